Context: an optimization exercise on an open-source flow, tuned for small area, a short achievable clock period and few clock cycles. The choices shown serve that exercise and are no tape-out recipe. Where RTL was checked, it was by simulation tests only, not by an equivalence proof against the original. Order is by start time. A run may have started before the one above it ended, and the first run may already hold edits. Some runs may be left out. An edit can pass the tests and still lose a function that they never use. Only the layout flow was run in runs 4, 5, 8, 9, 12, 14 to 16, 21, 26, 27, 33, 34, 36, 39 and 40; the RTL was not checked for function there. Power figures rest on the tool's default switching activity, not on a simulated workload.

### flow/config.mk
export PLATFORM = sky130hd
export DESIGN_NAME = UT_TOP
export DESIGN_NICKNAME = UT_TOP
export VERILOG_FILES = /design/flow/design.v
export SDC_FILE = /design/flow/constraint.sdc
export NUM_CORES = 4
export LEC_CHECK = 0
export CAP_MARGIN = 20
export CORE_MARGIN = 2
export CORE_UTILIZATION = 40
export SLEW_MARGIN = 20
### flow/constraint.sdc
create_clock -name core_clock -period 9.0 [get_ports {clk}]
set_input_delay 1.8000 -clock core_clock [delete_from_list [all_inputs] [get_ports {clk}]]
set_output_delay 1.8000 -clock core_clock [all_outputs]
set_load 0.01 [all_outputs]
### flow/design.v
module B2BCD_IP #(parameter WIDTH = 4, parameter DIGIT = 2) (
    Binary_code,
    BCD_code
);
input  [WIDTH-1:0]   Binary_code;
output [DIGIT*4-1:0] BCD_code;
wire [DIGIT*4+WIDTH-1 : 0] bcd[WIDTH:0];
genvar i, j;
generate
	assign bcd[0][WIDTH-1:0] = Binary_code;
	assign bcd[0][DIGIT*4+WIDTH-1:WIDTH] = 1'b0;
	for(i = 1; i < WIDTH ; i = i + 1) begin
		assign bcd[i][WIDTH-1:0] = {bcd[i-1][WIDTH-1:0], 1'b0};
		for(j = 1; j <= DIGIT;j = j + 1)begin
			assign bcd[i][(WIDTH-1+(j*4)) -: 4] = (bcd[i-1][(WIDTH-1+(j*4)-1) -: 4] > 4) ?  bcd[i-1][(WIDTH-1+(j*4)-1) -: 4] + 2'b11 :  bcd[i-1][(WIDTH-1+(j*4)- 1) -: 4] ;  
		end
	end
	assign bcd[WIDTH] = {bcd[WIDTH-1][DIGIT*4+WIDTH-2: 0], 1'b0};
	assign BCD_code = bcd[WIDTH][DIGIT*4+WIDTH-1 : WIDTH];
endgenerate
endmodule
module UT_TOP (
    clk, rst_n, in_valid, in_time,
    out_valid, out_display, out_day
);
input clk, rst_n, in_valid;
input [30:0] in_time;
output reg out_valid;
output reg [3:0] out_display;
output reg [2:0] out_day;
reg [3:0] c_state, n_state;
parameter ST_IDLE = 'd0,
	  	  ST_INPUT = 'd1,
	  	  ST_RUN = 'd2,
	  	  ST_OUT = 'd3;
reg [3:0] out_counter;
reg [2:0] run_counter;
reg [30:0] in_binary_time;
wire [24:0] sub1_in_b;
reg [27:0] sub4_in_a;
wire [27:0] sub64_out;
wire [30:0] sub64_in_a, sub32_in_a;
wire [29:0] sub32_out;
wire [28:0] sub16_out;
wire [27:0] sub8_out;
wire [26:0] sub4_out;
wire [25:0] sub2_out;
wire [24:0] sub1_out;
wire [6:0] sub_y_op;
wire larger64y;
reg [6:0] op_y;
wire [2:0] week_day_y[6:0];
wire [5:0] week_day_y_sum0;
wire [4:0] week_day_y_sum1;
wire [3:0] week_day_y_sum2;
wire [2:0] week_day_y_sum3;
wire [11:0] sub_w_op;
wire [30:0] sub_w_out11;
wire [29:0] sub_w_out10;
wire [28:0] sub_w_out9;
wire [27:0] sub_w_out8;
wire [26:0] sub_w_out7;
reg [26:0] sub_w_pip1;
wire [25:0] sub_w_out6;
wire [24:0] sub_w_out5;
wire [23:0] sub_w_out4;
wire [22:0] sub_w_out3;
wire [21:0] sub_w_out2;
reg [21:0] sub_w_pip2;
wire [20:0] sub_w_out1;
wire [19:0] sub_w_out0;
wire [18:0] sub_wd_out2;
wire [17:0] sub_wd_out1;
wire [16:0] sub_wd_out0;
wire [2:0] sub_wd_op;
reg[24:0] month_in;
wire[24:0] month_in2;
wire [24:0] subm_out[10:0];
reg [21:0] feb;
wire largerJUL;
reg [24:0] MAR_out, JUL_out;
reg MAR_op_en, JUL_op_en;
wire [10:0] sub_m_op;
reg [21:0] day_in;
wire [20:0] sub_d_out[4:0];
wire [4:0] sub_d_op;
reg [16:0] hour_in;
wire [16:0] sub_h_out[4:0];
wire [4:0] sub_h_op;
reg [11:0] minute_in;
wire [11:0] sub_min_out[5:0];
wire [5:0] sub_min_op;
wire [2:0] display_week;
reg [5:0] display_second;
reg [3:0] display_month;
reg [10:0] display_year;
reg [4:0] display_day;
reg [4:0] display_hour;
reg [5:0] display_minute;
wire [15:0] bcd_year;
wire [7:0] bcd_month;
wire [7:0] bcd_day;
wire [7:0] bcd_hour;
wire [7:0] bcd_minute;
wire [7:0] bcd_second;
always @(posedge clk or negedge rst_n)begin
	if(!rst_n) c_state <= ST_IDLE;
	else c_state <= n_state;
end
always @(*) begin
	case(c_state)
	ST_IDLE: begin
		if(in_valid) n_state = ST_INPUT;
		else n_state = ST_IDLE;
	end
	ST_INPUT: begin
		n_state = ST_RUN;
	end
	ST_RUN: begin
		if(run_counter == 3'd2) n_state = ST_OUT;
		else n_state = ST_RUN;
	end
	ST_OUT: begin
		if(out_counter == 4'd14) n_state = ST_IDLE;
		else n_state = ST_OUT;
	end
	default: n_state = ST_IDLE;
	endcase
end
always @(posedge clk or negedge rst_n) begin
	if(!rst_n) out_counter <= 4'b0;
	else begin
		case(n_state)
		ST_OUT: out_counter <= out_counter + 1'b1;
		default: out_counter <= 4'b0;
		endcase
	end
end
always @(posedge clk or negedge rst_n) begin
	if(!rst_n) run_counter <= 3'b0;
	else begin
		case(n_state)
		ST_RUN: run_counter <= run_counter + 1'b1;
		default: run_counter <= 3'b0;
		endcase
	end
end
always @(posedge clk or negedge rst_n) begin
	if(!rst_n) in_binary_time <= 31'b0;
	else begin
		case(n_state)
		ST_IDLE: in_binary_time <= 31'b0;
		ST_INPUT: in_binary_time <= in_time;
		default: in_binary_time <= in_binary_time;
		endcase
	end
end
assign larger64y = (in_binary_time >= 31'h7861_F800) ? 1'b1 : 1'b0;  
assign sub64_in_a = (larger64y)? in_binary_time : 31'b0;
assign sub32_in_a = (larger64y)? 31'b0 : in_binary_time;
SUB_IP #(31, 31, 28) Usub64(.in_a(sub64_in_a), .in_b(31'h7861_F800), .out(sub64_out), .op(sub_y_op[6]));
SUB_IP #(31, 30, 30) Usub32(.in_a(sub32_in_a), .in_b(30'h3C30_FC00), .out(sub32_out), .op(sub_y_op[5]));
SUB_IP #(30, 29, 29) Usub16(.in_a(sub32_out), .in_b(29'h1E18_7E00), .out(sub16_out), .op(sub_y_op[4]));
SUB_IP #(29, 28, 28) Usub8(.in_a(sub16_out), .in_b(28'hF0C_3F00), .out(sub8_out), .op(sub_y_op[3]));
SUB_IP #(28, 27, 27) Usub4(.in_a(sub4_in_a), .in_b(27'h786_1F80), .out(sub4_out), .op(sub_y_op[2]));
SUB_IP #(27, 26, 26) Usub2(.in_a(sub4_out), .in_b(26'h3C2_6700), .out(sub2_out), .op(sub_y_op[1]));
assign sub1_in_b = (sub_y_op[1])? ((sub2_out >=  25'h1E2_8500)? 25'h1E1_3380 : 25'h1E2_8500) : 25'h1E1_3380;
SUB_IP #(26, 25, 25) Usub1(.in_a(sub2_out), .in_b(sub1_in_b), .out(sub1_out), .op(sub_y_op[0]));
SUB_IP #(31, 31, 31) Usub_w2048(.in_a(in_binary_time), .in_b(31'h49D4_0000), .out(sub_w_out11), .op(sub_w_op[11]));  
SUB_IP #(31, 30, 30) Usub_w1024(.in_a(sub_w_out11), .in_b(30'h24EA_0000), .out(sub_w_out10), .op(sub_w_op[10]));  
SUB_IP #(30, 29, 29) Usub_w512(.in_a(sub_w_out10), .in_b(29'h1275_0000), .out(sub_w_out9), .op(sub_w_op[9]));  
SUB_IP #(29, 28, 28) Usub_w256(.in_a(sub_w_out9), .in_b(28'h93A_8000), .out(sub_w_out8), .op(sub_w_op[8]));  
SUB_IP #(28, 27, 27) Usub_w128(.in_a(sub_w_out8), .in_b(27'h49D_4000), .out(sub_w_out7), .op(sub_w_op[7]));  
always @(posedge clk or negedge rst_n) begin
	if(!rst_n) sub_w_pip1 <= 27'b0;
	else begin
		case(n_state)
		ST_IDLE: sub_w_pip1 <= 27'b0;
		ST_RUN: begin
			sub_w_pip1 <= sub_w_out7;
		end
		ST_OUT: sub_w_pip1 <= sub_w_out7;
		default: sub_w_pip1 <= sub_w_pip1;
		endcase
	end
end
SUB_IP #(27, 26, 26) Usub_w64(.in_a(sub_w_pip1), .in_b(26'h24E_A000), .out(sub_w_out6), .op(sub_w_op[6]));  
SUB_IP #(26, 25, 25) Usub_w32(.in_a(sub_w_out6), .in_b(25'h127_5000), .out(sub_w_out5), .op(sub_w_op[5]));  
SUB_IP #(25, 24, 24) Usub_w16(.in_a(sub_w_out5), .in_b(24'h93_A800), .out(sub_w_out4), .op(sub_w_op[4]));  
SUB_IP #(24, 23, 23) Usub_w8(.in_a(sub_w_out4), .in_b(23'h49_D400), .out(sub_w_out3), .op(sub_w_op[3]));  
SUB_IP #(23, 22, 22) Usub_w4(.in_a(sub_w_out3), .in_b(22'h24_EA00), .out(sub_w_out2), .op(sub_w_op[2]));  
always @(posedge clk or negedge rst_n) begin
	if(!rst_n) sub_w_pip2 <= 22'b0;
	else begin
		case(n_state)
		ST_IDLE: sub_w_pip2 <= 22'b0;
		ST_RUN: begin
			sub_w_pip2 <= sub_w_out2;
		end
		ST_OUT: sub_w_pip2 <= sub_w_out2;
		default: sub_w_pip2 <= sub_w_pip2;
		endcase
	end
end
SUB_IP #(22, 21, 21) Usub_w2(.in_a(sub_w_pip2), .in_b(21'h12_7500), .out(sub_w_out1), .op(sub_w_op[1]));  
SUB_IP #(21, 20, 20) Usub_w1(.in_a(sub_w_out1), .in_b(20'h9_3A80), .out(sub_w_out0), .op(sub_w_op[0]));  
SUB_IP #(20, 19, 19) Usub_wd4(.in_a(sub_w_out0), .in_b(19'h5_4600), .out(sub_wd_out2), .op(sub_wd_op[2]));  
SUB_IP #(19, 18, 18) Usub_wd2(.in_a(sub_wd_out2), .in_b(18'h2_A300), .out(sub_wd_out1), .op(sub_wd_op[1]));  
SUB_IP #(18, 17, 17) Usub_wd1(.in_a(sub_wd_out1), .in_b(17'h1_5180), .out(sub_wd_out0), .op(sub_wd_op[0]));  
assign display_week = (sub_wd_op >= 2'd3)? (sub_wd_op - 2'd3): (sub_wd_op + 3'd4);
always @(posedge clk or negedge rst_n) begin
	if(!rst_n) sub4_in_a <= 28'b0;
	else begin
		case(n_state)
		ST_IDLE: sub4_in_a <= 1'b0;
		ST_RUN: begin
			if(larger64y) sub4_in_a <= sub64_out;
			else sub4_in_a <= sub8_out;
		end
		ST_OUT: begin
			if(larger64y) sub4_in_a <= sub64_out;
			else sub4_in_a <= sub8_out;
		end
		default: sub4_in_a <= sub4_in_a;
		endcase
	end
end
always @(posedge clk or negedge rst_n) begin
	if(!rst_n) op_y <= 7'b0;
	else begin
		case(n_state)
		ST_IDLE: op_y <= 1'b1;
		ST_RUN: op_y <= sub_y_op[6:0];
		ST_OUT: op_y <= sub_y_op[6:0];
		default: op_y <= op_y;
		endcase
	end
end
always @(posedge clk or negedge rst_n) begin
	if(!rst_n) month_in <= 25'b0;
	else begin
		case(n_state)
		ST_IDLE: month_in <= 1'b0;
		ST_RUN: begin
			month_in <= sub1_out;
		end
		ST_OUT: month_in <= sub1_out;
		default: month_in <= month_in;
		endcase
	end
end
always @(posedge clk or negedge rst_n) begin
	if(!rst_n) display_year <= 11'b0;
	else begin
		case(n_state)
		ST_IDLE: display_year <= 1'b0;
		ST_RUN: begin
			display_year <= 11'd1970 + sub_y_op;
		end
		ST_OUT: display_year <= 11'd1970 + sub_y_op;
		default: display_year <= display_year;
		endcase
	end
end
always @(*) begin
	if(op_y[0] == 1'b0 && op_y[1] == 1'b1) feb = 22'h26_3B80;
	else feb = 22'h24_EA00;
end
assign month_in2 = (op_y[1] && op_y[0])? (month_in - 20'h1_5180) : month_in;
SUB_IP #(25, 22, 25) Usubm1(.in_a(month_in2), .in_b(22'h28_DE80), .out(subm_out[0]), .op(sub_m_op[0]));  
SUB_LOCK_IP #(25, 22, 25) Usubm2(.in_a(subm_out[0]), .in_b(feb), .en(sub_m_op[0]),.out(subm_out[1]), .op(sub_m_op[1]));  
SUB_LOCK_IP #(25, 22, 25) Usubm3(.in_a(subm_out[1]), .in_b(22'h28_DE80), .en(sub_m_op[1]), .out(subm_out[2]), .op(sub_m_op[2]));  
SUB_LOCK_IP #(25, 22, 25) Usubm4(.in_a(MAR_out), .in_b(22'h27_8D00), .en(MAR_op_en), .out(subm_out[3]), .op(sub_m_op[3]));  
SUB_LOCK_IP #(25, 22, 25) Usubm5(.in_a(subm_out[3]), .in_b(22'h28_DE80), .en(sub_m_op[3]), .out(subm_out[4]), .op(sub_m_op[4]));  
SUB_LOCK_IP #(25, 22, 25) Usubm6(.in_a(subm_out[4]), .in_b(22'h27_8D00), .en(sub_m_op[4]), .out(subm_out[5]), .op(sub_m_op[5]));  
SUB_LOCK_IP #(25, 22, 25) Usubm7(.in_a(subm_out[5]), .in_b(22'h28_DE80), .en(sub_m_op[5]), .out(subm_out[6]), .op(sub_m_op[6]));  
SUB_LOCK_IP #(25, 22, 25) Usubm8(.in_a(JUL_out), .in_b(22'h28_DE80), .en(JUL_op_en), .out(subm_out[7]), .op(sub_m_op[7]));  
SUB_LOCK_IP #(25, 22, 25) Usubm9(.in_a(subm_out[7]), .in_b(22'h27_8D00), .en(sub_m_op[7]), .out(subm_out[8]), .op(sub_m_op[8]));  
SUB_LOCK_IP #(25, 22, 25) Usubm10(.in_a(subm_out[8]), .in_b(22'h28_DE80), .en(sub_m_op[8]), .out(subm_out[9]), .op(sub_m_op[9]));  
SUB_LOCK_IP #(25, 22, 25) Usubm11(.in_a(subm_out[9]), .in_b(22'h27_8D00), .en(sub_m_op[9]), .out(subm_out[10]), .op(sub_m_op[10]));  
always @(posedge clk or negedge rst_n) begin
	if(!rst_n) MAR_out <= 25'b0;
	else begin
		case(n_state)
		ST_IDLE: MAR_out <= 1'b0;
		ST_RUN: begin
			MAR_out <= subm_out[2];
		end
		ST_OUT: MAR_out <= subm_out[2];
		default: MAR_out <= MAR_out;
		endcase
	end
end
always @(posedge clk or negedge rst_n) begin
	if(!rst_n) MAR_op_en <= 1'b0;
	else begin
		case(n_state)
		ST_IDLE: MAR_op_en <= 1'b0;
		ST_RUN: begin
			MAR_op_en <= sub_m_op[2];
		end
		ST_OUT: MAR_op_en <= sub_m_op[2];
		default: MAR_op_en <= MAR_op_en;
		endcase
	end
end
always @(posedge clk or negedge rst_n) begin
	if(!rst_n) JUL_out <= 25'b0;
	else begin
		case(n_state)
		ST_IDLE: JUL_out <= 1'b0;
		ST_RUN: begin
			JUL_out <= subm_out[6];
		end
		ST_OUT: JUL_out <= subm_out[6];
		default: JUL_out <= JUL_out;
		endcase
	end
end
always @(posedge clk or negedge rst_n) begin
	if(!rst_n) JUL_op_en <= 1'b0;
	else begin
		case(n_state)
		ST_IDLE: JUL_op_en <= 1'b0;
		ST_RUN: begin
			JUL_op_en <= sub_m_op[6];
		end
		ST_OUT: JUL_op_en <= sub_m_op[6];
		default: JUL_op_en <= JUL_op_en;
		endcase
	end
end
always @(posedge clk or negedge rst_n) begin
	if(!rst_n) display_month <= 4'b0;
	else begin
		case(n_state)
		ST_IDLE: display_month <= 4'b0;
		ST_RUN: begin
			display_month <= sub_m_op[0] + sub_m_op[1] + sub_m_op[2]
			 + sub_m_op[3] + sub_m_op[4] + sub_m_op[5] +sub_m_op[6] 
			 + sub_m_op[7] + sub_m_op[8] + sub_m_op[9] + sub_m_op[10] + 1'b1;
		end
		ST_OUT: begin
			display_month <= sub_m_op[0] + sub_m_op[1] + sub_m_op[2]
			 + sub_m_op[3] + sub_m_op[4] + sub_m_op[5] +sub_m_op[6] 
			 + sub_m_op[7] + sub_m_op[8] + sub_m_op[9] + sub_m_op[10] + 1'b1;
		end
		default: display_month <= display_month;
		endcase
	end
end
always @(posedge clk or negedge rst_n) begin
	if(!rst_n) day_in <= 22'b0;
	else begin
		case(n_state)
		ST_IDLE: day_in <= 22'b0;
		ST_RUN: begin
			day_in <= subm_out[10][21:0];
		end
		ST_OUT: begin
			day_in <= subm_out[10][21:0];
		end
		default: day_in <= day_in;
		endcase
	end
end
SUB_IP #(22, 21, 21) Usub_d16(.in_a(day_in), .in_b(21'h15_1800), .out(sub_d_out[4]), .op(sub_d_op[4]));  
SUB_IP #(21, 20, 21) Usub_d8(.in_a(sub_d_out[4]), .in_b(20'hA_8C00), .out(sub_d_out[3]), .op(sub_d_op[3]));  
SUB_IP #(21, 20, 21) Usub_d4(.in_a(sub_d_out[3]), .in_b(20'h5_4600), .out(sub_d_out[2]), .op(sub_d_op[2]));  
SUB_IP #(21, 20, 21) Usub_d2(.in_a(sub_d_out[2]), .in_b(20'h2_A300), .out(sub_d_out[1]), .op(sub_d_op[1]));  
SUB_IP #(21, 20, 21) Usub_d1(.in_a(sub_d_out[1]), .in_b(20'h1_5180), .out(sub_d_out[0]), .op(sub_d_op[0]));  
always @(posedge clk or negedge rst_n) begin
	if(!rst_n) display_day <= 5'b0;
	else begin
		case(n_state)
		ST_IDLE: display_day <= 5'b0;
		ST_RUN: begin
			display_day <= sub_d_op + 1'b1;
		end
		ST_OUT: display_day <= sub_d_op + 1'b1;
		default: display_day <= display_day;
		endcase
	end
end
always @(posedge clk or negedge rst_n) begin
	if(!rst_n) hour_in <= 17'b0;
	else begin
		case(n_state)
		ST_IDLE: hour_in <= 17'b0;
		ST_RUN: begin
			hour_in <= sub_d_out[0][16:0];
		end
		ST_OUT: hour_in <= sub_d_out[0][16:0];
		default: hour_in <= hour_in;
		endcase
	end
end
SUB_IP #(17, 16, 17) Usub_h12(.in_a(hour_in), .in_b(16'hE100), .out(sub_h_out[4]), .op(sub_h_op[4]));  
SUB_IP #(17, 16, 17) Usub_h8(.in_a(sub_h_out[4]), .in_b(16'h7080), .out(sub_h_out[3]), .op(sub_h_op[3]));  
SUB_IP #(17, 16, 17) Usub_h4(.in_a(sub_h_out[3]), .in_b(16'h3840), .out(sub_h_out[2]), .op(sub_h_op[2]));  
SUB_IP #(17, 16, 17) Usub_h2(.in_a(sub_h_out[2]), .in_b(16'h1C20), .out(sub_h_out[1]), .op(sub_h_op[1]));  
SUB_IP #(17, 12, 17) Usub_h1(.in_a(sub_h_out[1]), .in_b(12'hE10), .out(sub_h_out[0]), .op(sub_h_op[0]));  
always @(posedge clk or negedge rst_n) begin
	if(!rst_n) display_hour <= 5'b0;
	else begin
		case(n_state)
		ST_IDLE: display_hour <= 5'b0;
		ST_RUN: begin
			display_hour <= sub_h_op;
		end
		ST_OUT: display_hour <= sub_h_op;
		default: display_hour <= display_hour;
		endcase
	end
end
always @(posedge clk or negedge rst_n) begin
	if(!rst_n) minute_in <= 12'b0;
	else begin
		case(n_state)
		ST_IDLE: minute_in <= 12'b0;
		ST_RUN: begin
			minute_in <= sub_h_out[0][11:0];
		end
		ST_OUT: minute_in <= sub_h_out[0][11:0];
		default: minute_in <= minute_in;
		endcase
	end
end
SUB_IP #(12, 12, 12) Usub_min32(.in_a(minute_in), .in_b(12'h780), .out(sub_min_out[5]), .op(sub_min_op[5]));  
SUB_IP #(12, 12, 12) Usub_min16(.in_a(sub_min_out[5]), .in_b(12'h3C0), .out(sub_min_out[4]), .op(sub_min_op[4]));  
SUB_IP #(12, 12, 12) Usub_mib8(.in_a(sub_min_out[4]), .in_b(12'h1E0), .out(sub_min_out[3]), .op(sub_min_op[3]));  
SUB_IP #(12, 8, 12) Usub_min4(.in_a(sub_min_out[3]), .in_b(8'hF0), .out(sub_min_out[2]), .op(sub_min_op[2]));  
SUB_IP #(12, 8, 12) Usub_min2(.in_a(sub_min_out[2]), .in_b(8'h78), .out(sub_min_out[1]), .op(sub_min_op[1]));  
SUB_IP #(12, 8, 12) Usub_min1(.in_a(sub_min_out[1]), .in_b(8'h3C), .out(sub_min_out[0]), .op(sub_min_op[0]));  
always @(posedge clk or negedge rst_n) begin
	if(!rst_n) display_minute <= 6'b0;
	else begin
		case(n_state)
		ST_IDLE: display_minute <= 6'b0;
		ST_RUN: begin
			display_minute <= sub_min_op;
		end
		ST_OUT: display_minute <= sub_min_op;
		default: display_minute <= display_minute;
		endcase
	end
end
always @(posedge clk or negedge rst_n) begin
	if(!rst_n) display_second <= 6'b0;
	else begin
		case(n_state)
		ST_IDLE: display_second <= 6'b0;
		ST_RUN: begin
			display_second <= sub_min_out[0][5:0];
		end
		ST_OUT: display_second <= sub_min_out[0][5:0];
		default: display_second <= display_second;
		endcase
	end
end
B2BCD_IP #(11, 4) Ubcd_year(.Binary_code(display_year),.BCD_code(bcd_year));
B2BCD_IP #(4, 2) Ubcd_month(.Binary_code(display_month),.BCD_code(bcd_month));
B2BCD_IP #(5, 2) Ubcd_day(.Binary_code(display_day),.BCD_code(bcd_day));
B2BCD_IP #(5, 2) Ubcd_hour(.Binary_code(display_hour),.BCD_code(bcd_hour));
B2BCD_IP #(6, 2) Ubcd_minute(.Binary_code(display_minute),.BCD_code(bcd_minute));
B2BCD_IP #(6, 2) Ubcd_second(.Binary_code(display_second),.BCD_code(bcd_second));
always @(posedge clk or negedge rst_n) begin
	if(!rst_n) out_valid <= 1'b0;
	else begin
		case(n_state)
		ST_OUT: out_valid <= 1'b1;
		default: out_valid <= 1'b0;
		endcase
	end
end
always @(posedge clk or negedge rst_n) begin
	if(!rst_n) out_display <= 4'b0;
	else begin
		case(n_state)
		ST_OUT: begin
			case (out_counter)
				4'd0: out_display <= bcd_year[15:12];
				4'd1: out_display <= bcd_year[11:8];
				4'd2: out_display <= bcd_year[7:4];
				4'd3: out_display <= bcd_year[3:0];
				4'd4: out_display <= bcd_month[7:4];
				4'd5: out_display <= bcd_month[3:0];
				4'd6: out_display <= bcd_day[7:4];
				4'd7: out_display <= bcd_day[3:0];
				4'd8: out_display <= bcd_hour[7:4];
				4'd9: out_display <= bcd_hour[3:0];
				4'd10: out_display <= bcd_minute[7:4];
				4'd11: out_display <= bcd_minute[3:0];
				4'd12: out_display <= bcd_second[7:4];
				4'd13: out_display <= bcd_second[3:0];
				default: out_display <= 1'b0;
			endcase
		end
		default: out_display <= 4'b0;
		endcase
	end
end
always @(posedge clk or negedge rst_n) begin
	if(!rst_n) out_day <= 3'b0;
	else begin
		case(n_state)
		ST_OUT: out_day <= display_week;
		default: out_day <= 3'b0;
		endcase
	end
end
endmodule
module SUB_IP #(parameter WIDTH_IN_A = 4, parameter WIDTH_IN_B = 4, parameter WIDTH_OUT = 4) (
    in_a,
	in_b,
    out,
	op
);
	input [WIDTH_IN_A-1:0] in_a;
	input [WIDTH_IN_B-1:0] in_b;
	output reg [WIDTH_OUT-1:0] out;
	output reg op;
	generate
		always @(*) begin: SUB
			if(in_a >= in_b) out = in_a - in_b;
			else out = in_a;
		end
		always @(*) begin: OP
			if(in_a >= in_b) op = 1'b1;
			else op = 1'b0;
		end
	endgenerate
endmodule
module SUB_LOCK_IP #(parameter WIDTH_IN_A = 4, parameter WIDTH_IN_B = 4, parameter WIDTH_OUT = 4) (
    in_a,
	in_b,
	en,
    out,
	op
);
	input [WIDTH_IN_A-1:0] in_a;
	input [WIDTH_IN_B-1:0] in_b;
	input en;
	output reg [WIDTH_OUT-1:0] out;
	output reg op;
	generate
		always @(*) begin: SUB_L
			if((in_a >= in_b) && en) out = in_a - in_b;
			else out = in_a;
		end
		always @(*) begin: OP_L
			if((in_a >= in_b) && en) op = 1'b1;
			else op = 1'b0;
		end
	endgenerate
endmodule
### flow/run.sh
#!/bin/bash
# synth_recipe.tcl (not shown) runs the flow's synth.tcl, then flattens the netlist and writes it again
# the make line also repeats each setting of config.mk as NAME=value (left out here)
make -C /OpenROAD-flow-scripts/flow DESIGN_CONFIG=/design/flow/config.mk WORK_HOME=/design/flow/orfs CLKGATE_MAP_FILE= SYNTH_SCRIPT=/design/flow/synth_recipe.tcl finish
==> results of run 1 <==
cell type report:
cell class                 count  area (um^2)
fill                        9496        53130
clock inverter                18        232.7
multi-input combinational   4406        29550
tap                         1265         1583
timing repair buffer         185         1521
clock buffer                  52         1094
inverter                     206        778.2
sequential                   279         6982
registers in the layout, summed over array words and instances (netlist names), 2 cells and up:
name,count
JUL_out,25
MAR_out,25
c_state,2
day_in,22
display_day,5
display_hour,5
display_minute,6
display_month,4
display_second,6
display_year,11
hour_in,17
in_binary_time,31
minute_in,12
month_in,25
op_y,2
out_counter,4
out_day,3
out_display,4
run_counter,3
sub4_in_a,28
sub_w_pip1,19
sub_w_pip2,17
worst max-delay path, delay by kind of cell (launching register included):
kind / cells / cell delay (ns)
DFF: 1 / 0.48
xor gates and xnor gates: 3 / 0.51
and+or+nand+nor: 9 / 2.36
AOI/OAI and AO/OA: 8 / 1.95
adders and majority gates: 7 / 2.56
buffers and inverters: 6 / 0.56
stage by stage:
| stage | util | instance area, um^2 |
|---|---|---|
| floorplan | - | 38280 |
| CTS | 0.4384 | 41590 |
| global placement | 0.4244 | 40270 |
| finish | 0.4399 | 41740 |
| global route | 0.4399 | 41740 |
| detailed placement | 0.4244 | 40270 |
worst max path at each step:
stage,start,endpoint,slack (ns)
4_1_cts,JUL_out[7],display_month[2],0.04
6_report,JUL_out[7],display_month[2],0.40
3_3_place_gp,sub_w_pip2[8],out_day[1],0.20
5_1_grt,JUL_out[7],display_month[2],-0.02
2_1_floorplan,JUL_out[7],display_month[2],0.43
3_5_place_dp,JUL_out[7],display_month[2],0.07
repair_timing:
item,in CTS,in global routing
buffers inserted,0,3
gates resized for setup,0,21
endpoints found under the setup margin,0,19
layout by cell type, fill, tap and decap left out, types with 49 or more instances in the layout:
cell	count
sky130_fd_sc_hd__nand2_1	576
sky130_fd_sc_hd__nor2_1	416
sky130_fd_sc_hd__xnor2_1	385
sky130_fd_sc_hd__o21ai_0	317
sky130_fd_sc_hd__a21oi_1	283
sky130_fd_sc_hd__dfrtp_1	279
sky130_fd_sc_hd__inv_1	193
sky130_fd_sc_hd__nor3_1	158
sky130_fd_sc_hd__xor2_1	153
sky130_fd_sc_hd__ha_1	150
sky130_fd_sc_hd__nand3_1	148
sky130_fd_sc_hd__buf_4	142
sky130_fd_sc_hd__mux2i_1	99
sky130_fd_sc_hd__o22ai_1	80
sky130_fd_sc_hd__a31oi_1	80
sky130_fd_sc_hd__a22o_1	80
sky130_fd_sc_hd__and2_1	71
sky130_fd_sc_hd__nor4_1	69
sky130_fd_sc_hd__o211ai_1	65
sky130_fd_sc_hd__o21ai_1	58
sky130_fd_sc_hd__and3_1	58
sky130_fd_sc_hd__or3_1	57
sky130_fd_sc_hd__o21a_1	53
sky130_fd_sc_hd__nand4_1	52
sky130_fd_sc_hd__a21o_1	51
sky130_fd_sc_hd__nand2b_1	50
sky130_fd_sc_hd__or2_2	49
sky130_fd_sc_hd__a211oi_1	49
routing by layer:
layer / global-route usage / wire length (um) / up-vias
met2: 0.3842 / 54450 / 1136
met5: 0 / 0 / -
li1: - / - / 19020
met4: 0.05894 / 2618 / 0
met3: 0.02144 / 5647 / 158
met1: 0.3282 / 55490 / 18550
cells by family after synthesis:
family | Yosys count | synth area share
xor gates and xnor gates | 545 | 0.1255
buffers and inverters | 470 | 0.04978
adders and majority gates | 156 | 0.05217
and+or+nand+nor | 1942 | 0.2562
AOI/OAI and AO/OA | 1622 | 0.2953
muxes | 141 | 0.03867
DFF | 279 | 0.1824
==> impl_metrics.xml, run 1 <==
<?xml version="1.0" encoding="UTF-8"?>
<metrics>
  <group name="timing">
    <metric name="fin_crit" unit="ns">8.604</metric>
    <metric name="normalized_max_slew_margin" unit="">0.2928</metric>
    <metric name="timing.hold.ws" unit="ns">0.4614</metric>
    <metric name="fin_skew" unit="ns">0.03008</metric>
    <metric name="final.period_utilization" unit="">0.9560</metric>
    <metric name="max_freq" unit="MHz">116.2</metric>
    <metric name="setup_viol_count_final" unit="">0</metric>
    <metric name="worst_slack" unit="ns">0.3963</metric>
    <metric name="timing.final.max_slew_violations" unit="">0</metric>
    <metric name="fin_tns_setup" unit="ns">0</metric>
    <metric name="max_slew.worst_pin.slew" unit="ns">1.058</metric>
    <metric name="hold_violations" unit="">0</metric>
  </group>
  <group name="yosys">
    <metric name="synth_flop_cell" unit="">sky130_fd_sc_hd__dfrtp_1</metric>
    <metric name="mean_syn_cell_area" unit="um^2">7.425</metric>
    <metric name="ys.warnings.count" unit="">28</metric>
    <metric name="synthDominantAreaCellType" unit="">sky130_fd_sc_hd__dfrtp_1</metric>
    <metric name="ys_types" unit="">141</metric>
    <metric name="syn-cell-area" unit="um^2">38280</metric>
    <metric name="synthMostInstantiatedCell" unit="">sky130_fd_sc_hd__nand2_1</metric>
    <metric name="synthTopCellsByCount" unit="">sky130_fd_sc_hd__nand2_1, sky130_fd_sc_hd__nor2_1, sky130_fd_sc_hd__xnor2_1, sky130_fd_sc_hd__o21ai_0, sky130_fd_sc_hd__a21oi_1</metric>
    <metric name="ys_top_cells_by_area" unit="">sky130_fd_sc_hd__dfrtp_1, sky130_fd_sc_hd__xnor2_1, sky130_fd_sc_hd__nand2_1</metric>
    <metric name="postSynth.asyncResetShare" unit="">1.000</metric>
    <metric name="synth_edf_count" unit="">0</metric>
    <metric name="ys_seq_elements" unit="">279</metric>
    <metric name="syn-instance-count" unit="">5155</metric>
    <metric name="synth_fp_nets" unit="">5345</metric>
    <metric name="synth_top_cell_area_share" unit="">0.1824</metric>
    <metric name="ys_seq_area_frac" unit="">0.1824</metric>
  </group>
  <group name="setup_path">
    <metric name="critical_path.reg2reg.startpoint" unit="">JUL_out[7]</metric>
    <metric name="r2r.worst_path.cells" unit="">33</metric>
    <metric name="timing.reg2reg.setup_slack" unit="ns">0.40</metric>
    <metric name="critPathLaunchType" unit="">register</metric>
    <metric name="timing.critical_path.required" unit="ns">9.44</metric>
    <metric name="capture_point_of_the_worst_reg_to_reg_path" unit="">display_month[2]</metric>
    <metric name="critical_path_top_delay_cell" unit="">sky130_fd_sc_hd__or4_1</metric>
    <metric name="crit_arrival" unit="ns">9.04</metric>
    <metric name="worst_path_largest_cell_delay" unit="ns">0.58</metric>
    <metric name="end_kind" unit="">register</metric>
    <metric name="cpMostUsedCell" unit="">sky130_fd_sc_hd__fa_1</metric>
    <metric name="setup.worst_path.class" unit="">register to register</metric>
    <metric name="crit_path_max_fanout" unit="">14</metric>
  </group>
  <group name="floorplan">
    <metric name="die_area" unit="um^2">98180</metric>
    <metric name="floorplan.die.width" unit="um">313.3</metric>
    <metric name="floorplan.initialDensity" unit="">0.4035</metric>
    <metric name="core_area" unit="um^2">94870</metric>
    <metric name="rows" unit="">113</metric>
    <metric name="io_pins" unit="">42</metric>
    <metric name="die_h" unit="um">313.3</metric>
  </group>
  <group name="routing">
    <metric name="postRouteAntennaNets" unit="">0</metric>
    <metric name="route.vias.total" unit="">38870</metric>
    <metric name="drt-vias-per-instance" unit="">6.062</metric>
    <metric name="initialDrtViolationCount" unit="">3185</metric>
    <metric name="finalWirelength" unit="um">118200</metric>
    <metric name="wire_per_inst" unit="um">18.44</metric>
    <metric name="drcViolationCount" unit="">0</metric>
    <metric name="drt_pre_antenna_iters" unit="">6</metric>
  </group>
  <group name="status">
    <metric name="run_status" unit="">complete, no violations</metric>
  </group>
  <group name="clock_tree">
    <metric name="clkSinkCount" unit="">279</metric>
    <metric name="clk_pin_slew_worst_paths" unit="ns">0.06</metric>
    <metric name="cts_buffers" unit="">38</metric>
    <metric name="cts_tree" unit="">done</metric>
    <metric name="cts_hold_buf" unit="">0</metric>
    <metric name="clk-insertion-delay-late" unit="ns">0.59</metric>
    <metric name="ctsRootBufferMaster" unit="">sky130_fd_sc_hd__clkbuf_16</metric>
    <metric name="cts_htree_levels" unit="">2</metric>
    <metric name="clock_path_buffers" unit="">3</metric>
  </group>
  <group name="hold_path">
    <metric name="whs_path_cells" unit="">1</metric>
    <metric name="hold_path.class" unit="">register to register</metric>
    <metric name="worstHoldStart" unit="">run_counter[0]</metric>
    <metric name="timing.hold.worst_endpoint" unit="">run_counter[0]</metric>
  </group>
  <group name="place">
    <metric name="numPortBuffers" unit="">41</metric>
    <metric name="detailed_place_hpwl" unit="um">90070</metric>
    <metric name="place.detailed.instances" unit="">6338</metric>
    <metric name="preCtsSetupSlack" unit="ns">0.07322</metric>
    <metric name="gp_weighted_congestion" unit="">0.9314</metric>
  </group>
  <group name="finish">
    <metric name="layout.nets" unit="">5306</metric>
    <metric name="layout-drive-gt1-share" unit="">0.08725</metric>
    <metric name="final_cell_count_no_fill" unit="">6411</metric>
    <metric name="insertedDiodeCount" unit="">0</metric>
    <metric name="synthToLayoutAreaGrowth" unit="%">9.042</metric>
  </group>
  <group name="run">
    <metric name="cap_viol_max_count" unit="">0</metric>
  </group>
  <group name="global_routing">
    <metric name="grt.overflow.total" unit="">0</metric>
    <metric name="vias_in_the_first_global_route" unit="">36010</metric>
    <metric name="grt_first_pass_wirelength" unit="um">193400</metric>
    <metric name="global_route.usage.total" unit="">0.2335</metric>
    <metric name="grt_start_max_net_pins" unit="">174</metric>
    <metric name="antenna_found_initial" unit="">1</metric>
  </group>
</metrics>
Testbench counts, summed over its fixed seeds: cycles 9,208.
Power of run 1 is left out: the tool's default activity adds up to more than one toggle a clock period on the data nets, which glitch-free logic cannot reach.
==> inputs of run 2 (changes only) <==
==> flow/design.v (replaced) <==
module B2BCD_IP (
    input  [5:0] bin,
    output [3:0] tens,
    output [3:0] units
);
assign tens  = bin / 6'd10;
assign units = bin % 6'd10;
endmodule
module UT_TOP (
    clk, rst_n, in_valid, in_time,
    out_valid, out_display, out_day
);
input clk, rst_n, in_valid;
input [30:0] in_time;
output reg out_valid;
output reg [3:0] out_display;
output reg [2:0] out_day;
reg [4:0] cnt;
reg [9:0]  R1;     
reg [15:0] S;      
reg [6:0]  LO;     
reg [1:0]  QD;     
reg [2:0]  W;      
reg        gt, lt; 
reg [10:0] R2;
reg [6:0]  Y;
reg [1:0]  HH;
reg [3:0]  MO;
reg [4:0]  DY;
wire [11:0] x1 = {R1, S[15:14]};
wire [1:0]  q1 = (x1 >= 12'd2025) ? 2'd3 : (x1 >= 12'd1350) ? 2'd2 : (x1 >= 12'd675) ? 2'd1 : 2'd0;
wire [11:0] r1n = (x1 >= 12'd2025) ? x1 - 12'd2025 : (x1 >= 12'd1350) ? x1 - 12'd1350 :
                  (x1 >= 12'd675) ? x1 - 12'd675 : x1;
wire [12:0] x2 = {R2, QD};
wire [1:0]  q2 = (x2 >= 13'd4383) ? 2'd3 : (x2 >= 13'd2922) ? 2'd2 : (x2 >= 13'd1461) ? 2'd1 : 2'd0;
wire [12:0] r2n = (x2 >= 13'd4383) ? x2 - 13'd4383 : (x2 >= 13'd2922) ? x2 - 13'd2922 :
                  (x2 >= 13'd1461) ? x2 - 13'd1461 : x2;
reg [2:0] wn;
always @(*) begin
    case ({W, q1})
        default: wn = ({W, 2'b00} + q1) % 7;
    endcase
end
reg [1:0] gdig;
always @(*) begin
    case (cnt[3:0])
        4'd2, 4'd3, 4'd4: gdig = 2'd2;
        4'd5: gdig = 2'd3;
        4'd7: gdig = 2'd3;
        4'd8: gdig = 2'd1;
        default: gdig = 2'd0;
    endcase
end
wire [1:0]  hh = (R1 >= 10'd450) ? 2'd2 : (R1 >= 10'd225) ? 2'd1 : 2'd0;
wire [9:0]  r1h = (R1 >= 10'd450) ? R1 - 10'd450 : (R1 >= 10'd225) ? R1 - 10'd225 : R1;
wire [8:0]  xh = {R1[7:0], LO[6]};
wire        bh = (xh >= 9'd225);
wire [8:0]  rh = bh ? xh - 9'd225 : xh;
wire [6:0]  xm = {R1[7:2], R1[1]};
wire        bm = (xm >= 7'd60);
wire [6:0]  rm = bm ? xm - 7'd60 : xm;
wire [8:0] doy  = R2[10:2];
wire       leap = (Y[1:0] == 2'b10);
wire [8:0] doyL = doy - (leap && (doy[8:5] != 4'd0));
wire [3:0] mcalc = (doy >= 9'd31) + (doyL >= 9'd59) + (doyL >= 9'd90) + (doyL >= 9'd120) +
                   (doyL >= 9'd151) + (doyL >= 9'd181) + (doyL >= 9'd212) + (doyL >= 9'd243) +
                   (doyL >= 9'd273) + (doyL >= 9'd304) + (doyL >= 9'd334);
reg [8:0] mst;    
always @(*) begin
    case (MO)
        4'd0: mst = 9'h1FF;
        4'd1: mst = 9'd30;
        4'd2: mst = 9'd58;
        4'd3: mst = 9'd89;
        4'd4: mst = 9'd119;
        4'd5: mst = 9'd150;
        4'd6: mst = 9'd180;
        4'd7: mst = 9'd211;
        4'd8: mst = 9'd242;
        4'd9: mst = 9'd272;
        4'd10: mst = 9'd303;
        default: mst = 9'd333;
    endcase
end
wire [8:0] dcalc = ((MO <= 4'd1) ? doy : doyL) - mst;
wire [7:0] yv = {1'b0, Y} + 8'd70;
wire [6:0] y99 = (yv >= 8'd100) ? yv - 8'd100 : yv[6:0];
wire [3:0] ytens = y99 / 7'd10;
wire [3:0] yunits = y99 % 7'd10;
reg [5:0] cv;
always @(*) begin
    case (cnt)
        5'd15, 5'd16: cv = {1'b0, DY};
        5'd17, 5'd18: cv = {1'b0, HH, LO[2:0]};
        5'd19, 5'd20: cv = {R1[1:0], LO[6:3]};
        default:      cv = R1[7:2];
    endcase
end
wire [3:0] ctens, cunits;
B2BCD_IP u_bcd (.bin(cv), .tens(ctens), .units(cunits));
wire GE = gt | ~lt;
wire [3:0] mo1 = MO + 4'd1;
reg [3:0] dig;
always @(*) begin
    case (cnt)
        5'd9:  dig = GE ? 4'd2 : 4'd1;
        5'd10: dig = GE ? 4'd0 : 4'd9;
        5'd11: dig = ytens;
        5'd12: dig = yunits;
        5'd13: dig = (MO >= 4'd9) ? 4'd1 : 4'd0;
        5'd14: dig = (MO >= 4'd9) ? MO - 4'd9 : mo1;
        5'd15, 5'd17, 5'd19, 5'd21: dig = ctens;
        5'd16, 5'd18, 5'd20, 5'd22: dig = cunits;
        default: dig = 4'd0;
    endcase
end
wire dslot = (cnt >= 5'd9) && (cnt <= 5'd22);
always @(posedge clk or negedge rst_n) begin
    if (!rst_n) begin
        cnt <= 5'd0;
        out_valid <= 1'b0;
        out_display <= 4'd0;
        out_day <= 3'd0;
    end else begin
        if (in_valid) cnt <= 5'd1;
        else if (cnt == 5'd23) cnt <= 5'd0;
        else if (cnt != 5'd0) cnt <= cnt + 5'd1;
        out_valid <= dslot;
        out_display <= dslot ? dig : 4'd0;
        out_day <= dslot ? W : 3'd0;
    end
end
always @(posedge clk) begin
    if (in_valid) begin
        R1 <= {2'b00, in_time[30:23]};
        S  <= in_time[22:7];
        LO <= in_time[6:0];
        QD <= 2'd0;
        W  <= 3'd2;
        gt <= 1'b0;
        lt <= 1'b0;
        R2 <= 11'd0;
    end else begin
        if (cnt >= 5'd1 && cnt <= 5'd8) begin
            R1 <= r1n[9:0];
            S  <= {S[13:0], 2'b00};
            QD <= q1;
            W  <= wn;
            if (!gt && !lt) begin
                gt <= (q1 > gdig);
                lt <= (q1 < gdig);
            end
        end
        if (cnt == 5'd9) QD <= 2'd2;
        if (cnt >= 5'd1 && cnt <= 5'd10) begin
            R2 <= r2n[10:0];
            Y  <= {Y[4:0], q2};
        end
        if (cnt == 5'd9) begin
            R1 <= r1h;
            HH <= hh;
        end
        if (cnt >= 5'd10 && cnt <= 5'd12) begin
            R1[7:0] <= rh[7:0];
            LO <= {LO[5:0], bh};
        end
        if (cnt >= 5'd13 && cnt <= 5'd18) begin
            R1[7:0] <= {rm[5:0], R1[0], LO[6]};
            LO[6:3] <= {LO[5:3], bm};
        end
        if (cnt == 5'd11) MO <= mcalc;
        if (cnt == 5'd12) DY <= dcalc[4:0];
    end
end
endmodule
==> run 2 against run 1 <==
  * Sequential cell count shrank 192
  * Cell count is 78% lower
  * Critical endpoint is now mst[1]
  * Largest cell class unchanged
  * Global-route usage decreased by 2.8 points
  * Still clean
  * Via count down 79%
  * Hold slack better by 0.051 ns
==> impl_metrics.xml, run 2 <==
<?xml version="1.0" encoding="UTF-8"?>
<metrics>
  <group name="status">
    <metric name="run_status" unit="">complete, no violations</metric>
  </group>
  <group name="setup_path">
    <metric name="capture_point_of_the_worst_reg_to_reg_path" unit="">mst[1]</metric>
    <metric name="critical_path_top_delay_cell" unit="">sky130_fd_sc_hd__nor4_1</metric>
    <metric name="cpMostUsedCell" unit="">sky130_fd_sc_hd__fa_1</metric>
    <metric name="timing.reg2reg.setup_slack" unit="ns">2.48</metric>
    <metric name="timing.critical_path.required" unit="ns">9.23</metric>
    <metric name="endpoint_of_the_worst_setup_timing_path" unit="">mst[1]</metric>
    <metric name="crit_path_max_fanout" unit="">11</metric>
    <metric name="worst_path_largest_cell_delay" unit="ns">0.51</metric>
    <metric name="end_kind" unit="">register</metric>
    <metric name="critical_path.reg2reg.startpoint" unit="">R2[7]</metric>
    <metric name="setup.worst_path.class" unit="">register to register</metric>
    <metric name="startpoint" unit="">R2[7]</metric>
    <metric name="crit_arrival" unit="ns">6.75</metric>
    <metric name="critPathLaunchType" unit="">register</metric>
    <metric name="r2r.worst_path.cells" unit="">26</metric>
  </group>
  <group name="floorplan">
    <metric name="io_pins" unit="">42</metric>
    <metric name="core_area" unit="um^2">21820</metric>
    <metric name="die_h" unit="um">153.0</metric>
    <metric name="floorplan.initialDensity" unit="">0.4068</metric>
    <metric name="floorplan.die.width" unit="um">153.0</metric>
    <metric name="rows" unit="">54</metric>
    <metric name="die_area" unit="um^2">23400</metric>
  </group>
  <group name="finish">
    <metric name="largest_registers" unit="">S x16, R2 x11, R1 x10</metric>
    <metric name="layout.nets" unit="">1202</metric>
    <metric name="layout-drive-gt1-share" unit="">0.06962</metric>
    <metric name="fillCellCount" unit="">2169</metric>
    <metric name="final_common_cell" unit="">sky130_fd_sc_hd__nand2_1</metric>
    <metric name="number_of_flip_flops_in_the_largest_register" unit="">16</metric>
    <metric name="synthToLayoutAreaGrowth" unit="%">9.387</metric>
    <metric name="largest-register" unit="">S</metric>
    <metric name="final_cell_mix" unit="">sky130_fd_sc_hd__nand2_1, sky130_fd_sc_hd__nor2_1, sky130_fd_sc_hd__a21oi_1</metric>
    <metric name="insertedDiodeCount" unit="">0</metric>
    <metric name="multi_input_comb_area" unit="um^2">6040</metric>
    <metric name="final-seq-area" unit="um^2">2297</metric>
  </group>
  <group name="place">
    <metric name="detailed_place_hpwl" unit="um">17820</metric>
    <metric name="numPortBuffers" unit="">41</metric>
    <metric name="gp_weighted_congestion" unit="">0.9224</metric>
  </group>
  <group name="routing">
    <metric name="wire_per_inst" unit="um">17.43</metric>
    <metric name="initialDrtViolationCount" unit="">564</metric>
    <metric name="route.vias.total" unit="">8203</metric>
    <metric name="drcViolationCount" unit="">0</metric>
    <metric name="postRouteAntennaNets" unit="">0</metric>
    <metric name="drt_pre_antenna_iters" unit="">5</metric>
    <metric name="drt-vias-per-instance" unit="">5.918</metric>
    <metric name="finalWirelength" unit="um">24160</metric>
  </group>
  <group name="clock_tree">
    <metric name="cts_hold_buf" unit="">0</metric>
    <metric name="cts_buffers" unit="">9</metric>
    <metric name="ctsRootBufferMaster" unit="">sky130_fd_sc_hd__clkbuf_16</metric>
    <metric name="cts_setup_buffers" unit="">0</metric>
    <metric name="clk-insertion-delay-late" unit="ns">0.36</metric>
    <metric name="clkSinkCount" unit="">87</metric>
    <metric name="cts_resized" unit="">0</metric>
    <metric name="cts_htree_levels" unit="">3</metric>
    <metric name="clk_pin_slew_worst_paths" unit="ns">0.07</metric>
    <metric name="cts_tree" unit="">done</metric>
    <metric name="clock_path_buffers" unit="">2</metric>
  </group>
  <group name="yosys">
    <metric name="mean_syn_cell_area" unit="um^2">7.990</metric>
    <metric name="syn-instance-count" unit="">1111</metric>
    <metric name="ys.warnings.count" unit="">1</metric>
    <metric name="postSynth.asyncResetShare" unit="">0.1494</metric>
    <metric name="synthDominantAreaCellType" unit="">sky130_fd_sc_hd__edfxtp_1</metric>
    <metric name="ys_seq_area_frac" unit="">0.2588</metric>
    <metric name="synth_flop_cell" unit="">sky130_fd_sc_hd__edfxtp_1</metric>
    <metric name="synth_edf_count" unit="">49</metric>
    <metric name="syn-cell-area" unit="um^2">8877</metric>
    <metric name="synthTopCellsByCount" unit="">sky130_fd_sc_hd__nand2_1, sky130_fd_sc_hd__nor2_1, sky130_fd_sc_hd__a21oi_1, sky130_fd_sc_hd__o21ai_0, sky130_fd_sc_hd__inv_1</metric>
    <metric name="synthMostInstantiatedCell" unit="">sky130_fd_sc_hd__nand2_1</metric>
    <metric name="ys_seq_elements" unit="">87</metric>
    <metric name="ys_types" unit="">98</metric>
    <metric name="synth_top_cell_area_share" unit="">0.1658</metric>
    <metric name="ys_top_cells_by_area" unit="">sky130_fd_sc_hd__edfxtp_1, sky130_fd_sc_hd__ha_1, sky130_fd_sc_hd__dfxtp_1</metric>
    <metric name="synth_fp_nets" unit="">1212</metric>
  </group>
  <group name="timing">
    <metric name="fin_crit" unit="ns">6.523</metric>
    <metric name="normalized_max_slew_margin" unit="">0.3135</metric>
    <metric name="final.period_utilization" unit="">0.7247</metric>
    <metric name="hold_violations" unit="">0</metric>
    <metric name="timing.final.max_slew_violations" unit="">0</metric>
    <metric name="fin_tns_setup" unit="ns">0</metric>
    <metric name="rsz0062_at_grt" unit="">no</metric>
    <metric name="max_freq" unit="MHz">153.3</metric>
    <metric name="setup_viol_count_final" unit="">0</metric>
    <metric name="fin_skew" unit="ns">0.005675</metric>
    <metric name="max_slew.worst_pin.slew" unit="ns">1.023</metric>
  </group>
  <group name="global_routing">
    <metric name="antenna_found_initial" unit="">0</metric>
    <metric name="grt_start_max_net_pins" unit="">68</metric>
    <metric name="grt.overflow.total" unit="">0</metric>
    <metric name="global_route.usage.total" unit="">0.2050</metric>
    <metric name="vias_in_the_first_global_route" unit="">7618</metric>
    <metric name="grt_first_pass_wirelength" unit="um">39530</metric>
  </group>
  <group name="run">
    <metric name="cap_viol_max_count" unit="">0</metric>
  </group>
  <group name="hold_path">
    <metric name="hold_path.class" unit="">register to register</metric>
  </group>
</metrics>
[run 2: cell types whose count changed in the layout (fill, tap and decap cells not counted), moves of 116 or more]
cell / before / now
sky130_fd_sc_hd__nand3_1: 148 / 32
sky130_fd_sc_hd__buf_4: 142 / 7
sky130_fd_sc_hd__o21ai_0: 317 / 76
sky130_fd_sc_hd__inv_1: 193 / 69
sky130_fd_sc_hd__xor2_1: 153 / 14
sky130_fd_sc_hd__xnor2_1: 385 / 36
sky130_fd_sc_hd__dfrtp_1: 279 / 13
sky130_fd_sc_hd__a21oi_1: 283 / 79
sky130_fd_sc_hd__nor2_1: 416 / 95
sky130_fd_sc_hd__nor3_1: 158 / 30
sky130_fd_sc_hd__nand2_1: 576 / 108
[run 2: per-layer routing]
| layer | global-route usage | routed length (um) | vias up |
|---|---|---|---|
| met5 | 0 | 0 | - |
| met4 | 0.08289 | 695 | 0 |
| met3 | 0.02864 | 1255 | 40 |
| met2 | 0.3278 | 11110 | 261 |
| met1 | 0.2798 | 11100 | 3844 |
| li1 | - | - | 4058 |
[run 2: critical path, delay by kind of cell (launching register included)]
| family | cells | cell delay (ns) |
|---|---|---|
| mux | 1 | 0.08 |
| fa+ha+maj | 8 | 2.88 |
| flops | 1 | 0.42 |
| buf+inv | 3 | 0.25 |
| simple gates | 7 | 1.16 |
| xor+xnor | 1 | 0.51 |
| compound gates | 6 | 1.09 |
[run 2: how the worst min path moves through the flow]
stage,to,cells after the start,start
after global routing,lt,2,lt
final,lt,2,lt
after floorplan,Y[6],0,Y[4]
after detailed placement,lt,2,lt
after global placement,lt,2,lt
after CTS,gt,2,gt
[run 2: through the flow]
step | util | setup slack (ns) | area, um^2 | hold WS (ns) | instances
after floorplan | - | 3.127 | 8877 | 0.4277 | 1111
after global routing | 0.4450 | 1.764 | 9711 | 0.5374 | 1386
final | 0.4450 | 2.477 | 9711 | 0.5128 | 1386
after global placement | 0.4309 | 2.729 | 9404 | 0.4711 | 1370
after detailed placement | 0.4309 | 2.473 | 9404 | 0.4922 | 1370
after CTS | 0.4450 | 2.443 | 9711 | 0.5113 | 1386
[run 2: final cells by class]
| cell class | count | area share |
|---|---|---|
| Clock inverter | 6 | 0.005798 |
| Sequential cell | 87 | 0.2366 |
| Multi-Input combinational cell | 886 | 0.6220 |
| Timing Repair Buffer | 48 | 0.04716 |
| Clock buffer | 10 | 0.02577 |
| Tap cell | 280 | 0.03608 |
| Inverter | 69 | 0.02667 |
[run 2: kinds of logic after synthesis]
group / synth area share
buffers and inverters: 0.06145
AOI/OAI and AO/OA: 0.2825
adders and majority gates: 0.1023
xor gates and xnor gates: 0.04933
DFF: 0.2588
muxes: 0.05469
and+or+nand+nor: 0.1910
Testbench counts for the RTL of run 2, summed over its fixed seeds: cycles 12,280.
Power of run 2 is not shown: the default activity estimate is doubtful for this run.
==> inputs of run 3 (changes only) <==
--- a/flow/config.mk
+++ b/flow/config.mk
@@ -6,6 +6,7 @@
 export NUM_CORES = 4
 export LEC_CHECK = 0
+export ABC_AREA = 1
 export CAP_MARGIN = 20
 export CORE_MARGIN = 2
-export CORE_UTILIZATION = 40
+export CORE_UTILIZATION = 60
 export SLEW_MARGIN = 20
==> run 3 against run 2 <==
  * Still clean
  * Setup slack improved by 0.26 ns
  * Global-route usage rose by 10 points
  * Sequential cell count did not move
  * Core utilization rose by 22 points
  * Critical path depth fell by 1
  * Via count rose by 1.1%
  * Register-to-register slack improved by 0.26 ns
  * Critical endpoint is now mst[2]
==> impl_metrics.xml, run 3 <==
<?xml version="1.0" encoding="UTF-8"?>
<metrics>
  <group name="status">
    <metric name="run_status" unit="">complete, no violations</metric>
  </group>
  <group name="setup_path">
    <metric name="crit_path_max_fanout" unit="">8</metric>
    <metric name="setup.worst_path.class" unit="">register to register</metric>
    <metric name="end_kind" unit="">register</metric>
    <metric name="timing.critical_path.required" unit="ns">9.25</metric>
    <metric name="critPathLaunchType" unit="">register</metric>
    <metric name="crit_arrival" unit="ns">6.52</metric>
  </group>
  <group name="floorplan">
    <metric name="die_h" unit="um">122.4</metric>
    <metric name="floorplan.die.width" unit="um">122.4</metric>
    <metric name="io_pins" unit="">42</metric>
    <metric name="die_area" unit="um^2">14970</metric>
    <metric name="floorplan.initialDensity" unit="">0.6102</metric>
    <metric name="rows" unit="">43</metric>
    <metric name="core_area" unit="um^2">13770</metric>
  </group>
  <group name="finish">
    <metric name="synthToLayoutAreaGrowth" unit="%">9.692</metric>
    <metric name="largest_registers" unit="">S x16, R2 x11, R1 x10</metric>
    <metric name="layout_utilization" unit="">0.6693</metric>
    <metric name="layout-drive-gt1-share" unit="">0.06891</metric>
    <metric name="insertedDiodeCount" unit="">0</metric>
    <metric name="final_cell_mix" unit="">sky130_fd_sc_hd__nand2_1, sky130_fd_sc_hd__inv_1, sky130_fd_sc_hd__nor2_1</metric>
    <metric name="final_common_cell" unit="">sky130_fd_sc_hd__nand2_1</metric>
    <metric name="number_of_flip_flops_in_the_largest_register" unit="">16</metric>
    <metric name="layout.nets" unit="">1344</metric>
    <metric name="largest-register" unit="">S</metric>
  </group>
  <group name="routing">
    <metric name="finalWirelength" unit="um">22840</metric>
    <metric name="wire_per_inst" unit="um">16.00</metric>
    <metric name="drt-vias-per-instance" unit="">5.806</metric>
    <metric name="drt_pre_antenna_iters" unit="">7</metric>
    <metric name="postRouteAntennaNets" unit="">0</metric>
    <metric name="drcViolationCount" unit="">0</metric>
    <metric name="route.vias.total" unit="">8291</metric>
    <metric name="initialDrtViolationCount" unit="">661</metric>
  </group>
  <group name="global_routing">
    <metric name="global_route.usage.total" unit="">0.3071</metric>
    <metric name="vias_in_the_first_global_route" unit="">7471</metric>
    <metric name="grt.overflow.total" unit="">0</metric>
    <metric name="grt_first_pass_wirelength" unit="um">36130</metric>
    <metric name="grt_start_max_net_pins" unit="">52</metric>
    <metric name="antenna_found_initial" unit="">1</metric>
  </group>
  <group name="timing">
    <metric name="fin_crit" unit="ns">6.263</metric>
    <metric name="final.period_utilization" unit="">0.6959</metric>
    <metric name="fin_tns_setup" unit="ns">0</metric>
    <metric name="timing.final.max_slew_violations" unit="">0</metric>
    <metric name="normalized_max_slew_margin" unit="">0.3933</metric>
    <metric name="max_freq" unit="MHz">159.7</metric>
    <metric name="max_slew.worst_pin.slew" unit="ns">0.9100</metric>
    <metric name="fin_skew" unit="ns">0.01347</metric>
    <metric name="hold_violations" unit="">0</metric>
    <metric name="rsz0062_at_grt" unit="">no</metric>
    <metric name="setup_viol_count_final" unit="">0</metric>
  </group>
  <group name="clock_tree">
    <metric name="cts_resized" unit="">0</metric>
    <metric name="cts_htree_levels" unit="">3</metric>
    <metric name="ctsRootBufferMaster" unit="">sky130_fd_sc_hd__clkbuf_16</metric>
    <metric name="clk_pin_slew_worst_paths" unit="ns">0.08</metric>
    <metric name="cts_setup_buffers" unit="">0</metric>
    <metric name="clk-insertion-delay-late" unit="ns">0.37</metric>
    <metric name="clock_path_buffers" unit="">2</metric>
    <metric name="clkSinkCount" unit="">87</metric>
    <metric name="cts_hold_buf" unit="">0</metric>
    <metric name="cts_tree" unit="">done</metric>
    <metric name="cts_buffers" unit="">9</metric>
  </group>
  <group name="yosys">
    <metric name="synth_top_cell_area_share" unit="">0.1751</metric>
    <metric name="ys_types" unit="">60</metric>
    <metric name="synthDominantAreaCellType" unit="">sky130_fd_sc_hd__edfxtp_1</metric>
    <metric name="mean_syn_cell_area" unit="um^2">6.883</metric>
    <metric name="ys_top_cells_by_area" unit="">sky130_fd_sc_hd__edfxtp_1, sky130_fd_sc_hd__nand2_1, sky130_fd_sc_hd__ha_1</metric>
    <metric name="synth_edf_count" unit="">49</metric>
    <metric name="syn-cell-area" unit="um^2">8404</metric>
    <metric name="synthMostInstantiatedCell" unit="">sky130_fd_sc_hd__nand2_1</metric>
    <metric name="ys_seq_area_frac" unit="">0.2733</metric>
    <metric name="synthTopCellsByCount" unit="">sky130_fd_sc_hd__nand2_1, sky130_fd_sc_hd__inv_1, sky130_fd_sc_hd__nor2_1, sky130_fd_sc_hd__o21ai_0, sky130_fd_sc_hd__a21oi_1</metric>
    <metric name="postSynth.asyncResetShare" unit="">0.1494</metric>
    <metric name="ys_seq_elements" unit="">87</metric>
    <metric name="synth_fp_nets" unit="">1322</metric>
    <metric name="ys.warnings.count" unit="">1</metric>
    <metric name="syn-instance-count" unit="">1221</metric>
    <metric name="synth_flop_cell" unit="">sky130_fd_sc_hd__edfxtp_1</metric>
  </group>
  <group name="run">
    <metric name="cap_viol_max_count" unit="">0</metric>
  </group>
  <group name="place">
    <metric name="detailed_place_hpwl" unit="um">17340</metric>
    <metric name="numPortBuffers" unit="">41</metric>
    <metric name="gp_weighted_congestion" unit="">0.9857</metric>
  </group>
  <group name="hold_path">
    <metric name="hold_path.class" unit="">register to register</metric>
  </group>
</metrics>
-- run 3: metal layers --
layer  wire length (um)  GRT usage  vias to the layer above  part of all wire
li1                   -          -                     4109                 -
met1              10010     0.4051                     3814              0.44
met2              10520     0.5024                      306              0.46
met3               1426    0.03439                       60             0.062
met4                874     0.1487                        2             0.038
met5                 13          0                        -           0.00057
-- run 3: logic make-up after synthesis --
family,Yosys count,synth area share
and+or+nand+nor,525,0.2753
xor gates and xnor gates,37,0.03856
adders and majority gates,67,0.1069
AOI/OAI and AO/OA,282,0.2037
buffers and inverters,223,0.1023
DFF,87,0.2733
-- run 3: per-stage QoR --
step | setup WS (ns) | hold WS [ns] | std cells | area, um^2
finish | 2.737 | 0.4830 | 1428 | 9219
floorplan | 3.349 | 0.4458 | 1221 | 8404
CTS | 2.774 | 0.4873 | 1428 | 9219
global placement | 2.974 | 0.4597 | 1412 | 8911
detailed placement | 2.776 | 0.4753 | 1412 | 8911
global route | 2.263 | 0.5104 | 1428 | 9219
-- run 3: worst paths after layout --
path,to,start,depth (start not counted),slack [ns]
worst max-delay path,mst[2],R2[7],25,2.74
worst min-delay path,gt,gt,2,0.48
worst max register to register,mst[2],R2[7],25,2.74
worst min register to register,gt,gt,2,0.48
max in group asynchronous,out_display[3],rst_n,1,6.59
min in group asynchronous,out_valid,rst_n,1,1.89
-- run 3: final cells by class --
type,count,area (um^2)
inverter,190,713.2
clock buffer,9,225.2
clock inverter,7,82.58
tap,180,225.2
multi-input combinational,911,5248
timing repair buffer,44,427.9
sequential,87,2297
fill,1271,4554
-- run 3: critical path, cell delays in order, from the launching register on --
cell and delay [ns]:
sky130_fd_sc_hd__dfxtp_1 0.49, sky130_fd_sc_hd__nor2_1 0.11, sky130_fd_sc_hd__inv_1 0.08, sky130_fd_sc_hd__nor2_1 0.07, sky130_fd_sc_hd__nor3_1 0.17, sky130_fd_sc_hd__ha_1 0.24
sky130_fd_sc_hd__ha_1 0.24, sky130_fd_sc_hd__nand4_1 0.17, sky130_fd_sc_hd__nor3_1 0.20, sky130_fd_sc_hd__xor2_1 0.36, sky130_fd_sc_hd__inv_1 0.17, sky130_fd_sc_hd__nor2_1 0.31
sky130_fd_sc_hd__a31oi_1 0.11, sky130_fd_sc_hd__fa_1 0.55, sky130_fd_sc_hd__inv_1 0.05, sky130_fd_sc_hd__fa_1 0.48, sky130_fd_sc_hd__inv_1 0.06, sky130_fd_sc_hd__fa_1 0.50
sky130_fd_sc_hd__fa_1 0.45, sky130_fd_sc_hd__inv_1 0.10, sky130_fd_sc_hd__fa_1 0.44, sky130_fd_sc_hd__o21ai_0 0.36, sky130_fd_sc_hd__ha_1 0.23, sky130_fd_sc_hd__o21ai_0 0.10
sky130_fd_sc_hd__nand3_1 0.09, sky130_fd_sc_hd__nand2_1 0.05
Power of run 3 is not shown: the default activity estimate is doubtful for this run.
==> inputs of run 4 (changes only) <==
==> flow/design.v (replaced) <==
module B2BCD_IP (
    input  [5:0] bin,
    output reg [7:0] bcd
);
always @(*) begin
    case (bin)
        6'd0: bcd = 8'h00;
        6'd1: bcd = 8'h01;
        6'd2: bcd = 8'h02;
        6'd3: bcd = 8'h03;
        6'd4: bcd = 8'h04;
        6'd5: bcd = 8'h05;
        6'd6: bcd = 8'h06;
        6'd7: bcd = 8'h07;
        6'd8: bcd = 8'h08;
        6'd9: bcd = 8'h09;
        6'd10: bcd = 8'h10;
        6'd11: bcd = 8'h11;
        6'd12: bcd = 8'h12;
        6'd13: bcd = 8'h13;
        6'd14: bcd = 8'h14;
        6'd15: bcd = 8'h15;
        6'd16: bcd = 8'h16;
        6'd17: bcd = 8'h17;
        6'd18: bcd = 8'h18;
        6'd19: bcd = 8'h19;
        6'd20: bcd = 8'h20;
        6'd21: bcd = 8'h21;
        6'd22: bcd = 8'h22;
        6'd23: bcd = 8'h23;
        6'd24: bcd = 8'h24;
        6'd25: bcd = 8'h25;
        6'd26: bcd = 8'h26;
        6'd27: bcd = 8'h27;
        6'd28: bcd = 8'h28;
        6'd29: bcd = 8'h29;
        6'd30: bcd = 8'h30;
        6'd31: bcd = 8'h31;
        6'd32: bcd = 8'h32;
        6'd33: bcd = 8'h33;
        6'd34: bcd = 8'h34;
        6'd35: bcd = 8'h35;
        6'd36: bcd = 8'h36;
        6'd37: bcd = 8'h37;
        6'd38: bcd = 8'h38;
        6'd39: bcd = 8'h39;
        6'd40: bcd = 8'h40;
        6'd41: bcd = 8'h41;
        6'd42: bcd = 8'h42;
        6'd43: bcd = 8'h43;
        6'd44: bcd = 8'h44;
        6'd45: bcd = 8'h45;
        6'd46: bcd = 8'h46;
        6'd47: bcd = 8'h47;
        6'd48: bcd = 8'h48;
        6'd49: bcd = 8'h49;
        6'd50: bcd = 8'h50;
        6'd51: bcd = 8'h51;
        6'd52: bcd = 8'h52;
        6'd53: bcd = 8'h53;
        6'd54: bcd = 8'h54;
        6'd55: bcd = 8'h55;
        6'd56: bcd = 8'h56;
        6'd57: bcd = 8'h57;
        6'd58: bcd = 8'h58;
        6'd59: bcd = 8'h59;
        6'd60: bcd = 8'h60;
        6'd61: bcd = 8'h61;
        6'd62: bcd = 8'h62;
        6'd63: bcd = 8'h63;
    endcase
end
endmodule
module YEAR_LUT (
    input  [6:0] y,
    output reg [7:0] bcd
);
always @(*) begin
    case (y)
        7'd0: bcd = 8'h70;
        7'd1: bcd = 8'h71;
        7'd2: bcd = 8'h72;
        7'd3: bcd = 8'h73;
        7'd4: bcd = 8'h74;
        7'd5: bcd = 8'h75;
        7'd6: bcd = 8'h76;
        7'd7: bcd = 8'h77;
        7'd8: bcd = 8'h78;
        7'd9: bcd = 8'h79;
        7'd10: bcd = 8'h80;
        7'd11: bcd = 8'h81;
        7'd12: bcd = 8'h82;
        7'd13: bcd = 8'h83;
        7'd14: bcd = 8'h84;
        7'd15: bcd = 8'h85;
        7'd16: bcd = 8'h86;
        7'd17: bcd = 8'h87;
        7'd18: bcd = 8'h88;
        7'd19: bcd = 8'h89;
        7'd20: bcd = 8'h90;
        7'd21: bcd = 8'h91;
        7'd22: bcd = 8'h92;
        7'd23: bcd = 8'h93;
        7'd24: bcd = 8'h94;
        7'd25: bcd = 8'h95;
        7'd26: bcd = 8'h96;
        7'd27: bcd = 8'h97;
        7'd28: bcd = 8'h98;
        7'd29: bcd = 8'h99;
        7'd30: bcd = 8'h00;
        7'd31: bcd = 8'h01;
        7'd32: bcd = 8'h02;
        7'd33: bcd = 8'h03;
        7'd34: bcd = 8'h04;
        7'd35: bcd = 8'h05;
        7'd36: bcd = 8'h06;
        7'd37: bcd = 8'h07;
        7'd38: bcd = 8'h08;
        7'd39: bcd = 8'h09;
        7'd40: bcd = 8'h10;
        7'd41: bcd = 8'h11;
        7'd42: bcd = 8'h12;
        7'd43: bcd = 8'h13;
        7'd44: bcd = 8'h14;
        7'd45: bcd = 8'h15;
        7'd46: bcd = 8'h16;
        7'd47: bcd = 8'h17;
        7'd48: bcd = 8'h18;
        7'd49: bcd = 8'h19;
        7'd50: bcd = 8'h20;
        7'd51: bcd = 8'h21;
        7'd52: bcd = 8'h22;
        7'd53: bcd = 8'h23;
        7'd54: bcd = 8'h24;
        7'd55: bcd = 8'h25;
        7'd56: bcd = 8'h26;
        7'd57: bcd = 8'h27;
        7'd58: bcd = 8'h28;
        7'd59: bcd = 8'h29;
        7'd60: bcd = 8'h30;
        7'd61: bcd = 8'h31;
        7'd62: bcd = 8'h32;
        7'd63: bcd = 8'h33;
        7'd64: bcd = 8'h34;
        7'd65: bcd = 8'h35;
        7'd66: bcd = 8'h36;
        7'd67: bcd = 8'h37;
        7'd68: bcd = 8'h38;
        7'd69: bcd = 8'h39;
        7'd70: bcd = 8'h40;
        7'd71: bcd = 8'h41;
        7'd72: bcd = 8'h42;
        7'd73: bcd = 8'h43;
        7'd74: bcd = 8'h44;
        7'd75: bcd = 8'h45;
        7'd76: bcd = 8'h46;
        7'd77: bcd = 8'h47;
        7'd78: bcd = 8'h48;
        7'd79: bcd = 8'h49;
        7'd80: bcd = 8'h50;
        7'd81: bcd = 8'h51;
        7'd82: bcd = 8'h52;
        7'd83: bcd = 8'h53;
        7'd84: bcd = 8'h54;
        7'd85: bcd = 8'h55;
        7'd86: bcd = 8'h56;
        7'd87: bcd = 8'h57;
        7'd88: bcd = 8'h58;
        7'd89: bcd = 8'h59;
        7'd90: bcd = 8'h60;
        7'd91: bcd = 8'h61;
        7'd92: bcd = 8'h62;
        7'd93: bcd = 8'h63;
        7'd94: bcd = 8'h64;
        7'd95: bcd = 8'h65;
        7'd96: bcd = 8'h66;
        7'd97: bcd = 8'h67;
        7'd98: bcd = 8'h68;
        7'd99: bcd = 8'h69;
        7'd100: bcd = 8'h70;
        7'd101: bcd = 8'h71;
        7'd102: bcd = 8'h72;
        7'd103: bcd = 8'h73;
        7'd104: bcd = 8'h74;
        7'd105: bcd = 8'h75;
        7'd106: bcd = 8'h76;
        7'd107: bcd = 8'h77;
        7'd108: bcd = 8'h78;
        7'd109: bcd = 8'h79;
        7'd110: bcd = 8'h80;
        7'd111: bcd = 8'h81;
        7'd112: bcd = 8'h82;
        7'd113: bcd = 8'h83;
        7'd114: bcd = 8'h84;
        7'd115: bcd = 8'h85;
        7'd116: bcd = 8'h86;
        7'd117: bcd = 8'h87;
        7'd118: bcd = 8'h88;
        7'd119: bcd = 8'h89;
        7'd120: bcd = 8'h90;
        7'd121: bcd = 8'h91;
        7'd122: bcd = 8'h92;
        7'd123: bcd = 8'h93;
        7'd124: bcd = 8'h94;
        7'd125: bcd = 8'h95;
        7'd126: bcd = 8'h96;
        7'd127: bcd = 8'h97;
    endcase
end
endmodule
module UT_TOP (
    clk, rst_n, in_valid, in_time,
    out_valid, out_display, out_day
);
input clk, rst_n, in_valid;
input [30:0] in_time;
output reg out_valid;
output reg [3:0] out_display;
output reg [2:0] out_day;
reg [4:0] cnt;
function ge_c;
    input [12:0] x;
    input [12:0] c;
    integer i;
    reg g;
    begin
        g = 1'b1;
        for (i = 0; i < 13; i = i + 1)
            g = c[i] ? (x[i] & g) : (x[i] | g);
        ge_c = g;
    end
endfunction
function [12:0] sub_c;
    input [12:0] x;
    input [12:0] c;
    integer i;
    reg b;
    begin
        b = 1'b0;
        for (i = 0; i < 13; i = i + 1) begin
            sub_c[i] = x[i] ^ c[i] ^ b;
            b = c[i] ? (~x[i] | b) : (~x[i] & b);
        end
    end
endfunction
reg [9:0]  R1;     
reg [15:0] S;      
reg [6:0]  LO;     
reg [1:0]  QD;     
reg [2:0]  W;      
reg        gt, lt; 
reg [10:0] R2;
reg [6:0]  Y;
reg [1:0]  HH;
reg [3:0]  MO;
reg [4:0]  DY;
wire [11:0] x1 = {R1, S[15:14]};
wire        c1a = ge_c({1'b0, x1}, 13'd675), c1b = ge_c({1'b0, x1}, 13'd1350), c1c = ge_c({1'b0, x1}, 13'd2025);
wire [1:0]  q1 = c1c ? 2'd3 : c1b ? 2'd2 : c1a ? 2'd1 : 2'd0;
wire [12:0] s1a = sub_c({1'b0, x1}, 13'd675), s1b = sub_c({1'b0, x1}, 13'd1350), s1c = sub_c({1'b0, x1}, 13'd2025);
wire [11:0] r1n = c1c ? s1c[11:0] : c1b ? s1b[11:0] : c1a ? s1a[11:0] : x1;
wire [12:0] x2 = {R2, QD};
wire        c2a = ge_c(x2, 13'd1461), c2b = ge_c(x2, 13'd2922), c2c = ge_c(x2, 13'd4383);
wire [1:0]  q2 = c2c ? 2'd3 : c2b ? 2'd2 : c2a ? 2'd1 : 2'd0;
wire [12:0] s2a = sub_c(x2, 13'd1461), s2b = sub_c(x2, 13'd2922), s2c = sub_c(x2, 13'd4383);
wire [12:0] r2n = c2c ? s2c : c2b ? s2b : c2a ? s2a : x2;
reg [2:0] wn;
always @(*) begin
    case ({W, q1})
        5'd0: wn = 3'd0;
        5'd1: wn = 3'd1;
        5'd2: wn = 3'd2;
        5'd3: wn = 3'd3;
        5'd4: wn = 3'd4;
        5'd5: wn = 3'd5;
        5'd6: wn = 3'd6;
        5'd7: wn = 3'd0;
        5'd8: wn = 3'd1;
        5'd9: wn = 3'd2;
        5'd10: wn = 3'd3;
        5'd11: wn = 3'd4;
        5'd12: wn = 3'd5;
        5'd13: wn = 3'd6;
        5'd14: wn = 3'd0;
        5'd15: wn = 3'd1;
        5'd16: wn = 3'd2;
        5'd17: wn = 3'd3;
        5'd18: wn = 3'd4;
        5'd19: wn = 3'd5;
        5'd20: wn = 3'd6;
        5'd21: wn = 3'd0;
        5'd22: wn = 3'd1;
        5'd23: wn = 3'd2;
        5'd24: wn = 3'd3;
        5'd25: wn = 3'd4;
        5'd26: wn = 3'd5;
        5'd27: wn = 3'd6;
        5'd28: wn = 3'd0;
        5'd29: wn = 3'd1;
        5'd30: wn = 3'd2;
        5'd31: wn = 3'd3;
    endcase
end
reg [1:0] gdig;
always @(*) begin
    case (cnt[3:0])
        4'd2, 4'd3, 4'd4: gdig = 2'd2;
        4'd5: gdig = 2'd3;
        4'd7: gdig = 2'd3;
        4'd8: gdig = 2'd1;
        default: gdig = 2'd0;
    endcase
end
wire GEnow = gt | (~lt & c1a);
wire GE = gt | ~lt;
wire        ch1 = ge_c({3'b0, R1}, 13'd225), ch2 = ge_c({3'b0, R1}, 13'd450);
wire [1:0]  hh = ch2 ? 2'd2 : ch1 ? 2'd1 : 2'd0;
wire [12:0] sh1 = sub_c({3'b0, R1}, 13'd225), sh2 = sub_c({3'b0, R1}, 13'd450);
wire [9:0]  r1h = ch2 ? sh2[9:0] : ch1 ? sh1[9:0] : R1;
wire [8:0]  xh = {R1[7:0], LO[6]};
wire        bh = ge_c({4'b0, xh}, 13'd225);
wire [12:0] shh = sub_c({4'b0, xh}, 13'd225);
wire [8:0]  rh = bh ? shh[8:0] : xh;
wire        cm1 = ge_c({5'b0, R1[7:0]}, 13'd60), cm2 = ge_c({5'b0, R1[7:0]}, 13'd120), cm3 = ge_c({5'b0, R1[7:0]}, 13'd180);
wire [1:0]  mq = cm3 ? 2'd3 : cm2 ? 2'd2 : cm1 ? 2'd1 : 2'd0;
wire [12:0] sm1 = sub_c({5'b0, R1[7:0]}, 13'd60), sm2 = sub_c({5'b0, R1[7:0]}, 13'd120), sm3 = sub_c({5'b0, R1[7:0]}, 13'd180);
wire [7:0]  rmq = cm3 ? sm3[7:0] : cm2 ? sm2[7:0] : cm1 ? sm1[7:0] : R1[7:0];
wire [6:0]  xm = {R1[5:0], LO[6]};
wire        bm = ge_c({6'b0, xm}, 13'd60);
wire [12:0] smm = sub_c({6'b0, xm}, 13'd60);
wire [6:0]  rm = bm ? smm[6:0] : xm;
wire [8:0] doy  = R2[10:2];
wire       leap = (Y[1:0] == 2'b10);
wire T1 = ge_c({4'b0, doy}, 13'd31);
wire T2 = leap ? ge_c({4'b0, doy}, 13'd60) : ge_c({4'b0, doy}, 13'd59);
wire T3 = leap ? ge_c({4'b0, doy}, 13'd91) : ge_c({4'b0, doy}, 13'd90);
wire T4 = leap ? ge_c({4'b0, doy}, 13'd121) : ge_c({4'b0, doy}, 13'd120);
wire T5 = leap ? ge_c({4'b0, doy}, 13'd152) : ge_c({4'b0, doy}, 13'd151);
wire T6 = leap ? ge_c({4'b0, doy}, 13'd182) : ge_c({4'b0, doy}, 13'd181);
wire T7 = leap ? ge_c({4'b0, doy}, 13'd213) : ge_c({4'b0, doy}, 13'd212);
wire T8 = leap ? ge_c({4'b0, doy}, 13'd244) : ge_c({4'b0, doy}, 13'd243);
wire T9 = leap ? ge_c({4'b0, doy}, 13'd274) : ge_c({4'b0, doy}, 13'd273);
wire T10 = leap ? ge_c({4'b0, doy}, 13'd305) : ge_c({4'b0, doy}, 13'd304);
wire T11 = leap ? ge_c({4'b0, doy}, 13'd335) : ge_c({4'b0, doy}, 13'd334);
wire [3:0] mcalc;
assign mcalc[3] = T8;
assign mcalc[2] = T4 & ~T8;
assign mcalc[1] = (T2 & ~T4) | (T6 & ~T8) | T10;
assign mcalc[0] = (T1 & ~T2) | (T3 & ~T4) | (T5 & ~T6) | (T7 & ~T8) | (T9 & ~T10) | T11;
reg [4:0] mst;
always @(*) begin
    case ({leap, MO})
        5'd0: mst = 5'd31;
        5'd1: mst = 5'd30;
        5'd2: mst = 5'd26;
        5'd3: mst = 5'd25;
        5'd4: mst = 5'd23;
        5'd5: mst = 5'd22;
        5'd6: mst = 5'd20;
        5'd7: mst = 5'd19;
        5'd8: mst = 5'd18;
        5'd9: mst = 5'd16;
        5'd10: mst = 5'd15;
        5'd11: mst = 5'd13;
        5'd16: mst = 5'd31;
        5'd17: mst = 5'd30;
        5'd18: mst = 5'd27;
        5'd19: mst = 5'd26;
        5'd20: mst = 5'd24;
        5'd21: mst = 5'd23;
        5'd22: mst = 5'd21;
        5'd23: mst = 5'd20;
        5'd24: mst = 5'd19;
        5'd25: mst = 5'd17;
        5'd26: mst = 5'd16;
        5'd27: mst = 5'd14;
        default: mst = 5'd0;
    endcase
end
wire [12:0] dsub = sub_c({8'b0, doy[4:0]}, {8'b0, mst});
wire [4:0] dcalc = dsub[4:0];
wire [6:0] yin = (cnt == 5'd10) ? {Y[4:0], q2} : Y;
wire [7:0] ybcd;
YEAR_LUT u_year (.y(yin), .bcd(ybcd));
reg [5:0] cv;
always @(*) begin
    case (cnt)
        5'd14, 5'd15: cv = {1'b0, DY};
        5'd16, 5'd17: cv = {1'b0, HH, LO[2:0]};
        5'd18, 5'd19: cv = {LO[6:3], R1[7:6]};
        default:      cv = R1[5:0];
    endcase
end
wire [7:0] cbcd;
B2BCD_IP u_bcd (.bin(cv), .bcd(cbcd));
reg [3:0] mun;
always @(*) begin
    case (MO)
        4'd0: mun = 4'd1;
        4'd1: mun = 4'd2;
        4'd2: mun = 4'd3;
        4'd3: mun = 4'd4;
        4'd4: mun = 4'd5;
        4'd5: mun = 4'd6;
        4'd6: mun = 4'd7;
        4'd7: mun = 4'd8;
        4'd8: mun = 4'd9;
        4'd9: mun = 4'd0;
        4'd10: mun = 4'd1;
        4'd11: mun = 4'd2;
        default: mun = 4'd0;
    endcase
end
reg [3:0] dig;
always @(*) begin
    case (cnt)
        5'd8:  dig = GEnow ? 4'd2 : 4'd1;
        5'd9:  dig = GE ? 4'd0 : 4'd9;
        5'd10: dig = ybcd[7:4];
        5'd11: dig = ybcd[3:0];
        5'd12: dig = (MO >= 4'd9) ? 4'd1 : 4'd0;
        5'd13: dig = mun;
        5'd14, 5'd16, 5'd18, 5'd20: dig = cbcd[7:4];
        default: dig = cbcd[3:0];
    endcase
end
wire dslot = (cnt >= 5'd8) && (cnt <= 5'd21);
always @(posedge clk or negedge rst_n) begin
    if (!rst_n) begin
        cnt <= 5'd0;
        out_valid <= 1'b0;
        out_display <= 4'd0;
        out_day <= 3'd0;
    end else begin
        if (in_valid) cnt <= 5'd1;
        else if (cnt == 5'd22) cnt <= 5'd0;
        else if (cnt != 5'd0) cnt <= cnt + 5'd1;
        out_valid <= dslot;
        out_display <= dslot ? dig : 4'd0;
        if (cnt == 5'd8) out_day <= wn;
        else if (!dslot) out_day <= 3'd0;
    end
end
always @(posedge clk) begin
    if (in_valid) begin
        R1 <= {2'b00, in_time[30:23]};
        S  <= in_time[22:7];
        LO <= in_time[6:0];
        QD <= 2'd0;
        W  <= 3'd2;
        gt <= 1'b0;
        lt <= 1'b0;
        R2 <= 11'd0;
    end else begin
        if (cnt >= 5'd1 && cnt <= 5'd8) begin
            R1 <= r1n[9:0];
            S  <= {S[13:0], 2'b00};
            QD <= q1;
            W  <= wn;
            if (!gt && !lt) begin
                gt <= (q1 > gdig);
                lt <= (q1 < gdig);
            end
        end
        if (cnt == 5'd9) QD <= 2'd2;
        if (cnt >= 5'd1 && cnt <= 5'd10) begin
            R2 <= r2n[10:0];
            Y  <= {Y[4:0], q2};
        end
        if (cnt == 5'd9) begin
            R1 <= r1h;
            HH <= hh;
        end
        if (cnt >= 5'd10 && cnt <= 5'd12) begin
            R1[7:0] <= rh[7:0];
            LO <= {LO[5:0], bh};
        end
        if (cnt == 5'd13) begin
            R1[7:0] <= {mq, rmq[5:0]};
        end
        if (cnt >= 5'd14 && cnt <= 5'd17) begin
            R1[5:0] <= rm[5:0];
            R1[7:6] <= {R1[6], bm};
            LO[6:3] <= {LO[5:3], R1[7]};
        end
        if (cnt == 5'd11) MO <= mcalc;
        if (cnt == 5'd12) DY <= dcalc;
    end
end
endmodule
==> run 4 against run 3 <==
  * Via count rose by 1.4%
  * Cell count increased by 2.7%
  * Synthesized cell count is 3.6% higher
==> impl_metrics.xml, run 4 <==
<?xml version="1.0" encoding="UTF-8"?>
<metrics>
  <group name="floorplan">
    <metric name="floorplan.die.width" unit="um">123.9</metric>
    <metric name="io_pins" unit="">42</metric>
    <metric name="die_area" unit="um^2">15360</metric>
    <metric name="rows" unit="">43</metric>
    <metric name="die_h" unit="um">123.9</metric>
    <metric name="core_area" unit="um^2">13990</metric>
    <metric name="floorplan.initialDensity" unit="">0.6169</metric>
  </group>
  <group name="routing">
    <metric name="drt_pre_antenna_iters" unit="">5</metric>
    <metric name="wire_per_inst" unit="um">15.21</metric>
    <metric name="drt-vias-per-instance" unit="">5.735</metric>
    <metric name="initialDrtViolationCount" unit="">742</metric>
    <metric name="route.vias.total" unit="">8408</metric>
    <metric name="drcViolationCount" unit="">0</metric>
    <metric name="postRouteAntennaNets" unit="">0</metric>
    <metric name="finalWirelength" unit="um">22300</metric>
  </group>
  <group name="power">
    <metric name="p_comb_frac" unit="">0.614</metric>
    <metric name="share_seq_of_total_power" unit="">0.247</metric>
    <metric name="pwr_dens" unit="nW/um^2">307.8</metric>
    <metric name="switching_share_of_total_power" unit="">0.5179</metric>
    <metric name="power.switching" unit="uW">1498</metric>
    <metric name="power_leakage" unit="uW">0.004606</metric>
    <metric name="clock_power_share" unit="">0.139</metric>
    <metric name="p_int" unit="uW">1394</metric>
    <metric name="irDropWorstVdd" unit="uV">226.0</metric>
  </group>
  <group name="finish">
    <metric name="fillCellCount" unit="">1329</metric>
    <metric name="synthToLayoutAreaGrowth" unit="%">8.888</metric>
    <metric name="final_cell_mix" unit="">sky130_fd_sc_hd__nand2_1, sky130_fd_sc_hd__inv_1, sky130_fd_sc_hd__nor2_1</metric>
    <metric name="insertedDiodeCount" unit="">0</metric>
    <metric name="number_of_flip_flops_in_the_largest_register" unit="">16</metric>
    <metric name="layout_utilization" unit="">0.6717</metric>
    <metric name="largest_registers" unit="">S x16, R2 x11, R1 x10</metric>
    <metric name="final_cell_count_no_fill" unit="">1466</metric>
    <metric name="final_common_cell" unit="">sky130_fd_sc_hd__nand2_1</metric>
    <metric name="layout.nets" unit="">1420</metric>
    <metric name="largest-register" unit="">S</metric>
    <metric name="layout-drive-gt1-share" unit="">0.06221</metric>
  </group>
  <group name="place">
    <metric name="numPortBuffers" unit="">41</metric>
    <metric name="preCtsSetupSlack" unit="ns">4.587</metric>
    <metric name="detailed_place_hpwl" unit="um">16840</metric>
    <metric name="place.detailed.instances" unit="">1450</metric>
    <metric name="gp_weighted_congestion" unit="">0.9739</metric>
  </group>
  <group name="clock_tree">
    <metric name="clkSinkCount" unit="">86</metric>
    <metric name="clock_path_buffers" unit="">2</metric>
    <metric name="cts_tree" unit="">done</metric>
    <metric name="cts_hold_buf" unit="">0</metric>
    <metric name="clk-insertion-delay-late" unit="ns">0.36</metric>
    <metric name="cts_buffers" unit="">9</metric>
    <metric name="cts_resized" unit="">0</metric>
    <metric name="cts_htree_levels" unit="">3</metric>
    <metric name="cts_setup_buffers" unit="">0</metric>
    <metric name="clk_pin_slew_worst_paths" unit="ns">0.07</metric>
    <metric name="ctsRootBufferMaster" unit="">sky130_fd_sc_hd__clkbuf_16</metric>
  </group>
  <group name="timing">
    <metric name="worst_slack" unit="ns">4.501</metric>
    <metric name="hold_violations" unit="">0</metric>
    <metric name="fin_tns_setup" unit="ns">0</metric>
    <metric name="normalized_max_slew_margin" unit="">0.3211</metric>
    <metric name="timing.final.max_slew_violations" unit="">0</metric>
    <metric name="max_freq" unit="MHz">222.3</metric>
    <metric name="setup_viol_count_final" unit="">0</metric>
    <metric name="rsz0062_at_grt" unit="">no</metric>
    <metric name="fin_skew" unit="ns">0.009393</metric>
    <metric name="max_slew.worst_pin.slew" unit="ns">1.012</metric>
    <metric name="final.period_utilization" unit="">0.4999</metric>
    <metric name="fin_crit" unit="ns">4.499</metric>
    <metric name="timing.hold.ws" unit="ns">0.4706</metric>
  </group>
  <group name="setup_path">
    <metric name="path_buf_inv" unit="">4</metric>
    <metric name="crit_arrival" unit="ns">4.55</metric>
    <metric name="critPathLaunchType" unit="">primary input</metric>
    <metric name="end_kind" unit="">register</metric>
    <metric name="cpLargestDelayFamily" unit="">buffers and inverters</metric>
    <metric name="critical_path_top_delay_cell" unit="">sky130_fd_sc_hd__clkinv_1</metric>
    <metric name="crit_path_cell_trace" unit="">buf_2, buf_4, clkinv_1, nand2_1, nor2_1, nand3_1, inv_1, a311oi_1</metric>
    <metric name="setup.worst_path.class" unit="">primary input to register</metric>
    <metric name="timing.reg2reg.setup_slack" unit="ns">4.51</metric>
    <metric name="worst_path_largest_cell_delay" unit="ns">1.00</metric>
    <metric name="crit_path_max_fanout" unit="">56</metric>
    <metric name="timing.critical_path.required" unit="ns">9.05</metric>
  </group>
  <group name="hold_path">
    <metric name="hold_path.class" unit="">register to register</metric>
  </group>
  <group name="yosys">
    <metric name="synth_edf_count" unit="">49</metric>
    <metric name="synth_fp_nets" unit="">1404</metric>
    <metric name="ys_top_cells_by_area" unit="">sky130_fd_sc_hd__edfxtp_1, sky130_fd_sc_hd__nand2_1, sky130_fd_sc_hd__ha_1</metric>
    <metric name="ys_seq_area_frac" unit="">0.2639</metric>
    <metric name="synthDominantAreaCellType" unit="">sky130_fd_sc_hd__edfxtp_1</metric>
    <metric name="syn-cell-area" unit="um^2">8630</metric>
    <metric name="synthTopCellsByCount" unit="">sky130_fd_sc_hd__nand2_1, sky130_fd_sc_hd__inv_1, sky130_fd_sc_hd__nor2_1, sky130_fd_sc_hd__ha_1, sky130_fd_sc_hd__nand3_1</metric>
    <metric name="synthMostInstantiatedCell" unit="">sky130_fd_sc_hd__nand2_1</metric>
    <metric name="syn-instance-count" unit="">1265</metric>
    <metric name="ys_types" unit="">51</metric>
    <metric name="mean_syn_cell_area" unit="um^2">6.822</metric>
    <metric name="postSynth.asyncResetShare" unit="">0.1512</metric>
    <metric name="ys_seq_elements" unit="">86</metric>
    <metric name="ys.warnings.count" unit="">3</metric>
    <metric name="synth_top_cell_area_share" unit="">0.1705</metric>
    <metric name="synth_flop_cell" unit="">sky130_fd_sc_hd__edfxtp_1</metric>
  </group>
  <group name="run">
    <metric name="cap_viol_max_count" unit="">0</metric>
  </group>
  <group name="global_routing">
    <metric name="vias_in_the_first_global_route" unit="">7420</metric>
    <metric name="antenna_found_initial" unit="">0</metric>
    <metric name="grt.overflow.total" unit="">0</metric>
    <metric name="global_route.usage.total" unit="">0.3005</metric>
    <metric name="grt_start_max_net_pins" unit="">57</metric>
    <metric name="grt_first_pass_wirelength" unit="um">36490</metric>
  </group>
  <group name="status">
    <metric name="run_status" unit="">complete, no violations</metric>
  </group>
</metrics>
run 4: cell count changes after synthesis, sizes merged, moves of 11 or more:
cell   before  now
a31oi      16    5
xor2       31   10
inv       184  168
ha         59  105
nand2     296  374
nand3      70  104
o21ai     115   77
run 4: cells by family after synthesis:
logic type      synth area share
mux                     0.001160
xor+xnor                 0.01218
fa+ha+maj                 0.1522
simple gates              0.3140
compound gates            0.1608
buf+inv                  0.09569
flops                     0.2639
run 4: through the flow:
step	total power [uW]	instance area (um^2)
CTS	2868	9397
global route	3185	9397
floorplan	2024	8630
detailed placement	2455	9082
finish	2892	9397
global placement	2427	9082
run 4: area by class of cell:
cell class	count	area, um^2	area share
flip-flops and latches	86	2277	0.2423
clock inverters	7	88.84	0.009454
well taps	180	225.2	0.02397
repair buffers	43	420.4	0.04474
clock buffers	9	225.2	0.02397
multi-input cells	973	5527	0.5881
inverters	168	633.1	0.06738
run 4: metal layers:
layer	global-route usage	vias to the layer above	wire length [um]
met5	0	-	0
met4	0.09199	0	324
met3	0.04121	26	1495
met2	0.4739	280	10120
met1	0.4286	3852	10360
li1	-	4250	-
run 4: worst paths after layout:
kind                          start    endpoint  cells after the start
setup / recovery           in_valid       R1[2]                      8
hold / removal                 Y[0]        Y[2]                      0
setup reg to reg              R1[1]  out_day[0]                     25
hold reg to reg                Y[0]        Y[2]                      0
max in group asynchronous     rst_n      cnt[0]                      1
min in group asynchronous     rst_n  out_day[2]                      1
run 4: worst reg2reg max path: stages, from the launching register on:
cell                       delay [ns]
sky130_fd_sc_hd__edfxtp_1        0.55
sky130_fd_sc_hd__inv_1           0.27
sky130_fd_sc_hd__ha_1            0.27
sky130_fd_sc_hd__ha_1            0.17
sky130_fd_sc_hd__inv_1           0.05
sky130_fd_sc_hd__ha_1            0.13
sky130_fd_sc_hd__inv_1           0.04
sky130_fd_sc_hd__ha_1            0.17
sky130_fd_sc_hd__inv_1           0.05
sky130_fd_sc_hd__ha_1            0.13
sky130_fd_sc_hd__inv_1           0.04
sky130_fd_sc_hd__ha_1            0.17
sky130_fd_sc_hd__inv_1           0.05
sky130_fd_sc_hd__ha_1            0.14
sky130_fd_sc_hd__nor2_1          0.04
sky130_fd_sc_hd__nand2_1         0.31
sky130_fd_sc_hd__inv_1           0.22
sky130_fd_sc_hd__nor2_1          0.31
sky130_fd_sc_hd__inv_1           0.19
sky130_fd_sc_hd__ha_1            0.23
sky130_fd_sc_hd__inv_1           0.09
sky130_fd_sc_hd__nand2_1         0.07
sky130_fd_sc_hd__nor2_1          0.19
sky130_fd_sc_hd__a21oi_1         0.12
sky130_fd_sc_hd__o211ai_1        0.23
sky130_fd_sc_hd__o21ai_0         0.13
run 4: power by group through the flow:
stage,clock (uW),sequential (uW),combinational (uW)
detailed placement,0,719,1740
finish,402,715,1770
global route,420,732,2030
global placement,0,718,1710
CTS,408,712,1750
floorplan,0,631,1390
==> inputs of run 5 (changes only) <==
--- a/flow/config.mk
+++ b/flow/config.mk
@@ -10,3 +10,4 @@
 export CORE_MARGIN = 2
 export CORE_UTILIZATION = 60
+export SETUP_SLACK_MARGIN = 5
 export SLEW_MARGIN = 20
==> run 5 against run 4 <==
  * Still clean
  * Design area is 4.6% higher
  * Wire length up 5.0%
  * Largest cell class unchanged
  * Via count up 2.9%
  * Sequential power decreased by 2%
==> impl_metrics.xml, run 5 <==
<?xml version="1.0" encoding="UTF-8"?>
<metrics>
  <group name="routing">
    <metric name="drt_pre_antenna_iters" unit="">5</metric>
    <metric name="postRouteAntennaNets" unit="">0</metric>
    <metric name="initialDrtViolationCount" unit="">921</metric>
    <metric name="drt-vias-per-instance" unit="">5.775</metric>
    <metric name="wire_per_inst" unit="um">15.64</metric>
    <metric name="route.vias.total" unit="">8651</metric>
    <metric name="drcViolationCount" unit="">0</metric>
    <metric name="finalWirelength" unit="um">23420</metric>
  </group>
  <group name="timing">
    <metric name="max_slew.worst_pin.slew" unit="ns">0.8287</metric>
    <metric name="fin_crit" unit="ns">3.813</metric>
    <metric name="rsz0062_at_grt" unit="">yes</metric>
    <metric name="normalized_max_slew_margin" unit="">0.4439</metric>
    <metric name="timing.final.max_slew_violations" unit="">0</metric>
    <metric name="setup_viol_count_final" unit="">0</metric>
    <metric name="max_freq" unit="MHz">262.2</metric>
    <metric name="hold_violations" unit="">0</metric>
    <metric name="final.period_utilization" unit="">0.4237</metric>
    <metric name="fin_tns_setup" unit="ns">0</metric>
    <metric name="fin_skew" unit="ns">0.01185</metric>
  </group>
  <group name="global_routing">
    <metric name="global_route.usage.total" unit="">0.3080</metric>
    <metric name="vias_in_the_first_global_route" unit="">7517</metric>
    <metric name="grt.overflow.total" unit="">0</metric>
    <metric name="antenna_found_initial" unit="">0</metric>
    <metric name="grt_start_max_net_pins" unit="">58</metric>
    <metric name="grt_first_pass_wirelength" unit="um">37260</metric>
  </group>
  <group name="finish">
    <metric name="layout-drive-gt1-share" unit="">0.1206</metric>
    <metric name="design_area" unit="um^2">9833</metric>
    <metric name="synthToLayoutAreaGrowth" unit="%">13.95</metric>
    <metric name="layout.nets" unit="">1452</metric>
    <metric name="layout_utilization" unit="">0.7030</metric>
    <metric name="final_cell_mix" unit="">sky130_fd_sc_hd__nand2_1, sky130_fd_sc_hd__inv_1, sky130_fd_sc_hd__nor2_1</metric>
    <metric name="final_cell_count_no_fill" unit="">1498</metric>
    <metric name="insertedDiodeCount" unit="">0</metric>
    <metric name="number_of_flip_flops_in_the_largest_register" unit="">16</metric>
    <metric name="final_common_cell" unit="">sky130_fd_sc_hd__nand2_1</metric>
    <metric name="largest-register" unit="">S</metric>
    <metric name="largest_registers" unit="">S x16, R2 x11, R1 x10</metric>
  </group>
  <group name="power">
    <metric name="pwr_dens" unit="nW/um^2">316.7</metric>
    <metric name="irDropWorstVdd" unit="uV">220.8</metric>
    <metric name="p_comb_frac" unit="">0.645</metric>
    <metric name="power.switching" unit="uW">1595</metric>
    <metric name="power_leakage" unit="uW">0.004762</metric>
    <metric name="share_seq_of_total_power" unit="">0.225</metric>
    <metric name="clock_power_share" unit="">0.130</metric>
    <metric name="p_int" unit="uW">1519</metric>
    <metric name="switching_share_of_total_power" unit="">0.5123</metric>
  </group>
  <group name="status">
    <metric name="run_status" unit="">complete, no violations</metric>
  </group>
  <group name="setup_path">
    <metric name="critical_path_top_delay_cell" unit="">sky130_fd_sc_hd__edfxtp_1</metric>
    <metric name="crit_path_max_fanout" unit="">9</metric>
    <metric name="setup.worst_path.class" unit="">register to register</metric>
    <metric name="critPathLaunchType" unit="">register</metric>
    <metric name="crit_path_cell_trace" unit="">inv_2, ha_1, ha_1, inv_1, ha_1, inv_1, ha_1, inv_1, ha_1, ha_1, ha_1, ha_1, ha_1, a21oi_4, inv_4, nor2_4, buf_4, buf_4, o211ai_1, nand4_1, o211ai_1, nand2_1, o21ai_0, a21oi_1</metric>
    <metric name="timing.critical_path.required" unit="ns">9.22</metric>
    <metric name="cpMostUsedCell" unit="">sky130_fd_sc_hd__ha_1</metric>
    <metric name="end_kind" unit="">register</metric>
    <metric name="crit_arrival" unit="ns">4.03</metric>
    <metric name="worst_path_largest_cell_delay" unit="ns">0.43</metric>
  </group>
  <group name="clock_tree">
    <metric name="clk-insertion-delay-late" unit="ns">0.36</metric>
    <metric name="cts_hold_buf" unit="">0</metric>
    <metric name="clk_pin_slew_worst_paths" unit="ns">0.07</metric>
    <metric name="clkSinkCount" unit="">86</metric>
    <metric name="cts_buffers" unit="">9</metric>
    <metric name="cts_htree_levels" unit="">3</metric>
    <metric name="ctsRootBufferMaster" unit="">sky130_fd_sc_hd__clkbuf_16</metric>
    <metric name="cts_tree" unit="">done</metric>
    <metric name="clock_path_buffers" unit="">2</metric>
  </group>
  <group name="yosys">
    <metric name="ys_seq_area_frac" unit="">0.2639</metric>
    <metric name="ys.warnings.count" unit="">3</metric>
    <metric name="synth_fp_nets" unit="">1404</metric>
    <metric name="ys_seq_elements" unit="">86</metric>
    <metric name="synth_flop_cell" unit="">sky130_fd_sc_hd__edfxtp_1</metric>
    <metric name="ys_types" unit="">51</metric>
    <metric name="mean_syn_cell_area" unit="um^2">6.822</metric>
    <metric name="syn-instance-count" unit="">1265</metric>
    <metric name="postSynth.asyncResetShare" unit="">0.1512</metric>
    <metric name="syn-cell-area" unit="um^2">8630</metric>
    <metric name="synth_edf_count" unit="">49</metric>
    <metric name="synthMostInstantiatedCell" unit="">sky130_fd_sc_hd__nand2_1</metric>
    <metric name="synth_top_cell_area_share" unit="">0.1705</metric>
    <metric name="ys_top_cells_by_area" unit="">sky130_fd_sc_hd__edfxtp_1, sky130_fd_sc_hd__nand2_1, sky130_fd_sc_hd__ha_1</metric>
    <metric name="synthTopCellsByCount" unit="">sky130_fd_sc_hd__nand2_1, sky130_fd_sc_hd__inv_1, sky130_fd_sc_hd__nor2_1, sky130_fd_sc_hd__ha_1, sky130_fd_sc_hd__nand3_1</metric>
    <metric name="synthDominantAreaCellType" unit="">sky130_fd_sc_hd__edfxtp_1</metric>
  </group>
  <group name="floorplan">
    <metric name="die_h" unit="um">123.9</metric>
    <metric name="rows" unit="">43</metric>
    <metric name="die_area" unit="um^2">15360</metric>
    <metric name="floorplan.initialDensity" unit="">0.6169</metric>
    <metric name="io_pins" unit="">42</metric>
    <metric name="floorplan.die.width" unit="um">123.9</metric>
    <metric name="core_area" unit="um^2">13990</metric>
  </group>
  <group name="place">
    <metric name="numPortBuffers" unit="">41</metric>
    <metric name="place.detailed.instances" unit="">1450</metric>
    <metric name="gp_weighted_congestion" unit="">0.9739</metric>
    <metric name="detailed_place_hpwl" unit="um">16840</metric>
    <metric name="postPlaceCellArea" unit="um^2">9082</metric>
  </group>
  <group name="hold_path">
    <metric name="hold_path.class" unit="">register to register</metric>
  </group>
  <group name="run">
    <metric name="cap_viol_max_count" unit="">0</metric>
  </group>
</metrics>
run 5: cell counts after synthesis:
Identical to the previous run, type by type.
run 5: cell type report:
| class | count | area [um^2] |
|---|---|---|
| Timing Repair inverter | 1 | 5.005 |
| Tap cell | 180 | 225.2 |
| Clock inverter | 7 | 88.84 |
| Fill cell | 1254 | 4155 |
| Clock buffer | 9 | 225.2 |
| Inverter | 168 | 649.4 |
| Multi-Input combinational cell | 973 | 5703 |
| Timing Repair Buffer | 74 | 656.9 |
| Sequential cell | 86 | 2280 |
run 5: path summary, 6_finish.rpt:
check	start	to	slack, ns	cells past startpoint
max in group asynchronous	rst_n	cnt[0]	6.68	1
max reg2reg	S[15]	R1[6]	5.19	24
min	Y[0]	Y[2]	0.47	0
min in group asynchronous	rst_n	out_day[0]	1.87	1
max	S[15]	R1[6]	5.19	24
min reg2reg	Y[0]	Y[2]	0.47	0
run 5: metal layers:
metal  vias up  wire (um)  track usage
met3        34       1776      0.04670
met1      3943      10570       0.4398
met5         -          0            0
met4         0        397      0.09831
li1       4330          -            -
met2       344      10680       0.4797
run 5: critical path, delay by kind of cell, from the launching register on:
kind                       cells  cell delay, ns
adders and majority gates      9            1.54
AOI/OAI and AO/OA              5            0.70
buffers and inverters          7            0.60
DFF                            1            0.43
and+or+nand+nor                3            0.39
run 5: power by group through the flow:
stage | registers [uW] | clock network, uW | logic (uW)
CTS | 695 | 408 | 1810
global route | 717 | 421 | 2260
detailed placement | 719 | 0 | 1740
finish | 702 | 404 | 2010
floorplan | 631 | 0 | 1390
global placement | 718 | 0 | 1710
run 5: cell families (layout without fill, tap and decap cells):
group	after synthesis	in the layout	synth area share
multiplexers	1	1	0.001160
AO/OA/AOI/OAI	229	229	0.1608
XOR/XNOR	12	12	0.01218
AND/OR/NAND/NOR	626	626	0.3140
buffers and inverters	206	259	0.09569
adder cells (fa/ha/maj)	105	105	0.1522
flip-flops	86	86	0.2639
run 5: repair_timing:
| action | in CTS | in global routing |
|---|---|---|
| pin swaps | 1 | 21 |
| endpoints found under the setup margin | 21 | 22 |
| setup buffers | 8 | 23 |
| resized for setup | 9 | 57 |
| cloned | 1 | 0 |
run 5: metrics by stage:
stage               power (uW)  hold slack, ns  setup slack (ns)
finish                    3115          0.4716             5.187
global route              3400          0.4790             4.972
CTS                       2915          0.4699             4.957
detailed placement        2455          0.4477             4.587
global placement          2427          0.4292             4.626
floorplan                 2024          0.4264             5.473
==> run 6: too many edits to list; what changed since run 5 <==
flow/design.v: 490 -> 313 lines; modules unchanged: 1
  YEAR_LUT: edited, 137 -> 42 lines
  UT_TOP: edited, 280 -> 198 lines, shown in part
==> module YEAR_LUT as of run 6 <==
module YEAR_LUT (
    input  [4:0] y4,
    output reg [3:0] t,
    output reg [2:0] u
);
always @(*) begin
    case (y4)
        5'd0: begin t = 4'd7; u = 3'd0; end
        5'd1: begin t = 4'd7; u = 3'd2; end
        5'd2: begin t = 4'd7; u = 3'd4; end
        5'd3: begin t = 4'd8; u = 3'd1; end
        5'd4: begin t = 4'd8; u = 3'd3; end
        5'd5: begin t = 4'd9; u = 3'd0; end
        5'd6: begin t = 4'd9; u = 3'd2; end
        5'd7: begin t = 4'd9; u = 3'd4; end
        5'd8: begin t = 4'd0; u = 3'd1; end
        5'd9: begin t = 4'd0; u = 3'd3; end
        5'd10: begin t = 4'd1; u = 3'd0; end
        5'd11: begin t = 4'd1; u = 3'd2; end
        5'd12: begin t = 4'd1; u = 3'd4; end
        5'd13: begin t = 4'd2; u = 3'd1; end
        5'd14: begin t = 4'd2; u = 3'd3; end
        5'd15: begin t = 4'd3; u = 3'd0; end
        5'd16: begin t = 4'd3; u = 3'd2; end
        5'd17: begin t = 4'd3; u = 3'd4; end
        5'd18: begin t = 4'd4; u = 3'd1; end
        5'd19: begin t = 4'd4; u = 3'd3; end
        5'd20: begin t = 4'd5; u = 3'd0; end
        5'd21: begin t = 4'd5; u = 3'd2; end
        5'd22: begin t = 4'd5; u = 3'd4; end
        5'd23: begin t = 4'd6; u = 3'd1; end
        5'd24: begin t = 4'd6; u = 3'd3; end
        5'd25: begin t = 4'd7; u = 3'd0; end
        5'd26: begin t = 4'd7; u = 3'd2; end
        5'd27: begin t = 4'd7; u = 3'd4; end
        5'd28: begin t = 4'd8; u = 3'd1; end
        5'd29: begin t = 4'd8; u = 3'd3; end
        5'd30: begin t = 4'd9; u = 3'd0; end
        5'd31: begin t = 4'd9; u = 3'd2; end
    endcase
end
endmodule
==> module UT_TOP, changes in run 6, first 52 of 299 lines <==
@@ -9,29 +9,5 @@
 output reg [2:0] out_day;
 reg [4:0] cnt;
-function ge_c;
-    input [12:0] x;
-    input [12:0] c;
-    integer i;
-    reg g;
-    begin
-        g = 1'b1;
-        for (i = 0; i < 13; i = i + 1)
-            g = c[i] ? (x[i] & g) : (x[i] | g);
-        ge_c = g;
-    end
-endfunction
-function [12:0] sub_c;
-    input [12:0] x;
-    input [12:0] c;
-    integer i;
-    reg b;
-    begin
-        b = 1'b0;
-        for (i = 0; i < 13; i = i + 1) begin
-            sub_c[i] = x[i] ^ c[i] ^ b;
-            b = c[i] ? (~x[i] | b) : (~x[i] & b);
-        end
-    end
-endfunction
+wire idle = (cnt == 5'd0);
 reg [9:0]  R1;     
 reg [15:0] S;      
@@ -41,53 +17,28 @@
 reg        gt, lt; 
 reg [10:0] R2;
-reg [6:0]  Y;
+reg [4:0]  Y;      
+reg [1:0]  YO;     
 reg [1:0]  HH;
 reg [3:0]  MO;
 reg [4:0]  DY;
 wire [11:0] x1 = {R1, S[15:14]};
-wire        c1a = ge_c({1'b0, x1}, 13'd675), c1b = ge_c({1'b0, x1}, 13'd1350), c1c = ge_c({1'b0, x1}, 13'd2025);
+wire        c1a = (x1 >= 12'd675), c1b = (x1 >= 12'd1350), c1c = (x1 >= 12'd2025);
 wire [1:0]  q1 = c1c ? 2'd3 : c1b ? 2'd2 : c1a ? 2'd1 : 2'd0;
-wire [12:0] s1a = sub_c({1'b0, x1}, 13'd675), s1b = sub_c({1'b0, x1}, 13'd1350), s1c = sub_c({1'b0, x1}, 13'd2025);
-wire [11:0] r1n = c1c ? s1c[11:0] : c1b ? s1b[11:0] : c1a ? s1a[11:0] : x1;
+wire [11:0] r1n = c1c ? x1 - 12'd2025 : c1b ? x1 - 12'd1350 : c1a ? x1 - 12'd675 : x1;
 wire [12:0] x2 = {R2, QD};
-wire        c2a = ge_c(x2, 13'd1461), c2b = ge_c(x2, 13'd2922), c2c = ge_c(x2, 13'd4383);
+wire        c2a = (x2 >= 13'd1461), c2b = (x2 >= 13'd2922), c2c = (x2 >= 13'd4383);
 wire [1:0]  q2 = c2c ? 2'd3 : c2b ? 2'd2 : c2a ? 2'd1 : 2'd0;
-wire [12:0] s2a = sub_c(x2, 13'd1461), s2b = sub_c(x2, 13'd2922), s2c = sub_c(x2, 13'd4383);
--- a/flow/config.mk
+++ b/flow/config.mk
@@ -6,5 +6,6 @@
 export NUM_CORES = 4
 export LEC_CHECK = 0
-export ABC_AREA = 1
+export ABC_AREA = 0
+export ABC_CLOCK_PERIOD_IN_PS = 2500
 export CAP_MARGIN = 20
 export CORE_MARGIN = 2
==> run 6 against run 5 <==
  * Sequential share of layout area up 0.89 points
  * Register-to-register slack improved by 0.03 ns
  * Setup slack better by 0.031 ns
  * Critical path depth shrank 14
  * Die area about the same
  * Design area decreased by 4.5%
  * Count of clock-buffer cells in the layout up 3
  * Highest routed layer unchanged
  * Core utilization shrank 3.2 points
  * Wire length up 10%
  * Clock skew decreased by 0.0032 ns
  * Still clean
  * Maximum frequency rose by 0.81%
==> impl_metrics.xml, run 6 <==
<?xml version="1.0" encoding="UTF-8"?>
<metrics>
  <group name="floorplan">
    <metric name="io_pins" unit="">42</metric>
    <metric name="die_h" unit="um">123.9</metric>
    <metric name="floorplan.initialDensity" unit="">0.6168</metric>
    <metric name="die_area" unit="um^2">15360</metric>
    <metric name="floorplan.die.width" unit="um">123.9</metric>
    <metric name="core_area" unit="um^2">13990</metric>
    <metric name="rows" unit="">43</metric>
  </group>
  <group name="finish">
    <metric name="largest-register" unit="">S</metric>
    <metric name="layout-drive-gt1-share" unit="">0.06016</metric>
    <metric name="design_area" unit="um^2">9388</metric>
    <metric name="synthToLayoutAreaGrowth" unit="%">8.802</metric>
    <metric name="final_cell_mix" unit="">sky130_fd_sc_hd__nand2_1, sky130_fd_sc_hd__a21oi_1, sky130_fd_sc_hd__nor2_1</metric>
    <metric name="final_common_cell" unit="">sky130_fd_sc_hd__nand2_1</metric>
    <metric name="largest_registers" unit="">S x16, R2 x11, R1 x10</metric>
    <metric name="number_of_flip_flops_in_the_largest_register" unit="">16</metric>
    <metric name="insertedDiodeCount" unit="">0</metric>
    <metric name="fillCellCount" unit="">1225</metric>
    <metric name="layout.nets" unit="">1246</metric>
  </group>
  <group name="timing">
    <metric name="max_slew.worst_pin.slew" unit="ns">1.083</metric>
    <metric name="rsz0062_at_grt" unit="">no</metric>
    <metric name="final.period_utilization" unit="">0.4203</metric>
    <metric name="timing.final.max_slew_violations" unit="">0</metric>
    <metric name="fin_skew" unit="ns">0.008677</metric>
    <metric name="setup_viol_count_final" unit="">0</metric>
    <metric name="hold_violations" unit="">0</metric>
    <metric name="normalized_max_slew_margin" unit="">0.2778</metric>
    <metric name="fin_tns_setup" unit="ns">0</metric>
    <metric name="fin_crit" unit="ns">3.782</metric>
    <metric name="max_freq" unit="MHz">264.4</metric>
  </group>
  <group name="global_routing">
    <metric name="grt_first_pass_wirelength" unit="um">40590</metric>
    <metric name="grt_start_max_net_pins" unit="">50</metric>
    <metric name="global_route.usage.total" unit="">0.3381</metric>
    <metric name="antenna_found_initial" unit="">0</metric>
    <metric name="vias_in_the_first_global_route" unit="">7789</metric>
    <metric name="grt.overflow.total" unit="">0</metric>
  </group>
  <group name="yosys">
    <metric name="synthMostInstantiatedCell" unit="">sky130_fd_sc_hd__nand2_1</metric>
    <metric name="synth_top_cell_area_share" unit="">0.1148</metric>
    <metric name="ys_seq_area_frac" unit="">0.2616</metric>
    <metric name="ys_top_cells_by_area" unit="">sky130_fd_sc_hd__edfxtp_1, sky130_fd_sc_hd__dfxtp_1, sky130_fd_sc_hd__ha_1</metric>
    <metric name="mean_syn_cell_area" unit="um^2">7.490</metric>
    <metric name="synthDominantAreaCellType" unit="">sky130_fd_sc_hd__edfxtp_1</metric>
    <metric name="synth_edf_count" unit="">33</metric>
    <metric name="ys_types" unit="">81</metric>
    <metric name="synth_fp_nets" unit="">1256</metric>
    <metric name="synthTopCellsByCount" unit="">sky130_fd_sc_hd__nand2_1, sky130_fd_sc_hd__a21oi_1, sky130_fd_sc_hd__nor2_1, sky130_fd_sc_hd__o21ai_0, sky130_fd_sc_hd__ha_1</metric>
    <metric name="synth_flop_cell" unit="">sky130_fd_sc_hd__dfxtp_1</metric>
    <metric name="ys.warnings.count" unit="">3</metric>
    <metric name="ys_seq_elements" unit="">93</metric>
    <metric name="syn-cell-area" unit="um^2">8628</metric>
    <metric name="postSynth.asyncResetShare" unit="">0.1398</metric>
    <metric name="syn-instance-count" unit="">1152</metric>
  </group>
  <group name="clock_tree">
    <metric name="clk_pin_slew_worst_paths" unit="ns">0.07</metric>
    <metric name="clkSinkCount" unit="">93</metric>
    <metric name="cts_htree_levels" unit="">3</metric>
    <metric name="cts_tree" unit="">done</metric>
    <metric name="clock_path_buffers" unit="">2</metric>
    <metric name="ctsRootBufferMaster" unit="">sky130_fd_sc_hd__clkbuf_16</metric>
    <metric name="cts_buffers" unit="">9</metric>
    <metric name="clk-insertion-delay-late" unit="ns">0.36</metric>
  </group>
  <group name="setup_path">
    <metric name="critPathLaunchType" unit="">register</metric>
    <metric name="crit_path_max_fanout" unit="">14</metric>
    <metric name="end_kind" unit="">register</metric>
    <metric name="crit_arrival" unit="ns">4.00</metric>
    <metric name="setup.worst_path.class" unit="">register to register</metric>
    <metric name="timing.critical_path.required" unit="ns">9.21</metric>
  </group>
  <group name="routing">
    <metric name="initialDrtViolationCount" unit="">1164</metric>
    <metric name="route.vias.total" unit="">8734</metric>
    <metric name="wire_per_inst" unit="um">19.41</metric>
    <metric name="postRouteAntennaNets" unit="">0</metric>
    <metric name="finalWirelength" unit="um">25760</metric>
    <metric name="drt-vias-per-instance" unit="">6.582</metric>
    <metric name="drcViolationCount" unit="">0</metric>
    <metric name="drt_pre_antenna_iters" unit="">9</metric>
  </group>
  <group name="status">
    <metric name="run_status" unit="">complete, no violations</metric>
  </group>
  <group name="hold_path">
    <metric name="hold_path.class" unit="">register to register</metric>
  </group>
  <group name="place">
    <metric name="numPortBuffers" unit="">41</metric>
    <metric name="gp_weighted_congestion" unit="">0.9973</metric>
    <metric name="detailed_place_hpwl" unit="um">18670</metric>
    <metric name="postPlaceCellArea" unit="um^2">9000</metric>
  </group>
  <group name="run">
    <metric name="cap_viol_max_count" unit="">0</metric>
  </group>
</metrics>
run 6: critical path: stages (launching register included):
cell and delay, ns:
sky130_fd_sc_hd__dfrtp_1 0.51, sky130_fd_sc_hd__inv_1 0.14, sky130_fd_sc_hd__ha_1 0.38, sky130_fd_sc_hd__or4_4 0.61
sky130_fd_sc_hd__a221oi_4 0.46, sky130_fd_sc_hd__a22o_1 0.35, sky130_fd_sc_hd__nor2_1 0.18, sky130_fd_sc_hd__or3_1 0.35
sky130_fd_sc_hd__a31oi_1 0.19, sky130_fd_sc_hd__o21ai_1 0.08, sky130_fd_sc_hd__a211oi_1 0.40
run 6: metal layers:
layer	up-vias	GRT usage	wire length [um]
met1	4012	0.4638	10770
li1	4142	-	-
met4	0	0.1278	983
met2	495	0.5343	11490
met3	85	0.05723	2509
met5	-	0	0
run 6: layout make-up:
| type | instances | area (um^2) | area share |
|---|---|---|---|
| tap | 180 | 225.2 | 0.02399 |
| clock buffer | 12 | 261.5 | 0.02786 |
| timing repair buffer | 56 | 526.8 | 0.05611 |
| inverter | 63 | 236.5 | 0.02519 |
| sequential | 93 | 2260 | 0.2407 |
| clock inverter | 4 | 37.54 | 0.003998 |
| multi-input combinational | 919 | 5841 | 0.6222 |
run 6: final timing paths:
check                        from        endpoint  slack [ns]  cells past startpoint
max                        cnt[1]  out_display[0]        5.22                     10
min                         S[12]           S[14]        0.42                      2
max reg2reg                cnt[1]  out_display[0]        5.22                     10
min reg2reg                 S[12]           S[14]        0.42                      2
max in group asynchronous   rst_n          cnt[3]        6.49                      1
min in group asynchronous   rst_n  out_display[0]        1.93                      1
run 6: through the flow:
stage | instances | util | hold slack [ns] | setup slack [ns]
final | 1327 | 0.6711 | 0.4197 | 5.218
after global routing | 1327 | 0.6711 | 0.4298 | 4.999
after CTS | 1318 | 0.6649 | 0.4215 | 5.011
after detailed placement | 1302 | 0.6434 | 0.4050 | 4.972
after global placement | 1302 | 0.6434 | 0.4021 | 4.894
after floorplan | 1152 | - | 0.3988 | 5.658
run 6: repair_timing:
item                                    in CTS  in global routing
setup buffers                                0                  8
resized for setup                            1                  7
endpoints found under the hold margin        0                  0
pin swaps                                    0                  1
endpoints found under the setup margin       2                 15
hold buffers                                 0                  0
run 6: cell families (layout without fill, tap and decap cells):
group                      count (synthesis)  count (layout)  synth area share
AOI/OAI and AO/OA                        397             397            0.2999
xor gates and xnor gates                  42              42           0.04263
adders and majority gates                 70              70            0.1024
buffers and inverters                    140             135           0.06395
DFF                                       93              93            0.2616
muxes                                     20              20           0.02697
and+or+nand+nor                          390             390            0.2026
Testbench counts for the RTL of run 6, summed over its fixed seeds: cycles 11,768.
Power of run 6 is not shown: the default activity estimate is doubtful for this run.
==> inputs of run 7 (changes only) <==
--- a/flow/config.mk
+++ b/flow/config.mk
@@ -6,6 +6,5 @@
 export NUM_CORES = 4
 export LEC_CHECK = 0
-export ABC_AREA = 0
-export ABC_CLOCK_PERIOD_IN_PS = 2500
+export ABC_AREA = 1
 export CAP_MARGIN = 20
 export CORE_MARGIN = 2
==> run 7 against run 6 <==
  * Design area rose by 5.0%
  * Count of clock-buffer cells in the layout fell by 1
  * Critical endpoint is now out_day[1]
  * Via count rose by 10%
  * Sequential cell count did not move
  * Global-route usage fell by 1.4 points
  * Setup slack improved by 0.15 ns
  * Wire length rose by 1.7%
==> impl_metrics.xml, run 7 <==
<?xml version="1.0" encoding="UTF-8"?>
<metrics>
  <group name="status">
    <metric name="run_status" unit="">complete, no violations</metric>
  </group>
  <group name="run">
    <metric name="cap_viol_max_count" unit="">0</metric>
  </group>
  <group name="setup_path">
    <metric name="startpoint" unit="">R1[2]</metric>
    <metric name="r2r.worst_path.cells" unit="">16</metric>
    <metric name="critPathLaunchType" unit="">register</metric>
    <metric name="crit_arrival" unit="ns">3.85</metric>
    <metric name="critical_path_top_delay_cell" unit="">sky130_fd_sc_hd__edfxtp_1</metric>
    <metric name="crit_path_cell_trace" unit="">inv_2, ha_1, inv_1, nor2_1, nand4_1, nand3_2, clkinvlp_4, nand2_1, inv_1, ha_1, or2_2, a21boi_0, o21ai_0, nand2_1, o21ai_0, o21ai_0</metric>
    <metric name="path_depth" unit="">16</metric>
    <metric name="cpMostUsedCell" unit="">sky130_fd_sc_hd__o21ai_0</metric>
    <metric name="timing.critical_path.required" unit="ns">9.22</metric>
    <metric name="crit_path_max_fanout" unit="">12</metric>
    <metric name="path_buf_inv" unit="">4</metric>
    <metric name="end_kind" unit="">register</metric>
    <metric name="critical_path.reg2reg.startpoint" unit="">R1[2]</metric>
    <metric name="worst_path_largest_cell_delay" unit="ns">0.58</metric>
    <metric name="setup.worst_path.class" unit="">register to register</metric>
    <metric name="timing.reg2reg.setup_slack" unit="ns">5.37</metric>
    <metric name="cpLargestDelayFamily" unit="">simple AND/OR/NAND/NOR gates</metric>
  </group>
  <group name="finish">
    <metric name="layout_utilization" unit="">0.6755</metric>
    <metric name="largest-register" unit="">S</metric>
    <metric name="layout.nets" unit="">1541</metric>
    <metric name="synthToLayoutAreaGrowth" unit="%">9.663</metric>
    <metric name="fillCellCount" unit="">1338</metric>
    <metric name="insertedDiodeCount" unit="">0</metric>
    <metric name="layout-drive-gt1-share" unit="">0.05895</metric>
    <metric name="number_of_flip_flops_in_the_largest_register" unit="">16</metric>
    <metric name="largest_registers" unit="">S x16, R2 x11, R1 x10</metric>
    <metric name="final_cell_mix" unit="">sky130_fd_sc_hd__nand2_1, sky130_fd_sc_hd__inv_1, sky130_fd_sc_hd__nand3_1</metric>
    <metric name="final_common_cell" unit="">sky130_fd_sc_hd__nand2_1</metric>
  </group>
  <group name="routing">
    <metric name="finalWirelength" unit="um">26190</metric>
    <metric name="drt_pre_antenna_iters" unit="">6</metric>
    <metric name="initialDrtViolationCount" unit="">956</metric>
    <metric name="dr_wl_met2" unit="um">11970</metric>
    <metric name="wire_per_inst" unit="um">16.10</metric>
    <metric name="postRouteAntennaNets" unit="">0</metric>
    <metric name="drt-vias-per-instance" unit="">5.919</metric>
    <metric name="route.vias.total" unit="">9625</metric>
    <metric name="routed.top_layer" unit="">met4</metric>
    <metric name="drcViolationCount" unit="">0</metric>
    <metric name="route.met3.wl" unit="um">2231</metric>
    <metric name="m1WireLength" unit="um">10810</metric>
  </group>
  <group name="yosys">
    <metric name="postSynth.asyncResetShare" unit="">0.1398</metric>
    <metric name="ys_top_cells_by_area" unit="">sky130_fd_sc_hd__nand2_1, sky130_fd_sc_hd__edfxtp_1, sky130_fd_sc_hd__dfxtp_1</metric>
    <metric name="synth_top_cell_area_share" unit="">0.1792</metric>
    <metric name="ys.warnings.count" unit="">3</metric>
    <metric name="ys_types" unit="">63</metric>
    <metric name="synth_flop_cell" unit="">sky130_fd_sc_hd__dfxtp_1</metric>
    <metric name="synthDominantAreaCellType" unit="">sky130_fd_sc_hd__nand2_1</metric>
    <metric name="syn-instance-count" unit="">1414</metric>
    <metric name="synth_fp_nets" unit="">1518</metric>
    <metric name="syn-cell-area" unit="um^2">8986</metric>
    <metric name="synth_edf_count" unit="">33</metric>
    <metric name="ys_seq_area_frac" unit="">0.2512</metric>
    <metric name="ys_seq_elements" unit="">93</metric>
    <metric name="mean_syn_cell_area" unit="um^2">6.355</metric>
    <metric name="synthTopCellsByCount" unit="">sky130_fd_sc_hd__nand2_1, sky130_fd_sc_hd__inv_1, sky130_fd_sc_hd__nand3_1, sky130_fd_sc_hd__o21ai_0, sky130_fd_sc_hd__nor2_1</metric>
    <metric name="synthMostInstantiatedCell" unit="">sky130_fd_sc_hd__nand2_1</metric>
  </group>
  <group name="timing">
    <metric name="max_freq" unit="MHz">275.4</metric>
    <metric name="rsz0062_at_grt" unit="">no</metric>
    <metric name="setup_viol_count_final" unit="">0</metric>
    <metric name="max_slew.worst_pin.slew" unit="ns">0.8995</metric>
    <metric name="fin_skew" unit="ns">0.008966</metric>
    <metric name="fin_crit" unit="ns">3.631</metric>
    <metric name="normalized_max_slew_margin" unit="">0.3977</metric>
    <metric name="fin_tns_setup" unit="ns">0</metric>
    <metric name="hold_violations" unit="">0</metric>
    <metric name="timing.final.max_slew_violations" unit="">0</metric>
    <metric name="final.period_utilization" unit="">0.4034</metric>
  </group>
  <group name="clock_tree">
    <metric name="clkSinkCount" unit="">93</metric>
    <metric name="clk-insertion-delay-late" unit="ns">0.35</metric>
    <metric name="clock_path_buffers" unit="">2</metric>
    <metric name="cts_htree_levels" unit="">3</metric>
    <metric name="cts_hold_buf" unit="">0</metric>
    <metric name="cts_tree" unit="">done</metric>
    <metric name="cts_buffers" unit="">9</metric>
    <metric name="clk_pin_slew_worst_paths" unit="ns">0.07</metric>
    <metric name="ctsRootBufferMaster" unit="">sky130_fd_sc_hd__clkbuf_16</metric>
  </group>
  <group name="floorplan">
    <metric name="floorplan.initialDensity" unit="">0.6160</metric>
    <metric name="io_pins" unit="">42</metric>
    <metric name="floorplan.die.width" unit="um">126.4</metric>
    <metric name="core_area" unit="um^2">14590</metric>
    <metric name="die_h" unit="um">126.4</metric>
    <metric name="rows" unit="">44</metric>
    <metric name="die_area" unit="um^2">15970</metric>
  </group>
  <group name="global_routing">
    <metric name="global_route.usage.total" unit="">0.3246</metric>
    <metric name="grt_start_max_net_pins" unit="">55</metric>
    <metric name="grt.overflow.total" unit="">0</metric>
    <metric name="grt_first_pass_wirelength" unit="um">42590</metric>
    <metric name="antenna_found_initial" unit="">0</metric>
    <metric name="vias_in_the_first_global_route" unit="">8841</metric>
  </group>
  <group name="place">
    <metric name="numPortBuffers" unit="">41</metric>
    <metric name="gp_weighted_congestion" unit="">1.068</metric>
    <metric name="detailed_place_hpwl" unit="um">19250</metric>
  </group>
  <group name="hold_path">
    <metric name="whs_path_cells" unit="">2</metric>
    <metric name="hold_path.class" unit="">register to register</metric>
    <metric name="worstHoldStart" unit="">S[2]</metric>
  </group>
</metrics>
==> run 7: per-stage QoR <==
step                      instance area (um^2)  worst slack (ns)  hold slack (ns)  cells
after floorplan                           8986             6.037           0.3960   1414
after global placement                    9454             5.252           0.3993   1598
after detailed placement                  9454             5.145           0.4039   1598
after CTS                                 9729             5.125           0.4220   1614
after global routing                      9854             5.045           0.4405   1626
final                                     9854             5.369           0.4189   1626
==> run 7: tightest hold or removal path: stages, from the launching register on <==
cell	delay, ns
sky130_fd_sc_hd__dfxtp_1	0.31
sky130_fd_sc_hd__nand2_1	0.04
sky130_fd_sc_hd__nand2_1	0.04
==> run 7: cells by family (layout without fill, tap and decap cells) <==
family / after synthesis / after routing / synth area share
compound gates: 282 / 282 / 0.1834
xor+xnor: 39 / 39 / 0.03801
fa+ha+maj: 70 / 70 / 0.09830
buf+inv: 223 / 251 / 0.09816
flops: 93 / 93 / 0.2512
mux: 1 / 1 / 0.001114
simple gates: 706 / 706 / 0.3299
==> run 7: area by class of cell <==
class / count / area, um^2 / area share
multi-input cells: 1098 / 5858 / 0.5945
clock buffers: 11 / 232.7 / 0.02362
clock inverters: 5 / 42.54 / 0.004317
repair buffers: 59 / 558.0 / 0.05663
well taps: 184 / 230.2 / 0.02336
flip-flops and latches: 93 / 2257 / 0.2290
inverters: 176 / 675.6 / 0.06856
==> run 7: what timing repair did <==
action,4_1_cts,5_1_grt
hold endpoints to repair,0,0
resized for setup,0,6
buffers inserted,0,12
setup endpoints to repair,0,5
==> run 7: final timing paths <==
path	end
worst max-delay path	out_day[1]
worst min-delay path	S[4]
worst max register to register	out_day[1]
worst min register to register	S[4]
max in group asynchronous	out_day[0]
min in group asynchronous	cnt[2]
==> run 7: layer usage <==
layer  up-vias  track usage
li1       4704            -
met1      4296       0.4181
met2       512       0.5307
met3       113      0.06580
met4         0       0.1383
met5         -            0
Power of run 7 is not shown: the default activity estimate is doubtful for this run.
==> inputs of run 8 (changes only) <==
--- a/flow/design.v
+++ b/flow/design.v
@@ -124,5 +124,36 @@
 output reg [2:0] out_day;
 reg [4:0] cnt;
-wire idle = (cnt == 5'd0);
+reg [4:0] cnt_inc;
+reg idle, ph_d1, ph_y, ph_r2, dslot;
+always @(*) begin
+    case (cnt)
+        5'd0:  cnt_inc = 5'd0;   5'd1:  cnt_inc = 5'd2;   5'd2:  cnt_inc = 5'd3;
+        5'd3:  cnt_inc = 5'd4;   5'd4:  cnt_inc = 5'd5;   5'd5:  cnt_inc = 5'd6;
+        5'd6:  cnt_inc = 5'd7;   5'd7:  cnt_inc = 5'd8;   5'd8:  cnt_inc = 5'd9;
+        5'd9:  cnt_inc = 5'd10;  5'd10: cnt_inc = 5'd11;  5'd11: cnt_inc = 5'd12;
+        5'd12: cnt_inc = 5'd13;  5'd13: cnt_inc = 5'd14;  5'd14: cnt_inc = 5'd15;
+        5'd15: cnt_inc = 5'd16;  5'd16: cnt_inc = 5'd17;  5'd17: cnt_inc = 5'd18;
+        5'd18: cnt_inc = 5'd19;  5'd19: cnt_inc = 5'd20;  5'd20: cnt_inc = 5'd21;
+        5'd21: cnt_inc = 5'd22;  default: cnt_inc = 5'd0;
+    endcase
+    idle  = (cnt == 5'd0);
+    ph_d1 = 1'b0; ph_y = 1'b0; ph_r2 = 1'b0; dslot = 1'b0;
+    case (cnt)
+        5'd1, 5'd2, 5'd3, 5'd4, 5'd5, 5'd6, 5'd7, 5'd8: begin
+            ph_d1 = 1'b1; ph_y = 1'b1; ph_r2 = 1'b1;
+        end
+        default: ;
+    endcase
+    case (cnt)
+        5'd9:  begin ph_y = 1'b1; ph_r2 = 1'b1; end
+        5'd10: ph_r2 = 1'b1;
+        default: ;
+    endcase
+    case (cnt)
+        5'd8, 5'd9, 5'd10, 5'd11, 5'd12, 5'd13, 5'd14, 5'd15,
+        5'd16, 5'd17, 5'd18, 5'd19, 5'd20, 5'd21: dslot = 1'b1;
+        default: ;
+    endcase
+end
 reg [9:0]  R1;     
 reg [15:0] S;      
@@ -134,7 +165,7 @@
 reg [4:0]  Y;      
 reg [1:0]  YO;     
-reg [1:0]  HH;
 reg [3:0]  MO;
 reg [4:0]  DY;
+reg [7:0]  FB;     
 wire [11:0] x1 = {R1, S[15:14]};
 wire        c1a = (x1 >= 12'd675), c1b = (x1 >= 12'd1350), c1c = (x1 >= 12'd2025);
@@ -145,17 +176,18 @@
 wire [1:0]  q2 = c2c ? 2'd3 : c2b ? 2'd2 : c2a ? 2'd1 : 2'd0;
 wire [12:0] r2n = c2c ? x2 - 13'd4383 : c2b ? x2 - 13'd2922 : c2a ? x2 - 13'd1461 : x2;
-reg [2:0] wn;
+reg [2:0] w0, w1, w2, w3;
 always @(*) begin
-    case ({W, q1})
-        5'd0: wn = 3'd0;   5'd1: wn = 3'd1;   5'd2: wn = 3'd2;   5'd3: wn = 3'd3;
-        5'd4: wn = 3'd4;   5'd5: wn = 3'd5;   5'd6: wn = 3'd6;   5'd7: wn = 3'd0;
-        5'd8: wn = 3'd1;   5'd9: wn = 3'd2;   5'd10: wn = 3'd3;  5'd11: wn = 3'd4;
-        5'd12: wn = 3'd5;  5'd13: wn = 3'd6;  5'd14: wn = 3'd0;  5'd15: wn = 3'd1;
-        5'd16: wn = 3'd2;  5'd17: wn = 3'd3;  5'd18: wn = 3'd4;  5'd19: wn = 3'd5;
-        5'd20: wn = 3'd6;  5'd21: wn = 3'd0;  5'd22: wn = 3'd1;  5'd23: wn = 3'd2;
-        5'd24: wn = 3'd3;  5'd25: wn = 3'd4;  5'd26: wn = 3'd5;  5'd27: wn = 3'd6;
-        5'd28: wn = 3'd0;  5'd29: wn = 3'd1;  5'd30: wn = 3'd2;  default: wn = 3'd3;
+    case (W)
+        3'd0: begin w0 = 3'd0; w1 = 3'd1; w2 = 3'd2; w3 = 3'd3; end
+        3'd1: begin w0 = 3'd4; w1 = 3'd5; w2 = 3'd6; w3 = 3'd0; end
+        3'd2: begin w0 = 3'd1; w1 = 3'd2; w2 = 3'd3; w3 = 3'd4; end
+        3'd3: begin w0 = 3'd5; w1 = 3'd6; w2 = 3'd0; w3 = 3'd1; end
+        3'd4: begin w0 = 3'd2; w1 = 3'd3; w2 = 3'd4; w3 = 3'd5; end
+        3'd5: begin w0 = 3'd6; w1 = 3'd0; w2 = 3'd1; w3 = 3'd2; end
+        3'd6: begin w0 = 3'd3; w1 = 3'd4; w2 = 3'd5; w3 = 3'd6; end
+        default: begin w0 = 3'd0; w1 = 3'd1; w2 = 3'd2; w3 = 3'd3; end
     endcase
 end
+wire [2:0] wn = c1c ? w3 : c1b ? w2 : c1a ? w1 : w0;
 reg [1:0] gdig;
 always @(*) begin
@@ -170,17 +202,12 @@
 wire GEnow = gt | (~lt & c1a);
 wire GE = gt | ~lt;
-wire        ch1 = (R1 >= 10'd225), ch2 = (R1 >= 10'd450);
-wire [1:0]  hh = ch2 ? 2'd2 : ch1 ? 2'd1 : 2'd0;
-wire [9:0]  r1h = ch2 ? R1 - 10'd450 : ch1 ? R1 - 10'd225 : R1;
-wire [8:0]  xh = {R1[7:0], LO[6]};
-wire        bh = (xh >= 9'd225);
-wire [8:0]  rh = bh ? xh - 9'd225 : xh;
-wire [7:0]  RH = R1[7:0];
-wire        cm1 = (RH >= 8'd60), cm2 = (RH >= 8'd120), cm3 = (RH >= 8'd180);
-wire [1:0]  mq = cm3 ? 2'd3 : cm2 ? 2'd2 : cm1 ? 2'd1 : 2'd0;
-wire [7:0]  rmq = cm3 ? RH - 8'd180 : cm2 ? RH - 8'd120 : cm1 ? RH - 8'd60 : RH;
-wire [6:0]  xm = {R1[5:0], LO[6]};
-wire        bm = (xm >= 7'd60);
-wire [6:0]  rm = bm ? xm - 7'd60 : xm;
+wire [9:0]  xh = (cnt == 5'd9) ? {1'b0, R1[9:1]} : {S[15:8], S[5:4]};
+wire        cha = (xh >= 10'd225), chb = (xh >= 10'd450), chc = (xh >= 10'd675);
+wire [1:0]  qh = chc ? 2'd3 : chb ? 2'd2 : cha ? 2'd1 : 2'd0;
+wire [9:0]  rh = chc ? xh - 10'd675 : chb ? xh - 10'd450 : cha ? xh - 10'd225 : xh;
+wire [7:0]  xm = (cnt == 5'd12) ? S[15:8] : {S[13:8], R1[5:4]};
+wire        cma = (xm >= 8'd60), cmb = (xm >= 8'd120), cmc = (xm >= 8'd180);
+wire [1:0]  qm = cmc ? 2'd3 : cmb ? 2'd2 : cma ? 2'd1 : 2'd0;
+wire [7:0]  rm = cmc ? xm - 8'd180 : cmb ? xm - 8'd120 : cma ? xm - 8'd60 : xm;
 wire [8:0] doy  = R2[10:2];
 wire       leap = (YO == 2'd2);
@@ -222,19 +249,29 @@
     endcase
 end
+wire mten = MO[3] & (MO[1] | MO[0]) | (MO[3] & MO[2]);
 wire [3:0] yt;
 wire [2:0] yu;
 YEAR_LUT u_year (.y4(Y), .t(yt), .u(yu));
-wire [1:0] yo = (cnt == 5'd10) ? q2 : YO;
+wire [1:0] yo = cnt[0] ? YO : q2;
 wire       ycarry = (yu == 3'd4) && yo[1];
 wire [3:0] ytens = ycarry ? ((yt == 4'd9) ? 4'd0 : yt + 4'd1) : yt;
-wire [3:0] yu2 = {yu, 1'b0} + yo;
-wire [3:0] yunits = (yu2 >= 4'd10) ? yu2 - 4'd10 : yu2;
+reg  [3:0] yunits;
+always @(*) begin
+    case ({yu, yo})
+        5'd0: yunits = 4'd0;  5'd1: yunits = 4'd1;  5'd2: yunits = 4'd2;  5'd3: yunits = 4'd3;
+        5'd4: yunits = 4'd2;  5'd5: yunits = 4'd3;  5'd6: yunits = 4'd4;  5'd7: yunits = 4'd5;
+        5'd8: yunits = 4'd4;  5'd9: yunits = 4'd5;  5'd10: yunits = 4'd6; 5'd11: yunits = 4'd7;
+        5'd12: yunits = 4'd6; 5'd13: yunits = 4'd7; 5'd14: yunits = 4'd8; 5'd15: yunits = 4'd9;
+        5'd16: yunits = 4'd8; 5'd17: yunits = 4'd9; 5'd18: yunits = 4'd0; 5'd19: yunits = 4'd1;
+        default: yunits = 4'd0;
+    endcase
+end
 reg [5:0] cv;
 always @(*) begin
-    case (cnt)
-        5'd14, 5'd15: cv = {1'b0, DY};
-        5'd16, 5'd17: cv = {1'b0, HH, LO[2:0]};
-        5'd18, 5'd19: cv = {LO[6:3], R1[7:6]};
-        default:      cv = R1[5:0];
+    case (cnt[2:1])
+        2'b10:   cv = {1'b0, DY};       
+        2'b11:   cv = S[5:0];           
+        2'b00:   cv = R1[5:0];          
+        default: cv = S[13:8];          
     endcase
 end
@@ -248,11 +285,10 @@
         5'd10: dig = ytens;
         5'd11: dig = yunits;
-        5'd12: dig = (MO >= 4'd9) ? 4'd1 : 4'd0;
+        5'd12: dig = {3'b000, mten};
         5'd13: dig = mun;
-        5'd14, 5'd16, 5'd18, 5'd20: dig = cbcd[7:4];
-        default: dig = cbcd[3:0];
+        5'd14, 5'd16, 5'd18, 5'd20: dig = FB[7:4];
+        default: dig = FB[3:0];
     endcase
 end
-wire dslot = (cnt >= 5'd8) && (cnt <= 5'd21);
 always @(posedge clk or negedge rst_n) begin
     if (!rst_n) begin
@@ -262,7 +298,5 @@
         out_day <= 3'd0;
     end else begin
-        if (in_valid) cnt <= 5'd1;
-        else if (cnt == 5'd22) cnt <= 5'd0;
-        else if (!idle) cnt <= cnt + 5'd1;
+        cnt <= in_valid ? 5'd1 : cnt_inc;
         out_valid <= dslot;
         out_display <= dslot ? dig : 4'd0;
@@ -282,5 +316,4 @@
         R2 <= 11'd0;
     end else begin
-        S  <= {S[13:0], 2'b00};
         QD <= (cnt == 5'd9) ? 2'd2 : q1;
         W  <= wn;
@@ -289,24 +322,30 @@
             lt <= (q1 < gdig);
         end
-        if (cnt <= 5'd10) R2 <= r2n[10:0];
-        if (cnt <= 5'd9) Y <= {Y[2:0], q2};
+        if (ph_r2) R2 <= r2n[10:0];
+        if (ph_y) Y <= {Y[2:0], q2};
         if (cnt == 5'd10) YO <= q2;
-        if (cnt <= 5'd8) R1 <= r1n[9:0];
+        if (ph_d1) begin
+            R1 <= r1n[9:0];
+            S  <= {S[13:0], 2'b00};
+        end
         if (cnt == 5'd9) begin
-            R1 <= r1h;
-            HH <= hh;
+            S[15:8] <= rh[7:0];
+            S[5:0]  <= {R1[0], LO[6:4], qh};
+        end
+        if (cnt == 5'd10 || cnt == 5'd11) begin
+            S[15:8] <= rh[7:0];
+            S[5:0]  <= {S[3:0], qh};
+        end
+        if (cnt == 5'd12) begin
+            S[13:8] <= rm[5:0];
+            R1[5:0] <= {LO[3:0], qm};
         end
-        if (cnt >= 5'd10 && cnt <= 5'd12) begin
-            R1[7:0] <= rh[7:0];
-            LO <= {LO[5:0], bh};
-        end
-        if (cnt == 5'd13) R1[7:0] <= {mq, rmq[5:0]};
-        if (cnt >= 5'd14 && cnt <= 5'd17) begin
-            R1[5:0] <= rm[5:0];
-            R1[7:6] <= {R1[6], bm};
-            LO[6:3] <= {LO[5:3], R1[7]};
+        if (cnt == 5'd13 || cnt == 5'd14) begin
+            S[13:8] <= rm[5:0];
+            R1[5:0] <= {R1[3:0], qm};
         end
         if (cnt == 5'd11) MO <= mcalc;
         if (cnt == 5'd12) DY <= dcalc;
+        if (cnt == 5'd13 || cnt == 5'd15 || cnt == 5'd17 || cnt == 5'd19) FB <= cbcd;
     end
 end
==> run 8 against run 7 <==
  * Still clean on timing, DRC and antenna
  * Global-route usage barely moved
  * Area after synthesis up 5.6%
  * Die area is 5.4% higher
  * Setup slack improved by 0.0088 ns
  * Cell count fell by 1.5%
  * Critical endpoint is now S[10]
  * Largest cell class unchanged
==> impl_metrics.xml, run 8 <==
<?xml version="1.0" encoding="UTF-8"?>
<metrics>
  <group name="timing">
    <metric name="fin_crit" unit="ns">3.622</metric>
    <metric name="hold_violations" unit="">0</metric>
    <metric name="max_freq" unit="MHz">276.1</metric>
    <metric name="rsz0062_at_grt" unit="">no</metric>
    <metric name="max_slew.worst_pin.slew" unit="ns">1.087</metric>
    <metric name="final.period_utilization" unit="">0.4024</metric>
    <metric name="fin_skew" unit="ns">0.007507</metric>
    <metric name="fin_tns_setup" unit="ns">0</metric>
    <metric name="timing.final.max_slew_violations" unit="">0</metric>
    <metric name="setup_viol_count_final" unit="">0</metric>
    <metric name="normalized_max_slew_margin" unit="">0.2713</metric>
  </group>
  <group name="routing">
    <metric name="postRouteAntennaNets" unit="">0</metric>
    <metric name="wire_per_inst" unit="um">16.75</metric>
    <metric name="drcViolationCount" unit="">0</metric>
    <metric name="drt-vias-per-instance" unit="">5.896</metric>
    <metric name="drt_pre_antenna_iters" unit="">7</metric>
    <metric name="route.vias.total" unit="">9440</metric>
    <metric name="finalWirelength" unit="um">26820</metric>
    <metric name="initialDrtViolationCount" unit="">889</metric>
  </group>
  <group name="yosys">
    <metric name="synth_fp_nets" unit="">1470</metric>
    <metric name="synth_mux_area_frac" unit="">0.001055</metric>
    <metric name="adder_cell_area_share_of_the_yosys_netlist" unit="">0.07730</metric>
    <metric name="share_of_synthesized_cell_area_in_and_or_nand_and_nor_gates" unit="">0.3048</metric>
    <metric name="ys_seq_elements" unit="">98</metric>
    <metric name="mean_syn_cell_area" unit="um^2">6.883</metric>
    <metric name="synthTopCellsByCount" unit="">sky130_fd_sc_hd__nand2_1, sky130_fd_sc_hd__inv_1, sky130_fd_sc_hd__nor2_1, sky130_fd_sc_hd__o21ai_0, sky130_fd_sc_hd__nand3_1</metric>
    <metric name="ys_top_cells_by_area" unit="">sky130_fd_sc_hd__edfxtp_1, sky130_fd_sc_hd__nand2_1, sky130_fd_sc_hd__ha_1</metric>
    <metric name="synthMostInstantiatedCell" unit="">sky130_fd_sc_hd__nand2_1</metric>
    <metric name="ys_types" unit="">69</metric>
    <metric name="syn-instance-count" unit="">1378</metric>
    <metric name="postSynth.asyncResetShare" unit="">0.1327</metric>
    <metric name="ys.warnings.count" unit="">3</metric>
    <metric name="ys_seq_area_frac" unit="">0.2707</metric>
    <metric name="synthDominantAreaCellType" unit="">sky130_fd_sc_hd__edfxtp_1</metric>
    <metric name="syn-cell-area" unit="um^2">9485</metric>
    <metric name="synth_flop_cell" unit="">sky130_fd_sc_hd__edfxtp_1</metric>
    <metric name="post_synth_xor_area_fraction" unit="">0.03693</metric>
    <metric name="synth_edf_count" unit="">54</metric>
    <metric name="synth_compound_gate_area_share" unit="">0.2092</metric>
    <metric name="dominant_combinational_cell_family_by_area_after_synthesis" unit="">simple AND/OR/NAND/NOR gates</metric>
    <metric name="synth_top_cell_area_share" unit="">0.1710</metric>
  </group>
  <group name="finish">
    <metric name="largest-register" unit="">S</metric>
    <metric name="largest_registers" unit="">S x16, R2 x11, R1 x10</metric>
    <metric name="insertedDiodeCount" unit="">0</metric>
    <metric name="synthToLayoutAreaGrowth" unit="%">7.295</metric>
    <metric name="layout.nets" unit="">1477</metric>
    <metric name="layout_utilization" unit="">0.6645</metric>
    <metric name="final_cell_mix" unit="">sky130_fd_sc_hd__nand2_1, sky130_fd_sc_hd__inv_1, sky130_fd_sc_hd__nor2_1</metric>
    <metric name="final_common_cell" unit="">sky130_fd_sc_hd__nand2_1</metric>
    <metric name="number_of_flip_flops_in_the_largest_register" unit="">16</metric>
    <metric name="layout-drive-gt1-share" unit="">0.1022</metric>
  </group>
  <group name="clock_tree">
    <metric name="cts_setup_buffers" unit="">0</metric>
    <metric name="cts_tree" unit="">done</metric>
    <metric name="clk-insertion-delay-late" unit="ns">0.36</metric>
    <metric name="ctsRootBufferMaster" unit="">sky130_fd_sc_hd__clkbuf_16</metric>
    <metric name="cts_hold_buf" unit="">0</metric>
    <metric name="cts_resized" unit="">0</metric>
    <metric name="cts_htree_levels" unit="">3</metric>
    <metric name="cts_buffers" unit="">9</metric>
    <metric name="clock_path_buffers" unit="">2</metric>
    <metric name="clk_pin_slew_worst_paths" unit="ns">0.07</metric>
    <metric name="clkSinkCount" unit="">98</metric>
  </group>
  <group name="power">
    <metric name="pwr_dens" unit="nW/um^2">365.2</metric>
    <metric name="power_leakage" unit="uW">0.004670</metric>
    <metric name="irDropWorstVdd" unit="uV">230.4</metric>
  </group>
  <group name="hold_path">
    <metric name="whs_path_cells" unit="">0</metric>
    <metric name="worstHoldStart" unit="">Y[1]</metric>
    <metric name="hold_path.class" unit="">register to register</metric>
    <metric name="timing.hold.worst_endpoint" unit="">Y[3]</metric>
  </group>
  <group name="floorplan">
    <metric name="floorplan.die.width" unit="um">129.7</metric>
    <metric name="die_area" unit="um^2">16830</metric>
    <metric name="rows" unit="">45</metric>
    <metric name="die_h" unit="um">129.7</metric>
    <metric name="io_pins" unit="">42</metric>
    <metric name="floorplan.initialDensity" unit="">0.6194</metric>
    <metric name="core_area" unit="um^2">15310</metric>
  </group>
  <group name="status">
    <metric name="run_status" unit="">complete, no violations</metric>
  </group>
  <group name="place">
    <metric name="numPortBuffers" unit="">41</metric>
    <metric name="gp_weighted_congestion" unit="">0.9733</metric>
    <metric name="detailed_place_hpwl" unit="um">20010</metric>
  </group>
  <group name="setup_path">
    <metric name="crit_arrival" unit="ns">3.74</metric>
    <metric name="critical_path.reg2reg.startpoint" unit="">cnt[1]</metric>
    <metric name="setup.worst_path.class" unit="">register to register</metric>
    <metric name="capture_point_of_the_worst_reg_to_reg_path" unit="">S[10]</metric>
    <metric name="timing.critical_path.required" unit="ns">9.12</metric>
    <metric name="timing.reg2reg.setup_slack" unit="ns">5.38</metric>
    <metric name="r2r.worst_path.cells" unit="">18</metric>
    <metric name="crit_path_max_fanout" unit="">21</metric>
    <metric name="end_kind" unit="">register</metric>
    <metric name="critPathLaunchType" unit="">register</metric>
  </group>
  <group name="global_routing">
    <metric name="grt.overflow.total" unit="">0</metric>
    <metric name="vias_in_the_first_global_route" unit="">8535</metric>
    <metric name="antenna_found_initial" unit="">0</metric>
    <metric name="global_route.usage.total" unit="">0.3246</metric>
    <metric name="grt_first_pass_wirelength" unit="um">43180</metric>
    <metric name="grt_start_max_net_pins" unit="">40</metric>
  </group>
  <group name="run">
    <metric name="cap_viol_max_count" unit="">0</metric>
  </group>
</metrics>
==> run 8: worst max-delay path, stage by stage (launching register included) <==
cell and delay [ns]:
sky130_fd_sc_hd__dfrtp_1 0.54, sky130_fd_sc_hd__inv_1 0.15, sky130_fd_sc_hd__ha_1 0.20, sky130_fd_sc_hd__inv_1 0.17, sky130_fd_sc_hd__nor2_1 0.09, sky130_fd_sc_hd__nand2_2 0.46, sky130_fd_sc_hd__nand2_1 0.11, sky130_fd_sc_hd__o21ai_1 0.29
sky130_fd_sc_hd__inv_1 0.24, sky130_fd_sc_hd__ha_1 0.25, sky130_fd_sc_hd__inv_1 0.09, sky130_fd_sc_hd__nand3_1 0.10, sky130_fd_sc_hd__nand3_2 0.12, sky130_fd_sc_hd__inv_2 0.07, sky130_fd_sc_hd__nand2_2 0.12, sky130_fd_sc_hd__xor2_1 0.15
sky130_fd_sc_hd__a21oi_1 0.08, sky130_fd_sc_hd__nand2_1 0.08, sky130_fd_sc_hd__nand2_1 0.04
==> run 8: worst max-delay path by stage <==
stage	cells after the start	endpoint	slack, ns	start
2_1_floorplan	21	S[10]	6.09	cnt[1]
3_3_place_gp	17	S[10]	5.58	cnt[1]
3_5_place_dp	24	S[15]	5.49	cnt[1]
4_1_cts	24	S[15]	5.45	cnt[1]
5_1_grt	21	S[9]	5.04	cnt[1]
6_report	18	S[10]	5.38	cnt[1]
==> run 8: through the flow <==
step | power, uW | worst slack, ns | instance area (um^2) | std cells | hold slack (ns)
after detailed placement | 3284 | 5.490 | 9901 | 1585 | 0.4375
after CTS | 3677 | 5.450 | 10180 | 1601 | 0.4685
after floorplan | 2746 | 6.086 | 9485 | 1378 | 0.4264
after global routing | 4069 | 5.045 | 10180 | 1601 | 0.4727
after global placement | 3266 | 5.578 | 9901 | 1585 | 0.4535
final | 3717 | 5.378 | 10180 | 1601 | 0.4646
==> run 8: cell families after synthesis <==
group	after synthesis
AO/OA/AOI/OAI	324
XOR/XNOR	40
AND/OR/NAND/NOR	638
multiplexers	1
adder cells (fa/ha/maj)	58
buffers and inverters	219
flip-flops	98
==> run 8: area by class of cell <==
| class | instances | area [um^2] |
|---|---|---|
| Multi-Input combinational cell | 1061 | 5977 |
| Clock inverter | 7 | 51.30 |
| Inverter | 171 | 659.4 |
| Timing Repair Buffer | 44 | 432.9 |
| Fill cell | 1453 | 5137 |
| Clock buffer | 9 | 225.2 |
| Tap cell | 211 | 264.0 |
| Sequential cell | 98 | 2567 |
==> run 8: power by group <==
| group | switching, uW | internal [uW] |
|---|---|---|
| registers | 246 | 663 |
| clock network | 187 | 190 |
| logic | 1610 | 823 |
==> run 8: layer usage <==
| layer | GRT usage | wire [um] |
|---|---|---|
| met5 | 0 | 0 |
| met4 | 0.1448 | 920 |
| met3 | 0.04756 | 1968 |
| met2 | 0.5257 | 12410 |
| met1 | 0.4330 | 11520 |
==> inputs of run 9 (changes only) <==
--- a/flow/config.mk
+++ b/flow/config.mk
@@ -6,5 +6,6 @@
 export NUM_CORES = 4
 export LEC_CHECK = 0
-export ABC_AREA = 1
+export ABC_AREA = 0
+export ABC_CLOCK_PERIOD_IN_PS = 2500
 export CAP_MARGIN = 20
 export CORE_MARGIN = 2
==> run 9 against run 8 <==
  * Design area decreased by 4.6%
  * Count of clock-buffer cells in the layout increased by 1
  * Core utilization increased by 0.62 points
  * Sequential cell count unchanged
  * Hold slack improved by 0.046 ns
  * Global-route usage decreased by 0.72 points
  * Clock skew increased by 0.0059 ns
  * Synthesized cell count decreased by 22%
  * Die area decreased by 6.5%
  * Non-clock buffer count increased by 17
  * Wire length decreased by 6.0%
  * Sequential share of layout area increased by 1.2 points
  * Critical endpoint is now yu[1]
  * Largest cell class unchanged
==> impl_metrics.xml, run 9 <==
<?xml version="1.0" encoding="UTF-8"?>
<metrics>
  <group name="setup_path">
    <metric name="timing.reg2reg.setup_slack" unit="ns">5.25</metric>
    <metric name="timing.critical_path.required" unit="ns">9.24</metric>
    <metric name="cpLargestDelayFamily" unit="">compound AO/OA/AOI/OAI gates</metric>
    <metric name="r2r.worst_path.cells" unit="">15</metric>
    <metric name="path_buf_inv" unit="">1</metric>
    <metric name="worst_path_largest_cell_delay" unit="ns">0.52</metric>
    <metric name="end_kind" unit="">register</metric>
    <metric name="crit_path_cell_trace" unit="">nor3_4, nand3_1, a2111o_1, nand2_4, o21ai_0, buf_4, mux2_2, ha_1, nand2_1, o21ai_0, mux2i_1, nand2_1, o21a_1, o21ai_0, o22ai_1</metric>
    <metric name="path_depth" unit="">15</metric>
    <metric name="cpMostUsedCell" unit="">sky130_fd_sc_hd__o21ai_0</metric>
    <metric name="endpoint_of_the_worst_setup_timing_path" unit="">yu[1]</metric>
    <metric name="critical_path.reg2reg.startpoint" unit="">R2[4]</metric>
    <metric name="critical_path_top_delay_cell" unit="">sky130_fd_sc_hd__dfxtp_1</metric>
    <metric name="crit_arrival" unit="ns">3.98</metric>
    <metric name="crit_path_max_fanout" unit="">16</metric>
    <metric name="setup.worst_path.class" unit="">register to register</metric>
    <metric name="critPathLaunchType" unit="">register</metric>
    <metric name="startpoint" unit="">R2[4]</metric>
    <metric name="capture_point_of_the_worst_reg_to_reg_path" unit="">yu[1]</metric>
  </group>
  <group name="clock_tree">
    <metric name="cts_tree" unit="">done</metric>
    <metric name="cts_buffers" unit="">9</metric>
    <metric name="ctsRootBufferMaster" unit="">sky130_fd_sc_hd__clkbuf_16</metric>
    <metric name="cts_htree_levels" unit="">3</metric>
    <metric name="clkSinkCount" unit="">98</metric>
    <metric name="clk_pin_slew_worst_paths" unit="ns">0.08</metric>
    <metric name="clk-insertion-delay-late" unit="ns">0.36</metric>
    <metric name="clock_path_buffers" unit="">2</metric>
  </group>
  <group name="yosys">
    <metric name="synthMostInstantiatedCell" unit="">sky130_fd_sc_hd__nand2_1</metric>
    <metric name="synth_flop_cell" unit="">sky130_fd_sc_hd__edfxtp_1</metric>
    <metric name="mean_syn_cell_area" unit="um^2">8.203</metric>
    <metric name="synth_fp_nets" unit="">1171</metric>
    <metric name="synthTopCellsByCount" unit="">sky130_fd_sc_hd__nand2_1, sky130_fd_sc_hd__nor2_1, sky130_fd_sc_hd__o21ai_0, sky130_fd_sc_hd__a21oi_1, sky130_fd_sc_hd__ha_1</metric>
    <metric name="syn-instance-count" unit="">1079</metric>
    <metric name="ys_types" unit="">97</metric>
    <metric name="synthDominantAreaCellType" unit="">sky130_fd_sc_hd__edfxtp_1</metric>
    <metric name="synth_top_cell_area_share" unit="">0.1832</metric>
    <metric name="ys_top_cells_by_area" unit="">sky130_fd_sc_hd__edfxtp_1, sky130_fd_sc_hd__ha_1, sky130_fd_sc_hd__dfxtp_1</metric>
    <metric name="syn-cell-area" unit="um^2">8851</metric>
    <metric name="ys_seq_area_frac" unit="">0.2901</metric>
    <metric name="synth_edf_count" unit="">54</metric>
    <metric name="ys.warnings.count" unit="">3</metric>
    <metric name="ys_seq_elements" unit="">98</metric>
    <metric name="postSynth.asyncResetShare" unit="">0.1327</metric>
  </group>
  <group name="finish">
    <metric name="final_common_cell" unit="">sky130_fd_sc_hd__nand2_1</metric>
    <metric name="insertedDiodeCount" unit="">0</metric>
    <metric name="fillCellCount" unit="">1263</metric>
    <metric name="layout-drive-gt1-share" unit="">0.08973</metric>
    <metric name="synthToLayoutAreaGrowth" unit="%">9.726</metric>
    <metric name="number_of_flip_flops_in_the_largest_register" unit="">16</metric>
    <metric name="layout.nets" unit="">1168</metric>
    <metric name="layout_utilization" unit="">0.6708</metric>
    <metric name="final_cell_mix" unit="">sky130_fd_sc_hd__nand2_1, sky130_fd_sc_hd__nor2_1, sky130_fd_sc_hd__o21ai_0</metric>
    <metric name="largest-register" unit="">S</metric>
    <metric name="largest_registers" unit="">S x16, R2 x11, R1 x10</metric>
  </group>
  <group name="routing">
    <metric name="wire_per_inst" unit="um">19.92</metric>
    <metric name="m1WireLength" unit="um">11380</metric>
    <metric name="dr_wl_met2" unit="um">10930</metric>
    <metric name="routed.top_layer" unit="">met4</metric>
    <metric name="postRouteAntennaNets" unit="">0</metric>
    <metric name="route.vias.total" unit="">8324</metric>
    <metric name="initialDrtViolationCount" unit="">1052</metric>
    <metric name="drcViolationCount" unit="">0</metric>
    <metric name="drt_pre_antenna_iters" unit="">6</metric>
    <metric name="drt-vias-per-instance" unit="">6.580</metric>
    <metric name="route.met3.wl" unit="um">2361</metric>
    <metric name="finalWirelength" unit="um">25200</metric>
  </group>
  <group name="floorplan">
    <metric name="floorplan.die.width" unit="um">125.5</metric>
    <metric name="rows" unit="">44</metric>
    <metric name="die_area" unit="um^2">15740</metric>
    <metric name="io_pins" unit="">42</metric>
    <metric name="core_area" unit="um^2">14480</metric>
    <metric name="die_h" unit="um">125.5</metric>
    <metric name="floorplan.initialDensity" unit="">0.6113</metric>
  </group>
  <group name="global_routing">
    <metric name="global_route.usage.total" unit="">0.3174</metric>
    <metric name="grt_start_max_net_pins" unit="">32</metric>
    <metric name="antenna_found_initial" unit="">0</metric>
    <metric name="grt.overflow.total" unit="">0</metric>
    <metric name="grt_first_pass_wirelength" unit="um">40180</metric>
    <metric name="vias_in_the_first_global_route" unit="">7480</metric>
  </group>
  <group name="place">
    <metric name="preCtsSetupSlack" unit="ns">4.463</metric>
    <metric name="gp_weighted_congestion" unit="">0.9880</metric>
    <metric name="numPortBuffers" unit="">41</metric>
    <metric name="detailed_place_hpwl" unit="um">17710</metric>
  </group>
  <group name="timing">
    <metric name="hold_violations" unit="">0</metric>
    <metric name="max_freq" unit="MHz">266.7</metric>
    <metric name="fin_skew" unit="ns">0.01342</metric>
    <metric name="worst_slack" unit="ns">5.251</metric>
    <metric name="rsz0062_at_grt" unit="">no</metric>
    <metric name="final.period_utilization" unit="">0.4166</metric>
    <metric name="fin_tns_setup" unit="ns">0</metric>
    <metric name="fin_crit" unit="ns">3.749</metric>
    <metric name="normalized_max_slew_margin" unit="">0.3366</metric>
    <metric name="setup_viol_count_final" unit="">0</metric>
    <metric name="timing.final.max_slew_violations" unit="">0</metric>
    <metric name="max_slew.worst_pin.slew" unit="ns">0.9914</metric>
  </group>
  <group name="run">
    <metric name="cap_viol_max_count" unit="">0</metric>
  </group>
  <group name="hold_path">
    <metric name="hold_path.class" unit="">register to register</metric>
  </group>
  <group name="status">
    <metric name="run_status" unit="">complete, no violations</metric>
  </group>
</metrics>
[run 9: cell count changes after synthesis, sizes merged, moves of 35 or more]
cell   change
inv      -111
mux2i     +35
nand2    -238
nand3     -58
nor2      -50
o21ai     -44
[run 9: cell type report]
class                      instances  area, um^2  area share
sequential                        98        2571      0.2648
timing repair buffer              61       560.5     0.05772
tap                              184       230.2     0.02371
multi-input combinational        852        5816      0.5988
clock buffer                      10       250.2     0.02577
inverter                          54       219.0     0.02255
clock inverter                     6       65.06    0.006699
[run 9: worst min path at each step]
stage | startpoint | depth (start not counted) | endpoint
final | lt | 2 | lt
after global routing | out_day[1] | 2 | out_day[1]
after CTS | lt | 2 | lt
after detailed placement | lt | 2 | lt
after global placement | out_day[0] | 2 | out_day[0]
after floorplan | lt | 2 | lt
[run 9: cell families after synthesis]
logic type | Yosys count | share of synthesized area
AO/OA/AOI/OAI | 354 | 0.2655
AND/OR/NAND/NOR | 351 | 0.1886
buffers and inverters | 130 | 0.06262
flip-flops | 98 | 0.2901
adder cells (fa/ha/maj) | 59 | 0.08397
multiplexers | 54 | 0.07662
XOR/XNOR | 33 | 0.03266
[run 9: stage by stage]
step	instances	hold slack [ns]	cell area (um^2)
finish	1265	0.5103	9712
CTS	1253	0.5108	9560
global placement	1236	0.4936	9205
detailed placement	1236	0.4983	9205
global route	1265	0.5414	9712
floorplan	1079	0.4586	8851
[run 9: layer usage]
| layer | up-vias | GRT usage |
|---|---|---|
| met5 | - | 0 |
| met4 | 0 | 0.09150 |
| met3 | 43 | 0.06076 |
| met2 | 392 | 0.4738 |
| met1 | 3933 | 0.4690 |
| li1 | 3956 | - |
[run 9: what timing repair did]
action                                  CTS  global route
gates resized for setup                   7            13
pin swaps                                 1             1
endpoints found under the setup margin   12            13
gates cloned                              0             1
hold buffers                              0             0
buffers inserted                          1            11
[run 9: worst reg2reg max path, delay by kind of cell (launching register included)]
family,cells,cell delay (ns)
flip-flops,1,0.52
AND/OR/NAND/NOR,5,0.92
multiplexers,2,0.58
AO/OA/AOI/OAI,6,1.17
adder cells (fa/ha/maj),1,0.25
buffers and inverters,1,0.18
Power of run 9 is not shown: the default activity estimate is doubtful for this run.
==> inputs of run 10 (changes only) <==
==> flow/design.v: back to that of run 6 <==
==> flow/flow/run.sh (new file) <==
#!/bin/bash
# Standard layout, except that synthesis maps adders and comparators through ABC
# (no full/half-adder cell extraction), which gives smaller and faster logic here.
set -euo pipefail
bash standard.sh ADDER_MAP_FILE= finish > flow_make.log 2>&1
==> flow/standard.sh (new file) <==
#!/bin/bash
# synth_recipe.tcl (not shown) runs the flow's synth.tcl, then flattens the netlist and writes it again
# the make line also repeats each setting of config.mk as NAME=value (left out here)
make -C /OpenROAD-flow-scripts/flow DESIGN_CONFIG=/design/flow/config.mk WORK_HOME=/design/flow/orfs CLKGATE_MAP_FILE= SYNTH_SCRIPT=/design/flow/synth_recipe.tcl "${@:-finish}"
--- a/flow/config.mk
+++ b/flow/config.mk
@@ -6,6 +6,5 @@
 export NUM_CORES = 4
 export LEC_CHECK = 0
-export ABC_AREA = 0
-export ABC_CLOCK_PERIOD_IN_PS = 2500
+export ABC_AREA = 1
 export CAP_MARGIN = 20
 export CORE_MARGIN = 2
removed: flow/run.sh
==> run 10 against run 9 <==
  * Core utilization rose by 1.3 points
  * Non-clock buffer count decreased by 17
  * Global-route usage up 0.98 points
==> impl_metrics.xml, run 10 <==
<?xml version="1.0" encoding="UTF-8"?>
<metrics>
  <group name="status">
    <metric name="run_status" unit="">complete, no violations</metric>
  </group>
  <group name="floorplan">
    <metric name="rows" unit="">40</metric>
    <metric name="io_pins" unit="">42</metric>
    <metric name="die_h" unit="um">115.9</metric>
    <metric name="core_area" unit="um^2">12110</metric>
    <metric name="floorplan.die.width" unit="um">115.9</metric>
    <metric name="floorplan.initialDensity" unit="">0.6198</metric>
    <metric name="die_area" unit="um^2">13420</metric>
  </group>
  <group name="power">
    <metric name="share_seq_of_total_power" unit="">0.272</metric>
    <metric name="pwr_dens" unit="nW/um^2">348.4</metric>
    <metric name="power.switching" unit="uW">1527</metric>
    <metric name="p_comb_frac" unit="">0.590</metric>
    <metric name="switching_share_of_total_power" unit="">0.5291</metric>
    <metric name="irDropWorstVdd" unit="uV">228.4</metric>
    <metric name="power" unit="uW">2885</metric>
    <metric name="p_int" unit="uW">1359</metric>
    <metric name="clock_power_share" unit="">0.138</metric>
    <metric name="power_leakage" unit="uW">0.003975</metric>
  </group>
  <group name="clock_tree">
    <metric name="clk_pin_slew_worst_paths" unit="ns">0.07</metric>
    <metric name="clkSinkCount" unit="">93</metric>
    <metric name="cts_htree_levels" unit="">3</metric>
    <metric name="clock_path_buffers" unit="">2</metric>
    <metric name="cts_buffers" unit="">9</metric>
    <metric name="clk-insertion-delay-late" unit="ns">0.36</metric>
    <metric name="cts_tree" unit="">done</metric>
    <metric name="ctsRootBufferMaster" unit="">sky130_fd_sc_hd__clkbuf_16</metric>
    <metric name="cts_setup_buffers" unit="">0</metric>
    <metric name="cts_hold_buf" unit="">0</metric>
    <metric name="cts_resized" unit="">0</metric>
  </group>
  <group name="setup_path">
    <metric name="timing.reg2reg.setup_slack" unit="ns">5.76</metric>
    <metric name="end_kind" unit="">register</metric>
    <metric name="timing.critical_path.required" unit="ns">9.22</metric>
    <metric name="crit_arrival" unit="ns">3.46</metric>
    <metric name="setup.worst_path.class" unit="">register to register</metric>
    <metric name="critPathLaunchType" unit="">register</metric>
    <metric name="crit_path_max_fanout" unit="">13</metric>
  </group>
  <group name="yosys">
    <metric name="synth_fp_nets" unit="">1267</metric>
    <metric name="synth_flop_cell" unit="">sky130_fd_sc_hd__dfxtp_1</metric>
    <metric name="ys_types" unit="">53</metric>
    <metric name="synthDominantAreaCellType" unit="">sky130_fd_sc_hd__nand2_1</metric>
    <metric name="mean_syn_cell_area" unit="um^2">6.089</metric>
    <metric name="postSynth.asyncResetShare" unit="">0.1398</metric>
    <metric name="ys_top_cells_by_area" unit="">sky130_fd_sc_hd__nand2_1, sky130_fd_sc_hd__edfxtp_1, sky130_fd_sc_hd__dfxtp_1</metric>
    <metric name="synthMostInstantiatedCell" unit="">sky130_fd_sc_hd__nand2_1</metric>
    <metric name="synthTopCellsByCount" unit="">sky130_fd_sc_hd__nand2_1, sky130_fd_sc_hd__nor2_1, sky130_fd_sc_hd__inv_1, sky130_fd_sc_hd__o21ai_0, sky130_fd_sc_hd__nand3_1</metric>
    <metric name="ys_seq_elements" unit="">93</metric>
    <metric name="ys_seq_area_frac" unit="">0.3007</metric>
    <metric name="synth_top_cell_area_share" unit="">0.1980</metric>
    <metric name="ys.warnings.count" unit="">3</metric>
    <metric name="syn-instance-count" unit="">1233</metric>
    <metric name="syn-cell-area" unit="um^2">7507</metric>
    <metric name="synth_edf_count" unit="">33</metric>
  </group>
  <group name="finish">
    <metric name="largest-register" unit="">S</metric>
    <metric name="final_common_cell" unit="">sky130_fd_sc_hd__nand2_1</metric>
    <metric name="fillCellCount" unit="">1128</metric>
    <metric name="final_cell_mix" unit="">sky130_fd_sc_hd__nand2_1, sky130_fd_sc_hd__nor2_1, sky130_fd_sc_hd__inv_1</metric>
    <metric name="insertedDiodeCount" unit="">0</metric>
    <metric name="layout_utilization" unit="">0.6838</metric>
    <metric name="layout-drive-gt1-share" unit="">0.05502</metric>
    <metric name="synthToLayoutAreaGrowth" unit="%">10.32</metric>
    <metric name="layout.nets" unit="">1283</metric>
    <metric name="largest_registers" unit="">S x16, R2 x11, R1 x10</metric>
    <metric name="number_of_flip_flops_in_the_largest_register" unit="">16</metric>
    <metric name="final_cell_count_no_fill" unit="">1422</metric>
  </group>
  <group name="routing">
    <metric name="drt-vias-per-instance" unit="">5.771</metric>
    <metric name="initialDrtViolationCount" unit="">1007</metric>
    <metric name="finalWirelength" unit="um">21370</metric>
    <metric name="route.vias.total" unit="">8207</metric>
    <metric name="postRouteAntennaNets" unit="">0</metric>
    <metric name="drt_pre_antenna_iters" unit="">6</metric>
    <metric name="wire_per_inst" unit="um">15.03</metric>
    <metric name="drcViolationCount" unit="">0</metric>
  </group>
  <group name="timing">
    <metric name="max_freq" unit="MHz">308.6</metric>
    <metric name="final.period_utilization" unit="">0.3601</metric>
    <metric name="max_slew.worst_pin.slew" unit="ns">0.9822</metric>
    <metric name="fin_tns_setup" unit="ns">0</metric>
    <metric name="rsz0062_at_grt" unit="">no</metric>
    <metric name="fin_skew" unit="ns">0.01161</metric>
    <metric name="fin_crit" unit="ns">3.241</metric>
    <metric name="worst_slack" unit="ns">5.759</metric>
    <metric name="normalized_max_slew_margin" unit="">0.3428</metric>
    <metric name="hold_violations" unit="">0</metric>
    <metric name="timing.final.max_slew_violations" unit="">0</metric>
    <metric name="setup_viol_count_final" unit="">0</metric>
  </group>
  <group name="global_routing">
    <metric name="vias_in_the_first_global_route" unit="">7383</metric>
    <metric name="grt_first_pass_wirelength" unit="um">35020</metric>
    <metric name="grt_start_max_net_pins" unit="">47</metric>
    <metric name="antenna_found_initial" unit="">0</metric>
    <metric name="grt.overflow.total" unit="">0</metric>
    <metric name="global_route.usage.total" unit="">0.3272</metric>
  </group>
  <group name="place">
    <metric name="numPortBuffers" unit="">41</metric>
    <metric name="place.detailed.instances" unit="">1405</metric>
    <metric name="preCtsSetupSlack" unit="ns">5.893</metric>
    <metric name="detailed_place_hpwl" unit="um">15950</metric>
    <metric name="gp_weighted_congestion" unit="">0.9913</metric>
  </group>
  <group name="run">
    <metric name="cap_viol_max_count" unit="">0</metric>
  </group>
  <group name="hold_path">
    <metric name="hold_path.class" unit="">register to register</metric>
  </group>
</metrics>
-- run 10: changes by cell type in the layout (fill, tap and decap cells not counted), moves of 24 or more --
| cell | change |
|---|---|
| sky130_fd_sc_hd__nand2_1 | +276 |
| sky130_fd_sc_hd__mux2i_1 | -31 |
| sky130_fd_sc_hd__inv_1 | +77 |
| sky130_fd_sc_hd__xnor2_1 | -24 |
| sky130_fd_sc_hd__nand3_1 | +51 |
| sky130_fd_sc_hd__nor2_1 | +38 |
| sky130_fd_sc_hd__ha_1 | -56 |
-- run 10: cell families after synthesis --
family	count (synthesis)	share of synthesized area
xor+xnor	25	0.02917
simple gates	675	0.3765
compound gates	254	0.1940
buf+inv	186	0.09967
flops	93	0.3007
-- run 10: path summary, 6_finish.rpt --
check / from / end / depth (start not counted)
max: R1[2] / out_day[0] / 13
min reg2reg: S[1] / S[3] / 2
min in group asynchronous: rst_n / out_day[1] / 1
max in group asynchronous: rst_n / cnt[1] / 1
min: S[1] / S[3] / 2
max reg2reg: R1[2] / out_day[0] / 13
-- run 10: area by class of cell --
cell class,count,area (um^2),share of cell area
multi-input combinational,954,4502,0.5436
sequential,93,2257,0.2725
inverter,147,551.8,0.06663
timing repair buffer,44,452.9,0.05469
clock buffer,10,250.2,0.03022
tap,168,210.2,0.02538
clock inverter,6,57.56,0.006950
-- run 10: metal layers --
layer,vias to the layer above,wire length [um],GRT usage
li1,4092,-,-
met1,3690,8807,0.4266
met2,363,10090,0.5411
met3,62,1654,0.04498
met4,0,817,0.1500
met5,-,0,0
-- run 10: power groups by stage --
| stage | sequential [uW] | combinational, uW | clock (uW) |
|---|---|---|---|
| after floorplan | 662 | 1410 | 0 |
| after global placement | 786 | 1660 | 0 |
| after detailed placement | 785 | 1650 | 0 |
| after CTS | 777 | 1660 | 402 |
| after global routing | 803 | 1940 | 418 |
| final | 784 | 1700 | 399 |
-- run 10: stage by stage --
stage / instance area, um^2 / hold slack, ns
final: 8282 / 0.4290
after global routing: 8282 / 0.4440
after CTS: 8254 / 0.4263
after detailed placement: 7946 / 0.4088
after global placement: 7946 / 0.4050
after floorplan: 7507 / 0.4030
-- run 10: critical path: stages (launching register included) --
cell	delay (ns)
sky130_fd_sc_hd__edfxtp_1	0.68
sky130_fd_sc_hd__inv_1	0.28
sky130_fd_sc_hd__nand2_1	0.26
sky130_fd_sc_hd__nor2_1	0.06
sky130_fd_sc_hd__nand3_1	0.07
sky130_fd_sc_hd__nand3_1	0.37
sky130_fd_sc_hd__inv_1	0.46
sky130_fd_sc_hd__nand2_1	0.22
sky130_fd_sc_hd__nand2_1	0.20
sky130_fd_sc_hd__nand3_1	0.11
sky130_fd_sc_hd__nand2_1	0.08
sky130_fd_sc_hd__a21oi_1	0.04
sky130_fd_sc_hd__o21ai_1	0.16
sky130_fd_sc_hd__o21ai_0	0.12
Testbench counts for the RTL of run 10, summed over its fixed seeds: cycles 11,768.
==> inputs of run 11 (changes only) <==
==> flow/flow/run.sh (replaced) <==
#!/bin/bash
# Standard layout, except that synthesis maps adders and comparators through ABC
# (no full/half-adder cell extraction), and timing repair aims for 2.5 ns paths.
set -euo pipefail
bash standard.sh ADDER_MAP_FILE= SETUP_SLACK_MARGIN=6.5 finish > flow_make.log 2>&1
==> run 11 against run 10 <==
  * Global-route usage rose by 0.67 points
  * Register-to-register slack gained 0.81 ns
  * Count of clock-buffer cells in the layout unchanged
  * First-iteration DRC count rose by 11%
  * Non-clock buffer count rose by 48
  * Combinational power rose by 18%
==> impl_metrics.xml, run 11 <==
<?xml version="1.0" encoding="UTF-8"?>
<metrics>
  <group name="finish">
    <metric name="final_cell_mix" unit="">sky130_fd_sc_hd__nand2_1, sky130_fd_sc_hd__nor2_1, sky130_fd_sc_hd__inv_1</metric>
    <metric name="layout.nets" unit="">1332</metric>
    <metric name="number_of_flip_flops_in_the_largest_register" unit="">16</metric>
    <metric name="largest_registers" unit="">S x16, R2 x11, R1 x10</metric>
    <metric name="insertedDiodeCount" unit="">0</metric>
    <metric name="final-seq-area" unit="um^2">2272</metric>
    <metric name="fillCellCount" unit="">1069</metric>
    <metric name="final_common_cell" unit="">sky130_fd_sc_hd__nand2_1</metric>
    <metric name="layout-drive-gt1-share" unit="">0.1397</metric>
    <metric name="largest-register" unit="">S</metric>
    <metric name="multi_input_comb_area" unit="um^2">4737</metric>
    <metric name="synthToLayoutAreaGrowth" unit="%">18.35</metric>
  </group>
  <group name="status">
    <metric name="run_status" unit="">complete, no violations</metric>
  </group>
  <group name="clock_tree">
    <metric name="clkSinkCount" unit="">93</metric>
    <metric name="clk-insertion-delay-late" unit="ns">0.36</metric>
    <metric name="cts_buffers" unit="">9</metric>
    <metric name="cts_hold_buf" unit="">0</metric>
    <metric name="cts_tree" unit="">done</metric>
    <metric name="ctsRootBufferMaster" unit="">sky130_fd_sc_hd__clkbuf_16</metric>
    <metric name="clock_path_buffers" unit="">2</metric>
    <metric name="clk_pin_slew_worst_paths" unit="ns">0.08</metric>
    <metric name="cts_htree_levels" unit="">3</metric>
  </group>
  <group name="setup_path">
    <metric name="critical_path.reg2reg.startpoint" unit="">R1[7]</metric>
    <metric name="critical_path_top_delay_cell" unit="">sky130_fd_sc_hd__dfrtp_1</metric>
    <metric name="crit_arrival" unit="ns">0.90</metric>
    <metric name="end_kind" unit="">primary output</metric>
    <metric name="crit_path_max_fanout" unit="">2</metric>
    <metric name="setup.worst_path.class" unit="">register to primary output</metric>
    <metric name="cpLargestDelayFamily" unit="">flip-flops</metric>
    <metric name="crit_path_cell_trace" unit="">buf_2</metric>
    <metric name="timing.critical_path.required" unit="ns">7.20</metric>
    <metric name="critPathLaunchType" unit="">register</metric>
    <metric name="path_buf_inv" unit="">1</metric>
    <metric name="r2r.worst_path.cells" unit="">11</metric>
    <metric name="worst_path_largest_cell_delay" unit="ns">0.39</metric>
    <metric name="timing.reg2reg.setup_slack" unit="ns">6.57</metric>
    <metric name="capture_point_of_the_worst_reg_to_reg_path" unit="">R1[1]</metric>
  </group>
  <group name="yosys">
    <metric name="postSynth.asyncResetShare" unit="">0.1398</metric>
    <metric name="synth_flop_cell" unit="">sky130_fd_sc_hd__dfxtp_1</metric>
    <metric name="ys_types" unit="">53</metric>
    <metric name="syn-instance-count" unit="">1233</metric>
    <metric name="ys_seq_elements" unit="">93</metric>
    <metric name="syn-cell-area" unit="um^2">7507</metric>
    <metric name="synth_fp_nets" unit="">1267</metric>
    <metric name="synthDominantAreaCellType" unit="">sky130_fd_sc_hd__nand2_1</metric>
    <metric name="synth_edf_count" unit="">33</metric>
    <metric name="synth_top_cell_area_share" unit="">0.1980</metric>
    <metric name="ys_top_cells_by_area" unit="">sky130_fd_sc_hd__nand2_1, sky130_fd_sc_hd__edfxtp_1, sky130_fd_sc_hd__dfxtp_1</metric>
    <metric name="synthTopCellsByCount" unit="">sky130_fd_sc_hd__nand2_1, sky130_fd_sc_hd__nor2_1, sky130_fd_sc_hd__inv_1, sky130_fd_sc_hd__o21ai_0, sky130_fd_sc_hd__nand3_1</metric>
    <metric name="synthMostInstantiatedCell" unit="">sky130_fd_sc_hd__nand2_1</metric>
    <metric name="ys_seq_area_frac" unit="">0.3007</metric>
    <metric name="ys.warnings.count" unit="">3</metric>
    <metric name="mean_syn_cell_area" unit="um^2">6.089</metric>
  </group>
  <group name="timing">
    <metric name="fin_skew" unit="ns">0.01086</metric>
    <metric name="hold_violations" unit="">0</metric>
    <metric name="normalized_max_slew_margin" unit="">0.5964</metric>
    <metric name="rsz0062_at_grt" unit="">yes</metric>
    <metric name="setup_viol_count_final" unit="">0</metric>
    <metric name="fin_tns_setup" unit="ns">0</metric>
    <metric name="timing.final.max_slew_violations" unit="">0</metric>
    <metric name="fin_crit" unit="ns">2.696</metric>
    <metric name="max_slew.worst_pin.slew" unit="ns">0.6035</metric>
    <metric name="final.period_utilization" unit="">0.2995</metric>
    <metric name="max_freq" unit="MHz">371.0</metric>
  </group>
  <group name="routing">
    <metric name="drt-vias-per-instance" unit="">5.837</metric>
    <metric name="drt_pre_antenna_iters" unit="">6</metric>
    <metric name="wire_per_inst" unit="um">15.60</metric>
    <metric name="initialDrtViolationCount" unit="">1117</metric>
    <metric name="route.vias.total" unit="">8586</metric>
    <metric name="drcViolationCount" unit="">0</metric>
    <metric name="finalWirelength" unit="um">22950</metric>
    <metric name="postRouteAntennaNets" unit="">0</metric>
  </group>
  <group name="place">
    <metric name="numPortBuffers" unit="">41</metric>
    <metric name="gp_weighted_congestion" unit="">0.9913</metric>
    <metric name="detailed_place_hpwl" unit="um">15950</metric>
  </group>
  <group name="floorplan">
    <metric name="floorplan.die.width" unit="um">115.9</metric>
    <metric name="floorplan.initialDensity" unit="">0.6198</metric>
    <metric name="die_area" unit="um^2">13420</metric>
    <metric name="core_area" unit="um^2">12110</metric>
    <metric name="io_pins" unit="">42</metric>
    <metric name="rows" unit="">40</metric>
    <metric name="die_h" unit="um">115.9</metric>
  </group>
  <group name="global_routing">
    <metric name="vias_in_the_first_global_route" unit="">7571</metric>
    <metric name="grt_start_max_net_pins" unit="">47</metric>
    <metric name="grt_first_pass_wirelength" unit="um">35700</metric>
    <metric name="antenna_found_initial" unit="">0</metric>
    <metric name="global_route.usage.total" unit="">0.3339</metric>
    <metric name="grt.overflow.total" unit="">0</metric>
  </group>
  <group name="power">
    <metric name="irDropWorstVdd" unit="uV">203.1</metric>
    <metric name="power_leakage" unit="uW">0.004237</metric>
    <metric name="pwr_dens" unit="nW/um^2">354.5</metric>
    <metric name="power" unit="uW">3150</metric>
  </group>
  <group name="hold_path">
    <metric name="timing.hold.worst_endpoint" unit="">S[7]</metric>
    <metric name="hold_path.class" unit="">register to register</metric>
    <metric name="worstHoldStart" unit="">S[5]</metric>
    <metric name="whs_path_cells" unit="">2</metric>
  </group>
  <group name="run">
    <metric name="cap_viol_max_count" unit="">0</metric>
  </group>
</metrics>
run 11: how the worst max path moves through the flow:
stage                startpoint    endpoint  cells past startpoint
global placement         cnt[0]       R1[2]                      9
global route         out_day[2]  out_day[2]                      1
finish               out_day[2]  out_day[2]                      1
CTS                  out_day[2]  out_day[2]                      1
detailed placement        R1[2]  out_day[0]                     13
floorplan           in_time[27]       R1[4]                      3
run 11: power breakdown:
part	total (uW)	switching, uW	internal [uW]
clock network	401	189	212
logic	2000	1300	695
registers	753	156	596
run 11: through the flow:
stage	instances	instance area (um^2)	utilization	setup WS [ns]	hold slack (ns)
final	1471	8885	0.7336	6.304	0.4265
after global routing	1471	8885	0.7336	6.290	0.4385
after CTS	1437	8394	0.6931	6.299	0.4263
after detailed placement	1405	7946	0.6561	5.893	0.4088
after global placement	1405	7946	0.6561	6.041	0.4050
after floorplan	1233	7507	-	6.687	0.4030
run 11: cell families (layout without fill, tap and decap cells):
kind of cell	count (synthesis)	in the layout	share of synthesized area
simple gates	675	676	0.3765
compound gates	254	254	0.1940
buf+inv	186	255	0.09967
flops	93	93	0.3007
xor+xnor	25	25	0.02917
run 11: per-layer routing:
layer  part of all wire  track usage  up-vias
met2               0.47       0.5489      474
met3              0.088      0.05596      114
met4              0.051       0.1762        0
met5                  0            0        -
li1                   -            -     4181
met1               0.39       0.4223     3817
run 11: repair_timing:
item	4_1_cts	5_1_grt
endpoints found under the setup margin	60	54
pin swaps	1	14
gates cloned	0	1
resized for setup	53	72
setup buffers	16	33
run 11: layout make-up:
type | count | share of cell area
repair buffers | 92 | 0.08773
clock inverters | 6 | 0.006478
clock buffers | 10 | 0.02817
well taps | 168 | 0.02366
flip-flops and latches | 93 | 0.2557
inverters | 147 | 0.06506
multi-input cells | 955 | 0.5332
==> inputs of run 12 (changes only) <==
--- a/flow/design.v
+++ b/flow/design.v
@@ -137,4 +137,7 @@
 reg [3:0]  MO;
 reg [4:0]  DY;
+wire [9:0]  a0  = in_time[30:21];
+wire        c0  = (a0 >= 10'd675);
+wire [9:0]  r0  = c0 ? a0 - 10'd675 : a0;
 wire [11:0] x1 = {R1, S[15:14]};
 wire        c1a = (x1 >= 12'd675), c1b = (x1 >= 12'd1350), c1c = (x1 >= 12'd2025);
@@ -161,8 +164,8 @@
 always @(*) begin
     case (cnt[3:0])
-        4'd2, 4'd3, 4'd4: gdig = 2'd2;
-        4'd5: gdig = 2'd3;
-        4'd7: gdig = 2'd3;
-        4'd8: gdig = 2'd1;
+        4'd1, 4'd2, 4'd3: gdig = 2'd2;
+        4'd4: gdig = 2'd3;
+        4'd6: gdig = 2'd3;
+        4'd7: gdig = 2'd1;
         default: gdig = 2'd0;
     endcase
@@ -225,5 +228,5 @@
 wire [2:0] yu;
 YEAR_LUT u_year (.y4(Y), .t(yt), .u(yu));
-wire [1:0] yo = (cnt == 5'd10) ? q2 : YO;
+wire [1:0] yo = (cnt == 5'd9) ? q2 : YO;
 wire       ycarry = (yu == 3'd4) && yo[1];
 wire [3:0] ytens = ycarry ? ((yt == 4'd9) ? 4'd0 : yt + 4'd1) : yt;
@@ -233,7 +236,7 @@
 always @(*) begin
     case (cnt)
-        5'd14, 5'd15: cv = {1'b0, DY};
-        5'd16, 5'd17: cv = {1'b0, HH, LO[2:0]};
-        5'd18, 5'd19: cv = {LO[6:3], R1[7:6]};
+        5'd13, 5'd14: cv = {1'b0, DY};
+        5'd15, 5'd16: cv = {1'b0, HH, LO[2:0]};
+        5'd17, 5'd18: cv = {LO[6:3], R1[7:6]};
         default:      cv = R1[5:0];
     endcase
@@ -244,15 +247,15 @@
 always @(*) begin
     case (cnt)
-        5'd8:  dig = GEnow ? 4'd2 : 4'd1;
-        5'd9:  dig = GE ? 4'd0 : 4'd9;
-        5'd10: dig = ytens;
-        5'd11: dig = yunits;
-        5'd12: dig = (MO >= 4'd9) ? 4'd1 : 4'd0;
-        5'd13: dig = mun;
-        5'd14, 5'd16, 5'd18, 5'd20: dig = cbcd[7:4];
+        5'd7:  dig = GEnow ? 4'd2 : 4'd1;
+        5'd8:  dig = GE ? 4'd0 : 4'd9;
+        5'd9:  dig = ytens;
+        5'd10: dig = yunits;
+        5'd11: dig = (MO >= 4'd9) ? 4'd1 : 4'd0;
+        5'd12: dig = mun;
+        5'd13, 5'd15, 5'd17, 5'd19: dig = cbcd[7:4];
         default: dig = cbcd[3:0];
     endcase
 end
-wire dslot = (cnt >= 5'd8) && (cnt <= 5'd21);
+wire dslot = (cnt >= 5'd7) && (cnt <= 5'd20);
 always @(posedge clk or negedge rst_n) begin
     if (!rst_n) begin
@@ -263,9 +266,9 @@
     end else begin
         if (in_valid) cnt <= 5'd1;
-        else if (cnt == 5'd22) cnt <= 5'd0;
+        else if (cnt == 5'd21) cnt <= 5'd0;
         else if (!idle) cnt <= cnt + 5'd1;
         out_valid <= dslot;
         out_display <= dslot ? dig : 4'd0;
-        if (cnt == 5'd8) out_day <= wn;
+        if (cnt == 5'd7) out_day <= wn;
         else if (!dslot) out_day <= 3'd0;
     end
@@ -273,15 +276,15 @@
 always @(posedge clk) begin
     if (idle) begin
-        R1 <= {2'b00, in_time[30:23]};
-        S  <= in_time[22:7];
+        R1 <= r0;
+        S  <= {in_time[20:7], 2'b00};
         LO <= in_time[6:0];
-        QD <= 2'd0;
-        W  <= 3'd2;
-        gt <= 1'b0;
+        QD <= {1'b0, c0};
+        W  <= c0 ? 3'd2 : 3'd1;
+        gt <= c0;
         lt <= 1'b0;
         R2 <= 11'd0;
     end else begin
         S  <= {S[13:0], 2'b00};
-        QD <= (cnt == 5'd9) ? 2'd2 : q1;
+        QD <= (cnt == 5'd8) ? 2'd2 : q1;
         W  <= wn;
         if (!gt && !lt) begin
@@ -289,24 +292,24 @@
             lt <= (q1 < gdig);
         end
-        if (cnt <= 5'd10) R2 <= r2n[10:0];
-        if (cnt <= 5'd9) Y <= {Y[2:0], q2};
-        if (cnt == 5'd10) YO <= q2;
-        if (cnt <= 5'd8) R1 <= r1n[9:0];
-        if (cnt == 5'd9) begin
+        if (cnt <= 5'd9) R2 <= r2n[10:0];
+        if (cnt <= 5'd8) Y <= {Y[2:0], q2};
+        if (cnt == 5'd9) YO <= q2;
+        if (cnt <= 5'd7) R1 <= r1n[9:0];
+        if (cnt == 5'd8) begin
             R1 <= r1h;
             HH <= hh;
         end
-        if (cnt >= 5'd10 && cnt <= 5'd12) begin
+        if (cnt >= 5'd9 && cnt <= 5'd11) begin
             R1[7:0] <= rh[7:0];
             LO <= {LO[5:0], bh};
         end
-        if (cnt == 5'd13) R1[7:0] <= {mq, rmq[5:0]};
-        if (cnt >= 5'd14 && cnt <= 5'd17) begin
+        if (cnt == 5'd12) R1[7:0] <= {mq, rmq[5:0]};
+        if (cnt >= 5'd13 && cnt <= 5'd16) begin
             R1[5:0] <= rm[5:0];
             R1[7:6] <= {R1[6], bm};
             LO[6:3] <= {LO[5:3], R1[7]};
         end
-        if (cnt == 5'd11) MO <= mcalc;
-        if (cnt == 5'd12) DY <= dcalc;
+        if (cnt == 5'd10) MO <= mcalc;
+        if (cnt == 5'd11) DY <= dcalc;
     end
 end
==> flow/flow/run.sh (replaced) <==
#!/bin/bash
# Standard layout, except that synthesis maps adders and comparators through ABC
# (no full/half-adder cell extraction), which gives smaller and faster logic here.
set -euo pipefail
bash standard.sh ADDER_MAP_FILE= finish > flow_make.log 2>&1
==> run 12 against run 11 <==
  * Still clean on timing, DRC and antenna
  * Count of clock-buffer cells in the layout fell by 1
  * Register-to-register slack lost 0.78 ns
  * Hold slack worse by 0.0071 ns
  * Total power down 7.3%
  * Sequential power up 5.3%
  * Die area increased by 2.2%
  * Non-clock buffer count fell by 47
  * Critical path type is now primary input to register
  * Critical endpoint is now R1[1]
==> impl_metrics.xml, run 12 <==
<?xml version="1.0" encoding="UTF-8"?>
<metrics>
  <group name="global_routing">
    <metric name="grt_start_max_net_pins" unit="">37</metric>
    <metric name="vias_in_the_first_global_route" unit="">7484</metric>
    <metric name="antenna_found_initial" unit="">0</metric>
    <metric name="grt.overflow.total" unit="">0</metric>
    <metric name="global_route.usage.total" unit="">0.3431</metric>
    <metric name="grt_first_pass_wirelength" unit="um">36650</metric>
  </group>
  <group name="run">
    <metric name="cap_viol_max_count" unit="">0</metric>
  </group>
  <group name="setup_path">
    <metric name="cpMostUsedCell" unit="">sky130_fd_sc_hd__nand2_1</metric>
    <metric name="cpLargestDelayFamily" unit="">compound AO/OA/AOI/OAI gates</metric>
    <metric name="path_buf_inv" unit="">3</metric>
    <metric name="crit_path_max_fanout" unit="">8</metric>
    <metric name="crit_arrival" unit="ns">3.82</metric>
    <metric name="critical_path_top_delay_cell" unit="">sky130_fd_sc_hd__clkdlybuf4s50_1</metric>
    <metric name="worst_path_largest_cell_delay" unit="ns">0.46</metric>
    <metric name="path_depth" unit="">13</metric>
    <metric name="setup.worst_path.class" unit="">primary input to register</metric>
    <metric name="critPathLaunchType" unit="">primary input</metric>
    <metric name="crit_path_cell_trace" unit="">clkdlybuf4s50_1, nand2_1, nand2_1, inv_1, nand2_1, a21oi_1, nor2_1, o21ai_2, inv_1, nand2_1, o21ai_0, a21oi_1, a21oi_1</metric>
    <metric name="r2r.worst_path.cells" unit="">14</metric>
    <metric name="timing.critical_path.required" unit="ns">9.11</metric>
    <metric name="end_kind" unit="">register</metric>
  </group>
  <group name="routing">
    <metric name="wire_per_inst" unit="um">15.56</metric>
    <metric name="drt_pre_antenna_iters" unit="">5</metric>
    <metric name="drcViolationCount" unit="">0</metric>
    <metric name="initialDrtViolationCount" unit="">974</metric>
    <metric name="drt-vias-per-instance" unit="">5.771</metric>
    <metric name="postRouteAntennaNets" unit="">0</metric>
    <metric name="route.vias.total" unit="">8495</metric>
    <metric name="finalWirelength" unit="um">22900</metric>
  </group>
  <group name="clock_tree">
    <metric name="cts_hold_buf" unit="">0</metric>
    <metric name="clock_path_buffers" unit="">2</metric>
    <metric name="cts_setup_buffers" unit="">0</metric>
    <metric name="cts_tree" unit="">done</metric>
    <metric name="ctsRootBufferMaster" unit="">sky130_fd_sc_hd__clkbuf_16</metric>
    <metric name="cts_buffers" unit="">9</metric>
    <metric name="cts_htree_levels" unit="">3</metric>
    <metric name="clk_pin_slew_worst_paths" unit="ns">0.07</metric>
    <metric name="clkSinkCount" unit="">91</metric>
    <metric name="clk-insertion-delay-late" unit="ns">0.35</metric>
    <metric name="cts_resized" unit="">0</metric>
  </group>
  <group name="finish">
    <metric name="layout.nets" unit="">1328</metric>
    <metric name="final_common_cell" unit="">sky130_fd_sc_hd__nand2_1</metric>
    <metric name="largest_registers" unit="">S x14, R2 x11, R1 x10</metric>
    <metric name="final-seq-area" unit="um^2">2247</metric>
    <metric name="final_cell_mix" unit="">sky130_fd_sc_hd__nand2_1, sky130_fd_sc_hd__inv_1, sky130_fd_sc_hd__nor2_1</metric>
    <metric name="synthToLayoutAreaGrowth" unit="%">10.07</metric>
    <metric name="layout_utilization" unit="">0.6723</metric>
    <metric name="fillCellCount" unit="">1199</metric>
    <metric name="layout-drive-gt1-share" unit="">0.07236</metric>
    <metric name="multi_input_comb_area" unit="um^2">4652</metric>
    <metric name="largest-register" unit="">S</metric>
    <metric name="number_of_flip_flops_in_the_largest_register" unit="">14</metric>
  </group>
  <group name="timing">
    <metric name="normalized_max_slew_margin" unit="">0.3006</metric>
    <metric name="final.period_utilization" unit="">0.4126</metric>
    <metric name="worst_slack" unit="ns">5.287</metric>
    <metric name="fin_crit" unit="ns">3.713</metric>
    <metric name="timing.final.max_slew_violations" unit="">0</metric>
    <metric name="setup_viol_count_final" unit="">0</metric>
    <metric name="rsz0062_at_grt" unit="">no</metric>
    <metric name="fin_tns_setup" unit="ns">0</metric>
    <metric name="hold_violations" unit="">0</metric>
    <metric name="max_freq" unit="MHz">269.3</metric>
    <metric name="max_slew.worst_pin.slew" unit="ns">1.045</metric>
    <metric name="timing.hold.ws" unit="ns">0.4193</metric>
    <metric name="fin_skew" unit="ns">0.008770</metric>
  </group>
  <group name="status">
    <metric name="run_status" unit="">complete, no violations</metric>
  </group>
  <group name="place">
    <metric name="preCtsSetupSlack" unit="ns">4.968</metric>
    <metric name="gp_weighted_congestion" unit="">1.010</metric>
    <metric name="numPortBuffers" unit="">41</metric>
    <metric name="detailed_place_hpwl" unit="um">17070</metric>
  </group>
  <group name="yosys">
    <metric name="syn-instance-count" unit="">1273</metric>
    <metric name="ys_seq_elements" unit="">91</metric>
    <metric name="syn-cell-area" unit="um^2">7676</metric>
    <metric name="synth_edf_count" unit="">36</metric>
    <metric name="synthDominantAreaCellType" unit="">sky130_fd_sc_hd__nand2_1</metric>
    <metric name="ys_types" unit="">50</metric>
    <metric name="ys_top_cells_by_area" unit="">sky130_fd_sc_hd__nand2_1, sky130_fd_sc_hd__edfxtp_1, sky130_fd_sc_hd__dfxtp_1</metric>
    <metric name="synth_top_cell_area_share" unit="">0.2068</metric>
    <metric name="synthMostInstantiatedCell" unit="">sky130_fd_sc_hd__nand2_1</metric>
    <metric name="ys.warnings.count" unit="">3</metric>
    <metric name="synth_fp_nets" unit="">1307</metric>
    <metric name="ys_seq_area_frac" unit="">0.2927</metric>
    <metric name="postSynth.asyncResetShare" unit="">0.1429</metric>
    <metric name="synth_flop_cell" unit="">sky130_fd_sc_hd__dfxtp_1</metric>
    <metric name="synthTopCellsByCount" unit="">sky130_fd_sc_hd__nand2_1, sky130_fd_sc_hd__inv_1, sky130_fd_sc_hd__nor2_1, sky130_fd_sc_hd__nand3_1, sky130_fd_sc_hd__o21ai_0</metric>
    <metric name="mean_syn_cell_area" unit="um^2">6.030</metric>
  </group>
  <group name="power">
    <metric name="irDropWorstVdd" unit="uV">213.8</metric>
    <metric name="share_seq_of_total_power" unit="">0.272</metric>
    <metric name="switching_share_of_total_power" unit="">0.5351</metric>
    <metric name="power.switching" unit="uW">1562</metric>
    <metric name="pwr_dens" unit="nW/um^2">345.4</metric>
    <metric name="p_comb_frac" unit="">0.597</metric>
    <metric name="power_leakage" unit="uW">0.004059</metric>
    <metric name="clock_power_share" unit="">0.131</metric>
    <metric name="p_int" unit="uW">1357</metric>
  </group>
  <group name="floorplan">
    <metric name="floorplan.initialDensity" unit="">0.6108</metric>
    <metric name="io_pins" unit="">42</metric>
    <metric name="floorplan.die.width" unit="um">117.1</metric>
    <metric name="core_area" unit="um^2">12570</metric>
    <metric name="die_area" unit="um^2">13710</metric>
    <metric name="die_h" unit="um">117.1</metric>
    <metric name="rows" unit="">41</metric>
  </group>
  <group name="hold_path">
    <metric name="whs_path_cells" unit="">2</metric>
    <metric name="hold_path.class" unit="">register to register</metric>
  </group>
</metrics>
run 12: changes by cell type in the layout (fill, tap and decap cells not counted), moves of 9 or more:
cell,change
sky130_fd_sc_hd__nor2_4,-9
sky130_fd_sc_hd__a21oi_1,+11
sky130_fd_sc_hd__buf_4,-44
sky130_fd_sc_hd__nand3_1,+13
sky130_fd_sc_hd__inv_1,+12
sky130_fd_sc_hd__nand2_1,+38
run 12: worst min-delay path, cell delays in order, from the launching register on:
cell and delay [ns]:
sky130_fd_sc_hd__dfxtp_1 0.31, sky130_fd_sc_hd__nand2_1 0.04, sky130_fd_sc_hd__nand2_1 0.05
run 12: final timing paths:
| check | start | end | slack, ns |
|---|---|---|---|
| min reg2reg | S[11] | S[13] | 0.42 |
| max reg2reg | R1[3] | R1[9] | 5.79 |
| min | S[11] | S[13] | 0.42 |
| min in group asynchronous | rst_n | out_display[2] | 1.81 |
| max in group asynchronous | rst_n | out_display[3] | 6.83 |
| max | in_time[21] | R1[1] | 5.29 |
run 12: area by class of cell:
cell class,instances,share of cell area
diodes,1,0.0002962
clock buffers,9,0.02665
clock inverters,7,0.008441
inverters,158,0.07049
multi-input cells,989,0.5506
flip-flops and latches,91,0.2660
well taps,172,0.02547
repair buffers,45,0.05212
run 12: logic make-up after synthesis:
group	Yosys count	share of synthesized area
flops	91	0.2927
simple gates	715	0.3987
xor+xnor	19	0.02168
compound gates	255	0.1857
buf+inv	193	0.1012
run 12: metal layers:
metal,part of all wire,vias to the layer above,track usage
li1,-,4212,-
met2,0.46,393,0.5592
met1,0.41,3801,0.4471
met3,0.084,89,0.05561
met4,0.044,0,0.1631
met5,0,-,0
run 12: stage by stage:
stage | cells | instance area (um^2) | power, uW
after floorplan | 1273 | 7676 | 2068
after CTS | 1471 | 8447 | 2867
after global placement | 1455 | 8150 | 2458
final | 1472 | 8449 | 2919
after detailed placement | 1455 | 8150 | 2471
after global routing | 1471 | 8447 | 3186
run 12: power groups by stage:
stage                     Clock (uW)  Sequential [uW]  Combinational (uW)
after floorplan                    0              666                1400
after global placement             0              795                1660
after detailed placement           0              794                1680
after CTS                        388              786                1690
after global routing             405              814                1970
final                            383              793                1740
==> inputs of run 13 (changes only) <==
--- a/flow/design.v
+++ b/flow/design.v
@@ -97,18 +97,5 @@
         5'd16: begin t = 4'd3; u = 3'd2; end
         5'd17: begin t = 4'd3; u = 3'd4; end
-        5'd18: begin t = 4'd4; u = 3'd1; end
-        5'd19: begin t = 4'd4; u = 3'd3; end
-        5'd20: begin t = 4'd5; u = 3'd0; end
-        5'd21: begin t = 4'd5; u = 3'd2; end
-        5'd22: begin t = 4'd5; u = 3'd4; end
-        5'd23: begin t = 4'd6; u = 3'd1; end
-        5'd24: begin t = 4'd6; u = 3'd3; end
-        5'd25: begin t = 4'd7; u = 3'd0; end
-        5'd26: begin t = 4'd7; u = 3'd2; end
-        5'd27: begin t = 4'd7; u = 3'd4; end
-        5'd28: begin t = 4'd8; u = 3'd1; end
-        5'd29: begin t = 4'd8; u = 3'd3; end
-        5'd30: begin t = 4'd9; u = 3'd0; end
-        5'd31: begin t = 4'd9; u = 3'd2; end
+        default: begin t = y4[3:0]; u = y4[2:0]; end
     endcase
 end
@@ -137,7 +124,4 @@
 reg [3:0]  MO;
 reg [4:0]  DY;
-wire [9:0]  a0  = in_time[30:21];
-wire        c0  = (a0 >= 10'd675);
-wire [9:0]  r0  = c0 ? a0 - 10'd675 : a0;
 wire [11:0] x1 = {R1, S[15:14]};
 wire        c1a = (x1 >= 12'd675), c1b = (x1 >= 12'd1350), c1c = (x1 >= 12'd2025);
@@ -164,8 +148,8 @@
 always @(*) begin
     case (cnt[3:0])
-        4'd1, 4'd2, 4'd3: gdig = 2'd2;
-        4'd4: gdig = 2'd3;
-        4'd6: gdig = 2'd3;
-        4'd7: gdig = 2'd1;
+        4'd2, 4'd3, 4'd4: gdig = 2'd2;
+        4'd5: gdig = 2'd3;
+        4'd7: gdig = 2'd3;
+        4'd8: gdig = 2'd1;
         default: gdig = 2'd0;
     endcase
@@ -222,5 +206,6 @@
         4'd0: mun = 4'd1;  4'd1: mun = 4'd2;  4'd2: mun = 4'd3;  4'd3: mun = 4'd4;
         4'd4: mun = 4'd5;  4'd5: mun = 4'd6;  4'd6: mun = 4'd7;  4'd7: mun = 4'd8;
-        4'd8: mun = 4'd9;  4'd9: mun = 4'd0;  4'd10: mun = 4'd1; default: mun = 4'd2;
+        4'd8: mun = 4'd9;  4'd9: mun = 4'd0;  4'd10: mun = 4'd1; 4'd11: mun = 4'd2;
+        default: mun = MO;    
     endcase
 end
@@ -228,5 +213,5 @@
 wire [2:0] yu;
 YEAR_LUT u_year (.y4(Y), .t(yt), .u(yu));
-wire [1:0] yo = (cnt == 5'd9) ? q2 : YO;
+wire [1:0] yo = (cnt == 5'd10) ? q2 : YO;
 wire       ycarry = (yu == 3'd4) && yo[1];
 wire [3:0] ytens = ycarry ? ((yt == 4'd9) ? 4'd0 : yt + 4'd1) : yt;
@@ -236,7 +221,7 @@
 always @(*) begin
     case (cnt)
-        5'd13, 5'd14: cv = {1'b0, DY};
-        5'd15, 5'd16: cv = {1'b0, HH, LO[2:0]};
-        5'd17, 5'd18: cv = {LO[6:3], R1[7:6]};
+        5'd14, 5'd15: cv = {1'b0, DY};
+        5'd16, 5'd17: cv = {1'b0, HH, LO[2:0]};
+        5'd18, 5'd19: cv = {LO[6:3], R1[7:6]};
         default:      cv = R1[5:0];
     endcase
@@ -247,69 +232,67 @@
 always @(*) begin
     case (cnt)
-        5'd7:  dig = GEnow ? 4'd2 : 4'd1;
-        5'd8:  dig = GE ? 4'd0 : 4'd9;
-        5'd9:  dig = ytens;
-        5'd10: dig = yunits;
-        5'd11: dig = (MO >= 4'd9) ? 4'd1 : 4'd0;
-        5'd12: dig = mun;
-        5'd13, 5'd15, 5'd17, 5'd19: dig = cbcd[7:4];
+        5'd8:  dig = GEnow ? 4'd2 : 4'd1;
+        5'd9:  dig = GE ? 4'd0 : 4'd9;
+        5'd10: dig = ytens;
+        5'd11: dig = yunits;
+        5'd12: dig = (MO >= 4'd9) ? 4'd1 : 4'd0;
+        5'd13: dig = mun;
+        5'd14, 5'd16, 5'd18, 5'd20: dig = cbcd[7:4];
         default: dig = cbcd[3:0];
     endcase
 end
-wire dslot = (cnt >= 5'd7) && (cnt <= 5'd20);
+wire dslot = (cnt >= 5'd8) && (cnt <= 5'd21);
 always @(posedge clk or negedge rst_n) begin
     if (!rst_n) begin
         cnt <= 5'd0;
-        out_valid <= 1'b0;
-        out_display <= 4'd0;
-        out_day <= 3'd0;
     end else begin
         if (in_valid) cnt <= 5'd1;
-        else if (cnt == 5'd21) cnt <= 5'd0;
+        else if (cnt == 5'd22) cnt <= 5'd0;
         else if (!idle) cnt <= cnt + 5'd1;
-        out_valid <= dslot;
-        out_display <= dslot ? dig : 4'd0;
-        if (cnt == 5'd7) out_day <= wn;
-        else if (!dslot) out_day <= 3'd0;
     end
 end
 always @(posedge clk) begin
+    out_valid <= dslot;
+    out_display <= dslot ? dig : 4'd0;
+    out_day <= (cnt == 5'd8) ? wn : dslot ? W : 3'd0;
+end
+always @(posedge clk) begin
     if (idle) begin
-        R1 <= r0;
-        S  <= {in_time[20:7], 2'b00};
+        R1 <= {2'b00, in_time[30:23]};
+        S  <= in_time[22:7];
         LO <= in_time[6:0];
-        QD <= {1'b0, c0};
-        W  <= c0 ? 3'd2 : 3'd1;
-        gt <= c0;
+        QD <= 2'd0;
+        W  <= 3'd2;
+        gt <= 1'b0;
         lt <= 1'b0;
         R2 <= 11'd0;
     end else begin
         S  <= {S[13:0], 2'b00};
-        QD <= (cnt == 5'd8) ? 2'd2 : q1;
-        W  <= wn;
+        QD <= (cnt == 5'd9) ? 2'd2 : q1;
+        if (cnt <= 5'd8) W <= wn;
         if (!gt && !lt) begin
             gt <= (q1 > gdig);
             lt <= (q1 < gdig);
         end
-        if (cnt <= 5'd9) R2 <= r2n[10:0];
-        if (cnt <= 5'd8) Y <= {Y[2:0], q2};
-        if (cnt == 5'd9) YO <= q2;
-        if (cnt <= 5'd7) R1 <= r1n[9:0];
-        if (cnt == 5'd8) begin
+        if (cnt <= 5'd10) R2 <= r2n[10:0];
+        if (cnt <= 5'd9) Y <= {Y[2:0], q2};
+        if (cnt == 5'd10) YO <= q2;
+        if (cnt <= 5'd8) R1 <= r1n[9:0];
+        if (cnt == 5'd9) begin
             R1 <= r1h;
             HH <= hh;
         end
-        if (cnt >= 5'd9 && cnt <= 5'd11) begin
+        if (cnt >= 5'd10 && cnt <= 5'd12) begin
             R1[7:0] <= rh[7:0];
             LO <= {LO[5:0], bh};
         end
-        if (cnt == 5'd12) R1[7:0] <= {mq, rmq[5:0]};
-        if (cnt >= 5'd13 && cnt <= 5'd16) begin
+        if (cnt == 5'd13) R1[7:0] <= {mq, rmq[5:0]};
+        if (cnt >= 5'd14 && cnt <= 5'd17) begin
             R1[5:0] <= rm[5:0];
             R1[7:6] <= {R1[6], bm};
             LO[6:3] <= {LO[5:3], R1[7]};
         end
-        if (cnt == 5'd10) MO <= mcalc;
-        if (cnt == 5'd11) DY <= dcalc;
+        if (cnt == 5'd11) MO <= mcalc;
+        if (cnt == 5'd12) DY <= dcalc;
     end
 end
==> flow/flow/run.sh (replaced) <==
#!/bin/bash
# Standard layout, except that synthesis maps adders and comparators through ABC
# (no full/half-adder cell extraction), and timing repair aims for 2.5 ns paths.
set -euo pipefail
bash standard.sh ADDER_MAP_FILE= SETUP_SLACK_MARGIN=6.5 finish > flow_make.log 2>&1
--- a/flow/config.mk
+++ b/flow/config.mk
@@ -6,5 +6,6 @@
 export NUM_CORES = 4
 export LEC_CHECK = 0
-export ABC_AREA = 1
+export ABC_AREA = 0
+export ABC_CLOCK_PERIOD_IN_PS = 2500
 export CAP_MARGIN = 20
 export CORE_MARGIN = 2
==> run 13 against run 12 <==
  * Still clean on timing, DRC and antenna
  * Synthesized cell count fell by 20%
  * Sequential cell count fell by 9
  * Wire length rose by 27%
  * Maximum frequency rose by 29%
  * Die area fell by 4.8%
  * Sequential share of layout area fell by 5.5 points
  * Sequential power rose by 0.9%
  * Register-to-register slack improved by 0.34 ns
  * Hold slack improved by 0.0063 ns
  * Combinational power rose by 45%
==> impl_metrics.xml, run 13 <==
<?xml version="1.0" encoding="UTF-8"?>
<metrics>
  <group name="status">
    <metric name="run_status" unit="">complete, no violations</metric>
  </group>
  <group name="finish">
    <metric name="final_cell_mix" unit="">sky130_fd_sc_hd__nand2_1, sky130_fd_sc_hd__buf_4, sky130_fd_sc_hd__a21oi_1</metric>
    <metric name="layout-drive-gt1-share" unit="">0.2754</metric>
    <metric name="fillCellCount" unit="">746</metric>
    <metric name="layout.nets" unit="">1162</metric>
    <metric name="number_of_flip_flops_in_the_largest_register" unit="">16</metric>
    <metric name="final_common_cell" unit="">sky130_fd_sc_hd__nand2_1</metric>
    <metric name="synthToLayoutAreaGrowth" unit="%">32.74</metric>
    <metric name="largest_registers" unit="">S x16, R2 x11, R1 x10</metric>
    <metric name="largest-register" unit="">S</metric>
    <metric name="insertedDiodeCount" unit="">0</metric>
  </group>
  <group name="run">
    <metric name="cap_viol_max_count" unit="">0</metric>
  </group>
  <group name="timing">
    <metric name="max_slew.worst_pin.slew" unit="ns">0.9713</metric>
    <metric name="worst_slack" unit="ns">6.126</metric>
    <metric name="fin_crit" unit="ns">2.874</metric>
    <metric name="hold_violations" unit="">0</metric>
    <metric name="fin_tns_setup" unit="ns">0</metric>
    <metric name="setup_viol_count_final" unit="">0</metric>
    <metric name="normalized_max_slew_margin" unit="">0.3486</metric>
    <metric name="rsz0062_at_grt" unit="">yes</metric>
    <metric name="final.period_utilization" unit="">0.3193</metric>
    <metric name="fin_skew" unit="ns">0.02229</metric>
    <metric name="timing.final.max_slew_violations" unit="">0</metric>
    <metric name="max_freq" unit="MHz">347.9</metric>
  </group>
  <group name="yosys">
    <metric name="syn-instance-count" unit="">1016</metric>
    <metric name="synth_edf_count" unit="">33</metric>
    <metric name="synthTopCellsByCount" unit="">sky130_fd_sc_hd__nand2_1, sky130_fd_sc_hd__a21oi_1, sky130_fd_sc_hd__nor2_1, sky130_fd_sc_hd__o21ai_0, sky130_fd_sc_hd__clkbuf_1</metric>
    <metric name="ys.warnings.count" unit="">3</metric>
    <metric name="synth_flop_cell" unit="">sky130_fd_sc_hd__dfxtp_1</metric>
    <metric name="ys_types" unit="">91</metric>
    <metric name="ys_seq_elements" unit="">82</metric>
    <metric name="postSynth.asyncResetShare" unit="">0.06098</metric>
    <metric name="mean_syn_cell_area" unit="um^2">7.177</metric>
    <metric name="synth_fp_nets" unit="">1050</metric>
    <metric name="synthMostInstantiatedCell" unit="">sky130_fd_sc_hd__nand2_1</metric>
    <metric name="ys_seq_area_frac" unit="">0.2739</metric>
    <metric name="synth_top_cell_area_share" unit="">0.1359</metric>
    <metric name="ys_top_cells_by_area" unit="">sky130_fd_sc_hd__edfxtp_1, sky130_fd_sc_hd__dfxtp_1, sky130_fd_sc_hd__nand2_1</metric>
    <metric name="syn-cell-area" unit="um^2">7292</metric>
    <metric name="synthDominantAreaCellType" unit="">sky130_fd_sc_hd__edfxtp_1</metric>
  </group>
  <group name="setup_path">
    <metric name="crit_path_max_fanout" unit="">8</metric>
    <metric name="setup.worst_path.class" unit="">register to register</metric>
    <metric name="timing.critical_path.required" unit="ns">9.10</metric>
    <metric name="end_kind" unit="">register</metric>
    <metric name="critPathLaunchType" unit="">register</metric>
    <metric name="crit_arrival" unit="ns">2.97</metric>
  </group>
  <group name="routing">
    <metric name="finalWirelength" unit="um">29110</metric>
    <metric name="initialDrtViolationCount" unit="">1920</metric>
    <metric name="postRouteAntennaNets" unit="">0</metric>
    <metric name="wire_per_inst" unit="um">22.74</metric>
    <metric name="route.vias.total" unit="">9355</metric>
    <metric name="drcViolationCount" unit="">0</metric>
    <metric name="drt-vias-per-instance" unit="">7.309</metric>
    <metric name="drt_pre_antenna_iters" unit="">9</metric>
  </group>
  <group name="clock_tree">
    <metric name="clk-insertion-delay-late" unit="ns">0.37</metric>
    <metric name="clock_path_buffers" unit="">2</metric>
    <metric name="cts_htree_levels" unit="">3</metric>
    <metric name="clk_pin_slew_worst_paths" unit="ns">0.09</metric>
    <metric name="ctsRootBufferMaster" unit="">sky130_fd_sc_hd__clkbuf_16</metric>
    <metric name="cts_tree" unit="">done</metric>
    <metric name="cts_buffers" unit="">9</metric>
    <metric name="clkSinkCount" unit="">82</metric>
  </group>
  <group name="global_routing">
    <metric name="global_route.usage.total" unit="">0.3791</metric>
    <metric name="vias_in_the_first_global_route" unit="">7779</metric>
    <metric name="grt_first_pass_wirelength" unit="um">39740</metric>
    <metric name="grt_start_max_net_pins" unit="">45</metric>
    <metric name="grt.overflow.total" unit="">0</metric>
    <metric name="antenna_found_initial" unit="">1</metric>
  </group>
  <group name="power">
    <metric name="pwr_dens" unit="nW/um^2">382.6</metric>
    <metric name="irDropWorstVdd" unit="uV">262.1</metric>
    <metric name="power_leakage" unit="uW">0.003799</metric>
  </group>
  <group name="floorplan">
    <metric name="floorplan.initialDensity" unit="">0.6096</metric>
    <metric name="rows" unit="">40</metric>
    <metric name="core_area" unit="um^2">11960</metric>
    <metric name="floorplan.die.width" unit="um">114.2</metric>
    <metric name="die_area" unit="um^2">13050</metric>
    <metric name="io_pins" unit="">42</metric>
    <metric name="die_h" unit="um">114.2</metric>
  </group>
  <group name="place">
    <metric name="gp_weighted_congestion" unit="">0.9634</metric>
    <metric name="detailed_place_hpwl" unit="um">14970</metric>
    <metric name="preCtsSetupSlack" unit="ns">5.368</metric>
    <metric name="numPortBuffers" unit="">41</metric>
  </group>
  <group name="hold_path">
    <metric name="hold_path.class" unit="">register to register</metric>
  </group>
</metrics>
==> run 13: changes by cell type after synthesis, moves of 15 or more <==
cell / before / now
sky130_fd_sc_hd__clkbuf_1: 11 / 72
sky130_fd_sc_hd__xnor2_1: 3 / 30
sky130_fd_sc_hd__nor2_1: 121 / 91
sky130_fd_sc_hd__a211oi_1: 1 / 16
sky130_fd_sc_hd__nand3_1: 99 / 36
sky130_fd_sc_hd__inv_1: 127 / 23
sky130_fd_sc_hd__o21ai_1: 23 / 5
sky130_fd_sc_hd__nand2_1: 423 / 149
sky130_fd_sc_hd__o21ai_0: 95 / 74
sky130_fd_sc_hd__inv_2: 27 / 1
sky130_fd_sc_hd__a21oi_1: 83 / 100
==> run 13: worst max-delay path, stage by stage, from the launching register on <==
cell                        delay (ns)
sky130_fd_sc_hd__edfxtp_1         0.56
sky130_fd_sc_hd__buf_6            0.20
sky130_fd_sc_hd__a2111oi_4        0.39
sky130_fd_sc_hd__o211ai_1         0.17
sky130_fd_sc_hd__a311o_1          0.33
sky130_fd_sc_hd__buf_4            0.16
sky130_fd_sc_hd__and2_4           0.21
sky130_fd_sc_hd__xnor2_2          0.13
sky130_fd_sc_hd__o21ai_1          0.09
sky130_fd_sc_hd__o21ai_0          0.26
sky130_fd_sc_hd__a21oi_1          0.11
==> run 13: kinds of logic after synthesis <==
| group | count (synthesis) | share of synthesized area |
|---|---|---|
| buf+inv | 123 | 0.06846 |
| mux | 16 | 0.02299 |
| flops | 82 | 0.2738 |
| compound gates | 364 | 0.3339 |
| xor+xnor | 41 | 0.04924 |
| fa+ha+maj | 4 | 0.006005 |
| simple gates | 386 | 0.2455 |
==> run 13: metal layers <==
metal | share of wire | up-vias | wire [um] | global-route usage
met5 | 0.00065 | - | 19 | 0
met4 | 0.073 | 2 | 2117 | 0.1382
met3 | 0.15 | 275 | 4347 | 0.09052
met2 | 0.42 | 978 | 12210 | 0.5794
met1 | 0.36 | 4145 | 10410 | 0.5235
li1 | - | 3955 | - | -
==> run 13: what timing repair did <==
item	in CTS	in global routing
setup buffers	86	55
resized for setup	130	95
pin swaps	27	60
cloned	2	1
hold buffers	0	0
endpoints found under the setup margin	58	46
==> run 13: final cells by class <==
| class | count | area [um^2] | share of cell area |
|---|---|---|---|
| Multi-Input combinational cell | 811 | 5326 | 0.5503 |
| Timing Repair Buffer | 194 | 1697 | 0.1753 |
| Clock inverter | 6 | 47.55 | 0.004912 |
| Sequential cell | 82 | 2043 | 0.2111 |
| Tap cell | 147 | 183.9 | 0.01900 |
| Inverter | 30 | 131.4 | 0.01357 |
| Clock buffer | 10 | 250.2 | 0.02585 |
==> run 13: through the flow <==
stage	utilization	instances	power (uW)	hold slack, ns	cell area, um^2
floorplan	-	1016	2071	0.3988	7302
global placement	0.6338	1120	2396	0.3998	7581
detailed placement	0.6338	1120	2431	0.4075	7581
CTS	0.7428	1224	3194	0.4294	8885
global route	0.8092	1280	3857	0.4449	9679
finish	0.8092	1280	3703	0.4256	9679
==> run 13: final timing paths <==
path | slack, ns | end | start | cells past startpoint
hold / removal | 0.43 | S[7] | S[5] | 2
min in group asynchronous | 1.70 | cnt[0] | rst_n | 1
hold reg to reg | 0.43 | S[7] | S[5] | 2
setup reg to reg | 6.13 | R1[0] | R1[1] | 10
setup / recovery | 6.13 | R1[0] | R1[1] | 10
max in group asynchronous | 7.04 | cnt[3] | rst_n | 1
==> run 13: report_power, final <==
group / switching [uW] / internal [uW]
registers: 261 / 539
clock network: 175 / 207
logic: 1390 / 1130
total: 1830 / 1870
Testbench counts for the RTL of run 13, summed over its fixed seeds: cycles 11,768.
==> inputs of run 14 (changes only) <==
--- a/flow/design.v
+++ b/flow/design.v
@@ -127,9 +127,27 @@
 wire        c1a = (x1 >= 12'd675), c1b = (x1 >= 12'd1350), c1c = (x1 >= 12'd2025);
 wire [1:0]  q1 = c1c ? 2'd3 : c1b ? 2'd2 : c1a ? 2'd1 : 2'd0;
-wire [11:0] r1n = c1c ? x1 - 12'd2025 : c1b ? x1 - 12'd1350 : c1a ? x1 - 12'd675 : x1;
+reg  [11:0] k1;
+always @(*) begin
+    case (q1)
+        2'd0: k1 = 12'd0;
+        2'd1: k1 = 12'd675;
+        2'd2: k1 = 12'd1350;
+        default: k1 = 12'd2025;
+    endcase
+end
+wire [11:0] r1n = x1 - k1;
 wire [12:0] x2 = {R2, QD};
 wire        c2a = (x2 >= 13'd1461), c2b = (x2 >= 13'd2922), c2c = (x2 >= 13'd4383);
 wire [1:0]  q2 = c2c ? 2'd3 : c2b ? 2'd2 : c2a ? 2'd1 : 2'd0;
-wire [12:0] r2n = c2c ? x2 - 13'd4383 : c2b ? x2 - 13'd2922 : c2a ? x2 - 13'd1461 : x2;
+reg  [12:0] k2;
+always @(*) begin
+    case (q2)
+        2'd0: k2 = 13'd0;
+        2'd1: k2 = 13'd1461;
+        2'd2: k2 = 13'd2922;
+        default: k2 = 13'd4383;
+    endcase
+end
+wire [12:0] r2n = x2 - k2;
 reg [2:0] wn;
 always @(*) begin
==> flow/flow/run.sh (replaced) <==
#!/bin/bash
# Standard layout, except that synthesis maps adders and comparators through ABC
# (no full/half-adder cell extraction), and timing repair aims for 2.6 ns paths.
set -euo pipefail
bash standard.sh ADDER_MAP_FILE= SETUP_SLACK_MARGIN=6.4 finish > flow_make.log 2>&1
--- a/flow/config.mk
+++ b/flow/config.mk
@@ -6,6 +6,5 @@
 export NUM_CORES = 4
 export LEC_CHECK = 0
-export ABC_AREA = 0
-export ABC_CLOCK_PERIOD_IN_PS = 2500
+export ABC_AREA = 1
 export CAP_MARGIN = 20
 export CORE_MARGIN = 2
==> run 14 against run 13 <==
  * Core utilization decreased by 7.2 points
  * Non-clock buffer count fell by 81
  * Design area down 9.3%
  * Register-to-register slack improved by 0.22 ns
  * Wire length down 23%
  * First-iteration DRC count shrank 37%
  * Critical path type unchanged
  * Hold slack worse by 0.0070 ns
  * Sequential cell count stayed put
  * Via count down 10%
  * Critical path depth is 7 higher
  * Global-route usage decreased by 5.9 points
  * Maximum frequency is 8.1% higher
==> impl_metrics.xml, run 14 <==
<?xml version="1.0" encoding="UTF-8"?>
<metrics>
  <group name="status">
    <metric name="run_status" unit="">complete, no violations</metric>
  </group>
  <group name="yosys">
    <metric name="synth_top_cell_area_share" unit="">0.1687</metric>
    <metric name="synth_flop_cell" unit="">sky130_fd_sc_hd__dfxtp_1</metric>
    <metric name="synth_edf_count" unit="">33</metric>
    <metric name="syn-cell-area" unit="um^2">7254</metric>
    <metric name="ys_seq_elements" unit="">82</metric>
    <metric name="synthDominantAreaCellType" unit="">sky130_fd_sc_hd__nand2_1</metric>
    <metric name="syn-instance-count" unit="">1172</metric>
    <metric name="postSynth.asyncResetShare" unit="">0.06098</metric>
    <metric name="synth_fp_nets" unit="">1206</metric>
    <metric name="ys_types" unit="">60</metric>
    <metric name="mean_syn_cell_area" unit="um^2">6.190</metric>
    <metric name="synthMostInstantiatedCell" unit="">sky130_fd_sc_hd__nand2_1</metric>
    <metric name="ys_top_cells_by_area" unit="">sky130_fd_sc_hd__nand2_1, sky130_fd_sc_hd__edfxtp_1, sky130_fd_sc_hd__dfxtp_1</metric>
    <metric name="synthTopCellsByCount" unit="">sky130_fd_sc_hd__nand2_1, sky130_fd_sc_hd__inv_1, sky130_fd_sc_hd__nor2_1, sky130_fd_sc_hd__nand3_1, sky130_fd_sc_hd__o21ai_0</metric>
    <metric name="ys_seq_area_frac" unit="">0.2753</metric>
    <metric name="ys.warnings.count" unit="">3</metric>
  </group>
  <group name="timing">
    <metric name="rsz0062_at_grt" unit="">yes</metric>
    <metric name="fin_crit" unit="ns">2.659</metric>
    <metric name="fin_tns_setup" unit="ns">0</metric>
    <metric name="timing.final.max_slew_violations" unit="">0</metric>
    <metric name="fin_skew" unit="ns">0.007924</metric>
    <metric name="setup_viol_count_final" unit="">0</metric>
    <metric name="hold_violations" unit="">0</metric>
    <metric name="max_freq" unit="MHz">376.1</metric>
    <metric name="final.period_utilization" unit="">0.2954</metric>
    <metric name="max_slew.worst_pin.slew" unit="ns">1.017</metric>
    <metric name="normalized_max_slew_margin" unit="">0.3167</metric>
  </group>
  <group name="routing">
    <metric name="drcViolationCount" unit="">0</metric>
    <metric name="wire_per_inst" unit="um">15.76</metric>
    <metric name="dr_wl_met2" unit="um">9599</metric>
    <metric name="m1WireLength" unit="um">9397</metric>
    <metric name="postRouteAntennaNets" unit="">0</metric>
    <metric name="route.met3.wl" unit="um">2283</metric>
    <metric name="route.vias.total" unit="">8382</metric>
    <metric name="initialDrtViolationCount" unit="">1208</metric>
    <metric name="routed.top_layer" unit="">met4</metric>
    <metric name="finalWirelength" unit="um">22290</metric>
    <metric name="drt-vias-per-instance" unit="">5.928</metric>
    <metric name="drt_pre_antenna_iters" unit="">6</metric>
  </group>
  <group name="finish">
    <metric name="layout_utilization" unit="">0.7369</metric>
    <metric name="layout-drive-gt1-share" unit="">0.2163</metric>
    <metric name="final_common_cell" unit="">sky130_fd_sc_hd__nand2_1</metric>
    <metric name="final_cell_mix" unit="">sky130_fd_sc_hd__nand2_1, sky130_fd_sc_hd__inv_1, sky130_fd_sc_hd__nor2_1</metric>
    <metric name="insertedDiodeCount" unit="">0</metric>
    <metric name="largest-register" unit="">S</metric>
    <metric name="design_area" unit="um^2">8777</metric>
    <metric name="layout.nets" unit="">1296</metric>
    <metric name="final_cell_count_no_fill" unit="">1414</metric>
    <metric name="largest_registers" unit="">S x16, R2 x11, R1 x10</metric>
    <metric name="fillCellCount" unit="">997</metric>
    <metric name="number_of_flip_flops_in_the_largest_register" unit="">16</metric>
    <metric name="synthToLayoutAreaGrowth" unit="%">20.99</metric>
  </group>
  <group name="run">
    <metric name="cap_viol_max_count" unit="">0</metric>
  </group>
  <group name="clock_tree">
    <metric name="clkSinkCount" unit="">82</metric>
    <metric name="ctsRootBufferMaster" unit="">sky130_fd_sc_hd__clkbuf_16</metric>
    <metric name="cts_buffers" unit="">9</metric>
    <metric name="cts_hold_buf" unit="">0</metric>
    <metric name="clk_pin_slew_worst_paths" unit="ns">0.06</metric>
    <metric name="clk-insertion-delay-late" unit="ns">0.35</metric>
    <metric name="cts_htree_levels" unit="">3</metric>
    <metric name="cts_tree" unit="">done</metric>
    <metric name="clock_path_buffers" unit="">2</metric>
  </group>
  <group name="setup_path">
    <metric name="end_kind" unit="">register</metric>
    <metric name="crit_arrival" unit="ns">2.76</metric>
    <metric name="capture_point_of_the_worst_reg_to_reg_path" unit="">R1[4]</metric>
    <metric name="critical_path.reg2reg.startpoint" unit="">R1[7]</metric>
    <metric name="setup.worst_path.class" unit="">register to register</metric>
    <metric name="timing.critical_path.required" unit="ns">9.10</metric>
    <metric name="crit_path_max_fanout" unit="">7</metric>
    <metric name="r2r.worst_path.cells" unit="">17</metric>
    <metric name="critPathLaunchType" unit="">register</metric>
    <metric name="timing.reg2reg.setup_slack" unit="ns">6.34</metric>
  </group>
  <group name="hold_path">
    <metric name="hold_path.class" unit="">register to register</metric>
    <metric name="worstHoldStart" unit="">S[0]</metric>
    <metric name="timing.hold.worst_endpoint" unit="">S[2]</metric>
    <metric name="whs_path_cells" unit="">2</metric>
  </group>
  <group name="floorplan">
    <metric name="floorplan.initialDensity" unit="">0.6090</metric>
    <metric name="floorplan.die.width" unit="um">114.0</metric>
    <metric name="core_area" unit="um^2">11910</metric>
    <metric name="die_h" unit="um">114.0</metric>
    <metric name="rows" unit="">40</metric>
    <metric name="io_pins" unit="">42</metric>
    <metric name="die_area" unit="um^2">12990</metric>
  </group>
  <group name="global_routing">
    <metric name="grt.overflow.total" unit="">0</metric>
    <metric name="antenna_found_initial" unit="">0</metric>
    <metric name="grt_start_max_net_pins" unit="">48</metric>
    <metric name="grt_first_pass_wirelength" unit="um">33570</metric>
    <metric name="vias_in_the_first_global_route" unit="">7067</metric>
    <metric name="global_route.usage.total" unit="">0.3203</metric>
  </group>
  <group name="place">
    <metric name="place.detailed.instances" unit="">1329</metric>
    <metric name="detailed_place_hpwl" unit="um">15110</metric>
    <metric name="gp_weighted_congestion" unit="">0.9985</metric>
    <metric name="postPlaceCellArea" unit="um^2">7697</metric>
    <metric name="numPortBuffers" unit="">41</metric>
  </group>
</metrics>
-- run 14: cell count changes after synthesis, sizes merged, moves of 29 or more --
cell / delta
nand2: +208
nand3: +58
a21oi: -29
clkbuf: -56
inv: +143
nor2: +34
-- run 14: cell families after synthesis --
group / share of synthesized area
adders and majority gates: 0.001380
DFF: 0.2753
and+or+nand+nor: 0.3822
xor gates and xnor gates: 0.02415
buffers and inverters: 0.1157
AOI/OAI and AO/OA: 0.2013
-- run 14: timing repair --
action,4_1_cts,5_1_grt
buffers inserted,19,50
gates resized for setup,42,88
pin swaps,1,21
endpoints found under the setup margin,30,38
-- run 14: metal layers --
metal  vias to the layer above  GRT usage
met5                         -          0
met4                         0     0.1415
met1                      3711     0.4439
met3                       122    0.05526
met2                       510     0.4913
li1                       4039          -
-- run 14: cell type report --
class	count	area, um^2	share of cell area
inverter	173	688.2	0.07840
multi-input combinational	883	4668	0.5319
tap	147	183.9	0.02096
timing repair buffer	113	932.1	0.1062
clock buffer	10	229.0	0.02609
clock inverter	6	57.56	0.006557
sequential	82	2018	0.2299
-- run 14: worst max path at each step --
stage                     start  endpoint  slack (ns)  cells after the start
after global routing      R1[7]     R1[4]        6.22                     17
after CTS                 R1[2]     R1[4]        6.40                     18
after detailed placement  YO[0]     DY[4]        6.09                      9
final                     R1[7]     R1[4]        6.34                     17
after floorplan           R1[2]     R1[0]        6.77                     16
after global placement    YO[0]     DY[4]        6.11                      9
-- run 14: stage by stage --
step	worst slack, ns	hold WS, ns
2_1_floorplan	6.773	0.3960
3_3_place_gp	6.112	0.4025
3_5_place_dp	6.089	0.4085
4_1_cts	6.397	0.4236
5_1_grt	6.224	0.4448
6_report	6.341	0.4187
-- run 14: critical path, stage by stage (launching register included) --
cell	delay, ns
sky130_fd_sc_hd__edfxtp_1	0.53
sky130_fd_sc_hd__inv_4	0.08
sky130_fd_sc_hd__o21ai_0	0.45
sky130_fd_sc_hd__a21oi_4	0.08
sky130_fd_sc_hd__nand2_4	0.14
sky130_fd_sc_hd__nand2_2	0.10
sky130_fd_sc_hd__nand2_4	0.08
sky130_fd_sc_hd__nand2_1	0.08
sky130_fd_sc_hd__nor2_2	0.16
sky130_fd_sc_hd__nand2_2	0.10
sky130_fd_sc_hd__nand3_2	0.10
sky130_fd_sc_hd__nand2_1	0.06
sky130_fd_sc_hd__nand2_1	0.08
sky130_fd_sc_hd__nand2_1	0.06
sky130_fd_sc_hd__nand3_1	0.09
sky130_fd_sc_hd__nand2_1	0.06
sky130_fd_sc_hd__nand3_1	0.07
sky130_fd_sc_hd__nand2_1	0.07
Power of run 14 is not shown: the default activity estimate is doubtful for this run.
==> inputs of run 15 (changes only) <==
--- a/flow/design.v
+++ b/flow/design.v
@@ -118,4 +118,5 @@
 reg [2:0]  W;      
 reg        gt, lt; 
+reg        F1;     
 reg [10:0] R2;
 reg [4:0]  Y;      
@@ -124,14 +125,20 @@
 reg [3:0]  MO;
 reg [4:0]  DY;
+wire        c0 = (in_time[30:21] >= 10'd675);
 wire [11:0] x1 = {R1, S[15:14]};
-wire        c1a = (x1 >= 12'd675), c1b = (x1 >= 12'd1350), c1c = (x1 >= 12'd2025);
+wire        c1a = F1 ? (x1 >= 12'd3375) : (x1 >= 12'd675);
+wire        c1b = F1 ? (x1 >= 12'd4050) : (x1 >= 12'd1350);
+wire        c1c = ~F1 & (x1 >= 12'd2025);
 wire [1:0]  q1 = c1c ? 2'd3 : c1b ? 2'd2 : c1a ? 2'd1 : 2'd0;
 reg  [11:0] k1;
 always @(*) begin
-    case (q1)
-        2'd0: k1 = 12'd0;
-        2'd1: k1 = 12'd675;
-        2'd2: k1 = 12'd1350;
-        default: k1 = 12'd2025;
+    case ({F1, q1})
+        3'd0: k1 = 12'd0;
+        3'd1: k1 = 12'd675;
+        3'd2: k1 = 12'd1350;
+        3'd3: k1 = 12'd2025;
+        3'd4: k1 = 12'd2700;
+        3'd5: k1 = 12'd3375;
+        default: k1 = 12'd4050;
     endcase
 end
@@ -166,8 +173,8 @@
 always @(*) begin
     case (cnt[3:0])
-        4'd2, 4'd3, 4'd4: gdig = 2'd2;
-        4'd5: gdig = 2'd3;
-        4'd7: gdig = 2'd3;
-        4'd8: gdig = 2'd1;
+        4'd1, 4'd2, 4'd3: gdig = 2'd2;
+        4'd4: gdig = 2'd3;
+        4'd6: gdig = 2'd3;
+        4'd7: gdig = 2'd1;
         default: gdig = 2'd0;
     endcase
@@ -231,5 +238,5 @@
 wire [2:0] yu;
 YEAR_LUT u_year (.y4(Y), .t(yt), .u(yu));
-wire [1:0] yo = (cnt == 5'd10) ? q2 : YO;
+wire [1:0] yo = (cnt == 5'd9) ? q2 : YO;
 wire       ycarry = (yu == 3'd4) && yo[1];
 wire [3:0] ytens = ycarry ? ((yt == 4'd9) ? 4'd0 : yt + 4'd1) : yt;
@@ -239,7 +246,7 @@
 always @(*) begin
     case (cnt)
-        5'd14, 5'd15: cv = {1'b0, DY};
-        5'd16, 5'd17: cv = {1'b0, HH, LO[2:0]};
-        5'd18, 5'd19: cv = {LO[6:3], R1[7:6]};
+        5'd13, 5'd14: cv = {1'b0, DY};
+        5'd15, 5'd16: cv = {1'b0, HH, LO[2:0]};
+        5'd17, 5'd18: cv = {LO[6:3], R1[7:6]};
         default:      cv = R1[5:0];
     endcase
@@ -250,15 +257,15 @@
 always @(*) begin
     case (cnt)
-        5'd8:  dig = GEnow ? 4'd2 : 4'd1;
-        5'd9:  dig = GE ? 4'd0 : 4'd9;
-        5'd10: dig = ytens;
-        5'd11: dig = yunits;
-        5'd12: dig = (MO >= 4'd9) ? 4'd1 : 4'd0;
-        5'd13: dig = mun;
-        5'd14, 5'd16, 5'd18, 5'd20: dig = cbcd[7:4];
+        5'd7:  dig = GEnow ? 4'd2 : 4'd1;
+        5'd8:  dig = GE ? 4'd0 : 4'd9;
+        5'd9:  dig = ytens;
+        5'd10: dig = yunits;
+        5'd11: dig = (MO >= 4'd9) ? 4'd1 : 4'd0;
+        5'd12: dig = mun;
+        5'd13, 5'd15, 5'd17, 5'd19: dig = cbcd[7:4];
         default: dig = cbcd[3:0];
     endcase
 end
-wire dslot = (cnt >= 5'd8) && (cnt <= 5'd21);
+wire dslot = (cnt >= 5'd7) && (cnt <= 5'd20);
 always @(posedge clk or negedge rst_n) begin
     if (!rst_n) begin
@@ -266,5 +273,5 @@
     end else begin
         if (in_valid) cnt <= 5'd1;
-        else if (cnt == 5'd22) cnt <= 5'd0;
+        else if (cnt == 5'd21) cnt <= 5'd0;
         else if (!idle) cnt <= cnt + 5'd1;
     end
@@ -273,44 +280,46 @@
     out_valid <= dslot;
     out_display <= dslot ? dig : 4'd0;
-    out_day <= (cnt == 5'd8) ? wn : dslot ? W : 3'd0;
+    out_day <= (cnt == 5'd7) ? wn : dslot ? W : 3'd0;
 end
 always @(posedge clk) begin
     if (idle) begin
-        R1 <= {2'b00, in_time[30:23]};
-        S  <= in_time[22:7];
+        R1 <= in_time[30:21];
+        S  <= {in_time[20:7], 2'b00};
         LO <= in_time[6:0];
-        QD <= 2'd0;
-        W  <= 3'd2;
-        gt <= 1'b0;
+        F1 <= c0;
+        QD <= {1'b0, c0};
+        W  <= c0 ? 3'd2 : 3'd1;
+        gt <= c0;
         lt <= 1'b0;
         R2 <= 11'd0;
     end else begin
         S  <= {S[13:0], 2'b00};
-        QD <= (cnt == 5'd9) ? 2'd2 : q1;
-        if (cnt <= 5'd8) W <= wn;
+        F1 <= 1'b0;
+        QD <= (cnt == 5'd8) ? 2'd2 : q1;
+        if (cnt <= 5'd7) W <= wn;
         if (!gt && !lt) begin
             gt <= (q1 > gdig);
             lt <= (q1 < gdig);
         end
-        if (cnt <= 5'd10) R2 <= r2n[10:0];
-        if (cnt <= 5'd9) Y <= {Y[2:0], q2};
-        if (cnt == 5'd10) YO <= q2;
-        if (cnt <= 5'd8) R1 <= r1n[9:0];
-        if (cnt == 5'd9) begin
+        if (cnt <= 5'd9) R2 <= r2n[10:0];
+        if (cnt <= 5'd8) Y <= {Y[2:0], q2};
+        if (cnt == 5'd9) YO <= q2;
+        if (cnt <= 5'd7) R1 <= r1n[9:0];
+        if (cnt == 5'd8) begin
             R1 <= r1h;
             HH <= hh;
         end
-        if (cnt >= 5'd10 && cnt <= 5'd12) begin
+        if (cnt >= 5'd9 && cnt <= 5'd11) begin
             R1[7:0] <= rh[7:0];
             LO <= {LO[5:0], bh};
         end
-        if (cnt == 5'd13) R1[7:0] <= {mq, rmq[5:0]};
-        if (cnt >= 5'd14 && cnt <= 5'd17) begin
+        if (cnt == 5'd12) R1[7:0] <= {mq, rmq[5:0]};
+        if (cnt >= 5'd13 && cnt <= 5'd16) begin
             R1[5:0] <= rm[5:0];
             R1[7:6] <= {R1[6], bm};
             LO[6:3] <= {LO[5:3], R1[7]};
         end
-        if (cnt == 5'd11) MO <= mcalc;
-        if (cnt == 5'd12) DY <= dcalc;
+        if (cnt == 5'd10) MO <= mcalc;
+        if (cnt == 5'd11) DY <= dcalc;
     end
 end
==> run 15 against run 14 <==
  * Non-clock buffer count grew 28
  * Global-route usage grew 2.6 points
  * Largest cell class unchanged
  * Maximum frequency shrank 9.4%
  * Core utilization grew 5.1 points
  * Synthesized cell count grew 2.0%
  * Sequential share of layout area shrank 1.4 points
  * Area after synthesis grew 4.0%
  * First-iteration DRC count grew 13%
==> impl_metrics.xml, run 15 <==
<?xml version="1.0" encoding="UTF-8"?>
<metrics>
  <group name="clock_tree">
    <metric name="clk-insertion-delay-late" unit="ns">0.36</metric>
    <metric name="clk_pin_slew_worst_paths" unit="ns">0.07</metric>
    <metric name="clkSinkCount" unit="">81</metric>
    <metric name="cts_hold_buf" unit="">0</metric>
    <metric name="cts_tree" unit="">done</metric>
    <metric name="clock_path_buffers" unit="">2</metric>
    <metric name="cts_htree_levels" unit="">3</metric>
    <metric name="cts_buffers" unit="">9</metric>
    <metric name="ctsRootBufferMaster" unit="">sky130_fd_sc_hd__clkbuf_16</metric>
  </group>
  <group name="yosys">
    <metric name="synthTopCellsByCount" unit="">sky130_fd_sc_hd__nand2_1, sky130_fd_sc_hd__nor2_1, sky130_fd_sc_hd__inv_1, sky130_fd_sc_hd__nand3_1, sky130_fd_sc_hd__a21oi_1</metric>
    <metric name="synthDominantAreaCellType" unit="">sky130_fd_sc_hd__edfxtp_1</metric>
    <metric name="ys_top_cells_by_area" unit="">sky130_fd_sc_hd__edfxtp_1, sky130_fd_sc_hd__nand2_1, sky130_fd_sc_hd__dfxtp_1</metric>
    <metric name="postSynth.asyncResetShare" unit="">0.06173</metric>
    <metric name="mean_syn_cell_area" unit="um^2">6.308</metric>
    <metric name="synth_flop_cell" unit="">sky130_fd_sc_hd__edfxtp_1</metric>
    <metric name="ys_types" unit="">66</metric>
    <metric name="synth_edf_count" unit="">39</metric>
    <metric name="synth_top_cell_area_share" unit="">0.1552</metric>
    <metric name="syn-instance-count" unit="">1196</metric>
    <metric name="syn-cell-area" unit="um^2">7545</metric>
    <metric name="ys.warnings.count" unit="">3</metric>
    <metric name="synthMostInstantiatedCell" unit="">sky130_fd_sc_hd__nand2_1</metric>
    <metric name="ys_seq_area_frac" unit="">0.2700</metric>
    <metric name="ys_seq_elements" unit="">81</metric>
    <metric name="synth_fp_nets" unit="">1230</metric>
  </group>
  <group name="routing">
    <metric name="m1WireLength" unit="um">10100</metric>
    <metric name="route.vias.total" unit="">9022</metric>
    <metric name="drcViolationCount" unit="">0</metric>
    <metric name="route.met3.wl" unit="um">3199</metric>
    <metric name="postRouteAntennaNets" unit="">0</metric>
    <metric name="drt-vias-per-instance" unit="">6.063</metric>
    <metric name="wire_per_inst" unit="um">16.92</metric>
    <metric name="routed.top_layer" unit="">met4</metric>
    <metric name="finalWirelength" unit="um">25170</metric>
    <metric name="drt_pre_antenna_iters" unit="">8</metric>
    <metric name="initialDrtViolationCount" unit="">1359</metric>
    <metric name="dr_wl_met2" unit="um">10880</metric>
  </group>
  <group name="finish">
    <metric name="layout-drive-gt1-share" unit="">0.2689</metric>
    <metric name="largest_registers" unit="">S x14, R2 x11, R1 x10</metric>
    <metric name="number_of_flip_flops_in_the_largest_register" unit="">14</metric>
    <metric name="synthToLayoutAreaGrowth" unit="%">27.06</metric>
    <metric name="largest-register" unit="">S</metric>
    <metric name="final-seq-area" unit="um^2">2071</metric>
    <metric name="final_common_cell" unit="">sky130_fd_sc_hd__nand2_1</metric>
    <metric name="final_cell_mix" unit="">sky130_fd_sc_hd__nand2_1, sky130_fd_sc_hd__inv_1, sky130_fd_sc_hd__nor2_1</metric>
    <metric name="insertedDiodeCount" unit="">0</metric>
    <metric name="fillCellCount" unit="">924</metric>
    <metric name="layout.nets" unit="">1349</metric>
    <metric name="multi_input_comb_area" unit="um^2">5100</metric>
  </group>
  <group name="global_routing">
    <metric name="grt_start_max_net_pins" unit="">43</metric>
    <metric name="vias_in_the_first_global_route" unit="">7493</metric>
    <metric name="antenna_found_initial" unit="">0</metric>
    <metric name="grt_first_pass_wirelength" unit="um">36760</metric>
    <metric name="grt.overflow.total" unit="">0</metric>
    <metric name="global_route.usage.total" unit="">0.3458</metric>
  </group>
  <group name="timing">
    <metric name="rsz0062_at_grt" unit="">yes</metric>
    <metric name="fin_skew" unit="ns">0.01352</metric>
    <metric name="final.period_utilization" unit="">0.3259</metric>
    <metric name="hold_violations" unit="">0</metric>
    <metric name="timing.final.max_slew_violations" unit="">0</metric>
    <metric name="fin_tns_setup" unit="ns">0</metric>
    <metric name="normalized_max_slew_margin" unit="">0.4309</metric>
    <metric name="max_freq" unit="MHz">340.9</metric>
    <metric name="fin_crit" unit="ns">2.933</metric>
    <metric name="setup_viol_count_final" unit="">0</metric>
    <metric name="max_slew.worst_pin.slew" unit="ns">0.8480</metric>
  </group>
  <group name="floorplan">
    <metric name="rows" unit="">40</metric>
    <metric name="die_area" unit="um^2">13490</metric>
    <metric name="core_area" unit="um^2">12160</metric>
    <metric name="floorplan.die.width" unit="um">116.1</metric>
    <metric name="io_pins" unit="">42</metric>
    <metric name="die_h" unit="um">116.1</metric>
    <metric name="floorplan.initialDensity" unit="">0.6204</metric>
  </group>
  <group name="setup_path">
    <metric name="timing.reg2reg.setup_slack" unit="ns">6.07</metric>
    <metric name="timing.critical_path.required" unit="ns">9.11</metric>
    <metric name="setup.worst_path.class" unit="">register to register</metric>
    <metric name="critPathLaunchType" unit="">register</metric>
    <metric name="crit_arrival" unit="ns">3.04</metric>
    <metric name="end_kind" unit="">register</metric>
    <metric name="crit_path_max_fanout" unit="">5</metric>
  </group>
  <group name="run">
    <metric name="cap_viol_max_count" unit="">0</metric>
  </group>
  <group name="place">
    <metric name="numPortBuffers" unit="">41</metric>
    <metric name="detailed_place_hpwl" unit="um">16050</metric>
    <metric name="gp_weighted_congestion" unit="">0.9601</metric>
  </group>
  <group name="hold_path">
    <metric name="hold_path.class" unit="">register to register</metric>
  </group>
  <group name="status">
    <metric name="run_status" unit="">complete, no violations</metric>
  </group>
</metrics>
run 15: cell types whose count changed in the layout (fill, tap and decap cells not counted), moves of 6 or more:
cell / before / now
sky130_fd_sc_hd__nand3_2: 8 / 19
sky130_fd_sc_hd__nand2_2: 34 / 46
sky130_fd_sc_hd__buf_4: 68 / 90
sky130_fd_sc_hd__clkdlybuf4s50_1: 33 / 23
sky130_fd_sc_hd__nand2_1: 310 / 271
sky130_fd_sc_hd__edfxtp_1: 33 / 39
sky130_fd_sc_hd__o21ai_0: 70 / 59
sky130_fd_sc_hd__nor2_1: 96 / 125
sky130_fd_sc_hd__dfxtp_4: 1 / 7
sky130_fd_sc_hd__dfxtp_1: 34 / 25
sky130_fd_sc_hd__nand4_1: 12 / 19
sky130_fd_sc_hd__nand3_1: 85 / 69
run 15: area by class of cell:
cell class / instances / share of cell area
Clock buffer: 10 / 0.02388
Inverter: 179 / 0.07465
Sequential cell: 81 / 0.2160
Tap cell: 168 / 0.02193
Timing Repair Buffer: 141 / 0.1237
Multi-Input combinational cell: 903 / 0.5320
Clock inverter: 6 / 0.007831
run 15: worst max-delay path, cell delays in order, from the launching register on:
cell and delay [ns]:
sky130_fd_sc_hd__edfxtp_1 0.52, sky130_fd_sc_hd__nand2_2 0.18, sky130_fd_sc_hd__inv_1 0.20, sky130_fd_sc_hd__nand4_1 0.16
sky130_fd_sc_hd__a21oi_4 0.22, sky130_fd_sc_hd__a21oi_4 0.07, sky130_fd_sc_hd__buf_6 0.15, sky130_fd_sc_hd__nand2_2 0.08
sky130_fd_sc_hd__nand2_2 0.09, sky130_fd_sc_hd__o21ai_1 0.26, sky130_fd_sc_hd__inv_1 0.06, sky130_fd_sc_hd__nand2_1 0.07
sky130_fd_sc_hd__inv_1 0.08, sky130_fd_sc_hd__nand2_1 0.06, sky130_fd_sc_hd__nand2_1 0.07, sky130_fd_sc_hd__nand3_2 0.09
sky130_fd_sc_hd__nand2_1 0.06, sky130_fd_sc_hd__nand2_1 0.06, sky130_fd_sc_hd__nand2_1 0.05, sky130_fd_sc_hd__nand2_1 0.09
sky130_fd_sc_hd__a21oi_2 0.05
run 15: per-stage QoR:
stage | cells | cell area [um^2] | setup WS [ns] | utilization | hold WS (ns)
6_report | 1488 | 9587 | 6.067 | 0.7883 | 0.4201
5_1_grt | 1488 | 9587 | 6.040 | 0.7883 | 0.4467
4_1_cts | 1442 | 8887 | 6.299 | 0.7308 | 0.4230
3_5_place_dp | 1375 | 8016 | 5.565 | 0.6592 | 0.4078
3_3_place_gp | 1375 | 8016 | 5.599 | 0.6592 | 0.4035
2_1_floorplan | 1196 | 7560 | 6.296 | - | 0.3960
run 15: path summary, 6_finish.rpt:
kind | startpoint | cells after the start | to
worst max-delay path | R1[7] | 20 | R1[7]
max in group asynchronous | rst_n | 1 | cnt[3]
worst min register to register | S[12] | 2 | S[14]
worst max register to register | R1[7] | 20 | R1[7]
min in group asynchronous | rst_n | 1 | cnt[4]
worst min-delay path | S[12] | 2 | S[14]
run 15: logic make-up (layout without fill, tap and decap cells):
| kind of cell | count (synthesis) | in the layout | share of synthesized area |
|---|---|---|---|
| simple gates | 634 | 634 | 0.3842 |
| compound gates | 248 | 248 | 0.2048 |
| buf+inv | 212 | 336 | 0.1161 |
| flops | 81 | 81 | 0.2700 |
| xor+xnor | 19 | 19 | 0.02206 |
| fa+ha+maj | 1 | 1 | 0.001327 |
| mux | 1 | 1 | 0.001492 |
run 15: metal layers:
metal  vias to the layer above  global-route usage
li1                       4225                   -
met1                      3959              0.5031
met2                       701              0.5224
met3                       137             0.07058
met4                         0              0.1008
met5                         -                   0
run 15: timing repair:
| item | in CTS | in global routing |
|---|---|---|
| gates resized for setup | 133 | 108 |
| pin swaps | 25 | 42 |
| setup endpoints to repair | 39 | 33 |
| setup buffers | 51 | 46 |
Power of run 15 is not shown: the default activity estimate is doubtful for this run.
==> inputs of run 16 (changes only) <==
--- a/flow/design.v
+++ b/flow/design.v
@@ -122,7 +122,7 @@
 reg [4:0]  Y;      
 reg [1:0]  YO;     
-reg [1:0]  HH;
-reg [3:0]  MO;
-reg [4:0]  DY;
+wire [1:0] HH = S[1:0];
+wire [3:0] MO = S[5:2];
+wire [4:0] DY = S[10:6];
 wire        c0 = (in_time[30:21] >= 10'd675);
 wire [11:0] x1 = {R1, S[15:14]};
@@ -294,5 +294,5 @@
         R2 <= 11'd0;
     end else begin
-        S  <= {S[13:0], 2'b00};
+        if (cnt <= 5'd7) S <= {S[13:0], 2'b00};
         F1 <= 1'b0;
         QD <= (cnt == 5'd8) ? 2'd2 : q1;
@@ -308,5 +308,5 @@
         if (cnt == 5'd8) begin
             R1 <= r1h;
-            HH <= hh;
+            S[1:0] <= hh;
         end
         if (cnt >= 5'd9 && cnt <= 5'd11) begin
@@ -320,6 +320,6 @@
             LO[6:3] <= {LO[5:3], R1[7]};
         end
-        if (cnt == 5'd10) MO <= mcalc;
-        if (cnt == 5'd11) DY <= dcalc;
+        if (cnt == 5'd10) S[5:2] <= mcalc;
+        if (cnt == 5'd11) S[10:6] <= dcalc;
     end
 end
==> run 16 against run 15 <==
  * Still clean
  * Sequential share of layout area is 1.2 points lower
  * Via count is 2.3% higher
  * Die area is 3.3% lower
  * Maximum frequency is 4.2% higher
  * Largest cell class unchanged
==> impl_metrics.xml, run 16 <==
<?xml version="1.0" encoding="UTF-8"?>
<metrics>
  <group name="setup_path">
    <metric name="setup.worst_path.class" unit="">register to register</metric>
    <metric name="critical_path_top_delay_cell" unit="">sky130_fd_sc_hd__edfxtp_1</metric>
    <metric name="critical_path.reg2reg.startpoint" unit="">R1[3]</metric>
    <metric name="cpMostUsedCell" unit="">sky130_fd_sc_hd__nand2_1</metric>
    <metric name="capture_point_of_the_worst_reg_to_reg_path" unit="">R1[7]</metric>
    <metric name="timing.critical_path.required" unit="ns">9.20</metric>
    <metric name="r2r.worst_path.cells" unit="">17</metric>
    <metric name="critPathLaunchType" unit="">register</metric>
    <metric name="worst_path_largest_cell_delay" unit="ns">0.55</metric>
    <metric name="end_kind" unit="">register</metric>
    <metric name="crit_arrival" unit="ns">3.02</metric>
    <metric name="crit_path_cell_trace" unit="">inv_2, nand2_2, nor2_1, nand3_1, nand4_1, nand3_2, nand2_2, nand2_1, o21ai_1, nand2_1, nand3_1, nand2_1, nand3_1, nand2_1, o21ai_2, nand2_1, a21oi_1</metric>
    <metric name="timing.reg2reg.setup_slack" unit="ns">6.18</metric>
    <metric name="crit_path_max_fanout" unit="">6</metric>
  </group>
  <group name="floorplan">
    <metric name="floorplan.initialDensity" unit="">0.6116</metric>
    <metric name="io_pins" unit="">42</metric>
    <metric name="die_area" unit="um^2">13040</metric>
    <metric name="die_h" unit="um">114.2</metric>
    <metric name="core_area" unit="um^2">11910</metric>
    <metric name="rows" unit="">40</metric>
    <metric name="floorplan.die.width" unit="um">114.2</metric>
  </group>
  <group name="yosys">
    <metric name="ys_types" unit="">60</metric>
    <metric name="synthMostInstantiatedCell" unit="">sky130_fd_sc_hd__nand2_1</metric>
    <metric name="ys_seq_elements" unit="">72</metric>
    <metric name="synthDominantAreaCellType" unit="">sky130_fd_sc_hd__edfxtp_1</metric>
    <metric name="mean_syn_cell_area" unit="um^2">6.010</metric>
    <metric name="synth_top_cell_area_share" unit="">0.1731</metric>
    <metric name="synth_flop_cell" unit="">sky130_fd_sc_hd__edfxtp_1</metric>
    <metric name="postSynth.asyncResetShare" unit="">0.06944</metric>
    <metric name="syn-instance-count" unit="">1212</metric>
    <metric name="ys_seq_area_frac" unit="">0.2590</metric>
    <metric name="ys.warnings.count" unit="">3</metric>
    <metric name="ys_top_cells_by_area" unit="">sky130_fd_sc_hd__edfxtp_1, sky130_fd_sc_hd__nand2_1, sky130_fd_sc_hd__inv_1</metric>
    <metric name="synthTopCellsByCount" unit="">sky130_fd_sc_hd__nand2_1, sky130_fd_sc_hd__inv_1, sky130_fd_sc_hd__nor2_1, sky130_fd_sc_hd__o21ai_0, sky130_fd_sc_hd__nand3_1</metric>
    <metric name="synth_edf_count" unit="">42</metric>
    <metric name="syn-cell-area" unit="um^2">7284</metric>
    <metric name="synth_fp_nets" unit="">1246</metric>
  </group>
  <group name="global_routing">
    <metric name="global_route.usage.total" unit="">0.3607</metric>
    <metric name="grt_start_max_net_pins" unit="">40</metric>
    <metric name="grt.overflow.total" unit="">0</metric>
    <metric name="antenna_found_initial" unit="">0</metric>
    <metric name="vias_in_the_first_global_route" unit="">7659</metric>
    <metric name="grt_first_pass_wirelength" unit="um">37230</metric>
  </group>
  <group name="place">
    <metric name="place.detailed.instances" unit="">1370</metric>
    <metric name="detailed_place_hpwl" unit="um">16680</metric>
    <metric name="numPortBuffers" unit="">41</metric>
    <metric name="gp_weighted_congestion" unit="">0.9781</metric>
  </group>
  <group name="timing">
    <metric name="hold_violations" unit="">0</metric>
    <metric name="timing.hold.ws" unit="ns">0.5173</metric>
    <metric name="fin_tns_setup" unit="ns">0</metric>
    <metric name="fin_skew" unit="ns">0.008169</metric>
    <metric name="normalized_max_slew_margin" unit="">0.6605</metric>
    <metric name="fin_crit" unit="ns">2.816</metric>
    <metric name="setup_viol_count_final" unit="">0</metric>
    <metric name="timing.final.max_slew_violations" unit="">0</metric>
    <metric name="max_slew.worst_pin.slew" unit="ns">0.5054</metric>
    <metric name="final.period_utilization" unit="">0.3129</metric>
    <metric name="rsz0062_at_grt" unit="">yes</metric>
    <metric name="max_freq" unit="MHz">355.1</metric>
  </group>
  <group name="finish">
    <metric name="final_cell_mix" unit="">sky130_fd_sc_hd__nand2_1, sky130_fd_sc_hd__inv_1, sky130_fd_sc_hd__nor2_1</metric>
    <metric name="synthToLayoutAreaGrowth" unit="%">28.87</metric>
    <metric name="fillCellCount" unit="">911</metric>
    <metric name="insertedDiodeCount" unit="">0</metric>
    <metric name="number_of_flip_flops_in_the_largest_register" unit="">16</metric>
    <metric name="layout.nets" unit="">1365</metric>
    <metric name="largest_registers" unit="">S x16, R2 x11, R1 x10</metric>
    <metric name="final_common_cell" unit="">sky130_fd_sc_hd__nand2_1</metric>
    <metric name="final_cell_count_no_fill" unit="">1483</metric>
    <metric name="largest-register" unit="">S</metric>
    <metric name="layout-drive-gt1-share" unit="">0.2448</metric>
  </group>
  <group name="clock_tree">
    <metric name="clock_path_buffers" unit="">2</metric>
    <metric name="clk_pin_slew_worst_paths" unit="ns">0.07</metric>
    <metric name="cts_htree_levels" unit="">3</metric>
    <metric name="clk-insertion-delay-late" unit="ns">0.36</metric>
    <metric name="cts_buffers" unit="">9</metric>
    <metric name="clkSinkCount" unit="">72</metric>
    <metric name="ctsRootBufferMaster" unit="">sky130_fd_sc_hd__clkbuf_16</metric>
    <metric name="cts_hold_buf" unit="">0</metric>
    <metric name="cts_tree" unit="">done</metric>
  </group>
  <group name="hold_path">
    <metric name="hold_path.class" unit="">register to register</metric>
    <metric name="worstHoldStart" unit="">lt</metric>
    <metric name="timing.hold.worst_endpoint" unit="">lt</metric>
    <metric name="whs_path_cells" unit="">1</metric>
  </group>
  <group name="routing">
    <metric name="drt-vias-per-instance" unit="">6.222</metric>
    <metric name="wire_per_inst" unit="um">17.31</metric>
    <metric name="finalWirelength" unit="um">25680</metric>
    <metric name="route.vias.total" unit="">9227</metric>
    <metric name="drcViolationCount" unit="">0</metric>
    <metric name="drt_pre_antenna_iters" unit="">8</metric>
    <metric name="initialDrtViolationCount" unit="">1565</metric>
    <metric name="postRouteAntennaNets" unit="">0</metric>
  </group>
  <group name="run">
    <metric name="cap_viol_max_count" unit="">0</metric>
  </group>
  <group name="status">
    <metric name="run_status" unit="">complete, no violations</metric>
  </group>
</metrics>
## run 16: cell count changes after synthesis, moves of 6 or more
cell | previous run | this run
sky130_fd_sc_hd__nand2_4 | 10 | 4
sky130_fd_sc_hd__nand2_1 | 300 | 314
sky130_fd_sc_hd__nand2_2 | 21 | 9
sky130_fd_sc_hd__dfxtp_1 | 37 | 25
sky130_fd_sc_hd__inv_2 | 27 | 17
sky130_fd_sc_hd__inv_1 | 144 | 165
sky130_fd_sc_hd__o21ai_0 | 66 | 99
## run 16: kinds of logic (layout without fill, tap and decap cells)
kind of cell,Yosys count,after routing,share of synthesized area
buffers and inverters,220,344,0.1201
AND/OR/NAND/NOR,630,630,0.3775
XOR/XNOR,16,16,0.01924
flip-flops,72,72,0.2590
AO/OA/AOI/OAI,274,274,0.2242
## run 16: through the flow
stage | area [um^2] | utilization | setup WS, ns
after floorplan | 7300 | - | 6.311
after global placement | 7752 | 0.6508 | 5.604
after detailed placement | 7752 | 0.6508 | 5.553
after CTS | 8583 | 0.7206 | 6.310
after global routing | 9388 | 0.7881 | 6.029
final | 9388 | 0.7881 | 6.184
## run 16: area by class of cell
| cell class | count | area [um^2] | area share |
|---|---|---|---|
| clock inverters | 6 | 115.1 | 0.01226 |
| repair buffers | 143 | 1170 | 0.1246 |
| well taps | 147 | 183.9 | 0.01959 |
| inverters | 185 | 726.9 | 0.07744 |
| multi-input cells | 920 | 5039 | 0.5367 |
| flip-flops and latches | 72 | 1914 | 0.2039 |
| clock buffers | 10 | 239.0 | 0.02546 |
## run 16: metal layers
layer | share of wire | wire [um] | track usage
met5 | 0 | 0 | 0
met4 | 0.040 | 1028 | 0.1496
met3 | 0.12 | 3090 | 0.06829
met2 | 0.44 | 11170 | 0.5452
met1 | 0.40 | 10390 | 0.5068
## run 16: critical path, delay by kind of cell, from the launching register on
kind                   cells  cell delay (ns)
AOI/OAI and AO/OA          3             0.55
DFF                        1             0.55
and+or+nand+nor           13             1.39
buffers and inverters      1             0.16
## run 16: worst max path at each step
| stage | startpoint | endpoint | slack, ns | depth (start not counted) |
|---|---|---|---|---|
| floorplan | in_time[27] | W[0] | 6.31 | 6 |
| global placement | in_time[30] | W[0] | 5.60 | 8 |
| detailed placement | in_time[30] | W[0] | 5.55 | 8 |
| CTS | R1[2] | R1[9] | 6.31 | 22 |
| global route | R1[4] | R1[5] | 6.03 | 19 |
| finish | R1[3] | R1[7] | 6.18 | 17 |
## run 16: repair_timing
item,in CTS,in global routing
gates resized for setup,124,132
hold endpoints to repair,0,0
setup buffers,44,53
pin swaps,23,44
setup endpoints to repair,55,48
Power of run 16 is not shown: the default activity estimate is doubtful for this run.
==> inputs of run 17 (changes only) <==
--- a/flow/design.v
+++ b/flow/design.v
@@ -118,5 +118,4 @@
 reg [2:0]  W;      
 reg        gt, lt; 
-reg        F1;     
 reg [10:0] R2;
 reg [4:0]  Y;      
@@ -125,36 +124,12 @@
 wire [3:0] MO = S[5:2];
 wire [4:0] DY = S[10:6];
-wire        c0 = (in_time[30:21] >= 10'd675);
 wire [11:0] x1 = {R1, S[15:14]};
-wire        c1a = F1 ? (x1 >= 12'd3375) : (x1 >= 12'd675);
-wire        c1b = F1 ? (x1 >= 12'd4050) : (x1 >= 12'd1350);
-wire        c1c = ~F1 & (x1 >= 12'd2025);
+wire        c1a = (x1 >= 12'd675), c1b = (x1 >= 12'd1350), c1c = (x1 >= 12'd2025);
 wire [1:0]  q1 = c1c ? 2'd3 : c1b ? 2'd2 : c1a ? 2'd1 : 2'd0;
-reg  [11:0] k1;
-always @(*) begin
-    case ({F1, q1})
-        3'd0: k1 = 12'd0;
-        3'd1: k1 = 12'd675;
-        3'd2: k1 = 12'd1350;
-        3'd3: k1 = 12'd2025;
-        3'd4: k1 = 12'd2700;
-        3'd5: k1 = 12'd3375;
-        default: k1 = 12'd4050;
-    endcase
-end
-wire [11:0] r1n = x1 - k1;
+wire [11:0] r1n = c1c ? x1 - 12'd2025 : c1b ? x1 - 12'd1350 : c1a ? x1 - 12'd675 : x1;
 wire [12:0] x2 = {R2, QD};
 wire        c2a = (x2 >= 13'd1461), c2b = (x2 >= 13'd2922), c2c = (x2 >= 13'd4383);
 wire [1:0]  q2 = c2c ? 2'd3 : c2b ? 2'd2 : c2a ? 2'd1 : 2'd0;
-reg  [12:0] k2;
-always @(*) begin
-    case (q2)
-        2'd0: k2 = 13'd0;
-        2'd1: k2 = 13'd1461;
-        2'd2: k2 = 13'd2922;
-        default: k2 = 13'd4383;
-    endcase
-end
-wire [12:0] r2n = x2 - k2;
+wire [12:0] r2n = c2c ? x2 - 13'd4383 : c2b ? x2 - 13'd2922 : c2a ? x2 - 13'd1461 : x2;
 reg [2:0] wn;
 always @(*) begin
@@ -173,8 +148,8 @@
 always @(*) begin
     case (cnt[3:0])
-        4'd1, 4'd2, 4'd3: gdig = 2'd2;
-        4'd4: gdig = 2'd3;
-        4'd6: gdig = 2'd3;
-        4'd7: gdig = 2'd1;
+        4'd2, 4'd3, 4'd4: gdig = 2'd2;
+        4'd5: gdig = 2'd3;
+        4'd7: gdig = 2'd3;
+        4'd8: gdig = 2'd1;
         default: gdig = 2'd0;
     endcase
@@ -238,5 +213,5 @@
 wire [2:0] yu;
 YEAR_LUT u_year (.y4(Y), .t(yt), .u(yu));
-wire [1:0] yo = (cnt == 5'd9) ? q2 : YO;
+wire [1:0] yo = (cnt == 5'd10) ? q2 : YO;
 wire       ycarry = (yu == 3'd4) && yo[1];
 wire [3:0] ytens = ycarry ? ((yt == 4'd9) ? 4'd0 : yt + 4'd1) : yt;
@@ -246,7 +221,7 @@
 always @(*) begin
     case (cnt)
-        5'd13, 5'd14: cv = {1'b0, DY};
-        5'd15, 5'd16: cv = {1'b0, HH, LO[2:0]};
-        5'd17, 5'd18: cv = {LO[6:3], R1[7:6]};
+        5'd14, 5'd15: cv = {1'b0, DY};
+        5'd16, 5'd17: cv = {1'b0, HH, LO[2:0]};
+        5'd18, 5'd19: cv = {LO[6:3], R1[7:6]};
         default:      cv = R1[5:0];
     endcase
@@ -257,15 +232,15 @@
 always @(*) begin
     case (cnt)
-        5'd7:  dig = GEnow ? 4'd2 : 4'd1;
-        5'd8:  dig = GE ? 4'd0 : 4'd9;
-        5'd9:  dig = ytens;
-        5'd10: dig = yunits;
-        5'd11: dig = (MO >= 4'd9) ? 4'd1 : 4'd0;
-        5'd12: dig = mun;
-        5'd13, 5'd15, 5'd17, 5'd19: dig = cbcd[7:4];
+        5'd8:  dig = GEnow ? 4'd2 : 4'd1;
+        5'd9:  dig = GE ? 4'd0 : 4'd9;
+        5'd10: dig = ytens;
+        5'd11: dig = yunits;
+        5'd12: dig = (MO >= 4'd9) ? 4'd1 : 4'd0;
+        5'd13: dig = mun;
+        5'd14, 5'd16, 5'd18, 5'd20: dig = cbcd[7:4];
         default: dig = cbcd[3:0];
     endcase
 end
-wire dslot = (cnt >= 5'd7) && (cnt <= 5'd20);
+wire dslot = (cnt >= 5'd8) && (cnt <= 5'd21);
 always @(posedge clk or negedge rst_n) begin
     if (!rst_n) begin
@@ -273,5 +248,5 @@
     end else begin
         if (in_valid) cnt <= 5'd1;
-        else if (cnt == 5'd21) cnt <= 5'd0;
+        else if (cnt == 5'd22) cnt <= 5'd0;
         else if (!idle) cnt <= cnt + 5'd1;
     end
@@ -280,46 +255,44 @@
     out_valid <= dslot;
     out_display <= dslot ? dig : 4'd0;
-    out_day <= (cnt == 5'd7) ? wn : dslot ? W : 3'd0;
+    out_day <= (cnt == 5'd8) ? wn : dslot ? W : 3'd0;
 end
 always @(posedge clk) begin
     if (idle) begin
-        R1 <= in_time[30:21];
-        S  <= {in_time[20:7], 2'b00};
+        R1 <= {2'b00, in_time[30:23]};
+        S  <= in_time[22:7];
         LO <= in_time[6:0];
-        F1 <= c0;
-        QD <= {1'b0, c0};
-        W  <= c0 ? 3'd2 : 3'd1;
-        gt <= c0;
+        QD <= 2'd0;
+        W  <= 3'd2;
+        gt <= 1'b0;
         lt <= 1'b0;
         R2 <= 11'd0;
     end else begin
-        if (cnt <= 5'd7) S <= {S[13:0], 2'b00};
-        F1 <= 1'b0;
-        QD <= (cnt == 5'd8) ? 2'd2 : q1;
-        if (cnt <= 5'd7) W <= wn;
+        if (cnt <= 5'd8) S <= {S[13:0], 2'b00};
+        QD <= (cnt == 5'd9) ? 2'd2 : q1;
+        if (cnt <= 5'd8) W <= wn;
         if (!gt && !lt) begin
             gt <= (q1 > gdig);
             lt <= (q1 < gdig);
         end
-        if (cnt <= 5'd9) R2 <= r2n[10:0];
-        if (cnt <= 5'd8) Y <= {Y[2:0], q2};
-        if (cnt == 5'd9) YO <= q2;
-        if (cnt <= 5'd7) R1 <= r1n[9:0];
-        if (cnt == 5'd8) begin
+        if (cnt <= 5'd10) R2 <= r2n[10:0];
+        if (cnt <= 5'd9) Y <= {Y[2:0], q2};
+        if (cnt == 5'd10) YO <= q2;
+        if (cnt <= 5'd8) R1 <= r1n[9:0];
+        if (cnt == 5'd9) begin
             R1 <= r1h;
             S[1:0] <= hh;
         end
-        if (cnt >= 5'd9 && cnt <= 5'd11) begin
+        if (cnt >= 5'd10 && cnt <= 5'd12) begin
             R1[7:0] <= rh[7:0];
             LO <= {LO[5:0], bh};
         end
-        if (cnt == 5'd12) R1[7:0] <= {mq, rmq[5:0]};
-        if (cnt >= 5'd13 && cnt <= 5'd16) begin
+        if (cnt == 5'd13) R1[7:0] <= {mq, rmq[5:0]};
+        if (cnt >= 5'd14 && cnt <= 5'd17) begin
             R1[5:0] <= rm[5:0];
             R1[7:6] <= {R1[6], bm};
             LO[6:3] <= {LO[5:3], R1[7]};
         end
-        if (cnt == 5'd10) S[5:2] <= mcalc;
-        if (cnt == 5'd11) S[10:6] <= dcalc;
+        if (cnt == 5'd11) S[5:2] <= mcalc;
+        if (cnt == 5'd12) S[10:6] <= dcalc;
     end
 end
==> flow/flow/run.sh (replaced) <==
#!/bin/bash
# Standard layout, except that synthesis maps adders and comparators through ABC
# (no full/half-adder cell extraction), and timing repair aims for 2.5 ns paths.
set -euo pipefail
bash standard.sh ADDER_MAP_FILE= SETUP_SLACK_MARGIN=6.5 finish > flow_make.log 2>&1
==> run 17 against run 16 <==
  * Highest routed layer unchanged
  * First-iteration DRC count decreased by 7.6%
  * Hold slack got worse by 0.00051 ns
  * Cell count increased by 2.0%
  * Global-route usage decreased by 0.17 points
  * Non-clock buffer count decreased by 45
  * Largest cell class unchanged
  * Still clean
  * Count of clock-buffer cells in the layout increased by 1
  * Setup slack improved by 0.24 ns
==> impl_metrics.xml, run 17 <==
<?xml version="1.0" encoding="UTF-8"?>
<metrics>
  <group name="yosys">
    <metric name="synth_edf_count" unit="">38</metric>
    <metric name="synthMostInstantiatedCell" unit="">sky130_fd_sc_hd__nand2_1</metric>
    <metric name="synthTopCellsByCount" unit="">sky130_fd_sc_hd__nand2_1, sky130_fd_sc_hd__nor2_1, sky130_fd_sc_hd__inv_1, sky130_fd_sc_hd__nand3_1, sky130_fd_sc_hd__o21ai_0</metric>
    <metric name="ys_top_cells_by_area" unit="">sky130_fd_sc_hd__nand2_1, sky130_fd_sc_hd__edfxtp_1, sky130_fd_sc_hd__nor2_1</metric>
    <metric name="ys_seq_area_frac" unit="">0.2457</metric>
    <metric name="ys_seq_elements" unit="">71</metric>
    <metric name="syn-cell-area" unit="um^2">7433</metric>
    <metric name="ys.warnings.count" unit="">3</metric>
    <metric name="postSynth.asyncResetShare" unit="">0.07042</metric>
    <metric name="synth_top_cell_area_share" unit="">0.1878</metric>
    <metric name="synth_fp_nets" unit="">1306</metric>
    <metric name="synth_flop_cell" unit="">sky130_fd_sc_hd__edfxtp_1</metric>
    <metric name="synthDominantAreaCellType" unit="">sky130_fd_sc_hd__nand2_1</metric>
    <metric name="mean_syn_cell_area" unit="um^2">5.844</metric>
    <metric name="syn-instance-count" unit="">1272</metric>
    <metric name="ys_types" unit="">57</metric>
  </group>
  <group name="setup_path">
    <metric name="path_buf_inv" unit="">1</metric>
    <metric name="crit_arrival" unit="ns">0.78</metric>
    <metric name="cpLargestDelayFamily" unit="">flip-flops</metric>
    <metric name="setup.worst_path.class" unit="">register to primary output</metric>
    <metric name="crit_path_cell_trace" unit="">buf_2</metric>
    <metric name="worst_path_largest_cell_delay" unit="ns">0.31</metric>
    <metric name="critPathLaunchType" unit="">register</metric>
    <metric name="crit_path_max_fanout" unit="">1</metric>
    <metric name="end_kind" unit="">primary output</metric>
    <metric name="critical_path_top_delay_cell" unit="">sky130_fd_sc_hd__dfxtp_1</metric>
    <metric name="timing.critical_path.required" unit="ns">7.20</metric>
  </group>
  <group name="timing">
    <metric name="setup_viol_count_final" unit="">0</metric>
    <metric name="fin_skew" unit="ns">0.01236</metric>
    <metric name="fin_crit" unit="ns">2.576</metric>
    <metric name="max_freq" unit="MHz">388.2</metric>
    <metric name="timing.final.max_slew_violations" unit="">0</metric>
    <metric name="timing.hold.ws" unit="ns">0.5168</metric>
    <metric name="hold_violations" unit="">0</metric>
    <metric name="rsz0062_at_grt" unit="">yes</metric>
    <metric name="final.period_utilization" unit="">0.2862</metric>
    <metric name="fin_tns_setup" unit="ns">0</metric>
    <metric name="worst_slack" unit="ns">6.424</metric>
    <metric name="normalized_max_slew_margin" unit="">0.6196</metric>
    <metric name="max_slew.worst_pin.slew" unit="ns">0.5685</metric>
  </group>
  <group name="finish">
    <metric name="final_common_cell" unit="">sky130_fd_sc_hd__nand2_1</metric>
    <metric name="multi_input_comb_area" unit="um^2">4915</metric>
    <metric name="layout_utilization" unit="">0.7214</metric>
    <metric name="synthToLayoutAreaGrowth" unit="%">17.05</metric>
    <metric name="largest_registers" unit="">S x16, R2 x11, R1 x10</metric>
    <metric name="largest-register" unit="">S</metric>
    <metric name="insertedDiodeCount" unit="">0</metric>
    <metric name="final_cell_mix" unit="">sky130_fd_sc_hd__nand2_1, sky130_fd_sc_hd__nor2_1, sky130_fd_sc_hd__inv_1</metric>
    <metric name="layout.nets" unit="">1374</metric>
    <metric name="final-seq-area" unit="um^2">1841</metric>
    <metric name="number_of_flip_flops_in_the_largest_register" unit="">16</metric>
    <metric name="layout-drive-gt1-share" unit="">0.1435</metric>
    <metric name="fillCellCount" unit="">1063</metric>
  </group>
  <group name="clock_tree">
    <metric name="cts_tree" unit="">done</metric>
    <metric name="cts_htree_levels" unit="">3</metric>
    <metric name="clk_pin_slew_worst_paths" unit="ns">0.06</metric>
    <metric name="clock_path_buffers" unit="">2</metric>
    <metric name="cts_buffers" unit="">9</metric>
    <metric name="clkSinkCount" unit="">71</metric>
    <metric name="ctsRootBufferMaster" unit="">sky130_fd_sc_hd__clkbuf_16</metric>
    <metric name="clk-insertion-delay-late" unit="ns">0.35</metric>
  </group>
  <group name="routing">
    <metric name="drcViolationCount" unit="">0</metric>
    <metric name="finalWirelength" unit="um">24450</metric>
    <metric name="route.vias.total" unit="">9075</metric>
    <metric name="postRouteAntennaNets" unit="">0</metric>
    <metric name="wire_per_inst" unit="um">16.16</metric>
    <metric name="drt_pre_antenna_iters" unit="">7</metric>
    <metric name="initialDrtViolationCount" unit="">1446</metric>
    <metric name="drt-vias-per-instance" unit="">5.998</metric>
  </group>
  <group name="global_routing">
    <metric name="grt.overflow.total" unit="">0</metric>
    <metric name="antenna_found_initial" unit="">0</metric>
    <metric name="grt_first_pass_wirelength" unit="um">38180</metric>
    <metric name="grt_start_max_net_pins" unit="">46</metric>
    <metric name="global_route.usage.total" unit="">0.3590</metric>
    <metric name="vias_in_the_first_global_route" unit="">7759</metric>
  </group>
  <group name="floorplan">
    <metric name="core_area" unit="um^2">12060</metric>
    <metric name="floorplan.die.width" unit="um">115.3</metric>
    <metric name="die_area" unit="um^2">13300</metric>
    <metric name="floorplan.initialDensity" unit="">0.6163</metric>
    <metric name="io_pins" unit="">42</metric>
    <metric name="die_h" unit="um">115.3</metric>
    <metric name="rows" unit="">40</metric>
  </group>
  <group name="place">
    <metric name="numPortBuffers" unit="">41</metric>
    <metric name="gp_weighted_congestion" unit="">1.022</metric>
    <metric name="detailed_place_hpwl" unit="um">17100</metric>
    <metric name="preCtsSetupSlack" unit="ns">5.998</metric>
  </group>
  <group name="power">
    <metric name="pwr_dens" unit="nW/um^2">371.8</metric>
    <metric name="power_leakage" unit="uW">0.004139</metric>
    <metric name="irDropWorstVdd" unit="uV">240.7</metric>
  </group>
  <group name="run">
    <metric name="cap_viol_max_count" unit="">0</metric>
  </group>
  <group name="status">
    <metric name="run_status" unit="">complete, no violations</metric>
  </group>
  <group name="hold_path">
    <metric name="hold_path.class" unit="">register to register</metric>
  </group>
</metrics>
-- run 17: cell count changes in the layout (fill, tap and decap cells not counted), sizes merged, moves of 5 or more --
cell,previous run,this run
clkdlybuf4s50,23,33
nand3,87,117
or2,6,1
buf,115,63
nor4,7,2
o211ai,9,16
inv,178,149
nand2,327,394
o22ai,14,5
nor3,12,22
nor2,164,172
nand3b,6,1
nand4,18,13
-- run 17: final timing paths --
| kind | from | end | slack [ns] | cells past startpoint |
|---|---|---|---|---|
| max in group asynchronous | rst_n | cnt[4] | 7.11 | 1 |
| worst min register to register | gt | gt | 0.52 | 2 |
| worst max register to register | cnt[2] | R1[3] | 6.46 | 11 |
| worst min-delay path | gt | gt | 0.52 | 2 |
| min in group asynchronous | rst_n | cnt[2] | 1.68 | 1 |
| worst max-delay path | out_day[1] | out_day[1] | 6.42 | 1 |
-- run 17: timing repair --
action / in CTS / in global routing
gates resized for setup: 40 / 45
endpoints found under the setup margin: 39 / 41
hold buffers: 0 / 0
hold endpoints to repair: 0 / 0
buffers inserted: 21 / 32
cloned: 0 / 1
pin swaps: 2 / 7
-- run 17: metrics by stage --
stage / area [um^2] / power, uW / instances
3_5_place_dp: 7883 / 2549 / 1443
6_report: 8701 / 3235 / 1513
5_1_grt: 8701 / 3509 / 1513
3_3_place_gp: 7883 / 2558 / 1443
2_1_floorplan: 7433 / 2141 / 1272
4_1_cts: 8309 / 2992 / 1480
-- run 17: report_power, final --
part           internal [uW]  switching, uW  leakage, uW
clock                    203            154     0.000137
combinational            782           1440      0.00331
sequential               483            173     0.000696
total                   1470           1770      0.00414
-- run 17: cells by family after synthesis --
group	share of synthesized area
AND/OR/NAND/NOR	0.4254
AO/OA/AOI/OAI	0.1993
buffers and inverters	0.1071
flip-flops	0.2457
XOR/XNOR	0.02121
multiplexers	0.001347
-- run 17: area by class of cell --
class                   count  share of cell area
inverters                 155             0.07061
flip-flops and latches     71              0.2115
clock buffers              11             0.02919
well taps                 168             0.02416
repair inverters            1           0.0005752
repair buffers             98             0.09548
clock inverters             5            0.003595
multi-input cells        1004              0.5649
-- run 17: per-layer routing --
layer | vias up | GRT usage | share of wire
li1 | 4341 | - | -
met1 | 4035 | 0.5187 | 0.42
met2 | 591 | 0.5404 | 0.43
met3 | 108 | 0.05957 | 0.12
met4 | 0 | 0.1277 | 0.035
met5 | - | 0 | 0
-- run 17: tightest hold or removal path: cells and delay by family, from the launching register on --
kind	cells	cell delay [ns]
DFF	1	0.32
AOI/OAI and AO/OA	1	0.07
buffers and inverters	1	0.08
Testbench counts for the RTL of run 17, summed over its fixed seeds: cycles 11,768.
==> inputs of run 18 (changes only) <==
--- a/flow/design.v
+++ b/flow/design.v
@@ -121,7 +121,7 @@
 reg [4:0]  Y;      
 reg [1:0]  YO;     
-wire [1:0] HH = S[1:0];
-wire [3:0] MO = S[5:2];
-wire [4:0] DY = S[10:6];
+reg [1:0]  HH;
+reg [3:0]  MO;
+reg [4:0]  DY;
 wire [11:0] x1 = {R1, S[15:14]};
 wire        c1a = (x1 >= 12'd675), c1b = (x1 >= 12'd1350), c1c = (x1 >= 12'd2025);
@@ -268,5 +268,5 @@
         R2 <= 11'd0;
     end else begin
-        if (cnt <= 5'd8) S <= {S[13:0], 2'b00};
+        S  <= {S[13:0], 2'b00};
         QD <= (cnt == 5'd9) ? 2'd2 : q1;
         if (cnt <= 5'd8) W <= wn;
@@ -281,5 +281,5 @@
         if (cnt == 5'd9) begin
             R1 <= r1h;
-            S[1:0] <= hh;
+            HH <= hh;
         end
         if (cnt >= 5'd10 && cnt <= 5'd12) begin
@@ -293,6 +293,6 @@
             LO[6:3] <= {LO[5:3], R1[7]};
         end
-        if (cnt == 5'd11) S[5:2] <= mcalc;
-        if (cnt == 5'd12) S[10:6] <= dcalc;
+        if (cnt == 5'd11) MO <= mcalc;
+        if (cnt == 5'd12) DY <= dcalc;
     end
 end
==> run 18 against run 17 <==
  * Core utilization decreased by 1.6 points
  * Sequential power is 8.1% higher
  * Critical endpoint is now out_display[0]
  * Sequential share of layout area up 1.1 points
  * Area after synthesis rose by 6.2%
  * Critical path type unchanged
  * Synthesized cell count increased by 4.9%
==> impl_metrics.xml, run 18 <==
<?xml version="1.0" encoding="UTF-8"?>
<metrics>
  <group name="yosys">
    <metric name="synth_edf_count" unit="">33</metric>
    <metric name="syn-instance-count" unit="">1334</metric>
    <metric name="syn-cell-area" unit="um^2">7893</metric>
    <metric name="synthMostInstantiatedCell" unit="">sky130_fd_sc_hd__nand2_1</metric>
    <metric name="synthDominantAreaCellType" unit="">sky130_fd_sc_hd__nand2_1</metric>
    <metric name="synthTopCellsByCount" unit="">sky130_fd_sc_hd__nand2_1, sky130_fd_sc_hd__inv_1, sky130_fd_sc_hd__nor2_1, sky130_fd_sc_hd__nand3_1, sky130_fd_sc_hd__o21ai_0</metric>
    <metric name="post_synth_xor_area_fraction" unit="">0.02108</metric>
    <metric name="synth_compound_gate_area_share" unit="">0.1810</metric>
    <metric name="postSynth.asyncResetShare" unit="">0.06098</metric>
    <metric name="ys_types" unit="">53</metric>
    <metric name="ys_top_cells_by_area" unit="">sky130_fd_sc_hd__nand2_1, sky130_fd_sc_hd__edfxtp_1, sky130_fd_sc_hd__dfxtp_1</metric>
    <metric name="mean_syn_cell_area" unit="um^2">5.916</metric>
    <metric name="adder_cell_area_share_of_the_yosys_netlist" unit="">0</metric>
    <metric name="synth_flop_cell" unit="">sky130_fd_sc_hd__dfxtp_1</metric>
    <metric name="ys_seq_elements" unit="">82</metric>
    <metric name="dominant_combinational_cell_family_by_area_after_synthesis" unit="">simple AND/OR/NAND/NOR gates</metric>
    <metric name="share_of_synthesized_cell_area_in_and_or_nand_and_nor_gates" unit="">0.4239</metric>
    <metric name="synth_top_cell_area_share" unit="">0.1950</metric>
    <metric name="ys.warnings.count" unit="">3</metric>
    <metric name="synth_fp_nets" unit="">1368</metric>
    <metric name="synth_mux_area_frac" unit="">0</metric>
    <metric name="ys_seq_area_frac" unit="">0.2530</metric>
  </group>
  <group name="routing">
    <metric name="postRouteAntennaNets" unit="">0</metric>
    <metric name="drt_pre_antenna_iters" unit="">6</metric>
    <metric name="wire_per_inst" unit="um">15.54</metric>
    <metric name="finalWirelength" unit="um">24190</metric>
    <metric name="initialDrtViolationCount" unit="">1154</metric>
    <metric name="drcViolationCount" unit="">0</metric>
    <metric name="drt-vias-per-instance" unit="">5.962</metric>
    <metric name="route.vias.total" unit="">9277</metric>
  </group>
  <group name="timing">
    <metric name="fin_crit" unit="ns">2.575</metric>
    <metric name="timing.hold.ws" unit="ns">0.4202</metric>
    <metric name="final.period_utilization" unit="">0.2861</metric>
    <metric name="rsz0062_at_grt" unit="">yes</metric>
    <metric name="fin_skew" unit="ns">0.009862</metric>
    <metric name="hold_violations" unit="">0</metric>
    <metric name="max_freq" unit="MHz">388.4</metric>
    <metric name="setup_viol_count_final" unit="">0</metric>
    <metric name="normalized_max_slew_margin" unit="">0.5503</metric>
    <metric name="fin_tns_setup" unit="ns">0</metric>
    <metric name="timing.final.max_slew_violations" unit="">0</metric>
    <metric name="max_slew.worst_pin.slew" unit="ns">0.6661</metric>
  </group>
  <group name="power">
    <metric name="p_comb_frac" unit="">0.661</metric>
    <metric name="power" unit="uW">3293</metric>
    <metric name="irDropWorstVdd" unit="uV">262.5</metric>
    <metric name="pwr_dens" unit="nW/um^2">366.9</metric>
    <metric name="p_int" unit="uW">1507</metric>
    <metric name="share_seq_of_total_power" unit="">0.215</metric>
    <metric name="switching_share_of_total_power" unit="">0.5423</metric>
    <metric name="clock_power_share" unit="">0.124</metric>
    <metric name="power.switching" unit="uW">1786</metric>
    <metric name="power_leakage" unit="uW">0.004327</metric>
  </group>
  <group name="finish">
    <metric name="number_of_flip_flops_in_the_largest_register" unit="">16</metric>
    <metric name="layout-drive-gt1-share" unit="">0.1387</metric>
    <metric name="final-seq-area" unit="um^2">2002</metric>
    <metric name="final_common_cell" unit="">sky130_fd_sc_hd__nand2_1</metric>
    <metric name="design_area" unit="um^2">8977</metric>
    <metric name="synthToLayoutAreaGrowth" unit="%">13.74</metric>
    <metric name="final_cell_mix" unit="">sky130_fd_sc_hd__nand2_1, sky130_fd_sc_hd__inv_1, sky130_fd_sc_hd__nor2_1</metric>
    <metric name="fillCellCount" unit="">1217</metric>
    <metric name="final_cell_count_no_fill" unit="">1556</metric>
    <metric name="layout.nets" unit="">1413</metric>
    <metric name="multi_input_comb_area" unit="um^2">5057</metric>
    <metric name="largest_registers" unit="">S x16, R2 x11, R1 x10</metric>
    <metric name="largest-register" unit="">S</metric>
    <metric name="insertedDiodeCount" unit="">0</metric>
  </group>
  <group name="setup_path">
    <metric name="cpLargestDelayFamily" unit="">flip-flops</metric>
    <metric name="worst_path_largest_cell_delay" unit="ns">0.32</metric>
    <metric name="critical_path_top_delay_cell" unit="">sky130_fd_sc_hd__dfxtp_2</metric>
    <metric name="crit_path_cell_trace" unit="">buf_6</metric>
    <metric name="timing.critical_path.required" unit="ns">7.20</metric>
    <metric name="setup.worst_path.class" unit="">register to primary output</metric>
    <metric name="critPathLaunchType" unit="">register</metric>
    <metric name="path_buf_inv" unit="">1</metric>
    <metric name="crit_arrival" unit="ns">0.77</metric>
    <metric name="end_kind" unit="">primary output</metric>
    <metric name="crit_path_max_fanout" unit="">1</metric>
  </group>
  <group name="run">
    <metric name="cap_viol_max_count" unit="">0</metric>
  </group>
  <group name="clock_tree">
    <metric name="ctsRootBufferMaster" unit="">sky130_fd_sc_hd__clkbuf_16</metric>
    <metric name="cts_tree" unit="">done</metric>
    <metric name="cts_buffers" unit="">9</metric>
    <metric name="cts_hold_buf" unit="">0</metric>
    <metric name="clkSinkCount" unit="">82</metric>
    <metric name="clock_path_buffers" unit="">2</metric>
    <metric name="clk-insertion-delay-late" unit="ns">0.35</metric>
    <metric name="cts_htree_levels" unit="">3</metric>
    <metric name="clk_pin_slew_worst_paths" unit="ns">0.07</metric>
  </group>
  <group name="place">
    <metric name="numPortBuffers" unit="">41</metric>
    <metric name="gp_weighted_congestion" unit="">0.9936</metric>
    <metric name="place.detailed.instances" unit="">1498</metric>
    <metric name="postPlaceCellArea" unit="um^2">8229</metric>
    <metric name="detailed_place_hpwl" unit="um">17130</metric>
  </group>
  <group name="global_routing">
    <metric name="grt_first_pass_wirelength" unit="um">38070</metric>
    <metric name="vias_in_the_first_global_route" unit="">7866</metric>
    <metric name="grt.overflow.total" unit="">0</metric>
    <metric name="antenna_found_initial" unit="">0</metric>
    <metric name="grt_start_max_net_pins" unit="">56</metric>
    <metric name="global_route.usage.total" unit="">0.3304</metric>
  </group>
  <group name="floorplan">
    <metric name="core_area" unit="um^2">12720</metric>
    <metric name="die_h" unit="um">118.7</metric>
    <metric name="floorplan.initialDensity" unit="">0.6204</metric>
    <metric name="floorplan.die.width" unit="um">118.7</metric>
    <metric name="rows" unit="">41</metric>
    <metric name="io_pins" unit="">42</metric>
    <metric name="die_area" unit="um^2">14090</metric>
  </group>
  <group name="hold_path">
    <metric name="hold_path.class" unit="">register to register</metric>
  </group>
  <group name="status">
    <metric name="run_status" unit="">complete, no violations</metric>
  </group>
</metrics>
[run 18: changes by cell type after synthesis, sizes merged, moves of 4 or more]
cell    delta
buf       +12
nor2       -8
dfxtp     +16
o21ai      +5
inv       +15
edfxtp     -5
nor3       -6
a21oi      -4
nand3      +6
nand2     +36
nand4      +9
[run 18: kinds of logic (layout without fill, tap and decap cells)]
kind of cell | Yosys count | in the layout
AND/OR/NAND/NOR | 763 | 764
AO/OA/AOI/OAI | 249 | 249
buffers and inverters | 221 | 270
flip-flops | 82 | 82
XOR/XNOR | 19 | 19
[run 18: timing repair]
action,4_1_cts,5_1_grt
pin swaps,2,4
buffers inserted,19,22
gates resized for setup,44,34
gates cloned,0,1
endpoints found under the setup margin,35,47
[run 18: metrics by stage]
stage | setup slack [ns] | utilization
floorplan | 6.710 | -
global placement | 6.034 | 0.6468
detailed placement | 6.051 | 0.6468
CTS | 6.418 | 0.6839
global route | 6.397 | 0.7056
finish | 6.425 | 0.7056
[run 18: worst paths after layout]
path                           startpoint  slack, ns              to  cells past startpoint
max                        out_display[0]       6.43  out_display[0]                      1
min                                  S[1]       0.42            S[3]                      2
max reg2reg                        cnt[2]       6.56           R1[2]                     12
min reg2reg                          S[1]       0.42            S[3]                      2
max in group asynchronous           rst_n       7.04          cnt[4]                      1
min in group asynchronous           rst_n       1.71          cnt[1]                      1
[run 18: per-layer routing]
layer,vias to the layer above,routed length [um],track usage
li1,4457,-,-
met1,4081,10410,0.4790
met2,650,10210,0.4921
met3,89,2875,0.06805
met4,0,693,0.1004
met5,-,0,0
[run 18: cell type report]
class / instances / share of cell area
multi-input combinational: 1032 / 0.5633
sequential: 82 / 0.2230
timing repair buffer: 84 / 0.07847
inverter: 170 / 0.07415
clock buffer: 12 / 0.03094
tap: 172 / 0.02397
clock inverter: 4 / 0.006132
[run 18: worst reg2reg max path: cells and delay by family (launching register included)]
family | cells | cell delay [ns]
simple gates | 6 | 0.57
buf+inv | 3 | 0.59
flops | 1 | 0.54
compound gates | 3 | 0.50
[run 18: power groups by stage]
stage | clock network, uW | registers [uW] | logic (uW)
4_1_cts | 409 | 705 | 1990
5_1_grt | 425 | 723 | 2410
3_3_place_gp | 0 | 745 | 1850
6_report | 408 | 709 | 2180
2_1_floorplan | 0 | 585 | 1640
3_5_place_dp | 0 | 743 | 1870
Testbench counts for the RTL of run 18, summed over its fixed seeds: cycles 11,768.
==> inputs of run 19 (changes only) <==
--- a/flow/design.v
+++ b/flow/design.v
@@ -121,7 +121,7 @@
 reg [4:0]  Y;      
 reg [1:0]  YO;     
-reg [1:0]  HH;
-reg [3:0]  MO;
-reg [4:0]  DY;
+wire [1:0] HH = S[1:0];
+wire [3:0] MO = S[5:2];
+wire [4:0] DY = S[10:6];
 wire [11:0] x1 = {R1, S[15:14]};
 wire        c1a = (x1 >= 12'd675), c1b = (x1 >= 12'd1350), c1c = (x1 >= 12'd2025);
@@ -268,5 +268,5 @@
         R2 <= 11'd0;
     end else begin
-        S  <= {S[13:0], 2'b00};
+        if (cnt <= 5'd8) S <= {S[13:0], 2'b00};
         QD <= (cnt == 5'd9) ? 2'd2 : q1;
         if (cnt <= 5'd8) W <= wn;
@@ -281,5 +281,5 @@
         if (cnt == 5'd9) begin
             R1 <= r1h;
-            HH <= hh;
+            S[1:0] <= hh;
         end
         if (cnt >= 5'd10 && cnt <= 5'd12) begin
@@ -293,6 +293,6 @@
             LO[6:3] <= {LO[5:3], R1[7]};
         end
-        if (cnt == 5'd11) MO <= mcalc;
-        if (cnt == 5'd12) DY <= dcalc;
+        if (cnt == 5'd11) S[5:2] <= mcalc;
+        if (cnt == 5'd12) S[10:6] <= dcalc;
     end
 end
==> flow/flow/run.sh (replaced) <==
#!/bin/bash
# Standard layout, except:
#  - synthesis maps adders and comparators through ABC (no full/half-adder
#    cell extraction), which gives smaller and faster logic here;
#  - port buffers are plain buf_1 cells (resized later where timing needs it);
#  - clock tree synthesis adds no dummy loads;
#  - timing repair aims for 2.5 ns paths.
set -euo pipefail
bash standard.sh ADDER_MAP_FILE= SETUP_SLACK_MARGIN=6.5 \
  "BUFFER_PORTS_ARGS=-buffer_cell sky130_fd_sc_hd__buf_1" \
  "CTS_ARGS=-sink_clustering_enable -repair_clock_nets -dont_use_dummy_load" \
  finish > flow_make.log 2>&1
==> run 19 against run 18 <==
  * Non-clock buffer count rose by 14
  * Hold slack improved by 0.084 ns
  * Sequential cell count fell by 11
  * Setup slack got worse by 0.0035 ns
  * Synthesized cell count fell by 4.6%
  * Still clean
  * Critical endpoint is now out_day[2]
  * Via count fell by 3.8%
  * Core utilization fell by 0.37 points
  * Register-to-register slack got worse by 0.02 ns
  * Clock skew rose by 0.0095 ns
==> impl_metrics.xml, run 19 <==
<?xml version="1.0" encoding="UTF-8"?>
<metrics>
  <group name="status">
    <metric name="run_status" unit="">complete, no violations</metric>
  </group>
  <group name="yosys">
    <metric name="synthDominantAreaCellType" unit="">sky130_fd_sc_hd__nand2_1</metric>
    <metric name="ys_top_cells_by_area" unit="">sky130_fd_sc_hd__nand2_1, sky130_fd_sc_hd__edfxtp_1, sky130_fd_sc_hd__nor2_1</metric>
    <metric name="ys.warnings.count" unit="">3</metric>
    <metric name="synthMostInstantiatedCell" unit="">sky130_fd_sc_hd__nand2_1</metric>
    <metric name="synth_flop_cell" unit="">sky130_fd_sc_hd__edfxtp_1</metric>
    <metric name="synth_top_cell_area_share" unit="">0.1878</metric>
    <metric name="synth_fp_nets" unit="">1306</metric>
    <metric name="postSynth.asyncResetShare" unit="">0.07042</metric>
    <metric name="ys_seq_elements" unit="">71</metric>
    <metric name="ys_seq_area_frac" unit="">0.2457</metric>
    <metric name="mean_syn_cell_area" unit="um^2">5.844</metric>
    <metric name="ys_types" unit="">57</metric>
    <metric name="synthTopCellsByCount" unit="">sky130_fd_sc_hd__nand2_1, sky130_fd_sc_hd__nor2_1, sky130_fd_sc_hd__inv_1, sky130_fd_sc_hd__nand3_1, sky130_fd_sc_hd__o21ai_0</metric>
    <metric name="synth_edf_count" unit="">38</metric>
    <metric name="syn-instance-count" unit="">1272</metric>
    <metric name="syn-cell-area" unit="um^2">7433</metric>
  </group>
  <group name="timing">
    <metric name="fin_skew" unit="ns">0.01934</metric>
    <metric name="setup_viol_count_final" unit="">0</metric>
    <metric name="max_freq" unit="MHz">387.8</metric>
    <metric name="final.period_utilization" unit="">0.2865</metric>
    <metric name="max_slew.worst_pin.slew" unit="ns">0.6380</metric>
    <metric name="fin_crit" unit="ns">2.578</metric>
    <metric name="fin_tns_setup" unit="ns">0</metric>
    <metric name="normalized_max_slew_margin" unit="">0.5731</metric>
    <metric name="rsz0062_at_grt" unit="">yes</metric>
    <metric name="timing.final.max_slew_violations" unit="">0</metric>
    <metric name="hold_violations" unit="">0</metric>
  </group>
  <group name="floorplan">
    <metric name="rows" unit="">40</metric>
    <metric name="die_h" unit="um">115.3</metric>
    <metric name="floorplan.initialDensity" unit="">0.6163</metric>
    <metric name="die_area" unit="um^2">13300</metric>
    <metric name="io_pins" unit="">42</metric>
    <metric name="floorplan.die.width" unit="um">115.3</metric>
    <metric name="core_area" unit="um^2">12060</metric>
  </group>
  <group name="power">
    <metric name="power" unit="uW">3185</metric>
    <metric name="pwr_dens" unit="nW/um^2">376.1</metric>
    <metric name="power_leakage" unit="uW">0.004027</metric>
    <metric name="irDropWorstVdd" unit="uV">239.1</metric>
  </group>
  <group name="finish">
    <metric name="largest_registers" unit="">S x16, R2 x11, R1 x10</metric>
    <metric name="layout.nets" unit="">1375</metric>
    <metric name="layout-drive-gt1-share" unit="">0.1404</metric>
    <metric name="final_common_cell" unit="">sky130_fd_sc_hd__nand2_1</metric>
    <metric name="final_cell_mix" unit="">sky130_fd_sc_hd__nand2_1, sky130_fd_sc_hd__nor2_1, sky130_fd_sc_hd__inv_1</metric>
    <metric name="largest-register" unit="">S</metric>
    <metric name="synthToLayoutAreaGrowth" unit="%">13.90</metric>
    <metric name="insertedDiodeCount" unit="">0</metric>
    <metric name="number_of_flip_flops_in_the_largest_register" unit="">16</metric>
  </group>
  <group name="run">
    <metric name="cap_viol_max_count" unit="">0</metric>
  </group>
  <group name="setup_path">
    <metric name="path_buf_inv" unit="">1</metric>
    <metric name="crit_arrival" unit="ns">0.78</metric>
    <metric name="critPathLaunchType" unit="">register</metric>
    <metric name="end_kind" unit="">primary output</metric>
    <metric name="worst_path_largest_cell_delay" unit="ns">0.32</metric>
    <metric name="critical_path_top_delay_cell" unit="">sky130_fd_sc_hd__dfxtp_2</metric>
    <metric name="timing.critical_path.required" unit="ns">7.20</metric>
    <metric name="cpLargestDelayFamily" unit="">flip-flops</metric>
    <metric name="crit_path_max_fanout" unit="">1</metric>
    <metric name="setup.worst_path.class" unit="">register to primary output</metric>
    <metric name="crit_path_cell_trace" unit="">buf_6</metric>
  </group>
  <group name="clock_tree">
    <metric name="clock_path_buffers" unit="">2</metric>
    <metric name="clk-insertion-delay-late" unit="ns">0.35</metric>
    <metric name="clk_pin_slew_worst_paths" unit="ns">0.07</metric>
    <metric name="ctsRootBufferMaster" unit="">sky130_fd_sc_hd__clkbuf_16</metric>
    <metric name="cts_tree" unit="">done</metric>
    <metric name="cts_htree_levels" unit="">3</metric>
    <metric name="clkSinkCount" unit="">71</metric>
    <metric name="cts_hold_buf" unit="">0</metric>
    <metric name="cts_buffers" unit="">9</metric>
  </group>
  <group name="routing">
    <metric name="postRouteAntennaNets" unit="">0</metric>
    <metric name="route.vias.total" unit="">8929</metric>
    <metric name="finalWirelength" unit="um">23970</metric>
    <metric name="drcViolationCount" unit="">0</metric>
    <metric name="wire_per_inst" unit="um">15.91</metric>
    <metric name="drt-vias-per-instance" unit="">5.925</metric>
    <metric name="drt_pre_antenna_iters" unit="">6</metric>
    <metric name="initialDrtViolationCount" unit="">1243</metric>
  </group>
  <group name="global_routing">
    <metric name="grt_first_pass_wirelength" unit="um">36920</metric>
    <metric name="grt_start_max_net_pins" unit="">46</metric>
    <metric name="global_route.usage.total" unit="">0.3504</metric>
    <metric name="vias_in_the_first_global_route" unit="">7427</metric>
    <metric name="grt.overflow.total" unit="">0</metric>
    <metric name="antenna_found_initial" unit="">0</metric>
  </group>
  <group name="hold_path">
    <metric name="hold_path.class" unit="">register to register</metric>
  </group>
  <group name="place">
    <metric name="detailed_place_hpwl" unit="um">16810</metric>
    <metric name="numPortBuffers" unit="">41</metric>
    <metric name="gp_weighted_congestion" unit="">0.9894</metric>
  </group>
</metrics>
-- run 19: changes by cell type after synthesis, moves of 6 or more --
cell and change:
sky130_fd_sc_hd__nand2_1 -38, sky130_fd_sc_hd__nor2_2 -7, sky130_fd_sc_hd__buf_6 -6, sky130_fd_sc_hd__buf_4 -10
sky130_fd_sc_hd__nand4_1 -8, sky130_fd_sc_hd__inv_1 -9, sky130_fd_sc_hd__o21ai_1 -6, sky130_fd_sc_hd__inv_2 -6
sky130_fd_sc_hd__a21oi_1 +8, sky130_fd_sc_hd__nor2_1 +17, sky130_fd_sc_hd__dfxtp_1 -16
-- run 19: layout make-up --
type	count	area (um^2)
repair inverters	1	5.005
repair buffers	98	618.1
clock buffers	9	225.2
multi-input cells	1005	4950
inverters	155	619.3
flip-flops and latches	71	1839
well taps	168	210.2
fillers	1129	3595
-- run 19: layer usage --
layer,vias up,GRT usage,wire (um)
li1,4331,-,-
met1,3974,0.5216,10580
met2,555,0.4967,10170
met3,69,0.07169,2585
met4,0,0.1293,631
met5,-,0,0
-- run 19: report_power, final --
group	leakage, uW	switching, uW	internal, uW
registers	0.000694	174	483
logic	0.00322	1430	781
clock network	0.000111	137	176
total	0.00403	1750	1440
-- run 19: worst paths after layout --
| path | depth (start not counted) | slack, ns | startpoint | to |
|---|---|---|---|---|
| worst max-delay path | 1 | 6.42 | out_day[2] | out_day[2] |
| worst min-delay path | 2 | 0.50 | gt | gt |
| worst max register to register | 17 | 6.54 | R1[3] | R1[6] |
| worst min register to register | 2 | 0.50 | gt | gt |
| max in group asynchronous | 1 | 7.49 | rst_n | cnt[3] |
| min in group asynchronous | 1 | 1.28 | rst_n | cnt[4] |
-- run 19: per-stage QoR --
step	hold WS (ns)	setup WS (ns)	cells	area (um^2)	util
after global placement	0.4935	6.067	1441	7611	0.6310
after CTS	0.5023	6.414	1468	8008	0.6639
final	0.5045	6.422	1507	8467	0.7020
after detailed placement	0.4921	6.023	1441	7611	0.6310
after global routing	0.5356	6.326	1507	8467	0.7020
after floorplan	0.4206	6.817	1272	7433	-
-- run 19: what timing repair did --
item | CTS | global route
gates cloned | 1 | 1
endpoints found under the hold margin | 0 | 0
pin swaps | 3 | 7
gates resized for setup | 19 | 50
buffers inserted | 17 | 38
setup endpoints to repair | 39 | 47
-- run 19: logic make-up after synthesis --
family | synth area share
and+or+nand+nor | 0.4254
AOI/OAI and AO/OA | 0.1993
buffers and inverters | 0.1071
DFF | 0.2457
xor gates and xnor gates | 0.02121
muxes | 0.001347
Testbench counts for the RTL of run 19, summed over its fixed seeds: cycles 11,768.
==> inputs of run 20 (changes only) <==
--- a/flow/config.mk
+++ b/flow/config.mk
@@ -9,5 +9,5 @@
 export CAP_MARGIN = 20
 export CORE_MARGIN = 2
-export CORE_UTILIZATION = 60
+export CORE_UTILIZATION = 75
 export SETUP_SLACK_MARGIN = 5
 export SLEW_MARGIN = 20
==> run 20 against run 19 <==
  * Critical path type unchanged
  * Sequential cell count is the same
  * Critical path depth stayed put
  * Highest routed layer unchanged
  * Maximum frequency decreased by 1.3%
==> impl_metrics.xml, run 20 <==
<?xml version="1.0" encoding="UTF-8"?>
<metrics>
  <group name="finish">
    <metric name="layout_utilization" unit="">0.8614</metric>
    <metric name="final_common_cell" unit="">sky130_fd_sc_hd__nand2_1</metric>
    <metric name="largest-register" unit="">S</metric>
    <metric name="final_cell_mix" unit="">sky130_fd_sc_hd__nand2_1, sky130_fd_sc_hd__nor2_1, sky130_fd_sc_hd__inv_1</metric>
    <metric name="synthToLayoutAreaGrowth" unit="%">12.22</metric>
    <metric name="fillCellCount" unit="">629</metric>
    <metric name="insertedDiodeCount" unit="">0</metric>
    <metric name="layout.nets" unit="">1379</metric>
    <metric name="largest_registers" unit="">S x16, R2 x11, R1 x10</metric>
    <metric name="layout-drive-gt1-share" unit="">0.1445</metric>
    <metric name="number_of_flip_flops_in_the_largest_register" unit="">16</metric>
  </group>
  <group name="clock_tree">
    <metric name="cts_hold_buf" unit="">0</metric>
    <metric name="cts_tree" unit="">done</metric>
    <metric name="clk_pin_slew_worst_paths" unit="ns">0.09</metric>
    <metric name="cts_htree_levels" unit="">3</metric>
    <metric name="clock_path_buffers" unit="">2</metric>
    <metric name="clk-insertion-delay-late" unit="ns">0.38</metric>
    <metric name="clkSinkCount" unit="">71</metric>
    <metric name="cts_buffers" unit="">9</metric>
    <metric name="ctsRootBufferMaster" unit="">sky130_fd_sc_hd__clkbuf_8</metric>
  </group>
  <group name="timing">
    <metric name="hold_violations" unit="">0</metric>
    <metric name="final.period_utilization" unit="">0.2902</metric>
    <metric name="fin_skew" unit="ns">0.02708</metric>
    <metric name="fin_tns_setup" unit="ns">0</metric>
    <metric name="setup_viol_count_final" unit="">0</metric>
    <metric name="max_freq" unit="MHz">382.9</metric>
    <metric name="rsz0062_at_grt" unit="">yes</metric>
    <metric name="max_slew.worst_pin.slew" unit="ns">0.6278</metric>
    <metric name="timing.final.max_slew_violations" unit="">0</metric>
    <metric name="normalized_max_slew_margin" unit="">0.5799</metric>
    <metric name="fin_crit" unit="ns">2.612</metric>
  </group>
  <group name="hold_path">
    <metric name="timing.hold.worst_endpoint" unit="">gt</metric>
    <metric name="whs_path_cells" unit="">2</metric>
    <metric name="worstHoldStart" unit="">gt</metric>
    <metric name="hold_path.class" unit="">register to register</metric>
  </group>
  <group name="setup_path">
    <metric name="cpLargestDelayFamily" unit="">flip-flops</metric>
    <metric name="critical_path.reg2reg.startpoint" unit="">R1[3]</metric>
    <metric name="path_depth" unit="">1</metric>
    <metric name="setup.worst_path.class" unit="">register to primary output</metric>
    <metric name="worst_path_largest_cell_delay" unit="ns">0.32</metric>
    <metric name="r2r.worst_path.cells" unit="">15</metric>
    <metric name="timing.reg2reg.setup_slack" unit="ns">6.42</metric>
    <metric name="crit_arrival" unit="ns">0.81</metric>
    <metric name="critical_path_top_delay_cell" unit="">sky130_fd_sc_hd__dfxtp_1</metric>
    <metric name="startpoint" unit="">out_valid</metric>
    <metric name="crit_path_max_fanout" unit="">1</metric>
    <metric name="end_kind" unit="">primary output</metric>
    <metric name="timing.critical_path.required" unit="ns">7.20</metric>
    <metric name="crit_path_cell_trace" unit="">buf_2</metric>
    <metric name="capture_point_of_the_worst_reg_to_reg_path" unit="">R1[4]</metric>
    <metric name="path_buf_inv" unit="">1</metric>
    <metric name="critPathLaunchType" unit="">register</metric>
  </group>
  <group name="power">
    <metric name="p_comb_frac" unit="">0.724</metric>
    <metric name="switching_share_of_total_power" unit="">0.5716</metric>
    <metric name="share_seq_of_total_power" unit="">0.209</metric>
    <metric name="power_leakage" unit="uW">0.004005</metric>
    <metric name="pwr_dens" unit="nW/um^2">380.6</metric>
    <metric name="p_int" unit="uW">1360</metric>
    <metric name="clock_power_share" unit="">0.068</metric>
    <metric name="power.switching" unit="uW">1815</metric>
    <metric name="irDropWorstVdd" unit="uV">264.2</metric>
  </group>
  <group name="global_routing">
    <metric name="antenna_found_initial" unit="">0</metric>
    <metric name="global_route.usage.total" unit="">0.4284</metric>
    <metric name="vias_in_the_first_global_route" unit="">8013</metric>
    <metric name="grt.overflow.total" unit="">0</metric>
    <metric name="grt_start_max_net_pins" unit="">46</metric>
    <metric name="grt_first_pass_wirelength" unit="um">38030</metric>
  </group>
  <group name="yosys">
    <metric name="syn-cell-area" unit="um^2">7433</metric>
    <metric name="ys_seq_area_frac" unit="">0.2457</metric>
    <metric name="synthTopCellsByCount" unit="">sky130_fd_sc_hd__nand2_1, sky130_fd_sc_hd__nor2_1, sky130_fd_sc_hd__inv_1, sky130_fd_sc_hd__nand3_1, sky130_fd_sc_hd__o21ai_0</metric>
    <metric name="postSynth.asyncResetShare" unit="">0.07042</metric>
    <metric name="mean_syn_cell_area" unit="um^2">5.844</metric>
    <metric name="synthDominantAreaCellType" unit="">sky130_fd_sc_hd__nand2_1</metric>
    <metric name="ys_top_cells_by_area" unit="">sky130_fd_sc_hd__nand2_1, sky130_fd_sc_hd__edfxtp_1, sky130_fd_sc_hd__nor2_1</metric>
    <metric name="synth_top_cell_area_share" unit="">0.1878</metric>
    <metric name="syn-instance-count" unit="">1272</metric>
    <metric name="ys_types" unit="">57</metric>
    <metric name="synthMostInstantiatedCell" unit="">sky130_fd_sc_hd__nand2_1</metric>
    <metric name="ys.warnings.count" unit="">3</metric>
    <metric name="synth_edf_count" unit="">38</metric>
    <metric name="ys_seq_elements" unit="">71</metric>
    <metric name="synth_fp_nets" unit="">1306</metric>
    <metric name="synth_flop_cell" unit="">sky130_fd_sc_hd__edfxtp_1</metric>
  </group>
  <group name="routing">
    <metric name="wire_per_inst" unit="um">17.26</metric>
    <metric name="drt_pre_antenna_iters" unit="">10</metric>
    <metric name="initialDrtViolationCount" unit="">1712</metric>
    <metric name="drcViolationCount" unit="">0</metric>
    <metric name="finalWirelength" unit="um">25480</metric>
    <metric name="drt-vias-per-instance" unit="">6.513</metric>
    <metric name="postRouteAntennaNets" unit="">0</metric>
    <metric name="route.vias.total" unit="">9613</metric>
  </group>
  <group name="floorplan">
    <metric name="floorplan.initialDensity" unit="">0.7676</metric>
    <metric name="die_area" unit="um^2">10720</metric>
    <metric name="die_h" unit="um">103.6</metric>
    <metric name="floorplan.die.width" unit="um">103.6</metric>
    <metric name="rows" unit="">36</metric>
    <metric name="io_pins" unit="">42</metric>
    <metric name="core_area" unit="um^2">9684</metric>
  </group>
  <group name="run">
    <metric name="cap_viol_max_count" unit="">0</metric>
  </group>
  <group name="place">
    <metric name="gp_weighted_congestion" unit="">1.087</metric>
    <metric name="detailed_place_hpwl" unit="um">16720</metric>
    <metric name="numPortBuffers" unit="">41</metric>
  </group>
  <group name="status">
    <metric name="run_status" unit="">complete, no violations</metric>
  </group>
</metrics>
==> run 20: worst min-delay path, cell delays in order (launching register included) <==
cell,delay (ns)
sky130_fd_sc_hd__dfxtp_1,0.32
sky130_fd_sc_hd__inv_1,0.08
sky130_fd_sc_hd__a21oi_1,0.07
==> run 20: how the worst max path moves through the flow <==
stage,endpoint,slack (ns)
after floorplan,LO[0],6.82
after global placement,W[1],6.11
after detailed placement,W[1],6.01
after CTS,out_day[0],6.39
after global routing,R1[4],6.28
final,out_valid,6.39
==> run 20: what timing repair did <==
action                     CTS  global route
gates resized for setup     23            46
setup endpoints to repair   42            44
pin swaps                    2             5
setup buffers               18            43
==> run 20: final cells by class <==
| type | count | area [um^2] | share of cell area |
|---|---|---|---|
| timing repair buffer | 104 | 638.1 | 0.07650 |
| multi-input combinational | 1004 | 4964 | 0.5950 |
| sequential | 71 | 1837 | 0.2202 |
| clock buffer | 9 | 123.9 | 0.01485 |
| tap | 133 | 166.4 | 0.01995 |
| inverter | 155 | 613.1 | 0.07350 |
==> run 20: per-stage QoR <==
| stage | total power (uW) | setup WS [ns] | instances | instance area, um^2 | hold WS [ns] |
|---|---|---|---|---|---|
| 2_1_floorplan | 2141 | 6.817 | 1272 | 7433 | 0.4206 |
| 3_3_place_gp | 2482 | 6.105 | 1406 | 7567 | 0.4902 |
| 3_5_place_dp | 2534 | 6.010 | 1406 | 7567 | 0.4892 |
| 4_1_cts | 2817 | 6.395 | 1433 | 7876 | 0.5040 |
| 5_1_grt | 3401 | 6.285 | 1476 | 8342 | 0.5267 |
| 6_report | 3175 | 6.388 | 1476 | 8342 | 0.5110 |
==> run 20: logic make-up after synthesis <==
| logic type | synth area share |
|---|---|
| XOR/XNOR | 0.02121 |
| multiplexers | 0.001347 |
| AND/OR/NAND/NOR | 0.4254 |
| AO/OA/AOI/OAI | 0.1993 |
| buffers and inverters | 0.1071 |
| flip-flops | 0.2457 |
==> run 20: power groups by stage <==
stage               sequential, uW  combinational, uW  clock (uW)
floorplan                      554               1590           0
global placement               680               1800           0
detailed placement             687               1850           0
CTS                            666               1940         208
global route                   677               2500         223
finish                         663               2300         215
==> run 20: routing by layer <==
| layer | track usage | wire length [um] | vias to the layer above |
|---|---|---|---|
| li1 | - | - | 4349 |
| met1 | 0.5917 | 9344 | 4119 |
| met2 | 0.6542 | 10690 | 949 |
| met3 | 0.07804 | 3889 | 196 |
| met4 | 0.1979 | 1551 | 0 |
| met5 | 0 | 0 | - |
==> inputs of run 21 (changes only) <==
--- a/flow/design.v
+++ b/flow/design.v
@@ -124,4 +124,7 @@
 wire [3:0] MO = S[5:2];
 wire [4:0] DY = S[10:6];
+wire [9:0]  a0  = in_time[30:21];
+wire        c0  = (a0 >= 10'd675);
+wire [9:0]  r0  = c0 ? a0 - 10'd675 : a0;
 wire [11:0] x1 = {R1, S[15:14]};
 wire        c1a = (x1 >= 12'd675), c1b = (x1 >= 12'd1350), c1c = (x1 >= 12'd2025);
@@ -148,8 +151,8 @@
 always @(*) begin
     case (cnt[3:0])
-        4'd2, 4'd3, 4'd4: gdig = 2'd2;
-        4'd5: gdig = 2'd3;
-        4'd7: gdig = 2'd3;
-        4'd8: gdig = 2'd1;
+        4'd1, 4'd2, 4'd3: gdig = 2'd2;
+        4'd4: gdig = 2'd3;
+        4'd6: gdig = 2'd3;
+        4'd7: gdig = 2'd1;
         default: gdig = 2'd0;
     endcase
@@ -213,5 +216,5 @@
 wire [2:0] yu;
 YEAR_LUT u_year (.y4(Y), .t(yt), .u(yu));
-wire [1:0] yo = (cnt == 5'd10) ? q2 : YO;
+wire [1:0] yo = (cnt == 5'd9) ? q2 : YO;
 wire       ycarry = (yu == 3'd4) && yo[1];
 wire [3:0] ytens = ycarry ? ((yt == 4'd9) ? 4'd0 : yt + 4'd1) : yt;
@@ -221,7 +224,7 @@
 always @(*) begin
     case (cnt)
-        5'd14, 5'd15: cv = {1'b0, DY};
-        5'd16, 5'd17: cv = {1'b0, HH, LO[2:0]};
-        5'd18, 5'd19: cv = {LO[6:3], R1[7:6]};
+        5'd13, 5'd14: cv = {1'b0, DY};
+        5'd15, 5'd16: cv = {1'b0, HH, LO[2:0]};
+        5'd17, 5'd18: cv = {LO[6:3], R1[7:6]};
         default:      cv = R1[5:0];
     endcase
@@ -232,15 +235,15 @@
 always @(*) begin
     case (cnt)
-        5'd8:  dig = GEnow ? 4'd2 : 4'd1;
-        5'd9:  dig = GE ? 4'd0 : 4'd9;
-        5'd10: dig = ytens;
-        5'd11: dig = yunits;
-        5'd12: dig = (MO >= 4'd9) ? 4'd1 : 4'd0;
-        5'd13: dig = mun;
-        5'd14, 5'd16, 5'd18, 5'd20: dig = cbcd[7:4];
+        5'd7:  dig = GEnow ? 4'd2 : 4'd1;
+        5'd8:  dig = GE ? 4'd0 : 4'd9;
+        5'd9:  dig = ytens;
+        5'd10: dig = yunits;
+        5'd11: dig = (MO >= 4'd9) ? 4'd1 : 4'd0;
+        5'd12: dig = mun;
+        5'd13, 5'd15, 5'd17, 5'd19: dig = cbcd[7:4];
         default: dig = cbcd[3:0];
     endcase
 end
-wire dslot = (cnt >= 5'd8) && (cnt <= 5'd21);
+wire dslot = (cnt >= 5'd7) && (cnt <= 5'd20);
 always @(posedge clk or negedge rst_n) begin
     if (!rst_n) begin
@@ -248,5 +251,5 @@
     end else begin
         if (in_valid) cnt <= 5'd1;
-        else if (cnt == 5'd22) cnt <= 5'd0;
+        else if (cnt == 5'd21) cnt <= 5'd0;
         else if (!idle) cnt <= cnt + 5'd1;
     end
@@ -255,44 +258,44 @@
     out_valid <= dslot;
     out_display <= dslot ? dig : 4'd0;
-    out_day <= (cnt == 5'd8) ? wn : dslot ? W : 3'd0;
+    out_day <= (cnt == 5'd7) ? wn : dslot ? W : 3'd0;
 end
 always @(posedge clk) begin
     if (idle) begin
-        R1 <= {2'b00, in_time[30:23]};
-        S  <= in_time[22:7];
+        R1 <= r0;
+        S  <= {in_time[20:7], 2'b00};
         LO <= in_time[6:0];
-        QD <= 2'd0;
-        W  <= 3'd2;
-        gt <= 1'b0;
+        QD <= {1'b0, c0};
+        W  <= c0 ? 3'd2 : 3'd1;
+        gt <= c0;
         lt <= 1'b0;
         R2 <= 11'd0;
     end else begin
-        if (cnt <= 5'd8) S <= {S[13:0], 2'b00};
-        QD <= (cnt == 5'd9) ? 2'd2 : q1;
-        if (cnt <= 5'd8) W <= wn;
+        if (cnt <= 5'd7) S <= {S[13:0], 2'b00};
+        QD <= (cnt == 5'd8) ? 2'd2 : q1;
+        if (cnt <= 5'd7) W <= wn;
         if (!gt && !lt) begin
             gt <= (q1 > gdig);
             lt <= (q1 < gdig);
         end
-        if (cnt <= 5'd10) R2 <= r2n[10:0];
-        if (cnt <= 5'd9) Y <= {Y[2:0], q2};
-        if (cnt == 5'd10) YO <= q2;
-        if (cnt <= 5'd8) R1 <= r1n[9:0];
-        if (cnt == 5'd9) begin
+        if (cnt <= 5'd9) R2 <= r2n[10:0];
+        if (cnt <= 5'd8) Y <= {Y[2:0], q2};
+        if (cnt == 5'd9) YO <= q2;
+        if (cnt <= 5'd7) R1 <= r1n[9:0];
+        if (cnt == 5'd8) begin
             R1 <= r1h;
             S[1:0] <= hh;
         end
-        if (cnt >= 5'd10 && cnt <= 5'd12) begin
+        if (cnt >= 5'd9 && cnt <= 5'd11) begin
             R1[7:0] <= rh[7:0];
             LO <= {LO[5:0], bh};
         end
-        if (cnt == 5'd13) R1[7:0] <= {mq, rmq[5:0]};
-        if (cnt >= 5'd14 && cnt <= 5'd17) begin
+        if (cnt == 5'd12) R1[7:0] <= {mq, rmq[5:0]};
+        if (cnt >= 5'd13 && cnt <= 5'd16) begin
             R1[5:0] <= rm[5:0];
             R1[7:6] <= {R1[6], bm};
             LO[6:3] <= {LO[5:3], R1[7]};
         end
-        if (cnt == 5'd11) S[5:2] <= mcalc;
-        if (cnt == 5'd12) S[10:6] <= dcalc;
+        if (cnt == 5'd10) S[5:2] <= mcalc;
+        if (cnt == 5'd11) S[10:6] <= dcalc;
     end
 end
--- a/flow/config.mk
+++ b/flow/config.mk
@@ -9,5 +9,5 @@
 export CAP_MARGIN = 20
 export CORE_MARGIN = 2
-export CORE_UTILIZATION = 75
+export CORE_UTILIZATION = 60
 export SETUP_SLACK_MARGIN = 5
 export SLEW_MARGIN = 20
==> run 21 against run 20 <==
  * Sequential cell count unchanged
  * Wire length decreased by 2.8%
  * Combinational power is 7% lower
  * Hold slack lost 0.014 ns
  * Still clean
  * Non-clock buffer count grew 4
  * Critical path type is now primary input to register
  * Highest routed layer unchanged
  * Maximum frequency decreased by 17%
  * Largest power group unchanged
  * Total power is 1.8% lower
==> impl_metrics.xml, run 21 <==
<?xml version="1.0" encoding="UTF-8"?>
<metrics>
  <group name="routing">
    <metric name="postRouteAntennaNets" unit="">0</metric>
    <metric name="drt_pre_antenna_iters" unit="">6</metric>
    <metric name="initialDrtViolationCount" unit="">1264</metric>
    <metric name="route.vias.total" unit="">9109</metric>
    <metric name="drcViolationCount" unit="">0</metric>
    <metric name="drt-vias-per-instance" unit="">5.896</metric>
    <metric name="finalWirelength" unit="um">24770</metric>
    <metric name="wire_per_inst" unit="um">16.03</metric>
  </group>
  <group name="run">
    <metric name="cap_viol_max_count" unit="">0</metric>
  </group>
  <group name="floorplan">
    <metric name="rows" unit="">41</metric>
    <metric name="die_area" unit="um^2">13520</metric>
    <metric name="floorplan.die.width" unit="um">116.3</metric>
    <metric name="io_pins" unit="">42</metric>
    <metric name="floorplan.initialDensity" unit="">0.6066</metric>
    <metric name="core_area" unit="um^2">12470</metric>
    <metric name="die_h" unit="um">116.3</metric>
  </group>
  <group name="yosys">
    <metric name="synthMostInstantiatedCell" unit="">sky130_fd_sc_hd__nand2_1</metric>
    <metric name="mean_syn_cell_area" unit="um^2">5.835</metric>
    <metric name="postSynth.asyncResetShare" unit="">0.07042</metric>
    <metric name="synth_edf_count" unit="">42</metric>
    <metric name="synthTopCellsByCount" unit="">sky130_fd_sc_hd__nand2_1, sky130_fd_sc_hd__nor2_1, sky130_fd_sc_hd__inv_1, sky130_fd_sc_hd__o21ai_0, sky130_fd_sc_hd__nand3_1</metric>
    <metric name="synth_flop_cell" unit="">sky130_fd_sc_hd__edfxtp_1</metric>
    <metric name="ys_seq_elements" unit="">71</metric>
    <metric name="synth_top_cell_area_share" unit="">0.1866</metric>
    <metric name="syn-cell-area" unit="um^2">7562</metric>
    <metric name="synth_fp_nets" unit="">1330</metric>
    <metric name="ys_top_cells_by_area" unit="">sky130_fd_sc_hd__nand2_1, sky130_fd_sc_hd__edfxtp_1, sky130_fd_sc_hd__nor2_1</metric>
    <metric name="syn-instance-count" unit="">1296</metric>
    <metric name="ys.warnings.count" unit="">3</metric>
    <metric name="synthDominantAreaCellType" unit="">sky130_fd_sc_hd__nand2_1</metric>
    <metric name="ys_seq_area_frac" unit="">0.2469</metric>
    <metric name="ys_types" unit="">54</metric>
  </group>
  <group name="timing">
    <metric name="fin_tns_setup" unit="ns">0</metric>
    <metric name="fin_crit" unit="ns">3.128</metric>
    <metric name="rsz0062_at_grt" unit="">yes</metric>
    <metric name="timing.final.max_slew_violations" unit="">0</metric>
    <metric name="setup_viol_count_final" unit="">0</metric>
    <metric name="final.period_utilization" unit="">0.3475</metric>
    <metric name="timing.hold.ws" unit="ns">0.4965</metric>
    <metric name="max_freq" unit="MHz">319.7</metric>
    <metric name="max_slew.worst_pin.slew" unit="ns">0.6440</metric>
    <metric name="fin_skew" unit="ns">0.01307</metric>
    <metric name="hold_violations" unit="">0</metric>
    <metric name="normalized_max_slew_margin" unit="">0.5702</metric>
    <metric name="worst_slack" unit="ns">5.872</metric>
  </group>
  <group name="clock_tree">
    <metric name="clk_pin_slew_worst_paths" unit="ns">0.06</metric>
    <metric name="cts_htree_levels" unit="">3</metric>
    <metric name="cts_tree" unit="">done</metric>
    <metric name="cts_buffers" unit="">9</metric>
    <metric name="cts_hold_buf" unit="">0</metric>
    <metric name="clock_path_buffers" unit="">2</metric>
    <metric name="clkSinkCount" unit="">71</metric>
    <metric name="clk-insertion-delay-late" unit="ns">0.35</metric>
    <metric name="ctsRootBufferMaster" unit="">sky130_fd_sc_hd__clkbuf_16</metric>
  </group>
  <group name="setup_path">
    <metric name="critical_path.reg2reg.startpoint" unit="">R1[3]</metric>
    <metric name="setup.worst_path.class" unit="">primary input to register</metric>
    <metric name="timing.critical_path.required" unit="ns">9.10</metric>
    <metric name="end_kind" unit="">register</metric>
    <metric name="crit_path_max_fanout" unit="">6</metric>
    <metric name="critPathLaunchType" unit="">primary input</metric>
    <metric name="startpoint" unit="">in_time[24]</metric>
    <metric name="crit_arrival" unit="ns">3.23</metric>
  </group>
  <group name="hold_path">
    <metric name="worstHoldStart" unit="">lt</metric>
    <metric name="hold_path.class" unit="">register to register</metric>
  </group>
  <group name="power">
    <metric name="power_leakage" unit="uW">0.004210</metric>
    <metric name="pwr_dens" unit="nW/um^2">352.6</metric>
    <metric name="power" unit="uW">3118</metric>
    <metric name="irDropWorstVdd" unit="uV">262.0</metric>
  </group>
  <group name="global_routing">
    <metric name="vias_in_the_first_global_route" unit="">7740</metric>
    <metric name="grt.overflow.total" unit="">0</metric>
    <metric name="grt_start_max_net_pins" unit="">49</metric>
    <metric name="antenna_found_initial" unit="">0</metric>
    <metric name="grt_first_pass_wirelength" unit="um">37980</metric>
    <metric name="global_route.usage.total" unit="">0.3552</metric>
  </group>
  <group name="finish">
    <metric name="number_of_flip_flops_in_the_largest_register" unit="">16</metric>
    <metric name="layout.nets" unit="">1409</metric>
    <metric name="multi_input_comb_area" unit="um^2">5095</metric>
    <metric name="final_common_cell" unit="">sky130_fd_sc_hd__nand2_1</metric>
    <metric name="layout_utilization" unit="">0.7093</metric>
    <metric name="insertedDiodeCount" unit="">0</metric>
    <metric name="final-seq-area" unit="um^2">1889</metric>
    <metric name="layout-drive-gt1-share" unit="">0.1639</metric>
    <metric name="synthToLayoutAreaGrowth" unit="%">16.93</metric>
    <metric name="largest-register" unit="">S</metric>
    <metric name="largest_registers" unit="">S x16, R2 x11, R1 x10</metric>
    <metric name="fillCellCount" unit="">1128</metric>
    <metric name="final_cell_mix" unit="">sky130_fd_sc_hd__nand2_1, sky130_fd_sc_hd__nor2_1, sky130_fd_sc_hd__inv_1</metric>
  </group>
  <group name="place">
    <metric name="numPortBuffers" unit="">41</metric>
    <metric name="gp_weighted_congestion" unit="">0.9858</metric>
    <metric name="preCtsSetupSlack" unit="ns">5.482</metric>
    <metric name="detailed_place_hpwl" unit="um">17350</metric>
  </group>
  <group name="status">
    <metric name="run_status" unit="">complete, no violations</metric>
  </group>
</metrics>
[run 21: cell count changes after synthesis, moves of 5 or more]
cell,before,now
sky130_fd_sc_hd__a21oi_1,75,88
sky130_fd_sc_hd__buf_2,21,15
sky130_fd_sc_hd__inv_1,130,143
sky130_fd_sc_hd__nand2_2,19,11
sky130_fd_sc_hd__nand2_4,3,9
sky130_fd_sc_hd__nand3_1,114,95
sky130_fd_sc_hd__nor2_1,154,159
sky130_fd_sc_hd__nor3_1,20,12
sky130_fd_sc_hd__o21ai_0,103,115
sky130_fd_sc_hd__o21ai_1,14,20
[run 21: timing repair]
| item | in CTS | in global routing |
|---|---|---|
| pin swaps | 8 | 10 |
| hold endpoints to repair | 0 | 0 |
| cloned | 0 | 0 |
| setup buffers | 36 | 27 |
| resized for setup | 48 | 59 |
| endpoints found under the setup margin | 52 | 59 |
[run 21: path summary, 6_finish.rpt]
| path | end | slack [ns] | depth (start not counted) |
|---|---|---|---|
| setup / recovery | R1[5] | 5.87 | 15 |
| setup reg to reg | R1[6] | 6.39 | 14 |
| min in group asynchronous | cnt[0] | 1.32 | 1 |
| max in group asynchronous | cnt[3] | 7.41 | 1 |
| hold / removal | lt | 0.50 | 2 |
| hold reg to reg | lt | 0.50 | 2 |
[run 21: layout make-up]
type / count / area share
repair buffers: 108 / 0.08504
clock buffers: 9 / 0.02547
flip-flops and latches: 71 / 0.2137
well taps: 172 / 0.02434
inverters: 167 / 0.07528
multi-input cells: 1018 / 0.5762
[run 21: where the power goes]
group | internal [uW] | switching, uW | leakage, uW
clock | 175 | 129 | 0.000111
sequential | 494 | 187 | 0.000710
combinational | 737 | 1400 | 0.00339
[run 21: kinds of logic (layout without fill, tap and decap cells)]
family                    Yosys count  in the layout  share of synthesized area
xor gates and xnor gates           17             17                    0.01969
and+or+nand+nor                   718            718                     0.4156
buffers and inverters             207            284                     0.1094
AOI/OAI and AO/OA                 283            283                     0.2085
DFF                                71             71                     0.2469
[run 21: stage by stage]
| step | instances | instance area (um^2) |
|---|---|---|
| finish | 1545 | 8842 |
| global route | 1545 | 8842 |
| CTS | 1518 | 8437 |
| detailed placement | 1473 | 7804 |
| global placement | 1473 | 7804 |
| floorplan | 1296 | 7592 |
[run 21: worst max-delay path, cell delays in order]
cell and delay (ns):
sky130_fd_sc_hd__buf_6 0.10, sky130_fd_sc_hd__nor2_4 0.09, sky130_fd_sc_hd__nand2_2 0.06, sky130_fd_sc_hd__or2_4 0.26, sky130_fd_sc_hd__nand2_4 0.08, sky130_fd_sc_hd__nand2_4 0.06
sky130_fd_sc_hd__nand2_4 0.07, sky130_fd_sc_hd__inv_4 0.04, sky130_fd_sc_hd__o21ai_4 0.19, sky130_fd_sc_hd__inv_4 0.08, sky130_fd_sc_hd__buf_4 0.15, sky130_fd_sc_hd__nand2_2 0.06
sky130_fd_sc_hd__xnor2_1 0.07, sky130_fd_sc_hd__nand2_1 0.06, sky130_fd_sc_hd__nand2_1 0.06
[run 21: routing by layer]
layer	vias to the layer above	track usage	wire length, um
li1	4434	-	-
met1	4081	0.5003	10370
met2	523	0.5302	10870
met3	71	0.08199	2734
met4	0	0.1349	799
met5	-	0	0
==> inputs of run 22 (changes only) <==
==> flow/design.v: back to that of run 17 <==
==> flow/flow/run.sh (replaced) <==
#!/bin/bash
# Standard layout, except:
#  - synthesis maps adders and comparators through ABC (no full/half-adder
#    cell extraction), with a stronger area-oriented ABC script
#    (flow/abc_area.script, used in place of ORFS's abc_area.script);
#  - port buffers are plain buf_1 cells (resized later where timing needs it);
#  - clock tree synthesis adds no dummy loads;
#  - timing repair aims for 2.5 ns paths.
set -euo pipefail
rm -rf scripts_local
cp -r "$FLOW_HOME/scripts" scripts_local
cp flow/abc_area.script scripts_local/abc_area.script
bash standard.sh "SCRIPTS_DIR=$PWD/scripts_local" ADDER_MAP_FILE= SETUP_SLACK_MARGIN=6.5 \
  "BUFFER_PORTS_ARGS=-buffer_cell sky130_fd_sc_hd__buf_1" \
  "CTS_ARGS=-sink_clustering_enable -repair_clock_nets -dont_use_dummy_load" \
  finish > flow_make.log 2>&1
==> flow/flow/abc_area.script (new file) <==
strash
&get -n
&fraig -x
&put
scorr
dc2
strash
&get -n
&dch -f
&nf -R 1000
&put
topo
stime -c
buffer -c
upsize -c
dnsize -c
==> run 22 against run 21 <==
  * Sequential share of layout area up 0.19 points
  * Largest cell class unchanged
  * Via count decreased by 6.5%
  * Critical path depth unchanged
  * Synthesized cell count decreased by 28%
  * First-iteration DRC count is 11% higher
==> impl_metrics.xml, run 22 <==
<?xml version="1.0" encoding="UTF-8"?>
<metrics>
  <group name="status">
    <metric name="run_status" unit="">complete, no violations</metric>
  </group>
  <group name="global_routing">
    <metric name="grt.overflow.total" unit="">0</metric>
    <metric name="grt_start_max_net_pins" unit="">47</metric>
    <metric name="grt_first_pass_wirelength" unit="um">36340</metric>
    <metric name="antenna_found_initial" unit="">0</metric>
    <metric name="global_route.usage.total" unit="">0.3959</metric>
    <metric name="vias_in_the_first_global_route" unit="">7196</metric>
  </group>
  <group name="finish">
    <metric name="synthToLayoutAreaGrowth" unit="%">31.56</metric>
    <metric name="final_cell_count_no_fill" unit="">1193</metric>
    <metric name="layout.nets" unit="">1089</metric>
    <metric name="largest-register" unit="">S</metric>
    <metric name="number_of_flip_flops_in_the_largest_register" unit="">16</metric>
    <metric name="largest_registers" unit="">S x16, R2 x11, R1 x10</metric>
    <metric name="final_common_cell" unit="">sky130_fd_sc_hd__nand2_1</metric>
    <metric name="layout-drive-gt1-share" unit="">0.2840</metric>
    <metric name="final_cell_mix" unit="">sky130_fd_sc_hd__nand2_1, sky130_fd_sc_hd__buf_4, sky130_fd_sc_hd__o21ai_0</metric>
    <metric name="insertedDiodeCount" unit="">0</metric>
  </group>
  <group name="clock_tree">
    <metric name="cts_buffers" unit="">9</metric>
    <metric name="clk_pin_slew_worst_paths" unit="ns">0.09</metric>
    <metric name="cts_tree" unit="">done</metric>
    <metric name="clk-insertion-delay-late" unit="ns">0.38</metric>
    <metric name="clock_path_buffers" unit="">2</metric>
    <metric name="clkSinkCount" unit="">71</metric>
    <metric name="ctsRootBufferMaster" unit="">sky130_fd_sc_hd__clkbuf_8</metric>
    <metric name="cts_htree_levels" unit="">3</metric>
  </group>
  <group name="yosys">
    <metric name="ys_seq_elements" unit="">71</metric>
    <metric name="synthTopCellsByCount" unit="">sky130_fd_sc_hd__nand2_1, sky130_fd_sc_hd__o21ai_0, sky130_fd_sc_hd__nor2_1, sky130_fd_sc_hd__a21oi_1, sky130_fd_sc_hd__clkbuf_1</metric>
    <metric name="synth_top_cell_area_share" unit="">0.1750</metric>
    <metric name="syn-instance-count" unit="">938</metric>
    <metric name="synthDominantAreaCellType" unit="">sky130_fd_sc_hd__edfxtp_1</metric>
    <metric name="ys.warnings.count" unit="">3</metric>
    <metric name="mean_syn_cell_area" unit="um^2">6.952</metric>
    <metric name="postSynth.asyncResetShare" unit="">0.07042</metric>
    <metric name="ys_types" unit="">74</metric>
    <metric name="synth_flop_cell" unit="">sky130_fd_sc_hd__edfxtp_1</metric>
    <metric name="ys_seq_area_frac" unit="">0.2801</metric>
    <metric name="ys_top_cells_by_area" unit="">sky130_fd_sc_hd__edfxtp_1, sky130_fd_sc_hd__o21ai_0, sky130_fd_sc_hd__dfxtp_1</metric>
    <metric name="synthMostInstantiatedCell" unit="">sky130_fd_sc_hd__nand2_1</metric>
    <metric name="syn-cell-area" unit="um^2">6521</metric>
    <metric name="synth_edf_count" unit="">38</metric>
    <metric name="synth_fp_nets" unit="">972</metric>
  </group>
  <group name="routing">
    <metric name="initialDrtViolationCount" unit="">1406</metric>
    <metric name="wire_per_inst" unit="um">22.11</metric>
    <metric name="finalWirelength" unit="um">26380</metric>
    <metric name="drt_pre_antenna_iters" unit="">19</metric>
    <metric name="postRouteAntennaNets" unit="">0</metric>
    <metric name="drt-vias-per-instance" unit="">7.138</metric>
    <metric name="drcViolationCount" unit="">0</metric>
    <metric name="route.vias.total" unit="">8516</metric>
  </group>
  <group name="setup_path">
    <metric name="critPathLaunchType" unit="">register</metric>
    <metric name="timing.reg2reg.setup_slack" unit="ns">5.69</metric>
    <metric name="end_kind" unit="">register</metric>
    <metric name="crit_arrival" unit="ns">3.46</metric>
    <metric name="setup.worst_path.class" unit="">register to register</metric>
    <metric name="timing.critical_path.required" unit="ns">9.15</metric>
    <metric name="crit_path_max_fanout" unit="">4</metric>
  </group>
  <group name="timing">
    <metric name="normalized_max_slew_margin" unit="">0.1632</metric>
    <metric name="hold_violations" unit="">0</metric>
    <metric name="setup_viol_count_final" unit="">0</metric>
    <metric name="timing.final.max_slew_violations" unit="">0</metric>
    <metric name="fin_skew" unit="ns">0.02264</metric>
    <metric name="fin_crit" unit="ns">3.313</metric>
    <metric name="max_freq" unit="MHz">301.8</metric>
    <metric name="max_slew.worst_pin.slew" unit="ns">1.246</metric>
    <metric name="rsz0062_at_grt" unit="">yes</metric>
    <metric name="fin_tns_setup" unit="ns">0</metric>
    <metric name="final.period_utilization" unit="">0.3682</metric>
  </group>
  <group name="floorplan">
    <metric name="die_area" unit="um^2">11720</metric>
    <metric name="floorplan.die.width" unit="um">108.3</metric>
    <metric name="floorplan.initialDensity" unit="">0.6096</metric>
    <metric name="io_pins" unit="">42</metric>
    <metric name="die_h" unit="um">108.3</metric>
    <metric name="core_area" unit="um^2">10700</metric>
    <metric name="rows" unit="">38</metric>
  </group>
  <group name="place">
    <metric name="detailed_place_hpwl" unit="um">14620</metric>
    <metric name="numPortBuffers" unit="">41</metric>
    <metric name="place.detailed.instances" unit="">1057</metric>
    <metric name="gp_weighted_congestion" unit="">0.9568</metric>
  </group>
  <group name="run">
    <metric name="cap_viol_max_count" unit="">0</metric>
  </group>
  <group name="hold_path">
    <metric name="hold_path.class" unit="">register to register</metric>
  </group>
</metrics>
[run 22: cell count changes in the layout (fill, tap and decap cells not counted), moves of 16 or more]
| cell | previous run | this run |
|---|---|---|
| sky130_fd_sc_hd__nand3_1 | 93 | 24 |
| sky130_fd_sc_hd__buf_4 | 63 | 103 |
| sky130_fd_sc_hd__nand2_1 | 360 | 125 |
| sky130_fd_sc_hd__nor2_1 | 144 | 88 |
| sky130_fd_sc_hd__a21oi_2 | 2 | 20 |
| sky130_fd_sc_hd__inv_1 | 137 | 14 |
| sky130_fd_sc_hd__inv_2 | 17 | 1 |
[run 22: kinds of logic after synthesis]
kind of cell	share of synthesized area
flops	0.2801
compound gates	0.3340
fa+ha+maj	0.001535
simple gates	0.2748
xor+xnor	0.05334
mux	0.006332
buf+inv	0.04988
[run 22: routing by layer]
| layer | global-route usage | up-vias | share of wire |
|---|---|---|---|
| li1 | - | 3654 | - |
| met1 | 0.5322 | 3888 | 0.37 |
| met2 | 0.6128 | 772 | 0.44 |
| met3 | 0.07595 | 202 | 0.12 |
| met4 | 0.1914 | 0 | 0.070 |
| met5 | 0 | - | 0 |
[run 22: cell type report]
cell class	count	area [um^2]
repair buffers	172	1276
fillers	689	2118
flip-flops and latches	71	1849
multi-input cells	785	5094
well taps	140	175.2
inverters	16	61.31
clock buffers	9	123.9
[run 22: critical path, cell delays in order, from the launching register on]
cell and delay [ns]:
sky130_fd_sc_hd__edfxtp_1 0.45, sky130_fd_sc_hd__or3_4 0.42, sky130_fd_sc_hd__nand2b_4 0.18, sky130_fd_sc_hd__nand2_4 0.09, sky130_fd_sc_hd__nand2b_4 0.07, sky130_fd_sc_hd__a311o_2 0.47
sky130_fd_sc_hd__nand2_2 0.14, sky130_fd_sc_hd__o21ai_0 0.08, sky130_fd_sc_hd__a31oi_1 0.22, sky130_fd_sc_hd__a31oi_1 0.11, sky130_fd_sc_hd__xnor2_1 0.19, sky130_fd_sc_hd__o21ai_1 0.08
sky130_fd_sc_hd__nand3_1 0.09, sky130_fd_sc_hd__o21ai_1 0.10, sky130_fd_sc_hd__a221oi_1 0.30, sky130_fd_sc_hd__nor2_1 0.06
[run 22: timing repair]
item                                    4_1_cts  5_1_grt
hold buffers                                  0        0
pin swaps                                    40       68
gates resized for setup                      89      124
endpoints found under the setup margin       77       64
hold endpoints to repair                      0        0
setup buffers                                84       41
gates cloned                                  0        2
[run 22: path summary, 6_finish.rpt]
kind,cells past startpoint,to,from
max in group asynchronous,1,cnt[1],rst_n
max,15,R1[4],R1[3]
max reg2reg,15,R1[4],R1[3]
min in group asynchronous,1,cnt[2],rst_n
min,2,S[13],S[11]
min reg2reg,2,S[13],S[11]
[run 22: per-stage QoR]
stage | setup WS, ns | hold WS, ns | util | area (um^2)
6_report | 5.687 | 0.5383 | 0.8020 | 8579
5_1_grt | 5.598 | 0.5565 | 0.8020 | 8579
4_1_cts | 5.939 | 0.5322 | 0.7281 | 7789
3_5_place_dp | 5.315 | 0.5122 | 0.6322 | 6763
3_3_place_gp | 5.341 | 0.5049 | 0.6322 | 6763
2_1_floorplan | 5.952 | 0.4507 | - | 6701
Testbench counts for the RTL of run 22, summed over its fixed seeds: cycles 11,768.
Power of run 22 is not shown: the default activity estimate is doubtful for this run.
==> inputs of run 23 (changes only) <==
--- a/flow/flow/run.sh
+++ b/flow/flow/run.sh
@@ -6,10 +6,10 @@
 #  - port buffers are plain buf_1 cells (resized later where timing needs it);
 #  - clock tree synthesis adds no dummy loads;
-#  - timing repair aims for 2.5 ns paths.
+#  - timing repair aims for 2.57 ns paths.
 set -euo pipefail
 rm -rf scripts_local
 cp -r "$FLOW_HOME/scripts" scripts_local
 cp flow/abc_area.script scripts_local/abc_area.script
-bash standard.sh "SCRIPTS_DIR=$PWD/scripts_local" ADDER_MAP_FILE= SETUP_SLACK_MARGIN=6.5 \
+bash standard.sh "SCRIPTS_DIR=$PWD/scripts_local" ADDER_MAP_FILE= SETUP_SLACK_MARGIN=6.43 \
   "BUFFER_PORTS_ARGS=-buffer_cell sky130_fd_sc_hd__buf_1" \
   "CTS_ARGS=-sink_clustering_enable -repair_clock_nets -dont_use_dummy_load" \
==> flow/flow/abc_area.script (replaced) <==
strash
&get -n
&fraig -x
&put
scorr
dc2
strash
dch -f
&get -n
&dch -f
&nf {D} -R 1000
&put
topo
stime -c
buffer -c
upsize -c
dnsize -c
--- a/flow/config.mk
+++ b/flow/config.mk
@@ -7,4 +7,5 @@
 export LEC_CHECK = 0
 export ABC_AREA = 1
+export ABC_CLOCK_PERIOD_IN_PS = 1500
 export CAP_MARGIN = 20
 export CORE_MARGIN = 2
==> run 23 against run 22 <==
  * Critical path type unchanged
  * Global-route usage shrank 0.23 points
  * First-iteration DRC count grew 27%
  * Sequential share of layout area is essentially flat
==> impl_metrics.xml, run 23 <==
<?xml version="1.0" encoding="UTF-8"?>
<metrics>
  <group name="power">
    <metric name="irDropWorstVdd" unit="uV">269.4</metric>
    <metric name="p_comb_frac" unit="">0.734</metric>
    <metric name="power_leakage" unit="uW">0.003305</metric>
    <metric name="switching_share_of_total_power" unit="">0.5078</metric>
    <metric name="clock_power_share" unit="">0.063</metric>
    <metric name="p_int" unit="uW">1725</metric>
    <metric name="pwr_dens" unit="nW/um^2">408.3</metric>
    <metric name="power.switching" unit="uW">1780</metric>
    <metric name="share_seq_of_total_power" unit="">0.204</metric>
  </group>
  <group name="setup_path">
    <metric name="end_kind" unit="">register</metric>
    <metric name="crit_arrival" unit="ns">3.06</metric>
    <metric name="critical_path.reg2reg.startpoint" unit="">R1[0]</metric>
    <metric name="capture_point_of_the_worst_reg_to_reg_path" unit="">R1[4]</metric>
    <metric name="timing.critical_path.required" unit="ns">9.12</metric>
    <metric name="setup.worst_path.class" unit="">register to register</metric>
    <metric name="r2r.worst_path.cells" unit="">12</metric>
    <metric name="critPathLaunchType" unit="">register</metric>
    <metric name="timing.reg2reg.setup_slack" unit="ns">6.06</metric>
    <metric name="crit_path_max_fanout" unit="">5</metric>
  </group>
  <group name="yosys">
    <metric name="ys_seq_elements" unit="">71</metric>
    <metric name="postSynth.asyncResetShare" unit="">0.07042</metric>
    <metric name="synth_fp_nets" unit="">968</metric>
    <metric name="syn-instance-count" unit="">934</metric>
    <metric name="ys.warnings.count" unit="">3</metric>
    <metric name="ys_top_cells_by_area" unit="">sky130_fd_sc_hd__edfxtp_1, sky130_fd_sc_hd__dfxtp_1, sky130_fd_sc_hd__a21oi_1</metric>
    <metric name="synth_flop_cell" unit="">sky130_fd_sc_hd__edfxtp_1</metric>
    <metric name="mean_syn_cell_area" unit="um^2">7.140</metric>
    <metric name="ys_seq_area_frac" unit="">0.2739</metric>
    <metric name="syn-cell-area" unit="um^2">6669</metric>
    <metric name="synthTopCellsByCount" unit="">sky130_fd_sc_hd__nor2_1, sky130_fd_sc_hd__a21oi_1, sky130_fd_sc_hd__nand2_1, sky130_fd_sc_hd__o21ai_0, sky130_fd_sc_hd__clkbuf_1</metric>
    <metric name="synth_edf_count" unit="">38</metric>
    <metric name="synth_top_cell_area_share" unit="">0.1711</metric>
    <metric name="synthDominantAreaCellType" unit="">sky130_fd_sc_hd__edfxtp_1</metric>
    <metric name="ys_types" unit="">89</metric>
    <metric name="synthMostInstantiatedCell" unit="">sky130_fd_sc_hd__nor2_1</metric>
  </group>
  <group name="place">
    <metric name="numPortBuffers" unit="">41</metric>
    <metric name="gp_weighted_congestion" unit="">0.9901</metric>
    <metric name="place.detailed.instances" unit="">1044</metric>
    <metric name="detailed_place_hpwl" unit="um">14500</metric>
  </group>
  <group name="routing">
    <metric name="drt-vias-per-instance" unit="">7.269</metric>
    <metric name="drcViolationCount" unit="">0</metric>
    <metric name="postRouteAntennaNets" unit="">0</metric>
    <metric name="initialDrtViolationCount" unit="">1779</metric>
    <metric name="drt_pre_antenna_iters" unit="">19</metric>
    <metric name="route.vias.total" unit="">8657</metric>
    <metric name="wire_per_inst" unit="um">22.07</metric>
    <metric name="finalWirelength" unit="um">26280</metric>
  </group>
  <group name="global_routing">
    <metric name="grt.overflow.total" unit="">0</metric>
    <metric name="antenna_found_initial" unit="">0</metric>
    <metric name="grt_start_max_net_pins" unit="">44</metric>
    <metric name="vias_in_the_first_global_route" unit="">7366</metric>
    <metric name="global_route.usage.total" unit="">0.3936</metric>
    <metric name="grt_first_pass_wirelength" unit="um">37140</metric>
  </group>
  <group name="floorplan">
    <metric name="io_pins" unit="">42</metric>
    <metric name="floorplan.die.width" unit="um">109.4</metric>
    <metric name="die_area" unit="um^2">11970</metric>
    <metric name="core_area" unit="um^2">10840</metric>
    <metric name="die_h" unit="um">109.4</metric>
    <metric name="rows" unit="">38</metric>
    <metric name="floorplan.initialDensity" unit="">0.6152</metric>
  </group>
  <group name="finish">
    <metric name="number_of_flip_flops_in_the_largest_register" unit="">16</metric>
    <metric name="synthToLayoutAreaGrowth" unit="%">28.72</metric>
    <metric name="largest-register" unit="">S</metric>
    <metric name="insertedDiodeCount" unit="">0</metric>
    <metric name="layout.nets" unit="">1087</metric>
    <metric name="layout-drive-gt1-share" unit="">0.2731</metric>
    <metric name="final_common_cell" unit="">sky130_fd_sc_hd__buf_4</metric>
    <metric name="largest_registers" unit="">S x16, R2 x11, R1 x10</metric>
    <metric name="fillCellCount" unit="">733</metric>
    <metric name="final-seq-area" unit="um^2">1853</metric>
    <metric name="layout_utilization" unit="">0.7919</metric>
    <metric name="final_cell_count_no_fill" unit="">1191</metric>
    <metric name="final_cell_mix" unit="">sky130_fd_sc_hd__buf_4, sky130_fd_sc_hd__nor2_1, sky130_fd_sc_hd__nand2_1</metric>
    <metric name="multi_input_comb_area" unit="um^2">5009</metric>
  </group>
  <group name="timing">
    <metric name="timing.final.max_slew_violations" unit="">0</metric>
    <metric name="fin_crit" unit="ns">2.938</metric>
    <metric name="rsz0062_at_grt" unit="">yes</metric>
    <metric name="max_freq" unit="MHz">340.4</metric>
    <metric name="fin_tns_setup" unit="ns">0</metric>
    <metric name="hold_violations" unit="">0</metric>
    <metric name="max_slew.worst_pin.slew" unit="ns">0.9743</metric>
    <metric name="timing.hold.ws" unit="ns">0.5558</metric>
    <metric name="setup_viol_count_final" unit="">0</metric>
    <metric name="final.period_utilization" unit="">0.3264</metric>
    <metric name="normalized_max_slew_margin" unit="">0.3480</metric>
    <metric name="fin_skew" unit="ns">0.02721</metric>
  </group>
  <group name="clock_tree">
    <metric name="clock_path_buffers" unit="">2</metric>
    <metric name="clk_pin_slew_worst_paths" unit="ns">0.08</metric>
    <metric name="clkSinkCount" unit="">71</metric>
    <metric name="cts_tree" unit="">done</metric>
    <metric name="clk-insertion-delay-late" unit="ns">0.38</metric>
    <metric name="ctsRootBufferMaster" unit="">sky130_fd_sc_hd__clkbuf_8</metric>
    <metric name="cts_htree_levels" unit="">3</metric>
    <metric name="cts_buffers" unit="">9</metric>
  </group>
  <group name="hold_path">
    <metric name="whs_path_cells" unit="">2</metric>
    <metric name="worstHoldStart" unit="">lt</metric>
    <metric name="timing.hold.worst_endpoint" unit="">lt</metric>
    <metric name="hold_path.class" unit="">register to register</metric>
  </group>
  <group name="run">
    <metric name="cap_viol_max_count" unit="">0</metric>
  </group>
  <group name="status">
    <metric name="run_status" unit="">complete, no violations</metric>
  </group>
</metrics>
run 23: changes by cell type in the layout (fill, tap and decap cells not counted), moves of 7 or more:
cell,delta
sky130_fd_sc_hd__buf_4,+11
sky130_fd_sc_hd__nand2_1,-31
sky130_fd_sc_hd__or3_1,+8
sky130_fd_sc_hd__nor2_1,+23
sky130_fd_sc_hd__xor2_1,-10
sky130_fd_sc_hd__a21oi_1,+9
sky130_fd_sc_hd__o21ai_1,-9
sky130_fd_sc_hd__nor2_4,-7
sky130_fd_sc_hd__o21ai_0,-13
run 23: layout make-up:
| class | instances | share of cell area |
|---|---|---|
| timing repair buffer | 182 | 0.1560 |
| clock buffer | 9 | 0.01443 |
| tap | 140 | 0.02041 |
| sequential | 71 | 0.2159 |
| multi-input combinational | 769 | 0.5834 |
| inverter | 20 | 0.009911 |
run 23: per-stage QoR:
stage          area (um^2)  setup WS [ns]  power [uW]
2_1_floorplan         6706          6.410        2040
3_3_place_gp          6745          5.435        2316
3_5_place_dp          6745          5.280        2364
4_1_cts               7961          6.215        3061
5_1_grt               8584          5.958        3660
6_report              8584          6.062        3505
run 23: logic make-up after synthesis:
group	Yosys count	share of synthesized area
AOI/OAI and AO/OA	355	0.3413
xor gates and xnor gates	32	0.04203
adders and majority gates	1	0.001501
buffers and inverters	94	0.05685
DFF	71	0.2739
muxes	5	0.007880
and+or+nand+nor	376	0.2765
run 23: repair_timing:
| action | in CTS | in global routing |
|---|---|---|
| gates resized for setup | 93 | 84 |
| buffers inserted | 99 | 39 |
| pin swaps | 49 | 43 |
| endpoints found under the setup margin | 78 | 57 |
| hold buffers | 0 | 0 |
run 23: critical path, stage by stage (launching register included):
cell,delay [ns]
sky130_fd_sc_hd__edfxtp_1,0.46
sky130_fd_sc_hd__buf_6,0.16
sky130_fd_sc_hd__a2111o_1,0.41
sky130_fd_sc_hd__a21oi_4,0.26
sky130_fd_sc_hd__o21a_4,0.23
sky130_fd_sc_hd__nand2_2,0.06
sky130_fd_sc_hd__a211oi_2,0.15
sky130_fd_sc_hd__o2bb2ai_1,0.11
sky130_fd_sc_hd__or2_0,0.22
sky130_fd_sc_hd__a211oi_1,0.26
sky130_fd_sc_hd__nor3_1,0.10
sky130_fd_sc_hd__o21ai_1,0.18
sky130_fd_sc_hd__a21oi_1,0.08
run 23: worst max-delay path by stage:
stage | from | end | slack, ns
6_report | R1[0] | R1[4] | 6.06
3_5_place_dp | R1[0] | R1[0] | 5.28
4_1_cts | R1[0] | R1[4] | 6.22
5_1_grt | R1[0] | R1[4] | 5.96
3_3_place_gp | R1[0] | R1[2] | 5.43
2_1_floorplan | S[14] | R1[6] | 6.41
run 23: power groups by stage:
| stage | registers (uW) | clock network, uW | logic (uW) |
|---|---|---|---|
| after floorplan | 537 | 0 | 1500 |
| after global placement | 787 | 0 | 1530 |
| after detailed placement | 798 | 0 | 1570 |
| after CTS | 685 | 208 | 2170 |
| after global routing | 730 | 225 | 2700 |
| final | 713 | 220 | 2570 |
run 23: layer usage:
layer	global-route usage	vias up	share of wire
met1	0.5365	3942	0.37
li1	-	3683	-
met3	0.1043	205	0.14
met4	0.1772	0	0.066
met5	0	-	0
met2	0.5833	827	0.43
==> inputs of run 24 (changes only) <==
==> flow/flow/run.sh (replaced) <==
#!/bin/bash
# Standard layout, except:
#  - synthesis maps adders and comparators through ABC (no full/half-adder
#    cell extraction), which gives smaller and faster logic here;
#  - port buffers are plain buf_1 cells (resized later where timing needs it);
#  - clock tree synthesis adds no dummy loads;
#  - timing repair aims for 2.57 ns paths.
set -euo pipefail
bash standard.sh ADDER_MAP_FILE= SETUP_SLACK_MARGIN=6.43 \
  "BUFFER_PORTS_ARGS=-buffer_cell sky130_fd_sc_hd__buf_1" \
  "CTS_ARGS=-sink_clustering_enable -repair_clock_nets -dont_use_dummy_load" \
  finish > flow_make.log 2>&1
--- a/flow/config.mk
+++ b/flow/config.mk
@@ -7,5 +7,4 @@
 export LEC_CHECK = 0
 export ABC_AREA = 1
-export ABC_CLOCK_PERIOD_IN_PS = 1500
 export CAP_MARGIN = 20
 export CORE_MARGIN = 2
removed: flow/flow/abc_area.script
==> run 24 against run 23 <==
  * Area after synthesis rose by 11%
  * Largest cell class unchanged
  * Critical path type is now register to primary output
  * Design area is 3.8% lower
  * Still clean on timing, DRC and antenna
  * Cell count grew 25%
  * Total power decreased by 12%
  * Synthesized cell count up 36%
  * Critical endpoint is now out_day[2]
  * Critical path depth decreased by 11
==> impl_metrics.xml, run 24 <==
<?xml version="1.0" encoding="UTF-8"?>
<metrics>
  <group name="yosys">
    <metric name="synth_edf_count" unit="">38</metric>
    <metric name="synth_top_cell_area_share" unit="">0.1878</metric>
    <metric name="synth_flop_cell" unit="">sky130_fd_sc_hd__edfxtp_1</metric>
    <metric name="synthDominantAreaCellType" unit="">sky130_fd_sc_hd__nand2_1</metric>
    <metric name="postSynth.asyncResetShare" unit="">0.07042</metric>
    <metric name="synthMostInstantiatedCell" unit="">sky130_fd_sc_hd__nand2_1</metric>
    <metric name="synthTopCellsByCount" unit="">sky130_fd_sc_hd__nand2_1, sky130_fd_sc_hd__nor2_1, sky130_fd_sc_hd__inv_1, sky130_fd_sc_hd__nand3_1, sky130_fd_sc_hd__o21ai_0</metric>
    <metric name="ys_seq_area_frac" unit="">0.2457</metric>
    <metric name="syn-cell-area" unit="um^2">7433</metric>
    <metric name="ys_top_cells_by_area" unit="">sky130_fd_sc_hd__nand2_1, sky130_fd_sc_hd__edfxtp_1, sky130_fd_sc_hd__nor2_1</metric>
    <metric name="mean_syn_cell_area" unit="um^2">5.844</metric>
    <metric name="synth_fp_nets" unit="">1306</metric>
    <metric name="ys_seq_elements" unit="">71</metric>
    <metric name="ys_types" unit="">57</metric>
    <metric name="syn-instance-count" unit="">1272</metric>
    <metric name="ys.warnings.count" unit="">3</metric>
  </group>
  <group name="global_routing">
    <metric name="global_route.usage.total" unit="">0.3478</metric>
    <metric name="vias_in_the_first_global_route" unit="">7379</metric>
    <metric name="grt_start_max_net_pins" unit="">46</metric>
    <metric name="grt.overflow.total" unit="">0</metric>
    <metric name="grt_first_pass_wirelength" unit="um">36570</metric>
    <metric name="antenna_found_initial" unit="">0</metric>
  </group>
  <group name="timing">
    <metric name="normalized_max_slew_margin" unit="">0.5908</metric>
    <metric name="worst_slack" unit="ns">6.423</metric>
    <metric name="hold_violations" unit="">0</metric>
    <metric name="fin_tns_setup" unit="ns">0</metric>
    <metric name="final.period_utilization" unit="">0.2863</metric>
    <metric name="setup_viol_count_final" unit="">0</metric>
    <metric name="fin_skew" unit="ns">0.01976</metric>
    <metric name="fin_crit" unit="ns">2.577</metric>
    <metric name="rsz0062_at_grt" unit="">yes</metric>
    <metric name="timing.final.max_slew_violations" unit="">0</metric>
    <metric name="max_slew.worst_pin.slew" unit="ns">0.6115</metric>
    <metric name="max_freq" unit="MHz">388.1</metric>
  </group>
  <group name="setup_path">
    <metric name="path_buf_inv" unit="">1</metric>
    <metric name="worst_path_largest_cell_delay" unit="ns">0.32</metric>
    <metric name="critPathLaunchType" unit="">register</metric>
    <metric name="endpoint_of_the_worst_setup_timing_path" unit="">out_day[2]</metric>
    <metric name="critical_path_top_delay_cell" unit="">sky130_fd_sc_hd__dfxtp_2</metric>
    <metric name="timing.critical_path.required" unit="ns">7.20</metric>
    <metric name="setup.worst_path.class" unit="">register to primary output</metric>
    <metric name="path_depth" unit="">1</metric>
    <metric name="capture_point_of_the_worst_reg_to_reg_path" unit="">R1[3]</metric>
    <metric name="cpLargestDelayFamily" unit="">flip-flops</metric>
    <metric name="timing.reg2reg.setup_slack" unit="ns">6.49</metric>
    <metric name="crit_arrival" unit="ns">0.78</metric>
    <metric name="critical_path.reg2reg.startpoint" unit="">cnt[4]</metric>
    <metric name="crit_path_cell_trace" unit="">buf_6</metric>
    <metric name="crit_path_max_fanout" unit="">1</metric>
    <metric name="end_kind" unit="">primary output</metric>
    <metric name="r2r.worst_path.cells" unit="">14</metric>
    <metric name="startpoint" unit="">out_day[2]</metric>
  </group>
  <group name="clock_tree">
    <metric name="clk_pin_slew_worst_paths" unit="ns">0.07</metric>
    <metric name="cts_tree" unit="">done</metric>
    <metric name="ctsRootBufferMaster" unit="">sky130_fd_sc_hd__clkbuf_16</metric>
    <metric name="cts_htree_levels" unit="">3</metric>
    <metric name="clkSinkCount" unit="">71</metric>
    <metric name="clk-insertion-delay-late" unit="ns">0.35</metric>
    <metric name="clock_path_buffers" unit="">2</metric>
    <metric name="cts_buffers" unit="">9</metric>
  </group>
  <group name="routing">
    <metric name="route.vias.total" unit="">8726</metric>
    <metric name="dr_wl_met2" unit="um">9737</metric>
    <metric name="drt-vias-per-instance" unit="">5.864</metric>
    <metric name="drt_pre_antenna_iters" unit="">6</metric>
    <metric name="drcViolationCount" unit="">0</metric>
    <metric name="routed.top_layer" unit="">met4</metric>
    <metric name="initialDrtViolationCount" unit="">1110</metric>
    <metric name="finalWirelength" unit="um">23410</metric>
    <metric name="route.met3.wl" unit="um">2710</metric>
    <metric name="postRouteAntennaNets" unit="">0</metric>
    <metric name="m1WireLength" unit="um">10210</metric>
    <metric name="wire_per_inst" unit="um">15.73</metric>
  </group>
  <group name="power">
    <metric name="p_int" unit="uW">1372</metric>
    <metric name="clock_power_share" unit="">0.102</metric>
    <metric name="irDropWorstVdd" unit="uV">237.0</metric>
    <metric name="pwr_dens" unit="nW/um^2">371.7</metric>
    <metric name="p_comb_frac" unit="">0.684</metric>
    <metric name="power.switching" unit="uW">1698</metric>
    <metric name="share_seq_of_total_power" unit="">0.214</metric>
    <metric name="switching_share_of_total_power" unit="">0.5530</metric>
    <metric name="power_leakage" unit="uW">0.003936</metric>
  </group>
  <group name="floorplan">
    <metric name="die_h" unit="um">115.3</metric>
    <metric name="die_area" unit="um^2">13300</metric>
    <metric name="io_pins" unit="">42</metric>
    <metric name="core_area" unit="um^2">12060</metric>
    <metric name="floorplan.die.width" unit="um">115.3</metric>
    <metric name="floorplan.initialDensity" unit="">0.6163</metric>
    <metric name="rows" unit="">40</metric>
  </group>
  <group name="place">
    <metric name="detailed_place_hpwl" unit="um">16810</metric>
    <metric name="numPortBuffers" unit="">41</metric>
    <metric name="preCtsSetupSlack" unit="ns">6.023</metric>
    <metric name="gp_weighted_congestion" unit="">0.9894</metric>
  </group>
  <group name="finish">
    <metric name="largest_registers" unit="">S x16, R2 x11, R1 x10</metric>
    <metric name="insertedDiodeCount" unit="">0</metric>
    <metric name="number_of_flip_flops_in_the_largest_register" unit="">16</metric>
    <metric name="layout.nets" unit="">1356</metric>
    <metric name="largest-register" unit="">S</metric>
    <metric name="layout_utilization" unit="">0.6846</metric>
    <metric name="final_common_cell" unit="">sky130_fd_sc_hd__nand2_1</metric>
    <metric name="synthToLayoutAreaGrowth" unit="%">11.09</metric>
    <metric name="final_cell_mix" unit="">sky130_fd_sc_hd__nand2_1, sky130_fd_sc_hd__nor2_1, sky130_fd_sc_hd__inv_1</metric>
    <metric name="layout-drive-gt1-share" unit="">0.1212</metric>
  </group>
  <group name="hold_path">
    <metric name="hold_path.class" unit="">register to register</metric>
  </group>
  <group name="run">
    <metric name="cap_viol_max_count" unit="">0</metric>
  </group>
  <group name="status">
    <metric name="run_status" unit="">complete, no violations</metric>
  </group>
</metrics>
-- run 24: worst min path at each step --
stage          startpoint  endpoint  cells after the start
5_1_grt             S[11]     S[13]                      2
6_report               gt        gt                      2
4_1_cts                gt        gt                      2
3_3_place_gp           lt        lt                      2
3_5_place_dp           gt        gt                      2
2_1_floorplan        Y[1]      Y[3]                      0
-- run 24: final cells by class --
class / count / area [um^2]
Timing Repair Buffer: 80 / 475.5
Fill cell: 1171 / 3804
Multi-Input combinational cell: 1004 / 4893
Sequential cell: 71 / 1839
Clock buffer: 9 / 225.2
Tap cell: 168 / 210.2
Timing Repair inverter: 1 / 5.005
Inverter: 155 / 609.3
-- run 24: power by group through the flow --
stage	sequential (uW)	clock [uW]	combinational (uW)
finish	657	312	2100
global route	672	324	2340
CTS	663	313	1920
detailed placement	685	0	1840
global placement	688	0	1840
floorplan	554	0	1590
-- run 24: per-stage QoR --
stage          area [um^2]  instances  hold slack, ns  total power, uW
2_1_floorplan         7433       1272          0.4206             2141
3_3_place_gp          7611       1441          0.4935             2525
3_5_place_dp          7611       1441          0.4921             2529
4_1_cts               7960       1462          0.5023             2893
5_1_grt               8258       1488          0.5356             3335
6_report              8258       1488          0.5057             3070
-- run 24: logic make-up after synthesis --
group / Yosys count / synth area share
mux: 1 / 0.001347
compound gates: 260 / 0.1993
flops: 71 / 0.2457
xor+xnor: 18 / 0.02121
buf+inv: 197 / 0.1071
simple gates: 725 / 0.4254
-- run 24: routing by layer --
| layer | global-route usage | vias up |
|---|---|---|
| li1 | - | 4302 |
| met1 | 0.5147 | 3840 |
| met2 | 0.4877 | 522 |
| met3 | 0.07802 | 62 |
| met4 | 0.1365 | 0 |
| met5 | 0 | - |
-- run 24: repair_timing --
| item | CTS | global route |
|---|---|---|
| cloned | 0 | 1 |
| resized for setup | 17 | 34 |
| pin swaps | 2 | 4 |
| hold buffers | 0 | 0 |
| setup endpoints to repair | 33 | 45 |
| buffers inserted | 12 | 25 |
| hold endpoints to repair | 0 | 0 |
==> inputs of run 25 (changes only) <==
==> flow/flow/run.sh (replaced) <==
#!/bin/bash
# Standard layout, except:
#  - synthesis maps adders and comparators through ABC (no full/half-adder
#    cell extraction), with a stronger area-oriented ABC script
#    (flow/abc_area.script, used in place of ORFS's abc_area.script);
#  - port buffers are plain buf_1 cells (resized later where timing needs it);
#  - clock tree synthesis adds no dummy loads;
#  - timing repair aims for 2.57 ns paths.
set -euo pipefail
rm -rf scripts_local
cp -r "$FLOW_HOME/scripts" scripts_local
cp flow/abc_area.script scripts_local/abc_area.script
bash standard.sh "SCRIPTS_DIR=$PWD/scripts_local" ADDER_MAP_FILE= SETUP_SLACK_MARGIN=6.43 \
  "BUFFER_PORTS_ARGS=-buffer_cell sky130_fd_sc_hd__buf_1" \
  "CTS_ARGS=-sink_clustering_enable -repair_clock_nets -dont_use_dummy_load" \
  finish > flow_make.log 2>&1
==> flow/flow/abc_area.script (new file) <==
strash
&get -n
&fraig -x
&put
scorr
dc2
dc2
strash
dch -f
map {D}
topo
stime -c
buffer -c
upsize -c
dnsize -c
--- a/flow/config.mk
+++ b/flow/config.mk
@@ -7,4 +7,5 @@
 export LEC_CHECK = 0
 export ABC_AREA = 1
+export ABC_CLOCK_PERIOD_IN_PS = 1500
 export CAP_MARGIN = 20
 export CORE_MARGIN = 2
==> run 25 against run 24 <==
  * Total power about the same
  * Highest routed layer unchanged
  * Clock power down 2%
  * Synthesized cell count down 16%
  * Via count down 6.1%
  * Wire length down 2.6%
  * Setup slack worse by 0.044 ns
  * Still clean on timing, DRC and antenna
  * Combinational power about the same
  * Die area down 7.4%
  * Core utilization up 2.1 points
  * Register-to-register slack worse by 0.11 ns
  * Hold slack worse by 0.0052 ns
==> impl_metrics.xml, run 25 <==
<?xml version="1.0" encoding="UTF-8"?>
<metrics>
  <group name="status">
    <metric name="run_status" unit="">complete, no violations</metric>
  </group>
  <group name="yosys">
    <metric name="synthMostInstantiatedCell" unit="">sky130_fd_sc_hd__nand2_1</metric>
    <metric name="ys_types" unit="">70</metric>
    <metric name="ys_seq_elements" unit="">71</metric>
    <metric name="synth_edf_count" unit="">38</metric>
    <metric name="ys_seq_area_frac" unit="">0.2661</metric>
    <metric name="mean_syn_cell_area" unit="um^2">6.457</metric>
    <metric name="ys.warnings.count" unit="">3</metric>
    <metric name="synth_top_cell_area_share" unit="">0.1662</metric>
    <metric name="postSynth.asyncResetShare" unit="">0.07042</metric>
    <metric name="syn-cell-area" unit="um^2">6864</metric>
    <metric name="synthDominantAreaCellType" unit="">sky130_fd_sc_hd__edfxtp_1</metric>
    <metric name="syn-instance-count" unit="">1063</metric>
    <metric name="synth_flop_cell" unit="">sky130_fd_sc_hd__edfxtp_1</metric>
    <metric name="ys_top_cells_by_area" unit="">sky130_fd_sc_hd__edfxtp_1, sky130_fd_sc_hd__nand2_1, sky130_fd_sc_hd__dfxtp_1</metric>
    <metric name="synthTopCellsByCount" unit="">sky130_fd_sc_hd__nand2_1, sky130_fd_sc_hd__a21oi_1, sky130_fd_sc_hd__inv_1, sky130_fd_sc_hd__o21ai_0, sky130_fd_sc_hd__nor2_1</metric>
    <metric name="synth_fp_nets" unit="">1097</metric>
  </group>
  <group name="power">
    <metric name="power_leakage" unit="uW">0.003355</metric>
    <metric name="irDropWorstVdd" unit="uV">245.7</metric>
    <metric name="p_comb_frac" unit="">0.690</metric>
    <metric name="clock_power_share" unit="">0.100</metric>
    <metric name="switching_share_of_total_power" unit="">0.5366</metric>
    <metric name="share_seq_of_total_power" unit="">0.210</metric>
    <metric name="power.switching" unit="uW">1646</metric>
    <metric name="pwr_dens" unit="nW/um^2">385.5</metric>
    <metric name="p_int" unit="uW">1422</metric>
  </group>
  <group name="setup_path">
    <metric name="cpLargestDelayFamily" unit="">simple AND/OR/NAND/NOR gates</metric>
    <metric name="path_buf_inv" unit="">2</metric>
    <metric name="end_kind" unit="">register</metric>
    <metric name="r2r.worst_path.cells" unit="">15</metric>
    <metric name="crit_path_cell_trace" unit="">buf_4, nand2_1, nand3_2, a21oi_2, o21ai_2, nand2_1, nand2_2, nand2_2, nand2_2, inv_1, nand2_1, nand3_1, o211ai_1, o211ai_1, a21oi_1</metric>
    <metric name="timing.critical_path.required" unit="ns">9.10</metric>
    <metric name="critical_path_top_delay_cell" unit="">sky130_fd_sc_hd__edfxtp_1</metric>
    <metric name="crit_arrival" unit="ns">2.72</metric>
    <metric name="critPathLaunchType" unit="">register</metric>
    <metric name="path_depth" unit="">15</metric>
    <metric name="worst_path_largest_cell_delay" unit="ns">0.45</metric>
    <metric name="crit_path_max_fanout" unit="">7</metric>
    <metric name="setup.worst_path.class" unit="">register to register</metric>
  </group>
  <group name="global_routing">
    <metric name="global_route.usage.total" unit="">0.3511</metric>
    <metric name="vias_in_the_first_global_route" unit="">7051</metric>
    <metric name="grt.overflow.total" unit="">0</metric>
    <metric name="grt_first_pass_wirelength" unit="um">35220</metric>
    <metric name="grt_start_max_net_pins" unit="">51</metric>
    <metric name="antenna_found_initial" unit="">0</metric>
  </group>
  <group name="place">
    <metric name="place.detailed.instances" unit="">1210</metric>
    <metric name="numPortBuffers" unit="">41</metric>
    <metric name="detailed_place_hpwl" unit="um">15560</metric>
    <metric name="gp_weighted_congestion" unit="">0.9823</metric>
    <metric name="preCtsSetupSlack" unit="ns">5.873</metric>
  </group>
  <group name="timing">
    <metric name="worst_slack" unit="ns">6.379</metric>
    <metric name="fin_skew" unit="ns">0.01191</metric>
    <metric name="max_slew.worst_pin.slew" unit="ns">0.5899</metric>
    <metric name="fin_tns_setup" unit="ns">0</metric>
    <metric name="timing.final.max_slew_violations" unit="">0</metric>
    <metric name="hold_violations" unit="">0</metric>
    <metric name="setup_viol_count_final" unit="">0</metric>
    <metric name="fin_crit" unit="ns">2.621</metric>
    <metric name="max_freq" unit="MHz">381.5</metric>
    <metric name="normalized_max_slew_margin" unit="">0.6017</metric>
    <metric name="final.period_utilization" unit="">0.2912</metric>
    <metric name="rsz0062_at_grt" unit="">yes</metric>
  </group>
  <group name="floorplan">
    <metric name="rows" unit="">39</metric>
    <metric name="core_area" unit="um^2">11270</metric>
    <metric name="floorplan.die.width" unit="um">111.0</metric>
    <metric name="die_area" unit="um^2">12310</metric>
    <metric name="floorplan.initialDensity" unit="">0.6089</metric>
    <metric name="die_h" unit="um">111.0</metric>
    <metric name="io_pins" unit="">42</metric>
  </group>
  <group name="finish">
    <metric name="number_of_flip_flops_in_the_largest_register" unit="">16</metric>
    <metric name="final_cell_mix" unit="">sky130_fd_sc_hd__nand2_1, sky130_fd_sc_hd__a21oi_1, sky130_fd_sc_hd__inv_1</metric>
    <metric name="largest-register" unit="">S</metric>
    <metric name="final_cell_count_no_fill" unit="">1275</metric>
    <metric name="largest_registers" unit="">S x16, R2 x11, R1 x10</metric>
    <metric name="layout_utilization" unit="">0.7061</metric>
    <metric name="layout-drive-gt1-share" unit="">0.1714</metric>
    <metric name="layout.nets" unit="">1168</metric>
    <metric name="insertedDiodeCount" unit="">0</metric>
    <metric name="final_common_cell" unit="">sky130_fd_sc_hd__nand2_1</metric>
    <metric name="synthToLayoutAreaGrowth" unit="%">15.95</metric>
  </group>
  <group name="routing">
    <metric name="drt-vias-per-instance" unit="">6.424</metric>
    <metric name="drcViolationCount" unit="">0</metric>
    <metric name="wire_per_inst" unit="um">17.88</metric>
    <metric name="initialDrtViolationCount" unit="">1171</metric>
    <metric name="drt_pre_antenna_iters" unit="">6</metric>
    <metric name="finalWirelength" unit="um">22790</metric>
    <metric name="route.vias.total" unit="">8190</metric>
    <metric name="postRouteAntennaNets" unit="">0</metric>
  </group>
  <group name="clock_tree">
    <metric name="cts_tree" unit="">done</metric>
    <metric name="clk-insertion-delay-late" unit="ns">0.35</metric>
    <metric name="ctsRootBufferMaster" unit="">sky130_fd_sc_hd__clkbuf_16</metric>
    <metric name="cts_hold_buf" unit="">0</metric>
    <metric name="cts_buffers" unit="">9</metric>
    <metric name="clk_pin_slew_worst_paths" unit="ns">0.06</metric>
    <metric name="clock_path_buffers" unit="">2</metric>
    <metric name="clkSinkCount" unit="">71</metric>
    <metric name="cts_htree_levels" unit="">3</metric>
  </group>
  <group name="hold_path">
    <metric name="whs_path_cells" unit="">2</metric>
    <metric name="hold_path.class" unit="">register to register</metric>
  </group>
  <group name="run">
    <metric name="cap_viol_max_count" unit="">0</metric>
  </group>
</metrics>
## run 25: area by class of cell
cell class / instances / area, um^2
timing repair buffer: 101 / 656.9
inverter: 116 / 474.2
clock buffer: 9 / 225.2
fill: 964 / 3313
multi-input combinational: 835 / 4589
sequential: 71 / 1834
tap: 143 / 178.9
## run 25: worst paths after layout
kind / start / to / slack, ns
setup reg to reg: S[15] / R1[0] / 6.38
setup / recovery: S[15] / R1[0] / 6.38
hold reg to reg: gt / gt / 0.50
max in group asynchronous: rst_n / cnt[4] / 7.49
hold / removal: gt / gt / 0.50
min in group asynchronous: rst_n / cnt[2] / 1.29
## run 25: metal layers
metal / track usage / vias up / wire length [um]
met2: 0.5247 / 583 / 9718
met1: 0.5002 / 3638 / 9701
li1: - / 3871 / -
met4: 0.1392 / 0 / 839
met5: 0 / - / 0
met3: 0.06944 / 98 / 2532
## run 25: power by group through the flow
stage / Sequential, uW / Combinational [uW] / Clock, uW
2_1_floorplan: 549 / 1450 / 0
6_report: 645 / 2120 / 306
4_1_cts: 642 / 1810 / 307
3_3_place_gp: 684 / 1680 / 0
3_5_place_dp: 684 / 1680 / 0
5_1_grt: 661 / 2320 / 321
## run 25: worst min-delay path: stages (launching register included)
cell                      delay, ns
sky130_fd_sc_hd__dfxtp_1       0.29
sky130_fd_sc_hd__inv_1         0.09
sky130_fd_sc_hd__a21oi_1       0.07
## run 25: through the flow
stage,hold slack (ns),area (um^2),power (uW)
after floorplan,0.4206,6864,2000
after global placement,0.4897,7032,2360
after detailed placement,0.4933,7032,2360
after CTS,0.5006,7450,2761
after global routing,0.5239,7959,3301
final,0.5005,7959,3068
## run 25: cell families after synthesis
family / Yosys count / share of synthesized area
xor+xnor: 12 / 0.01531
compound gates: 347 / 0.3082
buf+inv: 157 / 0.09296
simple gates: 476 / 0.3174
flops: 71 / 0.2661
## run 25: repair_timing
item / in CTS / in global routing
gates cloned: 0 / 1
endpoints found under the setup margin: 50 / 46
pin swaps: 1 / 17
gates resized for setup: 23 / 59
buffers inserted: 18 / 37
==> inputs of run 26 (changes only) <==
--- a/flow/design.v
+++ b/flow/design.v
@@ -113,4 +113,5 @@
 wire idle = (cnt == 5'd0);
 reg [9:0]  R1;     
+reg [7:0]  T;      
 reg [15:0] S;      
 reg [6:0]  LO;     
@@ -160,12 +161,12 @@
 wire [1:0]  hh = ch2 ? 2'd2 : ch1 ? 2'd1 : 2'd0;
 wire [9:0]  r1h = ch2 ? R1 - 10'd450 : ch1 ? R1 - 10'd225 : R1;
-wire [8:0]  xh = {R1[7:0], LO[6]};
+wire [8:0]  xh = {T, LO[6]};
 wire        bh = (xh >= 9'd225);
 wire [8:0]  rh = bh ? xh - 9'd225 : xh;
-wire [7:0]  RH = R1[7:0];
+wire [7:0]  RH = T;
 wire        cm1 = (RH >= 8'd60), cm2 = (RH >= 8'd120), cm3 = (RH >= 8'd180);
 wire [1:0]  mq = cm3 ? 2'd3 : cm2 ? 2'd2 : cm1 ? 2'd1 : 2'd0;
 wire [7:0]  rmq = cm3 ? RH - 8'd180 : cm2 ? RH - 8'd120 : cm1 ? RH - 8'd60 : RH;
-wire [6:0]  xm = {R1[5:0], LO[6]};
+wire [6:0]  xm = {T[5:0], LO[6]};
 wire        bm = (xm >= 7'd60);
 wire [6:0]  rm = bm ? xm - 7'd60 : xm;
@@ -200,5 +201,5 @@
     endcase
 end
-wire [4:0] dcalc = doy[4:0] - mst;
+wire [4:0] dcalc = DY - mst;
 reg [3:0] mun;
 always @(*) begin
@@ -223,6 +224,6 @@
         5'd14, 5'd15: cv = {1'b0, DY};
         5'd16, 5'd17: cv = {1'b0, HH, LO[2:0]};
-        5'd18, 5'd19: cv = {LO[6:3], R1[7:6]};
-        default:      cv = R1[5:0];
+        5'd18, 5'd19: cv = {LO[6:3], T[7:6]};
+        default:      cv = T[5:0];
     endcase
 end
@@ -268,5 +269,6 @@
         R2 <= 11'd0;
     end else begin
-        if (cnt <= 5'd8) S <= {S[13:0], 2'b00};
+        S[15:11] <= S[13:9];
+        if (cnt <= 5'd8) S[10:0] <= {S[8:0], 2'b00};
         QD <= (cnt == 5'd9) ? 2'd2 : q1;
         if (cnt <= 5'd8) W <= wn;
@@ -275,23 +277,24 @@
             lt <= (q1 < gdig);
         end
-        if (cnt <= 5'd10) R2 <= r2n[10:0];
+        R2 <= r2n[10:0];
         if (cnt <= 5'd9) Y <= {Y[2:0], q2};
         if (cnt == 5'd10) YO <= q2;
-        if (cnt <= 5'd8) R1 <= r1n[9:0];
+        R1 <= r1n[9:0];
         if (cnt == 5'd9) begin
-            R1 <= r1h;
+            T <= r1h[7:0];
             S[1:0] <= hh;
         end
         if (cnt >= 5'd10 && cnt <= 5'd12) begin
-            R1[7:0] <= rh[7:0];
+            T <= rh[7:0];
             LO <= {LO[5:0], bh};
         end
-        if (cnt == 5'd13) R1[7:0] <= {mq, rmq[5:0]};
+        if (cnt == 5'd13) T <= {mq, rmq[5:0]};
         if (cnt >= 5'd14 && cnt <= 5'd17) begin
-            R1[5:0] <= rm[5:0];
-            R1[7:6] <= {R1[6], bm};
-            LO[6:3] <= {LO[5:3], R1[7]};
+            T[5:0] <= rm[5:0];
+            T[7:6] <= {T[6], bm};
+            LO[6:3] <= {LO[5:3], T[7]};
         end
         if (cnt == 5'd11) S[5:2] <= mcalc;
+        if (cnt == 5'd11) S[10:6] <= doy[4:0];
         if (cnt == 5'd12) S[10:6] <= dcalc;
     end
==> run 26 against run 25 <==
  * Hold slack worse by 0.085 ns
  * Die area decreased by 1.3%
  * Non-clock buffer count shrank 56
  * Clock skew shrank 0.0040 ns
==> impl_metrics.xml, run 26 <==
<?xml version="1.0" encoding="UTF-8"?>
<metrics>
  <group name="status">
    <metric name="run_status" unit="">complete, no violations</metric>
  </group>
  <group name="clock_tree">
    <metric name="clock_path_buffers" unit="">2</metric>
    <metric name="cts_tree" unit="">done</metric>
    <metric name="clk_pin_slew_worst_paths" unit="ns">0.05</metric>
    <metric name="clk-insertion-delay-late" unit="ns">0.35</metric>
    <metric name="clkSinkCount" unit="">79</metric>
    <metric name="cts_htree_levels" unit="">3</metric>
    <metric name="ctsRootBufferMaster" unit="">sky130_fd_sc_hd__clkbuf_16</metric>
    <metric name="cts_buffers" unit="">9</metric>
    <metric name="cts_hold_buf" unit="">0</metric>
  </group>
  <group name="routing">
    <metric name="drt-vias-per-instance" unit="">6.405</metric>
    <metric name="postRouteAntennaNets" unit="">0</metric>
    <metric name="route.vias.total" unit="">7750</metric>
    <metric name="wire_per_inst" unit="um">17.02</metric>
    <metric name="initialDrtViolationCount" unit="">964</metric>
    <metric name="drcViolationCount" unit="">0</metric>
    <metric name="finalWirelength" unit="um">20590</metric>
    <metric name="drt_pre_antenna_iters" unit="">6</metric>
  </group>
  <group name="timing">
    <metric name="setup_viol_count_final" unit="">0</metric>
    <metric name="fin_tns_setup" unit="ns">0</metric>
    <metric name="normalized_max_slew_margin" unit="">0.3244</metric>
    <metric name="timing.final.max_slew_violations" unit="">0</metric>
    <metric name="rsz0062_at_grt" unit="">yes</metric>
    <metric name="fin_skew" unit="ns">0.007935</metric>
    <metric name="max_freq" unit="MHz">387.2</metric>
    <metric name="max_slew.worst_pin.slew" unit="ns">1.012</metric>
    <metric name="worst_slack" unit="ns">6.417</metric>
    <metric name="hold_violations" unit="">0</metric>
    <metric name="fin_crit" unit="ns">2.583</metric>
    <metric name="final.period_utilization" unit="">0.2870</metric>
  </group>
  <group name="place">
    <metric name="numPortBuffers" unit="">41</metric>
    <metric name="detailed_place_hpwl" unit="um">14930</metric>
    <metric name="place.detailed.instances" unit="">1198</metric>
    <metric name="postPlaceCellArea" unit="um^2">6972</metric>
    <metric name="gp_weighted_congestion" unit="">0.9856</metric>
    <metric name="preCtsSetupSlack" unit="ns">5.834</metric>
  </group>
  <group name="setup_path">
    <metric name="end_kind" unit="">primary output</metric>
    <metric name="r2r.worst_path.cells" unit="">7</metric>
    <metric name="capture_point_of_the_worst_reg_to_reg_path" unit="">T[3]</metric>
    <metric name="path_depth" unit="">1</metric>
    <metric name="critical_path.reg2reg.startpoint" unit="">R1[5]</metric>
    <metric name="endpoint_of_the_worst_setup_timing_path" unit="">out_day[0]</metric>
    <metric name="path_buf_inv" unit="">1</metric>
    <metric name="crit_path_cell_trace" unit="">buf_6</metric>
    <metric name="cpLargestDelayFamily" unit="">flip-flops</metric>
    <metric name="setup.worst_path.class" unit="">register to primary output</metric>
    <metric name="timing.reg2reg.setup_slack" unit="ns">6.57</metric>
    <metric name="timing.critical_path.required" unit="ns">7.20</metric>
    <metric name="worst_path_largest_cell_delay" unit="ns">0.33</metric>
    <metric name="critPathLaunchType" unit="">register</metric>
    <metric name="crit_path_max_fanout" unit="">1</metric>
    <metric name="crit_arrival" unit="ns">0.78</metric>
    <metric name="startpoint" unit="">out_day[0]</metric>
    <metric name="critical_path_top_delay_cell" unit="">sky130_fd_sc_hd__dfxtp_2</metric>
  </group>
  <group name="finish">
    <metric name="number_of_flip_flops_in_the_largest_register" unit="">16</metric>
    <metric name="design_area" unit="um^2">7361</metric>
    <metric name="largest-register" unit="">S</metric>
    <metric name="final_cell_count_no_fill" unit="">1210</metric>
    <metric name="fillCellCount" unit="">1030</metric>
    <metric name="synthToLayoutAreaGrowth" unit="%">8.723</metric>
    <metric name="layout-drive-gt1-share" unit="">0.08785</metric>
    <metric name="layout.nets" unit="">1106</metric>
    <metric name="final_cell_mix" unit="">sky130_fd_sc_hd__nand2_1, sky130_fd_sc_hd__inv_1, sky130_fd_sc_hd__nor2_1</metric>
    <metric name="insertedDiodeCount" unit="">0</metric>
    <metric name="final_common_cell" unit="">sky130_fd_sc_hd__nand2_1</metric>
    <metric name="largest_registers" unit="">S x16, R2 x11, R1 x10</metric>
  </group>
  <group name="power">
    <metric name="irDropWorstVdd" unit="uV">246.9</metric>
    <metric name="pwr_dens" unit="nW/um^2">327.6</metric>
    <metric name="power_leakage" unit="uW">0.003165</metric>
  </group>
  <group name="yosys">
    <metric name="ys.warnings.count" unit="">3</metric>
    <metric name="synthDominantAreaCellType" unit="">sky130_fd_sc_hd__edfxtp_1</metric>
    <metric name="post_synth_xor_area_fraction" unit="">0.007762</metric>
    <metric name="ys_seq_elements" unit="">79</metric>
    <metric name="synth_mux_area_frac" unit="">0</metric>
    <metric name="postSynth.asyncResetShare" unit="">0.06329</metric>
    <metric name="dominant_combinational_cell_family_by_area_after_synthesis" unit="">simple AND/OR/NAND/NOR gates</metric>
    <metric name="ys_types" unit="">68</metric>
    <metric name="syn-cell-area" unit="um^2">6770</metric>
    <metric name="synth_compound_gate_area_share" unit="">0.2944</metric>
    <metric name="synth_top_cell_area_share" unit="">0.1464</metric>
    <metric name="synth_flop_cell" unit="">sky130_fd_sc_hd__dfxtp_1</metric>
    <metric name="syn-instance-count" unit="">1045</metric>
    <metric name="mean_syn_cell_area" unit="um^2">6.479</metric>
    <metric name="ys_top_cells_by_area" unit="">sky130_fd_sc_hd__edfxtp_1, sky130_fd_sc_hd__nand2_1, sky130_fd_sc_hd__dfxtp_1</metric>
    <metric name="share_of_synthesized_cell_area_in_and_or_nand_and_nor_gates" unit="">0.3219</metric>
    <metric name="synth_edf_count" unit="">33</metric>
    <metric name="synthTopCellsByCount" unit="">sky130_fd_sc_hd__nand2_1, sky130_fd_sc_hd__nor2_1, sky130_fd_sc_hd__inv_1, sky130_fd_sc_hd__a21oi_1, sky130_fd_sc_hd__o21ai_0</metric>
    <metric name="ys_seq_area_frac" unit="">0.2861</metric>
    <metric name="synthMostInstantiatedCell" unit="">sky130_fd_sc_hd__nand2_1</metric>
    <metric name="synth_fp_nets" unit="">1079</metric>
    <metric name="adder_cell_area_share_of_the_yosys_netlist" unit="">0</metric>
  </group>
  <group name="global_routing">
    <metric name="grt.overflow.total" unit="">0</metric>
    <metric name="grt_start_max_net_pins" unit="">30</metric>
    <metric name="vias_in_the_first_global_route" unit="">6503</metric>
    <metric name="global_route.usage.total" unit="">0.3365</metric>
    <metric name="grt_first_pass_wirelength" unit="um">31750</metric>
    <metric name="antenna_found_initial" unit="">0</metric>
  </group>
  <group name="floorplan">
    <metric name="core_area" unit="um^2">10940</metric>
    <metric name="die_h" unit="um">110.2</metric>
    <metric name="die_area" unit="um^2">12150</metric>
    <metric name="floorplan.die.width" unit="um">110.2</metric>
    <metric name="floorplan.initialDensity" unit="">0.6191</metric>
    <metric name="io_pins" unit="">42</metric>
    <metric name="rows" unit="">38</metric>
  </group>
  <group name="run">
    <metric name="cap_viol_max_count" unit="">0</metric>
  </group>
  <group name="hold_path">
    <metric name="hold_path.class" unit="">register to register</metric>
  </group>
</metrics>
-- run 26: cell types whose count changed after synthesis, moves of 8 or more --
cell                      before  now
sky130_fd_sc_hd__o21ai_0      99   90
sky130_fd_sc_hd__inv_1       100  109
sky130_fd_sc_hd__nor2_1       92  110
sky130_fd_sc_hd__a21oi_1     109  100
sky130_fd_sc_hd__xor2_1       12    4
sky130_fd_sc_hd__dfxtp_1      28   41
sky130_fd_sc_hd__nand4_1      14   29
-- run 26: power by group --
group / leakage, uW / internal [uW] / switching, uW / total [uW]
Combinational: 0.00231 / 461 / 946 / 1410
Clock: 0.000111 / 176 / 135 / 311
Sequential: 0.000742 / 513 / 181 / 694
-- run 26: cell families (layout without fill, tap and decap cells) --
group           count (synthesis)  after routing
simple gates                  491            493
compound gates                318            318
buf+inv                       151            174
flops                          79             79
xor+xnor                        6              6
-- run 26: how the worst min path moves through the flow --
| stage | cells past startpoint | from | slack (ns) | to |
|---|---|---|---|---|
| after global routing | 2 | S[12] | 0.43 | S[14] |
| after floorplan | 2 | S[11] | 0.40 | S[13] |
| after CTS | 2 | S[12] | 0.42 | S[14] |
| final | 2 | S[13] | 0.42 | S[15] |
| after detailed placement | 2 | S[12] | 0.40 | S[14] |
| after global placement | 2 | S[12] | 0.40 | S[14] |
-- run 26: cell type report --
cell class	instances	area, um^2	share of cell area
clock buffer	9	225.2	0.03060
timing repair buffer	45	219.0	0.02975
inverter	120	457.9	0.06221
sequential	79	1942	0.2638
multi-input combinational	817	4342	0.5898
tap	140	175.2	0.02380
-- run 26: layer usage --
| metal | track usage | wire [um] |
|---|---|---|
| met1 | 0.4669 | 8744 |
| met2 | 0.5140 | 9038 |
| met3 | 0.06349 | 2161 |
| met4 | 0.1402 | 648 |
| met5 | 0 | 0 |
-- run 26: metrics by stage --
| stage | utilization | total power, uW | hold slack, ns |
|---|---|---|---|
| 3_5_place_dp | 0.6375 | 2030 | 0.4047 |
| 2_1_floorplan | - | 1721 | 0.3960 |
| 5_1_grt | 0.6731 | 2600 | 0.4279 |
| 6_report | 0.6731 | 2412 | 0.4160 |
| 4_1_cts | 0.6622 | 2353 | 0.4175 |
| 3_3_place_gp | 0.6375 | 2023 | 0.4037 |
-- run 26: what timing repair did --
action | in CTS | in global routing
resized for setup | 12 | 28
setup endpoints to repair | 51 | 48
pin swaps | 1 | 0
gates cloned | 2 | 0
buffers inserted | 1 | 0
-- run 26: worst register-to-register path: stages (launching register included) --
cell and delay [ns]:
sky130_fd_sc_hd__dfxtp_1 0.53, sky130_fd_sc_hd__inv_1 0.24, sky130_fd_sc_hd__nor3_1 0.27, sky130_fd_sc_hd__a21oi_1 0.14
sky130_fd_sc_hd__o21ai_0 0.38, sky130_fd_sc_hd__a21oi_1 0.15, sky130_fd_sc_hd__o31ai_2 0.30, sky130_fd_sc_hd__a31oi_1 0.15
==> inputs of run 27 (changes only) <==
--- a/flow/flow/run.sh
+++ b/flow/flow/run.sh
@@ -13,4 +13,4 @@
 bash standard.sh "SCRIPTS_DIR=$PWD/scripts_local" ADDER_MAP_FILE= SETUP_SLACK_MARGIN=6.43 \
   "BUFFER_PORTS_ARGS=-buffer_cell sky130_fd_sc_hd__buf_1" \
-  "CTS_ARGS=-sink_clustering_enable -repair_clock_nets -dont_use_dummy_load" \
+  "CTS_ARGS=-sink_clustering_enable -repair_clock_nets -dont_use_dummy_load -buf_list sky130_fd_sc_hd__clkbuf_8" \
   finish > flow_make.log 2>&1
==> run 27 against run 26 <==
  * Die area stayed put
  * Critical path depth stayed put
  * Non-clock buffer count unchanged
  * First-iteration DRC count decreased by 6.4%
  * Setup slack worse by 0.027 ns
  * Maximum frequency shrank 1.0%
  * Largest power group unchanged
==> impl_metrics.xml, run 27 <==
<?xml version="1.0" encoding="UTF-8"?>
<metrics>
  <group name="status">
    <metric name="run_status" unit="">complete, no violations</metric>
  </group>
  <group name="yosys">
    <metric name="syn-cell-area" unit="um^2">6770</metric>
    <metric name="ys_seq_elements" unit="">79</metric>
    <metric name="ys_types" unit="">68</metric>
    <metric name="synthMostInstantiatedCell" unit="">sky130_fd_sc_hd__nand2_1</metric>
    <metric name="synth_flop_cell" unit="">sky130_fd_sc_hd__dfxtp_1</metric>
    <metric name="synthTopCellsByCount" unit="">sky130_fd_sc_hd__nand2_1, sky130_fd_sc_hd__nor2_1, sky130_fd_sc_hd__inv_1, sky130_fd_sc_hd__a21oi_1, sky130_fd_sc_hd__o21ai_0</metric>
    <metric name="ys_seq_area_frac" unit="">0.2861</metric>
    <metric name="synth_fp_nets" unit="">1079</metric>
    <metric name="ys_top_cells_by_area" unit="">sky130_fd_sc_hd__edfxtp_1, sky130_fd_sc_hd__nand2_1, sky130_fd_sc_hd__dfxtp_1</metric>
    <metric name="synthDominantAreaCellType" unit="">sky130_fd_sc_hd__edfxtp_1</metric>
    <metric name="ys.warnings.count" unit="">3</metric>
    <metric name="synth_top_cell_area_share" unit="">0.1464</metric>
    <metric name="syn-instance-count" unit="">1045</metric>
    <metric name="postSynth.asyncResetShare" unit="">0.06329</metric>
    <metric name="mean_syn_cell_area" unit="um^2">6.479</metric>
    <metric name="synth_edf_count" unit="">33</metric>
  </group>
  <group name="floorplan">
    <metric name="io_pins" unit="">42</metric>
    <metric name="rows" unit="">38</metric>
    <metric name="die_area" unit="um^2">12150</metric>
    <metric name="die_h" unit="um">110.2</metric>
    <metric name="floorplan.initialDensity" unit="">0.6191</metric>
    <metric name="core_area" unit="um^2">10940</metric>
    <metric name="floorplan.die.width" unit="um">110.2</metric>
  </group>
  <group name="clock_tree">
    <metric name="clock_path_buffers" unit="">2</metric>
    <metric name="clk-insertion-delay-late" unit="ns">0.37</metric>
    <metric name="clkSinkCount" unit="">79</metric>
    <metric name="cts_buffers" unit="">9</metric>
    <metric name="ctsRootBufferMaster" unit="">sky130_fd_sc_hd__clkbuf_8</metric>
    <metric name="clk_pin_slew_worst_paths" unit="ns">0.07</metric>
    <metric name="cts_tree" unit="">done</metric>
    <metric name="cts_htree_levels" unit="">3</metric>
    <metric name="cts_hold_buf" unit="">0</metric>
  </group>
  <group name="timing">
    <metric name="fin_crit" unit="ns">2.609</metric>
    <metric name="worst_slack" unit="ns">6.391</metric>
    <metric name="max_freq" unit="MHz">383.3</metric>
    <metric name="timing.hold.ws" unit="ns">0.4210</metric>
    <metric name="rsz0062_at_grt" unit="">yes</metric>
    <metric name="final.period_utilization" unit="">0.2899</metric>
    <metric name="normalized_max_slew_margin" unit="">0.3173</metric>
    <metric name="hold_violations" unit="">0</metric>
    <metric name="setup_viol_count_final" unit="">0</metric>
    <metric name="fin_skew" unit="ns">0.01200</metric>
    <metric name="max_slew.worst_pin.slew" unit="ns">1.023</metric>
    <metric name="fin_tns_setup" unit="ns">0</metric>
    <metric name="timing.final.max_slew_violations" unit="">0</metric>
  </group>
  <group name="hold_path">
    <metric name="hold_path.class" unit="">register to register</metric>
  </group>
  <group name="setup_path">
    <metric name="path_buf_inv" unit="">1</metric>
    <metric name="setup.worst_path.class" unit="">register to primary output</metric>
    <metric name="cpLargestDelayFamily" unit="">flip-flops</metric>
    <metric name="worst_path_largest_cell_delay" unit="ns">0.33</metric>
    <metric name="critical_path_top_delay_cell" unit="">sky130_fd_sc_hd__dfxtp_2</metric>
    <metric name="timing.critical_path.required" unit="ns">7.20</metric>
    <metric name="crit_path_max_fanout" unit="">1</metric>
    <metric name="crit_arrival" unit="ns">0.81</metric>
    <metric name="critPathLaunchType" unit="">register</metric>
    <metric name="crit_path_cell_trace" unit="">buf_6</metric>
    <metric name="end_kind" unit="">primary output</metric>
  </group>
  <group name="finish">
    <metric name="final_cell_mix" unit="">sky130_fd_sc_hd__nand2_1, sky130_fd_sc_hd__inv_1, sky130_fd_sc_hd__nor2_1</metric>
    <metric name="layout.nets" unit="">1106</metric>
    <metric name="insertedDiodeCount" unit="">0</metric>
    <metric name="largest_registers" unit="">S x16, R2 x11, R1 x10</metric>
    <metric name="largest-register" unit="">S</metric>
    <metric name="synthToLayoutAreaGrowth" unit="%">7.078</metric>
    <metric name="final_cell_count_no_fill" unit="">1210</metric>
    <metric name="layout-drive-gt1-share" unit="">0.08785</metric>
    <metric name="final_common_cell" unit="">sky130_fd_sc_hd__nand2_1</metric>
    <metric name="number_of_flip_flops_in_the_largest_register" unit="">16</metric>
  </group>
  <group name="run">
    <metric name="cap_viol_max_count" unit="">0</metric>
  </group>
  <group name="routing">
    <metric name="finalWirelength" unit="um">20510</metric>
    <metric name="wire_per_inst" unit="um">16.95</metric>
    <metric name="initialDrtViolationCount" unit="">902</metric>
    <metric name="drcViolationCount" unit="">0</metric>
    <metric name="postRouteAntennaNets" unit="">0</metric>
    <metric name="drt-vias-per-instance" unit="">6.403</metric>
    <metric name="drt_pre_antenna_iters" unit="">7</metric>
    <metric name="route.vias.total" unit="">7748</metric>
  </group>
  <group name="global_routing">
    <metric name="grt.overflow.total" unit="">0</metric>
    <metric name="vias_in_the_first_global_route" unit="">6456</metric>
    <metric name="grt_start_max_net_pins" unit="">30</metric>
    <metric name="antenna_found_initial" unit="">0</metric>
    <metric name="global_route.usage.total" unit="">0.3339</metric>
    <metric name="grt_first_pass_wirelength" unit="um">31570</metric>
  </group>
  <group name="place">
    <metric name="detailed_place_hpwl" unit="um">14930</metric>
    <metric name="gp_weighted_congestion" unit="">0.9856</metric>
    <metric name="numPortBuffers" unit="">41</metric>
    <metric name="place.detailed.instances" unit="">1198</metric>
    <metric name="preCtsSetupSlack" unit="ns">5.834</metric>
  </group>
  <group name="power">
    <metric name="power" unit="uW">2315</metric>
    <metric name="irDropWorstVdd" unit="uV">224.6</metric>
    <metric name="power_leakage" unit="uW">0.003117</metric>
    <metric name="pwr_dens" unit="nW/um^2">319.3</metric>
  </group>
</metrics>
[run 27: kinds of logic after synthesis]
group | share of synthesized area
flops | 0.2861
xor+xnor | 0.007762
simple gates | 0.3219
buf+inv | 0.08982
compound gates | 0.2944
[run 27: path summary, 6_finish.rpt]
path / cells past startpoint / start / endpoint / slack, ns
worst max-delay path: 1 / out_day[0] / out_day[0] / 6.39
min in group asynchronous: 1 / rst_n / cnt[1] / 1.30
worst min-delay path: 2 / S[13] / S[15] / 0.42
max in group asynchronous: 1 / rst_n / cnt[3] / 7.42
worst min register to register: 2 / S[13] / S[15] / 0.42
worst max register to register: 7 / R1[5] / T[3] / 6.57
[run 27: where the power goes]
part	switching (uW)	leakage, uW	internal (uW)
Clock	126	0.0000647	89.5
Sequential	182	0.000740	512
Combinational	945	0.00231	461
Total	1250	0.00312	1060
[run 27: stage by stage]
stage | utilization | area, um^2
final | 0.6629 | 7249
after detailed placement | 0.6375 | 6972
after global placement | 0.6375 | 6972
after CTS | 0.6530 | 7141
after global routing | 0.6629 | 7249
after floorplan | - | 6770
[run 27: final cells by class]
| type | count | area, um^2 |
|---|---|---|
| Tap cell | 140 | 175.2 |
| Inverter | 120 | 457.9 |
| Clock buffer | 9 | 123.9 |
| Multi-Input combinational cell | 817 | 4330 |
| Fill cell | 1052 | 3686 |
| Sequential cell | 79 | 1943 |
| Timing Repair Buffer | 45 | 219.0 |
[run 27: metal layers]
| layer | vias up | track usage | part of all wire |
|---|---|---|---|
| met5 | - | 0 | 0 |
| met4 | 0 | 0.1143 | 0.028 |
| met3 | 49 | 0.06878 | 0.097 |
| met2 | 429 | 0.5131 | 0.44 |
| met1 | 3521 | 0.4673 | 0.44 |
| li1 | 3749 | - | - |
[run 27: what timing repair did]
item / CTS / global route
gates cloned: 2 / 0
setup endpoints to repair: 51 / 47
buffers inserted: 1 / 0
pin swaps: 1 / 0
gates resized for setup: 12 / 27
endpoints found under the hold margin: 0 / 0
==> inputs of run 28 (changes only) <==
--- a/flow/design.v
+++ b/flow/design.v
@@ -253,8 +253,14 @@
     end
 end
-always @(posedge clk) begin
-    out_valid <= dslot;
-    out_display <= dslot ? dig : 4'd0;
-    out_day <= (cnt == 5'd8) ? wn : dslot ? W : 3'd0;
+always @(posedge clk or negedge rst_n) begin
+    if (!rst_n) begin
+        out_valid <= 1'b0;
+        out_display <= 4'd0;
+        out_day <= 3'd0;
+    end else begin
+        out_valid <= dslot;
+        out_display <= dslot ? dig : 4'd0;
+        out_day <= (cnt == 5'd8) ? wn : dslot ? W : 3'd0;
+    end
 end
 always @(posedge clk) begin
--- a/flow/flow/run.sh
+++ b/flow/flow/run.sh
@@ -13,4 +13,4 @@
 bash standard.sh "SCRIPTS_DIR=$PWD/scripts_local" ADDER_MAP_FILE= SETUP_SLACK_MARGIN=6.43 \
   "BUFFER_PORTS_ARGS=-buffer_cell sky130_fd_sc_hd__buf_1" \
-  "CTS_ARGS=-sink_clustering_enable -repair_clock_nets -dont_use_dummy_load -buf_list sky130_fd_sc_hd__clkbuf_8" \
+  "CTS_ARGS=-sink_clustering_enable -repair_clock_nets -dont_use_dummy_load" \
   finish > flow_make.log 2>&1
==> run 28 against run 27 <==
  * Largest power group unchanged
  * Synthesized cell count fell by 1.6%
  * Still clean
  * Core utilization is 0.81 points lower
  * Combinational power rose by 9%
==> impl_metrics.xml, run 28 <==
<?xml version="1.0" encoding="UTF-8"?>
<metrics>
  <group name="floorplan">
    <metric name="io_pins" unit="">42</metric>
    <metric name="floorplan.die.width" unit="um">111.2</metric>
    <metric name="rows" unit="">39</metric>
    <metric name="die_h" unit="um">111.2</metric>
    <metric name="die_area" unit="um^2">12360</metric>
    <metric name="core_area" unit="um^2">11320</metric>
    <metric name="floorplan.initialDensity" unit="">0.6085</metric>
  </group>
  <group name="yosys">
    <metric name="ys_seq_area_frac" unit="">0.2870</metric>
    <metric name="ys_seq_elements" unit="">79</metric>
    <metric name="synth_edf_count" unit="">33</metric>
    <metric name="synth_fp_nets" unit="">1062</metric>
    <metric name="synthTopCellsByCount" unit="">sky130_fd_sc_hd__nand2_1, sky130_fd_sc_hd__inv_1, sky130_fd_sc_hd__nand3_1, sky130_fd_sc_hd__nor2_1, sky130_fd_sc_hd__a21oi_1</metric>
    <metric name="synth_flop_cell" unit="">sky130_fd_sc_hd__edfxtp_1</metric>
    <metric name="synthDominantAreaCellType" unit="">sky130_fd_sc_hd__edfxtp_1</metric>
    <metric name="synthMostInstantiatedCell" unit="">sky130_fd_sc_hd__nand2_1</metric>
    <metric name="syn-cell-area" unit="um^2">6889</metric>
    <metric name="syn-instance-count" unit="">1028</metric>
    <metric name="ys_top_cells_by_area" unit="">sky130_fd_sc_hd__edfxtp_1, sky130_fd_sc_hd__nand2_1, sky130_fd_sc_hd__dfxtp_1</metric>
    <metric name="ys.warnings.count" unit="">3</metric>
    <metric name="ys_types" unit="">72</metric>
    <metric name="postSynth.asyncResetShare" unit="">0.1646</metric>
    <metric name="synth_top_cell_area_share" unit="">0.1438</metric>
    <metric name="mean_syn_cell_area" unit="um^2">6.701</metric>
  </group>
  <group name="finish">
    <metric name="layout.nets" unit="">1090</metric>
    <metric name="final-seq-area" unit="um^2">1982</metric>
    <metric name="layout-drive-gt1-share" unit="">0.1015</metric>
    <metric name="largest-register" unit="">S</metric>
    <metric name="number_of_flip_flops_in_the_largest_register" unit="">16</metric>
    <metric name="insertedDiodeCount" unit="">0</metric>
    <metric name="multi_input_comb_area" unit="um^2">4355</metric>
    <metric name="final_cell_mix" unit="">sky130_fd_sc_hd__nand2_1, sky130_fd_sc_hd__inv_1, sky130_fd_sc_hd__nand3_1</metric>
    <metric name="fillCellCount" unit="">1049</metric>
    <metric name="synthToLayoutAreaGrowth" unit="%">7.610</metric>
    <metric name="final_common_cell" unit="">sky130_fd_sc_hd__nand2_1</metric>
    <metric name="largest_registers" unit="">S x16, R2 x11, R1 x10</metric>
  </group>
  <group name="timing">
    <metric name="timing.final.max_slew_violations" unit="">0</metric>
    <metric name="fin_tns_setup" unit="ns">0</metric>
    <metric name="setup_viol_count_final" unit="">0</metric>
    <metric name="fin_skew" unit="ns">0.01018</metric>
    <metric name="timing.hold.ws" unit="ns">0.4217</metric>
    <metric name="fin_crit" unit="ns">2.677</metric>
    <metric name="normalized_max_slew_margin" unit="">0.3607</metric>
    <metric name="rsz0062_at_grt" unit="">yes</metric>
    <metric name="final.period_utilization" unit="">0.2975</metric>
    <metric name="max_freq" unit="MHz">373.5</metric>
    <metric name="hold_violations" unit="">0</metric>
    <metric name="worst_slack" unit="ns">6.323</metric>
    <metric name="max_slew.worst_pin.slew" unit="ns">0.9532</metric>
  </group>
  <group name="setup_path">
    <metric name="setup.worst_path.class" unit="">register to primary output</metric>
    <metric name="crit_path_max_fanout" unit="">1</metric>
    <metric name="timing.reg2reg.setup_slack" unit="ns">6.57</metric>
    <metric name="end_kind" unit="">primary output</metric>
    <metric name="worst_path_largest_cell_delay" unit="ns">0.40</metric>
    <metric name="critical_path_top_delay_cell" unit="">sky130_fd_sc_hd__dfrtp_1</metric>
    <metric name="r2r.worst_path.cells" unit="">8</metric>
    <metric name="critical_path.reg2reg.startpoint" unit="">cnt[2]</metric>
    <metric name="path_buf_inv" unit="">1</metric>
    <metric name="crit_path_cell_trace" unit="">clkbuf_2</metric>
    <metric name="cpLargestDelayFamily" unit="">flip-flops</metric>
    <metric name="crit_arrival" unit="ns">0.88</metric>
    <metric name="capture_point_of_the_worst_reg_to_reg_path" unit="">S[8]</metric>
    <metric name="critPathLaunchType" unit="">register</metric>
    <metric name="timing.critical_path.required" unit="ns">7.20</metric>
  </group>
  <group name="hold_path">
    <metric name="whs_path_cells" unit="">2</metric>
    <metric name="worstHoldStart" unit="">S[12]</metric>
    <metric name="timing.hold.worst_endpoint" unit="">S[14]</metric>
    <metric name="hold_path.class" unit="">register to register</metric>
  </group>
  <group name="routing">
    <metric name="drcViolationCount" unit="">0</metric>
    <metric name="drt_pre_antenna_iters" unit="">6</metric>
    <metric name="finalWirelength" unit="um">20180</metric>
    <metric name="drt-vias-per-instance" unit="">6.393</metric>
    <metric name="postRouteAntennaNets" unit="">0</metric>
    <metric name="route.vias.total" unit="">7653</metric>
    <metric name="wire_per_inst" unit="um">16.86</metric>
    <metric name="initialDrtViolationCount" unit="">1042</metric>
  </group>
  <group name="place">
    <metric name="preCtsSetupSlack" unit="ns">6.314</metric>
    <metric name="numPortBuffers" unit="">41</metric>
    <metric name="gp_weighted_congestion" unit="">0.9848</metric>
    <metric name="detailed_place_hpwl" unit="um">15020</metric>
  </group>
  <group name="clock_tree">
    <metric name="clock_path_buffers" unit="">2</metric>
    <metric name="cts_buffers" unit="">9</metric>
    <metric name="cts_tree" unit="">done</metric>
    <metric name="clk-insertion-delay-late" unit="ns">0.35</metric>
    <metric name="clkSinkCount" unit="">79</metric>
    <metric name="ctsRootBufferMaster" unit="">sky130_fd_sc_hd__clkbuf_16</metric>
    <metric name="clk_pin_slew_worst_paths" unit="ns">0.06</metric>
    <metric name="cts_htree_levels" unit="">3</metric>
  </group>
  <group name="power">
    <metric name="p_comb_frac" unit="">0.604</metric>
    <metric name="pwr_dens" unit="nW/um^2">342.9</metric>
    <metric name="share_seq_of_total_power" unit="">0.274</metric>
    <metric name="p_int" unit="uW">1209</metric>
    <metric name="power.switching" unit="uW">1333</metric>
    <metric name="irDropWorstVdd" unit="uV">249.9</metric>
    <metric name="power_leakage" unit="uW">0.003105</metric>
    <metric name="clock_power_share" unit="">0.122</metric>
    <metric name="switching_share_of_total_power" unit="">0.5243</metric>
  </group>
  <group name="global_routing">
    <metric name="antenna_found_initial" unit="">0</metric>
    <metric name="global_route.usage.total" unit="">0.3210</metric>
    <metric name="grt.overflow.total" unit="">0</metric>
    <metric name="grt_start_max_net_pins" unit="">46</metric>
    <metric name="vias_in_the_first_global_route" unit="">6573</metric>
    <metric name="grt_first_pass_wirelength" unit="um">32500</metric>
  </group>
  <group name="status">
    <metric name="run_status" unit="">complete, no violations</metric>
  </group>
  <group name="run">
    <metric name="cap_viol_max_count" unit="">0</metric>
  </group>
</metrics>
## run 28: per-layer routing
metal	global-route usage	wire length (um)	vias up
met2	0.4810	8687	427
li1	-	-	3705
met1	0.4641	9033	3472
met3	0.07108	1999	49
met4	0.09877	457	0
met5	0	0	-
## run 28: worst max-delay path by stage
stage / startpoint / to / slack [ns] / cells past startpoint
finish: out_day[0] / out_day[0] / 6.32 / 1
global route: out_day[1] / out_day[1] / 6.30 / 1
CTS: out_day[0] / out_day[0] / 6.31 / 1
detailed placement: cnt[4] / T[5] / 6.31 / 7
global placement: cnt[3] / T[4] / 6.37 / 8
floorplan: in_valid / cnt[2] / 6.71 / 2
## run 28: cell families after synthesis
family	after synthesis	share of synthesized area
xor gates and xnor gates	6	0.007628
DFF	79	0.2870
buffers and inverters	147	0.08899
AOI/OAI and AO/OA	307	0.2821
and+or+nand+nor	489	0.3344
## run 28: timing repair
item,CTS,global route
resized for setup,2,21
buffers inserted,2,6
cloned,0,0
endpoints found under the hold margin,0,0
pin swaps,1,0
endpoints found under the setup margin,21,44
hold buffers,0,0
## run 28: final cells by class
type | count | share of cell area
inverter | 113 | 0.05772
sequential | 79 | 0.2673
multi-input combinational | 802 | 0.5875
tap | 143 | 0.02414
timing repair buffer | 51 | 0.03291
clock buffer | 9 | 0.03038
## run 28: power by group through the flow
stage	logic, uW	registers [uW]	clock network (uW)
2_1_floorplan	1250	590	0
3_3_place_gp	1450	702	0
3_5_place_dp	1450	701	0
4_1_cts	1460	694	313
5_1_grt	1700	716	327
6_report	1530	697	311
## run 28: stage by stage
step | cells | cell area [um^2] | power (uW) | utilization
2_1_floorplan | 1028 | 6889 | 1837 | -
3_3_place_gp | 1180 | 7054 | 2148 | 0.6231
3_5_place_dp | 1180 | 7054 | 2151 | 0.6231
4_1_cts | 1191 | 7306 | 2468 | 0.6453
5_1_grt | 1197 | 7413 | 2746 | 0.6548
6_report | 1197 | 7413 | 2542 | 0.6548
Testbench counts for the RTL of run 28, summed over its fixed seeds: cycles 11,768.
==> inputs of run 29 (changes only) <==
--- a/flow/flow/run.sh
+++ b/flow/flow/run.sh
@@ -6,10 +6,10 @@
 #  - port buffers are plain buf_1 cells (resized later where timing needs it);
 #  - clock tree synthesis adds no dummy loads;
-#  - timing repair aims for 2.57 ns paths.
+#  - timing repair aims for 2.67 ns paths.
 set -euo pipefail
 rm -rf scripts_local
 cp -r "$FLOW_HOME/scripts" scripts_local
 cp flow/abc_area.script scripts_local/abc_area.script
-bash standard.sh "SCRIPTS_DIR=$PWD/scripts_local" ADDER_MAP_FILE= SETUP_SLACK_MARGIN=6.43 \
+bash standard.sh "SCRIPTS_DIR=$PWD/scripts_local" ADDER_MAP_FILE= SETUP_SLACK_MARGIN=6.33 \
   "BUFFER_PORTS_ARGS=-buffer_cell sky130_fd_sc_hd__buf_1" \
   "CTS_ARGS=-sink_clustering_enable -repair_clock_nets -dont_use_dummy_load" \
==> run 29 against run 28 <==
  * Register-to-register slack lost 0.12 ns
  * Global-route usage is the same
  * Area after synthesis is the same
  * Design area shrank 1.1%
  * Total power shrank 0.93%
  * First-iteration DRC count shrank 4.1%
  * Sequential power is essentially flat
  * Critical endpoint is now out_day[1]
  * Combinational power is essentially flat
  * Critical path depth is the same
  * Still clean on timing, DRC and antenna
  * Setup slack lost 0.00097 ns
  * Sequential share of layout area grew 0.27 points
==> impl_metrics.xml, run 29 <==
<?xml version="1.0" encoding="UTF-8"?>
<metrics>
  <group name="timing">
    <metric name="timing.final.max_slew_violations" unit="">0</metric>
    <metric name="hold_violations" unit="">0</metric>
    <metric name="fin_tns_setup" unit="ns">0</metric>
    <metric name="worst_slack" unit="ns">6.322</metric>
    <metric name="normalized_max_slew_margin" unit="">0.3592</metric>
    <metric name="fin_skew" unit="ns">0.01077</metric>
    <metric name="max_freq" unit="MHz">373.4</metric>
    <metric name="setup_viol_count_final" unit="">0</metric>
    <metric name="final.period_utilization" unit="">0.2976</metric>
    <metric name="max_slew.worst_pin.slew" unit="ns">0.9554</metric>
    <metric name="rsz0062_at_grt" unit="">yes</metric>
    <metric name="fin_crit" unit="ns">2.678</metric>
  </group>
  <group name="run">
    <metric name="cap_viol_max_count" unit="">0</metric>
  </group>
  <group name="floorplan">
    <metric name="io_pins" unit="">42</metric>
    <metric name="rows" unit="">39</metric>
    <metric name="floorplan.initialDensity" unit="">0.6085</metric>
    <metric name="core_area" unit="um^2">11320</metric>
    <metric name="die_h" unit="um">111.2</metric>
    <metric name="die_area" unit="um^2">12360</metric>
    <metric name="floorplan.die.width" unit="um">111.2</metric>
  </group>
  <group name="routing">
    <metric name="wire_per_inst" unit="um">16.89</metric>
    <metric name="postRouteAntennaNets" unit="">0</metric>
    <metric name="drt-vias-per-instance" unit="">6.389</metric>
    <metric name="finalWirelength" unit="um">20130</metric>
    <metric name="initialDrtViolationCount" unit="">999</metric>
    <metric name="route.vias.total" unit="">7616</metric>
    <metric name="drt_pre_antenna_iters" unit="">6</metric>
    <metric name="drcViolationCount" unit="">0</metric>
  </group>
  <group name="global_routing">
    <metric name="grt_util_met2" unit="">0.4802</metric>
    <metric name="globalRouteMet1Util" unit="">0.4655</metric>
    <metric name="grt_start_max_net_pins" unit="">46</metric>
    <metric name="antenna_found_initial" unit="">0</metric>
    <metric name="vias_in_the_first_global_route" unit="">6556</metric>
    <metric name="global_route.usage.total" unit="">0.3210</metric>
    <metric name="global_route.peak_usage_layer" unit="">met2</metric>
    <metric name="grt_first_pass_wirelength" unit="um">32470</metric>
    <metric name="grt.overflow.total" unit="">0</metric>
    <metric name="grt_util_met3" unit="">0.07217</metric>
  </group>
  <group name="clock_tree">
    <metric name="ctsRootBufferMaster" unit="">sky130_fd_sc_hd__clkbuf_16</metric>
    <metric name="clock_path_buffers" unit="">2</metric>
    <metric name="clk-insertion-delay-late" unit="ns">0.35</metric>
    <metric name="clk_pin_slew_worst_paths" unit="ns">0.06</metric>
    <metric name="cts_htree_levels" unit="">3</metric>
    <metric name="cts_hold_buf" unit="">0</metric>
    <metric name="cts_buffers" unit="">9</metric>
    <metric name="cts_tree" unit="">done</metric>
    <metric name="clkSinkCount" unit="">79</metric>
  </group>
  <group name="yosys">
    <metric name="ys_seq_elements" unit="">79</metric>
    <metric name="ys.warnings.count" unit="">3</metric>
    <metric name="synth_flop_cell" unit="">sky130_fd_sc_hd__edfxtp_1</metric>
    <metric name="ys_seq_area_frac" unit="">0.2870</metric>
    <metric name="mean_syn_cell_area" unit="um^2">6.701</metric>
    <metric name="syn-cell-area" unit="um^2">6889</metric>
    <metric name="postSynth.asyncResetShare" unit="">0.1646</metric>
    <metric name="synth_edf_count" unit="">33</metric>
    <metric name="synth_fp_nets" unit="">1062</metric>
    <metric name="synth_top_cell_area_share" unit="">0.1438</metric>
    <metric name="ys_types" unit="">72</metric>
    <metric name="ys_top_cells_by_area" unit="">sky130_fd_sc_hd__edfxtp_1, sky130_fd_sc_hd__nand2_1, sky130_fd_sc_hd__dfxtp_1</metric>
    <metric name="synthTopCellsByCount" unit="">sky130_fd_sc_hd__nand2_1, sky130_fd_sc_hd__inv_1, sky130_fd_sc_hd__nand3_1, sky130_fd_sc_hd__nor2_1, sky130_fd_sc_hd__a21oi_1</metric>
    <metric name="synthMostInstantiatedCell" unit="">sky130_fd_sc_hd__nand2_1</metric>
    <metric name="synthDominantAreaCellType" unit="">sky130_fd_sc_hd__edfxtp_1</metric>
    <metric name="syn-instance-count" unit="">1028</metric>
  </group>
  <group name="place">
    <metric name="postPlaceCellArea" unit="um^2">7054</metric>
    <metric name="detailed_place_hpwl" unit="um">15020</metric>
    <metric name="gp_weighted_congestion" unit="">0.9848</metric>
    <metric name="numPortBuffers" unit="">41</metric>
    <metric name="preCtsSetupSlack" unit="ns">6.314</metric>
  </group>
  <group name="setup_path">
    <metric name="setup.worst_path.class" unit="">register to primary output</metric>
    <metric name="worst_path_largest_cell_delay" unit="ns">0.40</metric>
    <metric name="critical_path_top_delay_cell" unit="">sky130_fd_sc_hd__dfrtp_1</metric>
    <metric name="crit_path_max_fanout" unit="">1</metric>
    <metric name="critPathLaunchType" unit="">register</metric>
    <metric name="crit_arrival" unit="ns">0.88</metric>
    <metric name="path_buf_inv" unit="">1</metric>
    <metric name="cpLargestDelayFamily" unit="">flip-flops</metric>
    <metric name="end_kind" unit="">primary output</metric>
    <metric name="crit_path_cell_trace" unit="">buf_1</metric>
    <metric name="timing.critical_path.required" unit="ns">7.20</metric>
  </group>
  <group name="power">
    <metric name="power" unit="uW">2518</metric>
    <metric name="pwr_dens" unit="nW/um^2">343.4</metric>
    <metric name="irDropWorstVdd" unit="uV">250.9</metric>
    <metric name="switching_share_of_total_power" unit="">0.5256</metric>
    <metric name="clock_power_share" unit="">0.123</metric>
    <metric name="share_seq_of_total_power" unit="">0.278</metric>
    <metric name="p_comb_frac" unit="">0.599</metric>
    <metric name="power.switching" unit="uW">1323</metric>
    <metric name="p_int" unit="uW">1195</metric>
    <metric name="power_leakage" unit="uW">0.003070</metric>
  </group>
  <group name="finish">
    <metric name="layout_utilization" unit="">0.6478</metric>
    <metric name="largest-register" unit="">S</metric>
    <metric name="layout-drive-gt1-share" unit="">0.08580</metric>
    <metric name="number_of_flip_flops_in_the_largest_register" unit="">16</metric>
    <metric name="insertedDiodeCount" unit="">0</metric>
    <metric name="synthToLayoutAreaGrowth" unit="%">6.447</metric>
    <metric name="design_area" unit="um^2">7333</metric>
    <metric name="layout.nets" unit="">1085</metric>
    <metric name="largest_registers" unit="">S x16, R2 x11, R1 x10</metric>
    <metric name="final_cell_mix" unit="">sky130_fd_sc_hd__nand2_1, sky130_fd_sc_hd__inv_1, sky130_fd_sc_hd__nand3_1</metric>
    <metric name="final_common_cell" unit="">sky130_fd_sc_hd__nand2_1</metric>
  </group>
  <group name="hold_path">
    <metric name="hold_path.class" unit="">register to register</metric>
  </group>
  <group name="status">
    <metric name="run_status" unit="">complete, no violations</metric>
  </group>
</metrics>
## run 29: metal layers
| layer | vias up | share of wire |
|---|---|---|
| li1 | 3697 | - |
| met1 | 3455 | 0.45 |
| met2 | 416 | 0.43 |
| met3 | 48 | 0.10 |
| met4 | 0 | 0.021 |
| met5 | - | 0 |
## run 29: kinds of logic after synthesis
| group | after synthesis | synth area share |
|---|---|---|
| AND/OR/NAND/NOR | 489 | 0.3344 |
| AO/OA/AOI/OAI | 307 | 0.2821 |
| buffers and inverters | 147 | 0.08899 |
| flip-flops | 79 | 0.2870 |
| XOR/XNOR | 6 | 0.007628 |
## run 29: final cells by class
| class | instances | area (um^2) |
|---|---|---|
| multi-input combinational | 802 | 4327 |
| sequential | 79 | 1981 |
| clock buffer | 9 | 225.2 |
| inverter | 113 | 424.2 |
| tap | 143 | 178.9 |
| fill | 1048 | 3988 |
| timing repair buffer | 46 | 197.7 |
## run 29: tightest hold or removal path, delay by kind of cell (launching register included)
family           cells  cell delay, ns
AND/OR/NAND/NOR      2            0.09
flip-flops           1            0.31
## run 29: final timing paths
kind                             from    endpoint  slack, ns  cells past startpoint
max                        out_day[1]  out_day[1]       6.32                      1
min                             S[12]       S[14]       0.42                      2
max in group asynchronous       rst_n      cnt[1]       6.94                      1
min reg2reg                     S[12]       S[14]       0.42                      2
min in group asynchronous       rst_n  out_day[0]       1.51                      1
max reg2reg                    cnt[2]        S[8]       6.45                      8
## run 29: what timing repair did
action	CTS	global route
gates resized for setup	1	9
setup endpoints to repair	9	37
setup buffers	0	3
pin swaps	0	1
endpoints found under the hold margin	0	0
## run 29: power by group through the flow
stage,Combinational [uW],Clock (uW),Sequential [uW]
floorplan,1250,0,590
global placement,1450,0,702
detailed placement,1450,0,701
CTS,1460,313,694
global route,1680,327,720
finish,1510,310,700
## run 29: per-stage QoR
step                      hold slack (ns)  cells
after floorplan                    0.3960   1028
after global placement             0.4077   1180
after detailed placement           0.4099   1180
after CTS                          0.4261   1189
after global routing               0.4391   1192
final                              0.4220   1192
==> inputs of run 30 (changes only) <==
--- a/flow/design.v
+++ b/flow/design.v
@@ -122,5 +122,4 @@
 reg [4:0]  Y;      
 reg [1:0]  YO;     
-wire [1:0] HH = S[1:0];
 wire [3:0] MO = S[5:2];
 wire [4:0] DY = S[10:6];
@@ -158,17 +157,11 @@
 wire GEnow = gt | (~lt & c1a);
 wire GE = gt | ~lt;
-wire        ch1 = (R1 >= 10'd225), ch2 = (R1 >= 10'd450);
-wire [1:0]  hh = ch2 ? 2'd2 : ch1 ? 2'd1 : 2'd0;
-wire [9:0]  r1h = ch2 ? R1 - 10'd450 : ch1 ? R1 - 10'd225 : R1;
-wire [8:0]  xh = {T, LO[6]};
+wire [4:0]  HQ = {S[1:0], LO[6:4]};
+wire [8:0]  xh = (cnt == 5'd9) ? R1[9:1] : {T, HQ[4]};
 wire        bh = (xh >= 9'd225);
 wire [8:0]  rh = bh ? xh - 9'd225 : xh;
-wire [7:0]  RH = T;
-wire        cm1 = (RH >= 8'd60), cm2 = (RH >= 8'd120), cm3 = (RH >= 8'd180);
-wire [1:0]  mq = cm3 ? 2'd3 : cm2 ? 2'd2 : cm1 ? 2'd1 : 2'd0;
-wire [7:0]  rmq = cm3 ? RH - 8'd180 : cm2 ? RH - 8'd120 : cm1 ? RH - 8'd60 : RH;
-wire [6:0]  xm = {T[5:0], LO[6]};
-wire        bm = (xm >= 7'd60);
-wire [6:0]  rm = bm ? xm - 7'd60 : xm;
+wire        cma = (T >= 8'd60), cmb = (T >= 8'd120), cmc = (T >= 8'd180);
+wire [1:0]  qm = cmc ? 2'd3 : cmb ? 2'd2 : cma ? 2'd1 : 2'd0;
+wire [7:0]  rm = cmc ? T - 8'd180 : cmb ? T - 8'd120 : cma ? T - 8'd60 : T;
 wire [8:0] doy  = R2[10:2];
 wire       leap = (YO == 2'd2);
@@ -223,7 +216,7 @@
     case (cnt)
         5'd14, 5'd15: cv = {1'b0, DY};
-        5'd16, 5'd17: cv = {1'b0, HH, LO[2:0]};
-        5'd18, 5'd19: cv = {LO[6:3], T[7:6]};
-        default:      cv = T[5:0];
+        5'd16, 5'd17: cv = {1'b0, HQ};
+        5'd18, 5'd19: cv = {T[1:0], LO[3:0]};
+        default:      cv = T[7:2];
     endcase
 end
@@ -288,16 +281,14 @@
         R1 <= r1n[9:0];
         if (cnt == 5'd9) begin
-            T <= r1h[7:0];
-            S[1:0] <= hh;
+            T <= rh[7:0];
+            {S[1:0], LO[6:4]} <= {R1[0], LO[6:4], bh};
         end
-        if (cnt >= 5'd10 && cnt <= 5'd12) begin
+        if (cnt >= 5'd10 && cnt <= 5'd13) begin
             T <= rh[7:0];
-            LO <= {LO[5:0], bh};
+            {S[1:0], LO[6:4]} <= {HQ[3:0], bh};
         end
-        if (cnt == 5'd13) T <= {mq, rmq[5:0]};
-        if (cnt >= 5'd14 && cnt <= 5'd17) begin
-            T[5:0] <= rm[5:0];
-            T[7:6] <= {T[6], bm};
-            LO[6:3] <= {LO[5:3], T[7]};
+        if (cnt >= 5'd14 && cnt <= 5'd16) begin
+            T <= {rm[5:0], LO[3:2]};
+            LO[3:0] <= {LO[1:0], qm};
         end
         if (cnt == 5'd11) S[5:2] <= mcalc;
==> flow/flow/run.sh (replaced) <==
#!/bin/bash
# Standard layout, except:
#  - synthesis maps adders and comparators through ABC (no full/half-adder
#    cell extraction), with a stronger area-oriented ABC script
#    (flow/abc_area.script, used in place of ORFS's abc_area.script);
#  - port buffers are plain buf_1 cells (resized later where timing needs it);
#  - clock tree synthesis adds no dummy loads;
#  - timing repair aims for 2.57 ns paths.
set -euo pipefail
rm -rf scripts_local
cp -r "$FLOW_HOME/scripts" scripts_local
cp flow/abc_area.script scripts_local/abc_area.script
bash standard.sh "SCRIPTS_DIR=$PWD/scripts_local" ADDER_MAP_FILE= SETUP_SLACK_MARGIN=6.43 \
  "BUFFER_PORTS_ARGS=-buffer_cell sky130_fd_sc_hd__buf_1" \
  "CTS_ARGS=-sink_clustering_enable -repair_clock_nets -dont_use_dummy_load -sink_clustering_size 100 -sink_clustering_max_diameter 500" \
  finish > flow_make.log 2>&1
==> run 30 against run 29 <==
  * Still clean on timing, DRC and antenna
  * Area after synthesis fell by 3.1%
  * Sequential cell count unchanged
  * Setup slack better by 0.015 ns
  * Clock skew up 0.0055 ns
  * Global-route usage fell by 0.087 points
  * First-iteration DRC count shrank 14%
  * Die area is 3.0% lower
  * Via count decreased by 5.2%
==> impl_metrics.xml, run 30 <==
<?xml version="1.0" encoding="UTF-8"?>
<metrics>
  <group name="status">
    <metric name="run_status" unit="">complete, no violations</metric>
  </group>
  <group name="routing">
    <metric name="finalWirelength" unit="um">18930</metric>
    <metric name="drcViolationCount" unit="">0</metric>
    <metric name="wire_per_inst" unit="um">16.22</metric>
    <metric name="drt-vias-per-instance" unit="">6.184</metric>
    <metric name="initialDrtViolationCount" unit="">859</metric>
    <metric name="route.vias.total" unit="">7217</metric>
    <metric name="postRouteAntennaNets" unit="">0</metric>
    <metric name="drt_pre_antenna_iters" unit="">7</metric>
  </group>
  <group name="setup_path">
    <metric name="crit_path_cell_trace" unit="">buf_1</metric>
    <metric name="cpLargestDelayFamily" unit="">flip-flops</metric>
    <metric name="setup.worst_path.class" unit="">register to primary output</metric>
    <metric name="crit_path_max_fanout" unit="">1</metric>
    <metric name="path_buf_inv" unit="">1</metric>
    <metric name="critical_path_top_delay_cell" unit="">sky130_fd_sc_hd__dfrtp_1</metric>
    <metric name="worst_path_largest_cell_delay" unit="ns">0.38</metric>
    <metric name="crit_arrival" unit="ns">0.86</metric>
    <metric name="timing.critical_path.required" unit="ns">7.20</metric>
    <metric name="critPathLaunchType" unit="">register</metric>
    <metric name="end_kind" unit="">primary output</metric>
  </group>
  <group name="floorplan">
    <metric name="rows" unit="">38</metric>
    <metric name="core_area" unit="um^2">10840</metric>
    <metric name="floorplan.die.width" unit="um">109.5</metric>
    <metric name="die_h" unit="um">109.5</metric>
    <metric name="io_pins" unit="">42</metric>
    <metric name="floorplan.initialDensity" unit="">0.6157</metric>
    <metric name="die_area" unit="um^2">11980</metric>
  </group>
  <group name="timing">
    <metric name="max_slew.worst_pin.slew" unit="ns">0.8557</metric>
    <metric name="setup_viol_count_final" unit="">0</metric>
    <metric name="worst_slack" unit="ns">6.337</metric>
    <metric name="final.period_utilization" unit="">0.2959</metric>
    <metric name="rsz0062_at_grt" unit="">yes</metric>
    <metric name="fin_crit" unit="ns">2.663</metric>
    <metric name="normalized_max_slew_margin" unit="">0.4257</metric>
    <metric name="fin_tns_setup" unit="ns">0</metric>
    <metric name="fin_skew" unit="ns">0.01626</metric>
    <metric name="max_freq" unit="MHz">375.5</metric>
    <metric name="timing.final.max_slew_violations" unit="">0</metric>
    <metric name="timing.hold.ws" unit="ns">0.4365</metric>
    <metric name="hold_violations" unit="">0</metric>
  </group>
  <group name="power">
    <metric name="irDropWorstVdd" unit="uV">215.0</metric>
    <metric name="power_leakage" unit="uW">0.003041</metric>
    <metric name="pwr_dens" unit="nW/um^2">326.7</metric>
  </group>
  <group name="finish">
    <metric name="layout_utilization" unit="">0.6563</metric>
    <metric name="synthToLayoutAreaGrowth" unit="%">6.599</metric>
    <metric name="layout.nets" unit="">1063</metric>
    <metric name="final_cell_mix" unit="">sky130_fd_sc_hd__nand2_1, sky130_fd_sc_hd__nor2_1, sky130_fd_sc_hd__o21ai_0</metric>
    <metric name="largest_registers" unit="">S x16, R2 x11, R1 x10</metric>
    <metric name="layout-drive-gt1-share" unit="">0.09737</metric>
    <metric name="fillCellCount" unit="">994</metric>
    <metric name="final_common_cell" unit="">sky130_fd_sc_hd__nand2_1</metric>
    <metric name="number_of_flip_flops_in_the_largest_register" unit="">16</metric>
    <metric name="largest-register" unit="">S</metric>
    <metric name="insertedDiodeCount" unit="">0</metric>
  </group>
  <group name="yosys">
    <metric name="synth_edf_count" unit="">33</metric>
    <metric name="syn-instance-count" unit="">993</metric>
    <metric name="synth_flop_cell" unit="">sky130_fd_sc_hd__edfxtp_1</metric>
    <metric name="synthDominantAreaCellType" unit="">sky130_fd_sc_hd__edfxtp_1</metric>
    <metric name="synthMostInstantiatedCell" unit="">sky130_fd_sc_hd__nand2_1</metric>
    <metric name="synth_fp_nets" unit="">1027</metric>
    <metric name="syn-cell-area" unit="um^2">6674</metric>
    <metric name="synth_top_cell_area_share" unit="">0.1485</metric>
    <metric name="ys.warnings.count" unit="">3</metric>
    <metric name="postSynth.asyncResetShare" unit="">0.1646</metric>
    <metric name="mean_syn_cell_area" unit="um^2">6.721</metric>
    <metric name="ys_types" unit="">74</metric>
    <metric name="synthTopCellsByCount" unit="">sky130_fd_sc_hd__nand2_1, sky130_fd_sc_hd__nor2_1, sky130_fd_sc_hd__o21ai_0, sky130_fd_sc_hd__inv_1, sky130_fd_sc_hd__a21oi_1</metric>
    <metric name="ys_seq_elements" unit="">79</metric>
    <metric name="ys_seq_area_frac" unit="">0.2962</metric>
    <metric name="ys_top_cells_by_area" unit="">sky130_fd_sc_hd__edfxtp_1, sky130_fd_sc_hd__nand2_1, sky130_fd_sc_hd__dfxtp_1</metric>
  </group>
  <group name="clock_tree">
    <metric name="clkSinkCount" unit="">79</metric>
    <metric name="cts_tree" unit="">done</metric>
    <metric name="clock_path_buffers" unit="">2</metric>
    <metric name="ctsRootBufferMaster" unit="">sky130_fd_sc_hd__clkbuf_8</metric>
    <metric name="cts_buffers" unit="">9</metric>
    <metric name="clk-insertion-delay-late" unit="ns">0.37</metric>
    <metric name="cts_htree_levels" unit="">3</metric>
    <metric name="cts_hold_buf" unit="">0</metric>
    <metric name="clk_pin_slew_worst_paths" unit="ns">0.08</metric>
  </group>
  <group name="place">
    <metric name="numPortBuffers" unit="">41</metric>
    <metric name="preCtsSetupSlack" unit="ns">6.429</metric>
    <metric name="detailed_place_hpwl" unit="um">14170</metric>
    <metric name="gp_weighted_congestion" unit="">0.9497</metric>
  </group>
  <group name="global_routing">
    <metric name="grt_util_met2" unit="">0.5256</metric>
    <metric name="grt.overflow.total" unit="">0</metric>
    <metric name="globalRouteMet1Util" unit="">0.4303</metric>
    <metric name="grt_start_max_net_pins" unit="">42</metric>
    <metric name="global_route.peak_usage_layer" unit="">met2</metric>
    <metric name="grt_util_met3" unit="">0.04090</metric>
    <metric name="antenna_found_initial" unit="">0</metric>
    <metric name="grt_first_pass_wirelength" unit="um">30000</metric>
    <metric name="global_route.usage.total" unit="">0.3202</metric>
    <metric name="vias_in_the_first_global_route" unit="">6209</metric>
  </group>
  <group name="run">
    <metric name="cap_viol_max_count" unit="">0</metric>
  </group>
  <group name="hold_path">
    <metric name="hold_path.class" unit="">register to register</metric>
  </group>
</metrics>
## run 30: cell count changes after synthesis, moves of 5 or more
cell	before	now
sky130_fd_sc_hd__nor2_1	90	100
sky130_fd_sc_hd__inv_1	99	92
sky130_fd_sc_hd__nand2_1	218	207
sky130_fd_sc_hd__o211ai_1	12	18
sky130_fd_sc_hd__a31oi_1	31	26
sky130_fd_sc_hd__nand3_1	90	71
sky130_fd_sc_hd__o21a_1	7	1
sky130_fd_sc_hd__a21oi_1	83	76
sky130_fd_sc_hd__o21ai_0	81	93
sky130_fd_sc_hd__nand4_1	20	28
## run 30: cells by family after synthesis
| logic type | after synthesis | share of synthesized area |
|---|---|---|
| and+or+nand+nor | 465 | 0.3178 |
| AOI/OAI and AO/OA | 304 | 0.2912 |
| buffers and inverters | 137 | 0.08436 |
| DFF | 79 | 0.2962 |
| xor gates and xnor gates | 8 | 0.01050 |
## run 30: final timing paths
check	from	to	cells past startpoint	slack (ns)
min in group asynchronous	rst_n	out_day[0]	1	1.49
setup reg to reg	R2[7]	out_display[2]	9	6.54
max in group asynchronous	rst_n	cnt[1]	1	6.97
hold reg to reg	S[13]	S[15]	2	0.44
setup / recovery	out_day[0]	out_day[0]	1	6.34
hold / removal	S[13]	S[15]	2	0.44
## run 30: layout make-up
class                   instances  area [um^2]  area share
clock buffers                   9        123.9     0.01741
well taps                     140        175.2     0.02462
inverters                     106        400.4     0.05628
repair buffers                 56        271.5     0.03816
flip-flops and latches         79         1982      0.2786
multi-input cells             777         4161      0.5849
## run 30: what timing repair did
| item | CTS | global route |
|---|---|---|
| pin swaps | 0 | 2 |
| setup buffers | 0 | 13 |
| setup endpoints to repair | 11 | 35 |
| gates resized for setup | 2 | 13 |
## run 30: per-layer routing
metal,share of wire,up-vias
met1,0.44,3266
li1,-,3594
met4,0.024,0
met3,0.066,42
met5,0,-
met2,0.47,315
## run 30: report_power, final
group	total [uW]	switching (uW)	internal, uW
Combinational	1440	947	490
Sequential	681	179	501
Clock	207	118	89.4
## run 30: stage by stage
step	instances	area [um^2]	total power, uW
final	1167	7114	2324
after global routing	1167	7114	2527
after CTS	1154	6998	2256
after detailed placement	1145	6858	2038
after global placement	1145	6858	2041
after floorplan	993	6674	1746
Testbench counts for the RTL of run 30, summed over its fixed seeds: cycles 11,768.
==> inputs of run 31 (changes only) <==
--- a/flow/flow/run.sh
+++ b/flow/flow/run.sh
@@ -13,4 +13,4 @@
 bash standard.sh "SCRIPTS_DIR=$PWD/scripts_local" ADDER_MAP_FILE= SETUP_SLACK_MARGIN=6.43 \
   "BUFFER_PORTS_ARGS=-buffer_cell sky130_fd_sc_hd__buf_1" \
-  "CTS_ARGS=-sink_clustering_enable -repair_clock_nets -dont_use_dummy_load -sink_clustering_size 100 -sink_clustering_max_diameter 500" \
+  "CTS_ARGS=-sink_clustering_enable -repair_clock_nets -dont_use_dummy_load" \
   finish > flow_make.log 2>&1
==> run 31 against run 30 <==
  * Still clean
  * Via count did not move
  * Count of clock-buffer cells in the layout did not move
  * Sequential power barely moved
  * Hold slack did not move
  * Design area did not move
  * Sequential share of layout area did not move
  * Critical path depth did not move
  * Register-to-register slack barely moved
  * Largest cell class unchanged
  * Highest routed layer unchanged
==> impl_metrics.xml, run 31 <==
<?xml version="1.0" encoding="UTF-8"?>
<metrics>
  <group name="setup_path">
    <metric name="critical_path_top_delay_cell" unit="">sky130_fd_sc_hd__dfrtp_1</metric>
    <metric name="end_kind" unit="">primary output</metric>
    <metric name="critical_path.reg2reg.startpoint" unit="">R2[7]</metric>
    <metric name="capture_point_of_the_worst_reg_to_reg_path" unit="">out_display[2]</metric>
    <metric name="timing.critical_path.required" unit="ns">7.20</metric>
    <metric name="cpLargestDelayFamily" unit="">flip-flops</metric>
    <metric name="r2r.worst_path.cells" unit="">9</metric>
    <metric name="critPathLaunchType" unit="">register</metric>
    <metric name="worst_path_largest_cell_delay" unit="ns">0.38</metric>
    <metric name="crit_path_cell_trace" unit="">buf_1</metric>
    <metric name="timing.reg2reg.setup_slack" unit="ns">6.54</metric>
    <metric name="crit_arrival" unit="ns">0.86</metric>
    <metric name="setup.worst_path.class" unit="">register to primary output</metric>
    <metric name="path_depth" unit="">1</metric>
    <metric name="crit_path_max_fanout" unit="">1</metric>
    <metric name="path_buf_inv" unit="">1</metric>
  </group>
  <group name="timing">
    <metric name="max_slew.worst_pin.slew" unit="ns">0.8557</metric>
    <metric name="normalized_max_slew_margin" unit="">0.4257</metric>
    <metric name="fin_crit" unit="ns">2.663</metric>
    <metric name="timing.final.max_slew_violations" unit="">0</metric>
    <metric name="hold_violations" unit="">0</metric>
    <metric name="final.period_utilization" unit="">0.2959</metric>
    <metric name="rsz0062_at_grt" unit="">yes</metric>
    <metric name="fin_tns_setup" unit="ns">0</metric>
    <metric name="setup_viol_count_final" unit="">0</metric>
    <metric name="fin_skew" unit="ns">0.01626</metric>
    <metric name="max_freq" unit="MHz">375.5</metric>
    <metric name="worst_slack" unit="ns">6.337</metric>
    <metric name="timing.hold.ws" unit="ns">0.4365</metric>
  </group>
  <group name="hold_path">
    <metric name="hold_path.class" unit="">register to register</metric>
    <metric name="worstHoldStart" unit="">S[13]</metric>
    <metric name="timing.hold.worst_endpoint" unit="">S[15]</metric>
    <metric name="whs_path_cells" unit="">2</metric>
  </group>
  <group name="routing">
    <metric name="route.vias.total" unit="">7217</metric>
    <metric name="drt-vias-per-instance" unit="">6.184</metric>
    <metric name="wire_per_inst" unit="um">16.22</metric>
    <metric name="drt_pre_antenna_iters" unit="">7</metric>
    <metric name="drcViolationCount" unit="">0</metric>
    <metric name="finalWirelength" unit="um">18930</metric>
    <metric name="initialDrtViolationCount" unit="">859</metric>
    <metric name="postRouteAntennaNets" unit="">0</metric>
  </group>
  <group name="yosys">
    <metric name="postSynth.asyncResetShare" unit="">0.1646</metric>
    <metric name="syn-instance-count" unit="">993</metric>
    <metric name="synthDominantAreaCellType" unit="">sky130_fd_sc_hd__edfxtp_1</metric>
    <metric name="syn-cell-area" unit="um^2">6674</metric>
    <metric name="synth_fp_nets" unit="">1027</metric>
    <metric name="synthMostInstantiatedCell" unit="">sky130_fd_sc_hd__nand2_1</metric>
    <metric name="ys_types" unit="">74</metric>
    <metric name="mean_syn_cell_area" unit="um^2">6.721</metric>
    <metric name="ys_top_cells_by_area" unit="">sky130_fd_sc_hd__edfxtp_1, sky130_fd_sc_hd__nand2_1, sky130_fd_sc_hd__dfxtp_1</metric>
    <metric name="ys.warnings.count" unit="">3</metric>
    <metric name="synth_edf_count" unit="">33</metric>
    <metric name="ys_seq_elements" unit="">79</metric>
    <metric name="ys_seq_area_frac" unit="">0.2962</metric>
    <metric name="synth_flop_cell" unit="">sky130_fd_sc_hd__edfxtp_1</metric>
    <metric name="synthTopCellsByCount" unit="">sky130_fd_sc_hd__nand2_1, sky130_fd_sc_hd__nor2_1, sky130_fd_sc_hd__o21ai_0, sky130_fd_sc_hd__inv_1, sky130_fd_sc_hd__a21oi_1</metric>
    <metric name="synth_top_cell_area_share" unit="">0.1485</metric>
  </group>
  <group name="global_routing">
    <metric name="vias_in_the_first_global_route" unit="">6209</metric>
    <metric name="grt.overflow.total" unit="">0</metric>
    <metric name="grt_start_max_net_pins" unit="">42</metric>
    <metric name="grt_first_pass_wirelength" unit="um">30000</metric>
    <metric name="global_route.usage.total" unit="">0.3202</metric>
    <metric name="antenna_found_initial" unit="">0</metric>
  </group>
  <group name="floorplan">
    <metric name="io_pins" unit="">42</metric>
    <metric name="core_area" unit="um^2">10840</metric>
    <metric name="floorplan.die.width" unit="um">109.5</metric>
    <metric name="rows" unit="">38</metric>
    <metric name="floorplan.initialDensity" unit="">0.6157</metric>
    <metric name="die_h" unit="um">109.5</metric>
    <metric name="die_area" unit="um^2">11980</metric>
  </group>
  <group name="clock_tree">
    <metric name="clock_path_buffers" unit="">2</metric>
    <metric name="clkSinkCount" unit="">79</metric>
    <metric name="ctsRootBufferMaster" unit="">sky130_fd_sc_hd__clkbuf_8</metric>
    <metric name="cts_tree" unit="">done</metric>
    <metric name="clk_pin_slew_worst_paths" unit="ns">0.08</metric>
    <metric name="clk-insertion-delay-late" unit="ns">0.37</metric>
    <metric name="cts_htree_levels" unit="">3</metric>
    <metric name="cts_buffers" unit="">9</metric>
  </group>
  <group name="finish">
    <metric name="synthToLayoutAreaGrowth" unit="%">6.599</metric>
    <metric name="number_of_flip_flops_in_the_largest_register" unit="">16</metric>
    <metric name="final_cell_mix" unit="">sky130_fd_sc_hd__nand2_1, sky130_fd_sc_hd__nor2_1, sky130_fd_sc_hd__o21ai_0</metric>
    <metric name="largest-register" unit="">S</metric>
    <metric name="layout.nets" unit="">1063</metric>
    <metric name="layout-drive-gt1-share" unit="">0.09737</metric>
    <metric name="largest_registers" unit="">S x16, R2 x11, R1 x10</metric>
    <metric name="fillCellCount" unit="">994</metric>
    <metric name="final_common_cell" unit="">sky130_fd_sc_hd__nand2_1</metric>
    <metric name="insertedDiodeCount" unit="">0</metric>
  </group>
  <group name="place">
    <metric name="preCtsSetupSlack" unit="ns">6.429</metric>
    <metric name="detailed_place_hpwl" unit="um">14170</metric>
    <metric name="gp_weighted_congestion" unit="">0.9497</metric>
    <metric name="numPortBuffers" unit="">41</metric>
  </group>
  <group name="status">
    <metric name="run_status" unit="">complete, no violations</metric>
  </group>
  <group name="power">
    <metric name="power_leakage" unit="uW">0.003041</metric>
    <metric name="irDropWorstVdd" unit="uV">215.0</metric>
    <metric name="pwr_dens" unit="nW/um^2">326.7</metric>
  </group>
  <group name="run">
    <metric name="cap_viol_max_count" unit="">0</metric>
  </group>
</metrics>
[run 31: metal layers]
layer / GRT usage / routed length [um]
met5: 0 / 0
met1: 0.4303 / 8259
met3: 0.04090 / 1255
met4: 0.1221 / 454
met2: 0.5256 / 8959
[run 31: stage by stage]
| stage | area [um^2] | total power [uW] | util | instances |
|---|---|---|---|---|
| after floorplan | 6674 | 1746 | - | 993 |
| after global placement | 6858 | 2041 | 0.6326 | 1145 |
| after detailed placement | 6858 | 2038 | 0.6326 | 1145 |
| after CTS | 6998 | 2256 | 0.6455 | 1154 |
| after global routing | 7114 | 2527 | 0.6563 | 1167 |
| final | 7114 | 2324 | 0.6563 | 1167 |
[run 31: area by class of cell]
cell class | count | area (um^2) | share of cell area
repair buffers | 56 | 271.5 | 0.03816
clock buffers | 9 | 123.9 | 0.01741
well taps | 140 | 175.2 | 0.02462
multi-input cells | 777 | 4161 | 0.5849
flip-flops and latches | 79 | 1982 | 0.2786
inverters | 106 | 400.4 | 0.05628
[run 31: kinds of logic (layout without fill, tap and decap cells)]
group / count (synthesis) / in the layout / synth area share
AND/OR/NAND/NOR: 465 / 465 / 0.3178
AO/OA/AOI/OAI: 304 / 304 / 0.2912
flip-flops: 79 / 79 / 0.2962
XOR/XNOR: 8 / 8 / 0.01050
buffers and inverters: 137 / 171 / 0.08436
[run 31: power breakdown]
part | total, uW | internal, uW | leakage, uW | switching, uW
Combinational | 1440 | 490 | 0.00220 | 947
Sequential | 681 | 501 | 0.000780 | 179
Clock | 207 | 89.4 | 0.0000647 | 118
[run 31: worst max path at each step]
stage	from	to	slack, ns
3_5_place_dp	cnt[4]	T[2]	6.43
5_1_grt	out_day[0]	out_day[0]	6.30
4_1_cts	out_day[0]	out_day[0]	6.31
6_report	out_day[0]	out_day[0]	6.34
3_3_place_gp	cnt[4]	T[2]	6.46
2_1_floorplan	in_valid	cnt[1]	6.71
[run 31: timing repair]
action                     4_1_cts  5_1_grt
pin swaps                        0        2
resized for setup                2       13
hold buffers                     0        0
buffers inserted                 0       13
setup endpoints to repair       11       35
==> inputs of run 32 (changes only) <==
--- a/flow/flow/run.sh
+++ b/flow/flow/run.sh
@@ -6,10 +6,10 @@
 #  - port buffers are plain buf_1 cells (resized later where timing needs it);
 #  - clock tree synthesis adds no dummy loads;
-#  - timing repair aims for 2.57 ns paths.
+#  - timing repair aims for 2.67 ns paths.
 set -euo pipefail
 rm -rf scripts_local
 cp -r "$FLOW_HOME/scripts" scripts_local
 cp flow/abc_area.script scripts_local/abc_area.script
-bash standard.sh "SCRIPTS_DIR=$PWD/scripts_local" ADDER_MAP_FILE= SETUP_SLACK_MARGIN=6.43 \
+bash standard.sh "SCRIPTS_DIR=$PWD/scripts_local" ADDER_MAP_FILE= SETUP_SLACK_MARGIN=6.33 \
   "BUFFER_PORTS_ARGS=-buffer_cell sky130_fd_sc_hd__buf_1" \
   "CTS_ARGS=-sink_clustering_enable -repair_clock_nets -dont_use_dummy_load" \
==> run 32 against run 31 <==
  * Via count down 1.3%
  * Hold slack worse by 0.00056 ns
  * Non-clock buffer count down 13
  * Sequential cell count unchanged
  * Combinational power down 3%
  * Clock skew down 0.00080 ns
  * Design area down 1.4%
  * Sequential power up 0.9%
  * Maximum frequency about the same
  * Sequential share of layout area up 0.38 points
  * Total power down 1.5%
  * Wire length down 1.6%
  * Largest power group unchanged
==> impl_metrics.xml, run 32 <==
<?xml version="1.0" encoding="UTF-8"?>
<metrics>
  <group name="routing">
    <metric name="drt_pre_antenna_iters" unit="">6</metric>
    <metric name="wire_per_inst" unit="um">16.15</metric>
    <metric name="postRouteAntennaNets" unit="">0</metric>
    <metric name="drt-vias-per-instance" unit="">6.174</metric>
    <metric name="initialDrtViolationCount" unit="">909</metric>
    <metric name="finalWirelength" unit="um">18630</metric>
    <metric name="route.vias.total" unit="">7125</metric>
    <metric name="drcViolationCount" unit="">0</metric>
  </group>
  <group name="run">
    <metric name="cap_viol_max_count" unit="">0</metric>
  </group>
  <group name="power">
    <metric name="clock_power_share" unit="">0.090</metric>
    <metric name="p_comb_frac" unit="">0.610</metric>
    <metric name="power_leakage" unit="uW">0.002975</metric>
    <metric name="irDropWorstVdd" unit="uV">216.3</metric>
    <metric name="switching_share_of_total_power" unit="">0.5381</metric>
    <metric name="power.switching" unit="uW">1232</metric>
    <metric name="pwr_dens" unit="nW/um^2">326.4</metric>
    <metric name="p_int" unit="uW">1057</metric>
    <metric name="share_seq_of_total_power" unit="">0.300</metric>
    <metric name="power" unit="uW">2289</metric>
  </group>
  <group name="floorplan">
    <metric name="io_pins" unit="">42</metric>
    <metric name="core_area" unit="um^2">10840</metric>
    <metric name="die_h" unit="um">109.5</metric>
    <metric name="rows" unit="">38</metric>
    <metric name="floorplan.die.width" unit="um">109.5</metric>
    <metric name="die_area" unit="um^2">11980</metric>
    <metric name="floorplan.initialDensity" unit="">0.6157</metric>
  </group>
  <group name="setup_path">
    <metric name="worst_path_largest_cell_delay" unit="ns">0.38</metric>
    <metric name="critPathLaunchType" unit="">register</metric>
    <metric name="crit_arrival" unit="ns">0.86</metric>
    <metric name="end_kind" unit="">primary output</metric>
    <metric name="crit_path_cell_trace" unit="">buf_1</metric>
    <metric name="crit_path_max_fanout" unit="">1</metric>
    <metric name="timing.critical_path.required" unit="ns">7.20</metric>
    <metric name="setup.worst_path.class" unit="">register to primary output</metric>
    <metric name="startpoint" unit="">out_day[0]</metric>
    <metric name="critical_path.reg2reg.startpoint" unit="">cnt[1]</metric>
    <metric name="cpLargestDelayFamily" unit="">flip-flops</metric>
    <metric name="critical_path_top_delay_cell" unit="">sky130_fd_sc_hd__dfrtp_1</metric>
    <metric name="path_buf_inv" unit="">1</metric>
  </group>
  <group name="global_routing">
    <metric name="grt.overflow.total" unit="">0</metric>
    <metric name="grt_first_pass_wirelength" unit="um">29930</metric>
    <metric name="antenna_found_initial" unit="">0</metric>
    <metric name="global_route.usage.total" unit="">0.3197</metric>
    <metric name="grt_start_max_net_pins" unit="">42</metric>
    <metric name="vias_in_the_first_global_route" unit="">6193</metric>
  </group>
  <group name="finish">
    <metric name="fillCellCount" unit="">1010</metric>
    <metric name="layout.nets" unit="">1050</metric>
    <metric name="final_cell_mix" unit="">sky130_fd_sc_hd__nand2_1, sky130_fd_sc_hd__nor2_1, sky130_fd_sc_hd__o21ai_0</metric>
    <metric name="final_common_cell" unit="">sky130_fd_sc_hd__nand2_1</metric>
    <metric name="insertedDiodeCount" unit="">0</metric>
    <metric name="layout-drive-gt1-share" unit="">0.08185</metric>
    <metric name="largest_registers" unit="">S x16, R2 x11, R1 x10</metric>
    <metric name="number_of_flip_flops_in_the_largest_register" unit="">16</metric>
    <metric name="layout_utilization" unit="">0.6470</metric>
    <metric name="largest-register" unit="">S</metric>
    <metric name="final_cell_count_no_fill" unit="">1154</metric>
    <metric name="synthToLayoutAreaGrowth" unit="%">5.099</metric>
  </group>
  <group name="yosys">
    <metric name="postSynth.asyncResetShare" unit="">0.1646</metric>
    <metric name="synthTopCellsByCount" unit="">sky130_fd_sc_hd__nand2_1, sky130_fd_sc_hd__nor2_1, sky130_fd_sc_hd__o21ai_0, sky130_fd_sc_hd__inv_1, sky130_fd_sc_hd__a21oi_1</metric>
    <metric name="ys_types" unit="">74</metric>
    <metric name="synth_flop_cell" unit="">sky130_fd_sc_hd__edfxtp_1</metric>
    <metric name="synthDominantAreaCellType" unit="">sky130_fd_sc_hd__edfxtp_1</metric>
    <metric name="ys.warnings.count" unit="">3</metric>
    <metric name="ys_seq_area_frac" unit="">0.2962</metric>
    <metric name="syn-cell-area" unit="um^2">6674</metric>
    <metric name="ys_top_cells_by_area" unit="">sky130_fd_sc_hd__edfxtp_1, sky130_fd_sc_hd__nand2_1, sky130_fd_sc_hd__dfxtp_1</metric>
    <metric name="ys_seq_elements" unit="">79</metric>
    <metric name="synth_top_cell_area_share" unit="">0.1485</metric>
    <metric name="mean_syn_cell_area" unit="um^2">6.721</metric>
    <metric name="synth_edf_count" unit="">33</metric>
    <metric name="synthMostInstantiatedCell" unit="">sky130_fd_sc_hd__nand2_1</metric>
    <metric name="syn-instance-count" unit="">993</metric>
    <metric name="synth_fp_nets" unit="">1027</metric>
  </group>
  <group name="timing">
    <metric name="final.period_utilization" unit="">0.2960</metric>
    <metric name="max_slew.worst_pin.slew" unit="ns">0.8597</metric>
    <metric name="rsz0062_at_grt" unit="">yes</metric>
    <metric name="fin_crit" unit="ns">2.664</metric>
    <metric name="setup_viol_count_final" unit="">0</metric>
    <metric name="fin_skew" unit="ns">0.01547</metric>
    <metric name="normalized_max_slew_margin" unit="">0.4230</metric>
    <metric name="hold_violations" unit="">0</metric>
    <metric name="timing.final.max_slew_violations" unit="">0</metric>
    <metric name="worst_slack" unit="ns">6.336</metric>
    <metric name="max_freq" unit="MHz">375.4</metric>
    <metric name="fin_tns_setup" unit="ns">0</metric>
  </group>
  <group name="clock_tree">
    <metric name="cts_setup_buffers" unit="">0</metric>
    <metric name="ctsRootBufferMaster" unit="">sky130_fd_sc_hd__clkbuf_8</metric>
    <metric name="clk_pin_slew_worst_paths" unit="ns">0.08</metric>
    <metric name="clock_path_buffers" unit="">2</metric>
    <metric name="cts_htree_levels" unit="">3</metric>
    <metric name="cts_tree" unit="">done</metric>
    <metric name="clkSinkCount" unit="">79</metric>
    <metric name="cts_buffers" unit="">9</metric>
    <metric name="clk-insertion-delay-late" unit="ns">0.37</metric>
  </group>
  <group name="place">
    <metric name="place.detailed.instances" unit="">1145</metric>
    <metric name="gp_weighted_congestion" unit="">0.9497</metric>
    <metric name="detailed_place_hpwl" unit="um">14170</metric>
    <metric name="preCtsSetupSlack" unit="ns">6.429</metric>
    <metric name="numPortBuffers" unit="">41</metric>
  </group>
  <group name="status">
    <metric name="run_status" unit="">complete, no violations</metric>
  </group>
  <group name="hold_path">
    <metric name="hold_path.class" unit="">register to register</metric>
    <metric name="worstHoldStart" unit="">S[13]</metric>
  </group>
</metrics>
-- run 32: cell counts after synthesis --
Identical to the previous run, type by type.
-- run 32: timing repair --
action	CTS	global route
endpoints found under the setup margin	3	24
hold buffers	0	0
gates resized for setup	0	11
-- run 32: final cells by class --
type,count,area [um^2],share of cell area
Timing Repair Buffer,43,175.2,0.02497
Tap cell,140,175.2,0.02497
Clock buffer,9,123.9,0.01766
Sequential cell,79,1981,0.2824
Inverter,106,400.4,0.05708
Multi-Input combinational cell,777,4159,0.5929
-- run 32: worst min-delay path, stage by stage (launching register included) --
cell and delay, ns:
sky130_fd_sc_hd__dfxtp_1 0.31, sky130_fd_sc_hd__nand2_1 0.04, sky130_fd_sc_hd__nand2_1 0.06
-- run 32: layer usage --
layer  part of all wire  global-route usage  up-vias  routed length, um
li1                   -                   -     3573                  -
met1               0.44              0.4325     3194               8164
met2               0.47              0.5238      323               8764
met3              0.068             0.03853       35               1263
met4              0.024              0.1203        0                442
met5                  0                   0        -                  0
-- run 32: kinds of logic after synthesis --
family,Yosys count,share of synthesized area
flops,79,0.2962
buf+inv,137,0.08436
compound gates,304,0.2912
xor+xnor,8,0.01050
simple gates,465,0.3178
-- run 32: worst paths after layout --
kind / to / slack, ns / cells after the start
setup / recovery: out_day[0] / 6.34 / 1
max in group asynchronous: cnt[4] / 6.97 / 1
min in group asynchronous: out_day[0] / 1.49 / 1
hold reg to reg: S[15] / 0.44 / 2
setup reg to reg: S[10] / 6.49 / 8
hold / removal: S[15] / 0.44 / 2
-- run 32: metrics by stage --
| step | cell area (um^2) | hold WS (ns) |
|---|---|---|
| floorplan | 6674 | 0.3960 |
| global placement | 6858 | 0.4239 |
| detailed placement | 6858 | 0.4235 |
| CTS | 6982 | 0.4429 |
| global route | 7014 | 0.4833 |
| finish | 7014 | 0.4359 |
-- run 32: power groups by stage --
stage                     Sequential, uW  Combinational, uW  Clock, uW
final                                687               1400        207
after global routing                 707               1560        225
after CTS                            682               1360        211
after detailed placement             689               1350          0
after global placement               691               1350          0
after floorplan                      579               1170          0
==> inputs of run 33 (changes only) <==
--- a/flow/design.v
+++ b/flow/design.v
@@ -166,15 +166,16 @@
 wire [8:0] doy  = R2[10:2];
 wire       leap = (YO == 2'd2);
+wire [8:0] doyL = doy - {8'd0, leap & (doy >= 9'd60)};
 wire T1  = (doy >= 9'd31);
-wire T2  = leap ? (doy >= 9'd60)  : (doy >= 9'd59);
-wire T3  = leap ? (doy >= 9'd91)  : (doy >= 9'd90);
-wire T4  = leap ? (doy >= 9'd121) : (doy >= 9'd120);
-wire T5  = leap ? (doy >= 9'd152) : (doy >= 9'd151);
-wire T6  = leap ? (doy >= 9'd182) : (doy >= 9'd181);
-wire T7  = leap ? (doy >= 9'd213) : (doy >= 9'd212);
-wire T8  = leap ? (doy >= 9'd244) : (doy >= 9'd243);
-wire T9  = leap ? (doy >= 9'd274) : (doy >= 9'd273);
-wire T10 = leap ? (doy >= 9'd305) : (doy >= 9'd304);
-wire T11 = leap ? (doy >= 9'd335) : (doy >= 9'd334);
+wire T2  = leap ? (doy >= 9'd60) : (doy >= 9'd59);
+wire T3  = (doyL >= 9'd90);
+wire T4  = (doyL >= 9'd120);
+wire T5  = (doyL >= 9'd151);
+wire T6  = (doyL >= 9'd181);
+wire T7  = (doyL >= 9'd212);
+wire T8  = (doyL >= 9'd243);
+wire T9  = (doyL >= 9'd273);
+wire T10 = (doyL >= 9'd304);
+wire T11 = (doyL >= 9'd334);
 wire [3:0] mcalc;
 assign mcalc[3] = T8;
==> run 33 against run 32 <==
  * Still clean on timing, DRC and antenna
  * Sequential power shrank 1%
  * Synthesized cell count grew 1.7%
  * Design area grew 1.9%
  * Critical endpoint is now out_day[1]
==> impl_metrics.xml, run 33 <==
<?xml version="1.0" encoding="UTF-8"?>
<metrics>
  <group name="global_routing">
    <metric name="grt_util_met2" unit="">0.5527</metric>
    <metric name="grt_start_max_net_pins" unit="">48</metric>
    <metric name="global_route.peak_usage_layer" unit="">met2</metric>
    <metric name="grt.overflow.total" unit="">0</metric>
    <metric name="antenna_found_initial" unit="">0</metric>
    <metric name="vias_in_the_first_global_route" unit="">6369</metric>
    <metric name="globalRouteMet1Util" unit="">0.4107</metric>
    <metric name="grt_util_met3" unit="">0.05021</metric>
    <metric name="grt_first_pass_wirelength" unit="um">30250</metric>
    <metric name="global_route.usage.total" unit="">0.3240</metric>
  </group>
  <group name="routing">
    <metric name="drt_pre_antenna_iters" unit="">6</metric>
    <metric name="initialDrtViolationCount" unit="">870</metric>
    <metric name="route.vias.total" unit="">7325</metric>
    <metric name="postRouteAntennaNets" unit="">0</metric>
    <metric name="wire_per_inst" unit="um">16.07</metric>
    <metric name="drt-vias-per-instance" unit="">6.197</metric>
    <metric name="drcViolationCount" unit="">0</metric>
    <metric name="finalWirelength" unit="um">19000</metric>
  </group>
  <group name="clock_tree">
    <metric name="cts_buffers" unit="">9</metric>
    <metric name="clk-insertion-delay-late" unit="ns">0.39</metric>
    <metric name="cts_tree" unit="">done</metric>
    <metric name="clk_pin_slew_worst_paths" unit="ns">0.09</metric>
    <metric name="clkSinkCount" unit="">79</metric>
    <metric name="cts_htree_levels" unit="">3</metric>
    <metric name="ctsRootBufferMaster" unit="">sky130_fd_sc_hd__clkbuf_8</metric>
    <metric name="cts_hold_buf" unit="">0</metric>
    <metric name="clock_path_buffers" unit="">2</metric>
  </group>
  <group name="finish">
    <metric name="number_of_flip_flops_in_the_largest_register" unit="">16</metric>
    <metric name="final_cell_mix" unit="">sky130_fd_sc_hd__nand2_1, sky130_fd_sc_hd__inv_1, sky130_fd_sc_hd__nor2_1</metric>
    <metric name="insertedDiodeCount" unit="">0</metric>
    <metric name="largest_registers" unit="">S x16, R2 x11, R1 x10</metric>
    <metric name="synthToLayoutAreaGrowth" unit="%">8.547</metric>
    <metric name="layout.nets" unit="">1078</metric>
    <metric name="largest-register" unit="">S</metric>
    <metric name="layout-drive-gt1-share" unit="">0.09213</metric>
    <metric name="final_common_cell" unit="">sky130_fd_sc_hd__nand2_1</metric>
  </group>
  <group name="yosys">
    <metric name="ys_seq_area_frac" unit="">0.3001</metric>
    <metric name="synth_fp_nets" unit="">1044</metric>
    <metric name="synth_flop_cell" unit="">sky130_fd_sc_hd__edfxtp_1</metric>
    <metric name="syn-cell-area" unit="um^2">6588</metric>
    <metric name="ys.warnings.count" unit="">3</metric>
    <metric name="synth_top_cell_area_share" unit="">0.1504</metric>
    <metric name="postSynth.asyncResetShare" unit="">0.1646</metric>
    <metric name="synth_edf_count" unit="">33</metric>
    <metric name="ys_seq_elements" unit="">79</metric>
    <metric name="mean_syn_cell_area" unit="um^2">6.522</metric>
    <metric name="synthTopCellsByCount" unit="">sky130_fd_sc_hd__nand2_1, sky130_fd_sc_hd__nor2_1, sky130_fd_sc_hd__inv_1, sky130_fd_sc_hd__o21ai_0, sky130_fd_sc_hd__a21oi_1</metric>
    <metric name="ys_types" unit="">66</metric>
    <metric name="synthDominantAreaCellType" unit="">sky130_fd_sc_hd__edfxtp_1</metric>
    <metric name="ys_top_cells_by_area" unit="">sky130_fd_sc_hd__edfxtp_1, sky130_fd_sc_hd__nand2_1, sky130_fd_sc_hd__dfxtp_1</metric>
    <metric name="syn-instance-count" unit="">1010</metric>
    <metric name="synthMostInstantiatedCell" unit="">sky130_fd_sc_hd__nand2_1</metric>
  </group>
  <group name="setup_path">
    <metric name="end_kind" unit="">primary output</metric>
    <metric name="critPathLaunchType" unit="">register</metric>
    <metric name="timing.critical_path.required" unit="ns">7.20</metric>
    <metric name="critical_path_top_delay_cell" unit="">sky130_fd_sc_hd__dfrtp_1</metric>
    <metric name="path_buf_inv" unit="">1</metric>
    <metric name="cpLargestDelayFamily" unit="">flip-flops</metric>
    <metric name="r2r.worst_path.cells" unit="">12</metric>
    <metric name="worst_path_largest_cell_delay" unit="ns">0.38</metric>
    <metric name="crit_arrival" unit="ns">0.89</metric>
    <metric name="timing.reg2reg.setup_slack" unit="ns">6.42</metric>
    <metric name="path_depth" unit="">1</metric>
    <metric name="critical_path.reg2reg.startpoint" unit="">R2[7]</metric>
    <metric name="crit_path_max_fanout" unit="">1</metric>
    <metric name="crit_path_cell_trace" unit="">clkbuf_2</metric>
    <metric name="setup.worst_path.class" unit="">register to primary output</metric>
    <metric name="capture_point_of_the_worst_reg_to_reg_path" unit="">S[2]</metric>
  </group>
  <group name="run">
    <metric name="cap_viol_max_count" unit="">0</metric>
  </group>
  <group name="timing">
    <metric name="rsz0062_at_grt" unit="">yes</metric>
    <metric name="fin_crit" unit="ns">2.685</metric>
    <metric name="max_freq" unit="MHz">372.4</metric>
    <metric name="fin_tns_setup" unit="ns">0</metric>
    <metric name="timing.final.max_slew_violations" unit="">0</metric>
    <metric name="max_slew.worst_pin.slew" unit="ns">0.8310</metric>
    <metric name="hold_violations" unit="">0</metric>
    <metric name="fin_skew" unit="ns">0.02589</metric>
    <metric name="final.period_utilization" unit="">0.2984</metric>
    <metric name="setup_viol_count_final" unit="">0</metric>
    <metric name="normalized_max_slew_margin" unit="">0.4460</metric>
  </group>
  <group name="floorplan">
    <metric name="core_area" unit="um^2">10790</metric>
    <metric name="rows" unit="">38</metric>
    <metric name="die_h" unit="um">108.8</metric>
    <metric name="io_pins" unit="">42</metric>
    <metric name="floorplan.initialDensity" unit="">0.6104</metric>
    <metric name="die_area" unit="um^2">11830</metric>
    <metric name="floorplan.die.width" unit="um">108.8</metric>
  </group>
  <group name="place">
    <metric name="detailed_place_hpwl" unit="um">13940</metric>
    <metric name="gp_weighted_congestion" unit="">0.9764</metric>
    <metric name="numPortBuffers" unit="">41</metric>
  </group>
  <group name="hold_path">
    <metric name="whs_path_cells" unit="">2</metric>
    <metric name="hold_path.class" unit="">register to register</metric>
    <metric name="timing.hold.worst_endpoint" unit="">S[14]</metric>
    <metric name="worstHoldStart" unit="">S[12]</metric>
  </group>
  <group name="status">
    <metric name="run_status" unit="">complete, no violations</metric>
  </group>
  <group name="power">
    <metric name="irDropWorstVdd" unit="uV">220.2</metric>
    <metric name="pwr_dens" unit="nW/um^2">329.5</metric>
    <metric name="power" unit="uW">2356</metric>
    <metric name="power_leakage" unit="uW">0.003097</metric>
  </group>
</metrics>
run 33: cell types whose count changed after synthesis, moves of 5 or more:
cell / delta
sky130_fd_sc_hd__nand2_1: +28
sky130_fd_sc_hd__inv_1: +13
sky130_fd_sc_hd__clkbuf_1: +11
sky130_fd_sc_hd__nor2_1: +11
sky130_fd_sc_hd__inv_2: -8
sky130_fd_sc_hd__o211ai_1: -8
sky130_fd_sc_hd__nand4_1: -7
sky130_fd_sc_hd__a31oi_1: -6
sky130_fd_sc_hd__buf_2: -5
sky130_fd_sc_hd__xor2_1: +5
run 33: power by group:
group | internal (uW) | switching (uW)
sequential | 508 | 169
combinational | 481 | 985
clock | 89.4 | 124
total | 1080 | 1280
run 33: worst max path at each step:
| stage | start | to | slack [ns] |
|---|---|---|---|
| 2_1_floorplan | in_valid | cnt[1] | 6.71 |
| 3_3_place_gp | R2[4] | S[2] | 6.07 |
| 3_5_place_dp | R2[4] | S[2] | 5.98 |
| 6_report | out_day[1] | out_day[1] | 6.31 |
| 4_1_cts | R2[5] | S[2] | 6.30 |
| 5_1_grt | R2[7] | S[2] | 6.24 |
run 33: timing repair:
item,in CTS,in global routing
buffers inserted,0,9
pin swaps,0,3
setup endpoints to repair,17,49
resized for setup,9,39
cloned,0,2
run 33: cell families after synthesis:
logic type	count (synthesis)	share of synthesized area
xor+xnor	13	0.01728
compound gates	288	0.2695
flops	79	0.3001
buf+inv	141	0.08414
simple gates	489	0.3290
run 33: metal layers:
metal | up-vias | wire (um)
met5 | - | 0
met4 | 0 | 526
met3 | 49 | 1125
met2 | 332 | 9152
met1 | 3361 | 8194
li1 | 3583 | -
run 33: area by class of cell:
class	instances	area, um^2
Tap cell	140	175.2
Fill cell	1001	3642
Sequential cell	79	1994
Multi-Input combinational cell	792	4192
Timing Repair Buffer	53	256.5
Inverter	109	409.1
Clock buffer	9	123.9
run 33: per-stage QoR:
stage	setup WS, ns	hold WS [ns]	std cells	instance area [um^2]	utilization
global route	6.245	0.4778	1182	7151	0.6625
global placement	6.068	0.4215	1162	6802	0.6302
detailed placement	5.983	0.4158	1162	6802	0.6302
CTS	6.299	0.4413	1171	6939	0.6429
floorplan	6.706	0.3960	1010	6588	-
finish	6.315	0.4390	1182	7151	0.6625
==> inputs of run 34 (changes only) <==
--- a/flow/flow/run.sh
+++ b/flow/flow/run.sh
@@ -6,10 +6,9 @@
 #  - port buffers are plain buf_1 cells (resized later where timing needs it);
 #  - clock tree synthesis adds no dummy loads;
-#  - timing repair aims for 2.67 ns paths.
 set -euo pipefail
 rm -rf scripts_local
 cp -r "$FLOW_HOME/scripts" scripts_local
 cp flow/abc_area.script scripts_local/abc_area.script
-bash standard.sh "SCRIPTS_DIR=$PWD/scripts_local" ADDER_MAP_FILE= SETUP_SLACK_MARGIN=6.33 \
+bash standard.sh "SCRIPTS_DIR=$PWD/scripts_local" ADDER_MAP_FILE= \
   "BUFFER_PORTS_ARGS=-buffer_cell sky130_fd_sc_hd__buf_1" \
   "CTS_ARGS=-sink_clustering_enable -repair_clock_nets -dont_use_dummy_load" \
==> run 34 against run 33 <==
  * Sequential cell count stayed put
  * Total power fell by 3.2%
  * Cell count fell by 0.93%
  * Clock skew rose by 0.0016 ns
  * Core utilization fell by 2.1 points
  * Combinational power is 6% lower
  * Critical path type is now register to register
  * Count of clock-buffer cells in the layout did not move
  * Area after synthesis stayed put
  * Global-route usage decreased by 0.063 points
==> impl_metrics.xml, run 34 <==
<?xml version="1.0" encoding="UTF-8"?>
<metrics>
  <group name="place">
    <metric name="gp_weighted_congestion" unit="">0.9764</metric>
    <metric name="detailed_place_hpwl" unit="um">13940</metric>
    <metric name="numPortBuffers" unit="">41</metric>
    <metric name="place.detailed.instances" unit="">1162</metric>
  </group>
  <group name="routing">
    <metric name="finalWirelength" unit="um">18420</metric>
    <metric name="drt_pre_antenna_iters" unit="">7</metric>
    <metric name="drt-vias-per-instance" unit="">6.102</metric>
    <metric name="route.vias.total" unit="">7146</metric>
    <metric name="drcViolationCount" unit="">0</metric>
    <metric name="wire_per_inst" unit="um">15.73</metric>
    <metric name="postRouteAntennaNets" unit="">0</metric>
    <metric name="initialDrtViolationCount" unit="">711</metric>
  </group>
  <group name="yosys">
    <metric name="ys_top_cells_by_area" unit="">sky130_fd_sc_hd__edfxtp_1, sky130_fd_sc_hd__nand2_1, sky130_fd_sc_hd__dfxtp_1</metric>
    <metric name="synth_edf_count" unit="">33</metric>
    <metric name="syn-instance-count" unit="">1010</metric>
    <metric name="ys.warnings.count" unit="">3</metric>
    <metric name="synthMostInstantiatedCell" unit="">sky130_fd_sc_hd__nand2_1</metric>
    <metric name="synthDominantAreaCellType" unit="">sky130_fd_sc_hd__edfxtp_1</metric>
    <metric name="synth_flop_cell" unit="">sky130_fd_sc_hd__edfxtp_1</metric>
    <metric name="ys_types" unit="">66</metric>
    <metric name="synth_top_cell_area_share" unit="">0.1504</metric>
    <metric name="syn-cell-area" unit="um^2">6588</metric>
    <metric name="ys_seq_area_frac" unit="">0.3001</metric>
    <metric name="ys_seq_elements" unit="">79</metric>
    <metric name="synth_fp_nets" unit="">1044</metric>
    <metric name="mean_syn_cell_area" unit="um^2">6.522</metric>
    <metric name="postSynth.asyncResetShare" unit="">0.1646</metric>
    <metric name="synthTopCellsByCount" unit="">sky130_fd_sc_hd__nand2_1, sky130_fd_sc_hd__nor2_1, sky130_fd_sc_hd__inv_1, sky130_fd_sc_hd__o21ai_0, sky130_fd_sc_hd__a21oi_1</metric>
  </group>
  <group name="clock_tree">
    <metric name="ctsRootBufferMaster" unit="">sky130_fd_sc_hd__clkbuf_8</metric>
    <metric name="clock_path_buffers" unit="">2</metric>
    <metric name="cts_setup_buffers" unit="">0</metric>
    <metric name="clk_pin_slew_worst_paths" unit="ns">0.09</metric>
    <metric name="cts_htree_levels" unit="">3</metric>
    <metric name="cts_hold_buf" unit="">0</metric>
    <metric name="clkSinkCount" unit="">79</metric>
    <metric name="cts_buffers" unit="">9</metric>
    <metric name="clk-insertion-delay-late" unit="ns">0.39</metric>
    <metric name="cts_tree" unit="">done</metric>
    <metric name="cts_resized" unit="">0</metric>
  </group>
  <group name="finish">
    <metric name="final_cell_mix" unit="">sky130_fd_sc_hd__nand2_1, sky130_fd_sc_hd__nor2_1, sky130_fd_sc_hd__inv_1</metric>
    <metric name="layout.nets" unit="">1067</metric>
    <metric name="synthToLayoutAreaGrowth" unit="%">5.128</metric>
    <metric name="largest_registers" unit="">S x16, R2 x11, R1 x10</metric>
    <metric name="fillCellCount" unit="">1027</metric>
    <metric name="layout-drive-gt1-share" unit="">0.04947</metric>
    <metric name="number_of_flip_flops_in_the_largest_register" unit="">16</metric>
    <metric name="final_common_cell" unit="">sky130_fd_sc_hd__nand2_1</metric>
    <metric name="largest-register" unit="">S</metric>
    <metric name="insertedDiodeCount" unit="">0</metric>
    <metric name="final_cell_count_no_fill" unit="">1171</metric>
  </group>
  <group name="setup_path">
    <metric name="critical_path_top_delay_cell" unit="">sky130_fd_sc_hd__dfxtp_1</metric>
    <metric name="crit_path_max_fanout" unit="">16</metric>
    <metric name="timing.reg2reg.setup_slack" unit="ns">5.90</metric>
    <metric name="setup.worst_path.class" unit="">register to register</metric>
    <metric name="end_kind" unit="">register</metric>
    <metric name="startpoint" unit="">R2[4]</metric>
    <metric name="endpoint_of_the_worst_setup_timing_path" unit="">S[2]</metric>
    <metric name="capture_point_of_the_worst_reg_to_reg_path" unit="">S[2]</metric>
    <metric name="timing.critical_path.required" unit="ns">9.12</metric>
    <metric name="crit_arrival" unit="ns">3.22</metric>
    <metric name="critical_path.reg2reg.startpoint" unit="">R2[4]</metric>
    <metric name="worst_path_largest_cell_delay" unit="ns">0.78</metric>
    <metric name="critPathLaunchType" unit="">register</metric>
    <metric name="crit_path_cell_trace" unit="">nand4_1, nand3_2, nand4_4, nor2_4, nand4_4, nand2_1, nand2_1, a21oi_1, o22ai_1, nand3_1, nand4_1, o2bb2ai_1</metric>
    <metric name="r2r.worst_path.cells" unit="">12</metric>
  </group>
  <group name="global_routing">
    <metric name="grt_start_max_net_pins" unit="">48</metric>
    <metric name="global_route.usage.total" unit="">0.3234</metric>
    <metric name="grt_first_pass_wirelength" unit="um">30190</metric>
    <metric name="grt.overflow.total" unit="">0</metric>
    <metric name="antenna_found_initial" unit="">0</metric>
    <metric name="vias_in_the_first_global_route" unit="">6357</metric>
  </group>
  <group name="power">
    <metric name="power" unit="uW">2280</metric>
    <metric name="power_leakage" unit="uW">0.003005</metric>
    <metric name="pwr_dens" unit="nW/um^2">329.2</metric>
    <metric name="irDropWorstVdd" unit="uV">213.7</metric>
  </group>
  <group name="floorplan">
    <metric name="rows" unit="">38</metric>
    <metric name="floorplan.initialDensity" unit="">0.6104</metric>
    <metric name="die_h" unit="um">108.8</metric>
    <metric name="die_area" unit="um^2">11830</metric>
    <metric name="io_pins" unit="">42</metric>
    <metric name="core_area" unit="um^2">10790</metric>
    <metric name="floorplan.die.width" unit="um">108.8</metric>
  </group>
  <group name="timing">
    <metric name="max_slew.worst_pin.slew" unit="ns">0.9737</metric>
    <metric name="timing.final.max_slew_violations" unit="">0</metric>
    <metric name="max_freq" unit="MHz">322.8</metric>
    <metric name="fin_crit" unit="ns">3.098</metric>
    <metric name="rsz0062_at_grt" unit="">no</metric>
    <metric name="fin_skew" unit="ns">0.02745</metric>
    <metric name="setup_viol_count_final" unit="">0</metric>
    <metric name="final.period_utilization" unit="">0.3442</metric>
    <metric name="hold_violations" unit="">0</metric>
    <metric name="fin_tns_setup" unit="ns">0</metric>
    <metric name="normalized_max_slew_margin" unit="">0.3485</metric>
  </group>
  <group name="hold_path">
    <metric name="hold_path.class" unit="">register to register</metric>
  </group>
  <group name="run">
    <metric name="cap_viol_max_count" unit="">0</metric>
  </group>
  <group name="status">
    <metric name="run_status" unit="">complete, no violations</metric>
  </group>
</metrics>
-- run 34: cell counts after synthesis --
Identical to the previous run, type by type.
-- run 34: metrics by stage --
stage | utilization | hold slack, ns | setup WS [ns] | cell area (um^2)
global placement | 0.6302 | 0.4215 | 6.068 | 6802
detailed placement | 0.6302 | 0.4158 | 5.983 | 6802
floorplan | - | 0.3960 | 6.706 | 6588
finish | 0.6417 | 0.4396 | 5.902 | 6925
CTS | 0.6417 | 0.4413 | 5.957 | 6925
global route | 0.6417 | 0.4778 | 5.664 | 6925
-- run 34: critical path: cells and delay by family (launching register included) --
| family | cells | cell delay, ns |
|---|---|---|
| flops | 1 | 0.78 |
| simple gates | 9 | 1.55 |
| compound gates | 3 | 0.49 |
-- run 34: logic make-up after synthesis --
logic type                share of synthesized area
and+or+nand+nor                              0.3290
AOI/OAI and AO/OA                            0.2695
buffers and inverters                       0.08414
DFF                                          0.3001
xor gates and xnor gates                    0.01728
-- run 34: worst min-delay path by stage --
stage	start	end	slack, ns	cells past startpoint
floorplan	S[11]	S[13]	0.40	2
global placement	S[11]	S[13]	0.42	2
detailed placement	S[11]	S[13]	0.42	2
CTS	S[12]	S[14]	0.44	2
global route	S[13]	S[15]	0.48	2
finish	S[12]	S[14]	0.44	2
-- run 34: report_power, final --
part	leakage, uW	internal, uW	switching (uW)
logic	0.00215	450	933
clock network	0.0000647	89.4	125
registers	0.000787	502	181
-- run 34: area by class of cell --
type,instances,area [um^2],share of cell area
flip-flops and latches,79,1977,0.2855
repair buffers,44,176.4,0.02547
clock buffers,9,123.9,0.01789
multi-input cells,790,4064,0.5868
well taps,140,175.2,0.02529
inverters,109,409.1,0.05908
-- run 34: per-layer routing --
layer	track usage	up-vias	wire length, um
met3	0.05021	54	1077
met5	0	-	0
met1	0.4096	3243	8065
met2	0.5518	290	8731
met4	0.1291	0	546
li1	-	3559	-
==> inputs of run 35 (changes only) <==
--- a/flow/design.v
+++ b/flow/design.v
@@ -119,5 +119,5 @@
 reg [2:0]  W;      
 reg        gt, lt; 
-reg [10:0] R2;
+reg [10:0] R2;     
 reg [4:0]  Y;      
 reg [1:0]  YO;     
@@ -166,16 +166,15 @@
 wire [8:0] doy  = R2[10:2];
 wire       leap = (YO == 2'd2);
-wire [8:0] doyL = doy - {8'd0, leap & (doy >= 9'd60)};
 wire T1  = (doy >= 9'd31);
-wire T2  = leap ? (doy >= 9'd60) : (doy >= 9'd59);
-wire T3  = (doyL >= 9'd90);
-wire T4  = (doyL >= 9'd120);
-wire T5  = (doyL >= 9'd151);
-wire T6  = (doyL >= 9'd181);
-wire T7  = (doyL >= 9'd212);
-wire T8  = (doyL >= 9'd243);
-wire T9  = (doyL >= 9'd273);
-wire T10 = (doyL >= 9'd304);
-wire T11 = (doyL >= 9'd334);
+wire T2  = leap ? (doy >= 9'd60)  : (doy >= 9'd59);
+wire T3  = leap ? (doy >= 9'd91)  : (doy >= 9'd90);
+wire T4  = leap ? (doy >= 9'd121) : (doy >= 9'd120);
+wire T5  = leap ? (doy >= 9'd152) : (doy >= 9'd151);
+wire T6  = leap ? (doy >= 9'd182) : (doy >= 9'd181);
+wire T7  = leap ? (doy >= 9'd213) : (doy >= 9'd212);
+wire T8  = leap ? (doy >= 9'd244) : (doy >= 9'd243);
+wire T9  = leap ? (doy >= 9'd274) : (doy >= 9'd273);
+wire T10 = leap ? (doy >= 9'd305) : (doy >= 9'd304);
+wire T11 = leap ? (doy >= 9'd335) : (doy >= 9'd334);
 wire [3:0] mcalc;
 assign mcalc[3] = T8;
@@ -242,5 +241,5 @@
         cnt <= 5'd0;
     end else begin
-        if (in_valid) cnt <= 5'd1;
+        if (in_valid && idle) cnt <= 5'd1;
         else if (cnt == 5'd22) cnt <= 5'd0;
         else if (!idle) cnt <= cnt + 5'd1;
--- a/flow/flow/run.sh
+++ b/flow/flow/run.sh
@@ -6,9 +6,10 @@
 #  - port buffers are plain buf_1 cells (resized later where timing needs it);
 #  - clock tree synthesis adds no dummy loads;
+#  - timing repair aims for 2.67 ns paths.
 set -euo pipefail
 rm -rf scripts_local
 cp -r "$FLOW_HOME/scripts" scripts_local
 cp flow/abc_area.script scripts_local/abc_area.script
-bash standard.sh "SCRIPTS_DIR=$PWD/scripts_local" ADDER_MAP_FILE= \
+bash standard.sh "SCRIPTS_DIR=$PWD/scripts_local" ADDER_MAP_FILE= SETUP_SLACK_MARGIN=6.33 \
   "BUFFER_PORTS_ARGS=-buffer_cell sky130_fd_sc_hd__buf_1" \
   "CTS_ARGS=-sink_clustering_enable -repair_clock_nets -dont_use_dummy_load" \
==> run 35 against run 34 <==
  * First-iteration DRC count is 36% higher
  * Clock skew hardly changed
  * Die area is 1.7% lower
  * Count of clock-buffer cells in the layout stayed put
  * Synthesized cell count is 2.8% lower
  * Maximum frequency is 16% higher
  * Design area is 0.79% higher
  * Core utilization is 2.8 points higher
  * Sequential cell count stayed put
  * Setup slack better by 0.43 ns
  * Global-route usage is 1.7 points higher
  * Non-clock buffer count is 9 higher
==> impl_metrics.xml, run 35 <==
<?xml version="1.0" encoding="UTF-8"?>
<metrics>
  <group name="clock_tree">
    <metric name="clock_path_buffers" unit="">2</metric>
    <metric name="clk_pin_slew_worst_paths" unit="ns">0.08</metric>
    <metric name="cts_htree_levels" unit="">3</metric>
    <metric name="ctsRootBufferMaster" unit="">sky130_fd_sc_hd__clkbuf_8</metric>
    <metric name="cts_buffers" unit="">9</metric>
    <metric name="cts_tree" unit="">done</metric>
    <metric name="clkSinkCount" unit="">79</metric>
    <metric name="clk-insertion-delay-late" unit="ns">0.37</metric>
    <metric name="cts_hold_buf" unit="">0</metric>
  </group>
  <group name="yosys">
    <metric name="ys_top_cells_by_area" unit="">sky130_fd_sc_hd__edfxtp_1, sky130_fd_sc_hd__nand2_1, sky130_fd_sc_hd__dfxtp_1</metric>
    <metric name="synth_edf_count" unit="">33</metric>
    <metric name="syn-instance-count" unit="">982</metric>
    <metric name="ys_types" unit="">63</metric>
    <metric name="syn-cell-area" unit="um^2">6474</metric>
    <metric name="synth_flop_cell" unit="">sky130_fd_sc_hd__edfxtp_1</metric>
    <metric name="synthDominantAreaCellType" unit="">sky130_fd_sc_hd__edfxtp_1</metric>
    <metric name="postSynth.asyncResetShare" unit="">0.1646</metric>
    <metric name="synth_top_cell_area_share" unit="">0.1531</metric>
    <metric name="mean_syn_cell_area" unit="um^2">6.592</metric>
    <metric name="synthMostInstantiatedCell" unit="">sky130_fd_sc_hd__nand2_1</metric>
    <metric name="synth_fp_nets" unit="">1016</metric>
    <metric name="synthTopCellsByCount" unit="">sky130_fd_sc_hd__nand2_1, sky130_fd_sc_hd__inv_1, sky130_fd_sc_hd__o21ai_0, sky130_fd_sc_hd__nor2_1, sky130_fd_sc_hd__a21oi_1</metric>
    <metric name="ys_seq_area_frac" unit="">0.3054</metric>
    <metric name="ys_seq_elements" unit="">79</metric>
    <metric name="ys.warnings.count" unit="">3</metric>
  </group>
  <group name="setup_path">
    <metric name="timing.critical_path.required" unit="ns">7.20</metric>
    <metric name="critical_path.reg2reg.startpoint" unit="">cnt[4]</metric>
    <metric name="critPathLaunchType" unit="">register</metric>
    <metric name="crit_path_cell_trace" unit="">clkbuf_2</metric>
    <metric name="crit_path_max_fanout" unit="">1</metric>
    <metric name="setup.worst_path.class" unit="">register to primary output</metric>
    <metric name="crit_arrival" unit="ns">0.87</metric>
    <metric name="worst_path_largest_cell_delay" unit="ns">0.38</metric>
    <metric name="cpLargestDelayFamily" unit="">flip-flops</metric>
    <metric name="timing.reg2reg.setup_slack" unit="ns">6.40</metric>
    <metric name="startpoint" unit="">out_display[1]</metric>
    <metric name="end_kind" unit="">primary output</metric>
    <metric name="critical_path_top_delay_cell" unit="">sky130_fd_sc_hd__dfrtp_1</metric>
    <metric name="path_buf_inv" unit="">1</metric>
  </group>
  <group name="run">
    <metric name="cap_viol_max_count" unit="">0</metric>
  </group>
  <group name="routing">
    <metric name="drt-vias-per-instance" unit="">6.536</metric>
    <metric name="drt_pre_antenna_iters" unit="">5</metric>
    <metric name="route.vias.total" unit="">7516</metric>
    <metric name="initialDrtViolationCount" unit="">968</metric>
    <metric name="postRouteAntennaNets" unit="">0</metric>
    <metric name="drcViolationCount" unit="">0</metric>
    <metric name="finalWirelength" unit="um">19730</metric>
    <metric name="wire_per_inst" unit="um">17.16</metric>
  </group>
  <group name="finish">
    <metric name="synthToLayoutAreaGrowth" unit="%">7.828</metric>
    <metric name="largest-register" unit="">S</metric>
    <metric name="final_cell_count_no_fill" unit="">1150</metric>
    <metric name="insertedDiodeCount" unit="">0</metric>
    <metric name="final_common_cell" unit="">sky130_fd_sc_hd__nand2_1</metric>
    <metric name="final_cell_mix" unit="">sky130_fd_sc_hd__nand2_1, sky130_fd_sc_hd__inv_1, sky130_fd_sc_hd__o21ai_0</metric>
    <metric name="layout_utilization" unit="">0.6702</metric>
    <metric name="number_of_flip_flops_in_the_largest_register" unit="">16</metric>
    <metric name="largest_registers" unit="">S x16, R2 x11, R1 x10</metric>
    <metric name="layout-drive-gt1-share" unit="">0.07298</metric>
    <metric name="layout.nets" unit="">1050</metric>
  </group>
  <group name="timing">
    <metric name="max_slew.worst_pin.slew" unit="ns">1.078</metric>
    <metric name="final.period_utilization" unit="">0.2964</metric>
    <metric name="fin_crit" unit="ns">2.667</metric>
    <metric name="timing.final.max_slew_violations" unit="">0</metric>
    <metric name="setup_viol_count_final" unit="">0</metric>
    <metric name="fin_skew" unit="ns">0.02703</metric>
    <metric name="rsz0062_at_grt" unit="">yes</metric>
    <metric name="hold_violations" unit="">0</metric>
    <metric name="fin_tns_setup" unit="ns">0</metric>
    <metric name="timing.hold.ws" unit="ns">0.4239</metric>
    <metric name="max_freq" unit="MHz">374.9</metric>
    <metric name="normalized_max_slew_margin" unit="">0.2804</metric>
  </group>
  <group name="global_routing">
    <metric name="global_route.peak_usage_layer" unit="">met2</metric>
    <metric name="grt_util_met2" unit="">0.5238</metric>
    <metric name="global_route.usage.total" unit="">0.3409</metric>
    <metric name="grt_util_met3" unit="">0.05085</metric>
    <metric name="grt_first_pass_wirelength" unit="um">31460</metric>
    <metric name="grt_start_max_net_pins" unit="">24</metric>
    <metric name="globalRouteMet1Util" unit="">0.4912</metric>
    <metric name="vias_in_the_first_global_route" unit="">6486</metric>
    <metric name="antenna_found_initial" unit="">0</metric>
    <metric name="grt.overflow.total" unit="">0</metric>
  </group>
  <group name="place">
    <metric name="place.detailed.instances" unit="">1126</metric>
    <metric name="gp_weighted_congestion" unit="">0.9682</metric>
    <metric name="numPortBuffers" unit="">41</metric>
    <metric name="detailed_place_hpwl" unit="um">14260</metric>
  </group>
  <group name="status">
    <metric name="run_status" unit="">complete, no violations</metric>
  </group>
  <group name="floorplan">
    <metric name="rows" unit="">37</metric>
    <metric name="floorplan.die.width" unit="um">107.9</metric>
    <metric name="floorplan.initialDensity" unit="">0.6215</metric>
    <metric name="die_h" unit="um">107.9</metric>
    <metric name="io_pins" unit="">42</metric>
    <metric name="core_area" unit="um^2">10420</metric>
    <metric name="die_area" unit="um^2">11640</metric>
  </group>
  <group name="hold_path">
    <metric name="worstHoldStart" unit="">S[11]</metric>
    <metric name="hold_path.class" unit="">register to register</metric>
  </group>
</metrics>
run 35: cell types whose count changed after synthesis, moves of 9 or more:
cell,change
sky130_fd_sc_hd__buf_2,+9
sky130_fd_sc_hd__nand2_1,-30
sky130_fd_sc_hd__nand4_1,+11
sky130_fd_sc_hd__nor2_1,-21
sky130_fd_sc_hd__o211ai_1,+10
sky130_fd_sc_hd__o21ai_0,+11
run 35: metal layers:
| layer | share of wire | up-vias | wire length [um] |
|---|---|---|---|
| met1 | 0.42 | 3454 | 8329 |
| met5 | 0 | - | 0 |
| met4 | 0.024 | 0 | 472 |
| met2 | 0.44 | 462 | 8714 |
| met3 | 0.11 | 47 | 2218 |
| li1 | - | 3553 | - |
run 35: stage by stage:
stage               instance area (um^2)  setup WS [ns]
finish                              6980          6.333
global route                        6980          6.218
CTS                                 6825          6.320
detailed placement                  6648          5.719
global placement                    6648          5.903
floorplan                           6474          6.808
run 35: what timing repair did:
action / in CTS / in global routing
pin swaps: 2 / 2
resized for setup: 7 / 23
cloned: 4 / 0
endpoints found under the setup margin: 65 / 52
buffers inserted: 0 / 11
run 35: area by class of cell:
cell class | instances | area (um^2)
fillers | 937 | 3436
clock buffers | 9 | 123.9
well taps | 136 | 170.2
repair inverters | 1 | 5.005
flip-flops and latches | 79 | 1982
inverters | 114 | 435.4
repair buffers | 53 | 250.2
multi-input cells | 758 | 4014
run 35: path summary, 6_finish.rpt:
kind	to	depth (start not counted)
max in group asynchronous	cnt[4]	1
max reg2reg	S[6]	5
min reg2reg	S[13]	2
max	out_display[1]	1
min	S[13]	2
min in group asynchronous	out_valid	1
run 35: kinds of logic after synthesis:
| logic type | after synthesis | share of synthesized area |
|---|---|---|
| AO/OA/AOI/OAI | 307 | 0.2915 |
| XOR/XNOR | 7 | 0.009471 |
| buffers and inverters | 148 | 0.09161 |
| flip-flops | 79 | 0.3054 |
| multiplexers | 1 | 0.001546 |
| AND/OR/NAND/NOR | 440 | 0.3005 |
Testbench counts for the RTL of run 35, summed over its fixed seeds: cycles 11,768.
Power of run 35 is not shown: the default activity estimate is doubtful for this run.
==> inputs of run 36 (changes only) <==
--- a/flow/design.v
+++ b/flow/design.v
@@ -124,4 +124,7 @@
 wire [3:0] MO = S[5:2];
 wire [4:0] DY = S[10:6];
+wire [9:0]  a0 = in_time[30:21];
+wire        c0 = (a0 >= 10'd675);
+wire [9:0]  r0 = c0 ? a0 - 10'd675 : a0;
 wire [11:0] x1 = {R1, S[15:14]};
 wire        c1a = (x1 >= 12'd675), c1b = (x1 >= 12'd1350), c1c = (x1 >= 12'd2025);
@@ -148,8 +151,8 @@
 always @(*) begin
     case (cnt[3:0])
-        4'd2, 4'd3, 4'd4: gdig = 2'd2;
-        4'd5: gdig = 2'd3;
-        4'd7: gdig = 2'd3;
-        4'd8: gdig = 2'd1;
+        4'd1, 4'd2, 4'd3: gdig = 2'd2;
+        4'd4: gdig = 2'd3;
+        4'd6: gdig = 2'd3;
+        4'd7: gdig = 2'd1;
         default: gdig = 2'd0;
     endcase
@@ -158,5 +161,5 @@
 wire GE = gt | ~lt;
 wire [4:0]  HQ = {S[1:0], LO[6:4]};
-wire [8:0]  xh = (cnt == 5'd9) ? R1[9:1] : {T, HQ[4]};
+wire [8:0]  xh = (cnt == 5'd8) ? R1[9:1] : {T, HQ[4]};
 wire        bh = (xh >= 9'd225);
 wire [8:0]  rh = bh ? xh - 9'd225 : xh;
@@ -207,5 +210,5 @@
 wire [2:0] yu;
 YEAR_LUT u_year (.y4(Y), .t(yt), .u(yu));
-wire [1:0] yo = (cnt == 5'd10) ? q2 : YO;
+wire [1:0] yo = (cnt == 5'd9) ? q2 : YO;
 wire       ycarry = (yu == 3'd4) && yo[1];
 wire [3:0] ytens = ycarry ? ((yt == 4'd9) ? 4'd0 : yt + 4'd1) : yt;
@@ -215,7 +218,7 @@
 always @(*) begin
     case (cnt)
-        5'd14, 5'd15: cv = {1'b0, DY};
-        5'd16, 5'd17: cv = {1'b0, HQ};
-        5'd18, 5'd19: cv = {T[1:0], LO[3:0]};
+        5'd13, 5'd14: cv = {1'b0, DY};
+        5'd15, 5'd16: cv = {1'b0, HQ};
+        5'd17, 5'd18: cv = {T[1:0], LO[3:0]};
         default:      cv = T[7:2];
     endcase
@@ -226,15 +229,15 @@
 always @(*) begin
     case (cnt)
-        5'd8:  dig = GEnow ? 4'd2 : 4'd1;
-        5'd9:  dig = GE ? 4'd0 : 4'd9;
-        5'd10: dig = ytens;
-        5'd11: dig = yunits;
-        5'd12: dig = (MO >= 4'd9) ? 4'd1 : 4'd0;
-        5'd13: dig = mun;
-        5'd14, 5'd16, 5'd18, 5'd20: dig = cbcd[7:4];
+        5'd7:  dig = GEnow ? 4'd2 : 4'd1;
+        5'd8:  dig = GE ? 4'd0 : 4'd9;
+        5'd9:  dig = ytens;
+        5'd10: dig = yunits;
+        5'd11: dig = (MO >= 4'd9) ? 4'd1 : 4'd0;
+        5'd12: dig = mun;
+        5'd13, 5'd15, 5'd17, 5'd19: dig = cbcd[7:4];
         default: dig = cbcd[3:0];
     endcase
 end
-wire dslot = (cnt >= 5'd8) && (cnt <= 5'd21);
+wire dslot = (cnt >= 5'd7) && (cnt <= 5'd20);
 always @(posedge clk or negedge rst_n) begin
     if (!rst_n) begin
@@ -242,5 +245,5 @@
     end else begin
         if (in_valid && idle) cnt <= 5'd1;
-        else if (cnt == 5'd22) cnt <= 5'd0;
+        else if (cnt == 5'd21) cnt <= 5'd0;
         else if (!idle) cnt <= cnt + 5'd1;
     end
@@ -254,22 +257,22 @@
         out_valid <= dslot;
         out_display <= dslot ? dig : 4'd0;
-        out_day <= (cnt == 5'd8) ? wn : dslot ? W : 3'd0;
+        out_day <= (cnt == 5'd7) ? wn : dslot ? W : 3'd0;
     end
 end
 always @(posedge clk) begin
     if (idle) begin
-        R1 <= {2'b00, in_time[30:23]};
-        S  <= in_time[22:7];
+        R1 <= r0;
+        S  <= {in_time[20:7], 2'b00};
         LO <= in_time[6:0];
-        QD <= 2'd0;
-        W  <= 3'd2;
-        gt <= 1'b0;
+        QD <= {1'b0, c0};
+        W  <= c0 ? 3'd2 : 3'd1;
+        gt <= c0;
         lt <= 1'b0;
         R2 <= 11'd0;
     end else begin
         S[15:11] <= S[13:9];
-        if (cnt <= 5'd8) S[10:0] <= {S[8:0], 2'b00};
-        QD <= (cnt == 5'd9) ? 2'd2 : q1;
-        if (cnt <= 5'd8) W <= wn;
+        if (cnt <= 5'd7) S[10:0] <= {S[8:0], 2'b00};
+        QD <= (cnt == 5'd8) ? 2'd2 : q1;
+        if (cnt <= 5'd7) W <= wn;
         if (!gt && !lt) begin
             gt <= (q1 > gdig);
@@ -277,22 +280,22 @@
         end
         R2 <= r2n[10:0];
-        if (cnt <= 5'd9) Y <= {Y[2:0], q2};
-        if (cnt == 5'd10) YO <= q2;
+        if (cnt <= 5'd8) Y <= {Y[2:0], q2};
+        if (cnt == 5'd9) YO <= q2;
         R1 <= r1n[9:0];
-        if (cnt == 5'd9) begin
+        if (cnt == 5'd8) begin
             T <= rh[7:0];
             {S[1:0], LO[6:4]} <= {R1[0], LO[6:4], bh};
         end
-        if (cnt >= 5'd10 && cnt <= 5'd13) begin
+        if (cnt >= 5'd9 && cnt <= 5'd12) begin
             T <= rh[7:0];
             {S[1:0], LO[6:4]} <= {HQ[3:0], bh};
         end
-        if (cnt >= 5'd14 && cnt <= 5'd16) begin
+        if (cnt >= 5'd13 && cnt <= 5'd15) begin
             T <= {rm[5:0], LO[3:2]};
             LO[3:0] <= {LO[1:0], qm};
         end
-        if (cnt == 5'd11) S[5:2] <= mcalc;
-        if (cnt == 5'd11) S[10:6] <= doy[4:0];
-        if (cnt == 5'd12) S[10:6] <= dcalc;
+        if (cnt == 5'd10) S[5:2] <= mcalc;
+        if (cnt == 5'd10) S[10:6] <= doy[4:0];
+        if (cnt == 5'd11) S[10:6] <= dcalc;
     end
 end
==> run 36 against run 35 <==
  * Critical endpoint is now R1[5]
  * Cell count rose by 5.1%
  * Still clean on timing, DRC and antenna
  * Register-to-register slack improved by 0.04 ns
  * Via count increased by 3.3%
  * Core utilization grew 2.8 points
  * Synthesized cell count grew 4.3%
  * Critical path depth grew 11
  * Highest routed layer unchanged
  * Die area grew 4.8%
  * First-iteration DRC count fell by 6.6%
  * Clock skew shrank 0.020 ns
  * Largest cell class unchanged
  * Wire length grew 6.1%
==> impl_metrics.xml, run 36 <==
<?xml version="1.0" encoding="UTF-8"?>
<metrics>
  <group name="clock_tree">
    <metric name="cts_htree_levels" unit="">3</metric>
    <metric name="clk_pin_slew_worst_paths" unit="ns">0.06</metric>
    <metric name="clk-insertion-delay-late" unit="ns">0.35</metric>
    <metric name="cts_buffers" unit="">9</metric>
    <metric name="cts_tree" unit="">done</metric>
    <metric name="clkSinkCount" unit="">79</metric>
    <metric name="clock_path_buffers" unit="">2</metric>
    <metric name="cts_hold_buf" unit="">0</metric>
    <metric name="ctsRootBufferMaster" unit="">sky130_fd_sc_hd__clkbuf_16</metric>
  </group>
  <group name="setup_path">
    <metric name="critPathLaunchType" unit="">primary input</metric>
    <metric name="critical_path.reg2reg.startpoint" unit="">cnt[3]</metric>
    <metric name="timing.reg2reg.setup_slack" unit="ns">6.44</metric>
    <metric name="r2r.worst_path.cells" unit="">9</metric>
    <metric name="crit_path_max_fanout" unit="">7</metric>
    <metric name="setup.worst_path.class" unit="">primary input to register</metric>
    <metric name="timing.critical_path.required" unit="ns">9.22</metric>
    <metric name="capture_point_of_the_worst_reg_to_reg_path" unit="">T[1]</metric>
    <metric name="worst_path_largest_cell_delay" unit="ns">0.18</metric>
    <metric name="critical_path_top_delay_cell" unit="">sky130_fd_sc_hd__a211oi_1</metric>
    <metric name="crit_arrival" unit="ns">2.92</metric>
    <metric name="end_kind" unit="">register</metric>
    <metric name="crit_path_cell_trace" unit="">buf_8, nand2_8, nand3_4, nor2_4, nor2_2, o21a_1, nand2_2, nand2_4, o21ai_2, a21oi_1, a211oi_1, a31oi_1</metric>
  </group>
  <group name="status">
    <metric name="run_status" unit="">complete, no violations</metric>
  </group>
  <group name="routing">
    <metric name="wire_per_inst" unit="um">17.32</metric>
    <metric name="route.vias.total" unit="">7762</metric>
    <metric name="drt-vias-per-instance" unit="">6.420</metric>
    <metric name="drcViolationCount" unit="">0</metric>
    <metric name="postRouteAntennaNets" unit="">0</metric>
    <metric name="initialDrtViolationCount" unit="">904</metric>
    <metric name="drt_pre_antenna_iters" unit="">5</metric>
    <metric name="finalWirelength" unit="um">20940</metric>
  </group>
  <group name="finish">
    <metric name="layout_utilization" unit="">0.6983</metric>
    <metric name="fillCellCount" unit="">972</metric>
    <metric name="final_cell_count_no_fill" unit="">1209</metric>
    <metric name="number_of_flip_flops_in_the_largest_register" unit="">16</metric>
    <metric name="largest-register" unit="">S</metric>
    <metric name="insertedDiodeCount" unit="">0</metric>
    <metric name="layout.nets" unit="">1105</metric>
    <metric name="synthToLayoutAreaGrowth" unit="%">12.35</metric>
    <metric name="final_common_cell" unit="">sky130_fd_sc_hd__nand2_1</metric>
    <metric name="final_cell_mix" unit="">sky130_fd_sc_hd__nand2_1, sky130_fd_sc_hd__inv_1, sky130_fd_sc_hd__nor2_1</metric>
    <metric name="largest_registers" unit="">S x16, R2 x11, R1 x10</metric>
    <metric name="layout-drive-gt1-share" unit="">0.1113</metric>
  </group>
  <group name="global_routing">
    <metric name="antenna_found_initial" unit="">0</metric>
    <metric name="grt_first_pass_wirelength" unit="um">34240</metric>
    <metric name="grt_util_met2" unit="">0.5415</metric>
    <metric name="globalRouteMet1Util" unit="">0.4705</metric>
    <metric name="grt.overflow.total" unit="">0</metric>
    <metric name="global_route.usage.total" unit="">0.3391</metric>
    <metric name="global_route.peak_usage_layer" unit="">met2</metric>
    <metric name="grt_util_met3" unit="">0.06367</metric>
    <metric name="grt_start_max_net_pins" unit="">23</metric>
    <metric name="vias_in_the_first_global_route" unit="">7004</metric>
  </group>
  <group name="hold_path">
    <metric name="timing.hold.worst_endpoint" unit="">S[13]</metric>
    <metric name="hold_path.class" unit="">register to register</metric>
    <metric name="whs_path_cells" unit="">2</metric>
    <metric name="worstHoldStart" unit="">S[11]</metric>
  </group>
  <group name="place">
    <metric name="preCtsSetupSlack" unit="ns">5.610</metric>
    <metric name="numPortBuffers" unit="">41</metric>
    <metric name="detailed_place_hpwl" unit="um">14830</metric>
    <metric name="gp_weighted_congestion" unit="">0.9938</metric>
    <metric name="place.detailed.instances" unit="">1173</metric>
  </group>
  <group name="floorplan">
    <metric name="core_area" unit="um^2">10940</metric>
    <metric name="floorplan.initialDensity" unit="">0.6215</metric>
    <metric name="rows" unit="">38</metric>
    <metric name="die_h" unit="um">110.4</metric>
    <metric name="io_pins" unit="">42</metric>
    <metric name="floorplan.die.width" unit="um">110.4</metric>
    <metric name="die_area" unit="um^2">12190</metric>
  </group>
  <group name="yosys">
    <metric name="syn-cell-area" unit="um^2">6797</metric>
    <metric name="synth_edf_count" unit="">35</metric>
    <metric name="synthDominantAreaCellType" unit="">sky130_fd_sc_hd__edfxtp_1</metric>
    <metric name="postSynth.asyncResetShare" unit="">0.1646</metric>
    <metric name="synth_top_cell_area_share" unit="">0.1546</metric>
    <metric name="synth_flop_cell" unit="">sky130_fd_sc_hd__edfxtp_1</metric>
    <metric name="synth_fp_nets" unit="">1058</metric>
    <metric name="ys_types" unit="">65</metric>
    <metric name="mean_syn_cell_area" unit="um^2">6.637</metric>
    <metric name="ys_top_cells_by_area" unit="">sky130_fd_sc_hd__edfxtp_1, sky130_fd_sc_hd__nand2_1, sky130_fd_sc_hd__dfxtp_1</metric>
    <metric name="ys_seq_elements" unit="">79</metric>
    <metric name="syn-instance-count" unit="">1024</metric>
    <metric name="ys.warnings.count" unit="">3</metric>
    <metric name="synthMostInstantiatedCell" unit="">sky130_fd_sc_hd__nand2_1</metric>
    <metric name="synthTopCellsByCount" unit="">sky130_fd_sc_hd__nand2_1, sky130_fd_sc_hd__inv_1, sky130_fd_sc_hd__nor2_1, sky130_fd_sc_hd__a21oi_1, sky130_fd_sc_hd__nand3_1</metric>
    <metric name="ys_seq_area_frac" unit="">0.2938</metric>
  </group>
  <group name="timing">
    <metric name="timing.final.max_slew_violations" unit="">0</metric>
    <metric name="fin_crit" unit="ns">2.693</metric>
    <metric name="normalized_max_slew_margin" unit="">0.4584</metric>
    <metric name="setup_viol_count_final" unit="">0</metric>
    <metric name="max_slew.worst_pin.slew" unit="ns">0.8124</metric>
    <metric name="fin_skew" unit="ns">0.007185</metric>
    <metric name="fin_tns_setup" unit="ns">0</metric>
    <metric name="rsz0062_at_grt" unit="">yes</metric>
    <metric name="hold_violations" unit="">0</metric>
    <metric name="worst_slack" unit="ns">6.307</metric>
    <metric name="final.period_utilization" unit="">0.2993</metric>
    <metric name="max_freq" unit="MHz">371.3</metric>
  </group>
  <group name="run">
    <metric name="cap_viol_max_count" unit="">0</metric>
  </group>
</metrics>
[run 36: changes by cell type after synthesis, sizes merged, moves of 6 or more]
| cell | before | now |
|---|---|---|
| a21oi | 77 | 88 |
| a22oi | 4 | 10 |
| a41oi | 1 | 9 |
| inv | 113 | 102 |
| nand2 | 207 | 217 |
| nand3 | 64 | 85 |
| nand4 | 32 | 43 |
| nor2 | 97 | 108 |
| nor3 | 25 | 15 |
| o2111ai | 12 | 4 |
| o211ai | 22 | 15 |
| o21a | 3 | 9 |
| o21ai | 116 | 100 |
[run 36: area by class of cell]
type | count | area (um^2) | area share
repair buffers | 68 | 395.4 | 0.05178
flip-flops and latches | 79 | 2004 | 0.2625
repair inverters | 1 | 5.005 | 0.0006554
clock buffers | 9 | 225.2 | 0.02949
well taps | 140 | 175.2 | 0.02294
inverters | 103 | 397.9 | 0.05211
multi-input cells | 809 | 4433 | 0.5805
[run 36: per-layer routing]
| metal | vias to the layer above | share of wire |
|---|---|---|
| met5 | - | 0 |
| met4 | 0 | 0.020 |
| met3 | 38 | 0.085 |
| met2 | 372 | 0.47 |
| met1 | 3592 | 0.43 |
| li1 | 3760 | - |
[run 36: logic make-up after synthesis]
family | count (synthesis) | share of synthesized area
compound gates | 308 | 0.2806
xor+xnor | 9 | 0.01160
buf+inv | 138 | 0.08174
flops | 79 | 0.2938
simple gates | 490 | 0.3323
[run 36: through the flow]
step | hold slack [ns] | cell area, um^2
floorplan | 0.3960 | 6849
global placement | 0.4103 | 7039
detailed placement | 0.4135 | 7039
CTS | 0.4273 | 7408
global route | 0.4443 | 7636
finish | 0.4302 | 7636
[run 36: worst max-delay path, delay by kind of cell]
family          cells  cell delay, ns
compound gates      5            0.55
simple gates        6            0.45
buf+inv             1            0.10
[run 36: worst max path at each step]
stage	startpoint	end	slack [ns]
3_3_place_gp	in_time[21]	gt	5.67
6_report	in_time[22]	R1[5]	6.31
3_5_place_dp	in_time[21]	gt	5.61
2_1_floorplan	in_time[21]	gt	6.04
5_1_grt	Y[4]	out_display[3]	6.10
4_1_cts	in_time[22]	R1[4]	6.29
[run 36: repair_timing]
| action | 4_1_cts | 5_1_grt |
|---|---|---|
| endpoints found under the setup margin | 55 | 43 |
| setup buffers | 8 | 16 |
| pin swaps | 10 | 6 |
| gates resized for setup | 24 | 28 |
| cloned | 3 | 0 |
Power of run 36 is not shown: the default activity estimate is doubtful for this run.
==> inputs of run 37 (changes only) <==
==> flow/design.v: back to that of run 35 <==
==> flow/flow/abc_area.script (replaced) <==
strash
&get -n
&fraig -x
&put
scorr
dc2
strash
dch -f
map {D}
topo
stime -c
buffer -c
upsize -c
dnsize -c
==> run 37 against run 36 <==
  * Count of clock-buffer cells in the layout is the same
  * Global-route usage shrank 1.4 points
  * Clock skew grew 0.0092 ns
  * Register-to-register slack gained 0.07 ns
  * Design area shrank 8.1%
  * Die area shrank 1.7%
  * Sequential cell count is the same
  * Largest cell class unchanged
  * Core utilization shrank 5.1 points
  * Area after synthesis shrank 1.8%
  * Setup slack lost 0.0032 ns
  * Via count shrank 4.4%
==> impl_metrics.xml, run 37 <==
<?xml version="1.0" encoding="UTF-8"?>
<metrics>
  <group name="clock_tree">
    <metric name="cts_buffers" unit="">9</metric>
    <metric name="ctsRootBufferMaster" unit="">sky130_fd_sc_hd__clkbuf_8</metric>
    <metric name="cts_tree" unit="">done</metric>
    <metric name="cts_hold_buf" unit="">0</metric>
    <metric name="clock_path_buffers" unit="">2</metric>
    <metric name="cts_setup_buffers" unit="">0</metric>
    <metric name="clkSinkCount" unit="">79</metric>
    <metric name="cts_htree_levels" unit="">3</metric>
    <metric name="clk_pin_slew_worst_paths" unit="ns">0.09</metric>
    <metric name="clk-insertion-delay-late" unit="ns">0.39</metric>
  </group>
  <group name="finish">
    <metric name="insertedDiodeCount" unit="">0</metric>
    <metric name="final_cell_count_no_fill" unit="">1162</metric>
    <metric name="largest-register" unit="">S</metric>
    <metric name="number_of_flip_flops_in_the_largest_register" unit="">16</metric>
    <metric name="largest_registers" unit="">S x16, R2 x11, R1 x10</metric>
    <metric name="synthToLayoutAreaGrowth" unit="%">5.099</metric>
    <metric name="final_common_cell" unit="">sky130_fd_sc_hd__nand2_1</metric>
    <metric name="final_cell_mix" unit="">sky130_fd_sc_hd__nand2_1, sky130_fd_sc_hd__nor2_1, sky130_fd_sc_hd__inv_1, sky130_fd_sc_hd__o21ai_0, sky130_fd_sc_hd__nand3_1</metric>
    <metric name="fillCellCount" unit="">1082</metric>
    <metric name="layout-drive-gt1-share" unit="">0.08219</metric>
    <metric name="multi_input_comb_area" unit="um^2">4172</metric>
    <metric name="design_area" unit="um^2">7014</metric>
    <metric name="layout.nets" unit="">1058</metric>
    <metric name="final-seq-area" unit="um^2">1979</metric>
  </group>
  <group name="floorplan">
    <metric name="core_area" unit="um^2">10840</metric>
    <metric name="die_h" unit="um">109.5</metric>
    <metric name="die_area" unit="um^2">11980</metric>
    <metric name="rows" unit="">38</metric>
    <metric name="floorplan.die.width" unit="um">109.5</metric>
    <metric name="io_pins" unit="">42</metric>
    <metric name="floorplan.initialDensity" unit="">0.6157</metric>
  </group>
  <group name="yosys">
    <metric name="ys_types" unit="">69</metric>
    <metric name="ys_seq_area_frac" unit="">0.2962</metric>
    <metric name="syn-cell-area" unit="um^2">6674</metric>
    <metric name="synthMostInstantiatedCell" unit="">sky130_fd_sc_hd__nand2_1</metric>
    <metric name="synthDominantAreaCellType" unit="">sky130_fd_sc_hd__edfxtp_1</metric>
    <metric name="synth_flop_cell" unit="">sky130_fd_sc_hd__edfxtp_1</metric>
    <metric name="postSynth.asyncResetShare" unit="">0.1646</metric>
    <metric name="synth_fp_nets" unit="">1040</metric>
    <metric name="syn-instance-count" unit="">1006</metric>
    <metric name="mean_syn_cell_area" unit="um^2">6.634</metric>
    <metric name="ys.warnings.count" unit="">3</metric>
    <metric name="ys_top_cells_by_area" unit="">sky130_fd_sc_hd__edfxtp_1, sky130_fd_sc_hd__nand2_1, sky130_fd_sc_hd__dfxtp_1</metric>
    <metric name="ys_seq_elements" unit="">79</metric>
    <metric name="synth_edf_count" unit="">33</metric>
    <metric name="synthTopCellsByCount" unit="">sky130_fd_sc_hd__nand2_1, sky130_fd_sc_hd__nor2_1, sky130_fd_sc_hd__inv_1, sky130_fd_sc_hd__o21ai_0, sky130_fd_sc_hd__nand3_1</metric>
    <metric name="synth_top_cell_area_share" unit="">0.1485</metric>
  </group>
  <group name="place">
    <metric name="detailed_place_hpwl" unit="um">14300</metric>
    <metric name="place.detailed.instances" unit="">1153</metric>
    <metric name="numPortBuffers" unit="">41</metric>
    <metric name="postPlaceCellArea" unit="um^2">6839</metric>
    <metric name="preCtsSetupSlack" unit="ns">6.224</metric>
    <metric name="gp_weighted_congestion" unit="">1.010</metric>
  </group>
  <group name="run">
    <metric name="cap_viol_max_count" unit="">0</metric>
  </group>
  <group name="routing">
    <metric name="route.vias.total" unit="">7417</metric>
    <metric name="finalWirelength" unit="um">19280</metric>
    <metric name="drt-vias-per-instance" unit="">6.383</metric>
    <metric name="initialDrtViolationCount" unit="">861</metric>
    <metric name="drt_pre_antenna_iters" unit="">7</metric>
    <metric name="postRouteAntennaNets" unit="">0</metric>
    <metric name="drcViolationCount" unit="">0</metric>
    <metric name="wire_per_inst" unit="um">16.59</metric>
  </group>
  <group name="global_routing">
    <metric name="grt_first_pass_wirelength" unit="um">30750</metric>
    <metric name="grt.overflow.total" unit="">0</metric>
    <metric name="grt_start_max_net_pins" unit="">38</metric>
    <metric name="antenna_found_initial" unit="">0</metric>
    <metric name="vias_in_the_first_global_route" unit="">6322</metric>
    <metric name="global_route.usage.total" unit="">0.3254</metric>
  </group>
  <group name="setup_path">
    <metric name="crit_path_max_fanout" unit="">1</metric>
    <metric name="crit_arrival" unit="ns">0.90</metric>
    <metric name="critPathLaunchType" unit="">register</metric>
    <metric name="setup.worst_path.class" unit="">register to primary output</metric>
    <metric name="path_buf_inv" unit="">1</metric>
    <metric name="worst_path_largest_cell_delay" unit="ns">0.38</metric>
    <metric name="timing.critical_path.required" unit="ns">7.20</metric>
    <metric name="crit_path_cell_trace" unit="">buf_1</metric>
    <metric name="end_kind" unit="">primary output</metric>
    <metric name="cpLargestDelayFamily" unit="">flip-flops</metric>
    <metric name="critical_path_top_delay_cell" unit="">sky130_fd_sc_hd__dfrtp_1</metric>
  </group>
  <group name="timing">
    <metric name="max_freq" unit="MHz">370.8</metric>
    <metric name="worst_slack" unit="ns">6.303</metric>
    <metric name="fin_crit" unit="ns">2.697</metric>
    <metric name="timing.final.max_slew_violations" unit="">0</metric>
    <metric name="fin_tns_setup" unit="ns">0</metric>
    <metric name="final.period_utilization" unit="">0.2996</metric>
    <metric name="normalized_max_slew_margin" unit="">0.4100</metric>
    <metric name="fin_skew" unit="ns">0.01635</metric>
    <metric name="setup_viol_count_final" unit="">0</metric>
    <metric name="max_slew.worst_pin.slew" unit="ns">0.8782</metric>
    <metric name="rsz0062_at_grt" unit="">yes</metric>
    <metric name="hold_violations" unit="">0</metric>
  </group>
  <group name="hold_path">
    <metric name="hold_path.class" unit="">register to register</metric>
  </group>
  <group name="status">
    <metric name="run_status" unit="">complete, no violations</metric>
  </group>
</metrics>
## run 37: cell types whose count changed in the layout (fill, tap and decap cells not counted), moves of 9 or more
| cell | change |
|---|---|
| sky130_fd_sc_hd__a21oi_1 | -15 |
| sky130_fd_sc_hd__o21ai_0 | +16 |
| sky130_fd_sc_hd__nor3_1 | +11 |
| sky130_fd_sc_hd__clkbuf_16 | -9 |
| sky130_fd_sc_hd__buf_4 | -25 |
| sky130_fd_sc_hd__clkbuf_8 | +9 |
| sky130_fd_sc_hd__nor2_1 | +17 |
## run 37: kinds of logic after synthesis
group / share of synthesized area
flops: 0.2962
xor+xnor: 0.005250
compound gates: 0.2850
buf+inv: 0.08455
simple gates: 0.3290
## run 37: worst register-to-register path, cell delays in order, from the launching register on
cell and delay (ns):
sky130_fd_sc_hd__dfrtp_1 0.46, sky130_fd_sc_hd__nor2_2 0.28, sky130_fd_sc_hd__nand3_1 0.17, sky130_fd_sc_hd__o21ai_1 0.49, sky130_fd_sc_hd__inv_1 0.35, sky130_fd_sc_hd__nand2_1 0.40
## run 37: worst paths after layout
path,startpoint,end,slack [ns],depth (start not counted)
max,out_day[1],out_day[1],6.30,1
min,S[11],S[13],0.43,2
max reg2reg,cnt[2],T[4],6.51,5
min reg2reg,S[11],S[13],0.43,2
max in group asynchronous,rst_n,out_day[0],6.98,1
min in group asynchronous,rst_n,out_day[1],1.49,1
## run 37: timing repair
item                       in CTS  in global routing
setup endpoints to repair       8                 26
cloned                          0                  0
resized for setup               2                 17
## run 37: layout make-up
| type | instances | share of cell area |
|---|---|---|
| multi-input combinational | 789 | 0.5947 |
| sequential | 79 | 0.2822 |
| inverter | 102 | 0.05512 |
| timing repair buffer | 43 | 0.02533 |
| tap | 140 | 0.02497 |
| clock buffer | 9 | 0.01766 |
## run 37: metrics by stage
stage | utilization | hold slack, ns
after floorplan | - | 0.3960
after global placement | 0.6309 | 0.4122
after detailed placement | 0.6309 | 0.4142
after CTS | 0.6428 | 0.4338
after global routing | 0.6470 | 0.4528
final | 0.6470 | 0.4264
## run 37: routing by layer
metal,part of all wire,track usage,vias up
li1,-,-,3602
met1,0.46,0.4806,3400
met2,0.43,0.4819,379
met3,0.082,0.04920,36
met4,0.025,0.1148,0
met5,0,0,-
Testbench counts for the RTL of run 37, summed over its fixed seeds: cycles 11,768.
Power of run 37 is not shown: the default activity estimate is doubtful for this run.
==> inputs of run 38 (changes only) <==
--- a/flow/flow/run.sh
+++ b/flow/flow/run.sh
@@ -13,4 +13,4 @@
 bash standard.sh "SCRIPTS_DIR=$PWD/scripts_local" ADDER_MAP_FILE= SETUP_SLACK_MARGIN=6.33 \
   "BUFFER_PORTS_ARGS=-buffer_cell sky130_fd_sc_hd__buf_1" \
-  "CTS_ARGS=-sink_clustering_enable -repair_clock_nets -dont_use_dummy_load" \
+  "CTS_ARGS=-sink_clustering_enable -repair_clock_nets -dont_use_dummy_load -root_buf sky130_fd_sc_hd__clkbuf_16 -buf_list sky130_fd_sc_hd__clkbuf_8" \
   finish > flow_make.log 2>&1
==> flow/flow/abc_area.script (replaced) <==
strash
&get -n
&fraig -x
&put
scorr
dc2
dc2
strash
dch -f
map {D}
topo
stime -c
buffer -c
upsize -c
dnsize -c
==> run 38 against run 37 <==
  * Sequential share of layout area shrank 0.27 points
  * Highest routed layer unchanged
  * Critical endpoint is now out_display[1]
  * Setup slack better by 0.058 ns
  * Register-to-register slack worse by 0.03 ns
  * Clock skew rose by 0.0043 ns
==> impl_metrics.xml, run 38 <==
<?xml version="1.0" encoding="UTF-8"?>
<metrics>
  <group name="timing">
    <metric name="fin_skew" unit="ns">0.02065</metric>
    <metric name="max_freq" unit="MHz">379.0</metric>
    <metric name="rsz0062_at_grt" unit="">no</metric>
    <metric name="hold_violations" unit="">0</metric>
    <metric name="final.period_utilization" unit="">0.2932</metric>
    <metric name="normalized_max_slew_margin" unit="">0.4138</metric>
    <metric name="setup_viol_count_final" unit="">0</metric>
    <metric name="fin_tns_setup" unit="ns">0</metric>
    <metric name="max_slew.worst_pin.slew" unit="ns">0.8792</metric>
    <metric name="fin_crit" unit="ns">2.639</metric>
    <metric name="timing.final.max_slew_violations" unit="">0</metric>
  </group>
  <group name="floorplan">
    <metric name="core_area" unit="um^2">10420</metric>
    <metric name="die_h" unit="um">107.9</metric>
    <metric name="die_area" unit="um^2">11640</metric>
    <metric name="rows" unit="">37</metric>
    <metric name="floorplan.die.width" unit="um">107.9</metric>
    <metric name="io_pins" unit="">42</metric>
    <metric name="floorplan.initialDensity" unit="">0.6215</metric>
  </group>
  <group name="yosys">
    <metric name="synth_edf_count" unit="">33</metric>
    <metric name="syn-instance-count" unit="">982</metric>
    <metric name="ys_seq_area_frac" unit="">0.3054</metric>
    <metric name="ys_types" unit="">63</metric>
    <metric name="ys.warnings.count" unit="">3</metric>
    <metric name="synth_flop_cell" unit="">sky130_fd_sc_hd__edfxtp_1</metric>
    <metric name="synth_top_cell_area_share" unit="">0.1531</metric>
    <metric name="mean_syn_cell_area" unit="um^2">6.592</metric>
    <metric name="synth_fp_nets" unit="">1016</metric>
    <metric name="ys_seq_elements" unit="">79</metric>
    <metric name="synthDominantAreaCellType" unit="">sky130_fd_sc_hd__edfxtp_1</metric>
    <metric name="syn-cell-area" unit="um^2">6474</metric>
    <metric name="ys_top_cells_by_area" unit="">sky130_fd_sc_hd__edfxtp_1, sky130_fd_sc_hd__nand2_1, sky130_fd_sc_hd__dfxtp_1</metric>
    <metric name="synthTopCellsByCount" unit="">sky130_fd_sc_hd__nand2_1, sky130_fd_sc_hd__inv_1, sky130_fd_sc_hd__o21ai_0, sky130_fd_sc_hd__nor2_1, sky130_fd_sc_hd__a21oi_1</metric>
    <metric name="synthMostInstantiatedCell" unit="">sky130_fd_sc_hd__nand2_1</metric>
    <metric name="postSynth.asyncResetShare" unit="">0.1646</metric>
  </group>
  <group name="setup_path">
    <metric name="critical_path.reg2reg.startpoint" unit="">cnt[4]</metric>
    <metric name="timing.reg2reg.setup_slack" unit="ns">6.48</metric>
    <metric name="cpLargestDelayFamily" unit="">flip-flops</metric>
    <metric name="setup.worst_path.class" unit="">register to primary output</metric>
    <metric name="worst_path_largest_cell_delay" unit="ns">0.37</metric>
    <metric name="end_kind" unit="">primary output</metric>
    <metric name="crit_arrival" unit="ns">0.84</metric>
    <metric name="path_buf_inv" unit="">1</metric>
    <metric name="endpoint_of_the_worst_setup_timing_path" unit="">out_display[1]</metric>
    <metric name="crit_path_cell_trace" unit="">buf_1</metric>
    <metric name="path_depth" unit="">1</metric>
    <metric name="critPathLaunchType" unit="">register</metric>
    <metric name="startpoint" unit="">out_display[1]</metric>
    <metric name="crit_path_max_fanout" unit="">1</metric>
    <metric name="timing.critical_path.required" unit="ns">7.20</metric>
    <metric name="critical_path_top_delay_cell" unit="">sky130_fd_sc_hd__dfrtp_1</metric>
    <metric name="r2r.worst_path.cells" unit="">10</metric>
    <metric name="capture_point_of_the_worst_reg_to_reg_path" unit="">out_display[0]</metric>
  </group>
  <group name="routing">
    <metric name="wire_per_inst" unit="um">17.46</metric>
    <metric name="finalWirelength" unit="um">20080</metric>
    <metric name="route.vias.total" unit="">7573</metric>
    <metric name="initialDrtViolationCount" unit="">1058</metric>
    <metric name="drt-vias-per-instance" unit="">6.585</metric>
    <metric name="drcViolationCount" unit="">0</metric>
    <metric name="drt_pre_antenna_iters" unit="">6</metric>
    <metric name="postRouteAntennaNets" unit="">0</metric>
  </group>
  <group name="finish">
    <metric name="final_cell_count_no_fill" unit="">1150</metric>
    <metric name="insertedDiodeCount" unit="">0</metric>
    <metric name="layout.nets" unit="">1050</metric>
    <metric name="final_common_cell" unit="">sky130_fd_sc_hd__nand2_1</metric>
    <metric name="largest_registers" unit="">S x16, R2 x11, R1 x10</metric>
    <metric name="layout-drive-gt1-share" unit="">0.07199</metric>
    <metric name="synthToLayoutAreaGrowth" unit="%">9.606</metric>
    <metric name="largest-register" unit="">S</metric>
    <metric name="number_of_flip_flops_in_the_largest_register" unit="">16</metric>
    <metric name="fillCellCount" unit="">907</metric>
    <metric name="final_cell_mix" unit="">sky130_fd_sc_hd__nand2_1, sky130_fd_sc_hd__inv_1, sky130_fd_sc_hd__o21ai_0</metric>
  </group>
  <group name="place">
    <metric name="detailed_place_hpwl" unit="um">14260</metric>
    <metric name="place.detailed.instances" unit="">1126</metric>
    <metric name="numPortBuffers" unit="">41</metric>
    <metric name="gp_weighted_congestion" unit="">0.9682</metric>
  </group>
  <group name="hold_path">
    <metric name="hold_path.class" unit="">register to register</metric>
  </group>
  <group name="global_routing">
    <metric name="grt_first_pass_wirelength" unit="um">31150</metric>
    <metric name="grt_start_max_net_pins" unit="">25</metric>
    <metric name="grt.overflow.total" unit="">0</metric>
    <metric name="global_route.usage.total" unit="">0.3365</metric>
    <metric name="vias_in_the_first_global_route" unit="">6451</metric>
    <metric name="antenna_found_initial" unit="">0</metric>
  </group>
  <group name="run">
    <metric name="cap_viol_max_count" unit="">0</metric>
  </group>
  <group name="clock_tree">
    <metric name="clk-insertion-delay-late" unit="ns">0.35</metric>
    <metric name="ctsRootBufferMaster" unit="">sky130_fd_sc_hd__clkbuf_16</metric>
    <metric name="clock_path_buffers" unit="">2</metric>
    <metric name="cts_tree" unit="">done</metric>
    <metric name="clk_pin_slew_worst_paths" unit="ns">0.06</metric>
    <metric name="cts_buffers" unit="">9</metric>
    <metric name="clkSinkCount" unit="">79</metric>
    <metric name="cts_htree_levels" unit="">3</metric>
  </group>
  <group name="status">
    <metric name="run_status" unit="">complete, no violations</metric>
  </group>
</metrics>
## run 38: cell count changes after synthesis, sizes merged, moves of 3 or more
cell    delta
a21oi      +3
a22oi      -3
a31oi      -3
inv       +13
nand2      -5
nand3     -17
nor2      -22
nor4       -3
o211ai     +6
or2        -4
xor2       +3
## run 38: kinds of logic after synthesis
family / share of synthesized area
AO/OA/AOI/OAI: 0.2915
XOR/XNOR: 0.009471
buffers and inverters: 0.09161
flip-flops: 0.3054
multiplexers: 0.001546
AND/OR/NAND/NOR: 0.3005
## run 38: layer usage
layer  track usage  wire length, um  vias up
li1              -                -     3546
met1        0.4796             8135     3446
met2        0.5189             8854      513
met3       0.05145             2479       68
met4        0.1163              610        0
met5             0                0        -
## run 38: final cells by class
| class | instances | area (um^2) | area share |
|---|---|---|---|
| multi-input combinational | 758 | 4033 | 0.5683 |
| sequential | 79 | 1983 | 0.2795 |
| inverter | 114 | 435.4 | 0.06136 |
| timing repair buffer | 53 | 244.0 | 0.03439 |
| clock buffer | 9 | 225.2 | 0.03174 |
| tap | 136 | 170.2 | 0.02398 |
| timing repair inverter | 1 | 5.005 | 0.0007053 |
## run 38: worst min path at each step
stage	startpoint	end	cells past startpoint
floorplan	S[11]	S[13]	2
global placement	S[13]	S[15]	2
detailed placement	S[11]	S[13]	2
CTS	S[11]	S[13]	2
global route	S[11]	S[13]	2
finish	S[11]	S[13]	2
## run 38: timing repair
| item | 4_1_cts | 5_1_grt |
|---|---|---|
| buffers inserted | 0 | 11 |
| cloned | 2 | 2 |
| resized for setup | 5 | 24 |
| pin swaps | 1 | 3 |
| hold buffers | 0 | 0 |
| endpoints found under the setup margin | 63 | 79 |
## run 38: metrics by stage
stage,hold WS (ns),utilization,cell area (um^2),setup slack [ns]
2_1_floorplan,0.3960,-,6474,6.808
3_3_place_gp,0.4066,0.6382,6648,5.903
3_5_place_dp,0.4091,0.6382,6648,5.719
4_1_cts,0.4241,0.6632,6908,6.157
5_1_grt,0.4484,0.6812,7096,6.206
6_report,0.4198,0.6812,7096,6.361
Power of run 38 is not shown: the default activity estimate is doubtful for this run.
==> inputs of run 39 (changes only) <==
--- a/flow/design.v
+++ b/flow/design.v
@@ -131,5 +131,14 @@
 wire        c2a = (x2 >= 13'd1461), c2b = (x2 >= 13'd2922), c2c = (x2 >= 13'd4383);
 wire [1:0]  q2 = c2c ? 2'd3 : c2b ? 2'd2 : c2a ? 2'd1 : 2'd0;
-wire [12:0] r2n = c2c ? x2 - 13'd4383 : c2b ? x2 - 13'd2922 : c2a ? x2 - 13'd1461 : x2;
+reg  [12:0] k2;     
+always @(*) begin
+    case (q2)
+        2'd0: k2 = 13'd0;
+        2'd1: k2 = 13'd1461;
+        2'd2: k2 = 13'd2922;
+        default: k2 = 13'd4383;
+    endcase
+end
+wire [12:0] r2n = x2 - k2;
 reg [2:0] wn;
 always @(*) begin
--- a/flow/flow/run.sh
+++ b/flow/flow/run.sh
@@ -13,4 +13,4 @@
 bash standard.sh "SCRIPTS_DIR=$PWD/scripts_local" ADDER_MAP_FILE= SETUP_SLACK_MARGIN=6.33 \
   "BUFFER_PORTS_ARGS=-buffer_cell sky130_fd_sc_hd__buf_1" \
-  "CTS_ARGS=-sink_clustering_enable -repair_clock_nets -dont_use_dummy_load -root_buf sky130_fd_sc_hd__clkbuf_16 -buf_list sky130_fd_sc_hd__clkbuf_8" \
+  "CTS_ARGS=-sink_clustering_enable -repair_clock_nets -dont_use_dummy_load" \
   finish > flow_make.log 2>&1
==> run 39 against run 38 <==
  * Hold slack worse by 0.026 ns
  * Design area up 6.3%
  * Synthesized cell count down 4.8%
  * Sequential cell count unchanged
  * Still clean on timing, DRC and antenna
  * Critical endpoint is now T[7]
  * Count of clock-buffer cells in the layout unchanged
  * Critical path depth up 13
  * Non-clock buffer count up 35
  * First-iteration DRC count down 15%
  * Die area about the same
  * Wire length up 1.2%
==> impl_metrics.xml, run 39 <==
<?xml version="1.0" encoding="UTF-8"?>
<metrics>
  <group name="timing">
    <metric name="max_freq" unit="MHz">369.1</metric>
    <metric name="fin_crit" unit="ns">2.709</metric>
    <metric name="max_slew.worst_pin.slew" unit="ns">0.8650</metric>
    <metric name="setup_viol_count_final" unit="">0</metric>
    <metric name="rsz0062_at_grt" unit="">yes</metric>
    <metric name="final.period_utilization" unit="">0.3010</metric>
    <metric name="normalized_max_slew_margin" unit="">0.4234</metric>
    <metric name="hold_violations" unit="">0</metric>
    <metric name="fin_skew" unit="ns">0.02816</metric>
    <metric name="timing.final.max_slew_violations" unit="">0</metric>
    <metric name="fin_tns_setup" unit="ns">0</metric>
  </group>
  <group name="finish">
    <metric name="final_common_cell" unit="">sky130_fd_sc_hd__nand2_1</metric>
    <metric name="layout-drive-gt1-share" unit="">0.1954</metric>
    <metric name="number_of_flip_flops_in_the_largest_register" unit="">16</metric>
    <metric name="largest_registers" unit="">S x16, R2 x11, R1 x10</metric>
    <metric name="insertedDiodeCount" unit="">0</metric>
    <metric name="largest-register" unit="">S</metric>
    <metric name="final_cell_count_no_fill" unit="">1144</metric>
    <metric name="layout.nets" unit="">1044</metric>
    <metric name="final_cell_mix" unit="">sky130_fd_sc_hd__nand2_1, sky130_fd_sc_hd__inv_1, sky130_fd_sc_hd__nor2_1</metric>
    <metric name="synthToLayoutAreaGrowth" unit="%">16.48</metric>
  </group>
  <group name="yosys">
    <metric name="ys_top_cells_by_area" unit="">sky130_fd_sc_hd__edfxtp_1, sky130_fd_sc_hd__nand2_1, sky130_fd_sc_hd__dfxtp_1</metric>
    <metric name="synthTopCellsByCount" unit="">sky130_fd_sc_hd__nand2_1, sky130_fd_sc_hd__inv_1, sky130_fd_sc_hd__nor2_1, sky130_fd_sc_hd__o21ai_0, sky130_fd_sc_hd__a21oi_1</metric>
    <metric name="syn-cell-area" unit="um^2">6476</metric>
    <metric name="syn-instance-count" unit="">935</metric>
    <metric name="mean_syn_cell_area" unit="um^2">6.926</metric>
    <metric name="ys_types" unit="">77</metric>
    <metric name="ys_seq_elements" unit="">79</metric>
    <metric name="ys_seq_area_frac" unit="">0.3053</metric>
    <metric name="synth_top_cell_area_share" unit="">0.1530</metric>
    <metric name="synth_fp_nets" unit="">969</metric>
    <metric name="synthMostInstantiatedCell" unit="">sky130_fd_sc_hd__nand2_1</metric>
    <metric name="postSynth.asyncResetShare" unit="">0.1646</metric>
    <metric name="synth_edf_count" unit="">33</metric>
    <metric name="ys.warnings.count" unit="">3</metric>
    <metric name="synth_flop_cell" unit="">sky130_fd_sc_hd__edfxtp_1</metric>
    <metric name="synthDominantAreaCellType" unit="">sky130_fd_sc_hd__edfxtp_1</metric>
  </group>
  <group name="setup_path">
    <metric name="timing.reg2reg.setup_slack" unit="ns">6.29</metric>
    <metric name="path_buf_inv" unit="">3</metric>
    <metric name="critPathLaunchType" unit="">register</metric>
    <metric name="end_kind" unit="">register</metric>
    <metric name="capture_point_of_the_worst_reg_to_reg_path" unit="">T[7]</metric>
    <metric name="critical_path_top_delay_cell" unit="">sky130_fd_sc_hd__dfrtp_1</metric>
    <metric name="timing.critical_path.required" unit="ns">9.12</metric>
    <metric name="r2r.worst_path.cells" unit="">14</metric>
    <metric name="crit_path_cell_trace" unit="">inv_2, nor3_4, buf_6, nand2_8, o21ai_4, nand3_2, nor3_4, nor4_4, nor2_4, inv_2, nand3_2, or2_1, a211oi_1, o21bai_1</metric>
    <metric name="setup.worst_path.class" unit="">register to register</metric>
    <metric name="crit_path_max_fanout" unit="">6</metric>
    <metric name="cpLargestDelayFamily" unit="">simple AND/OR/NAND/NOR gates</metric>
    <metric name="worst_path_largest_cell_delay" unit="ns">0.40</metric>
    <metric name="crit_arrival" unit="ns">2.83</metric>
    <metric name="critical_path.reg2reg.startpoint" unit="">cnt[0]</metric>
  </group>
  <group name="status">
    <metric name="run_status" unit="">complete, no violations</metric>
  </group>
  <group name="routing">
    <metric name="postRouteAntennaNets" unit="">0</metric>
    <metric name="dr_wl_met2" unit="um">9658</metric>
    <metric name="drcViolationCount" unit="">0</metric>
    <metric name="m1WireLength" unit="um">8293</metric>
    <metric name="wire_per_inst" unit="um">17.77</metric>
    <metric name="finalWirelength" unit="um">20330</metric>
    <metric name="route.met3.wl" unit="um">1546</metric>
    <metric name="drt-vias-per-instance" unit="">6.311</metric>
    <metric name="drt_pre_antenna_iters" unit="">7</metric>
    <metric name="initialDrtViolationCount" unit="">899</metric>
    <metric name="routed.top_layer" unit="">met4</metric>
    <metric name="route.vias.total" unit="">7220</metric>
  </group>
  <group name="global_routing">
    <metric name="grt.overflow.total" unit="">0</metric>
    <metric name="vias_in_the_first_global_route" unit="">6339</metric>
    <metric name="grt_start_max_net_pins" unit="">44</metric>
    <metric name="grt_first_pass_wirelength" unit="um">30190</metric>
    <metric name="antenna_found_initial" unit="">0</metric>
    <metric name="global_route.usage.total" unit="">0.3281</metric>
  </group>
  <group name="clock_tree">
    <metric name="cts_hold_buf" unit="">0</metric>
    <metric name="clock_path_buffers" unit="">2</metric>
    <metric name="clk-insertion-delay-late" unit="ns">0.39</metric>
    <metric name="clk_pin_slew_worst_paths" unit="ns">0.10</metric>
    <metric name="ctsRootBufferMaster" unit="">sky130_fd_sc_hd__clkbuf_8</metric>
    <metric name="clkSinkCount" unit="">79</metric>
    <metric name="cts_buffers" unit="">9</metric>
    <metric name="cts_htree_levels" unit="">3</metric>
    <metric name="cts_tree" unit="">done</metric>
  </group>
  <group name="hold_path">
    <metric name="hold_path.class" unit="">register to register</metric>
    <metric name="timing.hold.worst_endpoint" unit="">S[13]</metric>
    <metric name="worstHoldStart" unit="">S[11]</metric>
    <metric name="whs_path_cells" unit="">2</metric>
  </group>
  <group name="floorplan">
    <metric name="die_h" unit="um">107.9</metric>
    <metric name="floorplan.die.width" unit="um">107.9</metric>
    <metric name="core_area" unit="um^2">10420</metric>
    <metric name="floorplan.initialDensity" unit="">0.6217</metric>
    <metric name="io_pins" unit="">42</metric>
    <metric name="die_area" unit="um^2">11640</metric>
    <metric name="rows" unit="">37</metric>
  </group>
  <group name="place">
    <metric name="numPortBuffers" unit="">41</metric>
    <metric name="place.detailed.instances" unit="">1088</metric>
    <metric name="gp_weighted_congestion" unit="">1.016</metric>
    <metric name="detailed_place_hpwl" unit="um">14070</metric>
  </group>
  <group name="run">
    <metric name="cap_viol_max_count" unit="">0</metric>
  </group>
</metrics>
-- run 39: cell types whose count changed in the layout (fill, tap and decap cells not counted), sizes merged, moves of 13 or more --
cell    delta
o21ai     -24
nor2      +16
inv       +22
nand4     -22
o211ai    -13
buf       +29
nand2     -15
-- run 39: layout make-up --
type | instances | area, um^2
multi-input combinational | 695 | 4175
fill | 869 | 2873
sequential | 79 | 2016
timing repair buffer | 88 | 539.3
inverter | 137 | 519.2
tap | 136 | 170.2
clock buffer | 9 | 123.9
-- run 39: what timing repair did --
action,in CTS,in global routing
cloned,0,2
pin swaps,0,14
resized for setup,21,91
setup endpoints to repair,26,31
setup buffers,0,45
-- run 39: cells by family after synthesis --
kind of cell | count (synthesis) | synth area share
DFF | 79 | 0.3053
xor gates and xnor gates | 15 | 0.02029
muxes | 1 | 0.001546
and+or+nand+nor | 410 | 0.2908
AOI/OAI and AO/OA | 267 | 0.2767
buffers and inverters | 163 | 0.1055
-- run 39: per-stage QoR --
step | setup WS (ns) | util | hold slack (ns) | area, um^2
after global routing | 6.166 | 0.7242 | 0.4012 | 7543
after floorplan | 6.583 | - | 0.3960 | 6476
after detailed placement | 6.062 | 0.6383 | 0.4028 | 6649
after global placement | 6.116 | 0.6383 | 0.3982 | 6649
final | 6.291 | 0.7242 | 0.3940 | 7543
after CTS | 6.298 | 0.6547 | 0.3989 | 6819
-- run 39: how the worst max path moves through the flow --
stage	start	to	cells past startpoint
5_1_grt	cnt[0]	T[7]	14
3_3_place_gp	cnt[4]	out_display[0]	10
3_5_place_dp	cnt[4]	T[7]	12
6_report	cnt[0]	T[7]	14
2_1_floorplan	cnt[4]	T[7]	14
4_1_cts	out_day[1]	out_day[1]	1
-- run 39: layer usage --
metal,up-vias,global-route usage
met5,-,0
met4,0,0.1639
met3,70,0.05811
met2,413,0.5270
met1,3367,0.4241
li1,3370,-
-- run 39: tightest hold or removal path, stage by stage (launching register included) --
cell and delay [ns]:
sky130_fd_sc_hd__dfxtp_1 0.31, sky130_fd_sc_hd__nand2_1 0.05, sky130_fd_sc_hd__nand2_1 0.04
Power of run 39 is not shown: the default activity estimate is doubtful for this run.
==> inputs of run 40 (changes only) <==
--- a/flow/design.v
+++ b/flow/design.v
@@ -127,5 +127,14 @@
 wire        c1a = (x1 >= 12'd675), c1b = (x1 >= 12'd1350), c1c = (x1 >= 12'd2025);
 wire [1:0]  q1 = c1c ? 2'd3 : c1b ? 2'd2 : c1a ? 2'd1 : 2'd0;
-wire [11:0] r1n = c1c ? x1 - 12'd2025 : c1b ? x1 - 12'd1350 : c1a ? x1 - 12'd675 : x1;
+reg  [11:0] k1;     
+always @(*) begin
+    case (q1)
+        2'd0: k1 = 12'd0;
+        2'd1: k1 = 12'd675;
+        2'd2: k1 = 12'd1350;
+        default: k1 = 12'd2025;
+    endcase
+end
+wire [11:0] r1n = x1 - k1;
 wire [12:0] x2 = {R2, QD};
 wire        c2a = (x2 >= 13'd1461), c2b = (x2 >= 13'd2922), c2c = (x2 >= 13'd4383);
==> run 40 against run 39 <==
  * Still clean on timing, DRC and antenna
  * Sequential cell count unchanged
  * First-iteration DRC count is 15% lower
  * Critical path depth fell by 13
  * Critical path type is now register to primary output
==> impl_metrics.xml, run 40 <==
<?xml version="1.0" encoding="UTF-8"?>
<metrics>
  <group name="setup_path">
    <metric name="capture_point_of_the_worst_reg_to_reg_path" unit="">T[4]</metric>
    <metric name="worst_path_largest_cell_delay" unit="ns">0.38</metric>
    <metric name="timing.reg2reg.setup_slack" unit="ns">6.41</metric>
    <metric name="critical_path.reg2reg.startpoint" unit="">cnt[3]</metric>
    <metric name="critical_path_top_delay_cell" unit="">sky130_fd_sc_hd__dfrtp_1</metric>
    <metric name="setup.worst_path.class" unit="">register to primary output</metric>
    <metric name="crit_path_cell_trace" unit="">clkbuf_2</metric>
    <metric name="timing.critical_path.required" unit="ns">7.20</metric>
    <metric name="crit_path_max_fanout" unit="">1</metric>
    <metric name="path_depth" unit="">1</metric>
  </group>
  <group name="floorplan">
    <metric name="floorplan.die.width" unit="um">108.6</metric>
    <metric name="die_h" unit="um">108.6</metric>
    <metric name="rows" unit="">38</metric>
    <metric name="die_area" unit="um^2">11790</metric>
  </group>
  <group name="yosys">
    <metric name="ys_types" unit="">76</metric>
    <metric name="mean_syn_cell_area" unit="um^2">6.720</metric>
    <metric name="synth_fp_nets" unit="">1011</metric>
    <metric name="ys_seq_area_frac" unit="">0.3011</metric>
    <metric name="ys_seq_elements" unit="">79</metric>
    <metric name="synthMostInstantiatedCell" unit="">sky130_fd_sc_hd__nand2_1</metric>
    <metric name="synth_edf_count" unit="">33</metric>
    <metric name="synth_top_cell_area_share" unit="">0.1509</metric>
    <metric name="synthDominantAreaCellType" unit="">sky130_fd_sc_hd__edfxtp_1</metric>
  </group>
  <group name="timing">
    <metric name="fin_crit" unit="ns">2.683</metric>
    <metric name="setup_viol_count_final" unit="">0</metric>
    <metric name="rsz0062_at_grt" unit="">yes</metric>
    <metric name="final.period_utilization" unit="">0.2981</metric>
    <metric name="fin_tns_setup" unit="ns">0</metric>
    <metric name="max_slew.worst_pin.slew" unit="ns">0.8963</metric>
    <metric name="worst_slack" unit="ns">6.317</metric>
  </group>
  <group name="hold_path">
    <metric name="timing.hold.worst_endpoint" unit="">S[13]</metric>
    <metric name="whs_path_cells" unit="">2</metric>
  </group>
  <group name="clock_tree">
    <metric name="cts_buffers" unit="">9</metric>
    <metric name="clock_path_buffers" unit="">2</metric>
    <metric name="cts_hold_buf" unit="">0</metric>
  </group>
  <group name="status">
    <metric name="run_status" unit="">complete, no violations</metric>
  </group>
  <group name="place">
    <metric name="preCtsSetupSlack" unit="ns">5.901</metric>
    <metric name="gp_weighted_congestion" unit="">0.9808</metric>
  </group>
  <group name="global_routing">
    <metric name="grt_start_max_net_pins" unit="">25</metric>
  </group>
  <group name="finish">
    <metric name="multi_input_comb_area" unit="um^2">4190</metric>
    <metric name="final_cell_mix" unit="">sky130_fd_sc_hd__nand2_1, sky130_fd_sc_hd__nor2_1, sky130_fd_sc_hd__inv_1</metric>
    <metric name="final_common_cell" unit="">sky130_fd_sc_hd__nand2_1</metric>
    <metric name="final_cell_count_no_fill" unit="">1179</metric>
  </group>
  <group name="routing">
    <metric name="postRouteAntennaNets" unit="">0</metric>
    <metric name="drcViolationCount" unit="">0</metric>
    <metric name="drt-vias-per-instance" unit="">6.156</metric>
    <metric name="wire_per_inst" unit="um">16.91</metric>
    <metric name="drt_pre_antenna_iters" unit="">5</metric>
    <metric name="route.vias.total" unit="">7258</metric>
  </group>
</metrics>
==> run 40: worst max-delay path by stage <==
stage                  to  slack (ns)
2_1_floorplan        T[4]        6.66
3_3_place_gp         T[4]        6.02
3_5_place_dp         T[4]        5.90
4_1_cts              T[4]        6.25
5_1_grt              T[4]        6.23
6_report       out_day[1]        6.32
==> run 40: final cells by class <==
cell class              count  area share
multi-input cells         738      0.5605
clock buffers               9     0.01657
flip-flops and latches     79      0.2696
repair buffers             79     0.06209
inverters                 134     0.06778
well taps                 140     0.02343
==> run 40: routing by layer <==
layer  wire length [um]  up-vias  share of wire
met5                  0        -              0
met4                701        0          0.035
met1               8438     3352           0.42
met3               1642       70          0.082
li1                   -     3449              -
met2               9148      387           0.46
==> run 40: timing repair <==
item,in CTS,in global routing
buffers inserted,1,35
endpoints found under the hold margin,0,0
cloned,0,1
gates resized for setup,20,71
setup endpoints to repair,42,58
pin swaps,0,17
==> run 40: stage by stage <==
stage / hold WS (ns) / cell area, um^2 / utilization
after global placement: 0.4032 / 6777 / 0.6306
after CTS: 0.4184 / 6967 / 0.6483
after floorplan: 0.3960 / 6565 / -
after detailed placement: 0.4074 / 6777 / 0.6306
final: 0.4134 / 7476 / 0.6957
after global routing: 0.4421 / 7476 / 0.6957
==> run 40: cells by family after synthesis <==
family                 share of synthesized area
XOR/XNOR                                 0.01182
buffers and inverters                    0.09720
AO/OA/AOI/OAI                             0.2752
flip-flops                                0.3011
AND/OR/NAND/NOR                           0.3147
==> run 40: worst reg2reg max path, delay by kind of cell (launching register included) <==
kind / cells / cell delay, ns
and+or+nand+nor: 7 / 1.07
AOI/OAI and AO/OA: 4 / 0.45
buffers and inverters: 3 / 0.36
DFF: 1 / 0.45
Power of run 40 is not shown: the default activity estimate is doubtful for this run.

[static timing again, ports no longer ideal]
How much do the figures lean on ideal ports? The routed layouts below were timed once more, with nothing changed but the port constraints. Step 1 (the two cells are an assumption about what drives the block):
set clk [get_ports {clk}]
set_driving_cell -lib_cell sky130_fd_sc_hd__clkbuf_16 $clk
set_driving_cell -lib_cell sky130_fd_sc_hd__buf_2 [delete_from_list [all_inputs] $clk]
Step 2, shift: input delay + t, output delay - t, t = (earliest + latest rising clock arrival at the registers) / 2. This alone moves slack from input paths to output paths. Slacks: ideal ports / drivers / drivers and shift; pairs: ideal ports / drivers.
| run | shift t [ns] | setup slack, ns | worst setup path at the end | pins driven straight from the clock port |
|---|---|---|---|---|
| run 1 | 0.646 | 0.396 / 0.396 / 0.396 | register to register | 1 |
| run 2 | 0.397 | 2.477 / 2.477 / 2.477 | register to register | 1 |
| run 3 | 0.400 | 2.737 / 2.737 / 2.737 | register to register | 1 |
| run 4 | 0.396 | 4.501 / 4.507 / 4.126 | input to register | 1 |
| run 5 | 0.400 | 5.187 / 5.187 / 5.015 | input to register | 1 |
| run 6 | 0.394 | 5.218 / 5.218 / 5.218 | register to register | 1 |
| run 7 | 0.393 | 5.369 / 5.369 / 5.369 | register to register | 1 |
| run 8 | 0.401 | 5.378 / 5.378 / 5.378 | register to register | 1 |
| run 9 | 0.400 | 5.251 / 5.251 / 5.251 | register to register | 1 |
| run 10 | 0.395 | 5.759 / 5.759 / 5.759 | register to register | 1 |
| run 11 | 0.397 | 6.304 / 6.264 / 6.183 | input to register | 1 |
| run 12 | 0.390 | 5.287 / 5.307 / 4.917 | input to register | 1 |
| run 13 | 0.400 | 6.126 / 6.126 / 6.126 | register to register | 1 |
| run 14 | 0.394 | 6.341 / 6.341 / 6.253 | input to register | 1 |
| run 15 | 0.393 | 6.067 / 6.067 / 5.945 | input to register | 1 |
| run 16 | 0.398 | 6.184 / 6.184 / 6.009 | input to register | 1 |
| run 17 | 0.388 | 6.424 / 6.383 / 6.288 | input to register | 1 |
| run 18 | 0.386 | 6.425 / 6.382 / 6.238 | input to register | 1 |
| run 19 | 0.387 | 6.422 / 6.377 / 6.543 | register to register | 1 |
| run 20 | 0.401 | 6.388 / 6.350 / 6.422 | register to register | 1 |
| run 21 | 0.389 | 5.872 / 5.886 / 5.497 | input to register | 1 |
| run 22 | 0.411 | 5.687 / 5.687 / 5.687 | register to register | 1 |
| run 23 | 0.403 | 6.062 / 6.062 / 6.062 | register to register | 1 |
| run 24 | 0.387 | 6.423 / 6.380 / 6.489 | register to register | 1 |
| run 25 | 0.385 | 6.379 / 6.379 / 6.354 | input to register | 1 |
| run 26 | 0.384 | 6.417 / 6.376 / 6.482 | input to register | 1 |
| run 27 | 0.399 | 6.391 / 6.358 / 6.494 | input to register | 1 |
| run 28 | 0.389 | 6.323 / 6.277 / 6.462 | input to register | 1 |
| run 29 | 0.387 | 6.322 / 6.277 / 6.442 | input to register | 1 |
| run 30 | 0.399 | 6.337 / 6.298 / 6.536 | register to register | 1 |
| run 31 | 0.399 | 6.337 / 6.298 / 6.536 | register to register | 1 |
| run 32 | 0.398 | 6.336 / 6.299 / 6.488 | register to register | 1 |
| run 33 | 0.410 | 6.315 / 6.279 / 6.418 | register to register | 1 |
| run 34 | 0.411 | 5.902 / 5.902 / 5.902 | register to register | 1 |
| run 35 | 0.394 | 6.333 / 6.294 / 6.404 | register to register | 1 |
| run 36 | 0.383 | 6.307 / 6.299 / 5.916 | input to register | 1 |
| run 37 | 0.413 | 6.303 / 6.267 / 6.512 | register to register | 1 |
| run 38 | 0.379 | 6.361 / 6.319 / 6.477 | input, reset recovery | 1 |
| run 39 | 0.408 | 6.291 / 6.267 / 6.291 | register to register | 1 |
| run 40 | 0.403 | 6.317 / 6.282 / 6.414 | register to register | 1 |
After both steps every run listed still meets setup and hold. For run 36, which loses most, drivers alone change the setup slack by -0.008 ns; drivers and shift together by -0.391 ns. The worst setup slack also covers recovery checks on asynchronous resets.
